This design comes from an exercise in tuning for small area, a short achievable clock period and few clock cycles per item on the open sky130 flow, not from production work.
Where RTL was checked, it was by simulation tests only, not by an equivalence proof against the original.
Order is by start time. A run may have started before the one above it ended, and the first run may already hold edits.
Not every run is shown, and edits may drop behaviour that the tests do not exercise.
For runs 5 to 10, 21 and 27, only the layout was checked, not whether the RTL still works.

--- design/flow/config.mk ---
export PLATFORM = sky130hd
export DESIGN_NAME = MLP_RTL_IP_v1_0
export DESIGN_NICKNAME = MLP_RTL_IP_v1_0
export VERILOG_FILES = /design/flow/design.v
export SDC_FILE = /design/flow/constraint.sdc
export NUM_CORES = 4
export LEC_CHECK = 0
export CAP_MARGIN = 20
export CORE_MARGIN = 2
export CORE_UTILIZATION = 40
export SLEW_MARGIN = 20
--- design/flow/constraint.sdc ---
create_clock -name core_clock -period 6.0 [get_ports {ACLK}]
set_input_delay 1.2000 -clock core_clock [delete_from_list [all_inputs] [get_ports {ACLK}]]
set_output_delay 1.2000 -clock core_clock [all_outputs]
set_load 0.01 [all_outputs]
--- design/flow/design.v ---
`timescale 1ns / 1ps
module perceptron
    #(
        parameter WORDSIZE = 8,  
        parameter DIMENSION = 8  
    )
    (
    input clk,
    input rst,
    input start,
    input [(DIMENSION * WORDSIZE) - 1:0] data_in,
    input [(DIMENSION * WORDSIZE) - 1:0] weight,
    input [WORDSIZE - 1:0] bias,
    input activation_mode,
    output reg [WORDSIZE - 1:0] data_out,
    output reg done
    );
    reg start_status;
    reg go;
    reg [7:0] sigmoid_lookup_table[255:0];
    initial $readmemh("perceptron_sigmoid.mem", sigmoid_lookup_table);
    integer step;
    reg [(DIMENSION * WORDSIZE * 2) - 1:0] multiply_buffer;
    reg [WORDSIZE * 2 - 1:0] sum_buffer;
    genvar i;
    generate
        for (i=DIMENSION * WORDSIZE; i>0; i=i - WORDSIZE) begin: multiply
            always @(posedge clk) begin
                if (step == 0) begin
                    multiply_buffer[i * 2 - 1 -: WORDSIZE * 2] <= data_in[i - 1 -: WORDSIZE] * weight[i - 1 -: WORDSIZE];
                end
            end
        end
    endgenerate
    integer j;
    always @(posedge clk) begin
        if (!rst) begin
            start_status <= 0;
            go <= 0;
            step <= 0;
            done <= 0;
            sum_buffer <= bias;
            data_out <= 0;
        end else begin
            if (start && !start_status) begin
                go <= 1;
                step <= 0;
                done <= 0;
                sum_buffer <= bias;
            end else if (go) begin
                case (step)
                    1: for (j=DIMENSION * WORDSIZE * 2; j>0; j=j - WORDSIZE * 2) sum_buffer = sum_buffer + multiply_buffer[j - 1 -: WORDSIZE * 2];
                    2:
                    begin
                        if (activation_mode == 0) data_out <= sum_buffer[WORDSIZE * 2 - 1:WORDSIZE] + sum_buffer[WORDSIZE - 1];
                        else data_out <= sigmoid_lookup_table[sum_buffer[WORDSIZE * 2 - 1:WORDSIZE] + sum_buffer[WORDSIZE - 1]];
                        go <= 0;
                        done <= 1;
                    end
                endcase
                if (step < 2) step <= step + 1;
            end
            start_status <= start;
        end
    end
endmodule
module mlp
(
    input clk,
    input rst,
    input [55:0] data_in,
    input [63:0] data_weight_1_1,
    input [63:0] data_weight_1_2,
    input [23:0] data_weight_2_1,
    input start,
    output [7:0] data_out,
    output done
);
wire [15:0] data_out_1;
wire done_1;
wire done_1_1;
wire done_1_2;
assign done_1 = done_1_1 && done_1_2;
defparam perceptron_1_1.WORDSIZE = 8;
defparam perceptron_1_1.DIMENSION = 7;
perceptron perceptron_1_1 (
    .clk(clk),
    .rst(rst),
    .start(start),
    .data_in(data_in),
    .weight(data_weight_1_1[63:8]),
    .bias(data_weight_1_1[7:0]),
    .activation_mode(1),
    .data_out(data_out_1[7:0]),
    .done(done_1_1)
);
defparam perceptron_1_2.WORDSIZE = 8;
defparam perceptron_1_2.DIMENSION = 7;
perceptron perceptron_1_2 (
    .clk(clk),
    .rst(rst),
    .start(start),
    .data_in(data_in),
    .weight(data_weight_1_2[63:8]),
    .bias(data_weight_1_2[7:0]),
    .activation_mode(1),
    .data_out(data_out_1[15:8]),
    .done(done_1_2)
);
defparam perceptron_2_1.WORDSIZE = 8;
defparam perceptron_2_1.DIMENSION = 2;
perceptron perceptron_2_1 (
    .clk(clk),
    .rst(rst),
    .start(done_1),
    .data_in(data_out_1),
    .weight(data_weight_2_1[23:8]),
    .bias(data_weight_2_1[7:0]),
    .activation_mode(0),
    .data_out(data_out),
    .done(done)
);
endmodule
module MLP_RTL_IP_v1_0 
	(
		ACLK,
		ARESETN,
		S_AXIS_TREADY,
		S_AXIS_TDATA,
		S_AXIS_TLAST,
		S_AXIS_TVALID,
		M_AXIS_TVALID,
		M_AXIS_TDATA,
		M_AXIS_TLAST,
		M_AXIS_TREADY
	);
input ACLK;  
input ARESETN;  
output S_AXIS_TREADY;  
input [31:0] S_AXIS_TDATA;  
input S_AXIS_TLAST;  
input S_AXIS_TVALID;  
output M_AXIS_TVALID;  
output [31:0] M_AXIS_TDATA;  
output M_AXIS_TLAST;  
input M_AXIS_TREADY;  
    localparam Set_Weights = 3'b100;
    localparam Read_Inputs = 3'b010;
    localparam Write_Outputs  = 3'b001;
    reg [2:0] state;
    reg [55:0] data_in;
    wire [7:0] data_out;
    reg [63:0] data_weight_1_1;
    reg [63:0] data_weight_1_2;
    reg [23:0] data_weight_2_1;
    wire done;
    reg start;
    reg [4:0] weight_cnt;
    reg data_in_cnt;
    reg [3:0] pipeline_cnt;
    assign S_AXIS_TREADY = (state == Set_Weights || state == Read_Inputs);
    assign M_AXIS_TVALID = (state == Write_Outputs) && (pipeline_cnt == 8);
    assign M_AXIS_TLAST = M_AXIS_TVALID;
    assign M_AXIS_TDATA = {24'b0, data_out};
    always @(posedge ACLK) 
    begin
        if (!ARESETN)
        begin
            state <= Set_Weights;
            weight_cnt <= 0;
            data_in_cnt <= 0;
            pipeline_cnt <= 0;
            start <= 0;
        end
        else
            case (state)
                Set_Weights:
                    if (S_AXIS_TVALID == 1)
                    begin
                        if (weight_cnt < 8) begin
                            data_weight_1_1[(weight_cnt + 4) * 8 - 1-:32] <= S_AXIS_TDATA;
                            weight_cnt = weight_cnt + 4;
                        end else if (weight_cnt < 16) begin
                            data_weight_1_2[(weight_cnt + 4 - 8) * 8 - 1-:32] <= S_AXIS_TDATA;
                            weight_cnt = weight_cnt + 4;
                        end else begin
                            data_weight_2_1 <= S_AXIS_TDATA[23:0];
                            state <= Read_Inputs;
                            weight_cnt = 0;
                        end
                    end
                Read_Inputs:
                    if (S_AXIS_TVALID == 1) 
                    begin
                        if (data_in_cnt == 0) begin
                            data_in[31:0] <= S_AXIS_TDATA;
                            data_in_cnt = data_in_cnt + 1;
                        end else if (data_in_cnt == 1) begin
                            data_in[55:32] <= S_AXIS_TDATA[23:0];
                            state <= Write_Outputs;
                            start <= 1;
                            data_in_cnt = 0;
                        end
                    end
                Write_Outputs:
                    if (pipeline_cnt == 8)
                    begin
                        if (M_AXIS_TREADY == 1) begin
                            start <= 0;
                            state <= Read_Inputs;
                            pipeline_cnt = 0;
                        end
                    end else pipeline_cnt = pipeline_cnt + 1;
            endcase
    end
    mlp U (
        .clk(ACLK),
        .data_in(data_in),
        .data_out(data_out),
        .data_weight_1_1(data_weight_1_1),
        .data_weight_1_2(data_weight_1_2),
        .data_weight_2_1(data_weight_2_1),
        .done(done),
        .rst(ARESETN),
        .start(start)
    );
endmodule
--- design/flow/perceptron_sigmoid.mem ---
0c
0c
0c
0c
0d
0d
0d
0e
0e
0e
0f
0f
0f
10
10
10
11
11
12
12
12
13
13
14
14
15
15
15
16
16
17
17
18
18
19
1a
1a
1b
1b
1c
1c
1d
1e
1e
1f
20
20
21
22
22
23
24
24
25
26
27
27
28
29
2a
2b
2c
2c
2d
2e
2f
30
31
32
33
34
35
36
37
38
39
3a
3b
3c
3d
3e
3f
40
42
43
44
45
46
48
49
4a
4b
4c
4e
4f
50
52
53
54
56
57
58
5a
5b
5c
5e
5f
61
62
63
65
66
68
69
6b
6c
6e
6f
71
72
74
75
77
78
7a
7b
7d
7e
80
81
82
84
85
87
88
8a
8b
8d
8e
90
91
93
94
96
97
99
9a
9c
9d
9e
a0
a1
a3
a4
a5
a7
a8
a9
ab
ac
ad
af
b0
b1
b3
b4
b5
b6
b7
b9
ba
bb
bc
bd
bf
c0
c1
c2
c3
c4
c5
c6
c7
c8
c9
ca
cb
cc
cd
ce
cf
d0
d1
d2
d3
d3
d4
d5
d6
d7
d8
d8
d9
da
db
db
dc
dd
dd
de
df
df
e0
e1
e1
e2
e3
e3
e4
e4
e5
e5
e6
e7
e7
e8
e8
e9
e9
ea
ea
ea
eb
eb
ec
ec
ed
ed
ed
ee
ee
ef
ef
ef
f0
f0
f0
f1
f1
f1
f2
f2
f2
f3
f3
f3
--- design/flow/run.sh ---
#!/bin/bash
# synth_recipe.tcl (not shown) runs the flow's synth.tcl, then flattens the netlist and writes it again
# the make line also repeats each setting of config.mk as NAME=value (left out here)
make -C /OpenROAD-flow-scripts/flow DESIGN_CONFIG=/design/flow/config.mk WORK_HOME=/design/flow/orfs CLKGATE_MAP_FILE= SYNTH_SCRIPT=/design/flow/synth_recipe.tcl finish
==> run summary, run 1 <==
Timing
The final setup TNS is 0 ps. The max-slew violation total from the final report is 0. Across all setup checks in the final design, the least slack found is 958 ps. Setup repair after global routing left no endpoint under its margin. Setup violations remaining at the end of the flow were counted as 0.

The actual slew at the worst max-slew pin is 1100 ps. The clock period minus final worst setup slack is 5040 ps. Of the available clock period, the critical path in the final layout requires between 80 and 90%.

The count of final hold-check violations came to 0. The tightest slew margin relative to the limit is roughly a quarter. On the final layout, the worst clock skew is about 29 ps. For this run, the top clock speed supported by timing is 198 MHz.

Final layout
The post-synthesis to final-layout area growth is 8.46%. The leading cell type in the layout, fill and taps excluded is inv_1. The post-route cell area is between 0.07 and 0.08 mm^2. The filler cells instantiated in the layout total 15700.

The final layout contains 8148 nets. Leaving out fill and tap cells, the most frequent cells in the layout are inv_1, fa_1, nand2_1, ha_1, and2_1. Once layout is complete, the utilization of the core stands at 43.7%. In the final layout, the share of cells above drive strength 1 is 5.51%.

Worst setup path
The startpoint of the lowest-slack register-to-register path is U.perceptron_1_2.multiply_buffer[3]. Tracing the worst setup path back leads to its startpoint at U.perceptron_1_2.multiply_buffer[3]. Walking the worst path, the cells encountered are fa_1 -> fa_1 -> fa_1 -> fa_1 -> ha_1 -> a211oi_1 -> o21ai_0 -> a31oi_1 -> o21ai_0 -> o41ai_1 -> o21ai_0 -> xnor2_1 -> a211oi_1. For the worst flop-to-flop path, the logic depth is 13. In this run the critical register-to-register path is captured at U.perceptron_1_2.sum_buffer[15].

The internal reg-to-reg setup slack is 960 ps. The critical-path cell with the highest stage delay is fa_1. Data on the critical path is required at its endpoint by 6600 ps. STA classifies the critical path startpoint as a register. For the worst setup path, the data arrival time is 5640 ps.

The critical path is of the reg2reg type. For this run, the slowest stage of the critical path takes 560 ps. The top fanout value on the critical path is 2.

The dominant cell type by count on the critical path is fa_1. The critical path ends at U.perceptron_1_2.sum_buffer[15]. The endpoint type of the worst setup path is a register.

Placement
Input and output buffers added on the ports amount to 46. Once placement finished, the instance area stood at between 0.06 and 0.07 mm^2. OpenSTA, run right after detailed placement, puts the worst setup slack at ~1000 ps. The congestion estimate from routability-driven global placement came to ~0.9.

Once detailed placement completed, the half-perimeter wirelength came to 129000 um.

Synthesis
The number of synthesized flops with an enable pin is 488. Synthesis handed over a netlist of 6703 instances. For this run, the number of Yosys warnings is 6. The average size of a mapped cell is 9.92 um^2. For this run, the leading register cell type out of synthesis is edfxtp_1. Counting flops and latches in the post-synthesis netlist gives 651. The async set or reset register ratio after synthesis is 0%. The sequential fraction of the synthesis area is 27.0%. The netlist uses 85 different library cells. The total standard cell area after synthesis is 0.0665 mm^2.

Drt
Across all layers, the routed design uses 46400 vias. The post-detailed-routing wire length is 172000 um. The routed length per instance is roughly 19 um.

The first routing iteration left around 3900 violations. In this run the remaining antenna-violating nets after routing total 0. In the routed design, unresolved DRC markers number 0. The first TritonRoute pass finished after 5 iterations.

Using the TritonRoute via totals, the vias-per-cell ratio works out to 5.19.

Die
For this design the top-level I/O count stands at 72. The die area is 0.169 mm^2. The initial core utilization is 40.3%.

The core area is 0.165 mm^2. The height of the die is 412 um. In this run the core area contains 149 standard-cell rows. The horizontal die dimension is 412 um.

Clock tree
TritonCTS built the clock tree. Post-CTS timing repair inserted 0 buffers for setup. Clock-pin slew was measured on the worst setup and hold paths at about 60 ps. The clock tree synthesis step divided the H-tree into 3 levels. The clock passes through at most 3 buffers. The clock latency at the later pin of the worst-skew pair is 700 ps. The number of instances resized during post-cts repair is 0. The root buffer cell is clkbuf_16. The number of buffers added by the clock tree synthesis step is just over 80. The clock sink count is approximately 650. Buffers inserted to repair hold after CTS numbered 0.

Global route
The initial antenna violation count is 18. After global routing the overflow that remains totals 0. For this run, the total global-route usage over all layers was measured as 20.5%.

Entering global routing, the biggest net connects 113 pins. The via count of the first global-routing pass is approximately 47000. The first global-routing pass estimated around 270000 um of wire.

Status
The flow ran to the end and the layout has no timing, DRC or antenna violations.

Flow run
The tool flagged a number of max-cap violations equal to 0.

Min path
The origin of the worst min-delay path is U.perceptron_1_1.step[31]. The worst min-delay path class is reg2reg.
==> state kept, by name (all words and copies together), names as in the netlist, 3 cells and up <==
name / cells
data_weight_1_1: 64
U.perceptron_2_1.multiply_buffer: 32
state: 3
U.perceptron_2_1.step: 32
U.perceptron_1_1.step: 32
U.perceptron_1_2.sum_buffer: 16
U.perceptron_1_2.data_out: 8
U.perceptron_1_1.data_out: 8
U.perceptron_2_1.data_out: 8
U.perceptron_1_2.step: 32
U.perceptron_1_1.sum_buffer: 16
U.perceptron_2_1.sum_buffer: 16
pipeline_cnt: 4
U.perceptron_1_2.multiply_buffer: 112
data_weight_2_1: 24
data_in: 56
data_weight_1_2: 64
U.perceptron_1_1.multiply_buffer: 112
weight_cnt: 3
==> cell families after synthesis <==
kind of cell	after synthesis	synth area share [%]
AOI/OAI and AO/OA	725	7.07
and+or+nand+nor	2142	15.8
adders and majority gates	1446	35.9
DFF	651	27.0
buffers and inverters	1254	7.26
muxes	153	2.60
xor gates and xnor gates	331	4.39
other	1	0.00564
==> stage by stage <==
| step | instances | hold WS, ps |
|---|---|---|
| floorplan | 6726 | 436 |
| global placement | 8769 | 456 |
| detailed placement | 8770 | 461 |
| CTS | 8920 | 473 |
| global route | 8921 | 492 |
| finish | 8937 | 474 |
==> synth_stat cells (all sizes together) (13+ instances only) <==
cell type	number	share of area [%]
a21o	23	0.26
o22ai	17	0.16
o211ai	40	0.45
nand4	26	0.24
a211oi	24	0.27
mux2	129	2.2
a31oi	36	0.34
and3	34	0.32
nor4	28	0.32
nand2	756	4.3
clkbuf	193	1.1
or3	46	0.43
buf	58	0.50
a41oi	13	0.17
nand3	119	0.90
dfxtp	163	4.9
nor3	81	0.61
nand2b	27	0.25
a21boi	37	0.42
or2	21	0.20
fa	767	23
edfxtp	488	22
mux2i	21	0.32
xor2	83	1.1
a21oi	194	1.5
o221ai	14	0.18
o21ai	172	1.3
and2	595	5.6
nor2b	49	0.46
ha	679	13
nor2	328	1.9
xnor2	248	3.3
o31ai	24	0.29
inv	1001	5.7
==> metal layers <==
| metal | share of wire, % | routed length (um) | global-route usage [%] |
|---|---|---|---|
| met1 | 45 | 76800 | 28.5 |
| met2 | 45 | 77000 | 31.8 |
| met3 | 7.1 | 12200 | 4.22 |
| met4 | 3.5 | 5960 | 7.12 |
| met5 | 0.018 | 31 | 0 |
==> worst min-delay path by stage <==
stage                                     end  slack [ps]  cells after the start
floorplan           U.perceptron_1_1.step[31]         440                      2
global placement    U.perceptron_1_1.step[31]         460                      2
detailed placement  U.perceptron_1_1.step[31]         460                      2
CTS                 U.perceptron_1_1.step[31]         470                      2
global route        U.perceptron_1_1.step[31]         490                      2
finish              U.perceptron_1_1.step[31]         470                      2
==> critical path, delay by kind of cell, from the launching register on <==
kind	cells	cell delay [ps]
DFF	1	390
xor gates and xnor gates	1	160
adders and majority gates	5	2510
AOI/OAI and AO/OA	7	1900
==> layout make-up <==
| cell class | instances | area (um^2) | share of cell area [%] |
|---|---|---|---|
| Multi-Input combinational cell | 4821 | 44000 | 61.0 |
| Clock inverter | 48 | 571 | 0.791 |
| Tap cell | 2189 | 2740 | 3.80 |
| Timing Repair Buffer | 107 | 951 | 1.32 |
| Sequential cell | 651 | 17900 | 24.8 |
| Antenna cell | 16 | 40.0 | 0.0555 |
| Clock buffer | 102 | 2170 | 3.01 |
| Inverter | 1003 | 3760 | 5.22 |
Testbench counts, summed over its fixed seeds: cycles 11,304, items 1,024.
Power of run 1 is not shown: the default activity estimate is doubtful for this run.
==> run 2: changes to the inputs <==
==> design/flow/design.v (replaced) <==
module perceptron_sigmoid (
    input  [7:0] idx,
    output [7:0] val
);
    reg [7:0] sigmoid_lookup_table [255:0];
    initial $readmemh("perceptron_sigmoid.mem", sigmoid_lookup_table);
    assign val = sigmoid_lookup_table[idx];
endmodule
module mlp_s1 (
    input  [31:0] x,
    input  [31:0] w,
    output [51:0] r
);
    wire p0_0_0 = x[0] & w[0];
    wire p0_0_1 = x[0] & w[1];
    wire p0_0_2 = x[0] & w[2];
    wire p0_0_3 = x[0] & w[3];
    wire p0_0_4 = x[0] & w[4];
    wire p0_0_5 = x[0] & w[5];
    wire p0_0_6 = x[0] & w[6];
    wire p0_0_7 = x[0] & w[7];
    wire p0_1_0 = x[1] & w[0];
    wire p0_1_1 = x[1] & w[1];
    wire p0_1_2 = x[1] & w[2];
    wire p0_1_3 = x[1] & w[3];
    wire p0_1_4 = x[1] & w[4];
    wire p0_1_5 = x[1] & w[5];
    wire p0_1_6 = x[1] & w[6];
    wire p0_1_7 = x[1] & w[7];
    wire p0_2_0 = x[2] & w[0];
    wire p0_2_1 = x[2] & w[1];
    wire p0_2_2 = x[2] & w[2];
    wire p0_2_3 = x[2] & w[3];
    wire p0_2_4 = x[2] & w[4];
    wire p0_2_5 = x[2] & w[5];
    wire p0_2_6 = x[2] & w[6];
    wire p0_2_7 = x[2] & w[7];
    wire p0_3_0 = x[3] & w[0];
    wire p0_3_1 = x[3] & w[1];
    wire p0_3_2 = x[3] & w[2];
    wire p0_3_3 = x[3] & w[3];
    wire p0_3_4 = x[3] & w[4];
    wire p0_3_5 = x[3] & w[5];
    wire p0_3_6 = x[3] & w[6];
    wire p0_3_7 = x[3] & w[7];
    wire p0_4_0 = x[4] & w[0];
    wire p0_4_1 = x[4] & w[1];
    wire p0_4_2 = x[4] & w[2];
    wire p0_4_3 = x[4] & w[3];
    wire p0_4_4 = x[4] & w[4];
    wire p0_4_5 = x[4] & w[5];
    wire p0_4_6 = x[4] & w[6];
    wire p0_4_7 = x[4] & w[7];
    wire p0_5_0 = x[5] & w[0];
    wire p0_5_1 = x[5] & w[1];
    wire p0_5_2 = x[5] & w[2];
    wire p0_5_3 = x[5] & w[3];
    wire p0_5_4 = x[5] & w[4];
    wire p0_5_5 = x[5] & w[5];
    wire p0_5_6 = x[5] & w[6];
    wire p0_5_7 = x[5] & w[7];
    wire p0_6_0 = x[6] & w[0];
    wire p0_6_1 = x[6] & w[1];
    wire p0_6_2 = x[6] & w[2];
    wire p0_6_3 = x[6] & w[3];
    wire p0_6_4 = x[6] & w[4];
    wire p0_6_5 = x[6] & w[5];
    wire p0_6_6 = x[6] & w[6];
    wire p0_6_7 = x[6] & w[7];
    wire p0_7_0 = x[7] & w[0];
    wire p0_7_1 = x[7] & w[1];
    wire p0_7_2 = x[7] & w[2];
    wire p0_7_3 = x[7] & w[3];
    wire p0_7_4 = x[7] & w[4];
    wire p0_7_5 = x[7] & w[5];
    wire p0_7_6 = x[7] & w[6];
    wire p0_7_7 = x[7] & w[7];
    wire p1_0_0 = x[8] & w[8];
    wire p1_0_1 = x[8] & w[9];
    wire p1_0_2 = x[8] & w[10];
    wire p1_0_3 = x[8] & w[11];
    wire p1_0_4 = x[8] & w[12];
    wire p1_0_5 = x[8] & w[13];
    wire p1_0_6 = x[8] & w[14];
    wire p1_0_7 = x[8] & w[15];
    wire p1_1_0 = x[9] & w[8];
    wire p1_1_1 = x[9] & w[9];
    wire p1_1_2 = x[9] & w[10];
    wire p1_1_3 = x[9] & w[11];
    wire p1_1_4 = x[9] & w[12];
    wire p1_1_5 = x[9] & w[13];
    wire p1_1_6 = x[9] & w[14];
    wire p1_1_7 = x[9] & w[15];
    wire p1_2_0 = x[10] & w[8];
    wire p1_2_1 = x[10] & w[9];
    wire p1_2_2 = x[10] & w[10];
    wire p1_2_3 = x[10] & w[11];
    wire p1_2_4 = x[10] & w[12];
    wire p1_2_5 = x[10] & w[13];
    wire p1_2_6 = x[10] & w[14];
    wire p1_2_7 = x[10] & w[15];
    wire p1_3_0 = x[11] & w[8];
    wire p1_3_1 = x[11] & w[9];
    wire p1_3_2 = x[11] & w[10];
    wire p1_3_3 = x[11] & w[11];
    wire p1_3_4 = x[11] & w[12];
    wire p1_3_5 = x[11] & w[13];
    wire p1_3_6 = x[11] & w[14];
    wire p1_3_7 = x[11] & w[15];
    wire p1_4_0 = x[12] & w[8];
    wire p1_4_1 = x[12] & w[9];
    wire p1_4_2 = x[12] & w[10];
    wire p1_4_3 = x[12] & w[11];
    wire p1_4_4 = x[12] & w[12];
    wire p1_4_5 = x[12] & w[13];
    wire p1_4_6 = x[12] & w[14];
    wire p1_4_7 = x[12] & w[15];
    wire p1_5_0 = x[13] & w[8];
    wire p1_5_1 = x[13] & w[9];
    wire p1_5_2 = x[13] & w[10];
    wire p1_5_3 = x[13] & w[11];
    wire p1_5_4 = x[13] & w[12];
    wire p1_5_5 = x[13] & w[13];
    wire p1_5_6 = x[13] & w[14];
    wire p1_5_7 = x[13] & w[15];
    wire p1_6_0 = x[14] & w[8];
    wire p1_6_1 = x[14] & w[9];
    wire p1_6_2 = x[14] & w[10];
    wire p1_6_3 = x[14] & w[11];
    wire p1_6_4 = x[14] & w[12];
    wire p1_6_5 = x[14] & w[13];
    wire p1_6_6 = x[14] & w[14];
    wire p1_6_7 = x[14] & w[15];
    wire p1_7_0 = x[15] & w[8];
    wire p1_7_1 = x[15] & w[9];
    wire p1_7_2 = x[15] & w[10];
    wire p1_7_3 = x[15] & w[11];
    wire p1_7_4 = x[15] & w[12];
    wire p1_7_5 = x[15] & w[13];
    wire p1_7_6 = x[15] & w[14];
    wire p1_7_7 = x[15] & w[15];
    wire p2_0_0 = x[16] & w[16];
    wire p2_0_1 = x[16] & w[17];
    wire p2_0_2 = x[16] & w[18];
    wire p2_0_3 = x[16] & w[19];
    wire p2_0_4 = x[16] & w[20];
    wire p2_0_5 = x[16] & w[21];
    wire p2_0_6 = x[16] & w[22];
    wire p2_0_7 = x[16] & w[23];
    wire p2_1_0 = x[17] & w[16];
    wire p2_1_1 = x[17] & w[17];
    wire p2_1_2 = x[17] & w[18];
    wire p2_1_3 = x[17] & w[19];
    wire p2_1_4 = x[17] & w[20];
    wire p2_1_5 = x[17] & w[21];
    wire p2_1_6 = x[17] & w[22];
    wire p2_1_7 = x[17] & w[23];
    wire p2_2_0 = x[18] & w[16];
    wire p2_2_1 = x[18] & w[17];
    wire p2_2_2 = x[18] & w[18];
    wire p2_2_3 = x[18] & w[19];
    wire p2_2_4 = x[18] & w[20];
    wire p2_2_5 = x[18] & w[21];
    wire p2_2_6 = x[18] & w[22];
    wire p2_2_7 = x[18] & w[23];
    wire p2_3_0 = x[19] & w[16];
    wire p2_3_1 = x[19] & w[17];
    wire p2_3_2 = x[19] & w[18];
    wire p2_3_3 = x[19] & w[19];
    wire p2_3_4 = x[19] & w[20];
    wire p2_3_5 = x[19] & w[21];
    wire p2_3_6 = x[19] & w[22];
    wire p2_3_7 = x[19] & w[23];
    wire p2_4_0 = x[20] & w[16];
    wire p2_4_1 = x[20] & w[17];
    wire p2_4_2 = x[20] & w[18];
    wire p2_4_3 = x[20] & w[19];
    wire p2_4_4 = x[20] & w[20];
    wire p2_4_5 = x[20] & w[21];
    wire p2_4_6 = x[20] & w[22];
    wire p2_4_7 = x[20] & w[23];
    wire p2_5_0 = x[21] & w[16];
    wire p2_5_1 = x[21] & w[17];
    wire p2_5_2 = x[21] & w[18];
    wire p2_5_3 = x[21] & w[19];
    wire p2_5_4 = x[21] & w[20];
    wire p2_5_5 = x[21] & w[21];
    wire p2_5_6 = x[21] & w[22];
    wire p2_5_7 = x[21] & w[23];
    wire p2_6_0 = x[22] & w[16];
    wire p2_6_1 = x[22] & w[17];
    wire p2_6_2 = x[22] & w[18];
    wire p2_6_3 = x[22] & w[19];
    wire p2_6_4 = x[22] & w[20];
    wire p2_6_5 = x[22] & w[21];
    wire p2_6_6 = x[22] & w[22];
    wire p2_6_7 = x[22] & w[23];
    wire p2_7_0 = x[23] & w[16];
    wire p2_7_1 = x[23] & w[17];
    wire p2_7_2 = x[23] & w[18];
    wire p2_7_3 = x[23] & w[19];
    wire p2_7_4 = x[23] & w[20];
    wire p2_7_5 = x[23] & w[21];
    wire p2_7_6 = x[23] & w[22];
    wire p2_7_7 = x[23] & w[23];
    wire p3_0_0 = x[24] & w[24];
    wire p3_0_1 = x[24] & w[25];
    wire p3_0_2 = x[24] & w[26];
    wire p3_0_3 = x[24] & w[27];
    wire p3_0_4 = x[24] & w[28];
    wire p3_0_5 = x[24] & w[29];
    wire p3_0_6 = x[24] & w[30];
    wire p3_0_7 = x[24] & w[31];
    wire p3_1_0 = x[25] & w[24];
    wire p3_1_1 = x[25] & w[25];
    wire p3_1_2 = x[25] & w[26];
    wire p3_1_3 = x[25] & w[27];
    wire p3_1_4 = x[25] & w[28];
    wire p3_1_5 = x[25] & w[29];
    wire p3_1_6 = x[25] & w[30];
    wire p3_1_7 = x[25] & w[31];
    wire p3_2_0 = x[26] & w[24];
    wire p3_2_1 = x[26] & w[25];
    wire p3_2_2 = x[26] & w[26];
    wire p3_2_3 = x[26] & w[27];
    wire p3_2_4 = x[26] & w[28];
    wire p3_2_5 = x[26] & w[29];
    wire p3_2_6 = x[26] & w[30];
    wire p3_2_7 = x[26] & w[31];
    wire p3_3_0 = x[27] & w[24];
    wire p3_3_1 = x[27] & w[25];
    wire p3_3_2 = x[27] & w[26];
    wire p3_3_3 = x[27] & w[27];
    wire p3_3_4 = x[27] & w[28];
    wire p3_3_5 = x[27] & w[29];
    wire p3_3_6 = x[27] & w[30];
    wire p3_3_7 = x[27] & w[31];
    wire p3_4_0 = x[28] & w[24];
    wire p3_4_1 = x[28] & w[25];
    wire p3_4_2 = x[28] & w[26];
    wire p3_4_3 = x[28] & w[27];
    wire p3_4_4 = x[28] & w[28];
    wire p3_4_5 = x[28] & w[29];
    wire p3_4_6 = x[28] & w[30];
    wire p3_4_7 = x[28] & w[31];
    wire p3_5_0 = x[29] & w[24];
    wire p3_5_1 = x[29] & w[25];
    wire p3_5_2 = x[29] & w[26];
    wire p3_5_3 = x[29] & w[27];
    wire p3_5_4 = x[29] & w[28];
    wire p3_5_5 = x[29] & w[29];
    wire p3_5_6 = x[29] & w[30];
    wire p3_5_7 = x[29] & w[31];
    wire p3_6_0 = x[30] & w[24];
    wire p3_6_1 = x[30] & w[25];
    wire p3_6_2 = x[30] & w[26];
    wire p3_6_3 = x[30] & w[27];
    wire p3_6_4 = x[30] & w[28];
    wire p3_6_5 = x[30] & w[29];
    wire p3_6_6 = x[30] & w[30];
    wire p3_6_7 = x[30] & w[31];
    wire p3_7_0 = x[31] & w[24];
    wire p3_7_1 = x[31] & w[25];
    wire p3_7_2 = x[31] & w[26];
    wire p3_7_3 = x[31] & w[27];
    wire p3_7_4 = x[31] & w[28];
    wire p3_7_5 = x[31] & w[29];
    wire p3_7_6 = x[31] & w[30];
    wire p3_7_7 = x[31] & w[31];
    wire s1_1, s1_2;
    mlp_fa s1_1_u (.a(p0_0_0), .b(p1_0_0), .c(p2_0_0), .s(s1_1), .co(s1_2));
    wire s1_3, s1_4;
    mlp_fa s1_3_u (.a(p0_0_1), .b(p0_1_0), .c(p1_0_1), .s(s1_3), .co(s1_4));
    wire s1_5, s1_6;
    mlp_fa s1_5_u (.a(p1_1_0), .b(p2_0_1), .c(p2_1_0), .s(s1_5), .co(s1_6));
    wire s1_7, s1_8;
    mlp_fa s1_7_u (.a(p3_0_1), .b(p3_1_0), .c(s1_2), .s(s1_7), .co(s1_8));
    wire s1_9, s1_10;
    mlp_fa s1_9_u (.a(s1_3), .b(s1_5), .c(s1_7), .s(s1_9), .co(s1_10));
    wire s1_11, s1_12;
    mlp_fa s1_11_u (.a(p0_0_2), .b(p0_1_1), .c(p0_2_0), .s(s1_11), .co(s1_12));
    wire s1_13, s1_14;
    mlp_fa s1_13_u (.a(p1_0_2), .b(p1_1_1), .c(p1_2_0), .s(s1_13), .co(s1_14));
    wire s1_15, s1_16;
    mlp_fa s1_15_u (.a(p2_0_2), .b(p2_1_1), .c(p2_2_0), .s(s1_15), .co(s1_16));
    wire s1_17, s1_18;
    mlp_fa s1_17_u (.a(p3_0_2), .b(p3_1_1), .c(p3_2_0), .s(s1_17), .co(s1_18));
    wire s1_19, s1_20;
    mlp_fa s1_19_u (.a(s1_4), .b(s1_6), .c(s1_11), .s(s1_19), .co(s1_20));
    wire s1_21, s1_22;
    mlp_fa s1_21_u (.a(s1_13), .b(s1_15), .c(s1_17), .s(s1_21), .co(s1_22));
    wire s1_23, s1_24;
    mlp_fa s1_23_u (.a(s1_8), .b(s1_19), .c(s1_21), .s(s1_23), .co(s1_24));
    wire s1_25, s1_26;
    mlp_fa s1_25_u (.a(p0_0_3), .b(p0_1_2), .c(p0_2_1), .s(s1_25), .co(s1_26));
    wire s1_27, s1_28;
    mlp_fa s1_27_u (.a(p0_3_0), .b(p1_0_3), .c(p1_1_2), .s(s1_27), .co(s1_28));
    wire s1_29, s1_30;
    mlp_fa s1_29_u (.a(p1_2_1), .b(p1_3_0), .c(p2_0_3), .s(s1_29), .co(s1_30));
    wire s1_31, s1_32;
    mlp_fa s1_31_u (.a(p2_1_2), .b(p2_2_1), .c(p2_3_0), .s(s1_31), .co(s1_32));
    wire s1_33, s1_34;
    mlp_fa s1_33_u (.a(p3_0_3), .b(p3_1_2), .c(p3_2_1), .s(s1_33), .co(s1_34));
    wire s1_35, s1_36;
    mlp_fa s1_35_u (.a(p3_3_0), .b(s1_12), .c(s1_14), .s(s1_35), .co(s1_36));
    wire s1_37, s1_38;
    mlp_fa s1_37_u (.a(s1_16), .b(s1_18), .c(s1_25), .s(s1_37), .co(s1_38));
    wire s1_39, s1_40;
    mlp_fa s1_39_u (.a(s1_27), .b(s1_29), .c(s1_31), .s(s1_39), .co(s1_40));
    wire s1_41, s1_42;
    mlp_fa s1_41_u (.a(s1_33), .b(s1_35), .c(s1_20), .s(s1_41), .co(s1_42));
    wire s1_43, s1_44;
    mlp_fa s1_43_u (.a(s1_22), .b(s1_37), .c(s1_39), .s(s1_43), .co(s1_44));
    wire s1_45, s1_46;
    mlp_fa s1_45_u (.a(s1_24), .b(s1_41), .c(s1_43), .s(s1_45), .co(s1_46));
    wire s1_47, s1_48;
    mlp_fa s1_47_u (.a(p0_0_4), .b(p0_1_3), .c(p0_2_2), .s(s1_47), .co(s1_48));
    wire s1_49, s1_50;
    mlp_fa s1_49_u (.a(p0_3_1), .b(p0_4_0), .c(p1_0_4), .s(s1_49), .co(s1_50));
    wire s1_51, s1_52;
    mlp_fa s1_51_u (.a(p1_1_3), .b(p1_2_2), .c(p1_3_1), .s(s1_51), .co(s1_52));
    wire s1_53, s1_54;
    mlp_fa s1_53_u (.a(p1_4_0), .b(p2_0_4), .c(p2_1_3), .s(s1_53), .co(s1_54));
    wire s1_55, s1_56;
    mlp_fa s1_55_u (.a(p2_2_2), .b(p2_3_1), .c(p2_4_0), .s(s1_55), .co(s1_56));
    wire s1_57, s1_58;
    mlp_fa s1_57_u (.a(p3_0_4), .b(p3_1_3), .c(p3_2_2), .s(s1_57), .co(s1_58));
    wire s1_59, s1_60;
    mlp_fa s1_59_u (.a(p3_3_1), .b(p3_4_0), .c(s1_26), .s(s1_59), .co(s1_60));
    wire s1_61, s1_62;
    mlp_fa s1_61_u (.a(s1_28), .b(s1_30), .c(s1_32), .s(s1_61), .co(s1_62));
    wire s1_63, s1_64;
    mlp_fa s1_63_u (.a(s1_34), .b(s1_47), .c(s1_49), .s(s1_63), .co(s1_64));
    wire s1_65, s1_66;
    mlp_fa s1_65_u (.a(s1_51), .b(s1_53), .c(s1_55), .s(s1_65), .co(s1_66));
    wire s1_67, s1_68;
    mlp_fa s1_67_u (.a(s1_57), .b(s1_36), .c(s1_59), .s(s1_67), .co(s1_68));
    wire s1_69, s1_70;
    mlp_fa s1_69_u (.a(s1_61), .b(s1_38), .c(s1_40), .s(s1_69), .co(s1_70));
    wire s1_71, s1_72;
    mlp_fa s1_71_u (.a(s1_63), .b(s1_65), .c(s1_42), .s(s1_71), .co(s1_72));
    wire s1_73, s1_74;
    mlp_fa s1_73_u (.a(s1_44), .b(s1_67), .c(s1_69), .s(s1_73), .co(s1_74));
    wire s1_75, s1_76;
    mlp_fa s1_75_u (.a(p0_0_5), .b(p0_1_4), .c(p0_2_3), .s(s1_75), .co(s1_76));
    wire s1_77, s1_78;
    mlp_fa s1_77_u (.a(p0_3_2), .b(p0_4_1), .c(p0_5_0), .s(s1_77), .co(s1_78));
    wire s1_79, s1_80;
    mlp_fa s1_79_u (.a(p1_0_5), .b(p1_1_4), .c(p1_2_3), .s(s1_79), .co(s1_80));
    wire s1_81, s1_82;
    mlp_fa s1_81_u (.a(p1_3_2), .b(p1_4_1), .c(p1_5_0), .s(s1_81), .co(s1_82));
    wire s1_83, s1_84;
    mlp_fa s1_83_u (.a(p2_0_5), .b(p2_1_4), .c(p2_2_3), .s(s1_83), .co(s1_84));
    wire s1_85, s1_86;
    mlp_fa s1_85_u (.a(p2_3_2), .b(p2_4_1), .c(p2_5_0), .s(s1_85), .co(s1_86));
    wire s1_87, s1_88;
    mlp_fa s1_87_u (.a(p3_0_5), .b(p3_1_4), .c(p3_2_3), .s(s1_87), .co(s1_88));
    wire s1_89, s1_90;
    mlp_fa s1_89_u (.a(p3_3_2), .b(p3_4_1), .c(p3_5_0), .s(s1_89), .co(s1_90));
    wire s1_91, s1_92;
    mlp_fa s1_91_u (.a(s1_48), .b(s1_50), .c(s1_52), .s(s1_91), .co(s1_92));
    wire s1_93, s1_94;
    mlp_fa s1_93_u (.a(s1_54), .b(s1_56), .c(s1_58), .s(s1_93), .co(s1_94));
    wire s1_95, s1_96;
    mlp_fa s1_95_u (.a(s1_75), .b(s1_77), .c(s1_79), .s(s1_95), .co(s1_96));
    wire s1_97, s1_98;
    mlp_fa s1_97_u (.a(s1_81), .b(s1_83), .c(s1_85), .s(s1_97), .co(s1_98));
    wire s1_99, s1_100;
    mlp_fa s1_99_u (.a(s1_87), .b(s1_89), .c(s1_60), .s(s1_99), .co(s1_100));
    wire s1_101, s1_102;
    mlp_fa s1_101_u (.a(s1_62), .b(s1_91), .c(s1_93), .s(s1_101), .co(s1_102));
    wire s1_103, s1_104;
    mlp_fa s1_103_u (.a(s1_64), .b(s1_66), .c(s1_95), .s(s1_103), .co(s1_104));
    wire s1_105, s1_106;
    mlp_fa s1_105_u (.a(s1_97), .b(s1_99), .c(s1_68), .s(s1_105), .co(s1_106));
    wire s1_107, s1_108;
    mlp_fa s1_107_u (.a(s1_70), .b(s1_101), .c(s1_103), .s(s1_107), .co(s1_108));
    wire s1_109, s1_110;
    mlp_fa s1_109_u (.a(s1_72), .b(s1_74), .c(s1_105), .s(s1_109), .co(s1_110));
    wire s1_111, s1_112;
    mlp_fa s1_111_u (.a(p0_0_6), .b(p0_1_5), .c(p0_2_4), .s(s1_111), .co(s1_112));
    wire s1_113, s1_114;
    mlp_fa s1_113_u (.a(p0_3_3), .b(p0_4_2), .c(p0_5_1), .s(s1_113), .co(s1_114));
    wire s1_115, s1_116;
    mlp_fa s1_115_u (.a(p0_6_0), .b(p1_0_6), .c(p1_1_5), .s(s1_115), .co(s1_116));
    wire s1_117, s1_118;
    mlp_fa s1_117_u (.a(p1_2_4), .b(p1_3_3), .c(p1_4_2), .s(s1_117), .co(s1_118));
    wire s1_119, s1_120;
    mlp_fa s1_119_u (.a(p1_5_1), .b(p1_6_0), .c(p2_0_6), .s(s1_119), .co(s1_120));
    wire s1_121, s1_122;
    mlp_fa s1_121_u (.a(p2_1_5), .b(p2_2_4), .c(p2_3_3), .s(s1_121), .co(s1_122));
    wire s1_123, s1_124;
    mlp_fa s1_123_u (.a(p2_4_2), .b(p2_5_1), .c(p2_6_0), .s(s1_123), .co(s1_124));
    wire s1_125, s1_126;
    mlp_fa s1_125_u (.a(p3_0_6), .b(p3_1_5), .c(p3_2_4), .s(s1_125), .co(s1_126));
    wire s1_127, s1_128;
    mlp_fa s1_127_u (.a(p3_3_3), .b(p3_4_2), .c(p3_5_1), .s(s1_127), .co(s1_128));
    wire s1_129, s1_130;
    mlp_fa s1_129_u (.a(p3_6_0), .b(s1_76), .c(s1_78), .s(s1_129), .co(s1_130));
    wire s1_131, s1_132;
    mlp_fa s1_131_u (.a(s1_80), .b(s1_82), .c(s1_84), .s(s1_131), .co(s1_132));
    wire s1_133, s1_134;
    mlp_fa s1_133_u (.a(s1_86), .b(s1_88), .c(s1_90), .s(s1_133), .co(s1_134));
    wire s1_135, s1_136;
    mlp_fa s1_135_u (.a(s1_111), .b(s1_113), .c(s1_115), .s(s1_135), .co(s1_136));
    wire s1_137, s1_138;
    mlp_fa s1_137_u (.a(s1_117), .b(s1_119), .c(s1_121), .s(s1_137), .co(s1_138));
    wire s1_139, s1_140;
    mlp_fa s1_139_u (.a(s1_123), .b(s1_125), .c(s1_127), .s(s1_139), .co(s1_140));
    wire s1_141, s1_142;
    mlp_fa s1_141_u (.a(s1_92), .b(s1_94), .c(s1_129), .s(s1_141), .co(s1_142));
    wire s1_143, s1_144;
    mlp_fa s1_143_u (.a(s1_131), .b(s1_133), .c(s1_96), .s(s1_143), .co(s1_144));
    wire s1_145, s1_146;
    mlp_fa s1_145_u (.a(s1_98), .b(s1_135), .c(s1_137), .s(s1_145), .co(s1_146));
    wire s1_147, s1_148;
    mlp_fa s1_147_u (.a(s1_139), .b(s1_100), .c(s1_102), .s(s1_147), .co(s1_148));
    wire s1_149, s1_150;
    mlp_fa s1_149_u (.a(s1_104), .b(s1_141), .c(s1_143), .s(s1_149), .co(s1_150));
    wire s1_151, s1_152;
    mlp_fa s1_151_u (.a(s1_145), .b(s1_106), .c(s1_147), .s(s1_151), .co(s1_152));
    wire s1_153, s1_154;
    mlp_fa s1_153_u (.a(p0_0_7), .b(p0_1_6), .c(p0_2_5), .s(s1_153), .co(s1_154));
    wire s1_155, s1_156;
    mlp_fa s1_155_u (.a(p0_3_4), .b(p0_4_3), .c(p0_5_2), .s(s1_155), .co(s1_156));
    wire s1_157, s1_158;
    mlp_fa s1_157_u (.a(p0_6_1), .b(p0_7_0), .c(p1_0_7), .s(s1_157), .co(s1_158));
    wire s1_159, s1_160;
    mlp_fa s1_159_u (.a(p1_1_6), .b(p1_2_5), .c(p1_3_4), .s(s1_159), .co(s1_160));
    wire s1_161, s1_162;
    mlp_fa s1_161_u (.a(p1_4_3), .b(p1_5_2), .c(p1_6_1), .s(s1_161), .co(s1_162));
    wire s1_163, s1_164;
    mlp_fa s1_163_u (.a(p1_7_0), .b(p2_0_7), .c(p2_1_6), .s(s1_163), .co(s1_164));
    wire s1_165, s1_166;
    mlp_fa s1_165_u (.a(p2_2_5), .b(p2_3_4), .c(p2_4_3), .s(s1_165), .co(s1_166));
    wire s1_167, s1_168;
    mlp_fa s1_167_u (.a(p2_5_2), .b(p2_6_1), .c(p2_7_0), .s(s1_167), .co(s1_168));
    wire s1_169, s1_170;
    mlp_fa s1_169_u (.a(p3_0_7), .b(p3_1_6), .c(p3_2_5), .s(s1_169), .co(s1_170));
    wire s1_171, s1_172;
    mlp_fa s1_171_u (.a(p3_3_4), .b(p3_4_3), .c(p3_5_2), .s(s1_171), .co(s1_172));
    wire s1_173, s1_174;
    mlp_fa s1_173_u (.a(p3_6_1), .b(p3_7_0), .c(s1_112), .s(s1_173), .co(s1_174));
    wire s1_175, s1_176;
    mlp_fa s1_175_u (.a(s1_114), .b(s1_116), .c(s1_118), .s(s1_175), .co(s1_176));
    wire s1_177, s1_178;
    mlp_fa s1_177_u (.a(s1_120), .b(s1_122), .c(s1_124), .s(s1_177), .co(s1_178));
    wire s1_179, s1_180;
    mlp_fa s1_179_u (.a(s1_126), .b(s1_128), .c(s1_153), .s(s1_179), .co(s1_180));
    wire s1_181, s1_182;
    mlp_fa s1_181_u (.a(s1_155), .b(s1_157), .c(s1_159), .s(s1_181), .co(s1_182));
    wire s1_183, s1_184;
    mlp_fa s1_183_u (.a(s1_161), .b(s1_163), .c(s1_165), .s(s1_183), .co(s1_184));
    wire s1_185, s1_186;
    mlp_fa s1_185_u (.a(s1_167), .b(s1_169), .c(s1_171), .s(s1_185), .co(s1_186));
    wire s1_187, s1_188;
    mlp_fa s1_187_u (.a(s1_130), .b(s1_132), .c(s1_134), .s(s1_187), .co(s1_188));
    wire s1_189, s1_190;
    mlp_fa s1_189_u (.a(s1_173), .b(s1_175), .c(s1_177), .s(s1_189), .co(s1_190));
    wire s1_191, s1_192;
    mlp_fa s1_191_u (.a(s1_136), .b(s1_138), .c(s1_140), .s(s1_191), .co(s1_192));
    wire s1_193, s1_194;
    mlp_fa s1_193_u (.a(s1_179), .b(s1_181), .c(s1_183), .s(s1_193), .co(s1_194));
    wire s1_195, s1_196;
    mlp_fa s1_195_u (.a(s1_185), .b(s1_187), .c(s1_142), .s(s1_195), .co(s1_196));
    wire s1_197, s1_198;
    mlp_fa s1_197_u (.a(s1_144), .b(s1_146), .c(s1_189), .s(s1_197), .co(s1_198));
    wire s1_199, s1_200;
    mlp_fa s1_199_u (.a(s1_191), .b(s1_193), .c(s1_148), .s(s1_199), .co(s1_200));
    wire s1_201, s1_202;
    mlp_fa s1_201_u (.a(p0_1_7), .b(p0_2_6), .c(p0_3_5), .s(s1_201), .co(s1_202));
    wire s1_203, s1_204;
    mlp_fa s1_203_u (.a(p0_4_4), .b(p0_5_3), .c(p0_6_2), .s(s1_203), .co(s1_204));
    wire s1_205, s1_206;
    mlp_fa s1_205_u (.a(p0_7_1), .b(p1_1_7), .c(p1_2_6), .s(s1_205), .co(s1_206));
    wire s1_207, s1_208;
    mlp_fa s1_207_u (.a(p1_3_5), .b(p1_4_4), .c(p1_5_3), .s(s1_207), .co(s1_208));
    wire s1_209, s1_210;
    mlp_fa s1_209_u (.a(p1_6_2), .b(p1_7_1), .c(p2_1_7), .s(s1_209), .co(s1_210));
    wire s1_211, s1_212;
    mlp_fa s1_211_u (.a(p2_2_6), .b(p2_3_5), .c(p2_4_4), .s(s1_211), .co(s1_212));
    wire s1_213, s1_214;
    mlp_fa s1_213_u (.a(p2_5_3), .b(p2_6_2), .c(p2_7_1), .s(s1_213), .co(s1_214));
    wire s1_215, s1_216;
    mlp_fa s1_215_u (.a(p3_1_7), .b(p3_2_6), .c(p3_3_5), .s(s1_215), .co(s1_216));
    wire s1_217, s1_218;
    mlp_fa s1_217_u (.a(p3_4_4), .b(p3_5_3), .c(p3_6_2), .s(s1_217), .co(s1_218));
    wire s1_219, s1_220;
    mlp_fa s1_219_u (.a(p3_7_1), .b(s1_154), .c(s1_156), .s(s1_219), .co(s1_220));
    wire s1_221, s1_222;
    mlp_fa s1_221_u (.a(s1_158), .b(s1_160), .c(s1_162), .s(s1_221), .co(s1_222));
    wire s1_223, s1_224;
    mlp_fa s1_223_u (.a(s1_164), .b(s1_166), .c(s1_168), .s(s1_223), .co(s1_224));
    wire s1_225, s1_226;
    mlp_fa s1_225_u (.a(s1_170), .b(s1_172), .c(s1_201), .s(s1_225), .co(s1_226));
    wire s1_227, s1_228;
    mlp_fa s1_227_u (.a(s1_203), .b(s1_205), .c(s1_207), .s(s1_227), .co(s1_228));
    wire s1_229, s1_230;
    mlp_fa s1_229_u (.a(s1_209), .b(s1_211), .c(s1_213), .s(s1_229), .co(s1_230));
    wire s1_231, s1_232;
    mlp_fa s1_231_u (.a(s1_215), .b(s1_217), .c(s1_174), .s(s1_231), .co(s1_232));
    wire s1_233, s1_234;
    mlp_fa s1_233_u (.a(s1_176), .b(s1_178), .c(s1_219), .s(s1_233), .co(s1_234));
    wire s1_235, s1_236;
    mlp_fa s1_235_u (.a(s1_221), .b(s1_223), .c(s1_180), .s(s1_235), .co(s1_236));
    wire s1_237, s1_238;
    mlp_fa s1_237_u (.a(s1_182), .b(s1_184), .c(s1_186), .s(s1_237), .co(s1_238));
    wire s1_239, s1_240;
    mlp_fa s1_239_u (.a(s1_225), .b(s1_227), .c(s1_229), .s(s1_239), .co(s1_240));
    wire s1_241, s1_242;
    mlp_fa s1_241_u (.a(s1_188), .b(s1_231), .c(s1_190), .s(s1_241), .co(s1_242));
    wire s1_243, s1_244;
    mlp_fa s1_243_u (.a(s1_192), .b(s1_194), .c(s1_233), .s(s1_243), .co(s1_244));
    wire s1_245, s1_246;
    mlp_fa s1_245_u (.a(s1_235), .b(s1_237), .c(s1_239), .s(s1_245), .co(s1_246));
    wire s1_247, s1_248;
    mlp_fa s1_247_u (.a(s1_196), .b(s1_198), .c(s1_241), .s(s1_247), .co(s1_248));
    wire s1_249, s1_250;
    mlp_fa s1_249_u (.a(p0_2_7), .b(p0_3_6), .c(p0_4_5), .s(s1_249), .co(s1_250));
    wire s1_251, s1_252;
    mlp_fa s1_251_u (.a(p0_5_4), .b(p0_6_3), .c(p0_7_2), .s(s1_251), .co(s1_252));
    wire s1_253, s1_254;
    mlp_fa s1_253_u (.a(p1_2_7), .b(p1_3_6), .c(p1_4_5), .s(s1_253), .co(s1_254));
    wire s1_255, s1_256;
    mlp_fa s1_255_u (.a(p1_5_4), .b(p1_6_3), .c(p1_7_2), .s(s1_255), .co(s1_256));
    wire s1_257, s1_258;
    mlp_fa s1_257_u (.a(p2_2_7), .b(p2_3_6), .c(p2_4_5), .s(s1_257), .co(s1_258));
    wire s1_259, s1_260;
    mlp_fa s1_259_u (.a(p2_5_4), .b(p2_6_3), .c(p2_7_2), .s(s1_259), .co(s1_260));
    wire s1_261, s1_262;
    mlp_fa s1_261_u (.a(p3_2_7), .b(p3_3_6), .c(p3_4_5), .s(s1_261), .co(s1_262));
    wire s1_263, s1_264;
    mlp_fa s1_263_u (.a(p3_5_4), .b(p3_6_3), .c(p3_7_2), .s(s1_263), .co(s1_264));
    wire s1_265, s1_266;
    mlp_fa s1_265_u (.a(s1_202), .b(s1_204), .c(s1_206), .s(s1_265), .co(s1_266));
    wire s1_267, s1_268;
    mlp_fa s1_267_u (.a(s1_208), .b(s1_210), .c(s1_212), .s(s1_267), .co(s1_268));
    wire s1_269, s1_270;
    mlp_fa s1_269_u (.a(s1_214), .b(s1_216), .c(s1_218), .s(s1_269), .co(s1_270));
    wire s1_271, s1_272;
    mlp_fa s1_271_u (.a(s1_249), .b(s1_251), .c(s1_253), .s(s1_271), .co(s1_272));
    wire s1_273, s1_274;
    mlp_fa s1_273_u (.a(s1_255), .b(s1_257), .c(s1_259), .s(s1_273), .co(s1_274));
    wire s1_275, s1_276;
    mlp_fa s1_275_u (.a(s1_261), .b(s1_263), .c(s1_220), .s(s1_275), .co(s1_276));
    wire s1_277, s1_278;
    mlp_fa s1_277_u (.a(s1_222), .b(s1_224), .c(s1_265), .s(s1_277), .co(s1_278));
    wire s1_279, s1_280;
    mlp_fa s1_279_u (.a(s1_267), .b(s1_269), .c(s1_226), .s(s1_279), .co(s1_280));
    wire s1_281, s1_282;
    mlp_fa s1_281_u (.a(s1_228), .b(s1_230), .c(s1_271), .s(s1_281), .co(s1_282));
    wire s1_283, s1_284;
    mlp_fa s1_283_u (.a(s1_273), .b(s1_232), .c(s1_275), .s(s1_283), .co(s1_284));
    wire s1_285, s1_286;
    mlp_fa s1_285_u (.a(s1_234), .b(s1_236), .c(s1_238), .s(s1_285), .co(s1_286));
    wire s1_287, s1_288;
    mlp_fa s1_287_u (.a(s1_240), .b(s1_277), .c(s1_279), .s(s1_287), .co(s1_288));
    wire s1_289, s1_290;
    mlp_fa s1_289_u (.a(s1_281), .b(s1_242), .c(s1_244), .s(s1_289), .co(s1_290));
    wire s1_291, s1_292;
    mlp_fa s1_291_u (.a(p0_3_7), .b(p0_4_6), .c(p0_5_5), .s(s1_291), .co(s1_292));
    wire s1_293, s1_294;
    mlp_fa s1_293_u (.a(p0_6_4), .b(p0_7_3), .c(p1_3_7), .s(s1_293), .co(s1_294));
    wire s1_295, s1_296;
    mlp_fa s1_295_u (.a(p1_4_6), .b(p1_5_5), .c(p1_6_4), .s(s1_295), .co(s1_296));
    wire s1_297, s1_298;
    mlp_fa s1_297_u (.a(p1_7_3), .b(p2_3_7), .c(p2_4_6), .s(s1_297), .co(s1_298));
    wire s1_299, s1_300;
    mlp_fa s1_299_u (.a(p2_5_5), .b(p2_6_4), .c(p2_7_3), .s(s1_299), .co(s1_300));
    wire s1_301, s1_302;
    mlp_fa s1_301_u (.a(p3_3_7), .b(p3_4_6), .c(p3_5_5), .s(s1_301), .co(s1_302));
    wire s1_303, s1_304;
    mlp_fa s1_303_u (.a(p3_6_4), .b(p3_7_3), .c(s1_250), .s(s1_303), .co(s1_304));
    wire s1_305, s1_306;
    mlp_fa s1_305_u (.a(s1_252), .b(s1_254), .c(s1_256), .s(s1_305), .co(s1_306));
    wire s1_307, s1_308;
    mlp_fa s1_307_u (.a(s1_258), .b(s1_260), .c(s1_262), .s(s1_307), .co(s1_308));
    wire s1_309, s1_310;
    mlp_fa s1_309_u (.a(s1_264), .b(s1_291), .c(s1_293), .s(s1_309), .co(s1_310));
    wire s1_311, s1_312;
    mlp_fa s1_311_u (.a(s1_295), .b(s1_297), .c(s1_299), .s(s1_311), .co(s1_312));
    wire s1_313, s1_314;
    mlp_fa s1_313_u (.a(s1_301), .b(s1_266), .c(s1_268), .s(s1_313), .co(s1_314));
    wire s1_315, s1_316;
    mlp_fa s1_315_u (.a(s1_270), .b(s1_303), .c(s1_305), .s(s1_315), .co(s1_316));
    wire s1_317, s1_318;
    mlp_fa s1_317_u (.a(s1_307), .b(s1_272), .c(s1_274), .s(s1_317), .co(s1_318));
    wire s1_319, s1_320;
    mlp_fa s1_319_u (.a(s1_309), .b(s1_311), .c(s1_276), .s(s1_319), .co(s1_320));
    wire s1_321, s1_322;
    mlp_fa s1_321_u (.a(s1_313), .b(s1_278), .c(s1_280), .s(s1_321), .co(s1_322));
    wire s1_323, s1_324;
    mlp_fa s1_323_u (.a(s1_282), .b(s1_315), .c(s1_317), .s(s1_323), .co(s1_324));
    wire s1_325, s1_326;
    mlp_fa s1_325_u (.a(s1_284), .b(s1_286), .c(s1_319), .s(s1_325), .co(s1_326));
    wire s1_327, s1_328;
    mlp_fa s1_327_u (.a(p0_4_7), .b(p0_5_6), .c(p0_6_5), .s(s1_327), .co(s1_328));
    wire s1_329, s1_330;
    mlp_fa s1_329_u (.a(p0_7_4), .b(p1_4_7), .c(p1_5_6), .s(s1_329), .co(s1_330));
    wire s1_331, s1_332;
    mlp_fa s1_331_u (.a(p1_6_5), .b(p1_7_4), .c(p2_4_7), .s(s1_331), .co(s1_332));
    wire s1_333, s1_334;
    mlp_fa s1_333_u (.a(p2_5_6), .b(p2_6_5), .c(p2_7_4), .s(s1_333), .co(s1_334));
    wire s1_335, s1_336;
    mlp_fa s1_335_u (.a(p3_4_7), .b(p3_5_6), .c(p3_6_5), .s(s1_335), .co(s1_336));
    wire s1_337, s1_338;
    mlp_fa s1_337_u (.a(p3_7_4), .b(s1_292), .c(s1_294), .s(s1_337), .co(s1_338));
    wire s1_339, s1_340;
    mlp_fa s1_339_u (.a(s1_296), .b(s1_298), .c(s1_300), .s(s1_339), .co(s1_340));
    wire s1_341, s1_342;
    mlp_fa s1_341_u (.a(s1_302), .b(s1_327), .c(s1_329), .s(s1_341), .co(s1_342));
    wire s1_343, s1_344;
    mlp_fa s1_343_u (.a(s1_331), .b(s1_333), .c(s1_335), .s(s1_343), .co(s1_344));
    wire s1_345, s1_346;
    mlp_fa s1_345_u (.a(s1_304), .b(s1_306), .c(s1_308), .s(s1_345), .co(s1_346));
    wire s1_347, s1_348;
    mlp_fa s1_347_u (.a(s1_337), .b(s1_339), .c(s1_310), .s(s1_347), .co(s1_348));
    wire s1_349, s1_350;
    mlp_fa s1_349_u (.a(s1_312), .b(s1_341), .c(s1_343), .s(s1_349), .co(s1_350));
    wire s1_351, s1_352;
    mlp_fa s1_351_u (.a(s1_314), .b(s1_345), .c(s1_316), .s(s1_351), .co(s1_352));
    wire s1_353, s1_354;
    mlp_fa s1_353_u (.a(s1_318), .b(s1_347), .c(s1_349), .s(s1_353), .co(s1_354));
    wire s1_355, s1_356;
    mlp_fa s1_355_u (.a(s1_320), .b(s1_322), .c(s1_324), .s(s1_355), .co(s1_356));
    wire s1_357, s1_358;
    mlp_fa s1_357_u (.a(p0_5_7), .b(p0_6_6), .c(p0_7_5), .s(s1_357), .co(s1_358));
    wire s1_359, s1_360;
    mlp_fa s1_359_u (.a(p1_5_7), .b(p1_6_6), .c(p1_7_5), .s(s1_359), .co(s1_360));
    wire s1_361, s1_362;
    mlp_fa s1_361_u (.a(p2_5_7), .b(p2_6_6), .c(p2_7_5), .s(s1_361), .co(s1_362));
    wire s1_363, s1_364;
    mlp_fa s1_363_u (.a(p3_5_7), .b(p3_6_6), .c(p3_7_5), .s(s1_363), .co(s1_364));
    wire s1_365, s1_366;
    mlp_fa s1_365_u (.a(s1_328), .b(s1_330), .c(s1_332), .s(s1_365), .co(s1_366));
    wire s1_367, s1_368;
    mlp_fa s1_367_u (.a(s1_334), .b(s1_336), .c(s1_357), .s(s1_367), .co(s1_368));
    wire s1_369, s1_370;
    mlp_fa s1_369_u (.a(s1_359), .b(s1_361), .c(s1_363), .s(s1_369), .co(s1_370));
    wire s1_371, s1_372;
    mlp_fa s1_371_u (.a(s1_338), .b(s1_340), .c(s1_365), .s(s1_371), .co(s1_372));
    wire s1_373, s1_374;
    mlp_fa s1_373_u (.a(s1_342), .b(s1_344), .c(s1_367), .s(s1_373), .co(s1_374));
    wire s1_375, s1_376;
    mlp_fa s1_375_u (.a(s1_369), .b(s1_346), .c(s1_348), .s(s1_375), .co(s1_376));
    wire s1_377, s1_378;
    mlp_fa s1_377_u (.a(s1_350), .b(s1_371), .c(s1_373), .s(s1_377), .co(s1_378));
    wire s1_379, s1_380;
    mlp_fa s1_379_u (.a(p0_6_7), .b(p0_7_6), .c(p1_6_7), .s(s1_379), .co(s1_380));
    wire s1_381, s1_382;
    mlp_fa s1_381_u (.a(p1_7_6), .b(p2_6_7), .c(p2_7_6), .s(s1_381), .co(s1_382));
    wire s1_383, s1_384;
    mlp_fa s1_383_u (.a(p3_6_7), .b(p3_7_6), .c(s1_358), .s(s1_383), .co(s1_384));
    wire s1_385, s1_386;
    mlp_fa s1_385_u (.a(s1_360), .b(s1_362), .c(s1_364), .s(s1_385), .co(s1_386));
    wire s1_387, s1_388;
    mlp_fa s1_387_u (.a(s1_379), .b(s1_381), .c(s1_366), .s(s1_387), .co(s1_388));
    wire s1_389, s1_390;
    mlp_fa s1_389_u (.a(s1_383), .b(s1_385), .c(s1_368), .s(s1_389), .co(s1_390));
    wire s1_391, s1_392;
    mlp_fa s1_391_u (.a(s1_370), .b(s1_387), .c(s1_372), .s(s1_391), .co(s1_392));
    wire s1_393, s1_394;
    mlp_fa s1_393_u (.a(s1_374), .b(s1_389), .c(s1_376), .s(s1_393), .co(s1_394));
    wire s1_395, s1_396;
    mlp_fa s1_395_u (.a(p0_7_7), .b(p1_7_7), .c(p2_7_7), .s(s1_395), .co(s1_396));
    wire s1_397, s1_398;
    mlp_fa s1_397_u (.a(p3_7_7), .b(s1_380), .c(s1_382), .s(s1_397), .co(s1_398));
    wire s1_399, s1_400;
    mlp_fa s1_399_u (.a(s1_395), .b(s1_384), .c(s1_386), .s(s1_399), .co(s1_400));
    wire s1_401, s1_402;
    mlp_fa s1_401_u (.a(s1_397), .b(s1_388), .c(s1_399), .s(s1_401), .co(s1_402));
    wire s1_403, s1_404;
    mlp_fa s1_403_u (.a(s1_390), .b(s1_392), .c(s1_401), .s(s1_403), .co(s1_404));
    wire s1_405 = s1_396 ^ s1_398 ^ s1_400;
    assign r = {s1_404, s1_405, s1_402, s1_403, s1_394, s1_393, s1_378, s1_391, s1_356, s1_377, s1_354, s1_375, s1_352, s1_355, s1_326, s1_353, s1_351, s1_325, s1_290, s1_323, s1_321, s1_288, s1_289, s1_248, s1_287, s1_246, s1_285, s1_283, s1_247, s1_200, s1_245, s1_243, s1_199, s1_152, s1_197, s1_195, s1_150, s1_151, s1_110, s1_149, s1_108, s1_109, s1_107, s1_73, s1_46, s1_71, s1_45, s1_23, s1_10, s1_9, s1_1, p3_0_0};
endmodule
module mlp_s2 (
    input  [51:0] r,
    input  [15:0] base,
    output [15:0] y
);
    wire s2_1 = r[24] ^ r[25];
    wire s2_2 = r[24] & r[25];
    wire s2_3 = r[30] ^ r[31];
    wire s2_4 = r[30] & r[31];
    wire s2_5 = r[11] ^ r[12];
    wire s2_6 = r[11] & r[12];
    wire s2_7, s2_8;
    mlp_fa s2_7_u (.a(r[15]), .b(r[16]), .c(r[17]), .s(s2_7), .co(s2_8));
    wire s2_9 = r[18] ^ r[19];
    wire s2_10 = r[18] & r[19];
    wire s2_11, s2_12;
    mlp_fa s2_11_u (.a(r[20]), .b(r[21]), .c(r[22]), .s(s2_11), .co(s2_12));
    wire s2_13 = r[23] ^ base[8];
    wire s2_14 = r[23] & base[8];
    wire s2_15, s2_16;
    mlp_fa s2_15_u (.a(r[26]), .b(r[27]), .c(r[28]), .s(s2_15), .co(s2_16));
    wire s2_17, s2_18;
    mlp_fa s2_17_u (.a(r[29]), .b(s2_1), .c(base[9]), .s(s2_17), .co(s2_18));
    wire s2_19, s2_20;
    mlp_fa s2_19_u (.a(r[32]), .b(r[33]), .c(r[34]), .s(s2_19), .co(s2_20));
    wire s2_21, s2_22;
    mlp_fa s2_21_u (.a(s2_2), .b(s2_3), .c(base[10]), .s(s2_21), .co(s2_22));
    wire s2_23, s2_24;
    mlp_fa s2_23_u (.a(r[35]), .b(r[36]), .c(r[37]), .s(s2_23), .co(s2_24));
    wire s2_25, s2_26;
    mlp_fa s2_25_u (.a(r[38]), .b(s2_4), .c(base[11]), .s(s2_25), .co(s2_26));
    wire s2_27, s2_28;
    mlp_fa s2_27_u (.a(r[39]), .b(r[40]), .c(r[41]), .s(s2_27), .co(s2_28));
    wire s2_29, s2_30;
    mlp_fa s2_29_u (.a(r[42]), .b(r[43]), .c(base[12]), .s(s2_29), .co(s2_30));
    wire s2_31, s2_32;
    mlp_fa s2_31_u (.a(r[44]), .b(r[45]), .c(r[46]), .s(s2_31), .co(s2_32));
    wire s2_33 = r[6] ^ r[7];
    wire s2_34 = r[6] & r[7];
    wire s2_35 = r[9] ^ r[10];
    wire s2_36 = r[9] & r[10];
    wire s2_37, s2_38;
    mlp_fa s2_37_u (.a(r[13]), .b(r[14]), .c(s2_5), .s(s2_37), .co(s2_38));
    wire s2_39, s2_40;
    mlp_fa s2_39_u (.a(s2_6), .b(s2_9), .c(base[7]), .s(s2_39), .co(s2_40));
    wire s2_41, s2_42;
    mlp_fa s2_41_u (.a(s2_10), .b(s2_8), .c(s2_11), .s(s2_41), .co(s2_42));
    wire s2_43, s2_44;
    mlp_fa s2_43_u (.a(s2_12), .b(s2_15), .c(s2_14), .s(s2_43), .co(s2_44));
    wire s2_45, s2_46;
    mlp_fa s2_45_u (.a(s2_16), .b(s2_19), .c(s2_18), .s(s2_45), .co(s2_46));
    wire s2_47, s2_48;
    mlp_fa s2_47_u (.a(s2_20), .b(s2_23), .c(s2_22), .s(s2_47), .co(s2_48));
    wire s2_49, s2_50;
    mlp_fa s2_49_u (.a(s2_24), .b(s2_27), .c(s2_26), .s(s2_49), .co(s2_50));
    wire s2_51, s2_52;
    mlp_fa s2_51_u (.a(base[13]), .b(s2_28), .c(s2_31), .s(s2_51), .co(s2_52));
    wire s2_53, s2_54;
    mlp_fa s2_53_u (.a(r[47]), .b(r[48]), .c(base[14]), .s(s2_53), .co(s2_54));
    wire s2_55 = r[49] ^ r[50] ^ r[51];
    wire s2_56 = r[0] ^ r[1];
    wire s2_57 = r[0] & r[1];
    wire s2_58 = r[2] ^ base[1];
    wire s2_59 = r[2] & base[1];
    wire s2_60, s2_61;
    mlp_fa s2_60_u (.a(r[3]), .b(r[4]), .c(base[2]), .s(s2_60), .co(s2_61));
    wire s2_62 = r[5] ^ base[3];
    wire s2_63 = r[5] & base[3];
    wire s2_64, s2_65;
    mlp_fa s2_64_u (.a(r[8]), .b(s2_33), .c(base[4]), .s(s2_64), .co(s2_65));
    wire s2_66, s2_67;
    mlp_fa s2_66_u (.a(s2_34), .b(s2_35), .c(base[5]), .s(s2_66), .co(s2_67));
    wire s2_68, s2_69;
    mlp_fa s2_68_u (.a(s2_36), .b(base[6]), .c(s2_37), .s(s2_68), .co(s2_69));
    wire s2_70, s2_71;
    mlp_fa s2_70_u (.a(s2_7), .b(s2_38), .c(s2_39), .s(s2_70), .co(s2_71));
    wire s2_72, s2_73;
    mlp_fa s2_72_u (.a(s2_13), .b(s2_40), .c(s2_41), .s(s2_72), .co(s2_73));
    wire s2_74, s2_75;
    mlp_fa s2_74_u (.a(s2_17), .b(s2_42), .c(s2_43), .s(s2_74), .co(s2_75));
    wire s2_76, s2_77;
    mlp_fa s2_76_u (.a(s2_21), .b(s2_44), .c(s2_45), .s(s2_76), .co(s2_77));
    wire s2_78, s2_79;
    mlp_fa s2_78_u (.a(s2_25), .b(s2_46), .c(s2_47), .s(s2_78), .co(s2_79));
    wire s2_80, s2_81;
    mlp_fa s2_80_u (.a(s2_29), .b(s2_48), .c(s2_49), .s(s2_80), .co(s2_81));
    wire s2_82, s2_83;
    mlp_fa s2_82_u (.a(s2_30), .b(s2_51), .c(s2_50), .s(s2_82), .co(s2_83));
    wire s2_84, s2_85;
    mlp_fa s2_84_u (.a(s2_32), .b(s2_53), .c(s2_52), .s(s2_84), .co(s2_85));
    wire s2_86 = base[15] ^ s2_55 ^ s2_54;
    wire [15:0] ra = {s2_85, s2_83, s2_81, s2_79, s2_77, s2_75, s2_73, s2_71, s2_69, s2_67, s2_65, s2_63, s2_61, s2_59, s2_57, s2_56};
    wire [15:0] rb = {s2_86, s2_84, s2_82, s2_80, s2_78, s2_76, s2_74, s2_72, s2_70, s2_68, s2_66, s2_64, s2_62, s2_60, s2_58, base[0]};
    assign y = ra + rb;
endmodule
module mlp_l2 (
    input  [7:0]  h,
    input  [7:0]  c,
    input  [15:0] base,
    output [15:0] y
);
    wire q_0_0 = h[0] & c[0];
    wire q_0_1 = h[0] & c[1];
    wire q_0_2 = h[0] & c[2];
    wire q_0_3 = h[0] & c[3];
    wire q_0_4 = h[0] & c[4];
    wire q_0_5 = h[0] & c[5];
    wire q_0_6 = h[0] & c[6];
    wire q_0_7 = h[0] & c[7];
    wire q_1_0 = h[1] & c[0];
    wire q_1_1 = h[1] & c[1];
    wire q_1_2 = h[1] & c[2];
    wire q_1_3 = h[1] & c[3];
    wire q_1_4 = h[1] & c[4];
    wire q_1_5 = h[1] & c[5];
    wire q_1_6 = h[1] & c[6];
    wire q_1_7 = h[1] & c[7];
    wire q_2_0 = h[2] & c[0];
    wire q_2_1 = h[2] & c[1];
    wire q_2_2 = h[2] & c[2];
    wire q_2_3 = h[2] & c[3];
    wire q_2_4 = h[2] & c[4];
    wire q_2_5 = h[2] & c[5];
    wire q_2_6 = h[2] & c[6];
    wire q_2_7 = h[2] & c[7];
    wire q_3_0 = h[3] & c[0];
    wire q_3_1 = h[3] & c[1];
    wire q_3_2 = h[3] & c[2];
    wire q_3_3 = h[3] & c[3];
    wire q_3_4 = h[3] & c[4];
    wire q_3_5 = h[3] & c[5];
    wire q_3_6 = h[3] & c[6];
    wire q_3_7 = h[3] & c[7];
    wire q_4_0 = h[4] & c[0];
    wire q_4_1 = h[4] & c[1];
    wire q_4_2 = h[4] & c[2];
    wire q_4_3 = h[4] & c[3];
    wire q_4_4 = h[4] & c[4];
    wire q_4_5 = h[4] & c[5];
    wire q_4_6 = h[4] & c[6];
    wire q_4_7 = h[4] & c[7];
    wire q_5_0 = h[5] & c[0];
    wire q_5_1 = h[5] & c[1];
    wire q_5_2 = h[5] & c[2];
    wire q_5_3 = h[5] & c[3];
    wire q_5_4 = h[5] & c[4];
    wire q_5_5 = h[5] & c[5];
    wire q_5_6 = h[5] & c[6];
    wire q_5_7 = h[5] & c[7];
    wire q_6_0 = h[6] & c[0];
    wire q_6_1 = h[6] & c[1];
    wire q_6_2 = h[6] & c[2];
    wire q_6_3 = h[6] & c[3];
    wire q_6_4 = h[6] & c[4];
    wire q_6_5 = h[6] & c[5];
    wire q_6_6 = h[6] & c[6];
    wire q_6_7 = h[6] & c[7];
    wire q_7_0 = h[7] & c[0];
    wire q_7_1 = h[7] & c[1];
    wire q_7_2 = h[7] & c[2];
    wire q_7_3 = h[7] & c[3];
    wire q_7_4 = h[7] & c[4];
    wire q_7_5 = h[7] & c[5];
    wire q_7_6 = h[7] & c[6];
    wire q_7_7 = h[7] & c[7];
    wire l2_1 = q_0_5 ^ q_1_4;
    wire l2_2 = q_0_5 & q_1_4;
    wire l2_3, l2_4;
    mlp_fa l2_3_u (.a(q_0_6), .b(q_1_5), .c(q_2_4), .s(l2_3), .co(l2_4));
    wire l2_5 = q_3_3 ^ q_4_2;
    wire l2_6 = q_3_3 & q_4_2;
    wire l2_7, l2_8;
    mlp_fa l2_7_u (.a(q_0_7), .b(q_1_6), .c(q_2_5), .s(l2_7), .co(l2_8));
    wire l2_9, l2_10;
    mlp_fa l2_9_u (.a(q_3_4), .b(q_4_3), .c(q_5_2), .s(l2_9), .co(l2_10));
    wire l2_11 = q_6_1 ^ q_7_0;
    wire l2_12 = q_6_1 & q_7_0;
    wire l2_13, l2_14;
    mlp_fa l2_13_u (.a(q_1_7), .b(q_2_6), .c(q_3_5), .s(l2_13), .co(l2_14));
    wire l2_15, l2_16;
    mlp_fa l2_15_u (.a(q_4_4), .b(q_5_3), .c(q_6_2), .s(l2_15), .co(l2_16));
    wire l2_17 = q_7_1 ^ base[8];
    wire l2_18 = q_7_1 & base[8];
    wire l2_19, l2_20;
    mlp_fa l2_19_u (.a(q_2_7), .b(q_3_6), .c(q_4_5), .s(l2_19), .co(l2_20));
    wire l2_21, l2_22;
    mlp_fa l2_21_u (.a(q_5_4), .b(q_6_3), .c(q_7_2), .s(l2_21), .co(l2_22));
    wire l2_23, l2_24;
    mlp_fa l2_23_u (.a(q_3_7), .b(q_4_6), .c(q_5_5), .s(l2_23), .co(l2_24));
    wire l2_25 = q_0_3 ^ q_1_2;
    wire l2_26 = q_0_3 & q_1_2;
    wire l2_27, l2_28;
    mlp_fa l2_27_u (.a(q_0_4), .b(q_1_3), .c(q_2_2), .s(l2_27), .co(l2_28));
    wire l2_29 = q_3_1 ^ q_4_0;
    wire l2_30 = q_3_1 & q_4_0;
    wire l2_31, l2_32;
    mlp_fa l2_31_u (.a(q_2_3), .b(q_3_2), .c(q_4_1), .s(l2_31), .co(l2_32));
    wire l2_33, l2_34;
    mlp_fa l2_33_u (.a(q_5_0), .b(base[5]), .c(l2_1), .s(l2_33), .co(l2_34));
    wire l2_35, l2_36;
    mlp_fa l2_35_u (.a(q_5_1), .b(q_6_0), .c(base[6]), .s(l2_35), .co(l2_36));
    wire l2_37, l2_38;
    mlp_fa l2_37_u (.a(l2_2), .b(l2_5), .c(l2_3), .s(l2_37), .co(l2_38));
    wire l2_39, l2_40;
    mlp_fa l2_39_u (.a(base[7]), .b(l2_6), .c(l2_11), .s(l2_39), .co(l2_40));
    wire l2_41, l2_42;
    mlp_fa l2_41_u (.a(l2_4), .b(l2_7), .c(l2_9), .s(l2_41), .co(l2_42));
    wire l2_43, l2_44;
    mlp_fa l2_43_u (.a(l2_12), .b(l2_8), .c(l2_10), .s(l2_43), .co(l2_44));
    wire l2_45, l2_46;
    mlp_fa l2_45_u (.a(l2_13), .b(l2_15), .c(l2_17), .s(l2_45), .co(l2_46));
    wire l2_47, l2_48;
    mlp_fa l2_47_u (.a(base[9]), .b(l2_18), .c(l2_14), .s(l2_47), .co(l2_48));
    wire l2_49, l2_50;
    mlp_fa l2_49_u (.a(l2_16), .b(l2_19), .c(l2_21), .s(l2_49), .co(l2_50));
    wire l2_51, l2_52;
    mlp_fa l2_51_u (.a(q_6_4), .b(q_7_3), .c(base[10]), .s(l2_51), .co(l2_52));
    wire l2_53, l2_54;
    mlp_fa l2_53_u (.a(l2_20), .b(l2_22), .c(l2_23), .s(l2_53), .co(l2_54));
    wire l2_55, l2_56;
    mlp_fa l2_55_u (.a(q_4_7), .b(q_5_6), .c(q_6_5), .s(l2_55), .co(l2_56));
    wire l2_57, l2_58;
    mlp_fa l2_57_u (.a(q_7_4), .b(base[11]), .c(l2_24), .s(l2_57), .co(l2_58));
    wire l2_59, l2_60;
    mlp_fa l2_59_u (.a(q_5_7), .b(q_6_6), .c(q_7_5), .s(l2_59), .co(l2_60));
    wire l2_61 = q_0_2 ^ q_1_1;
    wire l2_62 = q_0_2 & q_1_1;
    wire l2_63, l2_64;
    mlp_fa l2_63_u (.a(q_2_1), .b(q_3_0), .c(base[3]), .s(l2_63), .co(l2_64));
    wire l2_65, l2_66;
    mlp_fa l2_65_u (.a(base[4]), .b(l2_26), .c(l2_29), .s(l2_65), .co(l2_66));
    wire l2_67, l2_68;
    mlp_fa l2_67_u (.a(l2_30), .b(l2_28), .c(l2_31), .s(l2_67), .co(l2_68));
    wire l2_69, l2_70;
    mlp_fa l2_69_u (.a(l2_32), .b(l2_35), .c(l2_34), .s(l2_69), .co(l2_70));
    wire l2_71, l2_72;
    mlp_fa l2_71_u (.a(l2_36), .b(l2_39), .c(l2_38), .s(l2_71), .co(l2_72));
    wire l2_73, l2_74;
    mlp_fa l2_73_u (.a(l2_40), .b(l2_42), .c(l2_43), .s(l2_73), .co(l2_74));
    wire l2_75, l2_76;
    mlp_fa l2_75_u (.a(l2_44), .b(l2_46), .c(l2_47), .s(l2_75), .co(l2_76));
    wire l2_77, l2_78;
    mlp_fa l2_77_u (.a(l2_51), .b(l2_48), .c(l2_50), .s(l2_77), .co(l2_78));
    wire l2_79, l2_80;
    mlp_fa l2_79_u (.a(l2_55), .b(l2_52), .c(l2_54), .s(l2_79), .co(l2_80));
    wire l2_81, l2_82;
    mlp_fa l2_81_u (.a(base[12]), .b(l2_56), .c(l2_59), .s(l2_81), .co(l2_82));
    wire l2_83, l2_84;
    mlp_fa l2_83_u (.a(q_6_7), .b(q_7_6), .c(base[13]), .s(l2_83), .co(l2_84));
    wire l2_85 = q_0_1 ^ q_1_0;
    wire l2_86 = q_0_1 & q_1_0;
    wire l2_87, l2_88;
    mlp_fa l2_87_u (.a(q_2_0), .b(base[2]), .c(l2_61), .s(l2_87), .co(l2_88));
    wire l2_89, l2_90;
    mlp_fa l2_89_u (.a(l2_62), .b(l2_25), .c(l2_63), .s(l2_89), .co(l2_90));
    wire l2_91, l2_92;
    mlp_fa l2_91_u (.a(l2_27), .b(l2_64), .c(l2_65), .s(l2_91), .co(l2_92));
    wire l2_93, l2_94;
    mlp_fa l2_93_u (.a(l2_66), .b(l2_33), .c(l2_67), .s(l2_93), .co(l2_94));
    wire l2_95, l2_96;
    mlp_fa l2_95_u (.a(l2_68), .b(l2_37), .c(l2_69), .s(l2_95), .co(l2_96));
    wire l2_97, l2_98;
    mlp_fa l2_97_u (.a(l2_41), .b(l2_70), .c(l2_71), .s(l2_97), .co(l2_98));
    wire l2_99, l2_100;
    mlp_fa l2_99_u (.a(l2_45), .b(l2_72), .c(l2_73), .s(l2_99), .co(l2_100));
    wire l2_101, l2_102;
    mlp_fa l2_101_u (.a(l2_49), .b(l2_74), .c(l2_75), .s(l2_101), .co(l2_102));
    wire l2_103, l2_104;
    mlp_fa l2_103_u (.a(l2_53), .b(l2_76), .c(l2_77), .s(l2_103), .co(l2_104));
    wire l2_105, l2_106;
    mlp_fa l2_105_u (.a(l2_57), .b(l2_78), .c(l2_79), .s(l2_105), .co(l2_106));
    wire l2_107, l2_108;
    mlp_fa l2_107_u (.a(l2_58), .b(l2_81), .c(l2_80), .s(l2_107), .co(l2_108));
    wire l2_109, l2_110;
    mlp_fa l2_109_u (.a(l2_60), .b(l2_83), .c(l2_82), .s(l2_109), .co(l2_110));
    wire l2_111, l2_112;
    mlp_fa l2_111_u (.a(q_7_7), .b(base[14]), .c(l2_84), .s(l2_111), .co(l2_112));
    wire [15:0] ra = {l2_112, l2_110, l2_108, l2_106, l2_104, l2_102, l2_100, l2_98, l2_96, l2_94, l2_92, l2_90, l2_88, l2_86, l2_85, q_0_0};
    wire [15:0] rb = {base[15], l2_111, l2_109, l2_107, l2_105, l2_103, l2_101, l2_99, l2_97, l2_95, l2_93, l2_91, l2_89, l2_87, base[1], base[0]};
    assign y = ra + rb;
endmodule
module mlp_neuron (
    input         clk,
    input  [31:0] x,       
    input  [31:0] w,       
    input         v1,      
    input         p1,      
    input  [7:0]  bias,
    output reg [15:0] acc
);
    reg  [51:0] r1;
    wire [51:0] r1_d;
    wire [15:0] sum;
    mlp_s1 s1 (.x(x), .w(w), .r(r1_d));
    wire [15:0] base = p1 ? acc : {7'd0, bias[7], ~bias[7], bias[6:0]};
    mlp_s2 s2 (.r(r1), .base(base), .y(sum));
    always @(posedge clk) begin
        r1 <= r1_d;
        if (v1) acc <= sum;
    end
endmodule
module mlp_fa (
    input  a,
    input  b,
    input  c,
    output s,
    output co
);
    assign s  = a ^ b ^ c;
    assign co = (a & b) | (a & c) | (b & c);
endmodule
module MLP_RTL_IP_v1_0 (
    ACLK,
    ARESETN,
    S_AXIS_TREADY,
    S_AXIS_TDATA,
    S_AXIS_TLAST,
    S_AXIS_TVALID,
    M_AXIS_TVALID,
    M_AXIS_TDATA,
    M_AXIS_TLAST,
    M_AXIS_TREADY
);
    input         ACLK;
    input         ARESETN;
    output        S_AXIS_TREADY;
    input  [31:0] S_AXIS_TDATA;
    input         S_AXIS_TLAST;
    input         S_AXIS_TVALID;
    output        M_AXIS_TVALID;
    output [31:0] M_AXIS_TDATA;
    output        M_AXIS_TLAST;
    input         M_AXIS_TREADY;
    reg       par;       
    reg       run;       
    reg [2:0] wcnt;      
    reg       word1;     
    reg [2:0] cnt;       
    reg       ov;        
    wire take = ov & M_AXIS_TREADY;
    reg  rdy;
    always @(*) begin
        if (!run) begin
            case (wcnt)
                3'd1, 3'd3: rdy = par;
                default:    rdy = ~par;
            endcase
        end else if (word1) begin
            rdy = ~par & ~cnt[2];
        end else begin
            rdy = par;
        end
    end
    assign S_AXIS_TREADY = rdy;
    wire acc_in = S_AXIS_TVALID & rdy;
    wire ld     = acc_in & ~run;
    reg [23:0] ra1, rb1, ra2, rb2;    
    reg [7:0]  a13, a23;              
    reg [7:0]  b1, b2, b3;
    reg [7:0]  rac, rbc;              
    always @(posedge ACLK) begin
        ra1 <= rb1;
        rb1 <= (ld & (wcnt == 3'd0 | wcnt == 3'd1)) ? S_AXIS_TDATA[31:8] : ra1;
        ra2 <= rb2;
        rb2 <= (ld & (wcnt == 3'd2 | wcnt == 3'd3)) ? S_AXIS_TDATA[31:8] : ra2;
        if (ld & wcnt == 3'd4) begin
            rac <= S_AXIS_TDATA[23:16];
            rbc <= S_AXIS_TDATA[15:8];
        end else begin
            rac <= rbc;
            rbc <= rac;
        end
        if (ld & wcnt == 3'd0) b1  <= S_AXIS_TDATA[7:0];
        if (ld & wcnt == 3'd1) a13 <= S_AXIS_TDATA[7:0];
        if (ld & wcnt == 3'd2) b2  <= S_AXIS_TDATA[7:0];
        if (ld & wcnt == 3'd3) a23 <= S_AXIS_TDATA[7:0];
        if (ld & wcnt == 3'd4) b3  <= S_AXIS_TDATA[7:0];
    end
    reg [31:0] xr;
    reg        xv, xp;
    always @(posedge ACLK) begin
        xr[23:0]  <= S_AXIS_TDATA[23:0];
        xr[31:24] <= S_AXIS_TDATA[31:24] & {8{par}};    
    end
    reg v1, p1, vs;
    wire [15:0] acc1, acc2;
    mlp_neuron n1 (.clk(ACLK), .x(xr), .w({a13, ra1}), .v1(v1), .p1(p1), .bias(b1), .acc(acc1));
    mlp_neuron n2 (.clk(ACLK), .x(xr), .w({a23, ra2}), .v1(v1), .p1(p1), .bias(b2), .acc(acc2));
    reg  [7:0] idx2;
    reg  [7:0] h;
    reg        vh1, vh2;
    wire [7:0] g;
    perceptron_sigmoid sig (.idx(vh1 ? idx2 : acc1[15:8]), .val(g));
    always @(posedge ACLK) begin
        idx2 <= acc2[15:8];
        h    <= g;
    end
    reg  [15:0] p;
    wire [15:0] l2;
    mlp_l2 l2u (.h(h), .c(rac), .base(vh2 ? p : {7'd0, b3[7], ~b3[7], b3[6:0]}), .y(l2));
    always @(posedge ACLK) p <= l2;
    reg [7:0] q0, q1, q2, q3;
    reg [3:0] wp, rp;    
    wire push = vh2;
    always @(posedge ACLK) begin
        if (push & wp[0]) q0 <= l2[15:8];
        if (push & wp[1]) q1 <= l2[15:8];
        if (push & wp[2]) q2 <= l2[15:8];
        if (push & wp[3]) q3 <= l2[15:8];
    end
    wire [7:0] yo = ({8{rp[0]}} & q0) | ({8{rp[1]}} & q1) |
                    ({8{rp[2]}} & q2) | ({8{rp[3]}} & q3);
    reg [2:0] qn;        
    assign M_AXIS_TVALID = ov;
    assign M_AXIS_TLAST  = ov;
    assign M_AXIS_TDATA  = {24'd0, yo};
    wire [2:0] qn_next = qn + {2'd0, push} - {2'd0, take};
    always @(posedge ACLK) begin
        if (!ARESETN) begin
            par   <= 1'b0;
            run   <= 1'b0;
            wcnt  <= 3'd0;
            word1 <= 1'b0;
            cnt   <= 3'd0;
            ov    <= 1'b0;
            xv    <= 1'b0;
            xp    <= 1'b0;
            v1    <= 1'b0;
            p1    <= 1'b0;
            vs    <= 1'b0;
            vh1   <= 1'b0;
            vh2   <= 1'b0;
            wp    <= 4'b0001;
            rp    <= 4'b0001;
            qn    <= 3'd0;
        end else begin
            par <= ~par;
            if (ld) begin
                wcnt <= wcnt + 3'd1;
                if (wcnt == 3'd4) run <= 1'b1;
            end
            if (acc_in & run) word1 <= ~word1;
            xv  <= acc_in & run;
            xp  <= word1;
            v1  <= xv;
            p1  <= xp;
            vs  <= v1 & p1;
            vh1 <= vs;
            vh2 <= vh1;
            cnt <= cnt + {2'd0, acc_in & run & word1} - {2'd0, take};
            if (push) wp <= {wp[2:0], wp[3]};
            if (take) rp <= {rp[2:0], rp[3]};
            qn  <= qn_next;
            ov  <= qn_next != 3'd0;
        end
    end
endmodule
--- a/design/flow/config.mk
+++ b/design/flow/config.mk
@@ -11 +11,3 @@
 export SLEW_MARGIN = 20
+export SYNTH_HIERARCHICAL = 1
+export SYNTH_MINIMUM_KEEP_SIZE = 0
==> run 2 against run 1 <==
First-iteration DRC count down 65%. Highest routed layer is now met4. Non-clock buffer count down 53. Sequential share of layout area up 3.0 points. Design area down 54%. Largest cell class unchanged. Still clean on timing, DRC and antenna.
==> run summary, run 2 <==
Status
The run finished with no timing, DRC or antenna violations.

Synthesis
By instance count, the leading cell after synthesis is and2_1. The fraction of the mapped netlist area in compound gates came to 5.91% (-1.2 points). The register bit total from synthesis is 412 (-37%).

The synthesized netlist cell count is 2520 (-62%). By area the synthesized netlist is led by fa_1, dfxtp_1, and2_1. The total standard cell area after synthesis is 0.0312 mm^2 (-53%). The area share of the largest cell type after synthesis is 33.4% (+10 points). The async set or reset register ratio after synthesis came to 0% (unchanged). The adder and majority cell fraction of the synthesized area is 37.2% (+1.4 points). The sequential fraction of the synthesis area is 29.8% (+2.8 points). The primary flip-flop cell chosen by synthesis mapping is dfxtp_1. The cell type contributing the most total cell area after synthesis is fa_1.

By area, the combinational part of the netlist is dominated by adder cells. The post-synthesis xor/xnor area fraction came to 1.69% (-2.7 points). The average size of a mapped cell is 12.4 um^2 (+25%). The number of unique standard cell types used by synthesis is 86 (+1.2%). The simple-gate portion of the synthesized area was 16.1% (+0.22 points).

The number of warning messages in the yosys log is 9 (+3). In the synthesized netlist, the cells that appear most often are and2_1, fa_1, dfxtp_1, buf_4, edfxtp_1. The number of synthesized flops with an enable pin is 104 (-79%).

The mux share of post-synthesis cell area was 4.75% (+2.1 points).

Drt
The number of DRC violations after detailed routing is 0 (unchanged). The routed length per instance was 22.0 um (+14%). The uppermost metal layer occupied by signal nets is met4. The per-cell via count in the routed design was 5.23 (+0.74%). The amount of wire on met2 after detailed routing came to 33800 um (-56%). The iteration count of the initial detailed-routing pass came to 6 (+1).

The detailed-route via count is 18500 (-60%). The routed wire length on met3 was 5700 um (-53%). The post-detailed-routing wire length is 77600 um (-55%). The first-iteration detailed-routing DRC count was 1370 (-65%).

The number of nets with antenna violations after routing was 0 (unchanged). The routed length on met1 is 35000 um (-54%).

Timing
The number of setup violations in the final report is 0 (unchanged). The final setup TNS is 0 ps (unchanged). The final cycle utilization of the critical path came to 80.3% (-3.8 points). The count of final hold-check violations was 0 (unchanged).

The setup skew after layout is 23.4 ps (-5.61 ps). Setup repair after global routing left no endpoint under its margin. The actual slew at the worst max-slew pin is 1070 ps (-32.3 ps). The achievable frequency is 208 MHz (+4.7%). The tightest slew margin relative to the limit is 28.3% (+2.2 points). The clock period minus final worst setup slack is 4820 ps (-226 ps). The max-slew violation total from the final report is 0 (unchanged).

Final layout
The fraction of final layout cells with drive strength greater than 1 is 8.55% (+3.0 points). The number of nets at the end of the flow is 3109 (-62%). The largest registers in the layout are n1.r1 (52), n2.r1 (52), xr (32). The post-synthesis to final-layout area growth is 6.74%. The top cell types in the final layout, fill and taps aside, are and2_1, fa_1, dfxtp_1, edfxtp_1, ha_1. The leading cell type in the layout, fill and taps excluded is and2_1. The number of fill cells is 7162 (-54%).

Worst setup path
The endpoint type of the worst setup path is a register. The start-to-end type of the worst setup path is reg2reg. The internal reg-to-reg setup slack is 1180 ps (+230 ps). The required time at the worst-slack endpoint is 6290 ps (-310 ps). The top fanout value on the critical path came to 9 (+7).

The endpoint arrival time on the critical path is 5110 ps (-530 ps). STA classifies the critical path startpoint as a register.

Die
The core area came to 0.0773 mm^2 (-53%). The die area is 0.0802 mm^2 (-53%). The initial core utilization is 40.3% (+0.045 points). The horizontal die dimension is 283 um (-31%). The count of pins on the block boundary is 72 (unchanged). The number of rows created at floorplan is 102 (-32%). The height of the die is 283 um (-31%).

Global route
The via count of the first global-routing pass is 20700 (-56%). The all-layer global routing usage came to 20.1% (-0.39 points). The global-route wire length before repair is 124000 um (-54%).

The aggregate global routing overflow is 0 (unchanged). The maximum number of pins on one net before global-route repair came to 69 (-39%). The initial antenna violation count is 3 (-15).

Placement
The number of buffers added on ports is 46 (unchanged). The post-DP HPWL is 60100 um (-54%). The routability-driven placement congestion ratio is 0.883 (-2.9%).

Clock tree
The number of instances resized during post-cts repair is 0 (unchanged). The H-tree level count is 2 (-1). The deepest clock path buffer count is 3 (unchanged). The clock-pin slew of the registers on the worst-case setup and hold paths is 60 ps (about the same).

The post-CTS repair timing setup buffer count is 0 (unchanged). The clock latency at the later pin of the worst-skew pair was 580 ps (-120 ps). The clock sink count is 412 (-37%). The count of hold buffers inserted by post-cts repair is 0 (unchanged). TritonCTS built the clock tree. The number of buffers added by the clock tree synthesis step is 45 (-44%). The root buffer cell is clkbuf_16.

Min path
The worst min-delay path class is reg2reg.

Flow run
The count of maximum capacitance violations is 0 (unchanged).
## run 2: per-module statistics from Yosys (local to each module, per instance)
module	area, um^2	flops+latches	copies in the design	cells inside
MLP_RTL_IP_v1_0	8600	276	1	542
mlp_fa	20.0	0	516	1
mlp_l2	1310	0	1	180
mlp_neuron	1690	68	2	87
mlp_s1	2020	0	2	309
mlp_s2	873	0	2	106
perceptron_sigmoid	1790	0	1	278
## run 2: critical path, stage by stage (launching register included)
cell,delay [ps]
dfxtp_1,520
and2_1,200
fa_1,440
fa_1,450
fa_1,530
fa_1,410
ha_1,380
a21oi_1,310
nand2b_1,110
o31ai_2,410
o41ai_2,150
a311oi_1,620
## run 2: logic make-up (layout without fill, tap and decap cells)
| kind of cell | Yosys count | in the layout |
|---|---|---|
| AOI/OAI and AO/OA | 252 | 252 |
| xor gates and xnor gates | 56 | 56 |
| adders and majority gates | 616 | 616 |
| buffers and inverters | 221 | 170 |
| DFF | 412 | 412 |
| muxes | 111 | 111 |
| other | 1 | 26 |
| and+or+nand+nor | 851 | 851 |
## run 2: metal layers
layer | GRT usage (%) | up-vias
li1 | - | 8087
met1 | 29.0 | 9603
met2 | 29.9 | 679
met3 | 4.13 | 116
met4 | 7.65 | 0
met5 | 0 | -
## run 2: path summary, 6_finish.rpt
| kind | start | cells after the start | end |
|---|---|---|---|
| max | rac[6] | 11 | q1[7] |
| min | rb2[11] | 0 | ra2[11] |
| max reg2reg | rac[6] | 11 | q1[7] |
| min reg2reg | rb2[11] | 0 | ra2[11] |
## run 2: final cells by class
class / instances / area [um^2] / share of cell area (%)
sequential: 412 / 9290 / 27.9
antenna: 2 / 5.00 / 0.0150
multi-input combinational: 1910 / 20600 / 61.8
clock buffer: 60 / 1270 / 3.82
timing repair buffer: 54 / 520 / 1.56
tap: 1040 / 1300 / 3.91
clock inverter: 23 / 213 / 0.639
inverter: 33 / 124 / 0.372
## run 2: per-stage QoR
stage	worst slack (ps)	util (%)	instance area [um^2]	hold slack, ps	std cells
floorplan	1660	-	31300	310	2543
global placement	1340	41.1	31800	310	3449
detailed placement	1330	41.1	31800	312	3449
CTS	1230	43.1	33300	320	3532
global route	957	43.1	33300	322	3533
finish	1180	43.1	33300	320	3534
Testbench counts for the RTL of run 2, summed over its fixed seeds: cycles 2,136, items 1,024.
Power of run 2 is not shown: the default activity estimate is doubtful for this run.
==> run 3: too many edits to list; what changed since run 2 <==
design/flow/design.v: 1133 -> 1197 lines; modules unchanged: 2
  mlp_s1: edited, 668 -> 687 lines, shown in part
  mlp_s2: edited, 95 -> 91 lines
  mlp_l2: edited, 186 -> 218 lines, not shown
  mlp_neuron: edited, 20 -> 25 lines
  MLP_RTL_IP_v1_0: edited, 146 -> 158 lines, not shown
==> module mlp_s1 as of run 3, first 52 of 687 lines <==
module mlp_s1 (
    input  [31:0] xn,      
    input  [31:0] wn,      
    input  [8:0]  bias,    
    output [51:0] r
);
    wire p0_0_0 = ~(xn[0] | wn[0]);
    wire p0_0_1 = ~(xn[0] | wn[1]);
    wire p0_0_2 = ~(xn[0] | wn[2]);
    wire p0_0_3 = ~(xn[0] | wn[3]);
    wire p0_0_4 = ~(xn[0] | wn[4]);
    wire p0_0_5 = ~(xn[0] | wn[5]);
    wire p0_0_6 = ~(xn[0] | wn[6]);
    wire p0_0_7 = ~(xn[0] | wn[7]);
    wire p0_1_0 = ~(xn[1] | wn[0]);
    wire p0_1_1 = ~(xn[1] | wn[1]);
    wire p0_1_2 = ~(xn[1] | wn[2]);
    wire p0_1_3 = ~(xn[1] | wn[3]);
    wire p0_1_4 = ~(xn[1] | wn[4]);
    wire p0_1_5 = ~(xn[1] | wn[5]);
    wire p0_1_6 = ~(xn[1] | wn[6]);
    wire p0_1_7 = ~(xn[1] | wn[7]);
    wire p0_2_0 = ~(xn[2] | wn[0]);
    wire p0_2_1 = ~(xn[2] | wn[1]);
    wire p0_2_2 = ~(xn[2] | wn[2]);
    wire p0_2_3 = ~(xn[2] | wn[3]);
    wire p0_2_4 = ~(xn[2] | wn[4]);
    wire p0_2_5 = ~(xn[2] | wn[5]);
    wire p0_2_6 = ~(xn[2] | wn[6]);
    wire p0_2_7 = ~(xn[2] | wn[7]);
    wire p0_3_0 = ~(xn[3] | wn[0]);
    wire p0_3_1 = ~(xn[3] | wn[1]);
    wire p0_3_2 = ~(xn[3] | wn[2]);
    wire p0_3_3 = ~(xn[3] | wn[3]);
    wire p0_3_4 = ~(xn[3] | wn[4]);
    wire p0_3_5 = ~(xn[3] | wn[5]);
    wire p0_3_6 = ~(xn[3] | wn[6]);
    wire p0_3_7 = ~(xn[3] | wn[7]);
    wire p0_4_0 = ~(xn[4] | wn[0]);
    wire p0_4_1 = ~(xn[4] | wn[1]);
    wire p0_4_2 = ~(xn[4] | wn[2]);
    wire p0_4_3 = ~(xn[4] | wn[3]);
    wire p0_4_4 = ~(xn[4] | wn[4]);
    wire p0_4_5 = ~(xn[4] | wn[5]);
    wire p0_4_6 = ~(xn[4] | wn[6]);
    wire p0_4_7 = ~(xn[4] | wn[7]);
    wire p0_5_0 = ~(xn[5] | wn[0]);
    wire p0_5_1 = ~(xn[5] | wn[1]);
    wire p0_5_2 = ~(xn[5] | wn[2]);
    wire p0_5_3 = ~(xn[5] | wn[3]);
    wire p0_5_4 = ~(xn[5] | wn[4]);
    wire p0_5_5 = ~(xn[5] | wn[5]);
==> module mlp_s2 as of run 3 <==
module mlp_s2 (
    input  [51:0] r,
    input  [15:0] acc,
    output [15:0] y
);
    wire s2_1 = r[29] ^ r[30];
    wire s2_2 = r[29] & r[30];
    wire s2_3 = r[8] ^ r[9];
    wire s2_4 = r[8] & r[9];
    wire s2_5 = r[12] ^ r[13];
    wire s2_6 = r[12] & r[13];
    wire s2_7, s2_8;
    mlp_fa s2_7_u (.a(r[15]), .b(r[16]), .c(r[17]), .s(s2_7), .co(s2_8));
    wire s2_9 = r[18] ^ r[19];
    wire s2_10 = r[18] & r[19];
    wire s2_11, s2_12;
    mlp_fa s2_11_u (.a(r[20]), .b(r[21]), .c(r[22]), .s(s2_11), .co(s2_12));
    wire s2_13 = r[23] ^ acc[8];
    wire s2_14 = r[23] & acc[8];
    wire s2_15, s2_16;
    mlp_fa s2_15_u (.a(r[24]), .b(r[25]), .c(r[26]), .s(s2_15), .co(s2_16));
    wire s2_17, s2_18;
    mlp_fa s2_17_u (.a(r[27]), .b(r[28]), .c(acc[9]), .s(s2_17), .co(s2_18));
    wire s2_19, s2_20;
    mlp_fa s2_19_u (.a(r[31]), .b(r[32]), .c(r[33]), .s(s2_19), .co(s2_20));
    wire s2_21, s2_22;
    mlp_fa s2_21_u (.a(r[34]), .b(acc[10]), .c(s2_1), .s(s2_21), .co(s2_22));
    wire s2_23, s2_24;
    mlp_fa s2_23_u (.a(r[35]), .b(r[36]), .c(r[37]), .s(s2_23), .co(s2_24));
    wire s2_25, s2_26;
    mlp_fa s2_25_u (.a(r[38]), .b(acc[11]), .c(s2_2), .s(s2_25), .co(s2_26));
    wire s2_27, s2_28;
    mlp_fa s2_27_u (.a(r[39]), .b(r[40]), .c(r[41]), .s(s2_27), .co(s2_28));
    wire s2_29, s2_30;
    mlp_fa s2_29_u (.a(r[42]), .b(r[43]), .c(acc[12]), .s(s2_29), .co(s2_30));
    wire s2_31, s2_32;
    mlp_fa s2_31_u (.a(r[44]), .b(r[45]), .c(r[46]), .s(s2_31), .co(s2_32));
    wire s2_33 = r[5] ^ r[6];
    wire s2_34 = r[5] & r[6];
    wire s2_35, s2_36;
    mlp_fa s2_35_u (.a(r[10]), .b(r[11]), .c(acc[5]), .s(s2_35), .co(s2_36));
    wire s2_37, s2_38;
    mlp_fa s2_37_u (.a(r[14]), .b(acc[6]), .c(s2_4), .s(s2_37), .co(s2_38));
    wire s2_39, s2_40;
    mlp_fa s2_39_u (.a(acc[7]), .b(s2_6), .c(s2_9), .s(s2_39), .co(s2_40));
    wire s2_41, s2_42;
    mlp_fa s2_41_u (.a(s2_10), .b(s2_13), .c(s2_8), .s(s2_41), .co(s2_42));
    wire s2_43, s2_44;
    mlp_fa s2_43_u (.a(s2_14), .b(s2_12), .c(s2_15), .s(s2_43), .co(s2_44));
    wire s2_45, s2_46;
    mlp_fa s2_45_u (.a(s2_16), .b(s2_18), .c(s2_19), .s(s2_45), .co(s2_46));
    wire s2_47, s2_48;
    mlp_fa s2_47_u (.a(s2_20), .b(s2_23), .c(s2_22), .s(s2_47), .co(s2_48));
    wire s2_49, s2_50;
    mlp_fa s2_49_u (.a(s2_24), .b(s2_27), .c(s2_29), .s(s2_49), .co(s2_50));
    wire s2_51, s2_52;
    mlp_fa s2_51_u (.a(acc[13]), .b(s2_28), .c(s2_30), .s(s2_51), .co(s2_52));
    wire s2_53, s2_54;
    mlp_fa s2_53_u (.a(r[47]), .b(r[48]), .c(acc[14]), .s(s2_53), .co(s2_54));
    wire s2_55 = r[49] ^ r[50] ^ r[51];
    wire s2_56 = r[2] ^ r[3];
    wire s2_57 = r[2] & r[3];
    wire s2_58 = r[4] ^ acc[3];
    wire s2_59 = r[4] & acc[3];
    wire s2_60, s2_61;
    mlp_fa s2_60_u (.a(r[7]), .b(acc[4]), .c(s2_33), .s(s2_60), .co(s2_61));
    wire s2_62, s2_63;
    mlp_fa s2_62_u (.a(s2_34), .b(s2_3), .c(s2_35), .s(s2_62), .co(s2_63));
    wire s2_64, s2_65;
    mlp_fa s2_64_u (.a(s2_5), .b(s2_36), .c(s2_37), .s(s2_64), .co(s2_65));
    wire s2_66, s2_67;
    mlp_fa s2_66_u (.a(s2_7), .b(s2_38), .c(s2_39), .s(s2_66), .co(s2_67));
    wire s2_68, s2_69;
    mlp_fa s2_68_u (.a(s2_11), .b(s2_40), .c(s2_41), .s(s2_68), .co(s2_69));
    wire s2_70, s2_71;
    mlp_fa s2_70_u (.a(s2_17), .b(s2_42), .c(s2_43), .s(s2_70), .co(s2_71));
    wire s2_72, s2_73;
    mlp_fa s2_72_u (.a(s2_21), .b(s2_44), .c(s2_45), .s(s2_72), .co(s2_73));
    wire s2_74, s2_75;
    mlp_fa s2_74_u (.a(s2_25), .b(s2_46), .c(s2_47), .s(s2_74), .co(s2_75));
    wire s2_76, s2_77;
    mlp_fa s2_76_u (.a(s2_26), .b(s2_49), .c(s2_48), .s(s2_76), .co(s2_77));
    wire s2_78, s2_79;
    mlp_fa s2_78_u (.a(s2_31), .b(s2_51), .c(s2_50), .s(s2_78), .co(s2_79));
    wire s2_80, s2_81;
    mlp_fa s2_80_u (.a(s2_32), .b(s2_53), .c(s2_52), .s(s2_80), .co(s2_81));
    wire s2_82 = acc[15] ^ s2_54 ^ s2_55;
    wire [15:0] ra = {s2_81, s2_79, s2_77, s2_75, s2_73, s2_71, s2_69, s2_67, s2_65, s2_63, s2_61, s2_59, s2_57, s2_56, r[1], r[0]};
    wire [15:0] rb = {s2_82, s2_80, s2_78, s2_76, s2_74, s2_72, s2_70, s2_68, s2_66, s2_64, s2_62, s2_60, s2_58, acc[2], acc[1], acc[0]};
    assign y = ra + rb;
endmodule
==> module mlp_neuron as of run 3 <==
module mlp_neuron (
    input         clk,
    input  [31:0] xn,      
    input  [31:0] wn,      
    input  [7:0]  bias,
    input         ph0,     
    input         v1,      
    input         p1,      
    input         clr,     
    output [7:0]  s
);
    reg  [51:0] r1;
    wire [51:0] r1_d;
    reg  [15:0] acc;
    wire [15:0] sum;
    wire [8:0]  brow = {bias[7], ~bias[7], bias[6:0]} & {9{ph0}};
    mlp_s1 s1 (.xn(xn), .wn(wn), .bias(brow), .r(r1_d));
    mlp_s2 s2 (.r(r1), .acc(acc), .y(sum));
    always @(posedge clk) begin
        r1 <= r1_d;
        if (clr) acc <= 16'd0;
        else if (v1) acc <= sum & {16{~p1}};
    end
    assign s = sum[15:8];
endmodule
==> run 3 against run 2 <==
Worst setup slack improved by 770 ps. Largest cell class unchanged. Critical endpoint is now S_AXIS_TREADY. Via count is 7.4% higher. Count of clock-buffer cells in the layout stayed put. Utilization decreased by 1.0 points. Synthesized cell count up 13%. Critical path type is now reg2out. Still clean. Clock skew increased by 61 ps. Critical path depth down 6. Design area fell by 0.72%.
==> run summary, run 3 <==
Clock tree
The cell sitting at the root of the clock tree is a clkbuf_16. The post-CTS repair timing setup buffer count is 0 (unchanged). The number of buffers added by the clock tree synthesis step is 47 (+4.4%).

The clock-pin slew of the registers on the worst-case setup and hold paths is 60 ps (about the same). The number of instances resized during post-cts repair is 0 (unchanged). The clock latency at the later pin of the worst-skew pair came to 640 ps (+60 ps). The count of hold buffers inserted by post-cts repair is 0 (unchanged). The clock sink count is 437 (+6.1%). The deepest clock path buffer count is 3 (unchanged). TritonCTS built the clock tree. The H-tree level count was 2 (unchanged).

Drt
The post-detailed-routing wire length came to 80500 um (+3.7%). The detailed-route via count is 19900 (+7.4%). The number of nets with antenna violations after routing is 0 (unchanged).

The number of DRC violations after detailed routing was 0 (unchanged). The first-iteration detailed-routing DRC count is 1673 (+22%). The iteration count of the initial detailed-routing pass came to 5 (-1). The per-cell via count in the routed design is 5.34 (+2.1%). The routed length per instance is 21.7 um (-1.4%).

Timing
The final cycle utilization of the critical path is 67.4% (-13 points). The count of final hold-check violations came to 0 (unchanged). The actual slew at the worst max-slew pin is 1150 ps (+77.3 ps). The max-slew violation total from the final report was 0 (unchanged). The final setup TNS is 0 ps (unchanged). The achievable frequency is 247 MHz (+19%). The clock period minus final worst setup slack is 4040 ps (-772 ps). Setup repair after global routing left no endpoint under its margin. The tightest slew margin relative to the limit is 23.3% (-5.0 points). The setup skew after layout is 84.8 ps (+61.3 ps). The number of setup violations in the final report was 0 (unchanged).

Global route
The global-route wire length before repair is 128000 um (+3.4%). The all-layer global routing usage is 20.5% (+0.32 points). The maximum number of pins on one net before global-route repair is 67 (-2.9%).

The aggregate global routing overflow came to 0 (unchanged). The initial antenna violation count is 1 (-2). The via count of the first global-routing pass is 21800 (+5.5%).

Final layout
The number of fill cells is 7394 (+3.2%). The largest registers in the layout are n1.r1 (52), n2.r1 (52), xr (32). The number of nets at the end of the flow is 3309 (+6.4%). The post-synthesis to final-layout area growth is 4.70%. In the layout the commonest cells are fa_1, nor2_1, dfxtp_1, and2_1, nand2_1. The leading cell type in the layout, fill and taps excluded is fa_1. The fraction of final layout cells with drive strength greater than 1 is 5.89% (-2.7 points).

Die
The core area is 0.0786 mm^2 (+1.6%). The horizontal die dimension came to 285 um (+0.60%). The initial core utilization is 40.2% (-0.17 points). The height of the die is 285 um (+0.60%). The number of rows created at floorplan is 103 (+0.98%). The count of pins on the block boundary is 72 (unchanged).

The die area is 0.0812 mm^2 (+1.2%).

Synthesis
The register bit total from synthesis was 437 (+6.1%). The total standard cell area after synthesis was 0.0316 mm^2 (+1.2%). The primary flip-flop cell chosen by synthesis mapping is dfxtp_1.

The synthesized netlist cell count is 2852 (+13%). The main combinational cell family by area after synthesis is adder cells. The cell type contributing the most total cell area after synthesis is fa_1. The simple-gate portion of the synthesized area is 14.0% (-2.0 points). The adder and majority cell fraction of the synthesized area was 38.7% (+1.4 points). The fraction of the mapped netlist area in compound gates was 6.37% (+0.46 points).

The leading cell type by number of instances after synthesis is fa_1. The mux share of post-synthesis cell area was 1.75% (-3.0 points). The area share of the largest cell type after synthesis came to 35.0% (+1.6 points).

The async set or reset register ratio after synthesis is 0% (unchanged). The number of synthesized flops with an enable pin is 72 (-31%). The number of unique standard cell types used by synthesis came to 82 (-4.7%). The sequential fraction of the synthesis area is 30.0% (+0.21 points). The post-synthesis xor/xnor area fraction is 1.58% (-0.11 points). In the post-synthesis netlist, the biggest area contributors are fa_1, dfxtp_1, edfxtp_1. The average size of a mapped cell came to 11.1 um^2 (-11%).

The number of warning messages in the yosys log is 9 (unchanged). The commonest cells after synthesis are fa_1, nor2_1, dfxtp_1, buf_4, and2_1.

Worst setup path
The required time at the worst-slack endpoint is 4800 ps (-1490 ps). The worst setup path is captured at a primary output. The top fanout value on the critical path was 18 (+9). The kind of launch point of the worst setup path is a register. The endpoint arrival time on the critical path was 2840 ps (-2270 ps). The start-to-end type of the worst setup path is reg2out.

Placement
The number of buffers added on ports is 46 (unchanged). The post-DP HPWL is 61800 um (+2.8%). The routability-driven placement congestion ratio is 0.901 (+2.1%).

Min path
The worst min-delay path class is reg2reg.

Flow run
The count of maximum capacitance violations came to 0 (unchanged).

Status
The flow ran to the end and the layout has no timing, DRC or antenna violations.
-- run 3: cell count changes in the layout (fill, tap and decap cells not counted), moves of 21 or more --
| cell | change |
|---|---|
| nand3b_1 | +34 |
| dfxtp_1 | +56 |
| a21oi_1 | +26 |
| nor2_1 | +510 |
| nand2b_1 | +28 |
| nand2_1 | +21 |
| mux2_4 | -50 |
| and2_1 | -499 |
| edfxtp_1 | -32 |
| fa_1 | +31 |
| o21ai_0 | +31 |
-- run 3: final timing paths --
| kind | start | to | slack (ps) | depth (start not counted) |
|---|---|---|---|---|
| worst min register to register | rb1[5] | ra1[5] | 310 | 0 |
| worst max register to register | xr[20] | n1.r1[28] | 2120 | 7 |
| worst min-delay path | rb1[5] | ra1[5] | 310 | 0 |
| worst max-delay path | run | S_AXIS_TREADY | 1960 | 5 |
-- run 3: per-module statistics from Yosys (local to each module, per instance) --
module | copies in the design | cells | area [um^2]
perceptron_sigmoid | 1 | 269 | 1770
mlp_s2 | 2 | 103 | 873
MLP_RTL_IP_v1_0 | 1 | 715 | 9400
mlp_l2 | 1 | 106 | 777
mlp_s1 | 2 | 373 | 1700
mlp_neuron | 2 | 131 | 1770
mlp_fa | 548 | 1 | 20.0
-- run 3: logic make-up after synthesis --
logic type,Yosys count
flops,437
simple gates,959
buf+inv,407
xor+xnor,52
compound gates,304
fa+ha+maj,645
other cells,1
mux,47
-- run 3: cell type report --
cell class                      instances  area [um^2]  area share, %
Clock inverter                         28          382           1.15
Inverter                               50          188          0.568
Sequential cell                       437         9470           28.6
Tap cell                             1050         1310           3.97
Multi-Input combinational cell       2031        19800           59.9
Antenna cell                            1         2.50        0.00757
Clock buffer                           60         1290           3.89
Timing Repair Buffer                   60          606           1.83
-- run 3: worst max-delay path: stages, from the launching register on --
cell	delay, ps
dfxtp_1	350
inv_1	620
buf_4	450
nand3_1	120
a21boi_0	140
clkdlybuf4s50_1	530
-- run 3: metrics by stage --
stage          std cells  area [um^2]  hold slack [ps]  setup WS, ps  utilization, %
2_1_floorplan       2875        31700              310          2670               -
3_3_place_gp        3626        31300              310          2240            39.9
3_5_place_dp        3627        31400              312          2240            39.9
4_1_cts             3715        33000              299          1920            42.0
5_1_grt             3716        33100              305          1780            42.1
6_report            3717        33100              311          1960            42.1
-- run 3: metal layers --
| layer | share of wire [%] | global-route usage, % |
|---|---|---|
| met5 | 0 | 0 |
| met2 | 46 | 32.5 |
| met3 | 9.4 | 4.49 |
| met4 | 3.9 | 7.85 |
| met1 | 41 | 27.5 |
Testbench counts for the RTL of run 3, summed over its fixed seeds: cycles 2,144, items 1,024.
Power of run 3 is not shown: default switching activity piles up to over one toggle a cycle in this logic, so the estimate is an artifact.
==> run 4: changes to the inputs <==
--- a/design/flow/config.mk
+++ b/design/flow/config.mk
@@ -10,2 +10,3 @@
 export CORE_UTILIZATION = 40
+export SETUP_SLACK_MARGIN = 2.5
 export SLEW_MARGIN = 20
==> run 4 against run 3 <==
Still clean. Flip-flop and latch count stayed put. First-iteration DRC count down 4.1%. Clock skew is 3.0 ps lower. Via count is 0.44% higher. Design area grew 1.4%. Register-to-register slack improved by 390 ps. Global-route usage grew 0.068 points. Critical path depth is 4 higher. Die area unchanged. Synthesized cell count unchanged. Synthesized area is the same. Routed wire length rose by 0.78%. Critical endpoint is now n2.acc[8].
==> run summary, run 4 <==
Die
The initial core utilization came to 40.2% (unchanged). The height of the die is 285 um (unchanged). The number of rows created at floorplan is 103 (unchanged). The core area is 0.0786 mm^2 (unchanged).

The count of pins on the block boundary came to 72 (unchanged). The die area is 0.0812 mm^2 (unchanged). The horizontal die dimension is 285 um (unchanged).

Timing
The achievable frequency came to 287 MHz (+16%). Setup repair after global routing could not meet its margin everywhere. The clock period minus final worst setup slack came to 3490 ps (-554 ps). The max-slew violation total from the final report was 0 (unchanged).

The final cycle utilization of the critical path was 58.2% (-9.2 points). The setup skew after layout is 81.8 ps (-2.95 ps). The final setup TNS is 0 ps (unchanged). The tightest slew margin relative to the limit is 33.0% (+9.7 points).

The number of setup violations in the final report came to 0 (unchanged). The smallest hold slack is 311 ps (-0.376 ps). The actual slew at the worst max-slew pin is 1010 ps (-144 ps). The count of final hold-check violations was 0 (unchanged).

Drt
The detailed-route via count is 19900 (+0.44%). The per-cell via count in the routed design is 5.34 (about the same). The number of DRC violations after detailed routing is 0 (unchanged). The post-detailed-routing wire length is 81200 um (+0.78%). The routed length per instance was 21.7 um (+0.26%). The first-iteration detailed-routing DRC count is 1605 (-4.1%). The number of nets with antenna violations after routing was 0 (unchanged). The iteration count of the initial detailed-routing pass came to 5 (unchanged).

Synthesis
After synthesis, the cell types taking the most area are fa_1, dfxtp_1, edfxtp_1. The sequential fraction of the synthesis area was 30.0% (unchanged). The synthesized netlist cell count came to 2852 (unchanged).

The number of synthesized flops with an enable pin came to 72 (unchanged). By count the netlist is led by fa_1, nor2_1, dfxtp_1, buf_4, and2_1. The number of warning messages in the yosys log is 9 (unchanged). The average size of a mapped cell is 11.1 um^2 (unchanged). fa_1 is the most common cell in the netlist. Among all flip-flop cells after synthesis, the most frequent one is dfxtp_1. The total standard cell area after synthesis came to 0.0316 mm^2 (unchanged). The register bit total from synthesis is 437 (unchanged). The area share of the largest cell type after synthesis was 35.0% (unchanged). The async set or reset register ratio after synthesis is 0% (unchanged). The number of unique standard cell types used by synthesis is 82 (unchanged).

The synthesized design spends more area on one cell type than any other, namely fa_1.

Min path
The worst min-delay path class is reg2reg. The hold-critical path depth is 0 (unchanged).

Placement
The routability-driven placement congestion ratio is 0.901 (unchanged). The post-DP HPWL was 61800 um (unchanged). The instance count after placement with tap cells included is 3627 (unchanged). The placed standard-cell area is 0.0314 mm^2 (unchanged). The number of buffers added on ports is 46 (unchanged).

Final layout
The post-route cell area is 0.0335 mm^2 (+1.4%). The top cell types in the final layout, fill and taps aside, are fa_1, nor2_1, dfxtp_1, and2_1, nand2_1. Relative to the synthesized area, the layout overhead comes to 6.15%. The number of nets at the end of the flow came to 3328 (+0.57%). The fraction of final layout cells with drive strength greater than 1 is 9.27% (+3.4 points). The number of cells in the finished layout apart from fillers is 3736 (+0.51%). The leading cell type in the layout, fill and taps excluded is fa_1. The largest registers in the layout are n1.r1 (52), n2.r1 (52), xr (32).

Global route
The global-route wire length before repair is 129000 um (+0.34%). The via count of the first global-routing pass is 21900 (+0.32%). The maximum number of pins on one net before global-route repair was 67 (unchanged). The all-layer global routing usage was 20.5% (+0.068 points). The aggregate global routing overflow is 0 (unchanged). The initial antenna violation count is 1 (unchanged).

Status
The flow ran to the end and the layout has no timing, DRC or antenna violations.

Flow run
The count of maximum capacitance violations is 0 (unchanged).

Worst setup path
The kind of launch point of the worst setup path is a register. The required time at the worst-slack endpoint is 6550 ps (+1750 ps). The top fanout value on the critical path came to 5 (-13). The path depth of the worst reg2reg path was 9 (+2). The worst setup path is captured at a register. The start-to-end type of the worst setup path is reg2reg.

The endpoint arrival time on the critical path is 4040 ps (+1200 ps).

Clock tree
The clock tree from TritonCTS is built. The root buffer cell is clkbuf_16. The H-tree level count is 2 (unchanged). The clock latency at the later pin of the worst-skew pair is 630 ps (about the same). The deepest clock path buffer count is 3 (unchanged). The number of buffers added by the clock tree synthesis step was 47 (unchanged). The clock sink count came to 437 (unchanged). The clock-pin slew of the registers on the worst-case setup and hold paths is 60 ps (about the same).
==> run 4: timing repair <==
item                                    4_1_cts  5_1_grt
pin swaps                                     1       15
cloned                                        0        1
hold buffers                                  0        0
endpoints found under the setup margin       50       25
gates resized for setup                      53       50
setup buffers                                 3       15
==> run 4: critical path: stages, from the launching register on <==
cell and delay [ps]:
dfxtp_1 300, ha_1 290, fa_1 510, fa_1 410, ha_1 420, o211a_1 320, a21boi_1 150, xnor2_1 700
nand3b_1 140, a21oi_1 170
==> run 4: metal layers <==
metal	vias up	part of all wire, %	GRT usage (%)
met3	159	8.6	4.48
met1	10300	41	27.5
met4	0	4.0	7.88
met5	-	0	0
li1	8580	-	-
met2	880	46	32.6
==> run 4: path summary, 6_finish.rpt <==
check	slack, ps	startpoint	to
worst min-delay path	310	rb1[5]	ra1[5]
worst min register to register	310	rb1[5]	ra1[5]
worst max-delay path	2510	n2.r1[18]	n2.acc[8]
worst max register to register	2510	n2.r1[18]	n2.acc[8]
==> run 4: cell families after synthesis <==
group / synth area share, %
fa+ha+maj: 38.7
buf+inv: 7.60
xor+xnor: 1.58
other cells: 0.0119
compound gates: 6.37
simple gates: 14.0
flops: 30.0
mux: 1.75
==> run 4: area by class of cell <==
type	count	area (um^2)
Fill cell	7335	45100
Inverter	50	195
Tap cell	1050	1310
Antenna cell	1	2.50
Timing Repair inverter	1	5.00
Sequential cell	437	9550
Multi-Input combinational cell	2031	20000
Clock inverter	28	382
Timing Repair Buffer	78	739
Clock buffer	60	1290
==> run 4: modules after synthesis (local to each module, per instance) <==
module	flops+latches	copies in the design	cells inside	area, um^2
MLP_RTL_IP_v1_0	301	1	715	9400
mlp_fa	0	548	1	20.0
mlp_l2	0	1	106	777
mlp_neuron	68	2	131	1770
mlp_s1	0	2	373	1700
mlp_s2	0	2	103	873
perceptron_sigmoid	0	1	269	1770
==> run 4: stage by stage <==
| step | utilization (%) | worst slack [ps] |
|---|---|---|
| floorplan | - | 2670 |
| global placement | 39.9 | 2240 |
| detailed placement | 39.9 | 2240 |
| CTS | 42.2 | 2480 |
| global route | 42.6 | 2370 |
| finish | 42.6 | 2510 |
Power of run 4 is left out for the same reason.
==> run 5: changes to the inputs <==
--- a/design/flow/design.v
+++ b/design/flow/design.v
@@ -1068,19 +1068,25 @@
     wire take = ov & M_AXIS_TREADY;
-    reg  rdy;
+    reg  rdy;            
+    assign S_AXIS_TREADY = rdy;
+    wire acc_in = S_AXIS_TVALID & rdy;
+    wire [31:0] dn = ~S_AXIS_TDATA;
+    wire       par_n   = ~par;
+    wire       run_n   = run | (acc_in & ~run & wcnt == 3'd4);
+    wire [2:0] wcnt_n  = wcnt + {2'd0, acc_in & ~run};
+    wire       word1_n = word1 ^ (acc_in & run);
+    wire [2:0] cnt_n   = cnt + {2'd0, acc_in & run & word1} - {2'd0, take};
+    reg        rdy_n;
     always @(*) begin
-        if (!run) begin
-            case (wcnt)
-                3'd1, 3'd3: rdy = par;
-                default:    rdy = ~par;
+        if (!run_n) begin
+            case (wcnt_n)
+                3'd1, 3'd3: rdy_n = par_n;
+                default:    rdy_n = ~par_n;
             endcase
-        end else if (word1) begin
-            rdy = ~par & ~cnt[2];
+        end else if (word1_n) begin
+            rdy_n = ~par_n & ~cnt_n[2];
         end else begin
-            rdy = par;
+            rdy_n = par_n;
         end
     end
-    assign S_AXIS_TREADY = rdy;
-    wire acc_in = S_AXIS_TVALID & rdy;
-    wire ld     = acc_in & ~run;
-    wire [31:0] dn = ~S_AXIS_TDATA;
+    wire ldw = ~run & rdy;
     reg [23:0] ra1, rb1, ra2, rb2;    
@@ -1091,6 +1097,6 @@
         ra1 <= rb1;
-        rb1 <= (ld & (wcnt == 3'd0 | wcnt == 3'd1)) ? dn[31:8] : ra1;
+        rb1 <= (ldw & (wcnt == 3'd0 | wcnt == 3'd1)) ? dn[31:8] : ra1;
         ra2 <= rb2;
-        rb2 <= (ld & (wcnt == 3'd2 | wcnt == 3'd3)) ? dn[31:8] : ra2;
-        if (ld & wcnt == 3'd4) begin
+        rb2 <= (ldw & (wcnt == 3'd2 | wcnt == 3'd3)) ? dn[31:8] : ra2;
+        if (ldw & wcnt == 3'd4) begin
             rac <= S_AXIS_TDATA[23:16];
@@ -1101,7 +1107,7 @@
         end
-        if (ld & wcnt == 3'd0) b1  <= S_AXIS_TDATA[7:0];
-        if (ld & wcnt == 3'd1) a13 <= dn[7:0];
-        if (ld & wcnt == 3'd2) b2  <= S_AXIS_TDATA[7:0];
-        if (ld & wcnt == 3'd3) a23 <= dn[7:0];
-        if (ld & wcnt == 3'd4) b3  <= S_AXIS_TDATA[7:0];
+        if (ldw & wcnt == 3'd0) b1  <= S_AXIS_TDATA[7:0];
+        if (ldw & wcnt == 3'd1) a13 <= dn[7:0];
+        if (ldw & wcnt == 3'd2) b2  <= S_AXIS_TDATA[7:0];
+        if (ldw & wcnt == 3'd3) a23 <= dn[7:0];
+        if (ldw & wcnt == 3'd4) b3  <= S_AXIS_TDATA[7:0];
     end
@@ -1139,14 +1145,18 @@
     wire [15:0] l2sum = ls + lc;
-    reg [7:0] q0, q1, q2, q3;
-    reg [3:0] wp, rp;    
-    wire push = vq;
-    always @(posedge ACLK) begin
-        if (push & wp[0]) q0 <= l2sum[15:8];
-        if (push & wp[1]) q1 <= l2sum[15:8];
-        if (push & wp[2]) q2 <= l2sum[15:8];
-        if (push & wp[3]) q3 <= l2sum[15:8];
-    end
-    wire [7:0] yo = ({8{rp[0]}} & q0) | ({8{rp[1]}} & q1) |
-                    ({8{rp[2]}} & q2) | ({8{rp[3]}} & q3);
-    reg [2:0] qn;        
+    reg  [7:0] yo;
+    reg  [7:0] q0, q1, q2;
+    reg  [2:0] wp, rp;   
+    reg  [1:0] fc;       
+    wire [7:0] y    = l2sum[15:8];
+    wire       push = vq;
+    wire       adv  = take | ~ov;               
+    wire       pop  = adv & (fc != 2'd0);
+    wire       qwr  = push & ~(adv & fc == 2'd0);
+    wire [7:0] qh   = ({8{rp[0]}} & q0) | ({8{rp[1]}} & q1) | ({8{rp[2]}} & q2);
+    always @(posedge ACLK) begin
+        if (qwr & wp[0]) q0 <= y;
+        if (qwr & wp[1]) q1 <= y;
+        if (qwr & wp[2]) q2 <= y;
+        if (adv) yo <= (fc != 2'd0) ? qh : y;
+    end
     assign M_AXIS_TVALID = ov;
@@ -1154,3 +1164,2 @@
     assign M_AXIS_TDATA  = {24'd0, yo};
-    wire [2:0] qn_next = qn + {2'd0, push} - {2'd0, take};
     always @(posedge ACLK) begin
@@ -1162,2 +1171,3 @@
             cnt   <= 3'd0;
+            rdy   <= 1'b1;
             ov    <= 1'b0;
@@ -1171,12 +1181,12 @@
             vq    <= 1'b0;
-            wp    <= 4'b0001;
-            rp    <= 4'b0001;
-            qn    <= 3'd0;
+            wp    <= 3'b001;
+            rp    <= 3'b001;
+            fc    <= 2'd0;
         end else begin
-            par <= ~par;
-            if (ld) begin
-                wcnt <= wcnt + 3'd1;
-                if (wcnt == 3'd4) run <= 1'b1;
-            end
-            if (acc_in & run) word1 <= ~word1;
+            par   <= par_n;
+            run   <= run_n;
+            wcnt  <= wcnt_n;
+            word1 <= word1_n;
+            cnt   <= cnt_n;
+            rdy   <= rdy_n;
             xv  <= acc_in & run;
@@ -1189,7 +1199,6 @@
             vq  <= vh2;
-            cnt <= cnt + {2'd0, acc_in & run & word1} - {2'd0, take};
-            if (push) wp <= {wp[2:0], wp[3]};
-            if (take) rp <= {rp[2:0], rp[3]};
-            qn  <= qn_next;
-            ov  <= qn_next != 3'd0;
+            if (qwr) wp <= {wp[1:0], wp[2]};
+            if (pop) rp <= {rp[1:0], rp[2]};
+            fc <= fc + {1'b0, qwr} - {1'b0, pop};
+            if (adv) ov <= push | (fc != 2'd0);
         end
==> run 5 against run 4 <==
Synthesized cell count grew 2.3%. Flip-flop and latch count shrank 2. Count of clock-buffer cells in the layout grew 2. Die area grew 0.59%. Via count grew 2.3%. Critical path type unchanged. Highest routed layer unchanged.
==> run summary, run 5 <==
Placement
The post-placement worst setup slack was 2140 ps (-99.7 ps). The routability-driven placement congestion ratio came to 0.897 (-0.52%). The post-DP HPWL came to 61400 um (-0.57%). The number of buffers added on ports is 46 (unchanged).

Die
The number of rows created at floorplan is 103 (unchanged). The die area is 0.0817 mm^2 (+0.59%). The initial core utilization is 40.3% (+0.11 points). The count of pins on the block boundary is 72 (unchanged). The horizontal die dimension came to 286 um (+0.29%). The core area was 0.0789 mm^2 (+0.33%). The height of the die is 286 um (+0.29%).

Worst setup path
The buffer and inverter count on the worst path was 0 (unchanged). By instance count, the cell type seen most on the critical path is fa_1. The critical path goes through fa_1 -> fa_1 -> fa_1 -> ha_4 -> and3_4 -> o2111ai_4 -> and4_4 -> nor4_4 -> nand3b_1 -> a21oi_1. The delay of the slowest cell on the worst path is 570 ps (-130 ps).

On the critical path the largest part of the delay comes from adder cells. The top fanout value on the critical path is 5 (unchanged). The endpoint arrival time on the critical path is 4010 ps (-30 ps). The kind of launch point of the worst setup path is a register. The critical-path cell with the highest stage delay is fa_1. The endpoint type of the worst setup path is a register. The required time at the worst-slack endpoint is 6530 ps (-20 ps). The setup path with the least slack is of type reg2reg.

Drt
The detailed-route via count is 20400 (+2.3%). The number of DRC violations after detailed routing is 0 (unchanged). The first-iteration detailed-routing DRC count is 1925 (+20%). The iteration count of the initial detailed-routing pass came to 6 (+1).

The per-cell via count in the routed design is 5.38 (+0.82%). The routed length per instance came to 21.2 um (-2.2%). The number of nets with antenna violations after routing is 0 (unchanged).

The post-detailed-routing wire length was 80500 um (-0.80%).

Clock tree
The clock-pin slew of the registers on the worst-case setup and hold paths was 70 ps (about the same). The deepest clock path buffer count is 3 (unchanged). The clock sink count was 435 (-0.46%). The number of buffers added by the clock tree synthesis step is 46 (-2.1%). The H-tree level count is 2 (unchanged).

The clock tree from TritonCTS is built. The clock latency at the later pin of the worst-skew pair is 590 ps (-40 ps). The count of hold buffers inserted by post-cts repair is 0 (unchanged). The tree is rooted in a clkbuf_16.

Synthesis
The average size of a mapped cell is 10.9 um^2 (-1.7%). The number of unique standard cell types used by synthesis is 88 (+7.3%). The number of synthesized flops with an enable pin is 72 (unchanged).

The sequential fraction of the synthesis area is 29.7% (-0.30 points). In the synthesized netlist, the cells that appear most often are nor2_1, fa_1, dfxtp_1, buf_4, nand2_1. The area share of the largest cell type after synthesis is 34.7% (-0.27 points). Of all cell types, the one taking the most synthesized area is fa_1. The number of warning messages in the yosys log is 9 (unchanged).

The async set or reset register ratio after synthesis is 0% (unchanged). The register bit total from synthesis is 435 (-0.46%). The synthesized netlist cell count was 2919 (+2.3%).

nor2_1 is the most common cell in the netlist. The primary flip-flop cell chosen by synthesis mapping is dfxtp_1. By area the synthesized netlist is led by fa_1, dfxtp_1, edfxtp_1. The total standard cell area after synthesis is 0.0318 mm^2 (+0.60%).

Global route
The initial antenna violation count is 4 (+3). The aggregate global routing overflow is 0 (unchanged). The maximum number of pins on one net before global-route repair is 66 (-1.5%). The all-layer global routing usage is 20.1% (-0.39 points). The global-route wire length before repair is 127000 um (-1.5%).

The via count of the first global-routing pass came to 21900 (-0.0046%).

Timing
The actual slew at the worst max-slew pin was 797 ps (-208 ps). The number of setup violations in the final report was 0 (unchanged). The final setup slack of the worst path is 2510 ps (+0.340 ps). The achievable frequency is 287 MHz (about the same). The count of final hold-check violations is 0 (unchanged).

The setup skew after layout came to 26.1 ps (-55.7 ps). The clock period minus final worst setup slack is 3490 ps (-0.340 ps). Setup repair after global routing could not meet its margin everywhere.

The tightest slew margin relative to the limit came to 46.8% (+14 points). The max-slew violation total from the final report is 0 (unchanged). The smallest hold slack is 325 ps (+14.6 ps). The final setup TNS was 0 ps (unchanged). The final cycle utilization of the critical path is 58.2% (about the same).

Final layout
The leading cell type in the layout, fill and taps excluded is nor2_1. In the layout the commonest cells are nor2_1, fa_1, dfxtp_1, nand2_1, and2_1. The number of nets at the end of the flow came to 3381 (+1.6%). The largest registers in the layout are n1.r1 (52), n2.r1 (52), xr (32). The number of inserted diodes was 0 (-1). The fraction of final layout cells with drive strength greater than 1 is 8.50% (-0.77 points). The area growth from synthesis to layout is 5.58%.

Min path
The tightest min-delay check is of the reg2reg type.

Flow run
The count of maximum capacitance violations is 0 (unchanged).

Status
The flow ran to the end and the layout has no timing, DRC or antenna violations.
[run 5: changes by cell type after synthesis, moves of 7 or more]
cell and delta:
nand2_1 +22, nor2b_1 -9, o21ai_0 +28, clkbuf_1 +9, mux2_2 -16, a222oi_1 +8, nor2_1 +24, o21ai_1 -7
a22oi_1 -16
[run 5: logic make-up (layout without fill, tap and decap cells)]
| group | count (synthesis) | in the layout | share of synthesized area (%) |
|---|---|---|---|
| AND/OR/NAND/NOR | 1009 | 1009 | 14.6 |
| adder cells (fa/ha/maj) | 642 | 642 | 38.3 |
| flip-flops | 435 | 435 | 29.7 |
| buffers and inverters | 416 | 214 | 7.59 |
| AO/OA/AOI/OAI | 330 | 330 | 6.98 |
| XOR/XNOR | 52 | 52 | 1.58 |
| multiplexers | 34 | 34 | 1.26 |
| other | 1 | 24 | 0.0118 |
[run 5: what timing repair did]
action                     CTS  global route
pin swaps                    6            20
gates resized for setup     57            29
setup buffers                4            12
setup endpoints to repair   43            18
[run 5: layout make-up]
cell class	count	area (um^2)
clock buffers	62	1350
clock inverters	24	246
multi-input cells	2091	20300
well taps	1050	1310
flip-flops and latches	435	9480
fillers	7462	45300
repair buffers	75	678
inverters	53	199
[run 5: worst paths after layout]
kind	startpoint	endpoint	slack, ps	depth (start not counted)
setup / recovery	n2.r1[31]	n2.acc[15]	2510	10
setup reg to reg	n2.r1[31]	n2.acc[15]	2510	10
hold / removal	rb2[16]	ra2[16]	330	0
hold reg to reg	rb2[16]	ra2[16]	330	0
[run 5: worst reg2reg max path, delay by kind of cell (launching register included)]
family | cells | cell delay (ps)
compound gates | 2 | 360
simple gates | 4 | 900
fa+ha+maj | 4 | 1840
flops | 1 | 310
[run 5: layer usage]
metal | wire length [um] | global-route usage, %
met4 | 3470 | 8.29
met3 | 7050 | 4.37
met1 | 33000 | 27.2
met2 | 37000 | 31.5
met5 | 0 | 0
[run 5: Yosys stat by module, one instance, submodules excluded]
module,copies in the design,cells inside
MLP_RTL_IP_v1_0,1,782
mlp_neuron,2,131
perceptron_sigmoid,1,269
mlp_s1,2,373
mlp_s2,2,103
mlp_l2,1,106
mlp_fa,548,1
[run 5: per-stage QoR]
stage               util (%)  instances  instance area (um^2)
global route            42.5       3790                 33500
detailed placement      40.0       3688                 31500
floorplan                  -       2942                 31900
CTS                     42.2       3778                 33300
finish                  42.5       3790                 33500
global placement        40.0       3688                 31500
Power of run 5 is left out for the same reason.
==> run 6: changes to the inputs <==
--- a/design/flow/config.mk
+++ b/design/flow/config.mk
@@ -10,3 +10,3 @@
 export CORE_UTILIZATION = 40
-export SETUP_SLACK_MARGIN = 2.5
+export SETUP_SLACK_MARGIN = 3.0
 export SLEW_MARGIN = 20
==> run 6 against run 5 <==
Largest cell class unchanged. Critical path depth is the same. Register-to-register slack barely moved. Die area unchanged. Design area rose by 10%. Critical endpoint is now sa[5]. First-iteration DRC count is 14% higher. Count of clock-buffer cells in the layout unchanged. Clock skew increased by 10 ps. Worst setup slack gained 14 ps. Synthesized cell count unchanged. Still clean on timing, DRC and antenna. Synthesized area is the same. Via count is 4.5% higher. Hold slack got worse by 1.4 ps.
==> run summary, run 6 <==
Status
The flow ran to the end and the layout has no timing, DRC or antenna violations.

Synthesis
The leading cell type by number of instances after synthesis is nor2_1. The number of unique standard cell types used by synthesis came to 88 (unchanged). The commonest cells after synthesis are nor2_1, fa_1, dfxtp_1, buf_4, nand2_1.

Ranked by total cell area, the synthesized netlist is headed by fa_1, dfxtp_1, edfxtp_1. The register bit total from synthesis is 435 (unchanged). Of all cell types, the one taking the most synthesized area is fa_1.

The total standard cell area after synthesis was 0.0318 mm^2 (unchanged). The synthesized netlist cell count was 2919 (unchanged). The primary flip-flop cell chosen by synthesis mapping is dfxtp_1. The average size of a mapped cell is 10.9 um^2 (unchanged). The area share of the largest cell type after synthesis is 34.7% (unchanged). The number of synthesized flops with an enable pin is 72 (unchanged). The async set or reset register ratio after synthesis is 0% (unchanged). The sequential fraction of the synthesis area was 29.7% (unchanged). The number of warning messages in the yosys log is 9 (unchanged).

Timing
The achievable frequency was 288 MHz (+0.40%). The smallest hold slack came to 324 ps (-1.36 ps). The clock period minus final worst setup slack came to 3480 ps (-13.7 ps). Setup repair after global routing could not meet its margin everywhere.

The tightest slew margin relative to the limit is 28.0% (-19 points). The number of setup violations in the final report was 0 (unchanged). The final setup TNS is 0 ps (unchanged). The setup skew after layout came to 36.4 ps (+10.2 ps). The final setup slack of the worst path is 2520 ps (+13.7 ps).

The actual slew at the worst max-slew pin came to 1080 ps (+280 ps). The final cycle utilization of the critical path was 57.9% (-0.23 points). The max-slew violation total from the final report was 0 (unchanged). The count of final hold-check violations is 0 (unchanged).

Die
The number of rows created at floorplan came to 103 (unchanged). The height of the die is 286 um (unchanged). The horizontal die dimension was 286 um (unchanged). The initial core utilization came to 40.3% (unchanged). The die area came to 0.0817 mm^2 (unchanged). The core area is 0.0789 mm^2 (unchanged). The count of pins on the block boundary is 72 (unchanged).

Global route
The global-route wire length before repair is 136000 um (+7.3%). The initial antenna violation count is 5 (+1). The via count of the first global-routing pass is 23100 (+5.4%). The maximum number of pins on one net before global-route repair is 66 (unchanged). The all-layer global routing usage is 21.9% (+1.8 points). The aggregate global routing overflow is 0 (unchanged).

Worst setup path
The endpoint arrival time on the critical path is 3920 ps (-90 ps). The required time at the worst-slack endpoint is 6450 ps (-80 ps). The top fanout value on the critical path was 4 (-1). The startpoint of the lowest-slack register-to-register path is n1.r1[24]. The critical path is of the reg2reg type. The endpoint type of the worst setup path is a register. The path depth of the worst reg2reg path is 10 (unchanged). The start point of the critical path is n1.r1[24]. The worst setup path is launched from a register.

Clock tree
The number of buffers added by the clock tree synthesis step is 46 (unchanged). The count of hold buffers inserted by post-cts repair is 0 (unchanged). The clock sink count was 435 (unchanged). The H-tree level count is 2 (unchanged). The root buffer cell is clkbuf_16. The clock latency at the later pin of the worst-skew pair came to 610 ps (+20 ps). The clock-pin slew of the registers on the worst-case setup and hold paths is 60 ps (about the same). The clock tree from TritonCTS is built.

The deepest clock path buffer count is 3 (unchanged).

Final layout
The number of fill cells was 6988 (-6.4%). The number of nets at the end of the flow is 3533 (+4.5%). In the final layout, the registers with the most flip-flops are n1.r1 (52), n2.r1 (52), xr (32).

The top cell types in the final layout, fill and taps aside, are nor2_1, fa_1, dfxtp_1, fa_2, nand2_1. The fraction of final layout cells with drive strength greater than 1 came to 26.3% (+18 points). The leading cell type in the layout, fill and taps excluded is nor2_1.

The final standard cell utilization of the core is 46.8% (+4.3 points). The post-synthesis to final-layout area growth is 16.2%. The number of inserted diodes is 0 (unchanged).

Min path
The worst min-delay path class is reg2reg. The origin of the worst min-delay path is rb2[4]. The hold-critical path depth came to 0 (unchanged).

Flow run
The count of maximum capacitance violations was 0 (unchanged).

Drt
The routed length per instance is 22.5 um (+5.9%). The number of nets with antenna violations after routing was 0 (unchanged). The iteration count of the initial detailed-routing pass is 5 (-1).

The first-iteration detailed-routing DRC count is 2199 (+14%). The per-cell via count in the routed design is 5.41 (+0.51%). The detailed-route via count came to 21300 (+4.5%). The number of DRC violations after detailed routing is 0 (unchanged). The post-detailed-routing wire length is 88600 um (+10%).

Placement
The routability-driven placement congestion ratio is 0.904 (+0.86%). The post-placement worst setup slack was 2270 ps (+130 ps). The post-DP HPWL came to 61100 um (-0.52%). The number of buffers added on ports is 46 (unchanged).
[run 6: cell counts after synthesis]
Identical to the previous run, type by type.
[run 6: per-layer routing]
metal,global-route usage [%],up-vias,routed length [um]
met4,10.5,4,4610
met1,28.2,10900,34500
met2,34.1,1127,40600
li1,-,9103,-
met3,6.24,220,8860
met5,0,-,20
[run 6: kinds of logic after synthesis]
| family | share of synthesized area (%) |
|---|---|
| flops | 29.7 |
| compound gates | 6.98 |
| mux | 1.26 |
| other cells | 0.0118 |
| xor+xnor | 1.58 |
| fa+ha+maj | 38.3 |
| simple gates | 14.6 |
| buf+inv | 7.59 |
[run 6: cell type report]
type                       instances  area (um^2)  share of cell area, %
clock inverter                    22          208                  0.563
multi-input combinational       2091        21300                   57.7
inverter                          53          203                  0.549
clock buffer                      62         1350                   3.64
tap                             1050         1310                   3.56
sequential                       435         9740                   26.4
timing repair buffer             227         2820                   7.64
[run 6: path summary, 6_finish.rpt]
path / to / slack, ps
hold reg to reg: ra2[4] / 320
setup reg to reg: sa[5] / 2520
setup / recovery: sa[5] / 2520
hold / removal: ra2[4] / 320
[run 6: worst max-delay path: stages (launching register included)]
cell	delay, ps
dfxtp_2	320
fa_1	550
fa_1	430
fa_1	500
ha_4	340
and3_4	210
o2111ai_4	170
buf_4	210
a21boi_1	110
o211ai_1	150
mux2_4	330
[run 6: per-module statistics from Yosys (local to each module, per instance)]
module	area [um^2]	cells	times used
mlp_fa	20.0	1	548
mlp_neuron	1770	131	2
mlp_l2	777	106	1
MLP_RTL_IP_v1_0	9590	782	1
mlp_s2	873	103	2
perceptron_sigmoid	1770	269	1
mlp_s1	1700	373	2
[run 6: what timing repair did]
action	4_1_cts	5_1_grt
endpoints found under the setup margin	137	68
setup buffers	147	24
resized for setup	324	217
pin swaps	81	117
[run 6: per-stage QoR]
step / std cells / area (um^2)
after floorplan: 2942 / 32700
after global placement: 3685 / 31800
after detailed placement: 3685 / 31800
after CTS: 3916 / 36000
after global routing: 3940 / 36900
final: 3940 / 36900
Power of run 6 is left out for the same reason.
==> run 7: too many edits to list; what changed since run 6 <==
design/flow/design.v: 1206 -> 1212 lines; modules unchanged: 2
  mlp_s1: edited, 687 -> 663 lines, shown in part
  mlp_s2: edited, 91 -> 147 lines, not shown
  mlp_l2: edited, 218 -> 186 lines, not shown
  mlp_neuron: edited, 25 -> 25 lines
  MLP_RTL_IP_v1_0: edited, 167 -> 173 lines
==> module mlp_s1, changes in run 7, first 34 of 568 lines <==
@@ -4,3 +4,3 @@
     input  [8:0]  bias,    
-    output [51:0] r
+    output [63:0] r
 );
@@ -289,5 +289,5 @@
     wire s1_27, s1_28;
-    mlp_fa s1_27_u (.a(s1_19), .b(s1_21), .c(s1_23), .s(s1_27), .co(s1_28));
+    mlp_fa s1_27_u (.a(s1_19), .b(s1_21), .c(s1_12), .s(s1_27), .co(s1_28));
     wire s1_29, s1_30;
-    mlp_fa s1_29_u (.a(s1_12), .b(s1_25), .c(s1_14), .s(s1_29), .co(s1_30));
+    mlp_fa s1_29_u (.a(s1_23), .b(s1_25), .c(s1_14), .s(s1_29), .co(s1_30));
     wire s1_31, s1_32;
@@ -311,377 +311,353 @@
     wire s1_49, s1_50;
-    mlp_fa s1_49_u (.a(s1_41), .b(s1_43), .c(s1_26), .s(s1_49), .co(s1_50));
+    mlp_fa s1_49_u (.a(s1_26), .b(s1_41), .c(s1_43), .s(s1_49), .co(s1_50));
     wire s1_51, s1_52;
-    mlp_fa s1_51_u (.a(s1_45), .b(s1_47), .c(s1_28), .s(s1_51), .co(s1_52));
+    mlp_fa s1_51_u (.a(s1_45), .b(s1_28), .c(s1_47), .s(s1_51), .co(s1_52));
     wire s1_53, s1_54;
-    mlp_fa s1_53_u (.a(s1_49), .b(s1_30), .c(s1_51), .s(s1_53), .co(s1_54));
+    mlp_fa s1_53_u (.a(p0_0_4), .b(p0_1_3), .c(p0_2_2), .s(s1_53), .co(s1_54));
     wire s1_55, s1_56;
-    mlp_fa s1_55_u (.a(p0_0_4), .b(p0_1_3), .c(p0_2_2), .s(s1_55), .co(s1_56));
+    mlp_fa s1_55_u (.a(p0_3_1), .b(p0_4_0), .c(p1_0_4), .s(s1_55), .co(s1_56));
     wire s1_57, s1_58;
-    mlp_fa s1_57_u (.a(p0_3_1), .b(p0_4_0), .c(p1_0_4), .s(s1_57), .co(s1_58));
+    mlp_fa s1_57_u (.a(p1_1_3), .b(p1_2_2), .c(p1_3_1), .s(s1_57), .co(s1_58));
     wire s1_59, s1_60;
-    mlp_fa s1_59_u (.a(p1_1_3), .b(p1_2_2), .c(p1_3_1), .s(s1_59), .co(s1_60));
+    mlp_fa s1_59_u (.a(p1_4_0), .b(p2_0_4), .c(p2_1_3), .s(s1_59), .co(s1_60));
     wire s1_61, s1_62;
-    mlp_fa s1_61_u (.a(p1_4_0), .b(p2_0_4), .c(p2_1_3), .s(s1_61), .co(s1_62));
==> module mlp_neuron as of run 7 <==
module mlp_neuron (
    input         clk,
    input  [31:0] xn,      
    input  [31:0] wn,      
    input  [7:0]  bias,
    input         ph0,     
    input         v1,      
    input         p1,      
    output reg [15:0] as,
    output reg [15:0] ac
);
    reg  [63:0] r1;
    wire [63:0] r1_d;
    wire [15:0] ys, yc;
    wire [8:0]  brow = {bias[7], ~bias[7], bias[6:0]} & {9{ph0}};
    mlp_s1 s1 (.xn(xn), .wn(wn), .bias(brow), .r(r1_d));
    mlp_s2 s2 (.r(r1), .as(as & {16{p1}}), .ac(ac & {16{p1}}), .ys(ys), .yc(yc));
    always @(posedge clk) begin
        r1 <= r1_d;
        if (v1) begin
            as <= ys;
            ac <= yc;
        end
    end
endmodule
==> module MLP_RTL_IP_v1_0, changes in run 7 <==
@@ -46,3 +46,3 @@
         end else if (word1_n) begin
-            rdy_n = ~par_n & ~cnt_n[2];
+            rdy_n = ~par_n & (cnt_n < 3'd5);
         end else begin
@@ -62,4 +62,4 @@
         if (ldw & wcnt == 3'd4) begin
-            rac <= S_AXIS_TDATA[23:16];
-            rbc <= S_AXIS_TDATA[15:8];
+            rac <= S_AXIS_TDATA[15:8];
+            rbc <= S_AXIS_TDATA[23:16];
         end else begin
@@ -80,8 +80,10 @@
     end
-    reg v1, p1, vs;
-    wire [7:0] s1, s2;
+    reg v1, p1, vs, vc;
+    wire [15:0] as1, ac1, as2, ac2;
     mlp_neuron n1 (.clk(ACLK), .xn(xr), .wn({a13, ra1}), .bias(b1), .ph0(~xp),
-                   .v1(v1), .p1(p1), .clr(~run), .s(s1));
+                   .v1(v1), .p1(p1), .as(as1), .ac(ac1));
     mlp_neuron n2 (.clk(ACLK), .xn(xr), .wn({a23, ra2}), .bias(b2), .ph0(~xp),
-                   .v1(v1), .p1(p1), .clr(~run), .s(s2));
+                   .v1(v1), .p1(p1), .as(as2), .ac(ac2));
+    wire [15:0] s1 = as1 + ac1;
+    wire [15:0] s2 = as2 + ac2;
     reg  [7:0] sa, sb;   
@@ -91,4 +93,4 @@
     always @(posedge ACLK) begin
-        sa <= (v1 & p1) ? s1 : sb;
-        sb <= s2;
+        sa <= vs ? s1[15:8] : sb;
+        sb <= s2[15:8];
     end
@@ -96,7 +98,6 @@
     always @(posedge ACLK) h <= g;
-    reg  [15:0] ls, lc;
+    reg  [15:0] ls, lc, pc;
     wire [15:0] ls_d, lc_d;
     wire [15:0] b3row = {7'd0, b3[7], ~b3[7], b3[6:0]};
-    mlp_l2 l2u (.h(h), .c(rac), .bs(vh2 ? ls : b3row), .bc(lc & {16{vh2}}),
-                .ys(ls_d), .yc(lc_d));
+    mlp_l2 l2u (.h(h), .c(rac), .base(vh2 ? ls : b3row), .ys(ls_d), .yc(lc_d));
     always @(posedge ACLK) begin
@@ -104,8 +105,9 @@
         lc <= lc_d;
+        pc <= lc;
     end
-    wire [15:0] l2sum = ls + lc;
+    wire [15:0] l2sum = ls + lc + pc;
     reg  [7:0] yo;
-    reg  [7:0] q0, q1, q2;
-    reg  [2:0] wp, rp;   
-    reg  [1:0] fc;       
+    reg  [7:0] q0, q1, q2, q3;
+    reg  [3:0] wp, rp;   
+    reg  [2:0] fc;       
     wire [7:0] y    = l2sum[15:8];
@@ -113,5 +115,6 @@
     wire       adv  = take | ~ov;               
-    wire       pop  = adv & (fc != 2'd0);
-    wire       qwr  = push & ~(adv & fc == 2'd0);
-    wire [7:0] qh   = ({8{rp[0]}} & q0) | ({8{rp[1]}} & q1) | ({8{rp[2]}} & q2);
+    wire       pop  = adv & (fc != 3'd0);
+    wire       qwr  = push & ~(adv & fc == 3'd0);
+    wire [7:0] qh   = ({8{rp[0]}} & q0) | ({8{rp[1]}} & q1) |
+                      ({8{rp[2]}} & q2) | ({8{rp[3]}} & q3);
     always @(posedge ACLK) begin
@@ -120,3 +123,4 @@
         if (qwr & wp[2]) q2 <= y;
-        if (adv) yo <= (fc != 2'd0) ? qh : y;
+        if (qwr & wp[3]) q3 <= y;
+        if (adv) yo <= (fc != 3'd0) ? qh : y;
     end
@@ -139,2 +143,3 @@
             vs    <= 1'b0;
+            vc    <= 1'b0;
             vh1   <= 1'b0;
@@ -142,5 +147,5 @@
             vq    <= 1'b0;
-            wp    <= 3'b001;
-            rp    <= 3'b001;
-            fc    <= 2'd0;
+            wp    <= 4'b0001;
+            rp    <= 4'b0001;
+            fc    <= 3'd0;
         end else begin
@@ -157,9 +162,10 @@
             vs  <= v1 & p1;
-            vh1 <= vs;
+            vc  <= vs;
+            vh1 <= vc;
             vh2 <= vh1;
             vq  <= vh2;
-            if (qwr) wp <= {wp[1:0], wp[2]};
-            if (pop) rp <= {rp[1:0], rp[2]};
-            fc <= fc + {1'b0, qwr} - {1'b0, pop};
-            if (adv) ov <= push | (fc != 2'd0);
+            if (qwr) wp <= {wp[2:0], wp[3]};
+            if (pop) rp <= {rp[2:0], rp[3]};
+            fc <= fc + {2'd0, qwr} - {2'd0, pop};
+            if (adv) ov <= push | (fc != 3'd0);
         end
--- a/design/flow/config.mk
+++ b/design/flow/config.mk
@@ -10,3 +10,3 @@
 export CORE_UTILIZATION = 40
-export SETUP_SLACK_MARGIN = 3.0
+export SETUP_SLACK_MARGIN = 2.8
 export SLEW_MARGIN = 20
==> run 7 against run 6 <==
Largest cell class unchanged. Register-to-register slack better by 400 ps. Hold slack worse by 14 ps. Sequential share of layout area rose by 6.7 points. Design area down 2.9%. Highest routed layer unchanged. Synthesized cell count increased by 2.3%.
==> run summary, run 7 <==
Timing
The number of setup violations in the final report came to 0 (unchanged). The count of final hold-check violations was 0 (unchanged). The max-slew violation total from the final report came to 0 (unchanged). Setup repair after global routing left no endpoint under its margin.

The setup skew after layout is 38.1 ps (+1.79 ps). The tightest slew margin relative to the limit was 34.8% (+6.7 points). The final setup TNS is 0 ps (unchanged).

The clock period minus final worst setup slack is 3080 ps (-397 ps). The actual slew at the worst max-slew pin is 977 ps (-101 ps). The achievable frequency is 325 MHz (+13%). The final setup slack of the worst path is 2920 ps (+397 ps). The final cycle utilization of the critical path is 51.3% (-6.6 points).

Synthesis
The number of unique standard cell types used by synthesis is 78 (-11%). The adder and majority cell fraction of the synthesized area is 36.5% (-1.8 points). The post-synthesis xor/xnor area fraction is 1.20% (-0.37 points).

The register bit total from synthesis is 519 (+19%). The average size of a mapped cell is 11.6 um^2 (+6.8%). The sequential fraction of the synthesis area is 34.1% (+4.4 points). The mux share of post-synthesis cell area is 1.90% (+0.64 points). The primary flip-flop cell chosen by synthesis mapping is dfxtp_1. By area the synthesized netlist is led by fa_1, dfxtp_1, edfxtp_1. The fraction of the mapped netlist area in compound gates is 4.99% (-2.0 points). The async set or reset register ratio after synthesis is 0% (unchanged). The area share of the largest cell type after synthesis was 33.4% (-1.4 points). The total standard cell area after synthesis is 0.0347 mm^2 (+9.2%). The synthesized netlist cell count is 2985 (+2.3%).

The number of synthesized flops with an enable pin came to 144 (+100%). After synthesis, the largest family of logic cells by area is adder cells. Sorting the synthesized cells by how often they occur yields fa_1, nor2_1, dfxtp_1, buf_4, edfxtp_1. Yosys instantiated no cell more often than fa_1. The biggest area contributor in the post-synthesis netlist is fa_1. The simple-gate portion of the synthesized area is 12.4% (-2.2 points).

The number of warning messages in the yosys log is 9 (unchanged).

Worst setup path
The required time at the worst-slack endpoint is 6470 ps (+20 ps). The path depth of the worst reg2reg path was 6 (-4). The kind of launch point of the worst setup path is a register. Walking the worst path, the cells encountered are inv_1 -> and2_1 -> fa_1 -> fa_1 -> fa_1 -> fa_1. The worst register-to-register path begins at xp.

The worst setup path is of the reg2reg kind. The endpoint identified for the worst register-to-register timing path is n1.r1[13]. The endpoint arrival time on the critical path was 3550 ps (-370 ps). The buffer and inverter count on the worst path is 1 (unchanged). The critical-path cell with the highest stage delay is fa_1.

The dominant cell type by count on the critical path is fa_1. The critical path's top delay family is adder cells. The top fanout value on the critical path came to 18 (+14).

The internal reg-to-reg setup slack is 2920 ps (+400 ps). The worst setup path is captured at a register. The delay of the slowest cell on the worst path is 540 ps (about the same).

Die
The height of the die is 298 um (+4.4%). The initial core utilization is 40.5% (+0.26 points). The count of pins on the block boundary is 72 (unchanged). The core area is 0.0855 mm^2 (+8.5%). The horizontal die dimension was 298 um (+4.4%). The number of rows created at floorplan is 107 (+3.9%). The die area is 0.0891 mm^2 (+9.0%).

Global route
The met1 global-route usage is 26.8% (-1.4 points). The all-layer global routing usage came to 19.6% (-2.3 points). The aggregate global routing overflow is 0 (unchanged).

The maximum number of pins on one net before global-route repair is 61 (-7.6%). The met2 demand-to-capacity share in global routing is 30.4% (-3.7 points). The global-route wire length before repair is 135000 um (-0.77%). The initial antenna violation count came to 5 (unchanged). The met3 usage is 4.57% (-1.7 points). The via count of the first global-routing pass is 22500 (-2.6%).

In this run the most used layer during global routing was met2.

Min path
The hold-critical path depth is 0 (unchanged). For hold timing, the worst endpoint is ra1[15]. The worst min-delay path class is reg2reg. In this run the most critical hold path is launched from rb1[15].

Final layout
Leaving out fill and tap cells, the most frequent cell in the layout is fa_1. The number of cells in the finished layout apart from fillers was 3862 (-2.0%). The top cell types in the final layout, fill and taps aside, are fa_1, nor2_1, dfxtp_1, edfxtp_1, and2_1. The post-route cell area is 0.0359 mm^2 (-2.9%). The fraction of final layout cells with drive strength greater than 1 came to 9.46% (-17 points). The post-synthesis to final-layout area growth is 3.41%.

The number of inserted diodes is 0 (unchanged). The number of nets at the end of the flow is 3376 (-4.4%). The largest registers in the layout are n1.r1 (64), n2.r1 (64), xr (32).

Drt
The number of nets with antenna violations after routing was 0 (unchanged). The iteration count of the initial detailed-routing pass was 6 (+1). The number of DRC violations after detailed routing was 0 (unchanged). The routed length per instance was 22.4 um (-0.53%). The detailed-route via count is 20400 (-4.3%). The post-detailed-routing wire length came to 86400 um (-2.5%).

The per-cell via count in the routed design is 5.28 (-2.4%). The first-iteration detailed-routing DRC count was 1735 (-21%).

Clock tree
The clock-pin slew of the registers on the worst-case setup and hold paths is 60 ps (about the same). In this run the clock root is driven by a clkbuf_16. The clock latency at the later pin of the worst-skew pair is 640 ps (+30 ps).

The H-tree level count is 2 (unchanged). The number of buffers added by the clock tree synthesis step is 54 (+17%). The clock tree from TritonCTS is built. The deepest clock path buffer count is 3 (unchanged).

The clock sink count came to 519 (+19%). The count of hold buffers inserted by post-cts repair is 0 (unchanged).

Status
The flow ran to the end and the layout has no timing, DRC or antenna violations.

Placement
The post-placement worst setup slack is 2120 ps (-151 ps). The placed standard-cell area is 0.0339 mm^2 (+6.8%). The instance count after placement with tap cells included was 3760 (+2.0%). The number of buffers added on ports is 46 (unchanged). The post-DP HPWL came to 66300 um (+8.6%). The routability-driven placement congestion ratio was 0.927 (+2.5%).

Flow run
The count of maximum capacitance violations came to 0 (unchanged).
## run 7: cell count changes in the layout (fill, tap and decap cells not counted), sizes merged, moves of 14 or more
cell | before | now
a21o | 24 | 4
a21oi | 88 | 44
a22oi | 0 | 15
and2 | 126 | 176
buf | 181 | 12
edfxtp | 72 | 144
fa | 551 | 578
inv | 56 | 74
mux2 | 19 | 33
nand2 | 129 | 89
nand2b | 52 | 18
nand3b | 36 | 1
o21ai | 106 | 82
xor2 | 24 | 10
## run 7: routing by layer
metal	part of all wire, %	up-vias	wire length, um
met3	9.0	227	7760
met5	0.031	-	27
met1	42	10400	36100
met4	4.2	4	3660
met2	45	1007	38900
li1	-	8706	-
## run 7: how the worst max path moves through the flow
stage | start | to | slack (ps) | cells after the start
2_1_floorplan | S_AXIS_TVALID | rdy | 2840 | 13
5_1_grt | xp | n1.r1[13] | 2840 | 6
6_report | xp | n1.r1[13] | 2920 | 6
3_3_place_gp | S_AXIS_TVALID | rdy | 2120 | 14
4_1_cts | xr[23] | n1.r1[53] | 2800 | 5
3_5_place_dp | S_AXIS_TVALID | rdy | 2120 | 14
## run 7: worst register-to-register path: cells and delay by family, from the launching register on
family / cells / cell delay (ps)
simple gates: 1 / 250
flops: 1 / 330
fa+ha+maj: 4 / 1870
buf+inv: 1 / 470
## run 7: per-stage QoR
step                util [%]  hold WS (ps)
finish                  41.9           310
detailed placement      39.7           312
global route            41.9           325
global placement        39.7           310
floorplan                  -           310
CTS                     41.9           314
## run 7: per-module statistics from Yosys (local to each module, per instance)
module	copies in the design	area, um^2	cells	flip-flops and latches
mlp_fa	562	20.0	1	0
mlp_l2	1	741	104	0
perceptron_sigmoid	1	1830	268	0
mlp_s2	2	415	45	0
MLP_RTL_IP_v1_0	1	11400	911	327
mlp_neuron	2	2550	140	96
mlp_s1	2	1790	385	0
## run 7: area by class of cell
cell class | count | area (um^2)
inverters | 65 | 248
flip-flops and latches | 519 | 11900
multi-input cells | 1975 | 19900
clock buffers | 76 | 1630
repair buffers | 58 | 553
well taps | 1144 | 1430
clock inverters | 25 | 226
fillers | 7902 | 49700
## run 7: cells by family after synthesis
family                   after synthesis
AO/OA/AOI/OAI                        261
XOR/XNOR                              38
adder cells (fa/ha/maj)              666
buffers and inverters                514
flip-flops                           519
multiplexers                          51
other                                  1
AND/OR/NAND/NOR                      935
## run 7: timing repair
action / CTS / global route
resized for setup: 30 / 15
setup buffers: 1 / 0
pin swaps: 1 / 1
endpoints found under the setup margin: 70 / 25
Power of run 7 is not shown: the default activity estimate is doubtful for this run.
==> run 8: changes to the inputs <==
--- a/design/flow/config.mk
+++ b/design/flow/config.mk
@@ -10,3 +10,3 @@
 export CORE_UTILIZATION = 40
-export SETUP_SLACK_MARGIN = 2.8
+export SETUP_SLACK_MARGIN = 3.2
 export SLEW_MARGIN = 20
==> run 8 against run 7 <==
Non-clock buffer count up 109. Cell count rose by 2.8%. Critical path type unchanged. Critical path depth stayed put. Utilization increased by 2.1 points. Still clean. Largest cell class unchanged. Via count is 3.0% higher. Critical endpoint unchanged. Count of clock-buffer cells in the layout is 9 lower. Routed wire length grew 3.3%. First-iteration DRC count rose by 18%. Design area grew 5.1%. Die area unchanged. Clock skew decreased by 9.3 ps.
==> run summary, run 8 <==
Status
The run finished with no timing, DRC or antenna violations.

Final layout
The fraction of final layout cells with drive strength greater than 1 is 17.9% (+8.5 points). The largest registers in the layout are n1.r1 (64), n2.r1 (64), xr (32). The number of fill cells was 7757 (-1.8%).

The library cells used most frequently in the layout, excluding fill and tap cells, are nor2_1, fa_1, dfxtp_1, edfxtp_1, and2_1. The number of nets at the end of the flow is 3483 (+3.2%). From synthesis to final layout, the design area changed by 8.64%.

Synthesis
The synthesized netlist cell count is 2985 (unchanged). The number of warning messages in the yosys log is 9 (unchanged). The area share of the largest cell type after synthesis is 33.4% (unchanged). The total standard cell area after synthesis was 0.0347 mm^2 (unchanged). The register bit total from synthesis is 519 (unchanged). By area the synthesized netlist is led by fa_1, dfxtp_1, edfxtp_1. Summed over all instances, the cell type with the most area after synthesis is fa_1. The average size of a mapped cell came to 11.6 um^2 (unchanged). The sequential fraction of the synthesis area came to 34.1% (unchanged).

The number of synthesized flops with an enable pin is 144 (unchanged). The async set or reset register ratio after synthesis is 0% (unchanged). Sorting the synthesized cells by how often they occur yields fa_1, nor2_1, dfxtp_1, buf_4, edfxtp_1.

For this run, the leading register cell type out of synthesis is dfxtp_1. The leading cell type by number of instances after synthesis is fa_1. The number of unique standard cell types used by synthesis is 78 (unchanged).

Worst setup path
The kind of launch point of the worst setup path is a register. Traced cell by cell, the critical path runs through clkbuf_8 -> nor2_1 -> fa_1 -> fa_2 -> fa_1 -> fa_1. By instance count, the cell type seen most on the critical path is fa_1. The delay of the slowest cell on the worst path is 580 ps (+40 ps). STA classifies the critical path endpoint as a register.

The required time at the worst-slack endpoint was 6460 ps (about the same). The top fanout value on the critical path is 7 (-11). The endpoint arrival time on the critical path came to 3290 ps (-260 ps). Among all stages on the critical path, the largest delay is contributed by fa_1. The start-to-end type of the worst setup path is reg2reg.

Timing
The achievable frequency is 353 MHz (+8.7%). The final cycle utilization of the critical path is 47.2% (-4.1 points). The clock period minus final worst setup slack came to 2830 ps (-247 ps). The tightest slew margin relative to the limit is 33.8% (-0.97 points). The final setup TNS is 0 ps (unchanged). The max-slew violation total from the final report is 0 (unchanged). Setup repair after global routing could not meet its margin everywhere. The count of final hold-check violations came to 0 (unchanged). The setup skew after layout is 28.9 ps (-9.27 ps). The actual slew at the worst max-slew pin was 991 ps (+14.6 ps).

The number of setup violations in the final report came to 0 (unchanged).

Placement
The number of buffers added on ports came to 46 (unchanged). The post-DP HPWL is 65100 um (-1.9%). The routability-driven placement congestion ratio is 0.906 (-2.2%).

Drt
The number of nets with antenna violations after routing is 0 (unchanged). The iteration count of the initial detailed-routing pass came to 7 (+1). The per-cell via count in the routed design is 5.29 (+0.24%).

The number of DRC violations after detailed routing is 0 (unchanged). The first-iteration detailed-routing DRC count was 2044 (+18%). The routed length per instance is 22.5 um (+0.45%). The detailed-route via count is 21000 (+3.0%). The post-detailed-routing wire length is 89200 um (+3.3%).

Die
The number of rows created at floorplan is 107 (unchanged). The horizontal die dimension is 298 um (unchanged). The height of the die is 298 um (unchanged).

The initial core utilization is 40.5% (unchanged). The core area is 0.0855 mm^2 (unchanged). The die area came to 0.0891 mm^2 (unchanged). The count of pins on the block boundary is 72 (unchanged).

Clock tree
The H-tree level count is 2 (unchanged). The clock latency at the later pin of the worst-skew pair came to 610 ps (-30 ps). The clock sink count is 519 (unchanged). The count of hold buffers inserted by post-cts repair is 0 (unchanged).

The number of buffers added by the clock tree synthesis step is 51 (-5.6%). The root buffer cell is clkbuf_16. The clock tree from TritonCTS is built.

The clock-pin slew of the registers on the worst-case setup and hold paths was 70 ps (about the same). The deepest clock path buffer count is 3 (unchanged).

Global route
The global-route wire length before repair is 134000 um (-0.35%). The all-layer global routing usage is 19.8% (+0.13 points). The maximum number of pins on one net before global-route repair was 63 (+3.3%). The aggregate global routing overflow is 0 (unchanged).

The initial antenna violation count is 4 (-1). The via count of the first global-routing pass is 22400 (-0.39%).

Flow run
The count of maximum capacitance violations came to 0 (unchanged).

Min path
The worst hold path belongs to the class reg2reg.
==> run 8: cell count changes in the layout (fill, tap and decap cells not counted), moves of 8 or more <==
cell and delta:
nor2_2 +19, nor2_1 -19, fa_2 +37, ha_1 -8, ha_4 +8, dfxtp_2 +8
fa_1 -37, buf_12 +34, dfxtp_4 +48, buf_6 +9, buf_4 +62, dfxtp_1 -56
==> run 8: layer usage <==
| metal | share of wire, % | wire length, um | vias up | GRT usage [%] |
|---|---|---|---|---|
| met5 | 0.026 | 23 | - | 0 |
| met4 | 4.2 | 3790 | 4 | 6.76 |
| met3 | 9.8 | 8780 | 246 | 4.58 |
| met2 | 45 | 40400 | 1125 | 31.2 |
| met1 | 41 | 36300 | 10700 | 26.9 |
| li1 | - | - | 8920 | - |
==> run 8: worst paths after layout <==
kind | to | from | slack, ps | cells past startpoint
worst max-delay path | n1.r1[13] | xr[10] | 3170 | 6
worst min-delay path | ra2[5] | rb2[5] | 320 | 0
worst max register to register | n1.r1[13] | xr[10] | 3170 | 6
worst min register to register | ra2[5] | rb2[5] | 320 | 0
==> run 8: what timing repair did <==
action / 4_1_cts / 5_1_grt
setup endpoints to repair: 191 / 89
pin swaps: 15 / 28
gates cloned: 1 / 0
endpoints found under the hold margin: 0 / 0
gates resized for setup: 154 / 100
setup buffers: 63 / 48
==> run 8: Yosys stat by module, one instance, submodules excluded <==
module	copies in the design	cells inside	cell area [um^2]	flip-flops and latches
MLP_RTL_IP_v1_0	1	911	11400	327
mlp_fa	562	1	20.0	0
mlp_l2	1	104	741	0
mlp_neuron	2	140	2550	96
mlp_s1	2	385	1790	0
mlp_s2	2	45	415	0
perceptron_sigmoid	1	268	1830	0
==> run 8: cell families after synthesis <==
logic type	after synthesis	synth area share [%]
compound gates	261	4.99
fa+ha+maj	666	36.5
buf+inv	514	8.85
flops	519	34.1
xor+xnor	38	1.20
simple gates	935	12.4
mux	51	1.90
other cells	1	0.0108
==> run 8: area by class of cell <==
type | instances | area [um^2] | share of cell area [%]
antenna | 3 | 7.51 | 0.0199
clock buffer | 67 | 1470 | 3.90
clock inverter | 29 | 302 | 0.800
inverter | 65 | 250 | 0.664
multi-input combinational | 1975 | 20300 | 53.8
sequential | 519 | 12100 | 32.0
tap | 1144 | 1430 | 3.80
timing repair buffer | 167 | 1870 | 4.95
timing repair inverter | 1 | 7.51 | 0.0199
==> run 8: worst max-delay path: cells and delay by family, from the launching register on <==
family	cells	cell delay, ps
flops	1	390
buf+inv	1	200
simple gates	1	80
fa+ha+maj	4	2010
==> run 8: per-stage QoR <==
stage | std cells | area [um^2] | hold WS, ps | setup WS (ps) | util [%]
2_1_floorplan | 3008 | 34800 | 310 | 2960 | -
5_1_grt | 3967 | 37700 | 324 | 3130 | 44.0
3_3_place_gp | 3759 | 34000 | 310 | 2320 | 39.7
3_5_place_dp | 3759 | 34000 | 312 | 2320 | 39.7
6_report | 3970 | 37700 | 321 | 3170 | 44.0
4_1_cts | 3919 | 36800 | 324 | 3100 | 43.1
Power of run 8 is not shown: the default activity estimate is doubtful for this run.
==> run 9: changes to the inputs <==
--- a/design/flow/config.mk
+++ b/design/flow/config.mk
@@ -10,3 +10,3 @@
 export CORE_UTILIZATION = 40
-export SETUP_SLACK_MARGIN = 3.2
+export SETUP_SLACK_MARGIN = 3.6
 export SLEW_MARGIN = 20
==> run 9 against run 8 <==
Cell count rose by 3.5%. Register-to-register slack better by 40 ps. Clock skew up 26 ps. Hold slack improved by 1.8 ps. Critical path depth unchanged. Utilization increased by 5.6 points. Flip-flop and latch count unchanged. Global-route usage increased by 1.2 points.
==> run summary, run 9 <==
Synthesis
The register bit total from synthesis is 519 (unchanged). The number of synthesized flops with an enable pin was 144 (unchanged). The cell type contributing the most total cell area after synthesis is fa_1. The async set or reset register ratio after synthesis is 0% (unchanged).

The sequential fraction of the synthesis area is 34.1% (unchanged). The total standard cell area after synthesis is 0.0347 mm^2 (unchanged). The primary flip-flop cell chosen by synthesis mapping is dfxtp_1. The average size of a mapped cell was 11.6 um^2 (unchanged). Ranked by total cell area, the synthesized netlist is headed by fa_1, dfxtp_1, edfxtp_1. The area share of the largest cell type after synthesis was 33.4% (unchanged). The synthesized netlist cell count was 2985 (unchanged).

The number of unique standard cell types used by synthesis is 78 (unchanged). The number of warning messages in the yosys log is 9 (unchanged). After synthesis, the most frequently instantiated cells are fa_1, nor2_1, dfxtp_1, buf_4, edfxtp_1. fa_1 is the most common cell in the netlist.

Timing
The tightest slew margin relative to the limit came to 30.9% (-2.9 points). The final setup TNS is 0 ps (unchanged). The achievable frequency is 359 MHz (+1.5%). The smallest hold slack came to 323 ps (+1.80 ps). Setup repair after global routing could not meet its margin everywhere. The count of final hold-check violations came to 0 (unchanged). The clock period minus final worst setup slack is 2790 ps (-42.3 ps). The setup skew after layout came to 54.6 ps (+25.7 ps). The final cycle utilization of the critical path is 46.5% (-0.70 points). The max-slew violation total from the final report is 0 (unchanged). The actual slew at the worst max-slew pin came to 1040 ps (+45.3 ps). The number of setup violations in the final report was 0 (unchanged).

Final layout
The number of fill cells is 7156 (-7.7%). The final standard cell utilization of the core came to 49.6% (+5.6 points). The number of nets at the end of the flow came to 3618 (+3.9%). The top cell types in the final layout, fill and taps aside, are fa_2, dfxtp_1, nor2_1, fa_1, nor2_4.

The largest registers in the layout are n1.r1 (64), n2.r1 (64), xr (32). From synthesis to final layout, the design area changed by 22.4%. The fraction of final layout cells with drive strength greater than 1 is 46.0% (+28 points).

The leading cell type in the layout, fill and taps excluded is fa_2.

Worst setup path
The endpoint arrival time on the critical path is 3350 ps (+60 ps). The buffer and inverter count on the worst path came to 1 (unchanged). The startpoint of the lowest-slack register-to-register path is a23[5].

Among all stages on the critical path, the largest delay is contributed by fa_2. The dominant cell type by count on the critical path is fa_2. The delay of the slowest cell on the worst path was 550 ps (-30 ps). The path depth of the worst reg2reg path came to 6 (unchanged). The required time at the worst-slack endpoint is 6560 ps (+100 ps). Traced cell by cell, the critical path runs through buf_6 -> nor2_4 -> fa_2 -> fa_2 -> fa_2 -> fa_2.

The critical path in this run is classified as reg2reg. STA classifies the critical path endpoint as a register. STA classifies the critical path startpoint as a register. The top fanout value on the critical path came to 3 (-4). The critical path's top delay family is adder cells. The endpoint of the most critical register-to-register path is n2.r1[49]. The internal reg-to-reg setup slack is 3210 ps (+40 ps).

Die
The count of pins on the block boundary was 72 (unchanged). The horizontal die dimension is 298 um (unchanged). The number of rows created at floorplan is 107 (unchanged). The height of the die was 298 um (unchanged). The core area is 0.0855 mm^2 (unchanged). The initial core utilization is 40.5% (unchanged). The die area is 0.0891 mm^2 (unchanged).

Min path
The sink of the worst hold path is ra1[5]. In this run the most critical hold path is launched from rb1[5]. The hold-critical path depth came to 0 (unchanged). The min-delay analysis places its worst path in the category reg2reg.

Drt
The first-iteration detailed-routing DRC count is 1705 (-17%). The number of nets with antenna violations after routing is 0 (unchanged). The number of DRC violations after detailed routing came to 0 (unchanged). The per-cell via count in the routed design is 5.28 (-0.22%). The routed length per instance was 22.8 um (+1.6%). The post-detailed-routing wire length is 93900 um (+5.2%). The iteration count of the initial detailed-routing pass is 7 (unchanged). The detailed-route via count is 21700 (+3.3%).

Global route
The initial antenna violation count was 14 (+10). The aggregate global routing overflow was 0 (unchanged). The maximum number of pins on one net before global-route repair is 66 (+4.8%).

The global-route wire length before repair is 143000 um (+6.1%). The via count of the first global-routing pass came to 23800 (+6.3%). The all-layer global routing usage came to 21.0% (+1.2 points).

Status
The flow ran to the end and the layout has no timing, DRC or antenna violations.

Clock tree
CTS placed an instance of clkbuf_16 at the clock tree root. The H-tree level count was 2 (unchanged). The number of buffers added by the clock tree synthesis step is 55 (+7.8%). The clock sink count came to 519 (unchanged). The deepest clock path buffer count is 3 (unchanged).

The clock-pin slew of the registers on the worst-case setup and hold paths came to 60 ps (about the same). The clock latency at the later pin of the worst-skew pair was 630 ps (+20 ps). TritonCTS built the clock tree.

Flow run
The count of maximum capacitance violations is 0 (unchanged).

Placement
The routability-driven placement congestion ratio is 0.893 (-1.5%). The post-DP HPWL is 63800 um (-1.9%). The number of buffers added on ports is 46 (unchanged).
==> run 9: worst max path at each step <==
| stage | slack [ps] | cells past startpoint | startpoint | endpoint |
|---|---|---|---|---|
| 3_5_place_dp | 2250 | 14 | S_AXIS_TVALID | rdy |
| 3_3_place_gp | 2250 | 14 | S_AXIS_TVALID | rdy |
| 6_report | 3210 | 6 | a23[5] | n2.r1[49] |
| 4_1_cts | 3250 | 6 | a23[6] | n2.r1[49] |
| 2_1_floorplan | 2970 | 13 | S_AXIS_TVALID | rdy |
| 5_1_grt | 3160 | 6 | a13[5] | n1.r1[49] |
==> run 9: cell families (layout without fill, tap and decap cells) <==
family / after synthesis / after routing / synth area share, %
other: 1 / 27 / 0.0108
adder cells (fa/ha/maj): 666 / 666 / 36.5
buffers and inverters: 514 / 468 / 8.85
XOR/XNOR: 38 / 38 / 1.20
AO/OA/AOI/OAI: 261 / 261 / 4.99
AND/OR/NAND/NOR: 935 / 935 / 12.4
multiplexers: 51 / 51 / 1.90
flip-flops: 519 / 519 / 34.1
==> run 9: what timing repair did <==
item,CTS,global route
endpoints found under the hold margin,0,0
pin swaps,174,136
setup endpoints to repair,249,211
gates cloned,4,2
buffers inserted,192,42
hold buffers,0,0
gates resized for setup,452,173
==> run 9: layout make-up <==
class                      instances  area, um^2  share of cell area [%]
antenna                            3        7.51                  0.0177
inverter                          65         272                   0.639
clock inverter                    31         239                   0.563
sequential                       519       12200                    28.8
tap                             1144        1430                    3.37
multi-input combinational       1975       23100                    54.4
clock buffer                      73        1530                    3.60
timing repair buffer             299        3650                    8.60
==> run 9: through the flow <==
stage / instance area (um^2) / cells / setup WS, ps
floorplan: 38100 / 3008 / 2970
CTS: 41400 / 4062 / 3250
global placement: 36100 / 3762 / 2250
global route: 42500 / 4106 / 3160
detailed placement: 36100 / 3762 / 2250
finish: 42500 / 4109 / 3210
==> run 9: per-module statistics from Yosys (local to each module, per instance) <==
module              cell area (um^2)  flops+latches  copies in the design
perceptron_sigmoid              1830              0                     1
mlp_s2                           415              0                     2
mlp_fa                          20.0              0                   562
mlp_l2                           741              0                     1
mlp_s1                          1790              0                     2
MLP_RTL_IP_v1_0                11400            327                     1
mlp_neuron                      2550             96                     2
==> run 9: worst register-to-register path, cell delays in order (launching register included) <==
cell and delay [ps]:
edfxtp_1 490, buf_6 180, nor2_4 100, fa_2 450
fa_2 550, fa_2 440, fa_2 530
==> run 9: per-layer routing <==
layer	track usage, %	up-vias	part of all wire [%]	wire (um)
li1	-	9231	-	-
met1	29.2	11300	42	39100
met5	0	-	0.060	56
met3	4.26	205	8.3	7780
met2	32.4	984	46	43000
met4	8.10	8	4.2	3970
Power of run 9 is not shown: the default activity estimate is doubtful for this run.
==> run 10: changes to the inputs <==
--- a/design/flow/config.mk
+++ b/design/flow/config.mk
@@ -10,3 +10,3 @@
 export CORE_UTILIZATION = 40
-export SETUP_SLACK_MARGIN = 3.6
+export SETUP_SLACK_MARGIN = 3.4
 export SLEW_MARGIN = 20
==> run 10 against run 9 <==
Sequential share of layout area rose by 0.55 points. Hold slack worse by 8.3 ps. First-iteration DRC count increased by 24%. Count of clock-buffer cells in the layout is 4 lower. Global-route usage increased by 0.14 points. Cell count down 0.22%. Critical path depth rose by 1. Fmax fell by 1.3%. Worst setup slack worse by 37 ps. Design area shrank 2.3%. Still clean. Flip-flop and latch count unchanged. Synthesized area unchanged. Largest cell class unchanged.
==> run summary, run 10 <==
Status
The run finished with no timing, DRC or antenna violations.

Timing
The final cycle utilization of the critical path is 47.1% (+0.61 points). The setup skew after layout is 71.1 ps (+16.5 ps). The final setup TNS was 0 ps (unchanged).

Setup repair after global routing could not meet its margin everywhere. The tightest slew margin relative to the limit is 29.4% (-1.5 points). The max-slew violation total from the final report is 0 (unchanged). The actual slew at the worst max-slew pin is 1050 ps (+18.0 ps). The count of final hold-check violations is 0 (unchanged).

The achievable frequency is 354 MHz (-1.3%). The clock period minus final worst setup slack is 2830 ps (+36.6 ps). The number of setup violations in the final report is 0 (unchanged).

Global route
The via count of the first global-routing pass is 23700 (-0.42%). The global-route wire length before repair is 143000 um (about the same). The aggregate global routing overflow is 0 (unchanged).

The all-layer global routing usage is 21.1% (+0.14 points). The initial antenna violation count is 1 (-13). The maximum number of pins on one net before global-route repair is 66 (unchanged).

Placement
The number of buffers added on ports came to 46 (unchanged). The post-DP HPWL is 62900 um (-1.5%). The routability-driven placement congestion ratio is 0.874 (-2.1%).

Drt
The first-iteration detailed-routing DRC count is 2121 (+24%). The number of nets with antenna violations after routing is 0 (unchanged). The per-cell via count in the routed design is 5.30 (+0.34%). The iteration count of the initial detailed-routing pass is 6 (-1). The detailed-route via count is 21700 (+0.12%). The number of DRC violations after detailed routing is 0 (unchanged). The routed length per instance is 23.2 um (+1.6%). The post-detailed-routing wire length is 95200 um (+1.4%).

Min path
The worst min-delay path class is reg2reg. The hold-critical path depth is 0 (unchanged). The origin of the worst min-delay path is rb1[7]. The worst hold path terminates at ra1[7].

Synthesis
The number of synthesized flops with an enable pin is 144 (unchanged). The register bit total from synthesis is 519 (unchanged). Of all cell types, the one taking the most synthesized area is fa_1. The most common cell in the synthesized netlist is fa_1. The most used flip-flop cell after synthesis is dfxtp_1. The total standard cell area after synthesis was 0.0347 mm^2 (unchanged). The area share of the largest cell type after synthesis is 33.4% (unchanged). Yosys attributes the largest share of cell area to fa_1, dfxtp_1, edfxtp_1. Ranked by instance count, the synthesized netlist is headed by fa_1, nor2_1, dfxtp_1, buf_4, edfxtp_1.

The number of warning messages in the yosys log was 9 (unchanged). The synthesized netlist cell count was 2985 (unchanged). The number of unique standard cell types used by synthesis is 78 (unchanged). The sequential fraction of the synthesis area is 34.1% (unchanged).

The async set or reset register ratio after synthesis came to 0% (unchanged). The average size of a mapped cell is 11.6 um^2 (unchanged).

Worst setup path
Traced cell by cell, the critical path runs through clkinvlp_4 -> buf_12 -> and2_4 -> fa_2 -> fa_2 -> fa_2 -> fa_2. The critical-path cell with the highest stage delay is fa_2. The worst setup path is captured at a register. The kind of launch point of the worst setup path is a register. The startpoint of the lowest-slack register-to-register path is xp. The required time at the worst-slack endpoint is 6530 ps (-30 ps). The internal reg-to-reg setup slack is 3170 ps (-40 ps). The delay of the slowest cell on the worst path is 550 ps (about the same). The top fanout value on the critical path was 7 (+4). The setup path with the least slack is of type reg2reg. The endpoint of the most critical register-to-register path is n1.r1[13]. The endpoint arrival time on the critical path is 3360 ps (about the same). The path depth of the worst reg2reg path was 7 (+1). Among the stages of the critical path, the cell type that occurs most often is fa_2.

Die
The core area was 0.0855 mm^2 (unchanged). The count of pins on the block boundary is 72 (unchanged). The die area is 0.0891 mm^2 (unchanged). The height of the die is 298 um (unchanged).

The horizontal die dimension was 298 um (unchanged). The initial core utilization was 40.5% (unchanged). The number of rows created at floorplan is 107 (unchanged).

Final layout
The register area was 0.0122 mm^2 (-0.41%). The largest registers in the layout are n1.r1 (64), n2.r1 (64), xr (32). In the layout the commonest cells are nor2_1, fa_1, fa_2, dfxtp_1. The post-synthesis to final-layout area growth is 19.6%. The number of fill cells is 7244 (+1.2%). The fraction of final layout cells with drive strength greater than 1 was 38.4% (-7.6 points).

The number of nets at the end of the flow is 3611 (-0.19%). The library cell used most frequently in the layout, excluding fill and tap cells, is nor2_1. The area used by multi-input combinational logic is 0.0220 mm^2 (-4.8%).

Clock tree
The clock latency at the later pin of the worst-skew pair is 650 ps (+20 ps). The H-tree level count is 2 (unchanged). The number of buffers added by the clock tree synthesis step came to 55 (unchanged).

TritonCTS built the clock tree. In this run the clock root is driven by a clkbuf_16. The deepest clock path buffer count is 3 (unchanged).

The count of hold buffers inserted by post-cts repair is 0 (unchanged). The clock sink count came to 519 (unchanged). The clock-pin slew of the registers on the worst-case setup and hold paths was 60 ps (about the same).

Flow run
The count of maximum capacitance violations is 0 (unchanged).
## run 10: changes by cell type in the layout (fill, tap and decap cells not counted), moves of 10 or more
cell | before | now
and2_2 | 31 | 46
and2_4 | 46 | 26
buf_2 | 12 | 0
buf_6 | 60 | 46
bufinv_16 | 1 | 11
dfxtp_2 | 16 | 33
dfxtp_4 | 96 | 77
dlygate4sd2_1 | 0 | 11
fa_1 | 190 | 297
fa_2 | 388 | 281
nor2_1 | 258 | 344
nor2_4 | 158 | 72
## run 10: through the flow
step / cell area, um^2 / hold slack (ps) / setup WS [ps] / util (%) / std cells
3_3_place_gp: 34700 / 310 / 2330 / 40.5 / 3758
5_1_grt: 41500 / 317 / 3130 / 48.5 / 4099
4_1_cts: 40200 / 310 / 3190 / 46.9 / 4057
3_5_place_dp: 34700 / 312 / 2320 / 40.5 / 3758
2_1_floorplan: 36200 / 310 / 2970 / - / 3008
6_report: 41500 / 315 / 3170 / 48.5 / 4100
## run 10: layout make-up
class	count	area share (%)
Clock inverter	35	1.29
Inverter	65	0.627
Timing Repair Buffer	292	8.71
Multi-Input combinational cell	1975	53.0
Sequential cell	519	29.3
Clock buffer	69	3.57
Tap cell	1144	3.45
Antenna cell	1	0.00603
## run 10: worst max-delay path: cells and delay by family (launching register included)
kind | cells | cell delay (ps)
simple gates | 1 | 140
flops | 1 | 380
buf+inv | 2 | 280
fa+ha+maj | 4 | 1890
## run 10: layer usage
| layer | part of all wire, % | global-route usage (%) | up-vias | wire length, um |
|---|---|---|---|---|
| met1 | 40 | 28.7 | 11200 | 38300 |
| met4 | 4.6 | 8.57 | 0 | 4340 |
| met2 | 45 | 32.0 | 1097 | 42600 |
| met5 | 0 | 0 | - | 0 |
| li1 | - | - | 9205 | - |
| met3 | 10 | 5.98 | 212 | 9940 |
## run 10: how the worst max path moves through the flow
stage             startpoint   endpoint  depth (start not counted)
6_report                  xp  n1.r1[13]                          7
5_1_grt                   xp  n1.r1[13]                          7
4_1_cts                   xp  n1.r1[13]                          7
3_5_place_dp   S_AXIS_TVALID        rdy                         14
3_3_place_gp   S_AXIS_TVALID        rdy                         14
2_1_floorplan  S_AXIS_TVALID        rdy                         13
## run 10: cells by family (layout without fill, tap and decap cells)
kind of cell / after synthesis / after routing / share of synthesized area, %
AO/OA/AOI/OAI: 261 / 261 / 4.99
other: 1 / 25 / 0.0108
flip-flops: 519 / 519 / 34.1
AND/OR/NAND/NOR: 935 / 935 / 12.4
adder cells (fa/ha/maj): 666 / 666 / 36.5
buffers and inverters: 514 / 461 / 8.85
multiplexers: 51 / 51 / 1.90
XOR/XNOR: 38 / 38 / 1.20
## run 10: what timing repair did
action | in CTS | in global routing
gates cloned | 3 | 4
resized for setup | 449 | 271
pin swaps | 141 | 168
setup buffers | 192 | 38
setup endpoints to repair | 234 | 161
## run 10: Yosys stat by module (local to each module, per instance)
module	cells	copies in the design
mlp_s1	385	2
mlp_l2	104	1
mlp_neuron	140	2
perceptron_sigmoid	268	1
mlp_s2	45	2
MLP_RTL_IP_v1_0	911	1
mlp_fa	1	562
Power of run 10 is not shown: the default activity estimate is doubtful for this run.
==> run 11: changes to the inputs <==
--- a/design/flow/design.v
+++ b/design/flow/design.v
@@ -1010,4 +1010,3 @@
     input         ph0,     
-    input         v1,      
-    input         p1,      
+    input         keep,    
     output reg [15:0] as,
@@ -1020,9 +1019,7 @@
     mlp_s1 s1 (.xn(xn), .wn(wn), .bias(brow), .r(r1_d));
-    mlp_s2 s2 (.r(r1), .as(as & {16{p1}}), .ac(ac & {16{p1}}), .ys(ys), .yc(yc));
+    mlp_s2 s2 (.r(r1), .as(as & {16{keep}}), .ac(ac & {16{keep}}), .ys(ys), .yc(yc));
     always @(posedge clk) begin
         r1 <= r1_d;
-        if (v1) begin
-            as <= ys;
-            ac <= yc;
-        end
+        as <= ys;
+        ac <= yc;
     end
@@ -1077,15 +1074,25 @@
     wire [2:0] cnt_n   = cnt + {2'd0, acc_in & run & word1} - {2'd0, take};
-    reg        rdy_n;
-    always @(*) begin
-        if (!run_n) begin
-            case (wcnt_n)
-                3'd1, 3'd3: rdy_n = par_n;
-                default:    rdy_n = ~par_n;
-            endcase
-        end else if (word1_n) begin
-            rdy_n = ~par_n & (cnt_n < 3'd5);
-        end else begin
-            rdy_n = par_n;
+    function rdy_of;
+        input       run_x;
+        input [2:0] wcnt_x;
+        input       word1_x;
+        input [2:0] cnt_x;
+        begin
+            if (!run_x)
+                rdy_of = (wcnt_x == 3'd1 || wcnt_x == 3'd3) ? par_n : ~par_n;
+            else if (word1_x)
+                rdy_of = ~par_n & (cnt_x < 3'd5);
+            else
+                rdy_of = par_n;
         end
-    end
+    endfunction
+    wire       run_a   = run | (wcnt == 3'd4);
+    wire [2:0] wcnt_a  = wcnt + {2'd0, ~run};
+    wire       word1_a = word1 ^ run;
+    wire [2:0] cnt_a   = cnt + {2'd0, run & word1};
+    wire r00 = rdy_of(run,   wcnt,   word1,   cnt);
+    wire r01 = rdy_of(run,   wcnt,   word1,   cnt - 3'd1);
+    wire r10 = rdy_of(run_a, wcnt_a, word1_a, cnt_a);
+    wire r11 = rdy_of(run_a, wcnt_a, word1_a, cnt_a - 3'd1);
+    wire rdy_n = acc_in ? (take ? r11 : r10) : (take ? r01 : r00);
     wire ldw = ~run & rdy;
@@ -1116,11 +1123,11 @@
     always @(posedge ACLK) begin
-        xr[23:0]  <= dn[23:0];
-        xr[31:24] <= dn[31:24] | {8{~par}};    
+        xr[23:0]  <= dn[23:0]  | {24{~(acc_in & run)}};
+        xr[31:24] <= dn[31:24] | {8{~(acc_in & run & par)}};
     end
-    reg v1, p1, vs, vc;
+    reg v1, p1, k1, vs, vc;
     wire [15:0] as1, ac1, as2, ac2;
-    mlp_neuron n1 (.clk(ACLK), .xn(xr), .wn({a13, ra1}), .bias(b1), .ph0(~xp),
-                   .v1(v1), .p1(p1), .as(as1), .ac(ac1));
-    mlp_neuron n2 (.clk(ACLK), .xn(xr), .wn({a23, ra2}), .bias(b2), .ph0(~xp),
-                   .v1(v1), .p1(p1), .as(as2), .ac(ac2));
+    mlp_neuron n1 (.clk(ACLK), .xn(xr), .wn({a13, ra1}), .bias(b1), .ph0(xv & ~xp),
+                   .keep(k1), .as(as1), .ac(ac1));
+    mlp_neuron n2 (.clk(ACLK), .xn(xr), .wn({a23, ra2}), .bias(b2), .ph0(xv & ~xp),
+                   .keep(k1), .as(as2), .ac(ac2));
     wire [15:0] s1 = as1 + ac1;
@@ -1181,2 +1188,3 @@
             p1    <= 1'b0;
+            k1    <= 1'b0;
             vs    <= 1'b0;
@@ -1200,2 +1208,3 @@
             p1  <= xp;
+            k1  <= xp | ~xv;
             vs  <= v1 & p1;
--- a/design/flow/config.mk
+++ b/design/flow/config.mk
@@ -10,3 +10,3 @@
 export CORE_UTILIZATION = 40
-export SETUP_SLACK_MARGIN = 3.4
+export SETUP_SLACK_MARGIN = 3.2
 export SLEW_MARGIN = 20
==> run 11 against run 10 <==
Die area down 1.7%. Register-to-register slack worse by 40 ps. Worst setup slack worse by 42 ps. Sequential share of layout area up 1.6 points. Non-clock buffer count down 159. Cell count down 2.6%. Count of clock-buffer cells in the layout up 4. Flip-flop and latch count up 1. Utilization down 4.9 points. First-iteration DRC count down 15%. Routed wire length down 13%. Largest cell class unchanged.
==> run summary, run 11 <==
Status
The flow ran to the end and the layout has no timing, DRC or antenna violations.

Synthesis
The largest total area in the synthesized netlist belongs to fa_1. The number of synthesized flops with an enable pin was 80 (-44%). The commonest cells after synthesis are fa_1, nor2_1, dfxtp_1, buf_4, nand2_1.

The average size of a mapped cell is 11.2 um^2 (-3.3%). The synthesized netlist cell count is 3032 (+1.6%). The primary flip-flop cell chosen by synthesis mapping is dfxtp_1.

The sequential fraction of the synthesis area came to 32.9% (-1.2 points). In the post-synthesis netlist, the biggest area contributors are fa_1, dfxtp_1, edfxtp_1. fa_1 is the most common cell in the netlist.

The area share of the largest cell type after synthesis is 34.0% (+0.59 points). The register bit total from synthesis came to 520 (+0.19%). The async set or reset register ratio after synthesis is 0% (unchanged). The number of warning messages in the yosys log is 9 (unchanged). The number of unique standard cell types used by synthesis is 78 (unchanged).

The total standard cell area after synthesis is 0.0341 mm^2 (-1.7%).

Timing
The setup skew after layout is 43.3 ps (-27.8 ps). The achievable frequency is 349 MHz (-1.4%). The tightest slew margin relative to the limit was 25.3% (-4.1 points). The final cycle utilization of the critical path is 47.8% (+0.69 points). The clock period minus final worst setup slack is 2870 ps (+41.5 ps). The max-slew violation total from the final report was 0 (unchanged). The final setup slack of the worst path is 3130 ps (-41.5 ps). The final setup TNS is 0 ps (unchanged). The count of final hold-check violations is 0 (unchanged).

Setup repair after global routing could not meet its margin everywhere. The number of setup violations in the final report is 0 (unchanged). The actual slew at the worst max-slew pin came to 1120 ps (+61.3 ps).

Final layout
The fraction of final layout cells with drive strength greater than 1 is 15.2% (-23 points). The largest registers in the layout are n1.r1 (64), n2.r1 (64), xr (32). The number of nets at the end of the flow is 3513 (-2.7%). The post-synthesis to final-layout area growth is 8.29%. The number of inserted diodes came to 0 (-1). The library cell used most frequently in the layout, excluding fill and tap cells, is fa_1. The library cells used most frequently in the layout, excluding fill and tap cells, are fa_1, nor2_1, dfxtp_1, nand2_1, and2_1. The final standard cell utilization of the core is 43.6% (-4.9 points).

Die
The initial core utilization was 40.2% (-0.32 points). The number of rows created at floorplan came to 107 (unchanged). The horizontal die dimension is 296 um (-0.86%). The count of pins on the block boundary is 72 (unchanged). The core area was 0.0847 mm^2 (-0.94%). The die area is 0.0876 mm^2 (-1.7%). The height of the die came to 296 um (-0.86%).

Drt
The iteration count of the initial detailed-routing pass came to 5 (-1). The number of nets with antenna violations after routing came to 0 (unchanged). The post-detailed-routing wire length is 82500 um (-13%). The first-iteration detailed-routing DRC count is 1795 (-15%). The detailed-route via count is 20100 (-7.3%). The amount of wire on met2 after detailed routing is 36800 um (-14%). The routed length on met1 came to 34400 um (-10%). The routed wire length on met3 is 7300 um (-27%). After detailed routing, no signal wire sits above met5. The per-cell via count in the routed design is 5.05 (-4.7%). The number of DRC violations after detailed routing is 0 (unchanged). The routed length per instance was 20.7 um (-11%).

Global route
The aggregate global routing overflow was 0 (unchanged). The maximum number of pins on one net before global-route repair is 70 (+6.1%). The via count of the first global-routing pass is 21300 (-10%). The global-route wire length before repair is 127000 um (-11%). The initial antenna violation count was 4 (+3). The all-layer global routing usage was 19.3% (-1.9 points).

Placement
The routability-driven placement congestion ratio is 0.899 (+2.8%). The post-DP HPWL came to 59700 um (-5.1%). The number of buffers added on ports came to 46 (unchanged). The post-placement worst setup slack is 2200 ps (-121 ps).

Clock tree
The clock latency at the later pin of the worst-skew pair is 640 ps (about the same). The H-tree level count is 2 (unchanged). The deepest clock path buffer count is 3 (unchanged). The clock sink count is 520 (+0.19%). The number of buffers added by the clock tree synthesis step is 56 (+1.8%). The root buffer cell is clkbuf_16.

The clock-pin slew of the registers on the worst-case setup and hold paths was 60 ps (about the same). The clock tree from TritonCTS is built.

Worst setup path
The endpoint arrival time on the critical path is 3240 ps (-120 ps). The delay of the slowest cell on the worst path came to 540 ps (about the same). The top fanout value on the critical path came to 5 (-2). The required time at the worst-slack endpoint is 6370 ps (-160 ps). The kind of launch point of the worst setup path is a register. On the critical path, the stage with the largest delay is an instance of fa_1. Traced cell by cell, the critical path runs through fa_1 -> ha_2 -> nand2b_1 -> a211oi_2 -> o31ai_4 -> a21oi_2 -> or3_4 -> xor2_4 -> o21a_1.

The buffer and inverter count on the worst path is 0 (-2). The endpoint type of the worst setup path is a register. The critical path's top delay family is adder cells. The start-to-end type of the worst setup path is reg2reg.

Flow run
The count of maximum capacitance violations came to 0 (unchanged).

Min path
The min-delay analysis places its worst path in the category reg2reg.
[run 11: changes by cell type after synthesis, sizes merged, moves of 14 or more]
cell and delta:
nand2 +77, inv -26, dfxtp +65, mux2 -19
a21oi +14, edfxtp -64
[run 11: area by class of cell]
type | count | area [um^2]
Clock buffer | 73 | 1660
Timing Repair Buffer | 133 | 1470
Clock inverter | 32 | 472
Multi-Input combinational cell | 2048 | 20300
Timing Repair inverter | 1 | 5.00
Fill cell | 7783 | 47800
Inverter | 41 | 159
Sequential cell | 520 | 11400
Tap cell | 1144 | 1430
[run 11: stage by stage]
stage                     hold slack, ps  cell area, um^2  cells
after detailed placement             312            33400   3808
final                                296            36900   3992
after CTS                            297            36100   3938
after global routing                 314            36900   3992
after global placement               310            33400   3808
after floorplan                      310            34200   3055
[run 11: path summary, 6_finish.rpt]
path | start | to | slack, ps | depth (start not counted)
max | ls[2] | yo[6] | 3130 | 9
min | rb1[9] | ra1[9] | 300 | 0
max reg2reg | ls[2] | yo[6] | 3130 | 9
min reg2reg | rb1[9] | ra1[9] | 300 | 0
[run 11: timing repair]
item | 4_1_cts | 5_1_grt
hold buffers | 0 | 0
pin swaps | 15 | 25
cloned | 1 | 1
setup buffers | 24 | 53
endpoints found under the setup margin | 163 | 95
gates resized for setup | 139 | 59
[run 11: per-layer routing]
metal / vias up / global-route usage, %
li1: 8914 / -
met1: 10200 / 26.5
met2: 827 / 29.4
met3: 155 / 4.08
met4: 6 / 8.21
met5: - / 0
[run 11: kinds of logic (layout without fill, tap and decap cells)]
logic type / Yosys count / in the layout / synth area share [%]
flops: 520 / 520 / 32.9
simple gates: 1009 / 1009 / 13.4
mux: 25 / 25 / 0.859
buf+inv: 487 / 280 / 8.76
other cells: 1 / 24 / 0.0110
xor+xnor: 47 / 47 / 1.46
fa+ha+maj: 675 / 675 / 37.5
compound gates: 268 / 268 / 5.08
[run 11: modules after synthesis (local to each module, per instance)]
| module | area, um^2 | cells inside |
|---|---|---|
| MLP_RTL_IP_v1_0 | 11500 | 945 |
| mlp_neuron | 2230 | 140 |
| mlp_s1 | 1790 | 385 |
| perceptron_sigmoid | 1760 | 281 |
| mlp_l2 | 741 | 104 |
| mlp_s2 | 415 | 45 |
| mlp_fa | 20.0 | 1 |
Testbench counts for the RTL of run 11, summed over its fixed seeds: cycles 2,152, items 1,024.
Power of run 11 is not shown: the default activity estimate is doubtful for this run.
==> run 12: changes to the inputs <==
--- a/design/flow/config.mk
+++ b/design/flow/config.mk
@@ -9,3 +9,3 @@
 export CORE_MARGIN = 2
-export CORE_UTILIZATION = 40
+export CORE_UTILIZATION = 60
 export SETUP_SLACK_MARGIN = 3.2
==> run 12 against run 11 <==
Still clean. Utilization rose by 22 points. Cell count fell by 8.7%. Count of clock-buffer cells in the layout rose by 2. Highest routed layer unchanged.
==> run summary, run 12 <==
Status
The run finished with no timing, DRC or antenna violations.

Die
The number of rows created at floorplan was 87 (-19%). The count of pins on the block boundary came to 72 (unchanged). The core area is 0.0563 mm^2 (-34%). The height of the die is 242 um (-18%). The die area was 0.0587 mm^2 (-33%).

The horizontal die dimension came to 242 um (-18%). The initial core utilization came to 60.6% (+20 points).

Timing
The count of final hold-check violations came to 0 (unchanged). The tightest slew margin relative to the limit came to 42.9% (+18 points). The final setup TNS was 0 ps (unchanged).

The smallest hold slack is 316 ps (+20.1 ps). The setup skew after layout is 46.2 ps (+2.91 ps). The max-slew violation total from the final report is 0 (unchanged). The achievable frequency was 344 MHz (-1.2%). The clock period minus final worst setup slack is 2900 ps (+36.3 ps). The number of setup violations in the final report is 0 (unchanged).

Setup repair after global routing could not meet its margin everywhere. The actual slew at the worst max-slew pin is 855 ps (-261 ps). The final cycle utilization of the critical path came to 48.4% (+0.60 points).

Clock tree
The deepest clock path buffer count is 3 (unchanged). The clock sink count is 520 (unchanged). The root buffer cell is clkbuf_16. The count of hold buffers inserted by post-cts repair is 0 (unchanged).

TritonCTS built the clock tree. The clock-pin slew of the registers on the worst-case setup and hold paths is 60 ps (about the same). The number of buffers added by the clock tree synthesis step is 54 (-3.6%). The H-tree level count is 2 (unchanged). The clock latency at the later pin of the worst-skew pair is 640 ps (about the same).

Synthesis
The synthesized netlist cell count came to 3032 (unchanged). The number of warning messages in the yosys log was 9 (unchanged). The primary flip-flop cell chosen by synthesis mapping is dfxtp_1. The async set or reset register ratio after synthesis came to 0% (unchanged). The register bit total from synthesis is 520 (unchanged).

The number of unique standard cell types used by synthesis is 78 (unchanged). Summed over all instances, the cell type with the most area after synthesis is fa_1. Sorting the synthesized cells by area gives the leading types as fa_1, dfxtp_1, edfxtp_1. Sorting the synthesized cells by how often they occur yields fa_1, nor2_1, dfxtp_1, buf_4, nand2_1. The leading cell type by number of instances after synthesis is fa_1. The number of synthesized flops with an enable pin came to 80 (unchanged). The average size of a mapped cell was 11.2 um^2 (unchanged). The total standard cell area after synthesis is 0.0341 mm^2 (unchanged). The area share of the largest cell type after synthesis is 34.0% (unchanged). The sequential fraction of the synthesis area came to 32.9% (unchanged).

Drt
The number of nets with antenna violations after routing is 0 (unchanged). The first-iteration detailed-routing DRC count is 1748 (-2.6%). The per-cell via count in the routed design is 5.77 (+14%). The number of DRC violations after detailed routing is 0 (unchanged). The iteration count of the initial detailed-routing pass is 7 (+2).

The post-detailed-routing wire length was 88600 um (+7.4%). The routed length per instance is 24.3 um (+18%). The detailed-route via count is 21000 (+4.4%).

Worst setup path
STA classifies the critical path startpoint as a register. The worst setup path is captured at a register. The top fanout value on the critical path came to 4 (-1). The endpoint arrival time on the critical path is 3390 ps (+150 ps).

The slowest stage of the critical path belongs to the cell fa_1. The buffer and inverter count on the worst path is 2 (+2). The required time at the worst-slack endpoint is 6480 ps (+110 ps). Broken down by cell family, the worst path's largest delay share belongs to adder cells. The delay of the slowest cell on the worst path came to 540 ps (about the same). The worst setup path is of the reg2reg kind. The critical path goes through nor2b_4 -> buf_6 -> buf_6 -> and2_4 -> fa_2 -> fa_2 -> fa_1 -> fa_1.

Final layout
The fraction of final layout cells with drive strength greater than 1 came to 18.7% (+3.5 points). The final standard cell utilization of the core is 65.9% (+22 points). The number of inserted diodes is 0 (unchanged).

Leaving out fill and tap cells, the most frequent cell in the layout is fa_1. In the layout the commonest cells are fa_1, nor2_1, dfxtp_1, nand2_1, and2_1. From synthesis to final layout, the design area changed by 8.86%.

The number of cells in the finished layout apart from fillers is 3643 (-8.7%). The number of nets at the end of the flow was 3553 (+1.1%). The largest registers in the layout are n1.r1 (64), n2.r1 (64), xr (32).

Global route
The via count of the first global-routing pass came to 22500 (+5.8%). The aggregate global routing overflow was 0 (unchanged). The all-layer global routing usage was 30.0% (+11 points). The initial antenna violation count came to 6 (+2).

The global-route wire length before repair is 132000 um (+4.1%). The maximum number of pins on one net before global-route repair was 70 (unchanged).

Placement
The instance count after placement with tap cells included came to 3421 (-10%). The post-DP HPWL is 63000 um (+5.5%). The number of buffers added on ports is 46 (unchanged).

The routability-driven placement congestion ratio is 0.942 (+4.7%).

Min path
The worst min-delay path class is reg2reg.

Flow run
The count of maximum capacitance violations came to 0 (unchanged).
-- run 12: cell counts after synthesis --
Identical to the previous run, type by type.
-- run 12: worst register-to-register path, cell delays in order, from the launching register on --
cell and delay, ps:
dfxtp_2 320, nor2b_4 270, buf_6 150, buf_6 100
and2_4 140, fa_2 430, fa_2 370, fa_1 540
fa_1 440
-- run 12: repair_timing --
action | 4_1_cts | 5_1_grt
cloned | 1 | 1
hold endpoints to repair | 0 | 0
buffers inserted | 44 | 74
resized for setup | 147 | 151
endpoints found under the setup margin | 176 | 103
pin swaps | 11 | 64
-- run 12: per-stage QoR --
step                instance area (um^2)  worst slack, ps
floorplan                          34200             3070
global placement                   32900             2070
detailed placement                 32900             2040
CTS                                35600             3120
global route                       37100             3000
finish                             37100             3100
-- run 12: final cells by class --
type	count	area, um^2
tap	756	946
fill	4296	19200
inverter	41	159
clock buffer	75	1600
timing repair inverter	1	5.00
multi-input combinational	2049	20500
sequential	520	11500
timing repair buffer	174	2020
clock inverter	27	362
-- run 12: final timing paths --
kind	startpoint	end	slack, ps	cells past startpoint
setup reg to reg	xv	n1.r1[13]	3100	8
setup / recovery	xv	n1.r1[13]	3100	8
hold reg to reg	rb1[18]	ra1[18]	320	0
hold / removal	rb1[18]	ra1[18]	320	0
-- run 12: routing by layer --
layer,wire [um],track usage (%)
met1,34000,39.2
met2,41200,48.5
met3,7950,5.94
met4,5350,13.8
met5,27,0
-- run 12: per-module statistics from Yosys, one instance, submodules excluded --
module              flops+latches  cells  times used  area, um^2
mlp_s1                          0    385           2        1790
mlp_fa                          0      1         562        20.0
MLP_RTL_IP_v1_0               328    945           1       11500
perceptron_sigmoid              0    281           1        1760
mlp_neuron                     96    140           2        2230
mlp_l2                          0    104           1         741
mlp_s2                          0     45           2         415
-- run 12: cells by family after synthesis --
family | Yosys count | synth area share, %
other | 1 | 0.0110
and+or+nand+nor | 1009 | 13.4
xor gates and xnor gates | 47 | 1.46
AOI/OAI and AO/OA | 268 | 5.08
muxes | 25 | 0.859
DFF | 520 | 32.9
adders and majority gates | 675 | 37.5
buffers and inverters | 487 | 8.76
Power of run 12 is not shown: the default activity estimate is doubtful for this run.
==> run 13: changes to the inputs <==
--- a/design/flow/config.mk
+++ b/design/flow/config.mk
@@ -9,3 +9,4 @@
 export CORE_MARGIN = 2
-export CORE_UTILIZATION = 60
+export CORE_UTILIZATION = 40
+export CTS_BUF_LIST = sky130_fd_sc_hd__clkbuf_4 sky130_fd_sc_hd__clkbuf_8
 export SETUP_SLACK_MARGIN = 3.2
==> run 13 against run 12 <==
Synthesized area stayed put. Register-to-register slack worse by 20 ps. Non-clock buffer count is 37 lower. Critical path type unchanged. Hold slack better by 3.1 ps. Critical path depth is 2 higher. Utilization is 22 points lower.
==> run summary, run 13 <==
Timing
The final cycle utilization of the critical path was 48.7% (+0.28 points). The actual slew at the worst max-slew pin came to 1150 ps (+294 ps). Setup repair after global routing could not meet its margin everywhere. The count of final hold-check violations is 0 (unchanged). The achievable frequency was 342 MHz (-0.57%). The tightest slew margin relative to the limit is 23.1% (-20 points). The number of setup violations in the final report is 0 (unchanged). The max-slew violation total from the final report was 0 (unchanged). The final setup TNS is 0 ps (unchanged).

The clock period minus final worst setup slack is 2920 ps (+16.6 ps). The setup skew after layout is 58.3 ps (+12.1 ps).

Clock tree
The root buffer cell is clkbuf_8. The deepest clock path buffer count was 3 (unchanged). The clock tree from TritonCTS is built.

The clock sink count is 520 (unchanged). The clock-pin slew of the registers on the worst-case setup and hold paths is 70 ps (about the same). The clock latency at the later pin of the worst-skew pair is 710 ps (+70 ps). The H-tree level count was 3 (+1).

The number of buffers added by the clock tree synthesis step is 88 (+63%). The count of hold buffers inserted by post-cts repair is 0 (unchanged).

Synthesis
The register bit total from synthesis is 520 (unchanged). The average size of a mapped cell is 11.2 um^2 (unchanged). The most common cell in the synthesized netlist is fa_1. The number of warning messages in the yosys log came to 9 (unchanged).

The number of unique standard cell types used by synthesis was 78 (unchanged). The sequential fraction of the synthesis area came to 32.9% (unchanged). The number of synthesized flops with an enable pin is 80 (unchanged).

Sorting the synthesized cells by area gives the leading types as fa_1, dfxtp_1, edfxtp_1. The synthesized netlist cell count came to 3032 (unchanged). The area share of the largest cell type after synthesis is 34.0% (unchanged). By count the netlist is led by fa_1, nor2_1, dfxtp_1, buf_4, nand2_1.

The total standard cell area after synthesis is 0.0341 mm^2 (unchanged). The synthesized design spends more area on one cell type than any other, namely fa_1. Among all flip-flop cells after synthesis, the most frequent one is dfxtp_1. The async set or reset register ratio after synthesis is 0% (unchanged).

Final layout
The number of fill cells is 7806 (+82%). In the layout the commonest cells are fa_1, nor2_1, dfxtp_1, nand2_1, clkbuf_8. In the final layout, the registers with the most flip-flops are n1.r1 (64), n2.r1 (64), xr (32). The post-synthesis to final-layout area growth is 8.17%. The fraction of final layout cells with drive strength greater than 1 is 17.8% (-0.91 points).

The number of nets at the end of the flow was 3549 (-0.11%). The library cell used most frequently in the layout, excluding fill and tap cells, is fa_1.

Min path
The tightest min-delay check is of the reg2reg type. The hold-critical path depth was 0 (unchanged). The sink of the worst hold path is ra2[19]. The origin of the worst min-delay path is rb2[19].

Drt
The routed length per instance came to 20.5 um (-16%). The first-iteration detailed-routing DRC count came to 1614 (-7.7%). The iteration count of the initial detailed-routing pass is 5 (-2).

The post-detailed-routing wire length is 83100 um (-6.2%). The detailed-route via count is 20300 (-3.6%). The number of DRC violations after detailed routing is 0 (unchanged). The per-cell via count in the routed design came to 5.00 (-13%).

The number of nets with antenna violations after routing is 0 (unchanged).

Global route
The global-route wire length before repair was 128000 um (-3.5%). The initial antenna violation count is 4 (-2). The aggregate global routing overflow is 0 (unchanged). The maximum number of pins on one net before global-route repair is 70 (unchanged).

The via count of the first global-routing pass is 21500 (-4.2%). The all-layer global routing usage is 19.4% (-11 points).

Worst setup path
The top fanout value on the critical path came to 5 (+1). The worst register-to-register path begins at ls[2]. The critical path is of the reg2reg type. In this run the critical register-to-register path is captured at yo[6]. The endpoint type of the worst setup path is a register.

For this design, the slowest cell found on the critical path is fa_1. The endpoint arrival time on the critical path came to 3380 ps (about the same). The path depth of the worst reg2reg path is 10 (+2).

The kind of launch point of the worst setup path is a register. The internal reg-to-reg setup slack was 3080 ps (-20 ps). In this run the worst setup path begins at ls[2]. The buffer and inverter count on the worst path was 1 (-1). The critical path's top delay family is adder cells. The delay of the slowest cell on the worst path was 540 ps (about the same).

The required time at the worst-slack endpoint came to 6460 ps (-20 ps). Walking the worst path, the cells encountered are fa_1 -> ha_2 -> nand2b_1 -> a211oi_2 -> o31ai_4 -> buf_4 -> a21oi_2 -> or3_4 -> xor2_4 -> o21a_1.

Die
The initial core utilization is 40.2% (-20 points). The count of pins on the block boundary is 72 (unchanged). The number of rows created at floorplan is 107 (+23%). The die area is 0.0876 mm^2 (+49%). The core area is 0.0847 mm^2 (+51%).

The horizontal die dimension is 296 um (+22%). The height of the die is 296 um (+22%).

Flow run
The count of maximum capacitance violations is 0 (unchanged).

Placement
The number of buffers added on ports is 46 (unchanged). The routability-driven placement congestion ratio is 0.899 (-4.5%). The post-DP HPWL was 59700 um (-5.3%).

Status
The flow ran to the end and the layout has no timing, DRC or antenna violations.
## run 13: cell counts after synthesis
Identical to the previous run, type by type.
## run 13: worst max path at each step
stage	end	slack, ps	cells after the start
6_report	yo[6]	3080	10
3_5_place_dp	cnt[2]	2200	13
3_3_place_gp	cnt[2]	2230	13
5_1_grt	yo[6]	3020	10
4_1_cts	yo[6]	3020	10
2_1_floorplan	cnt[2]	3070	12
## run 13: cell families after synthesis
group,count (synthesis),synth area share (%)
and+or+nand+nor,1009,13.4
AOI/OAI and AO/OA,268,5.08
buffers and inverters,487,8.76
muxes,25,0.859
adders and majority gates,675,37.5
other,1,0.0110
xor gates and xnor gates,47,1.46
DFF,520,32.9
## run 13: area by class of cell
| class | instances | area (um^2) | share of cell area (%) |
|---|---|---|---|
| repair buffers | 137 | 1470 | 3.99 |
| diodes | 2 | 5.00 | 0.0136 |
| inverters | 41 | 159 | 0.431 |
| clock buffers | 125 | 1610 | 4.38 |
| flip-flops and latches | 520 | 11400 | 31.0 |
| multi-input cells | 2048 | 20300 | 55.1 |
| repair inverters | 1 | 5.00 | 0.0136 |
| well taps | 1144 | 1430 | 3.88 |
| clock inverters | 39 | 442 | 1.20 |
## run 13: Yosys stat by module, one instance, submodules excluded
module              copies in the design  flops+latches  cell area, um^2
mlp_s2                                 2              0              415
mlp_neuron                             2             96             2230
mlp_fa                               562              0             20.0
MLP_RTL_IP_v1_0                        1            328            11500
mlp_l2                                 1              0              741
perceptron_sigmoid                     1              0             1760
mlp_s1                                 2              0             1790
## run 13: what timing repair did
| action | CTS | global route |
|---|---|---|
| setup buffers | 22 | 59 |
| gates cloned | 1 | 1 |
| gates resized for setup | 147 | 78 |
| pin swaps | 11 | 18 |
| endpoints found under the setup margin | 173 | 93 |
## run 13: stage by stage
| stage | std cells | setup WS, ps | cell area [um^2] | util [%] | hold WS, ps |
|---|---|---|---|---|---|
| floorplan | 3055 | 3070 | 34200 | - | 310 |
| global placement | 3808 | 2230 | 33400 | 39.4 | 310 |
| detailed placement | 3808 | 2200 | 33400 | 39.4 | 312 |
| CTS | 3995 | 3020 | 36000 | 42.5 | 312 |
| global route | 4056 | 3020 | 36900 | 43.5 | 328 |
| finish | 4057 | 3080 | 36900 | 43.5 | 319 |
## run 13: per-layer routing
metal	track usage [%]	share of wire (%)	routed length, um
met1	26.3	42	34500
met4	7.53	4.3	3550
met5	0	0.052	43
met2	30.1	45	37300
met3	4.83	9.2	7670
## run 13: worst reg2reg max path, delay by kind of cell (launching register included)
| family | cells | cell delay, ps |
|---|---|---|
| AO/OA/AOI/OAI | 4 | 700 |
| XOR/XNOR | 1 | 200 |
| adder cells (fa/ha/maj) | 2 | 810 |
| buffers and inverters | 1 | 170 |
| flip-flops | 1 | 330 |
| AND/OR/NAND/NOR | 2 | 530 |
Power of run 13 is not shown: the default activity estimate is doubtful for this run.
==> run 14: changes to the inputs <==
--- a/design/flow/config.mk
+++ b/design/flow/config.mk
@@ -10,3 +10,5 @@
 export CORE_UTILIZATION = 40
-export CTS_BUF_LIST = sky130_fd_sc_hd__clkbuf_4 sky130_fd_sc_hd__clkbuf_8
+export CTS_BUF_LIST = sky130_fd_sc_hd__clkbuf_8 sky130_fd_sc_hd__clkbuf_16
+export CTS_CLUSTER_DIAMETER = 60
+export CTS_CLUSTER_SIZE = 20
 export SETUP_SLACK_MARGIN = 3.2
==> run 14 against run 13 <==
Die area is the same. Clock skew shrank 27 ps. Still clean. Synthesized area is the same. Hold slack gained 1.6 ps. Utilization shrank 0.49 points. Flip-flop and latch count is the same.
==> run summary, run 14 <==
Clock tree
The H-tree level count was 2 (-1). The root buffer cell is clkbuf_16. The count of hold buffers inserted by post-cts repair is 0 (unchanged). The clock latency at the later pin of the worst-skew pair is 610 ps (-100 ps). The number of buffers added by the clock tree synthesis step is 45 (-49%). TritonCTS built the clock tree.

The deepest clock path buffer count is 3 (unchanged). The clock sink count is 520 (unchanged). The clock-pin slew of the registers on the worst-case setup and hold paths is 80 ps (about the same).

Placement
The post-DP HPWL is 59700 um (unchanged). The number of buffers added on ports is 46 (unchanged). The placed standard-cell area is 0.0334 mm^2 (unchanged). The routability-driven placement congestion ratio is 0.899 (unchanged).

Drt
The routed length per instance came to 20.6 um (+0.43%). The first-iteration detailed-routing DRC count was 1533 (-5.0%). The number of nets with antenna violations after routing is 0 (unchanged). The detailed-route via count was 20000 (-1.1%).

The number of DRC violations after detailed routing is 0 (unchanged). The post-detailed-routing wire length came to 81800 um (-1.6%). The iteration count of the initial detailed-routing pass came to 5 (unchanged). The per-cell via count in the routed design is 5.04 (+0.96%).

Die
The initial core utilization is 40.2% (unchanged). The horizontal die dimension is 296 um (unchanged). The height of the die is 296 um (unchanged).

The die area came to 0.0876 mm^2 (unchanged). The count of pins on the block boundary came to 72 (unchanged). The number of rows created at floorplan is 107 (unchanged). The core area is 0.0847 mm^2 (unchanged).

Global route
The aggregate global routing overflow is 0 (unchanged). The all-layer global routing usage is 19.1% (-0.31 points). The maximum number of pins on one net before global-route repair was 70 (unchanged). The via count of the first global-routing pass is 21200 (-1.7%). The initial antenna violation count is 6 (+2). The global-route wire length before repair was 126000 um (-1.1%).

Synthesis
The number of warning messages in the yosys log is 9 (unchanged). Ranked by instance count, the synthesized netlist is headed by fa_1, nor2_1, dfxtp_1, buf_4, nand2_1. The synthesized netlist cell count is 3032 (unchanged). The number of synthesized flops with an enable pin is 80 (unchanged). The async set or reset register ratio after synthesis is 0% (unchanged).

The adder and majority cell fraction of the synthesized area is 37.5% (unchanged). The register bit total from synthesis came to 520 (unchanged). The area share of the largest cell type after synthesis came to 34.0% (unchanged).

The largest total area in the synthesized netlist belongs to fa_1. The main combinational cell family by area after synthesis is adder cells. Among all flip-flop cells after synthesis, the most frequent one is dfxtp_1. The post-synthesis xor/xnor area fraction is 1.46% (unchanged).

The number of unique standard cell types used by synthesis was 78 (unchanged). The sequential fraction of the synthesis area is 32.9% (unchanged). Yosys attributes the largest share of cell area to fa_1, dfxtp_1, edfxtp_1. The average size of a mapped cell is 11.2 um^2 (unchanged). The simple-gate portion of the synthesized area is 13.4% (unchanged). The mux share of post-synthesis cell area is 0.859% (unchanged). The fraction of the mapped netlist area in compound gates is 5.08% (unchanged). The leading cell type by number of instances after synthesis is fa_1.

The total standard cell area after synthesis is 0.0341 mm^2 (unchanged).

Final layout
The fraction of final layout cells with drive strength greater than 1 is 15.4% (-2.4 points). The post-synthesis to final-layout area growth is 6.96%. The number of fill cells came to 7835 (+0.37%).

The post-route cell area is 0.0365 mm^2 (-1.1%). The number of inserted diodes is 0 (-2). The leading cell type in the layout, fill and taps excluded is fa_1. In the final layout, the registers with the most flip-flops are n1.r1 (64), n2.r1 (64), xr (32). The final standard cell utilization of the core is 43.0% (-0.49 points). The top cell types in the final layout, fill and taps aside, are fa_1, nor2_1, dfxtp_1, nand2_1, and2_1. The number of nets at the end of the flow is 3506 (-1.2%).

Worst setup path
The worst setup path is captured at a register. The required time at the worst-slack endpoint is 6480 ps (+20 ps). The top fanout value on the critical path is 8 (+3). The start-to-end type of the worst setup path is reg2reg. The worst setup path is launched from a register. The endpoint arrival time on the critical path is 3340 ps (-40 ps).

The path depth of the worst reg2reg path is 6 (-4).

Timing
The smallest hold slack is 321 ps (+1.57 ps). The clock period minus final worst setup slack is 2870 ps (-52.6 ps). The max-slew violation total from the final report was 0 (unchanged). Setup repair after global routing could not meet its margin everywhere. The setup skew after layout was 31.5 ps (-26.9 ps). The actual slew at the worst max-slew pin is 1150 ps (-2.62 ps). The tightest slew margin relative to the limit is 23.3% (+0.18 points). The number of setup violations in the final report is 0 (unchanged). The final setup TNS is 0 ps (unchanged). The count of final hold-check violations is 0 (unchanged). The achievable frequency came to 349 MHz (+1.8%). The final cycle utilization of the critical path is 47.8% (-0.88 points).

Min path
The path class of the tightest hold or removal check is reg2reg. The hold-critical path depth is 0 (unchanged).

Flow run
The count of maximum capacitance violations is 0 (unchanged).

Status
The run finished with no timing, DRC or antenna violations.
[run 14: cell counts after synthesis]
No cell type changed its count.
[run 14: kinds of logic after synthesis]
| group | count (synthesis) |
|---|---|
| AOI/OAI and AO/OA | 268 |
| other | 1 |
| muxes | 25 |
| and+or+nand+nor | 1009 |
| DFF | 520 |
| buffers and inverters | 487 |
| adders and majority gates | 675 |
| xor gates and xnor gates | 47 |
[run 14: metal layers]
| metal | routed length (um) | vias up | track usage (%) |
|---|---|---|---|
| met1 | 34300 | 10200 | 26.5 |
| met3 | 7070 | 159 | 3.75 |
| met5 | 67 | - | 0 |
| li1 | - | 8883 | - |
| met2 | 36400 | 832 | 29.5 |
| met4 | 3980 | 10 | 7.70 |
[run 14: final timing paths]
path / startpoint / to / slack (ps)
setup / recovery: a13[1] / n1.r1[24] / 3130
hold / removal: rb2[15] / ra2[15] / 320
setup reg to reg: a13[1] / n1.r1[24] / 3130
hold reg to reg: rb2[15] / ra2[15] / 320
[run 14: per-module statistics from Yosys (local to each module, per instance)]
module,copies in the design,cells
mlp_s2,2,45
perceptron_sigmoid,1,281
mlp_fa,562,1
mlp_neuron,2,140
mlp_l2,1,104
MLP_RTL_IP_v1_0,1,945
mlp_s1,2,385
[run 14: critical path: stages, from the launching register on]
cell	delay, ps
edfxtp_1	640
buf_4	200
nor2_2	40
fa_1	430
fa_1	520
fa_2	420
fa_1	480
[run 14: area by class of cell]
type	instances	area [um^2]	area share [%]
Multi-Input combinational cell	2048	20400	55.9
Sequential cell	520	11400	31.3
Timing Repair Buffer	138	1500	4.10
Tap cell	1144	1430	3.93
Clock buffer	48	1170	3.20
Clock inverter	35	415	1.14
Inverter	41	159	0.436
[run 14: timing repair]
item                                    in CTS  in global routing
pin swaps                                   14                 25
resized for setup                          142                 81
gates cloned                                 1                  0
setup buffers                               22                 60
endpoints found under the setup margin     164                106
[run 14: stage by stage]
| step | cells | worst slack [ps] |
|---|---|---|
| 3_5_place_dp | 3808 | 2200 |
| 3_3_place_gp | 3808 | 2230 |
| 2_1_floorplan | 3055 | 3070 |
| 6_report | 3974 | 3130 |
| 4_1_cts | 3914 | 3070 |
| 5_1_grt | 3974 | 3070 |
Power of run 14 is not shown: the default activity estimate is doubtful for this run.
==> run 15: changes to the inputs <==
--- a/design/flow/config.mk
+++ b/design/flow/config.mk
@@ -7,2 +7,3 @@
 export LEC_CHECK = 0
+export ABC_CLOCK_PERIOD_IN_PS = 2900
 export CAP_MARGIN = 20
@@ -10,5 +11,5 @@
 export CORE_UTILIZATION = 40
-export CTS_BUF_LIST = sky130_fd_sc_hd__clkbuf_8 sky130_fd_sc_hd__clkbuf_16
-export CTS_CLUSTER_DIAMETER = 60
-export CTS_CLUSTER_SIZE = 20
+export CTS_BUF_LIST = sky130_fd_sc_hd__clkbuf_16
+export CTS_CLUSTER_DIAMETER = 80
+export CTS_CLUSTER_SIZE = 30
 export SETUP_SLACK_MARGIN = 3.2
==> run 15 against run 14 <==
Still clean. Synthesized area did not move. Routed wire length increased by 0.73%. Fmax fell by 0.58%. Clock skew fell by 0.83 ps.
==> run summary, run 15 <==
Drt
The post-detailed-routing wire length is 82400 um (+0.73%). The first-iteration detailed-routing DRC count was 1784 (+16%). The routed length per instance came to 20.8 um (+0.98%). The number of DRC violations after detailed routing is 0 (unchanged).

The iteration count of the initial detailed-routing pass was 7 (+2). The number of nets with antenna violations after routing is 0 (unchanged). The per-cell via count in the routed design is 5.04 (about the same).

The detailed-route via count came to 20000 (-0.34%).

Synthesis
The total standard cell area after synthesis is 0.0341 mm^2 (unchanged). The average size of a mapped cell was 11.2 um^2 (unchanged). The area share of the largest cell type after synthesis is 34.0% (unchanged).

The async set or reset register ratio after synthesis was 0% (unchanged). The number of synthesized flops with an enable pin is 80 (unchanged). The sequential fraction of the synthesis area is 32.9% (unchanged).

The number of warning messages in the yosys log was 9 (unchanged). In the post-synthesis netlist, the biggest area contributors are fa_1, dfxtp_1, edfxtp_1. The synthesized netlist cell count is 3032 (unchanged). Yosys instantiated no cell more often than fa_1. The cell type contributing the most total cell area after synthesis is fa_1. The number of unique standard cell types used by synthesis is 78 (unchanged). The primary flip-flop cell chosen by synthesis mapping is dfxtp_1. The commonest cells after synthesis are fa_1, nor2_1, dfxtp_1, buf_4, nand2_1.

The register bit total from synthesis is 520 (unchanged).

Clock tree
The H-tree level count is 1 (-1). The deepest clock path buffer count came to 3 (unchanged). The clock latency at the later pin of the worst-skew pair is 610 ps (about the same). The clock sink count is 520 (unchanged). TritonCTS built the clock tree. The root buffer cell is clkbuf_16. The count of hold buffers inserted by post-cts repair is 0 (unchanged). The number of buffers added by the clock tree synthesis step is 27 (-40%). The clock-pin slew of the registers on the worst-case setup and hold paths is 110 ps (+30 ps).

Timing
The final cycle utilization of the critical path is 48.1% (+0.28 points). The achievable frequency is 347 MHz (-0.58%). The actual slew at the worst max-slew pin was 1160 ps (+16.6 ps).

Setup repair after global routing could not meet its margin everywhere. The setup skew after layout was 30.6 ps (-0.825 ps). The final setup TNS came to 0 ps (unchanged). The tightest slew margin relative to the limit is 22.2% (-1.1 points). The clock period minus final worst setup slack was 2880 ps (+16.9 ps). The number of setup violations in the final report was 0 (unchanged). The smallest hold slack is 328 ps (+7.70 ps). The count of final hold-check violations is 0 (unchanged). The max-slew violation total from the final report was 0 (unchanged).

Die
The die area is 0.0876 mm^2 (unchanged). The count of pins on the block boundary is 72 (unchanged). The core area was 0.0847 mm^2 (unchanged). The horizontal die dimension is 296 um (unchanged). The initial core utilization was 40.2% (unchanged). The height of the die is 296 um (unchanged). The number of rows created at floorplan is 107 (unchanged).

Worst setup path
The buffer and inverter count on the worst path is 0 (-1). The capture point of the worst path is yo[6]. The startpoint identified for the worst register-to-register timing path is ls[2].

The endpoint identified for the worst register-to-register timing path is yo[6]. The required time at the worst-slack endpoint is 6370 ps (-110 ps). Traced cell by cell, the critical path runs through fa_1 -> ha_2 -> a211oi_2 -> a211oi_4 -> o31ai_4 -> a21oi_2 -> or3_4 -> xor2_4 -> o21a_1. The endpoint arrival time on the critical path is 3250 ps (-90 ps). STA classifies the critical path endpoint as a register. Tracing the worst setup path back leads to its startpoint at ls[2]. The worst setup path is launched from a register. The critical-path cell with the highest stage delay is fa_1.

The start-to-end type of the worst setup path is reg2reg. The critical path's top delay family is compound AO/OA/AOI/OAI gates. The delay of the slowest cell on the worst path came to 470 ps (-170 ps). The count of cell instances traversed by the critical path was 9 (+3). The internal reg-to-reg setup slack is 3120 ps (-20 ps). The path depth of the worst reg2reg path was 9 (+3). The top fanout value on the critical path came to 4 (-4).

Global route
The all-layer global routing usage is 18.9% (-0.20 points). The initial antenna violation count was 5 (-1). The global-route wire length before repair is 125000 um (-0.69%).

The via count of the first global-routing pass is 21000 (-0.94%). The aggregate global routing overflow is 0 (unchanged). The maximum number of pins on one net before global-route repair came to 70 (unchanged).

Final layout
The largest registers in the layout are n1.r1 (64), n2.r1 (64), xr (32). The number of nets at the end of the flow is 3511 (+0.14%). The leading cell type in the layout, fill and taps excluded is fa_1. The fraction of final layout cells with drive strength greater than 1 is 15.4% (+0.025 points).

The post-synthesis to final-layout area growth is 6.21%. The top cell types in the final layout, fill and taps aside, are fa_1, nor2_1, dfxtp_1, nand2_1, and2_1.

Min path
The worst min-delay path class is reg2reg.

Placement
The routability-driven placement congestion ratio was 0.899 (unchanged). The number of buffers added on ports came to 46 (unchanged). The post-DP HPWL is 59700 um (unchanged).

Flow run
The count of maximum capacitance violations is 0 (unchanged).

Status
The flow ran to the end and the layout has no timing, DRC or antenna violations.
-- run 15: cell families (layout without fill, tap and decap cells) --
family,after synthesis,in the layout,share of synthesized area [%]
AND/OR/NAND/NOR,1009,1009,13.4
adder cells (fa/ha/maj),675,675,37.5
flip-flops,520,520,32.9
buffers and inverters,487,251,8.76
AO/OA/AOI/OAI,268,268,5.08
XOR/XNOR,47,47,1.46
multiplexers,25,25,0.859
other,1,25,0.0110
-- run 15: timing repair --
| item | CTS | global route |
|---|---|---|
| setup endpoints to repair | 167 | 108 |
| pin swaps | 14 | 33 |
| cloned | 1 | 0 |
| hold endpoints to repair | 0 | 0 |
| buffers inserted | 23 | 82 |
| resized for setup | 146 | 92 |
-- run 15: layout make-up --
cell class              count  area [um^2]
diodes                      1         2.50
clock buffers              28          701
clock inverters            21          244
fillers                  7836        48500
inverters                  41          159
multi-input cells        2048        20400
flip-flops and latches    520        11400
well taps                1144         1430
repair buffers            161         1800
-- run 15: stage by stage --
stage	util, %	cell area [um^2]	cells	setup slack [ps]
after detailed placement	39.4	33400	3808	2200
after global placement	39.4	33400	3808	2230
after floorplan	-	34200	3055	3070
after CTS	41.2	34900	3881	3060
after global routing	42.7	36200	3963	3040
final	42.7	36200	3964	3120
-- run 15: Yosys stat by module (local to each module, per instance) --
module / times used / flip-flops and latches / cells
MLP_RTL_IP_v1_0: 1 / 328 / 945
mlp_fa: 562 / 0 / 1
mlp_l2: 1 / 0 / 104
mlp_neuron: 2 / 96 / 140
mlp_s1: 2 / 0 / 385
mlp_s2: 2 / 0 / 45
perceptron_sigmoid: 1 / 0 / 281
-- run 15: per-layer routing --
layer	GRT usage, %	wire length, um	part of all wire [%]	up-vias
li1	-	-	-	8871
met1	26.5	34900	42	10100
met2	29.4	36800	45	815
met3	3.34	6850	8.3	136
met4	7.30	3750	4.6	6
met5	0	40	0.049	-
-- run 15: worst min path at each step --
stage             from       to  slack, ps  depth (start not counted)
3_3_place_gp   rb1[12]  ra1[12]        310                          0
3_5_place_dp   rb2[15]  ra2[15]        310                          0
6_report       rb1[18]  ra1[18]        330                          0
2_1_floorplan   rb1[0]   ra1[0]        310                          0
4_1_cts        rb2[19]  ra2[19]        330                          0
5_1_grt         rb1[4]   ra1[4]        340                          0
Power of run 15 is not shown: the default activity estimate is doubtful for this run.
==> run 16: changes to the inputs <==
--- a/design/flow/config.mk
+++ b/design/flow/config.mk
@@ -7,6 +7,5 @@
 export LEC_CHECK = 0
-export ABC_CLOCK_PERIOD_IN_PS = 2900
 export CAP_MARGIN = 20
 export CORE_MARGIN = 2
-export CORE_UTILIZATION = 40
+export CORE_UTILIZATION = 50
 export CTS_BUF_LIST = sky130_fd_sc_hd__clkbuf_16
==> run 16 against run 15 <==
Clock skew is 15 ps higher. Register-to-register slack worse by 80 ps. Highest routed layer unchanged. Synthesized area did not move. Worst setup slack worse by 78 ps. Largest cell class unchanged. Fmax decreased by 2.6%. Via count up 3.9%. Critical path type unchanged.
==> run summary, run 16 <==
Status
The flow ran to the end and the layout has no timing, DRC or antenna violations.

Clock tree
The clock sink count is 520 (unchanged). The clock-pin slew of the registers on the worst-case setup and hold paths is 110 ps (about the same). The root buffer cell chosen for the clock tree is clkbuf_16.

The H-tree level count is 1 (unchanged). The clock latency at the later pin of the worst-skew pair came to 660 ps (+50 ps). The deepest clock path buffer count came to 3 (unchanged). The clock tree from TritonCTS is built. The number of buffers added by the clock tree synthesis step is 28 (+3.7%).

Final layout
The largest registers in the layout are n1.r1 (64), n2.r1 (64), xr (32). The fraction of final layout cells with drive strength greater than 1 came to 16.4% (+0.94 points). The number of cells in the finished layout apart from fillers was 3709 (-6.4%). The library cells used most frequently in the layout, excluding fill and tap cells, are fa_1, nor2_1, dfxtp_1, nand2_1, and2_1. The number of nets at the end of the flow is 3525 (+0.40%). The library cell used most frequently in the layout, excluding fill and tap cells, is fa_1. Relative to the synthesized area, the layout overhead comes to 5.72%. The post-route cell area is 0.0360 mm^2 (-0.47%).

Synthesis
The total standard cell area after synthesis was 0.0341 mm^2 (unchanged). The leading cell type by number of instances after synthesis is fa_1. The number of warning messages in the yosys log is 9 (unchanged).

The synthesized netlist cell count is 3032 (unchanged). The primary flip-flop cell chosen by synthesis mapping is dfxtp_1. The number of unique standard cell types used by synthesis was 78 (unchanged).

The register bit total from synthesis is 520 (unchanged). Summed over all instances, the cell type with the most area after synthesis is fa_1. The average size of a mapped cell was 11.2 um^2 (unchanged). The sequential fraction of the synthesis area was 32.9% (unchanged). By area the synthesized netlist is led by fa_1, dfxtp_1, edfxtp_1. The area share of the largest cell type after synthesis is 34.0% (unchanged).

The commonest cells after synthesis are fa_1, nor2_1, dfxtp_1, buf_4, nand2_1. The number of synthesized flops with an enable pin was 80 (unchanged). The async set or reset register ratio after synthesis is 0% (unchanged).

Placement
The routability-driven placement congestion ratio came to 0.893 (-0.71%). The number of buffers added on ports is 46 (unchanged). The placed standard-cell area came to 0.0330 mm^2 (-1.1%). The post-DP HPWL is 61100 um (+2.4%).

The instance count after placement with tap cells included was 3535 (-7.2%).

Timing
The final setup TNS is 0 ps (unchanged). Setup repair after global routing could not meet its margin everywhere. The tightest slew margin relative to the limit came to 40.4% (+18 points). The number of setup violations in the final report is 0 (unchanged). The smallest hold slack is 316 ps (-11.9 ps). The achievable frequency is 338 MHz (-2.6%).

The final cycle utilization of the critical path is 49.4% (+1.3 points). The count of final hold-check violations is 0 (unchanged). The clock period minus final worst setup slack is 2960 ps (+78.0 ps). The setup skew after layout is 45.9 ps (+15.3 ps).

The max-slew violation total from the final report was 0 (unchanged). The actual slew at the worst max-slew pin is 892 ps (-271 ps).

Worst setup path
The endpoint arrival time on the critical path is 3370 ps (+120 ps). The required time at the worst-slack endpoint was 6410 ps (+40 ps). The kind of launch point of the worst setup path is a register. The top fanout value on the critical path is 5 (+1).

The delay of the slowest cell on the worst path came to 470 ps (about the same). The start point of the critical path is ls[8]. The internal reg-to-reg setup slack is 3040 ps (-80 ps). In this run the critical register-to-register path is captured at yo[6]. The capture point of the worst path is yo[6].

In this run the critical register-to-register path is launched from ls[8]. The path depth of the worst reg2reg path is 9 (unchanged). Traced cell by cell, the critical path runs through fa_1 -> ha_1 -> a21o_1 -> a21o_1 -> a21oi_4 -> a21oi_4 -> or3_4 -> xor2_4 -> o21a_1.

The slowest stage of the critical path belongs to the cell fa_1. The worst setup path is of the reg2reg kind. STA classifies the critical path endpoint as a register.

Drt
The per-cell via count in the routed design was 5.60 (+11%). The routed length per instance came to 23.1 um (+11%). The first-iteration detailed-routing DRC count is 1941 (+8.8%). The number of nets with antenna violations after routing is 0 (unchanged). The iteration count of the initial detailed-routing pass is 5 (-2). The number of DRC violations after detailed routing is 0 (unchanged).

The post-detailed-routing wire length was 85800 um (+4.2%). The detailed-route via count is 20800 (+3.9%).

Min path
The min-delay analysis places its worst path in the category reg2reg.

Global route
The aggregate global routing overflow is 0 (unchanged). The maximum number of pins on one net before global-route repair is 70 (unchanged). The global-route wire length before repair was 129000 um (+3.2%). The via count of the first global-routing pass is 22100 (+5.4%).

The all-layer global routing usage came to 24.2% (+5.3 points). The initial antenna violation count is 3 (-2).

Die
The horizontal die dimension is 265 um (-10%). The number of rows created at floorplan is 95 (-11%). The core area is 0.0673 mm^2 (-21%). The die area came to 0.0703 mm^2 (-20%).

The height of the die was 265 um (-10%). The initial core utilization is 50.7% (+10 points). The count of pins on the block boundary is 72 (unchanged).

Flow run
The count of maximum capacitance violations came to 0 (unchanged).
==> run 16: cell counts after synthesis <==
Identical to the previous run, type by type.
==> run 16: metrics by stage <==
stage	util [%]	setup slack (ps)
finish	53.6	3040
global route	53.5	2960
CTS	51.7	3070
detailed placement	49.1	2070
global placement	49.1	2070
floorplan	-	3070
==> run 16: metal layers <==
layer | GRT usage [%] | part of all wire, %
met1 | 31.7 | 38
met3 | 4.55 | 9.0
met5 | 0 | 0.015
met2 | 39.3 | 47
met4 | 10.9 | 5.9
==> run 16: per-module statistics from Yosys, one instance, submodules excluded, excerpt <==
| module | cells inside | copies in the design | flip-flops and latches |
|---|---|---|---|
| MLP_RTL_IP_v1_0 | 945 | 1 | 328 |
| mlp_fa | 1 | 562 | 0 |
| mlp_l2 | 104 | 1 | 0 |
| mlp_neuron | 140 | 2 | 96 |
| mlp_s2 | 45 | 2 | 0 |
| perceptron_sigmoid | 281 | 1 | 0 |
==> run 16: timing repair <==
item,in CTS,in global routing
endpoints found under the setup margin,187,94
buffers inserted,35,85
resized for setup,153,96
pin swaps,11,30
gates cloned,1,0
hold buffers,0,0
==> run 16: worst min path at each step <==
| stage | start | end | slack, ps | depth (start not counted) |
|---|---|---|---|---|
| after detailed placement | rb1[6] | ra1[6] | 310 | 0 |
| after global placement | rb1[8] | ra1[8] | 310 | 0 |
| final | rb2[10] | ra2[10] | 320 | 0 |
| after global routing | rb2[10] | ra2[10] | 300 | 0 |
| after CTS | rb2[10] | ra2[10] | 320 | 0 |
| after floorplan | rb1[0] | ra1[0] | 310 | 0 |
==> run 16: critical path, delay by kind of cell (launching register included) <==
kind	cells	cell delay, ps
fa+ha+maj	2	880
simple gates	1	430
xor+xnor	1	190
flops	1	350
compound gates	5	870
==> run 16: logic make-up (layout without fill, tap and decap cells) <==
family          count (synthesis)  in the layout  synth area share [%]
buf+inv                       487            265                  8.76
compound gates                268            268                  5.08
other cells                     1             26                0.0110
mux                            25             25                 0.859
simple gates                 1009           1010                  13.4
fa+ha+maj                     675            675                  37.5
xor+xnor                       47             47                  1.46
flops                         520            520                  32.9
==> run 16: area by class of cell <==
| type | count | area [um^2] |
|---|---|---|
| Fill cell | 5736 | 31200 |
| Multi-Input combinational cell | 2049 | 20400 |
| Sequential cell | 520 | 11400 |
| Timing Repair Buffer | 173 | 1920 |
| Tap cell | 873 | 1090 |
| Clock buffer | 28 | 701 |
| Clock inverter | 23 | 333 |
| Inverter | 41 | 159 |
| Antenna cell | 2 | 5.00 |
Power of run 16 is not shown: the default activity estimate is doubtful for this run.
==> run 17: changes to the inputs <==
--- a/design/flow/config.mk
+++ b/design/flow/config.mk
@@ -9,3 +9,3 @@
 export CORE_MARGIN = 2
-export CORE_UTILIZATION = 50
+export CORE_UTILIZATION = 40
 export CTS_BUF_LIST = sky130_fd_sc_hd__clkbuf_16
==> run 17 against run 16 <==
Fmax increased by 2.7%. Non-clock buffer count decreased by 12. Still clean on timing, DRC and antenna. Worst setup slack improved by 78 ps. Global-route usage decreased by 5.3 points. Critical path depth unchanged. Register-to-register slack improved by 80 ps. Clock skew decreased by 15 ps. Hold slack improved by 12 ps. Utilization decreased by 11 points.
==> run summary, run 17 <==
Status
The flow ran to the end and the layout has no timing, DRC or antenna violations.

Placement
The routability-driven placement congestion ratio was 0.899 (+0.72%). The post-DP HPWL is 59700 um (-2.3%). The number of buffers added on ports is 46 (unchanged).

Drt
The number of nets with antenna violations after routing is 0 (unchanged). The per-cell via count in the routed design came to 5.04 (-10%). The number of DRC violations after detailed routing is 0 (unchanged). The iteration count of the initial detailed-routing pass is 7 (+2). The routed wire length on met3 came to 6850 um (-12%). The amount of wire on met2 after detailed routing is 36800 um (-9.3%).

The routed length per instance is 20.8 um (-10%). The uppermost metal layer occupied by signal nets is met5. The first-iteration detailed-routing DRC count is 1784 (-8.1%).

The routed length on met1 is 34900 um (+7.9%). The post-detailed-routing wire length is 82400 um (-4.0%). The detailed-route via count came to 20000 (-3.8%).

Final layout
The fraction of final layout cells with drive strength greater than 1 is 15.4% (-0.94 points). The post-synthesis to final-layout area growth is 6.21%. The number of nets at the end of the flow is 3511 (-0.40%). The leading cell type in the layout, fill and taps excluded is fa_1. In the layout the commonest cells are fa_1, nor2_1, dfxtp_1, nand2_1, and2_1. The largest registers in the layout are n1.r1 (64), n2.r1 (64), xr (32). The number of fill cells is 7836 (+37%).

Timing
The number of setup violations in the final report is 0 (unchanged). The final cycle utilization of the critical path is 48.1% (-1.3 points). The smallest hold slack is 328 ps (+11.9 ps). The clock period minus final worst setup slack is 2880 ps (-78.0 ps). The count of final hold-check violations is 0 (unchanged).

The max-slew violation total from the final report is 0 (unchanged). The setup skew after layout is 30.6 ps (-15.3 ps). Setup repair after global routing could not meet its margin everywhere.

The achievable frequency is 347 MHz (+2.7%). The final setup TNS is 0 ps (unchanged). The tightest slew margin relative to the limit is 22.2% (-18 points). The actual slew at the worst max-slew pin is 1160 ps (+271 ps).

Synthesis
The leading cell type by number of instances after synthesis is fa_1. The number of unique standard cell types used by synthesis is 78 (unchanged). The async set or reset register ratio after synthesis is 0% (unchanged). The sequential fraction of the synthesis area came to 32.9% (unchanged).

The total standard cell area after synthesis came to 0.0341 mm^2 (unchanged). The number of synthesized flops with an enable pin came to 80 (unchanged). After synthesis, the cell types taking the most area are fa_1, dfxtp_1, edfxtp_1. The cell type contributing the most total cell area after synthesis is fa_1. The area share of the largest cell type after synthesis is 34.0% (unchanged).

The number of warning messages in the yosys log came to 9 (unchanged). The register bit total from synthesis is 520 (unchanged). The most used flip-flop cell after synthesis is dfxtp_1. Ranked by instance count, the synthesized netlist is headed by fa_1, nor2_1, dfxtp_1, buf_4, nand2_1. The synthesized netlist cell count is 3032 (unchanged). The average size of a mapped cell came to 11.2 um^2 (unchanged).

Global route
The aggregate global routing overflow came to 0 (unchanged). The global-route wire length before repair came to 125000 um (-3.1%). The via count of the first global-routing pass is 21000 (-5.1%).

The initial antenna violation count is 5 (+2). The all-layer global routing usage is 18.9% (-5.3 points). The maximum number of pins on one net before global-route repair is 70 (unchanged).

Die
The core area is 0.0847 mm^2 (+26%). The count of pins on the block boundary is 72 (unchanged). The horizontal die dimension is 296 um (+12%). The die area is 0.0876 mm^2 (+25%).

The height of the die came to 296 um (+12%). The initial core utilization was 40.2% (-10 points). The number of rows created at floorplan came to 107 (+13%).

Worst setup path
STA classifies the critical path endpoint as a register. The endpoint arrival time on the critical path is 3250 ps (-120 ps). The required time at the worst-slack endpoint is 6370 ps (-40 ps).

The critical path goes through fa_1 -> ha_2 -> a211oi_2 -> a211oi_4 -> o31ai_4 -> a21oi_2 -> or3_4 -> xor2_4 -> o21a_1. The top fanout value on the critical path came to 4 (-1). The worst setup path is launched from a register. The worst register-to-register path begins at ls[2]. The critical path is of the reg2reg type. The critical-path cell with the highest stage delay is fa_1. The delay of the slowest cell on the worst path is 470 ps (about the same).

Tracing the worst setup path back leads to its startpoint at ls[2].

Min path
The origin of the worst min-delay path is rb1[18]. The worst min-delay path class is reg2reg.

Clock tree
The number of buffers added by the clock tree synthesis step came to 27 (-3.6%). The deepest clock path buffer count is 3 (unchanged). The clock latency at the later pin of the worst-skew pair is 610 ps (-50 ps). The clock tree from TritonCTS is built.

The root buffer cell is clkbuf_16. The H-tree level count was 1 (unchanged). The clock-pin slew of the registers on the worst-case setup and hold paths came to 110 ps (about the same).

The clock sink count is 520 (unchanged).

Flow run
The count of maximum capacitance violations came to 0 (unchanged).
==> run 17: cell counts after synthesis <==
No cell type changed its count.
==> run 17: what timing repair did <==
item | CTS | global route
gates cloned | 1 | 0
endpoints found under the setup margin | 167 | 108
hold buffers | 0 | 0
buffers inserted | 23 | 82
pin swaps | 14 | 33
resized for setup | 146 | 92
==> run 17: Yosys stat by module (local to each module, per instance) <==
| module | cells inside | area, um^2 | times used | flops+latches |
|---|---|---|---|---|
| mlp_s1 | 385 | 1790 | 2 | 0 |
| mlp_s2 | 45 | 415 | 2 | 0 |
| mlp_neuron | 140 | 2230 | 2 | 96 |
| MLP_RTL_IP_v1_0 | 945 | 11500 | 1 | 328 |
| perceptron_sigmoid | 281 | 1760 | 1 | 0 |
| mlp_l2 | 104 | 741 | 1 | 0 |
| mlp_fa | 1 | 20.0 | 562 | 0 |
==> run 17: routing by layer <==
metal  up-vias  global-route usage, %
met3       136                   3.34
met5         -                      0
li1       8871                      -
met2       815                   29.4
met1     10100                   26.5
met4         6                   7.30
==> run 17: critical path, delay by kind of cell, from the launching register on <==
| kind | cells | cell delay, ps |
|---|---|---|
| AO/OA/AOI/OAI | 5 | 960 |
| XOR/XNOR | 1 | 190 |
| adder cells (fa/ha/maj) | 2 | 680 |
| flip-flops | 1 | 350 |
| AND/OR/NAND/NOR | 1 | 440 |
==> run 17: cell families after synthesis <==
kind of cell / after synthesis / synth area share, %
XOR/XNOR: 47 / 1.46
AO/OA/AOI/OAI: 268 / 5.08
buffers and inverters: 487 / 8.76
AND/OR/NAND/NOR: 1009 / 13.4
multiplexers: 25 / 0.859
flip-flops: 520 / 32.9
adder cells (fa/ha/maj): 675 / 37.5
other: 1 / 0.0110
==> run 17: layout make-up <==
cell class	instances	area (um^2)	share of cell area, %
Antenna cell	1	2.50	0.00691
Multi-Input combinational cell	2048	20400	56.5
Sequential cell	520	11400	31.5
Clock inverter	21	244	0.674
Inverter	41	159	0.439
Tap cell	1144	1430	3.95
Clock buffer	28	701	1.94
Timing Repair Buffer	161	1800	4.96
==> run 17: final timing paths <==
path | to | slack (ps) | cells past startpoint
min | ra1[18] | 330 | 0
max | yo[6] | 3120 | 9
max reg2reg | yo[6] | 3120 | 9
min reg2reg | ra1[18] | 330 | 0
==> run 17: through the flow <==
stage	setup WS, ps	instance area [um^2]	utilization (%)	std cells
after floorplan	3070	34200	-	3055
after global placement	2230	33400	39.4	3808
after detailed placement	2200	33400	39.4	3808
after CTS	3060	34900	41.2	3881
after global routing	3040	36200	42.7	3963
final	3120	36200	42.7	3964
Power of run 17 is not shown: the default activity estimate is doubtful for this run.
==> run 18: changes to the inputs <==
--- a/design/flow/config.mk
+++ b/design/flow/config.mk
@@ -13,3 +13,3 @@
 export CTS_CLUSTER_SIZE = 30
-export SETUP_SLACK_MARGIN = 3.2
+export SETUP_SLACK_MARGIN = 3.0
 export SLEW_MARGIN = 20
==> run 18 against run 17 <==
First-iteration DRC count decreased by 8.9%. Global-route usage decreased by 0.28 points. Routed wire length decreased by 4.9%. Fmax decreased by 3.7%. Still clean on timing, DRC and antenna. Design area decreased by 3.8%.
==> run summary, run 18 <==
Drt
The iteration count of the initial detailed-routing pass is 5 (-2). The post-detailed-routing wire length is 78300 um (-4.9%). The per-cell via count in the routed design is 5.05 (+0.23%). The detailed-route via count is 19600 (-2.1%). The first-iteration detailed-routing DRC count came to 1626 (-8.9%). The number of DRC violations after detailed routing came to 0 (unchanged). The routed length per instance came to 20.2 um (-2.6%).

The number of nets with antenna violations after routing is 0 (unchanged).

Worst setup path
The setup path with the least slack is of type reg2reg. The worst register-to-register path begins at pc[4]. The endpoint type of the worst setup path is a register. The critical path starts at pc[4].

Traced cell by cell, the critical path runs through fa_1 -> ha_4 -> a211oi_2 -> nor2_2 -> o31ai_4 -> a21oi_2 -> or3_4 -> xor2_4 -> o21a_1. The buffer and inverter count on the worst path is 0 (unchanged). The kind of launch point of the worst setup path is a register. The top fanout value on the critical path is 5 (+1).

The endpoint arrival time on the critical path came to 3370 ps (+120 ps). The delay of the slowest cell on the worst path is 570 ps (+100 ps). The slowest stage of the critical path is the fa_1 cell.

The critical path's top delay family is compound AO/OA/AOI/OAI gates. The required time at the worst-slack endpoint is 6380 ps (about the same).

Timing
The max-slew violation total from the final report is 0 (unchanged). The count of final hold-check violations was 0 (unchanged). The clock period minus final worst setup slack is 2990 ps (+110 ps). The smallest hold slack came to 328 ps (-0.706 ps). The final setup TNS is 0 ps (unchanged).

The tightest slew margin relative to the limit came to 27.5% (+5.3 points). The actual slew at the worst max-slew pin is 1080 ps (-79.5 ps). The final cycle utilization of the critical path is 49.9% (+1.8 points). Setup repair after global routing could not meet its margin everywhere.

The setup skew after layout is 30.4 ps (-0.203 ps). The number of setup violations in the final report is 0 (unchanged). The achievable frequency is 334 MHz (-3.7%).

Die
The core area was 0.0847 mm^2 (unchanged). The height of the die is 296 um (unchanged). The die area is 0.0876 mm^2 (unchanged). The initial core utilization came to 40.2% (unchanged). The count of pins on the block boundary was 72 (unchanged). The horizontal die dimension is 296 um (unchanged). The number of rows created at floorplan is 107 (unchanged).

Global route
The via count of the first global-routing pass is 20700 (-1.4%). The global-route wire length before repair was 124000 um (-0.92%). The met2 demand-to-capacity share in global routing came to 29.0% (-0.33 points).

The initial antenna violation count came to 2 (-3). The maximum number of pins on one net before global-route repair is 70 (unchanged). The met3 usage came to 3.34% (-0.0075 points). The met1 global-route usage is 26.6% (+0.12 points). The aggregate global routing overflow came to 0 (unchanged). The all-layer global routing usage is 18.6% (-0.28 points). The global routing stage identified its most utilized layer as met2.

Final layout
The fraction of final layout cells with drive strength greater than 1 is 8.37% (-7.1 points). The number of nets at the end of the flow is 3414 (-2.8%). From synthesis to final layout, the design area changed by 2.15%. The register area is 0.0113 mm^2 (-1.2%). The area used by multi-input combinational logic is 0.0202 mm^2 (-1.4%). The leading cell type in the layout, fill and taps excluded is fa_1. The top cell types in the final layout, fill and taps aside, are fa_1, nor2_1, dfxtp_1, nand2_1, and2_1. The largest registers in the layout are n1.r1 (64), n2.r1 (64), xr (32).

The number of fill cells is 7968 (+1.7%).

Status
The flow ran to the end and the layout has no timing, DRC or antenna violations.

Synthesis
The area share of the largest cell type after synthesis is 34.0% (unchanged). fa_1 takes more of the synthesized area than any other cell. The total standard cell area after synthesis was 0.0341 mm^2 (unchanged). The number of synthesized flops with an enable pin is 80 (unchanged). Among all flip-flop cells after synthesis, the most frequent one is dfxtp_1. Sorting the synthesized cells by how often they occur yields fa_1, nor2_1, dfxtp_1, buf_4, nand2_1. The average size of a mapped cell was 11.2 um^2 (unchanged). The number of unique standard cell types used by synthesis was 78 (unchanged). The number of warning messages in the yosys log is 9 (unchanged).

The register bit total from synthesis is 520 (unchanged). The synthesized netlist cell count is 3032 (unchanged). Yosys attributes the largest share of cell area to fa_1, dfxtp_1, edfxtp_1. The most common cell in the synthesized netlist is fa_1. The sequential fraction of the synthesis area is 32.9% (unchanged). The async set or reset register ratio after synthesis is 0% (unchanged).

Clock tree
The clock tree from TritonCTS is built. The root buffer cell is clkbuf_16. The number of buffers added by the clock tree synthesis step is 28 (+3.7%). The clock latency at the later pin of the worst-skew pair is 620 ps (about the same).

The deepest clock path buffer count is 3 (unchanged). The H-tree level count is 1 (unchanged). The clock-pin slew of the registers on the worst-case setup and hold paths came to 110 ps (about the same). The clock sink count came to 520 (unchanged).

Min path
The origin of the worst min-delay path is rb2[14]. The tightest min-delay check is of the reg2reg type.

Placement
The number of buffers added on ports is 46 (unchanged). The post-DP HPWL was 59300 um (-0.60%). The routability-driven placement congestion ratio is 0.880 (-2.2%).

Flow run
The count of maximum capacitance violations is 0 (unchanged).
run 18: cell families (layout without fill, tap and decap cells):
family / after synthesis / in the layout / share of synthesized area (%)
AND/OR/NAND/NOR: 1009 / 1009 / 13.4
adder cells (fa/ha/maj): 675 / 675 / 37.5
flip-flops: 520 / 520 / 32.9
buffers and inverters: 487 / 156 / 8.76
AO/OA/AOI/OAI: 268 / 268 / 5.08
XOR/XNOR: 47 / 47 / 1.46
multiplexers: 25 / 25 / 0.859
other: 1 / 27 / 0.0110
run 18: area by class of cell:
class | instances | share of cell area [%]
Multi-Input combinational cell | 2048 | 57.9
Sequential cell | 520 | 32.4
Tap cell | 1144 | 4.11
Clock buffer | 32 | 2.30
Timing Repair Buffer | 63 | 1.92
Clock inverter | 20 | 0.855
Inverter | 41 | 0.453
Antenna cell | 3 | 0.0216
run 18: worst register-to-register path, delay by kind of cell, from the launching register on:
kind / cells / cell delay [ps]
xor+xnor: 1 / 190
compound gates: 4 / 880
fa+ha+maj: 2 / 780
simple gates: 2 / 550
flops: 1 / 340
run 18: per-stage QoR:
step,setup WS (ps),cells,instance area [um^2],util [%]
after floorplan,2980,3055,34200,-
after global placement,2160,3809,33300,39.3
after detailed placement,2140,3809,33300,39.3
after CTS,2890,3865,34600,40.8
after global routing,2920,3868,34800,41.1
final,3010,3871,34800,41.1
run 18: per-layer routing:
| metal | share of wire [%] | wire length (um) |
|---|---|---|
| met2 | 46 | 35800 |
| met3 | 7.0 | 5480 |
| met1 | 44 | 34300 |
| met4 | 3.5 | 2730 |
| met5 | 0.029 | 23 |
run 18: what timing repair did:
| action | CTS | global route |
|---|---|---|
| endpoints found under the setup margin | 115 | 47 |
| cloned | 1 | 0 |
| resized for setup | 39 | 44 |
| hold buffers | 0 | 0 |
| buffers inserted | 3 | 3 |
| pin swaps | 1 | 15 |
run 18: final timing paths:
check / endpoint / slack, ps / depth (start not counted)
worst min-delay path: ra2[14] / 330 / 0
worst max-delay path: yo[6] / 3010 / 9
worst max register to register: yo[6] / 3010 / 9
worst min register to register: ra2[14] / 330 / 0
run 18: modules after synthesis, one instance, submodules excluded:
module | flops+latches | cells inside
MLP_RTL_IP_v1_0 | 328 | 945
mlp_neuron | 96 | 140
mlp_s1 | 0 | 385
perceptron_sigmoid | 0 | 281
mlp_l2 | 0 | 104
mlp_s2 | 0 | 45
mlp_fa | 0 | 1
Power of run 18 is not shown: the default activity estimate is doubtful for this run.
==> run 19: changes to the inputs <==
--- a/design/flow/config.mk
+++ b/design/flow/config.mk
@@ -13,3 +13,3 @@
 export CTS_CLUSTER_SIZE = 30
-export SETUP_SLACK_MARGIN = 3.0
+export SETUP_SLACK_MARGIN = 2.8
 export SLEW_MARGIN = 20
==> run 19 against run 18 <==
Still clean. Clock skew grew 4.8 ps. Count of clock-buffer cells in the layout shrank 5. Synthesized area stayed put. Non-clock buffer count fell by 4. Synthesized cell count did not move. Utilization down 0.49 points. Critical path type unchanged. Critical endpoint is now n1.r1[31].
==> run summary, run 19 <==
Global route
The all-layer global routing usage came to 18.3% (-0.31 points). The aggregate global routing overflow is 0 (unchanged). The global-route wire length before repair is 122000 um (-1.7%). The maximum number of pins on one net before global-route repair is 70 (unchanged). The via count of the first global-routing pass is 20200 (-2.5%).

The initial antenna violation count was 1 (-1).

Final layout
The number of fill cells is 7997 (+0.36%). The number of inserted diodes came to 0 (-3). The number of nets at the end of the flow is 3409 (-0.15%). The register area is 0.0113 mm^2 (-0.24%). Compared with the post-synthesis result, the final layout area differs by 0.936%.

In the final layout, the registers with the most flip-flops are n1.r1 (64), n2.r1 (64), xr (32). In the layout the commonest cells are fa_1, nor2_1, dfxtp_1, nand2_1, and2_1. Leaving out fill and tap cells, the most frequent cell in the layout is fa_1. The area used by multi-input combinational logic came to 0.0200 mm^2 (-0.65%). The number of cells in the finished layout apart from fillers came to 3861 (-0.26%). The fraction of final layout cells with drive strength greater than 1 was 7.43% (-0.94 points).

Synthesis
The number of warning messages in the yosys log came to 9 (unchanged). By area the synthesized netlist is led by fa_1, dfxtp_1, edfxtp_1. The cell type contributing the most total cell area after synthesis is fa_1.

The post-synthesis xor/xnor area fraction is 1.46% (unchanged). The async set or reset register ratio after synthesis is 0% (unchanged). The main combinational cell family by area after synthesis is adder cells. Counting instances in the post-synthesis netlist gives the leading cell types as fa_1, nor2_1, dfxtp_1, buf_4, nand2_1. The number of synthesized flops with an enable pin came to 80 (unchanged). The total standard cell area after synthesis is 0.0341 mm^2 (unchanged). The number of unique standard cell types used by synthesis is 78 (unchanged).

The leading cell type by number of instances after synthesis is fa_1. The sequential fraction of the synthesis area is 32.9% (unchanged). The area share of the largest cell type after synthesis is 34.0% (unchanged). The adder and majority cell fraction of the synthesized area is 37.5% (unchanged). The primary flip-flop cell chosen by synthesis mapping is dfxtp_1.

The register bit total from synthesis was 520 (unchanged). The fraction of the mapped netlist area in compound gates is 5.08% (unchanged). The mux share of post-synthesis cell area is 0.859% (unchanged). The simple-gate portion of the synthesized area is 13.4% (unchanged).

The average size of a mapped cell is 11.2 um^2 (unchanged). The synthesized netlist cell count is 3032 (unchanged).

Drt
The detailed-route via count came to 19400 (-0.90%). The number of DRC violations after detailed routing came to 0 (unchanged). The post-detailed-routing wire length is 77400 um (-1.1%).

The iteration count of the initial detailed-routing pass is 6 (+1). The per-cell via count in the routed design is 5.02 (-0.64%). The number of nets with antenna violations after routing is 0 (unchanged).

The routed length per instance came to 20.1 um (-0.88%). The first-iteration detailed-routing DRC count came to 1583 (-2.6%).

Min path
The hold-critical path depth is 0 (unchanged). The min-delay analysis places its worst path in the category reg2reg.

Placement
The post-DP HPWL is 59800 um (+0.78%). The instance count after placement with tap cells included is 3810 (+0.026%). The routability-driven placement congestion ratio is 0.881 (+0.16%). The number of buffers added on ports is 46 (unchanged).

Clock tree
Clock tree synthesis selected as its root buffer the cell clkbuf_16. The number of buffers added by the clock tree synthesis step is 27 (-3.6%). The H-tree level count is 1 (unchanged). The clock-pin slew of the registers on the worst-case setup and hold paths is 110 ps (about the same). The count of hold buffers inserted by post-cts repair was 0 (unchanged).

TritonCTS built the clock tree. The clock sink count is 520 (unchanged). The clock latency at the later pin of the worst-skew pair is 600 ps (-20 ps). The deepest clock path buffer count is 3 (unchanged).

Worst setup path
The endpoint arrival time on the critical path was 3600 ps (+230 ps). The top fanout value on the critical path is 16 (+11). The start-to-end type of the worst setup path is reg2reg. The required time at the worst-slack endpoint was 6490 ps (+110 ps). The path depth of the worst reg2reg path came to 5 (-4). The worst setup path is captured at a register. The kind of launch point of the worst setup path is a register.

Die
The initial core utilization is 40.2% (unchanged). The height of the die is 296 um (unchanged). The count of pins on the block boundary came to 72 (unchanged). The number of rows created at floorplan is 107 (unchanged).

The horizontal die dimension is 296 um (unchanged). The core area is 0.0847 mm^2 (unchanged). The die area is 0.0876 mm^2 (unchanged).

Timing
The tightest slew margin relative to the limit came to 27.0% (-0.48 points). The final setup TNS was 0 ps (unchanged). The final cycle utilization of the critical path is 51.9% (+1.9 points). The count of final hold-check violations was 0 (unchanged).

The number of setup violations in the final report is 0 (unchanged). The smallest hold slack is 323 ps (-4.89 ps). Setup repair after global routing left no endpoint under its margin. The actual slew at the worst max-slew pin is 1090 ps (+9.67 ps).

The max-slew violation total from the final report is 0 (unchanged). The setup skew after layout is 35.2 ps (+4.82 ps). The achievable frequency came to 321 MHz (-3.8%).

The clock period minus final worst setup slack was 3110 ps (+117 ps).

Status
The run finished with no timing, DRC or antenna violations.

Flow run
The count of maximum capacitance violations is 0 (unchanged).
[run 19: cell types whose count changed in the layout (fill, tap and decap cells not counted), moves of 3 or more]
| cell | previous run | this run |
|---|---|---|
| dfxtp_4 | 9 | 0 |
| inv_6 | 0 | 7 |
| dfxtp_2 | 31 | 36 |
| clkbuf_16 | 32 | 28 |
| dfxtp_1 | 400 | 404 |
| ha_1 | 93 | 97 |
| buf_6 | 3 | 0 |
| diode_2 | 3 | 0 |
[run 19: stage by stage]
stage,setup WS (ps),area (um^2),utilization [%]
global placement,2180,33300,39.3
CTS,2790,34300,40.4
finish,2890,34400,40.6
floorplan,2800,34200,-
global route,2800,34400,40.6
detailed placement,2140,33300,39.3
[run 19: repair_timing]
item,4_1_cts,5_1_grt
buffers inserted,0,1
cloned,0,1
endpoints found under the hold margin,0,0
pin swaps,0,2
endpoints found under the setup margin,11,47
gates resized for setup,12,34
[run 19: area by class of cell]
type	count	share of cell area, %
Multi-Input combinational cell	2048	58.2
Sequential cell	520	32.7
Tap cell	1144	4.16
Clock buffer	27	1.96
Timing Repair Buffer	59	1.71
Clock inverter	22	0.753
Inverter	41	0.447
[run 19: cells by family after synthesis]
family | after synthesis
simple gates | 1009
fa+ha+maj | 675
xor+xnor | 47
compound gates | 268
other cells | 1
mux | 25
buf+inv | 487
flops | 520
[run 19: modules after synthesis (local to each module, per instance)]
module | copies in the design | area (um^2)
mlp_fa | 562 | 20.0
MLP_RTL_IP_v1_0 | 1 | 11500
mlp_l2 | 1 | 741
mlp_s2 | 2 | 415
mlp_neuron | 2 | 2230
mlp_s1 | 2 | 1790
perceptron_sigmoid | 1 | 1760
[run 19: final timing paths]
kind | start | to | slack (ps)
min | rb1[12] | ra1[12] | 320
max reg2reg | xr[23] | n1.r1[31] | 2890
max | xr[23] | n1.r1[31] | 2890
min reg2reg | rb1[12] | ra1[12] | 320
[run 19: metal layers]
| metal | wire (um) | track usage, % |
|---|---|---|
| met5 | 0 | 0 |
| met4 | 2390 | 5.14 |
| met3 | 6030 | 3.08 |
| met2 | 35500 | 28.6 |
| met1 | 33500 | 26.3 |
[run 19: worst max-delay path, stage by stage (launching register included)]
cell,delay (ps)
dfxtp_1,890
nor2_1,130
fa_1,500
fa_1,470
fa_1,580
fa_1,430
Power of run 19 is not shown: the default activity estimate is doubtful for this run.
==> run 20: changes to the inputs <==
--- a/design/flow/config.mk
+++ b/design/flow/config.mk
@@ -13,3 +13,3 @@
 export CTS_CLUSTER_SIZE = 30
-export SETUP_SLACK_MARGIN = 2.8
+export SETUP_SLACK_MARGIN = 3.3
 export SLEW_MARGIN = 20
==> run 20 against run 19 <==
Worst setup slack gained 200 ps. Hold slack lost 24 ps. Critical path depth grew 4. Count of clock-buffer cells in the layout grew 1. Design area grew 9.0%. Flip-flop and latch count is the same. Global-route usage grew 1.2 points. Die area is the same.
==> run summary, run 20 <==
Synthesis
The number of synthesized flops with an enable pin is 80 (unchanged). The average size of a mapped cell came to 11.2 um^2 (unchanged). The register bit total from synthesis came to 520 (unchanged). The cell type contributing the most total cell area after synthesis is fa_1. The post-synthesis xor/xnor area fraction came to 1.46% (unchanged). The mux share of post-synthesis cell area is 0.859% (unchanged). The sequential fraction of the synthesis area is 32.9% (unchanged). The total standard cell area after synthesis is 0.0341 mm^2 (unchanged). The async set or reset register ratio after synthesis is 0% (unchanged).

The synthesized netlist cell count came to 3032 (unchanged). The adder and majority cell fraction of the synthesized area came to 37.5% (unchanged). The area share of the largest cell type after synthesis is 34.0% (unchanged).

The fraction of the mapped netlist area in compound gates came to 5.08% (unchanged). The number of unique standard cell types used by synthesis is 78 (unchanged). The simple-gate portion of the synthesized area was 13.4% (unchanged). After synthesis, the largest family of logic cells by area is adder cells. In the synthesized netlist, the cells that appear most often are fa_1, nor2_1, dfxtp_1, buf_4, nand2_1. By area the synthesized netlist is led by fa_1, dfxtp_1, edfxtp_1. The number of warning messages in the yosys log is 9 (unchanged). Yosys instantiated no cell more often than fa_1. The primary flip-flop cell chosen by synthesis mapping is dfxtp_1.

Worst setup path
The internal reg-to-reg setup slack came to 3090 ps (+200 ps). The critical path goes through fa_1 -> ha_1 -> nand4_1 -> a211oi_4 -> o31ai_4 -> a21oi_2 -> or3_4 -> xor2_4 -> o21a_1. The critical path is of the reg2reg type. The worst setup path is launched from a register.

The worst setup path is captured at a register. The critical-path cell with the highest stage delay is fa_1. The buffer and inverter count on the worst path is 0 (unchanged). The required time at the worst-slack endpoint is 6370 ps (-120 ps). The delay of the slowest cell on the worst path was 470 ps (-420 ps). The top fanout value on the critical path came to 4 (-12). The endpoint arrival time on the critical path came to 3280 ps (-320 ps). The critical path's top delay family is adder cells.

Clock tree
The count of hold buffers inserted by post-cts repair is 0 (unchanged). The clock-pin slew of the registers on the worst-case setup and hold paths is 110 ps (about the same). TritonCTS built the clock tree. The clock sink count came to 520 (unchanged). The clock latency at the later pin of the worst-skew pair is 620 ps (+20 ps).

The H-tree level count is 1 (unchanged). The deepest clock path buffer count was 3 (unchanged). The number of buffers added by the clock tree synthesis step came to 28 (+3.7%). The root buffer cell chosen for the clock tree is clkbuf_16.

Die
The initial core utilization was 40.2% (unchanged). The number of rows created at floorplan was 107 (unchanged). The core area came to 0.0847 mm^2 (unchanged).

The height of the die is 296 um (unchanged). The count of pins on the block boundary is 72 (unchanged). The horizontal die dimension is 296 um (unchanged). The die area was 0.0876 mm^2 (unchanged).

Final layout
The number of cells in the finished layout apart from fillers is 4019 (+4.1%). The area used by multi-input combinational logic came to 0.0210 mm^2 (+4.6%). The register area is 0.0115 mm^2 (+2.1%). The number of inserted diodes is 0 (unchanged).

In the final layout, the registers with the most flip-flops are n1.r1 (64), n2.r1 (64), xr (32). The fraction of final layout cells with drive strength greater than 1 is 23.7% (+16 points). The number of fill cells is 7676 (-4.0%). The library cells used most frequently in the layout, excluding fill and tap cells, are nor2_1, fa_1, dfxtp_1, nand2_1, fa_2.

Compared with the post-synthesis result, the final layout area differs by 9.98%. The number of nets at the end of the flow came to 3565 (+4.6%). The leading cell type in the layout, fill and taps excluded is nor2_1.

Timing
Setup repair after global routing could not meet its margin everywhere. The count of final hold-check violations came to 0 (unchanged). The final cycle utilization of the critical path came to 48.5% (-3.4 points).

The tightest slew margin relative to the limit is 26.4% (-0.62 points). The max-slew violation total from the final report was 0 (unchanged). The clock period minus final worst setup slack is 2910 ps (-203 ps). The achievable frequency is 344 MHz (+7.0%).

The number of setup violations in the final report is 0 (unchanged). The final setup TNS was 0 ps (unchanged). The setup skew after layout came to 36.0 ps (+0.739 ps). The actual slew at the worst max-slew pin is 1100 ps (+7.33 ps).

Placement
The routability-driven placement congestion ratio is 0.881 (about the same). The number of buffers added on ports is 46 (unchanged). The instance count after placement with tap cells included came to 3806 (-0.10%). The post-DP HPWL was 59800 um (about the same).

Drt
The routed length per instance is 21.1 um (+5.3%). The post-detailed-routing wire length is 84800 um (+9.6%). The number of nets with antenna violations after routing is 0 (unchanged). The detailed-route via count came to 20500 (+6.0%). The number of DRC violations after detailed routing is 0 (unchanged). The first-iteration detailed-routing DRC count was 1775 (+12%).

The iteration count of the initial detailed-routing pass is 8 (+2). The per-cell via count in the routed design was 5.11 (+1.8%).

Global route
The all-layer global routing usage was 19.5% (+1.2 points). The global-route wire length before repair is 129000 um (+5.5%). The maximum number of pins on one net before global-route repair is 70 (unchanged). The initial antenna violation count is 7 (+6). The aggregate global routing overflow is 0 (unchanged). The via count of the first global-routing pass came to 21400 (+5.9%).

Min path
The path class of the tightest hold or removal check is reg2reg.

Flow run
The count of maximum capacitance violations was 0 (unchanged).

Status
The run finished with no timing, DRC or antenna violations.
==> run 20: cell counts after synthesis <==
No cell type changed its count.
==> run 20: kinds of logic after synthesis <==
logic type,after synthesis
compound gates,268
flops,520
xor+xnor,47
simple gates,1009
other cells,1
fa+ha+maj,675
buf+inv,487
mux,25
==> run 20: metal layers <==
metal	up-vias	global-route usage, %	wire, um
met4	12	6.75	3570
met3	141	4.11	7380
met5	-	0	128
met1	10500	27.0	35200
li1	8991	-	-
met2	875	30.5	38500
==> run 20: cell type report <==
cell class                      count  area share (%)
Multi-Input combinational cell   2050            55.9
Clock inverter                     24           0.858
Tap cell                         1144            3.82
Inverter                           41           0.424
Timing Repair Buffer              212            6.46
Sequential cell                   520            30.7
Clock buffer                       28            1.87
==> run 20: final timing paths <==
kind | start | end | cells after the start
worst max-delay path | ls[6] | yo[6] | 9
worst min-delay path | rb2[8] | ra2[8] | 0
worst max register to register | ls[6] | yo[6] | 9
worst min register to register | rb2[8] | ra2[8] | 0
==> run 20: modules after synthesis (local to each module, per instance) <==
| module | flip-flops and latches | area [um^2] | cells |
|---|---|---|---|
| mlp_fa | 0 | 20.0 | 1 |
| MLP_RTL_IP_v1_0 | 328 | 11500 | 945 |
| perceptron_sigmoid | 0 | 1760 | 281 |
| mlp_neuron | 96 | 2230 | 140 |
| mlp_s2 | 0 | 415 | 45 |
| mlp_l2 | 0 | 741 | 104 |
| mlp_s1 | 0 | 1790 | 385 |
==> run 20: stage by stage <==
stage / util, % / cell area [um^2] / hold slack, ps / setup WS (ps)
6_report: 44.2 / 37500 / 299 / 3090
2_1_floorplan: - / 34300 / 310 / 3070
3_3_place_gp: 39.4 / 33400 / 310 / 1990
4_1_cts: 42.8 / 36300 / 304 / 3070
3_5_place_dp: 39.4 / 33400 / 312 / 2010
5_1_grt: 44.2 / 37500 / 307 / 3010
==> run 20: what timing repair did <==
| item | in CTS | in global routing |
|---|---|---|
| pin swaps | 33 | 95 |
| endpoints found under the setup margin | 196 | 160 |
| gates resized for setup | 241 | 258 |
| setup buffers | 115 | 43 |
| gates cloned | 2 | 1 |
Power of run 20 is not shown: the default activity estimate is doubtful for this run.
==> run 21: changes to the inputs <==
--- a/design/flow/design.v
+++ b/design/flow/design.v
@@ -12,3 +12,3 @@
     input  [8:0]  bias,    
-    output [63:0] r
+    output [47:0] r
 );
@@ -323,352 +323,384 @@
     wire s1_53, s1_54;
-    mlp_fa s1_53_u (.a(p0_0_4), .b(p0_1_3), .c(p0_2_2), .s(s1_53), .co(s1_54));
+    mlp_fa s1_53_u (.a(s1_49), .b(s1_30), .c(s1_51), .s(s1_53), .co(s1_54));
     wire s1_55, s1_56;
-    mlp_fa s1_55_u (.a(p0_3_1), .b(p0_4_0), .c(p1_0_4), .s(s1_55), .co(s1_56));
+    mlp_fa s1_55_u (.a(p0_0_4), .b(p0_1_3), .c(p0_2_2), .s(s1_55), .co(s1_56));
     wire s1_57, s1_58;
-    mlp_fa s1_57_u (.a(p1_1_3), .b(p1_2_2), .c(p1_3_1), .s(s1_57), .co(s1_58));
+    mlp_fa s1_57_u (.a(p0_3_1), .b(p0_4_0), .c(p1_0_4), .s(s1_57), .co(s1_58));
     wire s1_59, s1_60;
-    mlp_fa s1_59_u (.a(p1_4_0), .b(p2_0_4), .c(p2_1_3), .s(s1_59), .co(s1_60));
+    mlp_fa s1_59_u (.a(p1_1_3), .b(p1_2_2), .c(p1_3_1), .s(s1_59), .co(s1_60));
     wire s1_61, s1_62;
-    mlp_fa s1_61_u (.a(p2_2_2), .b(p2_3_1), .c(p2_4_0), .s(s1_61), .co(s1_62));
+    mlp_fa s1_61_u (.a(p1_4_0), .b(p2_0_4), .c(p2_1_3), .s(s1_61), .co(s1_62));
     wire s1_63, s1_64;
-    mlp_fa s1_63_u (.a(p3_0_4), .b(p3_1_3), .c(p3_2_2), .s(s1_63), .co(s1_64));
+    mlp_fa s1_63_u (.a(p2_2_2), .b(p2_3_1), .c(p2_4_0), .s(s1_63), .co(s1_64));
     wire s1_65, s1_66;
-    mlp_fa s1_65_u (.a(p3_3_1), .b(p3_4_0), .c(bias[4]), .s(s1_65), .co(s1_66));
+    mlp_fa s1_65_u (.a(p3_0_4), .b(p3_1_3), .c(p3_2_2), .s(s1_65), .co(s1_66));
     wire s1_67, s1_68;
-    mlp_fa s1_67_u (.a(s1_32), .b(s1_34), .c(s1_36), .s(s1_67), .co(s1_68));
+    mlp_fa s1_67_u (.a(p3_3_1), .b(p3_4_0), .c(bias[4]), .s(s1_67), .co(s1_68));
     wire s1_69, s1_70;
-    mlp_fa s1_69_u (.a(s1_38), .b(s1_40), .c(s1_53), .s(s1_69), .co(s1_70));
+    mlp_fa s1_69_u (.a(s1_32), .b(s1_34), .c(s1_36), .s(s1_69), .co(s1_70));
     wire s1_71, s1_72;
-    mlp_fa s1_71_u (.a(s1_55), .b(s1_57), .c(s1_59), .s(s1_71), .co(s1_72));
+    mlp_fa s1_71_u (.a(s1_38), .b(s1_40), .c(s1_55), .s(s1_71), .co(s1_72));
     wire s1_73, s1_74;
-    mlp_fa s1_73_u (.a(s1_61), .b(s1_63), .c(s1_65), .s(s1_73), .co(s1_74));
+    mlp_fa s1_73_u (.a(s1_57), .b(s1_59), .c(s1_61), .s(s1_73), .co(s1_74));
     wire s1_75, s1_76;
-    mlp_fa s1_75_u (.a(s1_42), .b(s1_44), .c(s1_46), .s(s1_75), .co(s1_76));
+    mlp_fa s1_75_u (.a(s1_63), .b(s1_65), .c(s1_67), .s(s1_75), .co(s1_76));
     wire s1_77, s1_78;
-    mlp_fa s1_77_u (.a(s1_67), .b(s1_69), .c(s1_71), .s(s1_77), .co(s1_78));
+    mlp_fa s1_77_u (.a(s1_42), .b(s1_44), .c(s1_46), .s(s1_77), .co(s1_78));
     wire s1_79, s1_80;
-    mlp_fa s1_79_u (.a(s1_73), .b(s1_48), .c(s1_50), .s(s1_79), .co(s1_80));
+    mlp_fa s1_79_u (.a(s1_69), .b(s1_71), .c(s1_73), .s(s1_79), .co(s1_80));
     wire s1_81, s1_82;
-    mlp_fa s1_81_u (.a(p0_0_5), .b(p0_1_4), .c(p0_2_3), .s(s1_81), .co(s1_82));
+    mlp_fa s1_81_u (.a(s1_75), .b(s1_48), .c(s1_50), .s(s1_81), .co(s1_82));
     wire s1_83, s1_84;
-    mlp_fa s1_83_u (.a(p0_3_2), .b(p0_4_1), .c(p0_5_0), .s(s1_83), .co(s1_84));
+    mlp_fa s1_83_u (.a(s1_77), .b(s1_79), .c(s1_52), .s(s1_83), .co(s1_84));
     wire s1_85, s1_86;
-    mlp_fa s1_85_u (.a(p1_0_5), .b(p1_1_4), .c(p1_2_3), .s(s1_85), .co(s1_86));
+    mlp_fa s1_85_u (.a(p0_0_5), .b(p0_1_4), .c(p0_2_3), .s(s1_85), .co(s1_86));
     wire s1_87, s1_88;
-    mlp_fa s1_87_u (.a(p1_3_2), .b(p1_4_1), .c(p1_5_0), .s(s1_87), .co(s1_88));
+    mlp_fa s1_87_u (.a(p0_3_2), .b(p0_4_1), .c(p0_5_0), .s(s1_87), .co(s1_88));
     wire s1_89, s1_90;
-    mlp_fa s1_89_u (.a(p2_0_5), .b(p2_1_4), .c(p2_2_3), .s(s1_89), .co(s1_90));
+    mlp_fa s1_89_u (.a(p1_0_5), .b(p1_1_4), .c(p1_2_3), .s(s1_89), .co(s1_90));
     wire s1_91, s1_92;
-    mlp_fa s1_91_u (.a(p2_3_2), .b(p2_4_1), .c(p2_5_0), .s(s1_91), .co(s1_92));
+    mlp_fa s1_91_u (.a(p1_3_2), .b(p1_4_1), .c(p1_5_0), .s(s1_91), .co(s1_92));
     wire s1_93, s1_94;
-    mlp_fa s1_93_u (.a(p3_0_5), .b(p3_1_4), .c(p3_2_3), .s(s1_93), .co(s1_94));
+    mlp_fa s1_93_u (.a(p2_0_5), .b(p2_1_4), .c(p2_2_3), .s(s1_93), .co(s1_94));
     wire s1_95, s1_96;
-    mlp_fa s1_95_u (.a(p3_3_2), .b(p3_4_1), .c(p3_5_0), .s(s1_95), .co(s1_96));
+    mlp_fa s1_95_u (.a(p2_3_2), .b(p2_4_1), .c(p2_5_0), .s(s1_95), .co(s1_96));
     wire s1_97, s1_98;
-    mlp_fa s1_97_u (.a(bias[5]), .b(s1_54), .c(s1_56), .s(s1_97), .co(s1_98));
+    mlp_fa s1_97_u (.a(p3_0_5), .b(p3_1_4), .c(p3_2_3), .s(s1_97), .co(s1_98));
     wire s1_99, s1_100;
-    mlp_fa s1_99_u (.a(s1_58), .b(s1_60), .c(s1_62), .s(s1_99), .co(s1_100));
+    mlp_fa s1_99_u (.a(p3_3_2), .b(p3_4_1), .c(p3_5_0), .s(s1_99), .co(s1_100));
     wire s1_101, s1_102;
-    mlp_fa s1_101_u (.a(s1_64), .b(s1_66), .c(s1_81), .s(s1_101), .co(s1_102));
+    mlp_fa s1_101_u (.a(bias[5]), .b(s1_56), .c(s1_58), .s(s1_101), .co(s1_102));
     wire s1_103, s1_104;
-    mlp_fa s1_103_u (.a(s1_83), .b(s1_85), .c(s1_87), .s(s1_103), .co(s1_104));
+    mlp_fa s1_103_u (.a(s1_60), .b(s1_62), .c(s1_64), .s(s1_103), .co(s1_104));
     wire s1_105, s1_106;
-    mlp_fa s1_105_u (.a(s1_89), .b(s1_91), .c(s1_93), .s(s1_105), .co(s1_106));
+    mlp_fa s1_105_u (.a(s1_66), .b(s1_68), .c(s1_85), .s(s1_105), .co(s1_106));
     wire s1_107, s1_108;
-    mlp_fa s1_107_u (.a(s1_95), .b(s1_68), .c(s1_70), .s(s1_107), .co(s1_108));
+    mlp_fa s1_107_u (.a(s1_87), .b(s1_89), .c(s1_91), .s(s1_107), .co(s1_108));
     wire s1_109, s1_110;
-    mlp_fa s1_109_u (.a(s1_72), .b(s1_74), .c(s1_97), .s(s1_109), .co(s1_110));
+    mlp_fa s1_109_u (.a(s1_93), .b(s1_95), .c(s1_97), .s(s1_109), .co(s1_110));
     wire s1_111, s1_112;
-    mlp_fa s1_111_u (.a(s1_99), .b(s1_101), .c(s1_103), .s(s1_111), .co(s1_112));
+    mlp_fa s1_111_u (.a(s1_99), .b(s1_70), .c(s1_72), .s(s1_111), .co(s1_112));
     wire s1_113, s1_114;
-    mlp_fa s1_113_u (.a(s1_105), .b(s1_76), .c(s1_78), .s(s1_113), .co(s1_114));
+    mlp_fa s1_113_u (.a(s1_74), .b(s1_76), .c(s1_101), .s(s1_113), .co(s1_114));
     wire s1_115, s1_116;
-    mlp_fa s1_115_u (.a(s1_107), .b(s1_109), .c(s1_111), .s(s1_115), .co(s1_116));
+    mlp_fa s1_115_u (.a(s1_103), .b(s1_105), .c(s1_107), .s(s1_115), .co(s1_116));
     wire s1_117, s1_118;
-    mlp_fa s1_117_u (.a(p0_0_6), .b(p0_1_5), .c(p0_2_4), .s(s1_117), .co(s1_118));
+    mlp_fa s1_117_u (.a(s1_109), .b(s1_78), .c(s1_80), .s(s1_117), .co(s1_118));
     wire s1_119, s1_120;
-    mlp_fa s1_119_u (.a(p0_3_3), .b(p0_4_2), .c(p0_5_1), .s(s1_119), .co(s1_120));
+    mlp_fa s1_119_u (.a(s1_111), .b(s1_113), .c(s1_115), .s(s1_119), .co(s1_120));
     wire s1_121, s1_122;
-    mlp_fa s1_121_u (.a(p0_6_0), .b(p1_0_6), .c(p1_1_5), .s(s1_121), .co(s1_122));
+    mlp_fa s1_121_u (.a(s1_82), .b(s1_117), .c(s1_119), .s(s1_121), .co(s1_122));
     wire s1_123, s1_124;
-    mlp_fa s1_123_u (.a(p1_2_4), .b(p1_3_3), .c(p1_4_2), .s(s1_123), .co(s1_124));
+    mlp_fa s1_123_u (.a(p0_0_6), .b(p0_1_5), .c(p0_2_4), .s(s1_123), .co(s1_124));
     wire s1_125, s1_126;
-    mlp_fa s1_125_u (.a(p1_5_1), .b(p1_6_0), .c(p2_0_6), .s(s1_125), .co(s1_126));
+    mlp_fa s1_125_u (.a(p0_3_3), .b(p0_4_2), .c(p0_5_1), .s(s1_125), .co(s1_126));
     wire s1_127, s1_128;
-    mlp_fa s1_127_u (.a(p2_1_5), .b(p2_2_4), .c(p2_3_3), .s(s1_127), .co(s1_128));
+    mlp_fa s1_127_u (.a(p0_6_0), .b(p1_0_6), .c(p1_1_5), .s(s1_127), .co(s1_128));
     wire s1_129, s1_130;
-    mlp_fa s1_129_u (.a(p2_4_2), .b(p2_5_1), .c(p2_6_0), .s(s1_129), .co(s1_130));
+    mlp_fa s1_129_u (.a(p1_2_4), .b(p1_3_3), .c(p1_4_2), .s(s1_129), .co(s1_130));
     wire s1_131, s1_132;
-    mlp_fa s1_131_u (.a(p3_0_6), .b(p3_1_5), .c(p3_2_4), .s(s1_131), .co(s1_132));
+    mlp_fa s1_131_u (.a(p1_5_1), .b(p1_6_0), .c(p2_0_6), .s(s1_131), .co(s1_132));
     wire s1_133, s1_134;
-    mlp_fa s1_133_u (.a(p3_3_3), .b(p3_4_2), .c(p3_5_1), .s(s1_133), .co(s1_134));
+    mlp_fa s1_133_u (.a(p2_1_5), .b(p2_2_4), .c(p2_3_3), .s(s1_133), .co(s1_134));
     wire s1_135, s1_136;
-    mlp_fa s1_135_u (.a(p3_6_0), .b(bias[6]), .c(s1_82), .s(s1_135), .co(s1_136));
+    mlp_fa s1_135_u (.a(p2_4_2), .b(p2_5_1), .c(p2_6_0), .s(s1_135), .co(s1_136));
     wire s1_137, s1_138;
-    mlp_fa s1_137_u (.a(s1_84), .b(s1_86), .c(s1_88), .s(s1_137), .co(s1_138));
+    mlp_fa s1_137_u (.a(p3_0_6), .b(p3_1_5), .c(p3_2_4), .s(s1_137), .co(s1_138));
     wire s1_139, s1_140;
-    mlp_fa s1_139_u (.a(s1_90), .b(s1_92), .c(s1_94), .s(s1_139), .co(s1_140));
+    mlp_fa s1_139_u (.a(p3_3_3), .b(p3_4_2), .c(p3_5_1), .s(s1_139), .co(s1_140));
     wire s1_141, s1_142;
-    mlp_fa s1_141_u (.a(s1_96), .b(s1_117), .c(s1_119), .s(s1_141), .co(s1_142));
+    mlp_fa s1_141_u (.a(p3_6_0), .b(bias[6]), .c(s1_86), .s(s1_141), .co(s1_142));
     wire s1_143, s1_144;
-    mlp_fa s1_143_u (.a(s1_121), .b(s1_123), .c(s1_125), .s(s1_143), .co(s1_144));
+    mlp_fa s1_143_u (.a(s1_88), .b(s1_90), .c(s1_92), .s(s1_143), .co(s1_144));
     wire s1_145, s1_146;
-    mlp_fa s1_145_u (.a(s1_127), .b(s1_129), .c(s1_131), .s(s1_145), .co(s1_146));
+    mlp_fa s1_145_u (.a(s1_94), .b(s1_96), .c(s1_98), .s(s1_145), .co(s1_146));
     wire s1_147, s1_148;
-    mlp_fa s1_147_u (.a(s1_133), .b(s1_98), .c(s1_100), .s(s1_147), .co(s1_148));
+    mlp_fa s1_147_u (.a(s1_100), .b(s1_123), .c(s1_125), .s(s1_147), .co(s1_148));
     wire s1_149, s1_150;
-    mlp_fa s1_149_u (.a(s1_102), .b(s1_104), .c(s1_106), .s(s1_149), .co(s1_150));
+    mlp_fa s1_149_u (.a(s1_127), .b(s1_129), .c(s1_131), .s(s1_149), .co(s1_150));
     wire s1_151, s1_152;
-    mlp_fa s1_151_u (.a(s1_135), .b(s1_137), .c(s1_139), .s(s1_151), .co(s1_152));
+    mlp_fa s1_151_u (.a(s1_133), .b(s1_135), .c(s1_137), .s(s1_151), .co(s1_152));
     wire s1_153, s1_154;
-    mlp_fa s1_153_u (.a(s1_141), .b(s1_143), .c(s1_145), .s(s1_153), .co(s1_154));
+    mlp_fa s1_153_u (.a(s1_139), .b(s1_102), .c(s1_104), .s(s1_153), .co(s1_154));
     wire s1_155, s1_156;
-    mlp_fa s1_155_u (.a(s1_108), .b(s1_110), .c(s1_147), .s(s1_155), .co(s1_156));
+    mlp_fa s1_155_u (.a(s1_106), .b(s1_108), .c(s1_110), .s(s1_155), .co(s1_156));
     wire s1_157, s1_158;
-    mlp_fa s1_157_u (.a(s1_112), .b(s1_149), .c(s1_151), .s(s1_157), .co(s1_158));
+    mlp_fa s1_157_u (.a(s1_141), .b(s1_143), .c(s1_145), .s(s1_157), .co(s1_158));
     wire s1_159, s1_160;
-    mlp_fa s1_159_u (.a(p0_0_7), .b(p0_1_6), .c(p0_2_5), .s(s1_159), .co(s1_160));
+    mlp_fa s1_159_u (.a(s1_147), .b(s1_149), .c(s1_151), .s(s1_159), .co(s1_160));
     wire s1_161, s1_162;
-    mlp_fa s1_161_u (.a(p0_3_4), .b(p0_4_3), .c(p0_5_2), .s(s1_161), .co(s1_162));
+    mlp_fa s1_161_u (.a(s1_112), .b(s1_114), .c(s1_153), .s(s1_161), .co(s1_162));
     wire s1_163, s1_164;
-    mlp_fa s1_163_u (.a(p0_6_1), .b(p0_7_0), .c(p1_0_7), .s(s1_163), .co(s1_164));
+    mlp_fa s1_163_u (.a(s1_116), .b(s1_155), .c(s1_157), .s(s1_163), .co(s1_164));
     wire s1_165, s1_166;
-    mlp_fa s1_165_u (.a(p1_1_6), .b(p1_2_5), .c(p1_3_4), .s(s1_165), .co(s1_166));
+    mlp_fa s1_165_u (.a(s1_159), .b(s1_118), .c(s1_161), .s(s1_165), .co(s1_166));
     wire s1_167, s1_168;
-    mlp_fa s1_167_u (.a(p1_4_3), .b(p1_5_2), .c(p1_6_1), .s(s1_167), .co(s1_168));
+    mlp_fa s1_167_u (.a(p0_0_7), .b(p0_1_6), .c(p0_2_5), .s(s1_167), .co(s1_168));
     wire s1_169, s1_170;
-    mlp_fa s1_169_u (.a(p1_7_0), .b(p2_0_7), .c(p2_1_6), .s(s1_169), .co(s1_170));
+    mlp_fa s1_169_u (.a(p0_3_4), .b(p0_4_3), .c(p0_5_2), .s(s1_169), .co(s1_170));
     wire s1_171, s1_172;
-    mlp_fa s1_171_u (.a(p2_2_5), .b(p2_3_4), .c(p2_4_3), .s(s1_171), .co(s1_172));
+    mlp_fa s1_171_u (.a(p0_6_1), .b(p0_7_0), .c(p1_0_7), .s(s1_171), .co(s1_172));
     wire s1_173, s1_174;
-    mlp_fa s1_173_u (.a(p2_5_2), .b(p2_6_1), .c(p2_7_0), .s(s1_173), .co(s1_174));
+    mlp_fa s1_173_u (.a(p1_1_6), .b(p1_2_5), .c(p1_3_4), .s(s1_173), .co(s1_174));
     wire s1_175, s1_176;
-    mlp_fa s1_175_u (.a(p3_0_7), .b(p3_1_6), .c(p3_2_5), .s(s1_175), .co(s1_176));
+    mlp_fa s1_175_u (.a(p1_4_3), .b(p1_5_2), .c(p1_6_1), .s(s1_175), .co(s1_176));
     wire s1_177, s1_178;
-    mlp_fa s1_177_u (.a(p3_3_4), .b(p3_4_3), .c(p3_5_2), .s(s1_177), .co(s1_178));
+    mlp_fa s1_177_u (.a(p1_7_0), .b(p2_0_7), .c(p2_1_6), .s(s1_177), .co(s1_178));
     wire s1_179, s1_180;
-    mlp_fa s1_179_u (.a(p3_6_1), .b(p3_7_0), .c(bias[7]), .s(s1_179), .co(s1_180));
+    mlp_fa s1_179_u (.a(p2_2_5), .b(p2_3_4), .c(p2_4_3), .s(s1_179), .co(s1_180));
     wire s1_181, s1_182;
-    mlp_fa s1_181_u (.a(s1_118), .b(s1_120), .c(s1_122), .s(s1_181), .co(s1_182));
+    mlp_fa s1_181_u (.a(p2_5_2), .b(p2_6_1), .c(p2_7_0), .s(s1_181), .co(s1_182));
     wire s1_183, s1_184;
-    mlp_fa s1_183_u (.a(s1_124), .b(s1_126), .c(s1_128), .s(s1_183), .co(s1_184));
+    mlp_fa s1_183_u (.a(p3_0_7), .b(p3_1_6), .c(p3_2_5), .s(s1_183), .co(s1_184));
     wire s1_185, s1_186;
-    mlp_fa s1_185_u (.a(s1_130), .b(s1_132), .c(s1_134), .s(s1_185), .co(s1_186));
+    mlp_fa s1_185_u (.a(p3_3_4), .b(p3_4_3), .c(p3_5_2), .s(s1_185), .co(s1_186));
     wire s1_187, s1_188;
-    mlp_fa s1_187_u (.a(s1_159), .b(s1_161), .c(s1_163), .s(s1_187), .co(s1_188));
+    mlp_fa s1_187_u (.a(p3_6_1), .b(p3_7_0), .c(bias[7]), .s(s1_187), .co(s1_188));
     wire s1_189, s1_190;
-    mlp_fa s1_189_u (.a(s1_165), .b(s1_167), .c(s1_169), .s(s1_189), .co(s1_190));
+    mlp_fa s1_189_u (.a(s1_124), .b(s1_126), .c(s1_128), .s(s1_189), .co(s1_190));
     wire s1_191, s1_192;
-    mlp_fa s1_191_u (.a(s1_171), .b(s1_173), .c(s1_175), .s(s1_191), .co(s1_192));
+    mlp_fa s1_191_u (.a(s1_130), .b(s1_132), .c(s1_134), .s(s1_191), .co(s1_192));
     wire s1_193, s1_194;
-    mlp_fa s1_193_u (.a(s1_177), .b(s1_179), .c(s1_136), .s(s1_193), .co(s1_194));
+    mlp_fa s1_193_u (.a(s1_136), .b(s1_138), .c(s1_140), .s(s1_193), .co(s1_194));
     wire s1_195, s1_196;
-    mlp_fa s1_195_u (.a(s1_138), .b(s1_140), .c(s1_142), .s(s1_195), .co(s1_196));
+    mlp_fa s1_195_u (.a(s1_167), .b(s1_169), .c(s1_171), .s(s1_195), .co(s1_196));
     wire s1_197, s1_198;
-    mlp_fa s1_197_u (.a(s1_144), .b(s1_146), .c(s1_181), .s(s1_197), .co(s1_198));
+    mlp_fa s1_197_u (.a(s1_173), .b(s1_175), .c(s1_177), .s(s1_197), .co(s1_198));
     wire s1_199, s1_200;
-    mlp_fa s1_199_u (.a(s1_183), .b(s1_185), .c(s1_187), .s(s1_199), .co(s1_200));
+    mlp_fa s1_199_u (.a(s1_179), .b(s1_181), .c(s1_183), .s(s1_199), .co(s1_200));
     wire s1_201, s1_202;
-    mlp_fa s1_201_u (.a(s1_189), .b(s1_191), .c(s1_148), .s(s1_201), .co(s1_202));
+    mlp_fa s1_201_u (.a(s1_185), .b(s1_187), .c(s1_142), .s(s1_201), .co(s1_202));
     wire s1_203, s1_204;
-    mlp_fa s1_203_u (.a(s1_150), .b(s1_152), .c(s1_193), .s(s1_203), .co(s1_204));
+    mlp_fa s1_203_u (.a(s1_144), .b(s1_146), .c(s1_148), .s(s1_203), .co(s1_204));
     wire s1_205, s1_206;
-    mlp_fa s1_205_u (.a(s1_154), .b(s1_195), .c(s1_197), .s(s1_205), .co(s1_206));
+    mlp_fa s1_205_u (.a(s1_150), .b(s1_152), .c(s1_189), .s(s1_205), .co(s1_206));
     wire s1_207, s1_208;
-    mlp_fa s1_207_u (.a(p0_1_7), .b(p0_2_6), .c(p0_3_5), .s(s1_207), .co(s1_208));
+    mlp_fa s1_207_u (.a(s1_191), .b(s1_193), .c(s1_195), .s(s1_207), .co(s1_208));
     wire s1_209, s1_210;
-    mlp_fa s1_209_u (.a(p0_4_4), .b(p0_5_3), .c(p0_6_2), .s(s1_209), .co(s1_210));
+    mlp_fa s1_209_u (.a(s1_197), .b(s1_199), .c(s1_154), .s(s1_209), .co(s1_210));
     wire s1_211, s1_212;
-    mlp_fa s1_211_u (.a(p0_7_1), .b(p1_1_7), .c(p1_2_6), .s(s1_211), .co(s1_212));
+    mlp_fa s1_211_u (.a(s1_156), .b(s1_158), .c(s1_201), .s(s1_211), .co(s1_212));
     wire s1_213, s1_214;
-    mlp_fa s1_213_u (.a(p1_3_5), .b(p1_4_4), .c(p1_5_3), .s(s1_213), .co(s1_214));
+    mlp_fa s1_213_u (.a(s1_160), .b(s1_203), .c(s1_205), .s(s1_213), .co(s1_214));
     wire s1_215, s1_216;
-    mlp_fa s1_215_u (.a(p1_6_2), .b(p1_7_1), .c(p2_1_7), .s(s1_215), .co(s1_216));
+    mlp_fa s1_215_u (.a(s1_207), .b(s1_162), .c(s1_209), .s(s1_215), .co(s1_216));
     wire s1_217, s1_218;
-    mlp_fa s1_217_u (.a(p2_2_6), .b(p2_3_5), .c(p2_4_4), .s(s1_217), .co(s1_218));
+    mlp_fa s1_217_u (.a(s1_164), .b(s1_211), .c(s1_213), .s(s1_217), .co(s1_218));
     wire s1_219, s1_220;
-    mlp_fa s1_219_u (.a(p2_5_3), .b(p2_6_2), .c(p2_7_1), .s(s1_219), .co(s1_220));
+    mlp_fa s1_219_u (.a(p0_1_7), .b(p0_2_6), .c(p0_3_5), .s(s1_219), .co(s1_220));
     wire s1_221, s1_222;
-    mlp_fa s1_221_u (.a(p3_1_7), .b(p3_2_6), .c(p3_3_5), .s(s1_221), .co(s1_222));
+    mlp_fa s1_221_u (.a(p0_4_4), .b(p0_5_3), .c(p0_6_2), .s(s1_221), .co(s1_222));
     wire s1_223, s1_224;
-    mlp_fa s1_223_u (.a(p3_4_4), .b(p3_5_3), .c(p3_6_2), .s(s1_223), .co(s1_224));
+    mlp_fa s1_223_u (.a(p0_7_1), .b(p1_1_7), .c(p1_2_6), .s(s1_223), .co(s1_224));
     wire s1_225, s1_226;
-    mlp_fa s1_225_u (.a(p3_7_1), .b(bias[8]), .c(s1_160), .s(s1_225), .co(s1_226));
+    mlp_fa s1_225_u (.a(p1_3_5), .b(p1_4_4), .c(p1_5_3), .s(s1_225), .co(s1_226));
     wire s1_227, s1_228;
-    mlp_fa s1_227_u (.a(s1_162), .b(s1_164), .c(s1_166), .s(s1_227), .co(s1_228));
+    mlp_fa s1_227_u (.a(p1_6_2), .b(p1_7_1), .c(p2_1_7), .s(s1_227), .co(s1_228));
     wire s1_229, s1_230;
-    mlp_fa s1_229_u (.a(s1_168), .b(s1_170), .c(s1_172), .s(s1_229), .co(s1_230));
+    mlp_fa s1_229_u (.a(p2_2_6), .b(p2_3_5), .c(p2_4_4), .s(s1_229), .co(s1_230));
     wire s1_231, s1_232;
-    mlp_fa s1_231_u (.a(s1_174), .b(s1_176), .c(s1_178), .s(s1_231), .co(s1_232));
+    mlp_fa s1_231_u (.a(p2_5_3), .b(p2_6_2), .c(p2_7_1), .s(s1_231), .co(s1_232));
     wire s1_233, s1_234;
-    mlp_fa s1_233_u (.a(s1_180), .b(s1_207), .c(s1_209), .s(s1_233), .co(s1_234));
+    mlp_fa s1_233_u (.a(p3_1_7), .b(p3_2_6), .c(p3_3_5), .s(s1_233), .co(s1_234));
     wire s1_235, s1_236;
-    mlp_fa s1_235_u (.a(s1_211), .b(s1_213), .c(s1_215), .s(s1_235), .co(s1_236));
+    mlp_fa s1_235_u (.a(p3_4_4), .b(p3_5_3), .c(p3_6_2), .s(s1_235), .co(s1_236));
     wire s1_237, s1_238;
-    mlp_fa s1_237_u (.a(s1_217), .b(s1_219), .c(s1_221), .s(s1_237), .co(s1_238));
+    mlp_fa s1_237_u (.a(p3_7_1), .b(bias[8]), .c(s1_168), .s(s1_237), .co(s1_238));
     wire s1_239, s1_240;
-    mlp_fa s1_239_u (.a(s1_223), .b(s1_182), .c(s1_184), .s(s1_239), .co(s1_240));
+    mlp_fa s1_239_u (.a(s1_170), .b(s1_172), .c(s1_174), .s(s1_239), .co(s1_240));
     wire s1_241, s1_242;
-    mlp_fa s1_241_u (.a(s1_186), .b(s1_188), .c(s1_190), .s(s1_241), .co(s1_242));
+    mlp_fa s1_241_u (.a(s1_176), .b(s1_178), .c(s1_180), .s(s1_241), .co(s1_242));
     wire s1_243, s1_244;
-    mlp_fa s1_243_u (.a(s1_192), .b(s1_225), .c(s1_227), .s(s1_243), .co(s1_244));
+    mlp_fa s1_243_u (.a(s1_182), .b(s1_184), .c(s1_186), .s(s1_243), .co(s1_244));
     wire s1_245, s1_246;
-    mlp_fa s1_245_u (.a(s1_229), .b(s1_231), .c(s1_233), .s(s1_245), .co(s1_246));
+    mlp_fa s1_245_u (.a(s1_188), .b(s1_219), .c(s1_221), .s(s1_245), .co(s1_246));
     wire s1_247, s1_248;
-    mlp_fa s1_247_u (.a(s1_235), .b(s1_237), .c(s1_194), .s(s1_247), .co(s1_248));
+    mlp_fa s1_247_u (.a(s1_223), .b(s1_225), .c(s1_227), .s(s1_247), .co(s1_248));
     wire s1_249, s1_250;
-    mlp_fa s1_249_u (.a(s1_196), .b(s1_198), .c(s1_239), .s(s1_249), .co(s1_250));
+    mlp_fa s1_249_u (.a(s1_229), .b(s1_231), .c(s1_233), .s(s1_249), .co(s1_250));
     wire s1_251, s1_252;
-    mlp_fa s1_251_u (.a(s1_200), .b(s1_241), .c(s1_243), .s(s1_251), .co(s1_252));
+    mlp_fa s1_251_u (.a(s1_235), .b(s1_190), .c(s1_192), .s(s1_251), .co(s1_252));
     wire s1_253, s1_254;
-    mlp_fa s1_253_u (.a(p0_2_7), .b(p0_3_6), .c(p0_4_5), .s(s1_253), .co(s1_254));
+    mlp_fa s1_253_u (.a(s1_194), .b(s1_196), .c(s1_198), .s(s1_253), .co(s1_254));
     wire s1_255, s1_256;
-    mlp_fa s1_255_u (.a(p0_5_4), .b(p0_6_3), .c(p0_7_2), .s(s1_255), .co(s1_256));
+    mlp_fa s1_255_u (.a(s1_200), .b(s1_237), .c(s1_239), .s(s1_255), .co(s1_256));
     wire s1_257, s1_258;
-    mlp_fa s1_257_u (.a(p1_2_7), .b(p1_3_6), .c(p1_4_5), .s(s1_257), .co(s1_258));
+    mlp_fa s1_257_u (.a(s1_241), .b(s1_243), .c(s1_245), .s(s1_257), .co(s1_258));
     wire s1_259, s1_260;
-    mlp_fa s1_259_u (.a(p1_5_4), .b(p1_6_3), .c(p1_7_2), .s(s1_259), .co(s1_260));
+    mlp_fa s1_259_u (.a(s1_247), .b(s1_249), .c(s1_202), .s(s1_259), .co(s1_260));
     wire s1_261, s1_262;
-    mlp_fa s1_261_u (.a(p2_2_7), .b(p2_3_6), .c(p2_4_5), .s(s1_261), .co(s1_262));
+    mlp_fa s1_261_u (.a(s1_204), .b(s1_206), .c(s1_251), .s(s1_261), .co(s1_262));
     wire s1_263, s1_264;
-    mlp_fa s1_263_u (.a(p2_5_4), .b(p2_6_3), .c(p2_7_2), .s(s1_263), .co(s1_264));
+    mlp_fa s1_263_u (.a(s1_208), .b(s1_253), .c(s1_255), .s(s1_263), .co(s1_264));
     wire s1_265, s1_266;
-    mlp_fa s1_265_u (.a(p3_2_7), .b(p3_3_6), .c(p3_4_5), .s(s1_265), .co(s1_266));
+    mlp_fa s1_265_u (.a(s1_257), .b(s1_210), .c(s1_212), .s(s1_265), .co(s1_266));
     wire s1_267, s1_268;
-    mlp_fa s1_267_u (.a(p3_5_4), .b(p3_6_3), .c(p3_7_2), .s(s1_267), .co(s1_268));
+    mlp_fa s1_267_u (.a(s1_259), .b(s1_214), .c(s1_261), .s(s1_267), .co(s1_268));
     wire s1_269, s1_270;
-    mlp_fa s1_269_u (.a(s1_208), .b(s1_210), .c(s1_212), .s(s1_269), .co(s1_270));
+    mlp_fa s1_269_u (.a(p0_2_7), .b(p0_3_6), .c(p0_4_5), .s(s1_269), .co(s1_270));
     wire s1_271, s1_272;
-    mlp_fa s1_271_u (.a(s1_214), .b(s1_216), .c(s1_218), .s(s1_271), .co(s1_272));
+    mlp_fa s1_271_u (.a(p0_5_4), .b(p0_6_3), .c(p0_7_2), .s(s1_271), .co(s1_272));
     wire s1_273, s1_274;
-    mlp_fa s1_273_u (.a(s1_220), .b(s1_222), .c(s1_224), .s(s1_273), .co(s1_274));
+    mlp_fa s1_273_u (.a(p1_2_7), .b(p1_3_6), .c(p1_4_5), .s(s1_273), .co(s1_274));
     wire s1_275, s1_276;
-    mlp_fa s1_275_u (.a(s1_253), .b(s1_255), .c(s1_257), .s(s1_275), .co(s1_276));
+    mlp_fa s1_275_u (.a(p1_5_4), .b(p1_6_3), .c(p1_7_2), .s(s1_275), .co(s1_276));
     wire s1_277, s1_278;
-    mlp_fa s1_277_u (.a(s1_259), .b(s1_261), .c(s1_263), .s(s1_277), .co(s1_278));
+    mlp_fa s1_277_u (.a(p2_2_7), .b(p2_3_6), .c(p2_4_5), .s(s1_277), .co(s1_278));
     wire s1_279, s1_280;
-    mlp_fa s1_279_u (.a(s1_265), .b(s1_267), .c(s1_226), .s(s1_279), .co(s1_280));
+    mlp_fa s1_279_u (.a(p2_5_4), .b(p2_6_3), .c(p2_7_2), .s(s1_279), .co(s1_280));
     wire s1_281, s1_282;
-    mlp_fa s1_281_u (.a(s1_228), .b(s1_230), .c(s1_232), .s(s1_281), .co(s1_282));
+    mlp_fa s1_281_u (.a(p3_2_7), .b(p3_3_6), .c(p3_4_5), .s(s1_281), .co(s1_282));
     wire s1_283, s1_284;
-    mlp_fa s1_283_u (.a(s1_234), .b(s1_236), .c(s1_238), .s(s1_283), .co(s1_284));
+    mlp_fa s1_283_u (.a(p3_5_4), .b(p3_6_3), .c(p3_7_2), .s(s1_283), .co(s1_284));
     wire s1_285, s1_286;
-    mlp_fa s1_285_u (.a(s1_269), .b(s1_271), .c(s1_273), .s(s1_285), .co(s1_286));
+    mlp_fa s1_285_u (.a(s1_220), .b(s1_222), .c(s1_224), .s(s1_285), .co(s1_286));
     wire s1_287, s1_288;
-    mlp_fa s1_287_u (.a(s1_275), .b(s1_277), .c(s1_240), .s(s1_287), .co(s1_288));
+    mlp_fa s1_287_u (.a(s1_226), .b(s1_228), .c(s1_230), .s(s1_287), .co(s1_288));
     wire s1_289, s1_290;
-    mlp_fa s1_289_u (.a(s1_242), .b(s1_244), .c(s1_279), .s(s1_289), .co(s1_290));
+    mlp_fa s1_289_u (.a(s1_232), .b(s1_234), .c(s1_236), .s(s1_289), .co(s1_290));
     wire s1_291, s1_292;
-    mlp_fa s1_291_u (.a(s1_281), .b(s1_246), .c(s1_283), .s(s1_291), .co(s1_292));
+    mlp_fa s1_291_u (.a(s1_269), .b(s1_271), .c(s1_273), .s(s1_291), .co(s1_292));
     wire s1_293, s1_294;
-    mlp_fa s1_293_u (.a(p0_3_7), .b(p0_4_6), .c(p0_5_5), .s(s1_293), .co(s1_294));
+    mlp_fa s1_293_u (.a(s1_275), .b(s1_277), .c(s1_279), .s(s1_293), .co(s1_294));
     wire s1_295, s1_296;
-    mlp_fa s1_295_u (.a(p0_6_4), .b(p0_7_3), .c(p1_3_7), .s(s1_295), .co(s1_296));
+    mlp_fa s1_295_u (.a(s1_281), .b(s1_283), .c(s1_238), .s(s1_295), .co(s1_296));
     wire s1_297, s1_298;
-    mlp_fa s1_297_u (.a(p1_4_6), .b(p1_5_5), .c(p1_6_4), .s(s1_297), .co(s1_298));
+    mlp_fa s1_297_u (.a(s1_240), .b(s1_242), .c(s1_244), .s(s1_297), .co(s1_298));
     wire s1_299, s1_300;
-    mlp_fa s1_299_u (.a(p1_7_3), .b(p2_3_7), .c(p2_4_6), .s(s1_299), .co(s1_300));
+    mlp_fa s1_299_u (.a(s1_246), .b(s1_248), .c(s1_250), .s(s1_299), .co(s1_300));
     wire s1_301, s1_302;
-    mlp_fa s1_301_u (.a(p2_5_5), .b(p2_6_4), .c(p2_7_3), .s(s1_301), .co(s1_302));
+    mlp_fa s1_301_u (.a(s1_285), .b(s1_287), .c(s1_289), .s(s1_301), .co(s1_302));
     wire s1_303, s1_304;
-    mlp_fa s1_303_u (.a(p3_3_7), .b(p3_4_6), .c(p3_5_5), .s(s1_303), .co(s1_304));
+    mlp_fa s1_303_u (.a(s1_291), .b(s1_293), .c(s1_252), .s(s1_303), .co(s1_304));
     wire s1_305, s1_306;
-    mlp_fa s1_305_u (.a(p3_6_4), .b(p3_7_3), .c(s1_254), .s(s1_305), .co(s1_306));
+    mlp_fa s1_305_u (.a(s1_254), .b(s1_256), .c(s1_295), .s(s1_305), .co(s1_306));
     wire s1_307, s1_308;
-    mlp_fa s1_307_u (.a(s1_256), .b(s1_258), .c(s1_260), .s(s1_307), .co(s1_308));
+    mlp_fa s1_307_u (.a(s1_297), .b(s1_258), .c(s1_299), .s(s1_307), .co(s1_308));
     wire s1_309, s1_310;
-    mlp_fa s1_309_u (.a(s1_262), .b(s1_264), .c(s1_266), .s(s1_309), .co(s1_310));
+    mlp_fa s1_309_u (.a(s1_301), .b(s1_260), .c(s1_262), .s(s1_309), .co(s1_310));
     wire s1_311, s1_312;
-    mlp_fa s1_311_u (.a(s1_268), .b(s1_293), .c(s1_295), .s(s1_311), .co(s1_312));
+    mlp_fa s1_311_u (.a(s1_303), .b(s1_264), .c(s1_305), .s(s1_311), .co(s1_312));
     wire s1_313, s1_314;
-    mlp_fa s1_313_u (.a(s1_297), .b(s1_299), .c(s1_301), .s(s1_313), .co(s1_314));
+    mlp_fa s1_313_u (.a(p0_3_7), .b(p0_4_6), .c(p0_5_5), .s(s1_313), .co(s1_314));
     wire s1_315, s1_316;
-    mlp_fa s1_315_u (.a(s1_303), .b(s1_270), .c(s1_272), .s(s1_315), .co(s1_316));
+    mlp_fa s1_315_u (.a(p0_6_4), .b(p0_7_3), .c(p1_3_7), .s(s1_315), .co(s1_316));
     wire s1_317, s1_318;
-    mlp_fa s1_317_u (.a(s1_274), .b(s1_276), .c(s1_278), .s(s1_317), .co(s1_318));
+    mlp_fa s1_317_u (.a(p1_4_6), .b(p1_5_5), .c(p1_6_4), .s(s1_317), .co(s1_318));
     wire s1_319, s1_320;
-    mlp_fa s1_319_u (.a(s1_305), .b(s1_307), .c(s1_309), .s(s1_319), .co(s1_320));
+    mlp_fa s1_319_u (.a(p1_7_3), .b(p2_3_7), .c(p2_4_6), .s(s1_319), .co(s1_320));
     wire s1_321, s1_322;
-    mlp_fa s1_321_u (.a(s1_311), .b(s1_313), .c(s1_280), .s(s1_321), .co(s1_322));
+    mlp_fa s1_321_u (.a(p2_5_5), .b(p2_6_4), .c(p2_7_3), .s(s1_321), .co(s1_322));
     wire s1_323, s1_324;
-    mlp_fa s1_323_u (.a(s1_282), .b(s1_284), .c(s1_286), .s(s1_323), .co(s1_324));
+    mlp_fa s1_323_u (.a(p3_3_7), .b(p3_4_6), .c(p3_5_5), .s(s1_323), .co(s1_324));
     wire s1_325, s1_326;
-    mlp_fa s1_325_u (.a(s1_315), .b(s1_317), .c(s1_319), .s(s1_325), .co(s1_326));
+    mlp_fa s1_325_u (.a(p3_6_4), .b(p3_7_3), .c(s1_270), .s(s1_325), .co(s1_326));
     wire s1_327, s1_328;
-    mlp_fa s1_327_u (.a(p0_4_7), .b(p0_5_6), .c(p0_6_5), .s(s1_327), .co(s1_328));
+    mlp_fa s1_327_u (.a(s1_272), .b(s1_274), .c(s1_276), .s(s1_327), .co(s1_328));
     wire s1_329, s1_330;
-    mlp_fa s1_329_u (.a(p0_7_4), .b(p1_4_7), .c(p1_5_6), .s(s1_329), .co(s1_330));
+    mlp_fa s1_329_u (.a(s1_278), .b(s1_280), .c(s1_282), .s(s1_329), .co(s1_330));
     wire s1_331, s1_332;
-    mlp_fa s1_331_u (.a(p1_6_5), .b(p1_7_4), .c(p2_4_7), .s(s1_331), .co(s1_332));
+    mlp_fa s1_331_u (.a(s1_284), .b(s1_313), .c(s1_315), .s(s1_331), .co(s1_332));
     wire s1_333, s1_334;
-    mlp_fa s1_333_u (.a(p2_5_6), .b(p2_6_5), .c(p2_7_4), .s(s1_333), .co(s1_334));
+    mlp_fa s1_333_u (.a(s1_317), .b(s1_319), .c(s1_321), .s(s1_333), .co(s1_334));
     wire s1_335, s1_336;
-    mlp_fa s1_335_u (.a(p3_4_7), .b(p3_5_6), .c(p3_6_5), .s(s1_335), .co(s1_336));
+    mlp_fa s1_335_u (.a(s1_323), .b(s1_286), .c(s1_288), .s(s1_335), .co(s1_336));
     wire s1_337, s1_338;
-    mlp_fa s1_337_u (.a(p3_7_4), .b(s1_294), .c(s1_296), .s(s1_337), .co(s1_338));
+    mlp_fa s1_337_u (.a(s1_290), .b(s1_292), .c(s1_294), .s(s1_337), .co(s1_338));
     wire s1_339, s1_340;
-    mlp_fa s1_339_u (.a(s1_298), .b(s1_300), .c(s1_302), .s(s1_339), .co(s1_340));
+    mlp_fa s1_339_u (.a(s1_325), .b(s1_327), .c(s1_329), .s(s1_339), .co(s1_340));
     wire s1_341, s1_342;
-    mlp_fa s1_341_u (.a(s1_304), .b(s1_327), .c(s1_329), .s(s1_341), .co(s1_342));
+    mlp_fa s1_341_u (.a(s1_331), .b(s1_333), .c(s1_296), .s(s1_341), .co(s1_342));
     wire s1_343, s1_344;
-    mlp_fa s1_343_u (.a(s1_331), .b(s1_333), .c(s1_335), .s(s1_343), .co(s1_344));
+    mlp_fa s1_343_u (.a(s1_298), .b(s1_300), .c(s1_302), .s(s1_343), .co(s1_344));
     wire s1_345, s1_346;
-    mlp_fa s1_345_u (.a(s1_306), .b(s1_308), .c(s1_310), .s(s1_345), .co(s1_346));
+    mlp_fa s1_345_u (.a(s1_335), .b(s1_337), .c(s1_339), .s(s1_345), .co(s1_346));
     wire s1_347, s1_348;
-    mlp_fa s1_347_u (.a(s1_312), .b(s1_314), .c(s1_337), .s(s1_347), .co(s1_348));
+    mlp_fa s1_347_u (.a(s1_304), .b(s1_306), .c(s1_341), .s(s1_347), .co(s1_348));
     wire s1_349, s1_350;
-    mlp_fa s1_349_u (.a(s1_339), .b(s1_341), .c(s1_343), .s(s1_349), .co(s1_350));
+    mlp_fa s1_349_u (.a(s1_308), .b(s1_343), .c(s1_345), .s(s1_349), .co(s1_350));
     wire s1_351, s1_352;
-    mlp_fa s1_351_u (.a(s1_316), .b(s1_318), .c(s1_320), .s(s1_351), .co(s1_352));
+    mlp_fa s1_351_u (.a(p0_4_7), .b(p0_5_6), .c(p0_6_5), .s(s1_351), .co(s1_352));
     wire s1_353, s1_354;
-    mlp_fa s1_353_u (.a(s1_345), .b(s1_347), .c(s1_349), .s(s1_353), .co(s1_354));
+    mlp_fa s1_353_u (.a(p0_7_4), .b(p1_4_7), .c(p1_5_6), .s(s1_353), .co(s1_354));
     wire s1_355, s1_356;
-    mlp_fa s1_355_u (.a(p0_5_7), .b(p0_6_6), .c(p0_7_5), .s(s1_355), .co(s1_356));
+    mlp_fa s1_355_u (.a(p1_6_5), .b(p1_7_4), .c(p2_4_7), .s(s1_355), .co(s1_356));
     wire s1_357, s1_358;
-    mlp_fa s1_357_u (.a(p1_5_7), .b(p1_6_6), .c(p1_7_5), .s(s1_357), .co(s1_358));
+    mlp_fa s1_357_u (.a(p2_5_6), .b(p2_6_5), .c(p2_7_4), .s(s1_357), .co(s1_358));
     wire s1_359, s1_360;
-    mlp_fa s1_359_u (.a(p2_5_7), .b(p2_6_6), .c(p2_7_5), .s(s1_359), .co(s1_360));
+    mlp_fa s1_359_u (.a(p3_4_7), .b(p3_5_6), .c(p3_6_5), .s(s1_359), .co(s1_360));
     wire s1_361, s1_362;
-    mlp_fa s1_361_u (.a(p3_5_7), .b(p3_6_6), .c(p3_7_5), .s(s1_361), .co(s1_362));
+    mlp_fa s1_361_u (.a(p3_7_4), .b(s1_314), .c(s1_316), .s(s1_361), .co(s1_362));
     wire s1_363, s1_364;
-    mlp_fa s1_363_u (.a(s1_328), .b(s1_330), .c(s1_332), .s(s1_363), .co(s1_364));
+    mlp_fa s1_363_u (.a(s1_318), .b(s1_320), .c(s1_322), .s(s1_363), .co(s1_364));
     wire s1_365, s1_366;
-    mlp_fa s1_365_u (.a(s1_334), .b(s1_336), .c(s1_355), .s(s1_365), .co(s1_366));
+    mlp_fa s1_365_u (.a(s1_324), .b(s1_351), .c(s1_353), .s(s1_365), .co(s1_366));
     wire s1_367, s1_368;
-    mlp_fa s1_367_u (.a(s1_357), .b(s1_359), .c(s1_361), .s(s1_367), .co(s1_368));
+    mlp_fa s1_367_u (.a(s1_355), .b(s1_357), .c(s1_359), .s(s1_367), .co(s1_368));
     wire s1_369, s1_370;
-    mlp_fa s1_369_u (.a(s1_338), .b(s1_340), .c(s1_342), .s(s1_369), .co(s1_370));
+    mlp_fa s1_369_u (.a(s1_326), .b(s1_328), .c(s1_330), .s(s1_369), .co(s1_370));
     wire s1_371, s1_372;
-    mlp_fa s1_371_u (.a(s1_344), .b(s1_363), .c(s1_365), .s(s1_371), .co(s1_372));
+    mlp_fa s1_371_u (.a(s1_332), .b(s1_334), .c(s1_361), .s(s1_371), .co(s1_372));
     wire s1_373, s1_374;
-    mlp_fa s1_373_u (.a(s1_367), .b(s1_346), .c(s1_348), .s(s1_373), .co(s1_374));
+    mlp_fa s1_373_u (.a(s1_363), .b(s1_365), .c(s1_367), .s(s1_373), .co(s1_374));
     wire s1_375, s1_376;
-    mlp_fa s1_375_u (.a(s1_350), .b(s1_369), .c(s1_371), .s(s1_375), .co(s1_376));
+    mlp_fa s1_375_u (.a(s1_336), .b(s1_338), .c(s1_340), .s(s1_375), .co(s1_376));
     wire s1_377, s1_378;
-    mlp_fa s1_377_u (.a(p0_6_7), .b(p0_7_6), .c(p1_6_7), .s(s1_377), .co(s1_378));
+    mlp_fa s1_377_u (.a(s1_369), .b(s1_371), .c(s1_373), .s(s1_377), .co(s1_378));
     wire s1_379, s1_380;
-    mlp_fa s1_379_u (.a(p1_7_6), .b(p2_6_7), .c(p2_7_6), .s(s1_379), .co(s1_380));
+    mlp_fa s1_379_u (.a(s1_342), .b(s1_344), .c(s1_346), .s(s1_379), .co(s1_380));
     wire s1_381, s1_382;
-    mlp_fa s1_381_u (.a(p3_6_7), .b(p3_7_6), .c(s1_356), .s(s1_381), .co(s1_382));
+    mlp_fa s1_381_u (.a(p0_5_7), .b(p0_6_6), .c(p0_7_5), .s(s1_381), .co(s1_382));
     wire s1_383, s1_384;
-    mlp_fa s1_383_u (.a(s1_358), .b(s1_360), .c(s1_362), .s(s1_383), .co(s1_384));
+    mlp_fa s1_383_u (.a(p1_5_7), .b(p1_6_6), .c(p1_7_5), .s(s1_383), .co(s1_384));
     wire s1_385, s1_386;
-    mlp_fa s1_385_u (.a(s1_377), .b(s1_379), .c(s1_364), .s(s1_385), .co(s1_386));
+    mlp_fa s1_385_u (.a(p2_5_7), .b(p2_6_6), .c(p2_7_5), .s(s1_385), .co(s1_386));
     wire s1_387, s1_388;
-    mlp_fa s1_387_u (.a(s1_366), .b(s1_368), .c(s1_381), .s(s1_387), .co(s1_388));
+    mlp_fa s1_387_u (.a(p3_5_7), .b(p3_6_6), .c(p3_7_5), .s(s1_387), .co(s1_388));
     wire s1_389, s1_390;
-    mlp_fa s1_389_u (.a(s1_383), .b(s1_370), .c(s1_385), .s(s1_389), .co(s1_390));
+    mlp_fa s1_389_u (.a(s1_352), .b(s1_354), .c(s1_356), .s(s1_389), .co(s1_390));
     wire s1_391, s1_392;
-    mlp_fa s1_391_u (.a(p0_7_7), .b(p1_7_7), .c(p2_7_7), .s(s1_391), .co(s1_392));
+    mlp_fa s1_391_u (.a(s1_358), .b(s1_360), .c(s1_381), .s(s1_391), .co(s1_392));
     wire s1_393, s1_394;
-    mlp_fa s1_393_u (.a(p3_7_7), .b(s1_378), .c(s1_380), .s(s1_393), .co(s1_394));
+    mlp_fa s1_393_u (.a(s1_383), .b(s1_385), .c(s1_387), .s(s1_393), .co(s1_394));
     wire s1_395, s1_396;
-    mlp_fa s1_395_u (.a(s1_391), .b(s1_382), .c(s1_384), .s(s1_395), .co(s1_396));
+    mlp_fa s1_395_u (.a(s1_362), .b(s1_364), .c(s1_366), .s(s1_395), .co(s1_396));
     wire s1_397, s1_398;
-    mlp_fa s1_397_u (.a(s1_393), .b(s1_386), .c(s1_388), .s(s1_397), .co(s1_398));
-    wire s1_399 = s1_392 ^ s1_394 ^ s1_396;
-    assign r = {s1_399, s1_398, s1_397, s1_390, s1_395, s1_376, s1_389, s1_374, s1_387, s1_372, s1_375, s1_354, s1_373, s1_352, s1_353, s1_351, s1_326, s1_324, s1_322, s1_325, s1_323, s1_292, s1_321, s1_290, s1_288, s1_291, s1_289, s1_252, s1_287, s1_250, s1_248, s1_285, s1_251, s1_249, s1_206, s1_247, s1_204, s1_202, s1_245, s1_205, s1_203, s1_158, s1_201, s1_156, s1_199, s1_157, s1_116, s1_155, s1_114, s1_153, s1_115, s1_113, s1_80, s1_79, s1_52, s1_77, s1_75, s1_51, s1_30, s1_49, s1_29, s1_27, s1_13, s1_3};
+    mlp_fa s1_397_u (.a(s1_368), .b(s1_389), .c(s1_391), .s(s1_397), .co(s1_398));
+    wire s1_399, s1_400;
+    mlp_fa s1_399_u (.a(s1_393), .b(s1_370), .c(s1_372), .s(s1_399), .co(s1_400));
+    wire s1_401, s1_402;
+    mlp_fa s1_401_u (.a(s1_374), .b(s1_395), .c(s1_397), .s(s1_401), .co(s1_402));
+    wire s1_403, s1_404;
+    mlp_fa s1_403_u (.a(s1_376), .b(s1_399), .c(s1_378), .s(s1_403), .co(s1_404));
+    wire s1_405, s1_406;
+    mlp_fa s1_405_u (.a(p0_6_7), .b(p0_7_6), .c(p1_6_7), .s(s1_405), .co(s1_406));
+    wire s1_407, s1_408;
+    mlp_fa s1_407_u (.a(p1_7_6), .b(p2_6_7), .c(p2_7_6), .s(s1_407), .co(s1_408));
+    wire s1_409, s1_410;
+    mlp_fa s1_409_u (.a(p3_6_7), .b(p3_7_6), .c(s1_382), .s(s1_409), .co(s1_410));
+    wire s1_411, s1_412;
+    mlp_fa s1_411_u (.a(s1_384), .b(s1_386), .c(s1_388), .s(s1_411), .co(s1_412));
+    wire s1_413, s1_414;
+    mlp_fa s1_413_u (.a(s1_405), .b(s1_407), .c(s1_390), .s(s1_413), .co(s1_414));
+    wire s1_415, s1_416;
+    mlp_fa s1_415_u (.a(s1_392), .b(s1_394), .c(s1_409), .s(s1_415), .co(s1_416));
+    wire s1_417, s1_418;
+    mlp_fa s1_417_u (.a(s1_411), .b(s1_396), .c(s1_413), .s(s1_417), .co(s1_418));
+    wire s1_419, s1_420;
+    mlp_fa s1_419_u (.a(s1_398), .b(s1_415), .c(s1_400), .s(s1_419), .co(s1_420));
+    wire s1_421, s1_422;
+    mlp_fa s1_421_u (.a(p0_7_7), .b(p1_7_7), .c(p2_7_7), .s(s1_421), .co(s1_422));
+    wire s1_423, s1_424;
+    mlp_fa s1_423_u (.a(p3_7_7), .b(s1_406), .c(s1_408), .s(s1_423), .co(s1_424));
+    wire s1_425, s1_426;
+    mlp_fa s1_425_u (.a(s1_421), .b(s1_410), .c(s1_412), .s(s1_425), .co(s1_426));
+    wire s1_427, s1_428;
+    mlp_fa s1_427_u (.a(s1_423), .b(s1_414), .c(s1_416), .s(s1_427), .co(s1_428));
+    wire s1_429, s1_430;
+    mlp_fa s1_429_u (.a(s1_425), .b(s1_418), .c(s1_427), .s(s1_429), .co(s1_430));
+    wire s1_431 = s1_422 ^ s1_424 ^ s1_426;
+    assign r = {s1_430, s1_431, s1_428, s1_429, s1_420, s1_404, s1_419, s1_402, s1_417, s1_403, s1_380, s1_401, s1_379, s1_350, s1_348, s1_377, s1_375, s1_349, s1_347, s1_312, s1_310, s1_311, s1_309, s1_268, s1_266, s1_307, s1_267, s1_218, s1_265, s1_216, s1_263, s1_217, s1_215, s1_166, s1_122, s1_165, s1_163, s1_120, s1_121, s1_84, s1_83, s1_54, s1_81, s1_53, s1_29, s1_27, s1_13, s1_3};
 endmodule
 module mlp_s2 (
-    input  [63:0] r,
+    input  [47:0] r,
     input  [15:0] as,
@@ -678,141 +710,109 @@
 );
-    wire s2_1 = r[14] ^ r[15];
-    wire s2_2 = r[14] & r[15];
+    wire s2_1 = r[17] ^ r[18];
+    wire s2_2 = r[17] & r[18];
     wire s2_3, s2_4;
-    mlp_fa s2_3_u (.a(r[19]), .b(r[20]), .c(r[21]), .s(s2_3), .co(s2_4));
-    wire s2_5 = r[22] ^ r[23];
-    wire s2_6 = r[22] & r[23];
+    mlp_fa s2_3_u (.a(r[22]), .b(r[23]), .c(r[24]), .s(s2_3), .co(s2_4));
+    wire s2_5 = r[27] ^ r[28];
+    wire s2_6 = r[27] & r[28];
     wire s2_7, s2_8;
-    mlp_fa s2_7_u (.a(r[25]), .b(r[26]), .c(r[27]), .s(s2_7), .co(s2_8));
-    wire s2_9, s2_10;
-    mlp_fa s2_9_u (.a(r[28]), .b(r[29]), .c(r[30]), .s(s2_9), .co(s2_10));
-    wire s2_11 = r[31] ^ as[8];
-    wire s2_12 = r[31] & as[8];
+    mlp_fa s2_7_u (.a(r[31]), .b(r[32]), .c(r[33]), .s(s2_7), .co(s2_8));
+    wire s2_9 = r[5] ^ r[6];
+    wire s2_10 = r[5] & r[6];
+    wire s2_11 = r[8] ^ r[9];
+    wire s2_12 = r[8] & r[9];
     wire s2_13, s2_14;
-    mlp_fa s2_13_u (.a(r[32]), .b(r[33]), .c(r[34]), .s(s2_13), .co(s2_14));
-    wire s2_15, s2_16;
-    mlp_fa s2_15_u (.a(r[35]), .b(r[36]), .c(r[37]), .s(s2_15), .co(s2_16));
+    mlp_fa s2_13_u (.a(r[10]), .b(r[11]), .c(r[12]), .s(s2_13), .co(s2_14));
+    wire s2_15 = r[13] ^ as[6];
+    wire s2_16 = r[13] & as[6];
     wire s2_17, s2_18;
-    mlp_fa s2_17_u (.a(r[38]), .b(as[9]), .c(ac[9]), .s(s2_17), .co(s2_18));
-    wire s2_19, s2_20;
-    mlp_fa s2_19_u (.a(r[39]), .b(r[40]), .c(r[41]), .s(s2_19), .co(s2_20));
+    mlp_fa s2_17_u (.a(r[14]), .b(r[15]), .c(r[16]), .s(s2_17), .co(s2_18));
+    wire s2_19 = as[7] ^ ac[7];
+    wire s2_20 = as[7] & ac[7];
     wire s2_21, s2_22;
-    mlp_fa s2_21_u (.a(r[42]), .b(r[43]), .c(r[44]), .s(s2_21), .co(s2_22));
-    wire s2_23 = as[10] ^ ac[10];
-    wire s2_24 = as[10] & ac[10];
+    mlp_fa s2_21_u (.a(r[19]), .b(r[20]), .c(r[21]), .s(s2_21), .co(s2_22));
+    wire s2_23, s2_24;
+    mlp_fa s2_23_u (.a(s2_1), .b(as[8]), .c(ac[8]), .s(s2_23), .co(s2_24));
     wire s2_25, s2_26;
-    mlp_fa s2_25_u (.a(r[45]), .b(r[46]), .c(r[47]), .s(s2_25), .co(s2_26));
+    mlp_fa s2_25_u (.a(r[25]), .b(r[26]), .c(s2_2), .s(s2_25), .co(s2_26));
     wire s2_27, s2_28;
-    mlp_fa s2_27_u (.a(r[48]), .b(r[49]), .c(as[11]), .s(s2_27), .co(s2_28));
+    mlp_fa s2_27_u (.a(as[9]), .b(ac[9]), .c(s2_3), .s(s2_27), .co(s2_28));
     wire s2_29, s2_30;
-    mlp_fa s2_29_u (.a(r[50]), .b(r[51]), .c(r[52]), .s(s2_29), .co(s2_30));
+    mlp_fa s2_29_u (.a(r[29]), .b(r[30]), .c(s2_5), .s(s2_29), .co(s2_30));
     wire s2_31, s2_32;
-    mlp_fa s2_31_u (.a(r[54]), .b(r[55]), .c(r[56]), .s(s2_31), .co(s2_32));
-    wire s2_33 = r[4] ^ r[5];
-    wire s2_34 = r[4] & r[5];
+    mlp_fa s2_31_u (.a(as[10]), .b(ac[10]), .c(s2_4), .s(s2_31), .co(s2_32));
+    wire s2_33, s2_34;
+    mlp_fa s2_33_u (.a(r[34]), .b(r[35]), .c(s2_6), .s(s2_33), .co(s2_34));
     wire s2_35, s2_36;
-    mlp_fa s2_35_u (.a(r[7]), .b(r[8]), .c(r[9]), .s(s2_35), .co(s2_36));
-    wire s2_37 = r[10] ^ as[4];
-    wire s2_38 = r[10] & as[4];
+    mlp_fa s2_35_u (.a(as[11]), .b(ac[11]), .c(s2_7), .s(s2_35), .co(s2_36));
+    wire s2_37, s2_38;
+    mlp_fa s2_37_u (.a(r[36]), .b(r[37]), .c(r[38]), .s(s2_37), .co(s2_38));
     wire s2_39, s2_40;
-    mlp_fa s2_39_u (.a(r[11]), .b(r[12]), .c(r[13]), .s(s2_39), .co(s2_40));
-    wire s2_41 = as[5] ^ ac[5];
-    wire s2_42 = as[5] & ac[5];
+    mlp_fa s2_39_u (.a(as[12]), .b(ac[12]), .c(s2_8), .s(s2_39), .co(s2_40));
+    wire s2_41, s2_42;
+    mlp_fa s2_41_u (.a(r[39]), .b(r[40]), .c(r[41]), .s(s2_41), .co(s2_42));
     wire s2_43, s2_44;
-    mlp_fa s2_43_u (.a(r[16]), .b(r[17]), .c(r[18]), .s(s2_43), .co(s2_44));
+    mlp_fa s2_43_u (.a(r[42]), .b(as[13]), .c(ac[13]), .s(s2_43), .co(s2_44));
     wire s2_45, s2_46;
-    mlp_fa s2_45_u (.a(s2_1), .b(as[6]), .c(ac[6]), .s(s2_45), .co(s2_46));
-    wire s2_47, s2_48;
-    mlp_fa s2_47_u (.a(r[24]), .b(s2_2), .c(s2_5), .s(s2_47), .co(s2_48));
-    wire s2_49, s2_50;
-    mlp_fa s2_49_u (.a(as[7]), .b(ac[7]), .c(s2_3), .s(s2_49), .co(s2_50));
-    wire s2_51, s2_52;
-    mlp_fa s2_51_u (.a(s2_6), .b(ac[8]), .c(s2_4), .s(s2_51), .co(s2_52));
-    wire s2_53, s2_54;
-    mlp_fa s2_53_u (.a(s2_7), .b(s2_9), .c(s2_11), .s(s2_53), .co(s2_54));
-    wire s2_55, s2_56;
-    mlp_fa s2_55_u (.a(s2_8), .b(s2_10), .c(s2_13), .s(s2_55), .co(s2_56));
-    wire s2_57, s2_58;
-    mlp_fa s2_57_u (.a(s2_15), .b(s2_12), .c(s2_17), .s(s2_57), .co(s2_58));
-    wire s2_59, s2_60;
-    mlp_fa s2_59_u (.a(s2_14), .b(s2_16), .c(s2_19), .s(s2_59), .co(s2_60));
-    wire s2_61, s2_62;
-    mlp_fa s2_61_u (.a(s2_21), .b(s2_23), .c(s2_18), .s(s2_61), .co(s2_62));
-    wire s2_63, s2_64;
-    mlp_fa s2_63_u (.a(ac[11]), .b(s2_20), .c(s2_22), .s(s2_63), .co(s2_64));
-    wire s2_65, s2_66;
-    mlp_fa s2_65_u (.a(s2_25), .b(s2_24), .c(s2_27), .s(s2_65), .co(s2_66));
-    wire s2_67, s2_68;
-    mlp_fa s2_67_u (.a(r[53]), .b(as[12]), .c(ac[12]), .s(s2_67), .co(s2_68));
-    wire s2_69, s2_70;
-    mlp_fa s2_69_u (.a(s2_26), .b(s2_29), .c(s2_28), .s(s2_69), .co(s2_70));
-    wire s2_71, s2_72;
-    mlp_fa s2_71_u (.a(r[57]), .b(r[58]), .c(as[13]), .s(s2_71), .co(s2_72));
-    wire s2_73, s2_74;
-    mlp_fa s2_73_u (.a(ac[13]), .b(s2_30), .c(s2_31), .s(s2_73), .co(s2_74));
-    wire s2_75, s2_76;
-    mlp_fa s2_75_u (.a(r[59]), .b(r[60]), .c(r[61]), .s(s2_75), .co(s2_76));
+    mlp_fa s2_45_u (.a(r[43]), .b(r[44]), .c(as[14]), .s(s2_45), .co(s2_46));
+    wire s2_47 = r[45] ^ r[46] ^ r[47];
+    wire s2_48 = r[2] ^ r[3];
+    wire s2_49 = r[2] & r[3];
+    wire s2_50 = r[4] ^ as[3];
+    wire s2_51 = r[4] & as[3];
+    wire s2_52, s2_53;
+    mlp_fa s2_52_u (.a(r[7]), .b(s2_9), .c(as[4]), .s(s2_52), .co(s2_53));
+    wire s2_54, s2_55;
+    mlp_fa s2_54_u (.a(s2_10), .b(s2_11), .c(as[5]), .s(s2_54), .co(s2_55));
+    wire s2_56, s2_57;
+    mlp_fa s2_56_u (.a(s2_12), .b(ac[6]), .c(s2_13), .s(s2_56), .co(s2_57));
+    wire s2_58, s2_59;
+    mlp_fa s2_58_u (.a(s2_14), .b(s2_17), .c(s2_16), .s(s2_58), .co(s2_59));
+    wire s2_60, s2_61;
+    mlp_fa s2_60_u (.a(s2_18), .b(s2_21), .c(s2_20), .s(s2_60), .co(s2_61));
+    wire s2_62, s2_63;
+    mlp_fa s2_62_u (.a(s2_22), .b(s2_25), .c(s2_24), .s(s2_62), .co(s2_63));
+    wire s2_64, s2_65;
+    mlp_fa s2_64_u (.a(s2_26), .b(s2_29), .c(s2_28), .s(s2_64), .co(s2_65));
+    wire s2_66, s2_67;
+    mlp_fa s2_66_u (.a(s2_33), .b(s2_30), .c(s2_32), .s(s2_66), .co(s2_67));
+    wire s2_68, s2_69;
+    mlp_fa s2_68_u (.a(s2_37), .b(s2_34), .c(s2_36), .s(s2_68), .co(s2_69));
+    wire s2_70, s2_71;
+    mlp_fa s2_70_u (.a(s2_38), .b(s2_41), .c(s2_43), .s(s2_70), .co(s2_71));
+    wire s2_72, s2_73;
+    mlp_fa s2_72_u (.a(ac[14]), .b(s2_42), .c(s2_44), .s(s2_72), .co(s2_73));
+    wire s2_74 = as[15] ^ ac[15] ^ s2_47;
+    wire s2_75 = r[0] ^ as[0];
+    wire s2_76 = r[0] & as[0];
     wire s2_77, s2_78;
-    mlp_fa s2_77_u (.a(as[14]), .b(ac[14]), .c(s2_32), .s(s2_77), .co(s2_78));
-    wire s2_79 = r[62] ^ r[63] ^ as[15];
-    wire s2_80 = r[2] ^ r[3];
-    wire s2_81 = r[2] & r[3];
-    wire s2_82, s2_83;
-    mlp_fa s2_82_u (.a(r[6]), .b(s2_33), .c(as[3]), .s(s2_82), .co(s2_83));
-    wire s2_84, s2_85;
-    mlp_fa s2_84_u (.a(s2_34), .b(ac[4]), .c(s2_35), .s(s2_84), .co(s2_85));
-    wire s2_86, s2_87;
-    mlp_fa s2_86_u (.a(s2_36), .b(s2_39), .c(s2_38), .s(s2_86), .co(s2_87));
-    wire s2_88, s2_89;
-    mlp_fa s2_88_u (.a(s2_40), .b(s2_43), .c(s2_42), .s(s2_88), .co(s2_89));
-    wire s2_90, s2_91;
-    mlp_fa s2_90_u (.a(s2_44), .b(s2_47), .c(s2_46), .s(s2_90), .co(s2_91));
-    wire s2_92, s2_93;
-    mlp_fa s2_92_u (.a(s2_48), .b(s2_50), .c(s2_51), .s(s2_92), .co(s2_93));
-    wire s2_94, s2_95;
-    mlp_fa s2_94_u (.a(s2_52), .b(s2_55), .c(s2_54), .s(s2_94), .co(s2_95));
-    wire s2_96, s2_97;
-    mlp_fa s2_96_u (.a(s2_56), .b(s2_59), .c(s2_58), .s(s2_96), .co(s2_97));
-    wire s2_98, s2_99;
-    mlp_fa s2_98_u (.a(s2_60), .b(s2_63), .c(s2_62), .s(s2_98), .co(s2_99));
-    wire s2_100, s2_101;
-    mlp_fa s2_100_u (.a(s2_67), .b(s2_64), .c(s2_66), .s(s2_100), .co(s2_101));
-    wire s2_102, s2_103;
-    mlp_fa s2_102_u (.a(s2_68), .b(s2_71), .c(s2_73), .s(s2_102), .co(s2_103));
-    wire s2_104, s2_105;
-    mlp_fa s2_104_u (.a(s2_75), .b(s2_72), .c(s2_74), .s(s2_104), .co(s2_105));
-    wire s2_106 = ac[15] ^ s2_76 ^ s2_79;
-    wire s2_107 = r[0] ^ as[0];
-    wire s2_108 = r[0] & as[0];
-    wire s2_109, s2_110;
-    mlp_fa s2_109_u (.a(r[1]), .b(as[1]), .c(ac[1]), .s(s2_109), .co(s2_110));
-    wire s2_111, s2_112;
-    mlp_fa s2_111_u (.a(s2_80), .b(as[2]), .c(ac[2]), .s(s2_111), .co(s2_112));
-    wire s2_113, s2_114;
-    mlp_fa s2_113_u (.a(s2_81), .b(ac[3]), .c(s2_82), .s(s2_113), .co(s2_114));
-    wire s2_115, s2_116;
-    mlp_fa s2_115_u (.a(s2_37), .b(s2_83), .c(s2_84), .s(s2_115), .co(s2_116));
-    wire s2_117, s2_118;
-    mlp_fa s2_117_u (.a(s2_41), .b(s2_85), .c(s2_86), .s(s2_117), .co(s2_118));
-    wire s2_119, s2_120;
-    mlp_fa s2_119_u (.a(s2_45), .b(s2_87), .c(s2_88), .s(s2_119), .co(s2_120));
-    wire s2_121, s2_122;
-    mlp_fa s2_121_u (.a(s2_49), .b(s2_89), .c(s2_90), .s(s2_121), .co(s2_122));
-    wire s2_123, s2_124;
-    mlp_fa s2_123_u (.a(s2_53), .b(s2_91), .c(s2_92), .s(s2_123), .co(s2_124));
-    wire s2_125, s2_126;
-    mlp_fa s2_125_u (.a(s2_57), .b(s2_93), .c(s2_94), .s(s2_125), .co(s2_126));
-    wire s2_127, s2_128;
-    mlp_fa s2_127_u (.a(s2_61), .b(s2_95), .c(s2_96), .s(s2_127), .co(s2_128));
-    wire s2_129, s2_130;
-    mlp_fa s2_129_u (.a(s2_65), .b(s2_97), .c(s2_98), .s(s2_129), .co(s2_130));
-    wire s2_131, s2_132;
-    mlp_fa s2_131_u (.a(s2_69), .b(s2_99), .c(s2_100), .s(s2_131), .co(s2_132));
-    wire s2_133, s2_134;
-    mlp_fa s2_133_u (.a(s2_70), .b(s2_102), .c(s2_101), .s(s2_133), .co(s2_134));
-    wire s2_135, s2_136;
-    mlp_fa s2_135_u (.a(s2_77), .b(s2_103), .c(s2_104), .s(s2_135), .co(s2_136));
-    wire s2_137 = s2_78 ^ s2_106 ^ s2_105;
-    assign ys = {s2_136, s2_134, s2_132, s2_130, s2_128, s2_126, s2_124, s2_122, s2_120, s2_118, s2_116, s2_114, s2_112, s2_110, s2_108, s2_107};
-    assign yc = {s2_137, s2_135, s2_133, s2_131, s2_129, s2_127, s2_125, s2_123, s2_121, s2_119, s2_117, s2_115, s2_113, s2_111, s2_109, ac[0]};
+    mlp_fa s2_77_u (.a(r[1]), .b(as[1]), .c(ac[1]), .s(s2_77), .co(s2_78));
+    wire s2_79, s2_80;
+    mlp_fa s2_79_u (.a(s2_48), .b(as[2]), .c(ac[2]), .s(s2_79), .co(s2_80));
+    wire s2_81, s2_82;
+    mlp_fa s2_81_u (.a(s2_49), .b(ac[3]), .c(s2_50), .s(s2_81), .co(s2_82));
+    wire s2_83, s2_84;
+    mlp_fa s2_83_u (.a(ac[4]), .b(s2_51), .c(s2_52), .s(s2_83), .co(s2_84));
+    wire s2_85, s2_86;
+    mlp_fa s2_85_u (.a(ac[5]), .b(s2_53), .c(s2_54), .s(s2_85), .co(s2_86));
+    wire s2_87, s2_88;
+    mlp_fa s2_87_u (.a(s2_15), .b(s2_55), .c(s2_56), .s(s2_87), .co(s2_88));
+    wire s2_89, s2_90;
+    mlp_fa s2_89_u (.a(s2_19), .b(s2_57), .c(s2_58), .s(s2_89), .co(s2_90));
+    wire s2_91, s2_92;
+    mlp_fa s2_91_u (.a(s2_23), .b(s2_59), .c(s2_60), .s(s2_91), .co(s2_92));
+    wire s2_93, s2_94;
+    mlp_fa s2_93_u (.a(s2_27), .b(s2_61), .c(s2_62), .s(s2_93), .co(s2_94));
+    wire s2_95, s2_96;
+    mlp_fa s2_95_u (.a(s2_31), .b(s2_63), .c(s2_64), .s(s2_95), .co(s2_96));
+    wire s2_97, s2_98;
+    mlp_fa s2_97_u (.a(s2_35), .b(s2_65), .c(s2_66), .s(s2_97), .co(s2_98));
+    wire s2_99, s2_100;
+    mlp_fa s2_99_u (.a(s2_39), .b(s2_67), .c(s2_68), .s(s2_99), .co(s2_100));
+    wire s2_101, s2_102;
+    mlp_fa s2_101_u (.a(s2_40), .b(s2_70), .c(s2_69), .s(s2_101), .co(s2_102));
+    wire s2_103, s2_104;
+    mlp_fa s2_103_u (.a(s2_45), .b(s2_71), .c(s2_72), .s(s2_103), .co(s2_104));
+    wire s2_105 = s2_46 ^ s2_74 ^ s2_73;
+    assign ys = {s2_104, s2_102, s2_100, s2_98, s2_96, s2_94, s2_92, s2_90, s2_88, s2_86, s2_84, s2_82, s2_80, s2_78, s2_76, s2_75};
+    assign yc = {s2_105, s2_103, s2_101, s2_99, s2_97, s2_95, s2_93, s2_91, s2_89, s2_87, s2_85, s2_83, s2_81, s2_79, s2_77, ac[0]};
 endmodule
@@ -1014,4 +1014,4 @@
 );
-    reg  [63:0] r1;
-    wire [63:0] r1_d;
+    reg  [47:0] r1;
+    wire [47:0] r1_d;
     wire [15:0] ys, yc;
--- a/design/flow/config.mk
+++ b/design/flow/config.mk
@@ -13,3 +13,3 @@
 export CTS_CLUSTER_SIZE = 30
-export SETUP_SLACK_MARGIN = 3.3
+export SETUP_SLACK_MARGIN = 3.2
 export SLEW_MARGIN = 20
==> run 21 against run 20 <==
Non-clock buffer count increased by 38. Cell count shrank 1.8%. Via count grew 1.8%. Flip-flop and latch count is 32 lower. First-iteration DRC count decreased by 9.4%. Highest routed layer is now met4. Fmax down 9.9%. Critical path depth fell by 2. Critical path type unchanged.
==> run summary, run 21 <==
Drt
The per-cell via count in the routed design came to 5.30 (+3.6%). The number of DRC violations after detailed routing came to 0 (unchanged). The routed length per instance is 22.0 um (+4.2%). The first-iteration detailed-routing DRC count is 1608 (-9.4%).

The detailed-route via count was 20900 (+1.8%). The iteration count of the initial detailed-routing pass is 6 (-2). The post-detailed-routing wire length came to 86800 um (+2.3%). The number of nets with antenna violations after routing is 0 (unchanged).

Synthesis
The synthesized netlist cell count is 2968 (-2.1%). The sequential fraction of the synthesis area is 31.8% (-1.1 points). For this run, the leading register cell type out of synthesis is dfxtp_1. The average size of a mapped cell was 11.2 um^2 (-0.47%).

The number of synthesized flops with an enable pin was 80 (unchanged). The async set or reset register ratio after synthesis is 0% (unchanged). The total standard cell area after synthesis is 0.0332 mm^2 (-2.6%).

Yosys instantiated no cell more often than fa_1. The number of unique standard cell types used by synthesis was 79 (+1.3%). Sorting the synthesized cells by area gives the leading types as fa_1, dfxtp_1, edfxtp_1. The number of warning messages in the yosys log is 9 (unchanged). The biggest area contributor in the post-synthesis netlist is fa_1. The commonest cells after synthesis are fa_1, nor2_1, dfxtp_1, buf_4, nand2_1. The register bit total from synthesis was 488 (-6.2%). The area share of the largest cell type after synthesis is 34.8% (+0.90 points).

Worst setup path
The kind of launch point of the worst setup path is a register. The endpoint arrival time on the critical path is 3730 ps (+450 ps). The internal reg-to-reg setup slack is 2770 ps (-320 ps). The required time at the worst-slack endpoint came to 6500 ps (+130 ps). The start-to-end type of the worst setup path is reg2reg. The top fanout value on the critical path is 6 (+2). The endpoint type of the worst setup path is a register.

Timing
The achievable frequency is 310 MHz (-9.9%). The actual slew at the worst max-slew pin is 1140 ps (+41.7 ps). The tightest slew margin relative to the limit was 23.7% (-2.7 points). The final cycle utilization of the critical path is 53.8% (+5.4 points).

Setup repair after global routing could not meet its margin everywhere. The setup skew after layout came to 32.4 ps (-3.61 ps). The final setup TNS is 0 ps (unchanged).

The number of setup violations in the final report is 0 (unchanged). The smallest hold slack is 314 ps (+15.1 ps). The count of final hold-check violations is 0 (unchanged). The max-slew violation total from the final report was 0 (unchanged). The clock period minus final worst setup slack is 3230 ps (+321 ps).

Clock tree
The clock sink count is 488 (-6.2%). The deepest clock path buffer count is 3 (unchanged). The H-tree level count is 1 (unchanged). TritonCTS built the clock tree. The root buffer cell is clkbuf_16.

The count of hold buffers inserted by post-cts repair is 0 (unchanged). The clock-pin slew of the registers on the worst-case setup and hold paths is 110 ps (about the same). The clock latency at the later pin of the worst-skew pair is 620 ps (about the same). The number of buffers added by the clock tree synthesis step was 26 (-7.1%).

Final layout
The post-route cell area is 0.0381 mm^2 (+1.5%). Relative to the synthesized area, the layout overhead comes to 14.6%. The largest registers in the layout are n1.r1 (48), n2.r1 (48), xr (32).

The final standard cell utilization of the core is 46.3% (+2.1 points). The number of nets at the end of the flow is 3568 (+0.084%). The library cells used most frequently in the layout, excluding fill and tap cells, are nor2_1, fa_1, dfxtp_1, fa_2, nand2_1. The fraction of final layout cells with drive strength greater than 1 is 32.7% (+9.0 points). The number of inserted diodes is 0 (unchanged). The library cell used most frequently in the layout, excluding fill and tap cells, is nor2_1.

Die
The count of pins on the block boundary is 72 (unchanged). The number of rows created at floorplan is 105 (-1.9%). The die area is 0.0853 mm^2 (-2.5%). The horizontal die dimension is 292 um (-1.3%).

The core area came to 0.0821 mm^2 (-3.1%). The initial core utilization is 40.4% (+0.22 points). The height of the die is 292 um (-1.3%).

Global route
The global-route wire length before repair is 135000 um (+4.4%). The initial antenna violation count is 0 (-7). The met1 global-route usage came to 27.3% (+0.31 points). The met3 usage is 4.51% (+0.41 points). The met2 demand-to-capacity share in global routing is 32.2% (+1.8 points). The layer with the highest usage after global routing is met2. The all-layer global routing usage is 20.6% (+1.1 points). The maximum number of pins on one net before global-route repair is 70 (unchanged). The via count of the first global-routing pass is 22900 (+7.2%). The aggregate global routing overflow was 0 (unchanged).

Placement
The routability-driven placement congestion ratio is 0.891 (+1.1%). The placed standard-cell area is 0.0330 mm^2 (-1.0%). The number of buffers added on ports is 46 (unchanged). The post-DP HPWL came to 60800 um (+1.8%).

Min path
The worst min-delay path class is reg2reg.

Status
The run finished with no timing, DRC or antenna violations.

Flow run
The count of maximum capacitance violations came to 0 (unchanged).
==> run 21: changes by cell type in the layout (fill, tap and decap cells not counted), sizes merged <==
cell           before  now
buf               164  202
clkbuf             30   29
clkdlybuf4s15       1    0
clkdlybuf4s50      34   43
clkinv             10   11
dfxtp             440  408
dlygate4sd2        11    2
dlymetal6s2s        0    1
inv                53   49
nor2b              19   18
==> run 21: cell type report <==
cell class	count	area, um^2
fill	7086	44100
inverter	41	159
tap	1070	1340
timing repair buffer	250	2870
clock inverter	21	288
sequential	488	10900
clock buffer	27	676
multi-input combinational	2049	21900
==> run 21: cell families (layout without fill, tap and decap cells) <==
kind of cell | Yosys count | count (layout) | synth area share [%]
multiplexers | 25 | 25 | 0.882
XOR/XNOR | 47 | 47 | 1.50
buffers and inverters | 455 | 339 | 8.27
flip-flops | 488 | 488 | 31.8
other | 1 | 24 | 0.0113
AND/OR/NAND/NOR | 1009 | 1010 | 13.8
AO/OA/AOI/OAI | 268 | 268 | 5.23
adder cells (fa/ha/maj) | 675 | 675 | 38.5
==> run 21: modules after synthesis (local to each module, per instance) <==
| module | copies in the design | flip-flops and latches |
|---|---|---|
| mlp_s1 | 2 | 0 |
| MLP_RTL_IP_v1_0 | 1 | 328 |
| mlp_fa | 562 | 0 |
| mlp_l2 | 1 | 0 |
| perceptron_sigmoid | 1 | 0 |
| mlp_neuron | 2 | 80 |
| mlp_s2 | 2 | 0 |
==> run 21: worst max-delay path, stage by stage, from the launching register on <==
cell and delay, ps:
dfxtp_4 360, buf_4 180, nor2_1 190, fa_2 500
fa_2 410, fa_2 600, fa_1 440, fa_1 440
==> run 21: timing repair <==
action,CTS,global route
gates cloned,2,1
setup endpoints to repair,137,135
buffers inserted,163,29
gates resized for setup,493,184
endpoints found under the hold margin,0,0
pin swaps,149,118
==> run 21: per-layer routing <==
metal,vias to the layer above,part of all wire [%],routed length [um]
li1,8985,-,-
met1,10800,40,34900
met2,920,46,40000
met3,193,8.7,7520
met4,0,5.1,4410
met5,-,0,0
==> run 21: final timing paths <==
path	from	to	cells after the start
min reg2reg	rb2[2]	ra2[2]	0
max reg2reg	xr[17]	n1.r1[9]	7
min	rb2[2]	ra2[2]	0
max	xr[17]	n1.r1[9]	7
==> run 21: through the flow <==
stage | setup slack, ps | instances
finish | 2770 | 3946
global route | 2690 | 3946
CTS | 2760 | 3916
detailed placement | 2060 | 3703
global placement | 2070 | 3703
floorplan | 2880 | 2991
Power of run 21 is not shown: the default activity estimate is doubtful for this run.
==> run 22: changes to the inputs <==
==> design/flow/design.v: back to that of run 11 <==
--- a/design/flow/config.mk
+++ b/design/flow/config.mk
@@ -13,3 +13,3 @@
 export CTS_CLUSTER_SIZE = 30
-export SETUP_SLACK_MARGIN = 3.2
+export SETUP_SLACK_MARGIN = 3.1
 export SLEW_MARGIN = 20
==> run 22 against run 21 <==
Highest routed layer is now met5. First-iteration DRC count down 11%. Flip-flop and latch count up 32. Register-to-register slack better by 260 ps.
==> run summary, run 22 <==
Status
The flow ran to the end and the layout has no timing, DRC or antenna violations.

Worst setup path
The top fanout value on the critical path was 5 (-1). The worst setup path is of the reg2reg kind. Walking the worst path, the cells encountered are fa_1 -> ha_1 -> nand4_1 -> a211oi_4 -> o31ai_4 -> buf_4 -> a21oi_4 -> or3_4 -> xor2_4 -> o21a_1. The required time at the worst-slack endpoint is 6360 ps (-140 ps). The critical-path cell with the highest stage delay is fa_1.

The endpoint type of the worst setup path is a register. The kind of launch point of the worst setup path is a register. The delay of the slowest cell on the worst path is 480 ps (-120 ps). The endpoint arrival time on the critical path was 3330 ps (-400 ps).

Global route
The via count of the first global-routing pass was 20500 (-11%). The maximum number of pins on one net before global-route repair was 70 (unchanged). The all-layer global routing usage is 18.5% (-2.1 points). The aggregate global routing overflow is 0 (unchanged). The global-route wire length before repair was 123000 um (-8.7%). The initial antenna violation count came to 5 (+5).

Synthesis
The number of synthesized flops with an enable pin is 80 (unchanged). Among all cell types in the netlist, the one instantiated most often is fa_1. The async set or reset register ratio after synthesis is 0% (unchanged).

The largest total area in the synthesized netlist belongs to fa_1. The average size of a mapped cell is 11.2 um^2 (+0.47%). The synthesized netlist cell count is 3032 (+2.2%).

The register bit total from synthesis is 520 (+6.6%). The area share of the largest cell type after synthesis was 34.0% (-0.90 points). The number of warning messages in the yosys log came to 9 (unchanged).

The sequential fraction of the synthesis area is 32.9% (+1.1 points). Ranked by total cell area, the synthesized netlist is headed by fa_1, dfxtp_1, edfxtp_1. The number of unique standard cell types used by synthesis came to 78 (-1.3%). By count the netlist is led by fa_1, nor2_1, dfxtp_1, buf_4, nand2_1.

The total standard cell area after synthesis is 0.0341 mm^2 (+2.6%). The primary flip-flop cell chosen by synthesis mapping is dfxtp_1.

Clock tree
The number of buffers added by the clock tree synthesis step is 28 (+7.7%). The deepest clock path buffer count came to 3 (unchanged). The H-tree level count was 1 (unchanged).

The clock tree from TritonCTS is built. The clock latency at the later pin of the worst-skew pair is 610 ps (about the same). The root buffer cell is clkbuf_16. The clock-pin slew of the registers on the worst-case setup and hold paths is 110 ps (about the same). The count of hold buffers inserted by post-cts repair is 0 (unchanged).

The clock sink count is 520 (+6.6%).

Placement
The post-DP HPWL is 59900 um (-1.6%). The routability-driven placement congestion ratio was 0.882 (-0.97%). The number of buffers added on ports came to 46 (unchanged).

Drt
The number of nets with antenna violations after routing came to 0 (unchanged). The detailed-route via count is 19600 (-6.4%). The iteration count of the initial detailed-routing pass is 5 (-1). The first-iteration detailed-routing DRC count was 1438 (-11%). The routed length per instance is 20.3 um (-7.9%). The per-cell via count in the routed design was 5.03 (-5.0%). The number of DRC violations after detailed routing is 0 (unchanged). The post-detailed-routing wire length is 78800 um (-9.3%).

Die
The number of rows created at floorplan is 107 (+1.9%). The initial core utilization is 40.2% (-0.22 points). The core area is 0.0847 mm^2 (+3.2%). The die area is 0.0876 mm^2 (+2.6%). The height of the die is 296 um (+1.3%). The count of pins on the block boundary is 72 (unchanged).

The horizontal die dimension is 296 um (+1.3%).

Timing
The setup skew after layout is 32.7 ps (+0.341 ps). The final setup TNS is 0 ps (unchanged). Setup repair after global routing could not meet its margin everywhere. The achievable frequency is 337 MHz (+8.7%). The max-slew violation total from the final report came to 0 (unchanged). The final cycle utilization of the critical path was 49.5% (-4.3 points). The actual slew at the worst max-slew pin is 842 ps (-300 ps). The count of final hold-check violations is 0 (unchanged). The tightest slew margin relative to the limit was 43.6% (+20 points). The number of setup violations in the final report was 0 (unchanged). The clock period minus final worst setup slack is 2970 ps (-258 ps).

Final layout
The post-synthesis to final-layout area growth is 2.88%. The fraction of final layout cells with drive strength greater than 1 was 11.0% (-22 points). The number of nets at the end of the flow is 3435 (-3.7%). In the layout the commonest cells are fa_1, nor2_1, dfxtp_1, nand2_1, and2_1.

The number of inserted diodes is 0 (unchanged). The leading cell type in the layout, fill and taps excluded is fa_1. The largest registers in the layout are n1.r1 (64), n2.r1 (64), xr (32).

Min path
The path class of the tightest hold or removal check is reg2reg.

Flow run
The count of maximum capacitance violations is 0 (unchanged).
-- run 22: changes by cell type after synthesis --
cell	before	now
a21oi_2	1	0
a21oi_1	57	58
dfxtp_1	408	440
buf_4	223	255
-- run 22: Yosys stat by module, one instance, submodules excluded --
module	copies in the design	cells
mlp_neuron	2	140
mlp_l2	1	104
MLP_RTL_IP_v1_0	1	945
mlp_s2	2	45
perceptron_sigmoid	1	281
mlp_fa	562	1
mlp_s1	2	385
-- run 22: stage by stage --
stage	hold WS, ps	area [um^2]	util [%]	setup slack [ps]	std cells
finish	292	35100	41.4	3030	3888
global route	303	35100	41.4	2940	3888
CTS	303	34600	40.8	2960	3866
detailed placement	312	33300	39.3	2210	3809
global placement	310	33300	39.3	2220	3809
floorplan	310	34200	-	3030	3055
-- run 22: final timing paths --
check	start	end	slack (ps)	cells past startpoint
max	ls[6]	yo[6]	3030	10
min	rb1[11]	ra1[11]	290	0
max reg2reg	ls[6]	yo[6]	3030	10
min reg2reg	rb1[11]	ra1[11]	290	0
-- run 22: critical path, delay by kind of cell (launching register included) --
family / cells / cell delay [ps]
adders and majority gates: 2 / 780
AOI/OAI and AO/OA: 4 / 630
and+or+nand+nor: 2 / 610
DFF: 1 / 340
xor gates and xnor gates: 1 / 190
buffers and inverters: 1 / 180
-- run 22: what timing repair did --
| item | in CTS | in global routing |
|---|---|---|
| pin swaps | 9 | 10 |
| setup buffers | 5 | 21 |
| endpoints found under the hold margin | 0 | 0 |
| endpoints found under the setup margin | 143 | 63 |
| resized for setup | 66 | 91 |
| cloned | 1 | 0 |
-- run 22: area by class of cell --
cell class | instances | area (um^2)
Clock buffer | 29 | 726
Clock inverter | 22 | 297
Fill cell | 7957 | 49700
Inverter | 41 | 155
Multi-Input combinational cell | 2048 | 20200
Sequential cell | 520 | 11400
Tap cell | 1144 | 1430
Timing Repair Buffer | 84 | 853
-- run 22: cell families (layout without fill, tap and decap cells) --
kind of cell	after synthesis	count (layout)	share of synthesized area [%]
flip-flops	520	520	32.9
multiplexers	25	25	0.859
other	1	24	0.0110
AND/OR/NAND/NOR	1009	1009	13.4
buffers and inverters	487	176	8.76
adder cells (fa/ha/maj)	675	675	37.5
AO/OA/AOI/OAI	268	268	5.08
XOR/XNOR	47	47	1.46
-- run 22: layer usage --
| metal | up-vias | wire (um) | track usage [%] |
|---|---|---|---|
| met1 | 9961 | 33300 | 25.6 |
| met2 | 763 | 35600 | 28.7 |
| met3 | 110 | 6730 | 3.99 |
| met5 | - | 27 | 0 |
| met4 | 4 | 3040 | 6.65 |
| li1 | 8728 | - | - |
Testbench counts for the RTL of run 22, summed over its fixed seeds: cycles 2,152, items 1,024.
Power of run 22 is not shown: the default activity estimate is doubtful for this run.
==> run 23: too many edits to list; what changed since run 22 <==
design/flow/design.v: 1221 -> 1210 lines; modules unchanged: 3
  mlp_s1: edited, 663 -> 651 lines, shown in part
  mlp_s2: edited, 147 -> 145 lines, not shown
  mlp_neuron: edited, 22 -> 20 lines
  MLP_RTL_IP_v1_0: edited, 185 -> 190 lines
==> module mlp_s1, changes in run 23, first 35 of 600 lines <==
@@ -3,4 +3,4 @@
     input  [31:0] wn,      
-    input  [8:0]  bias,    
-    output [63:0] r
+    input         b8,      
+    output [61:0] r
 );
@@ -265,349 +265,349 @@
     wire s1_3, s1_4;
-    mlp_fa s1_3_u (.a(p3_0_0), .b(bias[0]), .c(s1_1), .s(s1_3), .co(s1_4));
+    mlp_fa s1_3_u (.a(p0_0_1), .b(p0_1_0), .c(p1_0_1), .s(s1_3), .co(s1_4));
     wire s1_5, s1_6;
-    mlp_fa s1_5_u (.a(p0_0_1), .b(p0_1_0), .c(p1_0_1), .s(s1_5), .co(s1_6));
+    mlp_fa s1_5_u (.a(p1_1_0), .b(p2_0_1), .c(p2_1_0), .s(s1_5), .co(s1_6));
     wire s1_7, s1_8;
-    mlp_fa s1_7_u (.a(p1_1_0), .b(p2_0_1), .c(p2_1_0), .s(s1_7), .co(s1_8));
+    mlp_fa s1_7_u (.a(p3_0_1), .b(p3_1_0), .c(s1_2), .s(s1_7), .co(s1_8));
     wire s1_9, s1_10;
-    mlp_fa s1_9_u (.a(p3_0_1), .b(p3_1_0), .c(bias[1]), .s(s1_9), .co(s1_10));
+    mlp_fa s1_9_u (.a(s1_3), .b(s1_5), .c(s1_7), .s(s1_9), .co(s1_10));
     wire s1_11, s1_12;
-    mlp_fa s1_11_u (.a(s1_2), .b(s1_5), .c(s1_7), .s(s1_11), .co(s1_12));
+    mlp_fa s1_11_u (.a(p0_0_2), .b(p0_1_1), .c(p0_2_0), .s(s1_11), .co(s1_12));
     wire s1_13, s1_14;
-    mlp_fa s1_13_u (.a(s1_9), .b(s1_4), .c(s1_11), .s(s1_13), .co(s1_14));
+    mlp_fa s1_13_u (.a(p1_0_2), .b(p1_1_1), .c(p1_2_0), .s(s1_13), .co(s1_14));
     wire s1_15, s1_16;
-    mlp_fa s1_15_u (.a(p0_0_2), .b(p0_1_1), .c(p0_2_0), .s(s1_15), .co(s1_16));
+    mlp_fa s1_15_u (.a(p2_0_2), .b(p2_1_1), .c(p2_2_0), .s(s1_15), .co(s1_16));
     wire s1_17, s1_18;
-    mlp_fa s1_17_u (.a(p1_0_2), .b(p1_1_1), .c(p1_2_0), .s(s1_17), .co(s1_18));
+    mlp_fa s1_17_u (.a(p3_0_2), .b(p3_1_1), .c(p3_2_0), .s(s1_17), .co(s1_18));
     wire s1_19, s1_20;
-    mlp_fa s1_19_u (.a(p2_0_2), .b(p2_1_1), .c(p2_2_0), .s(s1_19), .co(s1_20));
+    mlp_fa s1_19_u (.a(s1_4), .b(s1_6), .c(s1_11), .s(s1_19), .co(s1_20));
==> module mlp_neuron as of run 23 <==
module mlp_neuron (
    input         clk,
    input  [31:0] xn,      
    input  [31:0] wn,      
    input         b8,      
    input         keep,    
    output reg [15:0] as,
    output reg [15:0] ac
);
    reg  [61:0] r1;
    wire [61:0] r1_d;
    wire [15:0] ys, yc;
    mlp_s1 s1 (.xn(xn), .wn(wn), .b8(b8), .r(r1_d));
    mlp_s2 s2 (.r(r1), .as(as & {16{keep}}), .ac(ac & {16{keep}}), .ys(ys), .yc(yc));
    always @(posedge clk) begin
        r1 <= r1_d;
        as <= ys;
        ac <= yc;
    end
endmodule
==> module MLP_RTL_IP_v1_0, changes in run 23 <==
@@ -61,6 +61,8 @@
     wire rdy_n = acc_in ? (take ? r11 : r10) : (take ? r01 : r00);
+    wire [7:0] blane = wcnt[0] ? dn[7:0] : {S_AXIS_TDATA[7], dn[6:0]};
     wire ldw = ~run & rdy;
     reg [23:0] ra1, rb1, ra2, rb2;    
-    reg [7:0]  a13, a23;              
-    reg [7:0]  b1, b2, b3;
+    reg [7:0]  ra13, rb13, ra23, rb23;    
+    reg        b17, b27;
+    reg [7:0]  b3;
     reg [7:0]  rac, rbc;              
@@ -78,6 +80,8 @@
         end
-        if (ldw & wcnt == 3'd0) b1  <= S_AXIS_TDATA[7:0];
-        if (ldw & wcnt == 3'd1) a13 <= dn[7:0];
-        if (ldw & wcnt == 3'd2) b2  <= S_AXIS_TDATA[7:0];
-        if (ldw & wcnt == 3'd3) a23 <= dn[7:0];
+        ra13 <= (ldw & (wcnt == 3'd0 | wcnt == 3'd1)) ? blane : rb13;
+        rb13 <= ra13;
+        ra23 <= (ldw & (wcnt == 3'd2 | wcnt == 3'd3)) ? blane : rb23;
+        rb23 <= ra23;
+        if (ldw & wcnt == 3'd0) b17 <= S_AXIS_TDATA[7];
+        if (ldw & wcnt == 3'd2) b27 <= S_AXIS_TDATA[7];
         if (ldw & wcnt == 3'd4) b3  <= S_AXIS_TDATA[7:0];
@@ -88,3 +92,4 @@
         xr[23:0]  <= dn[23:0]  | {24{~(acc_in & run)}};
-        xr[31:24] <= dn[31:24] | {8{~(acc_in & run & par)}};
+        xr[31:25] <= dn[31:25] | {7{~(acc_in & run & par)}};
+        xr[24]    <= (acc_in & run) ? (par & dn[24]) : 1'b1;
     end
@@ -92,5 +97,5 @@
     wire [15:0] as1, ac1, as2, ac2;
-    mlp_neuron n1 (.clk(ACLK), .xn(xr), .wn({a13, ra1}), .bias(b1), .ph0(xv & ~xp),
+    mlp_neuron n1 (.clk(ACLK), .xn(xr), .wn({ra13, ra1}), .b8(b17 & xv & xp),
                    .keep(k1), .as(as1), .ac(ac1));
-    mlp_neuron n2 (.clk(ACLK), .xn(xr), .wn({a23, ra2}), .bias(b2), .ph0(xv & ~xp),
+    mlp_neuron n2 (.clk(ACLK), .xn(xr), .wn({ra23, ra2}), .b8(b27 & xv & xp),
                    .keep(k1), .as(as2), .ac(ac2));
--- a/design/flow/config.mk
+++ b/design/flow/config.mk
@@ -13,3 +13,3 @@
 export CTS_CLUSTER_SIZE = 30
-export SETUP_SLACK_MARGIN = 3.1
+export SETUP_SLACK_MARGIN = 3.2
 export SLEW_MARGIN = 20
==> run 23 against run 22 <==
Still clean on timing, DRC and antenna. First-iteration DRC count rose by 33%. Fmax decreased by 2.2%. Via count up 0.62%. Routed wire length increased by 0.23%. Hold slack better by 13 ps. Count of clock-buffer cells in the layout unchanged. Global-route usage down 0.25 points. Flip-flop and latch count decreased by 2. Cell count down 0.46%. Register-to-register slack lost 70 ps. Non-clock buffer count rose by 51. Synthesized area fell by 1.9%. Critical endpoint unchanged. Highest routed layer unchanged.
==> run summary, run 23 <==
Die
The die area came to 0.0859 mm^2 (-1.9%). The count of pins on the block boundary is 72 (unchanged). The core area is 0.0832 mm^2 (-1.9%). The horizontal die dimension came to 293 um (-0.94%). The initial core utilization came to 40.2% (about the same). The number of rows created at floorplan came to 106 (-0.93%). The height of the die is 293 um (-0.94%).

Clock tree
The deepest clock path buffer count came to 3 (unchanged). The clock-pin slew of the registers on the worst-case setup and hold paths is 110 ps (about the same). The number of buffers added by the clock tree synthesis step is 29 (+3.6%). The clock sink count is 518 (-0.38%).

The clock tree from TritonCTS is built. The H-tree level count came to 1 (unchanged). The root buffer cell chosen for the clock tree is clkbuf_16.

The clock latency at the later pin of the worst-skew pair is 630 ps (+20 ps).

Status
The run finished with no timing, DRC or antenna violations.

Worst setup path
The critical-path cell with the highest stage delay is fa_1. The endpoint arrival time on the critical path was 3390 ps (+60 ps). The buffer and inverter count on the worst path was 1 (unchanged). The path depth of the worst reg2reg path is 10 (unchanged). The endpoint of the most critical register-to-register path is yo[6]. The internal reg-to-reg setup slack came to 2960 ps (-70 ps). The critical path's top delay family is compound AO/OA/AOI/OAI gates. The delay of the slowest cell on the worst path was 570 ps (+90 ps). The critical path ends at yo[6]. The count of cell instances traversed by the critical path came to 10 (unchanged). The required time at the worst-slack endpoint is 6350 ps (about the same). STA classifies the critical path startpoint as a register. The startpoint of the lowest-slack register-to-register path is ls[4].

The start point of the critical path is ls[4]. The endpoint type of the worst setup path is a register. Traced cell by cell, the critical path runs through fa_1 -> ha_4 -> a211oi_2 -> nor2_2 -> o31ai_4 -> buf_4 -> a21oi_2 -> or3_4 -> xor2_2 -> o21a_1.

The start-to-end type of the worst setup path is reg2reg. The top fanout value on the critical path was 5 (unchanged).

Drt
The per-cell via count in the routed design came to 5.09 (+1.1%). The iteration count of the initial detailed-routing pass is 6 (+1). The routed length per instance came to 20.4 um (+0.69%).

The detailed-route via count is 19700 (+0.62%). The number of nets with antenna violations after routing is 0 (unchanged). The first-iteration detailed-routing DRC count is 1910 (+33%). The number of DRC violations after detailed routing was 0 (unchanged).

The post-detailed-routing wire length came to 78900 um (+0.23%).

Timing
The setup skew after layout was 35.5 ps (+2.80 ps). The number of setup violations in the final report is 0 (unchanged). The clock period minus final worst setup slack is 3040 ps (+67.8 ps). The max-slew violation total from the final report is 0 (unchanged). The final setup TNS was 0 ps (unchanged). The achievable frequency was 329 MHz (-2.2%).

The count of final hold-check violations is 0 (unchanged). The tightest slew margin relative to the limit is 33.9% (-9.8 points). Setup repair after global routing could not meet its margin everywhere. The final cycle utilization of the critical path was 50.7% (+1.1 points). The actual slew at the worst max-slew pin is 989 ps (+147 ps).

Synthesis
The number of warning messages in the yosys log is 9 (unchanged). The sequential fraction of the synthesis area is 32.5% (-0.38 points). The area share of the largest cell type after synthesis was 33.6% (-0.30 points). The synthesized netlist cell count is 3021 (-0.36%).

The average size of a mapped cell is 11.1 um^2 (-1.5%). fa_1 takes more of the synthesized area than any other cell. Ranked by total cell area, the synthesized netlist is headed by fa_1, dfxtp_1, nor2_1.

The most used flip-flop cell after synthesis is dfxtp_1. The async set or reset register ratio after synthesis is 0% (unchanged). Counting instances in the post-synthesis netlist gives the leading cell types as fa_1, nor2_1, dfxtp_1, buf_4, nand2_1.

The total standard cell area after synthesis is 0.0334 mm^2 (-1.9%). The leading cell type by number of instances after synthesis is fa_1. The number of synthesized flops with an enable pin came to 50 (-38%). The register bit total from synthesis is 518 (-0.38%). The number of unique standard cell types used by synthesis was 78 (unchanged).

Global route
The all-layer global routing usage came to 18.3% (-0.25 points). The global-route wire length before repair is 121000 um (-1.7%). The maximum number of pins on one net before global-route repair was 70 (unchanged). The aggregate global routing overflow was 0 (unchanged). The via count of the first global-routing pass is 20400 (-0.65%). The initial antenna violation count is 7 (+2).

Final layout
The area used by multi-input combinational logic is 0.0200 mm^2 (-1.2%). Compared with the post-synthesis result, the final layout area differs by 5.17%. In the final layout, the registers with the most flip-flops are n1.r1 (62), n2.r1 (62), xr (32).

The number of nets at the end of the flow is 3465 (+0.87%). The register area is 0.0111 mm^2 (-2.6%). In the layout the commonest cells are fa_1, nor2_1, dfxtp_1, nand2_1, o21ai_0. The number of fill cells is 7682 (-3.5%). The library cell used most frequently in the layout, excluding fill and tap cells, is fa_1. The fraction of final layout cells with drive strength greater than 1 came to 13.8% (+2.8 points).

Placement
The post-DP HPWL is 56800 um (-5.2%). The number of buffers added on ports is 46 (unchanged). The routability-driven placement congestion ratio is 0.890 (+0.94%).

Flow run
The count of maximum capacitance violations is 0 (unchanged).

Min path
The worst hold path belongs to the class reg2reg.
run 23: changes by cell type after synthesis, sizes merged, moves of 3 or more:
cell,before,now
nand2,166,181
dfxtp,440,468
o21ai,88,105
and2,176,159
clkbuf,147,151
inv,38,31
nor2,565,562
edfxtp,80,50
fa,578,562
buf,299,293
nor2b,18,15
run 23: how the worst min path moves through the flow:
stage               cells after the start    start  slack [ps]  endpoint
finish                                  0   rb1[0]         310    ra1[0]
detailed placement                      0   rb1[9]         310    ra1[9]
global route                            0   rb1[0]         310    ra1[0]
CTS                                     0   rb1[0]         310    ra1[0]
floorplan                               0   rb1[0]         310    ra1[0]
global placement                        0  rb1[22]         310   ra1[22]
run 23: final cells by class:
class / count / area share (%)
flip-flops and latches: 518 / 31.6
repair buffers: 135 / 4.38
diodes: 2 / 0.0142
well taps: 1080 / 3.84
inverters: 34 / 0.370
clock inverters: 23 / 0.979
clock buffers: 29 / 2.06
multi-input cells: 2049 / 56.8
run 23: through the flow:
stage | setup slack [ps] | area (um^2) | util (%) | hold slack, ps | std cells
finish | 2960 | 35200 | 42.3 | 305 | 3870
global route | 2860 | 35200 | 42.3 | 308 | 3868
CTS | 2930 | 34100 | 41.0 | 308 | 3792
detailed placement | 2080 | 32700 | 39.3 | 312 | 3734
global placement | 2060 | 32700 | 39.3 | 310 | 3734
floorplan | 3040 | 33600 | - | 310 | 3044
run 23: cells by family after synthesis:
kind of cell             share of synthesized area (%)
XOR/XNOR                                          1.51
multiplexers                                     0.876
buffers and inverters                             8.79
flip-flops                                        32.5
AND/OR/NAND/NOR                                   13.5
adder cells (fa/ha/maj)                           37.4
AO/OA/AOI/OAI                                     5.46
other                                           0.0112
run 23: repair_timing:
| item | CTS | global route |
|---|---|---|
| setup endpoints to repair | 180 | 103 |
| pin swaps | 7 | 14 |
| cloned | 1 | 0 |
| setup buffers | 5 | 75 |
| gates resized for setup | 133 | 55 |
| hold buffers | 0 | 0 |
run 23: per-layer routing:
metal	GRT usage, %	vias up	wire, um
li1	-	8816	-
met1	25.5	9984	32800
met2	28.3	751	35900
met3	3.47	127	6720
met4	7.14	10	3390
met5	0	-	64
run 23: per-module statistics from Yosys, one instance, submodules excluded:
module | copies in the design | cells inside | flip-flops and latches
mlp_s2 | 2 | 46 | 0
mlp_fa | 546 | 1 | 0
mlp_neuron | 2 | 129 | 94
perceptron_sigmoid | 1 | 281 | 0
mlp_s1 | 2 | 383 | 0
mlp_l2 | 1 | 104 | 0
MLP_RTL_IP_v1_0 | 1 | 974 | 330
Testbench counts for the RTL of run 23, summed over its fixed seeds: cycles 2,152, items 1,024.
Power of run 23 is not shown: the default activity estimate is doubtful for this run.
==> run 24: changes to the inputs <==
--- a/design/flow/config.mk
+++ b/design/flow/config.mk
@@ -13,3 +13,3 @@
 export CTS_CLUSTER_SIZE = 30
-export SETUP_SLACK_MARGIN = 3.2
+export SETUP_SLACK_MARGIN = 3.0
 export SLEW_MARGIN = 20
==> run 24 against run 23 <==
Register-to-register slack better by 70 ps. Critical path depth decreased by 1. Worst setup slack improved by 72 ps. Clock skew increased by 1.8 ps. Synthesized cell count is the same. Count of clock-buffer cells in the layout did not move. Utilization fell by 1.5 points. Design area is 3.4% lower. First-iteration DRC count fell by 23%. Synthesized area did not move. Critical path type unchanged. Highest routed layer unchanged.
==> run summary, run 24 <==
Status
The run finished with no timing, DRC or antenna violations.

Clock tree
The clock sink count came to 518 (unchanged). The count of hold buffers inserted by post-cts repair is 0 (unchanged). The number of buffers added by the clock tree synthesis step was 28 (-3.4%). The root buffer cell is clkbuf_16. The H-tree level count came to 1 (unchanged).

The deepest clock path buffer count came to 3 (unchanged). The clock latency at the later pin of the worst-skew pair is 620 ps (about the same). The clock-pin slew of the registers on the worst-case setup and hold paths came to 110 ps (about the same). TritonCTS built the clock tree.

Worst setup path
The worst register-to-register path ends at yo[6]. The start point of the critical path is pc[4]. The path depth of the worst reg2reg path is 9 (-1).

The endpoint arrival time on the critical path is 3350 ps (-40 ps). The required time at the worst-slack endpoint was 6380 ps (+30 ps). The top fanout value on the critical path is 5 (unchanged). The start-to-end type of the worst setup path is reg2reg. The worst register-to-register path begins at pc[4].

The kind of launch point of the worst setup path is a register. The internal reg-to-reg setup slack was 3030 ps (+70 ps). The critical path ends at yo[6].

The endpoint type of the worst setup path is a register.

Die
The number of rows created at floorplan is 106 (unchanged). The height of the die is 293 um (unchanged). The count of pins on the block boundary came to 72 (unchanged).

The die area is 0.0859 mm^2 (unchanged). The initial core utilization is 40.2% (unchanged). The horizontal die dimension is 293 um (unchanged). The core area is 0.0832 mm^2 (unchanged).

Final layout
Compared with the post-synthesis result, the final layout area differs by 1.55%. The largest registers in the layout are n1.r1 (62), n2.r1 (62), xr (32). The number of nets at the end of the flow came to 3387 (-2.3%). The fraction of final layout cells with drive strength greater than 1 was 8.34% (-5.5 points). The leading cell type in the layout, fill and taps excluded is fa_1. Leaving out fill and tap cells, the most frequent cells in the layout are fa_1, nor2_1, dfxtp_1, nand2_1, o21ai_0.

Global route
The maximum number of pins on one net before global-route repair is 70 (unchanged). The all-layer global routing usage is 18.3% (-0.028 points). The aggregate global routing overflow came to 0 (unchanged). The via count of the first global-routing pass is 20400 (+0.16%). The initial antenna violation count is 5 (-2).

The global-route wire length before repair is 121000 um (about the same).

Drt
The number of nets with antenna violations after routing is 0 (unchanged). The post-detailed-routing wire length came to 75700 um (-4.1%). The number of DRC violations after detailed routing came to 0 (unchanged). The routed length per instance is 20.0 um (-2.1%).

The detailed-route via count is 19200 (-2.2%). The iteration count of the initial detailed-routing pass came to 5 (-1). The per-cell via count in the routed design came to 5.08 (-0.17%). The first-iteration detailed-routing DRC count came to 1480 (-23%).

Placement
The post-DP HPWL is 56700 um (about the same). The routability-driven placement congestion ratio is 0.880 (-1.1%). The number of buffers added on ports is 46 (unchanged).

Timing
The final cycle utilization of the critical path is 49.4% (-1.2 points). The max-slew violation total from the final report is 0 (unchanged). The count of final hold-check violations is 0 (unchanged). The final setup TNS is 0 ps (unchanged). Setup repair after global routing could not meet its margin everywhere. The clock period minus final worst setup slack is 2970 ps (-72.2 ps).

The actual slew at the worst max-slew pin is 886 ps (-103 ps). The tightest slew margin relative to the limit is 40.8% (+7.0 points). The achievable frequency came to 337 MHz (+2.4%).

The number of setup violations in the final report is 0 (unchanged). The setup skew after layout is 37.3 ps (+1.80 ps).

Synthesis
The register bit total from synthesis is 518 (unchanged). Ranked by total cell area, the synthesized netlist is headed by fa_1, dfxtp_1, nor2_1. Yosys instantiated no cell more often than fa_1.

The adder and majority cell fraction of the synthesized area is 37.4% (unchanged). The average size of a mapped cell is 11.1 um^2 (unchanged). After synthesis, the largest family of logic cells by area is adder cells.

Counting instances in the post-synthesis netlist gives the leading cell types as fa_1, nor2_1, dfxtp_1, buf_4, nand2_1. The fraction of the mapped netlist area in compound gates was 5.46% (unchanged). The synthesized netlist cell count is 3021 (unchanged). The primary flip-flop cell chosen by synthesis mapping is dfxtp_1.

The async set or reset register ratio after synthesis is 0% (unchanged). The total standard cell area after synthesis is 0.0334 mm^2 (unchanged). The simple-gate portion of the synthesized area was 13.5% (unchanged). The post-synthesis xor/xnor area fraction is 1.51% (unchanged). The area share of the largest cell type after synthesis is 33.6% (unchanged). The sequential fraction of the synthesis area is 32.5% (unchanged). The mux share of post-synthesis cell area came to 0.876% (unchanged). The number of unique standard cell types used by synthesis came to 78 (unchanged). The biggest area contributor in the post-synthesis netlist is fa_1. The number of warning messages in the yosys log came to 9 (unchanged). The number of synthesized flops with an enable pin is 50 (unchanged).

Min path
The worst hold path belongs to the class reg2reg. The hold-critical path depth is 0 (unchanged).

Flow run
The count of maximum capacitance violations is 0 (unchanged).
run 24: how the worst min path moves through the flow:
stage                     startpoint       to  slack [ps]
final                        rb1[20]  ra1[20]         300
after global routing         rb1[20]  ra1[20]         310
after CTS                    rb1[20]  ra1[20]         310
after detailed placement     rb1[21]  ra1[21]         310
after global placement        rb2[5]   ra2[5]         310
after floorplan               rb1[0]   ra1[0]         310
run 24: area by class of cell:
cell class	count	area, um^2
fill	7766	49200
multi-input combinational	2049	19900
sequential	518	10900
tap	1080	1350
clock buffer	29	726
timing repair buffer	57	568
clock inverter	21	349
inverter	34	131
timing repair inverter	1	5.00
antenna	1	2.50
run 24: what timing repair did:
item	CTS	global route
pin swaps	1	8
cloned	1	1
setup endpoints to repair	113	54
resized for setup	37	38
buffers inserted	2	1
run 24: worst max-delay path: stages, from the launching register on:
cell and delay, ps:
dfxtp_1 330, fa_1 570, ha_4 210, a211oi_2 220, nor2_2 90, o31ai_4 370, a21oi_2 110, or3_4 460
xor2_4 190, o21a_1 180
run 24: kinds of logic after synthesis:
kind of cell               after synthesis
buffers and inverters                  478
other                                    1
and+or+nand+nor                       1004
DFF                                    518
AOI/OAI and AO/OA                      286
xor gates and xnor gates                48
adders and majority gates              661
muxes                                   25
run 24: metrics by stage:
| stage | hold WS (ps) | instances | worst slack, ps | utilization, % | instance area [um^2] |
|---|---|---|---|---|---|
| 3_3_place_gp | 310 | 3734 | 1960 | 39.2 | 32600 |
| 5_1_grt | 307 | 3789 | 2960 | 40.8 | 34000 |
| 4_1_cts | 305 | 3787 | 2880 | 40.6 | 33800 |
| 2_1_floorplan | 310 | 3044 | 3000 | - | 33600 |
| 3_5_place_dp | 312 | 3734 | 1940 | 39.2 | 32600 |
| 6_report | 301 | 3790 | 3030 | 40.8 | 34000 |
run 24: per-module statistics from Yosys, one instance, submodules excluded:
module / flops+latches / cell area, um^2 / times used
MLP_RTL_IP_v1_0: 330 / 11300 / 1
perceptron_sigmoid: 0 / 1760 / 1
mlp_s1: 0 / 1770 / 2
mlp_neuron: 94 / 2140 / 2
mlp_s2: 0 / 428 / 2
mlp_l2: 0 / 741 / 1
mlp_fa: 0 / 20.0 / 546
run 24: metal layers:
metal | share of wire [%] | global-route usage (%) | up-vias
met5 | 0.059 | 0 | -
met2 | 46 | 29.2 | 700
li1 | - | - | 8654
met3 | 7.5 | 3.46 | 105
met4 | 3.3 | 5.39 | 8
met1 | 43 | 25.2 | 9781
Power of run 24 is not shown: the default activity estimate is doubtful for this run.
## Run 25: large edit since run 24, in outline
design/flow/design.v: 1210 -> 1707 lines; modules unchanged: 3
  mlp_s1: edited, 651 -> 1162 lines, shown in part
  mlp_s2: edited, 145 -> 126 lines, not shown
  mlp_s3: new, 34 lines
  mlp_neuron: edited, 20 -> 19 lines
  MLP_RTL_IP_v1_0: edited, 190 -> 162 lines
==> module mlp_s1, changes in run 25, first 51 of 1108 lines <==
@@ -1,6 +1,6 @@
 module mlp_s1 (
-    input  [31:0] xn,      
-    input  [31:0] wn,      
-    input         b8,      
-    output [61:0] r
+    input  [55:0] xn,      
+    input  [55:0] wn,      
+    input  [8:0]  bias,    
+    output [100:0] r
 );
@@ -262,390 +262,901 @@
     wire p3_7_7 = ~(xn[31] | wn[31]);
+    wire p4_0_0 = ~(xn[32] | wn[32]);
+    wire p4_0_1 = ~(xn[32] | wn[33]);
+    wire p4_0_2 = ~(xn[32] | wn[34]);
+    wire p4_0_3 = ~(xn[32] | wn[35]);
+    wire p4_0_4 = ~(xn[32] | wn[36]);
+    wire p4_0_5 = ~(xn[32] | wn[37]);
+    wire p4_0_6 = ~(xn[32] | wn[38]);
+    wire p4_0_7 = ~(xn[32] | wn[39]);
+    wire p4_1_0 = ~(xn[33] | wn[32]);
+    wire p4_1_1 = ~(xn[33] | wn[33]);
+    wire p4_1_2 = ~(xn[33] | wn[34]);
+    wire p4_1_3 = ~(xn[33] | wn[35]);
+    wire p4_1_4 = ~(xn[33] | wn[36]);
+    wire p4_1_5 = ~(xn[33] | wn[37]);
+    wire p4_1_6 = ~(xn[33] | wn[38]);
+    wire p4_1_7 = ~(xn[33] | wn[39]);
+    wire p4_2_0 = ~(xn[34] | wn[32]);
+    wire p4_2_1 = ~(xn[34] | wn[33]);
+    wire p4_2_2 = ~(xn[34] | wn[34]);
+    wire p4_2_3 = ~(xn[34] | wn[35]);
+    wire p4_2_4 = ~(xn[34] | wn[36]);
+    wire p4_2_5 = ~(xn[34] | wn[37]);
+    wire p4_2_6 = ~(xn[34] | wn[38]);
+    wire p4_2_7 = ~(xn[34] | wn[39]);
+    wire p4_3_0 = ~(xn[35] | wn[32]);
+    wire p4_3_1 = ~(xn[35] | wn[33]);
+    wire p4_3_2 = ~(xn[35] | wn[34]);
+    wire p4_3_3 = ~(xn[35] | wn[35]);
+    wire p4_3_4 = ~(xn[35] | wn[36]);
+    wire p4_3_5 = ~(xn[35] | wn[37]);
+    wire p4_3_6 = ~(xn[35] | wn[38]);
+    wire p4_3_7 = ~(xn[35] | wn[39]);
+    wire p4_4_0 = ~(xn[36] | wn[32]);
+    wire p4_4_1 = ~(xn[36] | wn[33]);
+    wire p4_4_2 = ~(xn[36] | wn[34]);
+    wire p4_4_3 = ~(xn[36] | wn[35]);
+    wire p4_4_4 = ~(xn[36] | wn[36]);
+    wire p4_4_5 = ~(xn[36] | wn[37]);
==> module mlp_s3 as of run 25 <==
module mlp_s3 (
    input  [44:0] r,
    output [7:0]  y
);
    wire s3_1 = r[6] ^ r[7];
    wire s3_2 = r[6] & r[7];
    wire s3_3, s3_4;
    mlp_fa s3_3_u (.a(r[9]), .b(r[10]), .c(r[11]), .s(s3_3), .co(s3_4));
    wire s3_5, s3_6;
    mlp_fa s3_5_u (.a(r[12]), .b(r[13]), .c(r[14]), .s(s3_5), .co(s3_6));
    wire s3_7, s3_8;
    mlp_fa s3_7_u (.a(r[15]), .b(r[16]), .c(r[17]), .s(s3_7), .co(s3_8));
    wire s3_9, s3_10;
    mlp_fa s3_9_u (.a(r[18]), .b(r[19]), .c(r[20]), .s(s3_9), .co(s3_10));
    wire s3_11, s3_12;
    mlp_fa s3_11_u (.a(r[21]), .b(r[22]), .c(r[23]), .s(s3_11), .co(s3_12));
    wire s3_13, s3_14;
    mlp_fa s3_13_u (.a(r[24]), .b(r[25]), .c(r[26]), .s(s3_13), .co(s3_14));
    wire s3_15, s3_16;
    mlp_fa s3_15_u (.a(r[27]), .b(r[28]), .c(r[29]), .s(s3_15), .co(s3_16));
    wire s3_17, s3_18;
    mlp_fa s3_17_u (.a(r[30]), .b(r[31]), .c(r[32]), .s(s3_17), .co(s3_18));
    wire s3_19, s3_20;
    mlp_fa s3_19_u (.a(r[33]), .b(r[34]), .c(r[35]), .s(s3_19), .co(s3_20));
    wire s3_21, s3_22;
    mlp_fa s3_21_u (.a(r[36]), .b(r[37]), .c(r[38]), .s(s3_21), .co(s3_22));
    wire s3_23, s3_24;
    mlp_fa s3_23_u (.a(r[39]), .b(r[40]), .c(r[41]), .s(s3_23), .co(s3_24));
    wire s3_25 = r[42] ^ r[43] ^ r[44];
    wire [15:0] ra = {s3_24, s3_22, s3_20, s3_18, s3_16, s3_14, s3_12, s3_10, s3_8, s3_6, s3_4, s3_2, s3_1, r[4], r[2], r[0]};
    wire [15:0] rb = {s3_25, s3_23, s3_21, s3_19, s3_17, s3_15, s3_13, s3_11, s3_9, s3_7, s3_5, s3_3, r[8], r[5], r[3], r[1]};
    wire [15:0] sum = ra + rb;
    assign y = sum[15:8];
endmodule
==> module mlp_neuron as of run 25 <==
module mlp_neuron (
    input         clk,
    input  [55:0] xn,      
    input  [55:0] wn,      
    input  [8:0]  bias,    
    output [7:0]  s        
);
    reg  [100:0] r1;
    reg  [44:0] r2;
    wire [100:0] r1_d;
    wire [44:0] r2_d;
    mlp_s1 s1 (.xn(xn), .wn(wn), .bias(bias), .r(r1_d));
    mlp_s2 s2 (.r(r1), .y(r2_d));
    mlp_s3 s3 (.r(r2), .y(s));
    always @(posedge clk) begin
        r1 <= r1_d;
        r2 <= r2_d;
    end
endmodule
==> module MLP_RTL_IP_v1_0 as of run 25 <==
module MLP_RTL_IP_v1_0 (
    ACLK,
    ARESETN,
    S_AXIS_TREADY,
    S_AXIS_TDATA,
    S_AXIS_TLAST,
    S_AXIS_TVALID,
    M_AXIS_TVALID,
    M_AXIS_TDATA,
    M_AXIS_TLAST,
    M_AXIS_TREADY
);
    input         ACLK;
    input         ARESETN;
    output        S_AXIS_TREADY;
    input  [31:0] S_AXIS_TDATA;
    input         S_AXIS_TLAST;
    input         S_AXIS_TVALID;
    output        M_AXIS_TVALID;
    output [31:0] M_AXIS_TDATA;
    output        M_AXIS_TLAST;
    input         M_AXIS_TREADY;
    reg       par;       
    reg       run;       
    reg [2:0] wcnt;      
    reg       word1;     
    reg [2:0] cnt;       
    reg       ov;        
    wire take = ov & M_AXIS_TREADY;
    reg  rdy;            
    assign S_AXIS_TREADY = rdy;
    wire acc_in = S_AXIS_TVALID & rdy;
    wire [31:0] dn = ~S_AXIS_TDATA;
    wire       par_n   = ~par;
    wire       run_n   = run | (acc_in & ~run & wcnt == 3'd4);
    wire [2:0] wcnt_n  = wcnt + {2'd0, acc_in & ~run};
    wire       word1_n = word1 ^ (acc_in & run);
    wire [2:0] cnt_n   = cnt + {2'd0, acc_in & run & word1} - {2'd0, take};
    function rdy_of;
        input       run_x;
        input [2:0] wcnt_x;
        input       word1_x;
        input [2:0] cnt_x;
        begin
            if (!run_x)
                rdy_of = (wcnt_x == 3'd0 || wcnt_x == 3'd3) ? ~par_n : par_n;
            else if (word1_x)
                rdy_of = par_n & (cnt_x < 3'd5);
            else
                rdy_of = ~par_n;
        end
    endfunction
    wire       run_a   = run | (wcnt == 3'd4);
    wire [2:0] wcnt_a  = wcnt + {2'd0, ~run};
    wire       word1_a = word1 ^ run;
    wire [2:0] cnt_a   = cnt + {2'd0, run & word1};
    wire r00 = rdy_of(run,   wcnt,   word1,   cnt);
    wire r01 = rdy_of(run,   wcnt,   word1,   cnt - 3'd1);
    wire r10 = rdy_of(run_a, wcnt_a, word1_a, cnt_a);
    wire r11 = rdy_of(run_a, wcnt_a, word1_a, cnt_a - 3'd1);
    wire rdy_n = acc_in ? (take ? r11 : r10) : (take ? r01 : r00);
    wire ldw = ~run & rdy;
    reg [32:0] ra0, rb0;              
    reg [31:0] ra3, rb3;              
    reg [7:0]  b3;
    reg [7:0]  rac, rbc;              
    wire [32:0] f0 = {S_AXIS_TDATA[7], ~S_AXIS_TDATA[7], S_AXIS_TDATA[6:0], dn[31:8]};
    always @(posedge ACLK) begin
        ra0 <= rb0;
        rb0 <= (ldw & (wcnt == 3'd0 | wcnt == 3'd2)) ? f0 : ra0;
        ra3 <= (ldw & (wcnt == 3'd1 | wcnt == 3'd3)) ? dn : rb3;
        rb3 <= ra3;
        if (ldw & wcnt == 3'd4) begin
            rac <= S_AXIS_TDATA[15:8];
            rbc <= S_AXIS_TDATA[23:16];
        end else begin
            rac <= rbc;
            rbc <= rac;
        end
        if (ldw & wcnt == 3'd4) b3 <= S_AXIS_TDATA[7:0];
    end
    reg [31:0] xr0, xq;
    reg [23:0] xr1;
    always @(posedge ACLK) begin
        if (run & ~word1 & ~par) xr0 <= dn;
        if (run & word1 & par) begin
            xq  <= xr0;
            xr1 <= dn[23:0];
        end
    end
    wire [7:0] s;
    mlp_neuron nu (.clk(ACLK), .xn({xr1, xq}), .wn({ra3, ra0[23:0]}), .bias(ra0[32:24]),
                   .s(s));
    reg  [7:0] sa;       
    reg  [7:0] h;
    reg  [6:0] f;        
    wire       vh1 = f[4];
    wire       vh2 = f[5];
    wire       vq  = f[6];
    wire [7:0] g;
    always @(posedge ACLK) sa <= s;
    perceptron_sigmoid sig (.idx(sa), .val(g));
    always @(posedge ACLK) h <= g;
    reg  [15:0] ls, lc, pc;
    wire [15:0] ls_d, lc_d;
    wire [15:0] b3row = {7'd0, b3[7], ~b3[7], b3[6:0]};
    mlp_l2 l2u (.h(h), .c(rac), .base(vh2 ? ls : b3row), .ys(ls_d), .yc(lc_d));
    always @(posedge ACLK) begin
        ls <= ls_d;
        lc <= lc_d;
        pc <= lc;
    end
    wire [15:0] l2sum = ls + lc + pc;
    reg  [7:0] yo;
    reg  [7:0] q0, q1, q2, q3;
    reg  [3:0] wp, rp;   
    reg  [2:0] fc;       
    wire [7:0] y    = l2sum[15:8];
    wire       push = vq;
    wire       adv  = take | ~ov;               
    wire       pop  = adv & (fc != 3'd0);
    wire       qwr  = push & ~(adv & fc == 3'd0);
    wire [7:0] qh   = ({8{rp[0]}} & q0) | ({8{rp[1]}} & q1) |
                      ({8{rp[2]}} & q2) | ({8{rp[3]}} & q3);
    always @(posedge ACLK) begin
        if (qwr & wp[0]) q0 <= y;
        if (qwr & wp[1]) q1 <= y;
        if (qwr & wp[2]) q2 <= y;
        if (qwr & wp[3]) q3 <= y;
        if (adv) yo <= (fc != 3'd0) ? qh : y;
    end
    assign M_AXIS_TVALID = ov;
    assign M_AXIS_TLAST  = ov;
    assign M_AXIS_TDATA  = {24'd0, yo};
    always @(posedge ACLK) begin
        if (!ARESETN) begin
            par   <= 1'b0;
            run   <= 1'b0;
            wcnt  <= 3'd0;
            word1 <= 1'b0;
            cnt   <= 3'd0;
            rdy   <= 1'b1;
            f     <= 7'd0;
            ov    <= 1'b0;
            wp    <= 4'b0001;
            rp    <= 4'b0001;
            fc    <= 3'd0;
        end else begin
            par   <= par_n;
            run   <= run_n;
            wcnt  <= wcnt_n;
            word1 <= word1_n;
            cnt   <= cnt_n;
            rdy   <= rdy_n;
            f     <= {f[5:0], acc_in & run & word1};
            if (qwr) wp <= {wp[2:0], wp[3]};
            if (pop) rp <= {rp[2:0], rp[3]};
            fc <= fc + {2'd0, qwr} - {2'd0, pop};
            if (adv) ov <= push | (fc != 3'd0);
        end
    end
endmodule
--- a/design/flow/config.mk
+++ b/design/flow/config.mk
@@ -13,3 +13,3 @@
 export CTS_CLUSTER_SIZE = 30
-export SETUP_SLACK_MARGIN = 3.0
+export SETUP_SLACK_MARGIN = 3.3
 export SLEW_MARGIN = 20
==> run 25 against run 24 <==
Hold slack gained 30 ps. Register-to-register slack gained 90 ps. Worst setup slack gained 88 ps.
==> run summary, run 25 <==
Die
The initial core utilization is 40.3% (+0.048 points). The count of pins on the block boundary is 72 (unchanged). The number of rows created at floorplan came to 102 (-3.8%).

The die area is 0.0798 mm^2 (-7.1%). The horizontal die dimension is 283 um (-3.6%). The height of the die is 283 um (-3.6%).

The core area was 0.0771 mm^2 (-7.3%).

Worst setup path
The delay of the slowest cell on the worst path is 590 ps (+20 ps). Traced cell by cell, the critical path runs through buf_6 -> nor2_4 -> fa_1 -> fa_2 -> fa_2 -> fa_2. The critical path starts at xq[15]. The endpoint type of the worst setup path is a register.

The kind of launch point of the worst setup path is a register. The critical-path cell with the highest stage delay is fa_2. The required time at the worst-slack endpoint is 6560 ps (+180 ps). The endpoint of the most critical register-to-register path is nu.r1[77]. The endpoint arrival time on the critical path is 3430 ps (+80 ps).

The top fanout value on the critical path was 4 (-1). The critical path in this run is classified as reg2reg. The startpoint identified for the worst register-to-register timing path is xq[15]. The dominant cell type by count on the critical path is fa_2. The path depth of the worst reg2reg path is 6 (-3). The internal reg-to-reg setup slack is 3120 ps (+90 ps).

Final layout
The library cell used most frequently in the layout, excluding fill and tap cells, is fa_1. The area used by multi-input combinational logic was 0.0181 mm^2 (-8.8%). The fraction of final layout cells with drive strength greater than 1 came to 27.3% (+19 points). Compared with the post-synthesis result, the final layout area differs by 11.8%.

The number of nets at the end of the flow is 3164 (-6.6%). The final standard cell utilization of the core was 45.0% (+4.2 points). Leaving out fill and tap cells, the most frequent cells in the layout are fa_1, dfxtp_1, nor2_1, nor2_2, edfxtp_1. The number of fill cells is 7004 (-9.8%). The register area was 0.0120 mm^2 (+9.8%).

The most flop-heavy register is nu.r1. The number of flip-flops under the largest register name is 101. In the final layout, the registers with the most flip-flops are nu.r1 (101), nu.r2 (45).

Clock tree
The clock-pin slew of the registers on the worst-case setup and hold paths is 110 ps (about the same). The deepest clock path buffer count was 3 (unchanged). TritonCTS built the clock tree. The H-tree level count came to 1 (unchanged).

The clock sink count is 521 (+0.58%). The count of hold buffers inserted by post-cts repair is 0 (unchanged). The number of buffers added by the clock tree synthesis step is 26 (-7.1%). The clock latency at the later pin of the worst-skew pair is 630 ps (about the same).

The root buffer cell is clkbuf_16.

Synthesis
The number of synthesized flops with an enable pin is 136 (+170%). The synthesized netlist cell count came to 2724 (-9.8%). Yosys attributes the largest share of cell area to fa_1, dfxtp_1, edfxtp_1. The number of unique standard cell types used by synthesis was 72 (-7.7%). The async set or reset register ratio after synthesis is 0% (unchanged). The sequential fraction of the synthesis area is 38.0% (+5.5 points). The area share of the largest cell type after synthesis is 30.9% (-2.7 points). The total standard cell area after synthesis was 0.0310 mm^2 (-7.2%). In the post-synthesis netlist, the cell with the most instances is nor2_1. The register bit total from synthesis is 521 (+0.58%).

The number of warning messages in the yosys log is 9 (unchanged). In the synthesized netlist the dominant register cell turns out to be dfxtp_1. The average size of a mapped cell was 11.4 um^2 (+2.9%).

Of all cell types, the one taking the most synthesized area is fa_1. After synthesis, the most frequently instantiated cells are nor2_1, fa_1, dfxtp_1, buf_4, edfxtp_1.

Timing
The final setup TNS was 0 ps (unchanged). The actual slew at the worst max-slew pin is 840 ps (-46.3 ps). The number of setup violations in the final report is 0 (unchanged). Setup repair after global routing could not meet its margin everywhere. The count of final hold-check violations was 0 (unchanged).

The setup skew after layout was 28.4 ps (-8.91 ps). The tightest slew margin relative to the limit is 43.9% (+3.1 points). The achievable frequency is 347 MHz (+3.1%). The final cycle utilization of the critical path is 48.0% (-1.5 points). The smallest hold slack is 331 ps (+29.5 ps). The max-slew violation total from the final report is 0 (unchanged). The clock period minus final worst setup slack is 2880 ps (-88.4 ps).

Drt
The detailed-route via count was 19000 (-1.5%). The post-detailed-routing wire length is 84400 um (+11%). The first-iteration detailed-routing DRC count was 1491 (+0.74%).

The iteration count of the initial detailed-routing pass was 5 (unchanged). The number of nets with antenna violations after routing came to 0 (unchanged). The routed length per instance is 23.2 um (+16%). The number of DRC violations after detailed routing is 0 (unchanged).

The per-cell via count in the routed design is 5.21 (+2.7%).

Min path
The worst hold path begins at rb0[18]. The path class of the tightest hold or removal check is reg2reg. The worst hold path terminates at ra0[18]. The hold-critical path depth is 0 (unchanged).

Global route
The maximum number of pins on one net before global-route repair is 70 (unchanged). The all-layer global routing usage was 21.3% (+3.1 points). The via count of the first global-routing pass is 20200 (-0.81%). The global-route wire length before repair was 126000 um (+4.5%). The initial antenna violation count is 5 (unchanged). The aggregate global routing overflow is 0 (unchanged).

Placement
The number of buffers added on ports was 46 (unchanged). The post-DP HPWL is 63300 um (+12%). The routability-driven placement congestion ratio is 0.972 (+10%).

Status
The run finished with no timing, DRC or antenna violations.

Flow run
The count of maximum capacitance violations was 0 (unchanged).
run 25: changes by cell type after synthesis, sizes merged, moves of 7 or more:
cell	delta
a21oi	+13
and2	-71
buf	-42
clkbuf	-21
dfxtp	-83
edfxtp	+86
fa	-83
ha	-25
inv	+56
nand2	-50
nand3	-8
nor2	-48
o21ai	+20
xnor2	-7
run 25: timing repair:
item | CTS | global route
setup buffers | 94 | 29
pin swaps | 116 | 141
gates resized for setup | 311 | 231
endpoints found under the setup margin | 147 | 107
run 25: per-stage QoR:
step / area (um^2) / std cells / setup WS (ps)
2_1_floorplan: 31600 / 2747 / 3080
3_3_place_gp: 30900 / 3463 / 2390
3_5_place_dp: 30900 / 3463 / 2360
4_1_cts: 33700 / 3605 / 3100
5_1_grt: 34700 / 3634 / 3080
6_report: 34700 / 3635 / 3120
run 25: layout make-up:
class                           count  area share [%]
Clock buffer                       26            1.88
Clock inverter                     22           0.689
Sequential cell                   521            34.6
Timing Repair Buffer              180            5.85
Antenna cell                        1         0.00721
Inverter                           88           0.956
Multi-Input combinational cell   1757            52.2
Tap cell                         1040            3.75
run 25: worst max path at each step:
| stage | cells after the start | endpoint | slack [ps] |
|---|---|---|---|
| finish | 6 | nu.r1[77] | 3120 |
| global route | 6 | nu.r1[77] | 3080 |
| CTS | 6 | nu.r1[77] | 3100 |
| detailed placement | 12 | fc[2] | 2360 |
| global placement | 12 | fc[2] | 2390 |
| floorplan | 10 | fc[2] | 3080 |
run 25: per-layer routing:
layer  wire [um]  track usage [%]  vias to the layer above
li1            -                -                     8185
met1       35100             29.0                     9777
met2       39400             34.5                      794
met3        6910             3.89                      193
met4        2940             7.24                        4
met5          51                0                        -
run 25: cell families after synthesis:
| group | count (synthesis) | share of synthesized area (%) |
|---|---|---|
| and+or+nand+nor | 800 | 10.9 |
| adders and majority gates | 553 | 33.9 |
| DFF | 521 | 38.0 |
| buffers and inverters | 469 | 8.77 |
| AOI/OAI and AO/OA | 324 | 6.50 |
| xor gates and xnor gates | 37 | 1.19 |
| muxes | 19 | 0.734 |
| other | 1 | 0.0121 |
run 25: per-module statistics from Yosys (local to each module, per instance):
| module | cells inside | flip-flops and latches | times used |
|---|---|---|---|
| mlp_s3 | 93 | 0 | 1 |
| perceptron_sigmoid | 281 | 0 | 1 |
| MLP_RTL_IP_v1_0 | 919 | 375 | 1 |
| mlp_l2 | 104 | 0 | 1 |
| mlp_fa | 1 | 0 | 463 |
| mlp_s2 | 55 | 0 | 1 |
| mlp_neuron | 146 | 146 | 1 |
| mlp_s1 | 663 | 0 | 1 |
run 25: critical path: cells and delay by family (launching register included):
kind	cells	cell delay, ps
buffers and inverters	1	190
flip-flops	1	530
AND/OR/NAND/NOR	1	70
adder cells (fa/ha/maj)	4	2030
Testbench counts for the RTL of run 25, summed over its fixed seeds: cycles 2,160, items 1,024.
Power of run 25 is not shown: default switching activity piles up to over one toggle a cycle in this logic, so the estimate is an artifact.
==> run 26: changes to the inputs <==
--- a/design/flow/config.mk
+++ b/design/flow/config.mk
@@ -13,3 +13,3 @@
 export CTS_CLUSTER_SIZE = 30
-export SETUP_SLACK_MARGIN = 3.3
+export SETUP_SLACK_MARGIN = 3.0
 export SLEW_MARGIN = 20
==> run 26 against run 25 <==
Global-route usage is 0.61 points lower. Still clean on timing, DRC and antenna. Synthesized cell count stayed put. Utilization is 3.0 points lower. Sequential share of layout area is 2.0 points higher. Hold slack worse by 2.4 ps. Flip-flop and latch count stayed put. Count of clock-buffer cells in the layout is 2 lower. Worst setup slack worse by 85 ps. Critical path depth is 1 lower. Clock skew is 0.76 ps higher. Die area stayed put.
==> run summary, run 26 <==
Final layout
The post-route cell area was 0.0324 mm^2 (-6.7%). The number of fill cells is 7247 (+3.5%). The most flop-heavy register is nu.r1.

The fraction of final layout cells with drive strength greater than 1 is 8.19% (-19 points). The number of flip-flops under the largest register name is 101 (unchanged). The post-synthesis to final-layout area growth is 4.32%. Leaving out fill and tap cells, the most frequent cell in the layout is nor2_1.

In the final layout, the registers with the most flip-flops are nu.r1 (101), nu.r2 (45). In the layout the commonest cells are nor2_1, fa_1, dfxtp_1, edfxtp_1, nand2_1. The number of nets at the end of the flow is 3099 (-2.1%).

Synthesis
The fraction of the mapped netlist area in compound gates is 6.50% (unchanged). The average size of a mapped cell is 11.4 um^2 (unchanged). The adder and majority cell fraction of the synthesized area is 33.9% (unchanged). The async set or reset register ratio after synthesis was 0% (unchanged).

The cell type contributing the most total cell area after synthesis is fa_1. The mux share of post-synthesis cell area was 0.734% (unchanged). The area share of the largest cell type after synthesis is 30.9% (unchanged). In the synthesized netlist the dominant register cell turns out to be dfxtp_1. By instance count, the leading cell after synthesis is nor2_1. The simple-gate portion of the synthesized area is 10.9% (unchanged). The sequential fraction of the synthesis area is 38.0% (unchanged). The number of warning messages in the yosys log is 9 (unchanged). By area, the combinational part of the netlist is dominated by adder cells. The post-synthesis xor/xnor area fraction is 1.19% (unchanged). The total standard cell area after synthesis was 0.0310 mm^2 (unchanged).

The number of synthesized flops with an enable pin is 136 (unchanged). The number of unique standard cell types used by synthesis is 72 (unchanged). The commonest cells after synthesis are nor2_1, fa_1, dfxtp_1, buf_4, edfxtp_1. The synthesized netlist cell count was 2724 (unchanged). The register bit total from synthesis is 521 (unchanged). After synthesis, the cell types taking the most area are fa_1, dfxtp_1, edfxtp_1.

Worst setup path
The delay of the slowest cell on the worst path was 700 ps (+110 ps). The critical path starts at xr1[2]. The worst setup path is captured at a register. In this run the worst setup path terminates at nu.r1[8]. The endpoint arrival time on the critical path is 3440 ps (about the same). The required time at the worst-slack endpoint is 6480 ps (-80 ps). The critical-path cell with the highest stage delay is edfxtp_1. The top fanout value on the critical path is 8 (+4). The worst setup path is launched from a register. The startpoint of the lowest-slack register-to-register path is xr1[2]. The endpoint of the most critical register-to-register path is nu.r1[8].

By startpoint and endpoint, the worst setup path is classified as reg2reg. The signal on the critical path passes through nor2_1 -> fa_1 -> fa_1 -> fa_1 -> fa_1. Among the stages of the critical path, the cell type that occurs most often is fa_1.

The path depth of the worst reg2reg path is 5 (-1). The internal reg-to-reg setup slack is 3040 ps (-80 ps).

Drt
The routed length per instance came to 22.8 um (-1.9%). The number of nets with antenna violations after routing is 0 (unchanged). The first-iteration detailed-routing DRC count is 1547 (+3.8%). The detailed-route via count is 18700 (-1.2%). The number of DRC violations after detailed routing is 0 (unchanged). The per-cell via count in the routed design is 5.25 (+0.63%). The iteration count of the initial detailed-routing pass was 6 (+1). The post-detailed-routing wire length was 81300 um (-3.7%).

Die
The core area is 0.0771 mm^2 (unchanged). The number of rows created at floorplan is 102 (unchanged). The height of the die came to 283 um (unchanged). The count of pins on the block boundary is 72 (unchanged). The initial core utilization is 40.3% (unchanged).

The die area is 0.0798 mm^2 (unchanged). The horizontal die dimension came to 283 um (unchanged).

Clock tree
The number of buffers added by the clock tree synthesis step came to 24 (-7.7%). The count of hold buffers inserted by post-cts repair is 0 (unchanged). The clock sink count came to 521 (unchanged). The deepest clock path buffer count is 3 (unchanged). The root buffer cell is clkbuf_16. The H-tree level count came to 1 (unchanged). The clock latency at the later pin of the worst-skew pair is 610 ps (-20 ps).

The clock tree from TritonCTS is built. The clock-pin slew of the registers on the worst-case setup and hold paths is 110 ps (about the same).

Global route
The global-route wire length before repair is 123000 um (-2.8%). The initial antenna violation count is 1 (-4). The aggregate global routing overflow is 0 (unchanged). The maximum number of pins on one net before global-route repair is 70 (unchanged). The all-layer global routing usage is 20.7% (-0.61 points). The via count of the first global-routing pass is 19800 (-2.2%).

Timing
The final setup TNS is 0 ps (unchanged). The number of setup violations in the final report is 0 (unchanged). The actual slew at the worst max-slew pin is 1020 ps (+180 ps). The max-slew violation total from the final report is 0 (unchanged). The achievable frequency came to 337 MHz (-2.9%). The final cycle utilization of the critical path is 49.4% (+1.4 points). The count of final hold-check violations is 0 (unchanged).

The setup skew after layout is 29.2 ps (+0.758 ps). The tightest slew margin relative to the limit is 31.9% (-12 points). Setup repair after global routing left no endpoint under its margin. The clock period minus final worst setup slack is 2960 ps (+84.7 ps).

Placement
The routability-driven placement congestion ratio came to 0.967 (-0.57%). The number of buffers added on ports was 46 (unchanged). The post-DP HPWL came to 63100 um (-0.31%). The placed standard-cell area came to 0.0306 mm^2 (-1.1%).

Min path
The worst min-delay path class is reg2reg.

Flow run
The count of maximum capacitance violations is 0 (unchanged).

Status
The flow ran to the end and the layout has no timing, DRC or antenna violations.
-- run 26: changes by cell type in the layout (fill, tap and decap cells not counted), sizes merged --
cell           before  now
buf               133   71
dlygate4sd2        10    1
clkdlybuf4s50      33   45
bufinv              0    1
inv               106  103
dlymetal6s2s        2    0
clkbuf             28   24
-- run 26: per-stage QoR --
| stage | utilization [%] | worst slack, ps | instances | hold slack [ps] |
|---|---|---|---|---|
| 6_report | 42.0 | 3040 | 3568 | 328 |
| 5_1_grt | 42.0 | 2970 | 3567 | 338 |
| 4_1_cts | 41.2 | 3000 | 3524 | 333 |
| 3_5_place_dp | 39.6 | 2240 | 3458 | 312 |
| 3_3_place_gp | 39.6 | 2290 | 3458 | 310 |
| 2_1_floorplan | - | 3030 | 2747 | 310 |
-- run 26: final cells by class --
type	count	area, um^2	share of cell area (%)
inverter	88	332	1.02
tap	1040	1300	4.02
multi-input combinational	1757	16700	51.7
sequential	521	11900	36.7
timing repair buffer	117	1320	4.08
antenna	1	2.50	0.00773
clock inverter	20	215	0.665
clock buffer	24	601	1.86
-- run 26: per-module statistics from Yosys (local to each module, per instance), a selection --
| module | flops+latches | area, um^2 | cells inside |
|---|---|---|---|
| mlp_s1 | 0 | 3050 | 663 |
| mlp_s3 | 0 | 651 | 93 |
| perceptron_sigmoid | 0 | 1760 | 281 |
| mlp_neuron | 146 | 2920 | 146 |
| mlp_s2 | 0 | 465 | 55 |
| MLP_RTL_IP_v1_0 | 375 | 12200 | 919 |
| mlp_l2 | 0 | 741 | 104 |
-- run 26: per-layer routing --
metal | GRT usage, % | part of all wire, %
met5 | 0 | 0.016
met4 | 5.79 | 3.3
met3 | 3.72 | 8.4
met2 | 33.5 | 46
met1 | 28.7 | 42
-- run 26: timing repair --
action | CTS | global route
resized for setup | 37 | 39
pin swaps | 0 | 6
setup buffers | 22 | 43
endpoints found under the setup margin | 48 | 40
-- run 26: logic make-up after synthesis --
| logic type | after synthesis |
|---|---|
| AOI/OAI and AO/OA | 324 |
| xor gates and xnor gates | 37 |
| adders and majority gates | 553 |
| buffers and inverters | 469 |
| DFF | 521 |
| muxes | 19 |
| other | 1 |
| and+or+nand+nor | 800 |
-- run 26: worst min-delay path by stage --
stage,from,endpoint,cells past startpoint,slack (ps)
2_1_floorplan,rb0[0],ra0[0],0,310
3_3_place_gp,rb0[16],ra0[16],0,310
3_5_place_dp,rb0[14],ra0[14],0,310
4_1_cts,rb0[14],ra0[14],0,330
5_1_grt,rb0[5],ra0[5],0,340
6_report,rb0[12],ra0[12],0,330
-- run 26: worst max-delay path: cells and delay by family (launching register included) --
kind	cells	cell delay, ps
AND/OR/NAND/NOR	1	130
flip-flops	1	700
adder cells (fa/ha/maj)	4	2010
Power of run 26 is left out for the same reason.
==> run 27: changes to the inputs <==
--- a/design/flow/design.v
+++ b/design/flow/design.v
@@ -1172,3 +1172,3 @@
     input  [100:0] r,
-    output [44:0] y
+    output [31:0] y
 );
@@ -1294,35 +1294,35 @@
     wire s2_120 = r[100] ^ s2_94 ^ s2_97;
-    assign y = {s2_96, s2_120, s2_119, s2_92, s2_118, s2_117, s2_88, s2_116, s2_115, s2_87, s2_114, s2_113, s2_83, s2_112, s2_111, s2_79, s2_110, s2_109, s2_75, s2_108, s2_107, s2_71, s2_106, s2_105, s2_67, s2_104, s2_103, s2_63, s2_102, s2_101, s2_57, s2_100, s2_99, s2_55, r[14], s2_98, r[8], r[7], r[6], r[5], r[4], r[3], r[2], r[1], r[0]};
+    wire s2_121 = r[6] ^ r[7];
+    wire s2_122 = r[6] & r[7];
+    wire s2_123, s2_124;
+    mlp_fa s2_123_u (.a(r[14]), .b(s2_98), .c(s2_55), .s(s2_123), .co(s2_124));
+    wire s2_125, s2_126;
+    mlp_fa s2_125_u (.a(s2_99), .b(s2_57), .c(s2_100), .s(s2_125), .co(s2_126));
+    wire s2_127, s2_128;
+    mlp_fa s2_127_u (.a(s2_63), .b(s2_101), .c(s2_102), .s(s2_127), .co(s2_128));
+    wire s2_129, s2_130;
+    mlp_fa s2_129_u (.a(s2_103), .b(s2_67), .c(s2_104), .s(s2_129), .co(s2_130));
+    wire s2_131, s2_132;
+    mlp_fa s2_131_u (.a(s2_71), .b(s2_105), .c(s2_106), .s(s2_131), .co(s2_132));
+    wire s2_133, s2_134;
+    mlp_fa s2_133_u (.a(s2_107), .b(s2_75), .c(s2_108), .s(s2_133), .co(s2_134));
+    wire s2_135, s2_136;
+    mlp_fa s2_135_u (.a(s2_79), .b(s2_109), .c(s2_110), .s(s2_135), .co(s2_136));
+    wire s2_137, s2_138;
+    mlp_fa s2_137_u (.a(s2_83), .b(s2_111), .c(s2_112), .s(s2_137), .co(s2_138));
+    wire s2_139, s2_140;
+    mlp_fa s2_139_u (.a(s2_87), .b(s2_113), .c(s2_114), .s(s2_139), .co(s2_140));
+    wire s2_141, s2_142;
+    mlp_fa s2_141_u (.a(s2_88), .b(s2_116), .c(s2_115), .s(s2_141), .co(s2_142));
+    wire s2_143, s2_144;
+    mlp_fa s2_143_u (.a(s2_92), .b(s2_118), .c(s2_117), .s(s2_143), .co(s2_144));
+    wire s2_145 = s2_96 ^ s2_120 ^ s2_119;
+    assign y = {s2_145, s2_144, s2_143, s2_142, s2_141, s2_140, s2_139, s2_138, s2_137, s2_136, s2_135, s2_134, s2_133, s2_132, s2_131, s2_130, s2_129, s2_128, s2_127, s2_126, s2_125, s2_124, s2_123, s2_122, r[8], s2_121, r[5], r[4], r[3], r[2], r[1], r[0]};
 endmodule
 module mlp_s3 (
-    input  [44:0] r,
+    input  [31:0] r,
     output [7:0]  y
 );
-    wire s3_1 = r[6] ^ r[7];
-    wire s3_2 = r[6] & r[7];
-    wire s3_3, s3_4;
-    mlp_fa s3_3_u (.a(r[9]), .b(r[10]), .c(r[11]), .s(s3_3), .co(s3_4));
-    wire s3_5, s3_6;
-    mlp_fa s3_5_u (.a(r[12]), .b(r[13]), .c(r[14]), .s(s3_5), .co(s3_6));
-    wire s3_7, s3_8;
-    mlp_fa s3_7_u (.a(r[15]), .b(r[16]), .c(r[17]), .s(s3_7), .co(s3_8));
-    wire s3_9, s3_10;
-    mlp_fa s3_9_u (.a(r[18]), .b(r[19]), .c(r[20]), .s(s3_9), .co(s3_10));
-    wire s3_11, s3_12;
-    mlp_fa s3_11_u (.a(r[21]), .b(r[22]), .c(r[23]), .s(s3_11), .co(s3_12));
-    wire s3_13, s3_14;
-    mlp_fa s3_13_u (.a(r[24]), .b(r[25]), .c(r[26]), .s(s3_13), .co(s3_14));
-    wire s3_15, s3_16;
-    mlp_fa s3_15_u (.a(r[27]), .b(r[28]), .c(r[29]), .s(s3_15), .co(s3_16));
-    wire s3_17, s3_18;
-    mlp_fa s3_17_u (.a(r[30]), .b(r[31]), .c(r[32]), .s(s3_17), .co(s3_18));
-    wire s3_19, s3_20;
-    mlp_fa s3_19_u (.a(r[33]), .b(r[34]), .c(r[35]), .s(s3_19), .co(s3_20));
-    wire s3_21, s3_22;
-    mlp_fa s3_21_u (.a(r[36]), .b(r[37]), .c(r[38]), .s(s3_21), .co(s3_22));
-    wire s3_23, s3_24;
-    mlp_fa s3_23_u (.a(r[39]), .b(r[40]), .c(r[41]), .s(s3_23), .co(s3_24));
-    wire s3_25 = r[42] ^ r[43] ^ r[44];
-    wire [15:0] ra = {s3_24, s3_22, s3_20, s3_18, s3_16, s3_14, s3_12, s3_10, s3_8, s3_6, s3_4, s3_2, s3_1, r[4], r[2], r[0]};
-    wire [15:0] rb = {s3_25, s3_23, s3_21, s3_19, s3_17, s3_15, s3_13, s3_11, s3_9, s3_7, s3_5, s3_3, r[8], r[5], r[3], r[1]};
+    wire [15:0] ra = {r[30], r[28], r[26], r[24], r[22], r[20], r[18], r[16], r[14], r[12], r[10], r[8], r[6], r[4], r[2], r[0]};
+    wire [15:0] rb = {r[31], r[29], r[27], r[25], r[23], r[21], r[19], r[17], r[15], r[13], r[11], r[9], r[7], r[5], r[3], r[1]};
     wire [15:0] sum = ra + rb;
@@ -1524,5 +1524,5 @@
     reg  [100:0] r1;
-    reg  [44:0] r2;
+    reg  [31:0] r2;
     wire [100:0] r1_d;
-    wire [44:0] r2_d;
+    wire [31:0] r2_d;
     mlp_s1 s1 (.xn(xn), .wn(wn), .bias(bias), .r(r1_d));
@@ -1630,6 +1630,4 @@
         if (run & ~word1 & ~par) xr0 <= dn;
-        if (run & word1 & par) begin
-            xq  <= xr0;
-            xr1 <= dn[23:0];
-        end
+        if (par) xr1 <= dn[23:0];
+        xq <= xr0;
     end
==> run 27 against run 26 <==
Flip-flop and latch count decreased by 13. Via count decreased by 2.2%. Count of clock-buffer cells in the layout unchanged. First-iteration DRC count decreased by 4.8%. Global-route usage decreased by 0.23 points. Critical path depth unchanged. Hold slack improved by 3.3 ps. Routed wire length decreased by 1.8%. Design area decreased by 2.7%. Register-to-register slack about the same. Cell count decreased by 3.1%.
==> run summary, run 27 <==
Status
The flow ran to the end and the layout has no timing, DRC or antenna violations.

Timing
The smallest hold slack is 331 ps (+3.28 ps). The max-slew violation total from the final report is 0 (unchanged). The count of final hold-check violations was 0 (unchanged). The actual slew at the worst max-slew pin is 1080 ps (+63.3 ps). The tightest slew margin relative to the limit is 27.6% (-4.2 points). The achievable frequency was 338 MHz (+0.11%). The number of setup violations in the final report was 0 (unchanged). Setup repair after global routing could not meet its margin everywhere. The clock period minus final worst setup slack came to 2960 ps (-3.19 ps). The final setup TNS is 0 ps (unchanged).

The final cycle utilization of the critical path is 49.3% (-0.053 points). The setup skew after layout is 31.0 ps (+1.82 ps).

Clock tree
The clock-pin slew of the registers on the worst-case setup and hold paths is 110 ps (about the same). The deepest clock path buffer count is 3 (unchanged). The count of hold buffers inserted by post-cts repair is 0 (unchanged). The tree is rooted in a clkbuf_16.

The H-tree level count came to 1 (unchanged). TritonCTS built the clock tree. The clock latency at the later pin of the worst-skew pair came to 610 ps (about the same).

The clock sink count is 508 (-2.5%). The number of buffers added by the clock tree synthesis step came to 24 (unchanged).

Synthesis
In the post-synthesis netlist, the biggest area contributors are fa_1, dfxtp_1, edfxtp_1. The area share of the largest cell type after synthesis is 31.5% (+0.61 points). The post-synthesis xor/xnor area fraction is 1.23% (+0.040 points).

The async set or reset register ratio after synthesis is 0% (unchanged). The number of unique standard cell types used by synthesis is 79 (+9.7%). The adder and majority cell fraction of the synthesized area is 34.6% (+0.67 points). The mux share of post-synthesis cell area is 0.991% (+0.26 points). The commonest cells after synthesis are nor2_1, fa_1, dfxtp_1, buf_4, nand2_1. The synthesized netlist cell count is 2686 (-1.4%). The total standard cell area after synthesis is 0.0304 mm^2 (-1.9%).

The number of warning messages in the yosys log is 9 (unchanged). The synthesized design spends more area on one cell type than any other, namely fa_1. The register bit total from synthesis is 508 (-2.5%). The simple-gate portion of the synthesized area is 11.7% (+0.80 points).

The average size of a mapped cell is 11.3 um^2 (-0.56%). After synthesis, the largest family of logic cells by area is adder cells. The sequential fraction of the synthesis area is 36.8% (-1.2 points). In the synthesized netlist the dominant register cell turns out to be dfxtp_1.

The fraction of the mapped netlist area in compound gates is 6.21% (-0.29 points). The leading cell type by number of instances after synthesis is nor2_1. The number of synthesized flops with an enable pin is 104 (-24%).

Final layout
Ranked by flip-flop count, first place goes to nu.r1. The number of nets at the end of the flow is 3052 (-1.5%). The library cell used most frequently in the layout, excluding fill and tap cells, is nor2_1. The area used by multi-input combinational logic came to 0.0168 mm^2 (+0.30%). The post-synthesis to final-layout area growth is 3.47%. The number of fill cells is 7056 (-2.6%). The library cells used most frequently in the layout, excluding fill and tap cells, are nor2_1, fa_1, dfxtp_1, nand2_1, o21ai_0. The number of flip-flops under the largest register name is 101 (unchanged).

In the final layout, the registers with the most flip-flops are nu.r1 (101), ra0 (33), rb0 (33). The fraction of final layout cells with drive strength greater than 1 is 7.50% (-0.69 points). The final standard cell utilization of the core is 41.7% (-0.33 points). The register area is 0.0113 mm^2 (-4.8%).

Global route
The global-route wire length before repair is 120000 um (-2.4%). The all-layer global routing usage was 20.5% (-0.23 points). The initial antenna violation count is 1 (unchanged). The maximum number of pins on one net before global-route repair was 67 (-4.3%). The aggregate global routing overflow was 0 (unchanged). The via count of the first global-routing pass came to 19400 (-2.1%).

Worst setup path
The worst setup path is launched from a register. The required time at the worst-slack endpoint is 6490 ps (about the same). Walking the worst path, the cells encountered are nor2_1 -> fa_1 -> fa_1 -> fa_1 -> fa_1.

The worst setup path is captured at a register. The internal reg-to-reg setup slack is 3040 ps (about the same). The start-to-end type of the worst setup path is reg2reg.

The top fanout value on the critical path came to 8 (unchanged). The endpoint arrival time on the critical path is 3450 ps (about the same). The endpoint of the most critical register-to-register path is nu.r1[27]. The delay of the slowest cell on the worst path is 680 ps (-20 ps). The startpoint of the lowest-slack register-to-register path is xq[29].

The critical path's top delay family is adder cells. The path depth of the worst reg2reg path is 5 (unchanged). The buffer and inverter count on the worst path is 0 (unchanged).

The dominant cell type by count on the critical path is fa_1. The slowest stage of the critical path belongs to the cell dfxtp_1.

Die
The die area was 0.0783 mm^2 (-1.9%). The height of the die is 280 um (-0.96%). The number of rows created at floorplan is 101 (-0.98%).

The horizontal die dimension is 280 um (-0.96%). The count of pins on the block boundary is 72 (unchanged). The initial core utilization is 40.3% (about the same). The core area came to 0.0756 mm^2 (-2.0%).

Drt
The routed length per instance is 23.1 um (+1.3%). The first-iteration detailed-routing DRC count is 1473 (-4.8%). The number of DRC violations after detailed routing was 0 (unchanged). The detailed-route via count came to 18300 (-2.2%). The number of nets with antenna violations after routing is 0 (unchanged). The iteration count of the initial detailed-routing pass is 5 (-1).

The post-detailed-routing wire length came to 79800 um (-1.8%). The per-cell via count in the routed design is 5.29 (+0.90%).

Min path
The sink of the worst hold path is ra0[30]. The origin of the worst min-delay path is rb0[30]. The path class of the tightest hold or removal check is reg2reg.

The hold-critical path depth came to 0 (unchanged).

Placement
The routability-driven placement congestion ratio is 0.975 (+0.90%). The post-DP HPWL is 62000 um (-1.8%). The number of buffers added on ports is 46 (unchanged).

Flow run
The count of maximum capacitance violations is 0 (unchanged).
-- run 27: changes by cell type in the layout (fill, tap and decap cells not counted), moves of 6 or more --
cell	change
buf_4	-24
nor2_1	-11
o221ai_1	+6
and3_1	+8
dfxtp_2	+14
dfxtp_1	+7
nor3_1	+8
a21oi_1	-24
buf_12	-7
nand3_1	+12
nand2_1	-7
edfxtp_1	-32
o311ai_0	-6
-- run 27: worst max-delay path by stage --
stage | startpoint | endpoint | slack (ps) | depth (start not counted)
after global routing | ls[3] | q1[6] | 2990 | 10
final | xq[29] | nu.r1[27] | 3040 | 5
after detailed placement | M_AXIS_TREADY | fc[2] | 2400 | 12
after CTS | xq[16] | nu.r1[27] | 3000 | 5
after floorplan | M_AXIS_TREADY | fc[2] | 3000 | 10
after global placement | M_AXIS_TREADY | fc[2] | 2370 | 12
-- run 27: timing repair --
| action | CTS | global route |
|---|---|---|
| gates resized for setup | 44 | 30 |
| pin swaps | 1 | 2 |
| endpoints found under the setup margin | 55 | 43 |
| buffers inserted | 15 | 17 |
-- run 27: per-layer routing --
layer  part of all wire (%)  track usage [%]  vias to the layer above
li1                       -                -                     7927
met1                     42             27.6                     9506
met2                     48             34.1                      705
met3                    6.7             3.05                      175
met4                    3.5             6.57                        0
met5                      0                0                        -
-- run 27: area by class of cell --
cell class              instances  area share [%]
flip-flops and latches        508            35.9
clock buffers                  24            1.91
clock inverters                20           0.759
repair buffers                 86            3.18
inverters                      90            1.07
diodes                          1         0.00795
well taps                     978            3.89
multi-input cells            1752            53.3
-- run 27: cells by family (layout without fill, tap and decap cells) --
family / count (synthesis) / after routing
and+or+nand+nor: 819 / 819
adders and majority gates: 553 / 553
AOI/OAI and AO/OA: 295 / 295
muxes: 25 / 25
buffers and inverters: 449 / 220
xor gates and xnor gates: 36 / 36
other: 1 / 25
DFF: 508 / 508
-- run 27: modules after synthesis, one instance, submodules excluded, excerpt --
module	cells inside	cell area (um^2)	times used	flip-flops and latches
perceptron_sigmoid	269	1770	1	0
MLP_RTL_IP_v1_0	936	12000	1	375
mlp_s3	74	571	1	0
mlp_l2	104	741	1	0
mlp_neuron	133	2660	1	133
mlp_fa	1	20.0	463	0
-- run 27: stage by stage --
stage                     worst slack [ps]  cells  instance area, um^2
after detailed placement              2400   3382                30100
after global routing                  2990   3458                31500
after global placement                2370   3382                30100
final                                 3040   3459                31500
after floorplan                       3000   2709                30500
after CTS                             3000   3441                31200
Power of run 27 is left out for the same reason.
==> run 28: changes to the inputs <==
--- a/design/flow/design.v
+++ b/design/flow/design.v
@@ -1172,3 +1172,3 @@
     input  [100:0] r,
-    output [31:0] y
+    output [16:0] y        
 );
@@ -1319,12 +1319,29 @@
     wire s2_145 = s2_96 ^ s2_120 ^ s2_119;
-    assign y = {s2_145, s2_144, s2_143, s2_142, s2_141, s2_140, s2_139, s2_138, s2_137, s2_136, s2_135, s2_134, s2_133, s2_132, s2_131, s2_130, s2_129, s2_128, s2_127, s2_126, s2_125, s2_124, s2_123, s2_122, r[8], s2_121, r[5], r[4], r[3], r[2], r[1], r[0]};
-endmodule
-module mlp_s3 (
-    input  [31:0] r,
-    output [7:0]  y
-);
-    wire [15:0] ra = {r[30], r[28], r[26], r[24], r[22], r[20], r[18], r[16], r[14], r[12], r[10], r[8], r[6], r[4], r[2], r[0]};
-    wire [15:0] rb = {r[31], r[29], r[27], r[25], r[23], r[21], r[19], r[17], r[15], r[13], r[11], r[9], r[7], r[5], r[3], r[1]};
-    wire [15:0] sum = ra + rb;
-    assign y = sum[15:8];
+    wire [7:0] lg = {s2_128, s2_126, s2_124, s2_122, s2_121, r[4], r[2], r[0]} & {s2_129, s2_127, s2_125, s2_123, r[8], r[5], r[3], r[1]};
+    wire [7:0] lp = {s2_128, s2_126, s2_124, s2_122, s2_121, r[4], r[2], r[0]} ^ {s2_129, s2_127, s2_125, s2_123, r[8], r[5], r[3], r[1]};
+    wire cg1 = lg[1] | (lp[1] & lg[0]);
+    wire cp1 = lp[1] & lp[0];
+    wire cg2 = lg[3] | (lp[3] & lg[2]);
+    wire cp2 = lp[3] & lp[2];
+    wire cg3 = lg[5] | (lp[5] & lg[4]);
+    wire cp3 = lp[5] & lp[4];
+    wire cg4 = lg[7] | (lp[7] & lg[6]);
+    wire cp4 = lp[7] & lp[6];
+    wire cg5 = lg[2] | (lp[2] & cg1);
+    wire cp5 = lp[2] & cp1;
+    wire cg6 = cg2 | (cp2 & cg1);
+    wire cp6 = cp2 & cp1;
+    wire cg7 = lg[6] | (lp[6] & cg3);
+    wire cp7 = lp[6] & cp3;
+    wire cg8 = cg4 | (cp4 & cg3);
+    wire cp8 = cp4 & cp3;
+    wire cg9 = lg[4] | (lp[4] & cg6);
+    wire cp9 = lp[4] & cp6;
+    wire cg10 = cg3 | (cp3 & cg6);
+    wire cp10 = cp3 & cp6;
+    wire cg11 = cg7 | (cp7 & cg6);
+    wire cp11 = cp7 & cp6;
+    wire cg12 = cg8 | (cp8 & cg6);
+    wire cp12 = cp8 & cp6;
+    assign y = {s2_144, s2_142, s2_140, s2_138, s2_136, s2_134, s2_132, s2_130, s2_145, s2_143, s2_141, s2_139, s2_137, s2_135, s2_133, s2_131, cg12};
 endmodule
@@ -1524,8 +1541,8 @@
     reg  [100:0] r1;
-    reg  [31:0] r2;
+    reg  [16:0] r2;
     wire [100:0] r1_d;
-    wire [31:0] r2_d;
+    wire [16:0] r2_d;
     mlp_s1 s1 (.xn(xn), .wn(wn), .bias(bias), .r(r1_d));
     mlp_s2 s2 (.r(r1), .y(r2_d));
-    mlp_s3 s3 (.r(r2), .y(s));
+    assign s = r2[16:9] + r2[8:1] + {7'd0, r2[0]};
     always @(posedge clk) begin
==> run 28 against run 27 <==
Register-to-register slack about the same. Synthesized cell count down 2.1%. Via count down 2.5%. Cell count down 1.5%. Sequential share of layout area down 0.46 points. Routed wire length down 2.5%. Global-route usage about the same. Worst setup slack better by 5.0 ps. Utilization up 0.18 points. Flip-flop and latch count down 15.
==> run summary, run 28 <==
Drt
The post-detailed-routing wire length was 77800 um (-2.5%). The number of nets with antenna violations after routing is 0 (unchanged). The routed length per instance came to 22.8 um (-1.1%). The per-cell via count in the routed design is 5.24 (-1.0%). The detailed-route via count is 17900 (-2.5%). The first-iteration detailed-routing DRC count came to 1305 (-11%). The number of DRC violations after detailed routing is 0 (unchanged). The iteration count of the initial detailed-routing pass is 5 (unchanged).

Global route
The initial antenna violation count is 0 (-1). The via count of the first global-routing pass is 19500 (+0.63%). The maximum number of pins on one net before global-route repair is 67 (unchanged). The aggregate global routing overflow came to 0 (unchanged). The met1 global-route usage is 27.8% (+0.22 points). The global-route wire length before repair came to 119000 um (-0.87%). The all-layer global routing usage is 20.4% (-0.050 points).

The layer with the highest usage after global routing is met2. The met3 usage is 3.10% (+0.047 points). The met2 demand-to-capacity share in global routing was 32.8% (-1.4 points).

Die
The die area came to 0.0770 mm^2 (-1.6%). The height of the die is 277 um (-0.83%). The horizontal die dimension was 277 um (-0.83%).

The count of pins on the block boundary is 72 (unchanged). The number of rows created at floorplan is 100 (-0.99%). The initial core utilization came to 40.3% (+0.061 points). The core area came to 0.0742 mm^2 (-1.8%).

Clock tree
The clock latency at the later pin of the worst-skew pair is 640 ps (+30 ps). The deepest clock path buffer count was 3 (unchanged). The number of buffers added by the clock tree synthesis step came to 26 (+8.3%). The clock sink count is 493 (-3.0%). The clock-pin slew of the registers on the worst-case setup and hold paths was 110 ps (about the same). The H-tree level count came to 1 (unchanged). The count of hold buffers inserted by post-cts repair is 0 (unchanged). The tree is rooted in a clkbuf_16. TritonCTS built the clock tree.

Status
The flow ran to the end and the layout has no timing, DRC or antenna violations.

Final layout
In the layout the commonest cells are nor2_1, fa_1, dfxtp_1, nand2_1, edfxtp_1. The leading cell type in the layout, fill and taps excluded is nor2_1. The area used by multi-input combinational logic is 0.0166 mm^2 (-0.80%).

The fraction of final layout cells with drive strength greater than 1 was 8.17% (+0.67 points). The number of nets at the end of the flow was 3007 (-1.5%). In the final layout, the registers with the most flip-flops are nu.r1 (101), ra0 (33), rb0 (33). Compared with the post-synthesis result, the final layout area differs by 3.78%. The number of flip-flops under the largest register name is 101 (unchanged).

The most flop-heavy register is nu.r1. The register area is 0.0110 mm^2 (-2.6%). The number of fill cells was 6896 (-2.3%).

Worst setup path
The endpoint arrival time on the critical path came to 3480 ps (+30 ps). The kind of launch point of the worst setup path is a register. The startpoint of the lowest-slack register-to-register path is xq[3]. The worst register-to-register path ends at nu.r1[47].

The path depth of the worst reg2reg path is 5 (unchanged). The required time at the worst-slack endpoint is 6520 ps (+30 ps). The worst setup path is captured at a register.

The top fanout value on the critical path was 8 (unchanged). The internal reg-to-reg setup slack is 3040 ps (about the same). The start-to-end type of the worst setup path is reg2reg.

Timing
The clock period minus final worst setup slack came to 2960 ps (-5.04 ps). The final setup TNS is 0 ps (unchanged). The setup skew after layout is 26.5 ps (-4.46 ps). The achievable frequency was 338 MHz (+0.17%). The count of final hold-check violations is 0 (unchanged). The number of setup violations in the final report is 0 (unchanged).

The actual slew at the worst max-slew pin is 1080 ps (-2.72 ps). The tightest slew margin relative to the limit is 27.8% (+0.18 points). The final cycle utilization of the critical path came to 49.3% (-0.084 points). The max-slew violation total from the final report came to 0 (unchanged).

Setup repair after global routing left no endpoint under its margin.

Min path
The hold-critical path depth is 0 (unchanged). For hold timing, the worst endpoint is ra0[0]. The startpoint identified for the worst hold timing path is rb0[0]. In this run the worst hold path is classified as reg2reg.

Synthesis
The total standard cell area after synthesis came to 0.0299 mm^2 (-1.7%). In the synthesized netlist, the cells that appear most often are nor2_1, fa_1, dfxtp_1, buf_4, nand2_1. fa_1 takes more of the synthesized area than any other cell. The number of synthesized flops with an enable pin came to 104 (unchanged).

The sequential fraction of the synthesis area is 36.5% (-0.38 points). The number of unique standard cell types used by synthesis is 87 (+10%). The number of warning messages in the yosys log came to 9 (unchanged). The most common cell in the synthesized netlist is nor2_1. The synthesized netlist cell count is 2629 (-2.1%).

The average size of a mapped cell came to 11.4 um^2 (+0.46%). By area the synthesized netlist is led by fa_1, dfxtp_1, edfxtp_1. The register bit total from synthesis is 493 (-3.0%). The area share of the largest cell type after synthesis is 32.2% (+0.67 points). The async set or reset register ratio after synthesis is 0% (unchanged). The primary flip-flop cell chosen by synthesis mapping is dfxtp_1.

Flow run
The count of maximum capacitance violations came to 0 (unchanged).

Placement
The post-DP HPWL came to 60900 um (-1.7%). The routability-driven placement congestion ratio came to 0.981 (+0.57%). The number of buffers added on ports was 46 (unchanged).
## run 28: what timing repair did
action | CTS | global route
buffers inserted | 12 | 16
gates cloned | 0 | 0
pin swaps | 0 | 2
gates resized for setup | 34 | 45
setup endpoints to repair | 45 | 47
## run 28: how the worst max path moves through the flow
stage,from,end,slack (ps),cells after the start
2_1_floorplan,M_AXIS_TREADY,fc[2],3010,10
3_3_place_gp,M_AXIS_TREADY,fc[2],2330,12
3_5_place_dp,M_AXIS_TREADY,fc[2],2310,12
4_1_cts,ra0[8],nu.r1[27],3000,5
5_1_grt,sa[1],h[0],3000,7
6_report,xq[3],nu.r1[47],3040,5
## run 28: per-layer routing
metal / up-vias / routed length, um
li1: 7779 / -
met1: 9209 / 33500
met2: 672 / 36000
met3: 191 / 4970
met4: 0 / 3360
met5: - / 0
## run 28: kinds of logic (layout without fill, tap and decap cells)
kind of cell,after synthesis,in the layout,share of synthesized area (%)
AO/OA/AOI/OAI,288,288,6.31
XOR/XNOR,34,34,1.10
adder cells (fa/ha/maj),554,554,35.2
buffers and inverters,438,222,8.33
flip-flops,493,493,36.5
multiplexers,25,25,1.01
other,1,26,0.0125
AND/OR/NAND/NOR,796,796,11.5
## run 28: cell type report
| class | instances | area share [%] |
|---|---|---|
| Multi-Input combinational cell | 1721 | 53.6 |
| Sequential cell | 493 | 35.4 |
| Tap cell | 969 | 3.90 |
| Timing Repair Buffer | 82 | 2.89 |
| Clock buffer | 26 | 2.10 |
| Inverter | 92 | 1.11 |
| Clock inverter | 22 | 0.943 |
| Antenna cell | 2 | 0.0161 |
## run 28: critical path, cell delays in order (launching register included)
cell	delay (ps)
dfxtp_1	600
nor2_1	130
fa_1	580
fa_1	480
fa_1	610
fa_1	440
## run 28: stage by stage
| stage | instance area (um^2) | hold slack [ps] | setup slack, ps | cells | util (%) |
|---|---|---|---|---|---|
| 2_1_floorplan | 30000 | 310 | 3010 | 2652 | - |
| 4_1_cts | 30800 | 329 | 3000 | 3389 | 41.5 |
| 5_1_grt | 31000 | 336 | 3000 | 3405 | 41.8 |
| 6_report | 31000 | 325 | 3040 | 3407 | 41.8 |
| 3_3_place_gp | 29600 | 310 | 2330 | 3329 | 39.9 |
| 3_5_place_dp | 29600 | 312 | 2310 | 3329 | 39.9 |
## run 28: per-module statistics from Yosys (local to each module, per instance)
| module | cell area (um^2) | cells | flip-flops and latches |
|---|---|---|---|
| MLP_RTL_IP_v1_0 | 12000 | 922 | 375 |
| mlp_fa | 20.0 | 1 | 0 |
| mlp_l2 | 741 | 104 | 0 |
| mlp_neuron | 2700 | 160 | 118 |
| mlp_s1 | 3050 | 663 | 0 |
| mlp_s2 | 427 | 48 | 0 |
| perceptron_sigmoid | 1770 | 269 | 0 |
Testbench counts for the RTL of run 28, summed over its fixed seeds: cycles 2,160, items 1,024.
Power of run 28 is left out for the same reason.
==> run 29: changes to the inputs <==
--- a/design/flow/design.v
+++ b/design/flow/design.v
@@ -1546,3 +1546,4 @@
     mlp_s2 s2 (.r(r1), .y(r2_d));
-    assign s = r2[16:9] + r2[8:1] + {7'd0, r2[0]};
+    wire [8:0] sc = {r2[16:9], 1'b1} + {r2[8:1], r2[0]};    
+    assign s = sc[8:1];
     always @(posedge clk) begin
@@ -1609,3 +1610,3 @@
             else if (word1_x)
-                rdy_of = par_n & (cnt_x < 3'd5);
+                rdy_of = par_n & (cnt_x < 3'd4);
             else
@@ -1635,4 +1636,4 @@
         if (ldw & wcnt == 3'd4) begin
-            rac <= S_AXIS_TDATA[15:8];
-            rbc <= S_AXIS_TDATA[23:16];
+            rac <= S_AXIS_TDATA[23:16];
+            rbc <= S_AXIS_TDATA[15:8];
         end else begin
@@ -1653,11 +1654,8 @@
                    .s(s));
-    reg  [7:0] sa;       
     reg  [7:0] h;
-    reg  [6:0] f;        
-    wire       vh1 = f[4];
-    wire       vh2 = f[5];
-    wire       vq  = f[6];
+    reg  [5:0] f;        
+    wire       vh2 = f[4];
+    wire       vq  = f[5];
     wire [7:0] g;
-    always @(posedge ACLK) sa <= s;
-    perceptron_sigmoid sig (.idx(sa), .val(g));
+    perceptron_sigmoid sig (.idx(s), .val(g));
     always @(posedge ACLK) h <= g;
@@ -1674,5 +1672,5 @@
     reg  [7:0] yo;
-    reg  [7:0] q0, q1, q2, q3;
-    reg  [3:0] wp, rp;   
-    reg  [2:0] fc;       
+    reg  [7:0] q0, q1, q2;
+    reg  [2:0] wp, rp;   
+    reg  [1:0] fc;       
     wire [7:0] y    = l2sum[15:8];
@@ -1680,6 +1678,5 @@
     wire       adv  = take | ~ov;               
-    wire       pop  = adv & (fc != 3'd0);
-    wire       qwr  = push & ~(adv & fc == 3'd0);
-    wire [7:0] qh   = ({8{rp[0]}} & q0) | ({8{rp[1]}} & q1) |
-                      ({8{rp[2]}} & q2) | ({8{rp[3]}} & q3);
+    wire       pop  = adv & (fc != 2'd0);
+    wire       qwr  = push & ~(adv & fc == 2'd0);
+    wire [7:0] qh   = ({8{rp[0]}} & q0) | ({8{rp[1]}} & q1) | ({8{rp[2]}} & q2);
     always @(posedge ACLK) begin
@@ -1688,4 +1685,3 @@
         if (qwr & wp[2]) q2 <= y;
-        if (qwr & wp[3]) q3 <= y;
-        if (adv) yo <= (fc != 3'd0) ? qh : y;
+        if (adv) yo <= (fc != 2'd0) ? qh : y;
     end
@@ -1702,7 +1698,7 @@
             rdy   <= 1'b1;
-            f     <= 7'd0;
+            f     <= 6'd0;
             ov    <= 1'b0;
-            wp    <= 4'b0001;
-            rp    <= 4'b0001;
-            fc    <= 3'd0;
+            wp    <= 3'b001;
+            rp    <= 3'b001;
+            fc    <= 2'd0;
         end else begin
@@ -1714,7 +1710,7 @@
             rdy   <= rdy_n;
-            f     <= {f[5:0], acc_in & run & word1};
-            if (qwr) wp <= {wp[2:0], wp[3]};
-            if (pop) rp <= {rp[2:0], rp[3]};
-            fc <= fc + {2'd0, qwr} - {2'd0, pop};
-            if (adv) ov <= push | (fc != 3'd0);
+            f     <= {f[4:0], acc_in & run & word1};
+            if (qwr) wp <= {wp[1:0], wp[2]};
+            if (pop) rp <= {rp[1:0], rp[2]};
+            fc <= fc + {1'b0, qwr} - {1'b0, pop};
+            if (adv) ov <= push | (fc != 2'd0);
         end
--- a/design/flow/config.mk
+++ b/design/flow/config.mk
@@ -13,3 +13,3 @@
 export CTS_CLUSTER_SIZE = 30
-export SETUP_SLACK_MARGIN = 3.0
+export SETUP_SLACK_MARGIN = 3.15
 export SLEW_MARGIN = 20
==> run 29 against run 28 <==
Clock skew increased by 1.6 ps. Cell count unchanged. Critical path depth increased by 4. Critical path type unchanged. Count of clock-buffer cells in the layout decreased by 1. First-iteration DRC count increased by 18%.
==> run summary, run 29 <==
Drt
The detailed-route via count was 18100 (+1.3%). The first-iteration detailed-routing DRC count is 1546 (+18%). The number of DRC violations after detailed routing is 0 (unchanged). The iteration count of the initial detailed-routing pass is 6 (+1). The routed length per instance came to 23.2 um (+1.8%). The number of nets with antenna violations after routing came to 0 (unchanged). The post-detailed-routing wire length is 79200 um (+1.8%). The per-cell via count in the routed design was 5.31 (+1.3%).

Timing
The final cycle utilization of the critical path is 51.0% (+1.8 points). Setup repair after global routing could not meet its margin everywhere. The clock period minus final worst setup slack was 3060 ps (+108 ps). The count of final hold-check violations came to 0 (unchanged).

The achievable frequency is 327 MHz (-3.5%). The max-slew violation total from the final report is 0 (unchanged). The setup skew after layout is 28.1 ps (+1.56 ps).

The actual slew at the worst max-slew pin is 1040 ps (-44.9 ps). The tightest slew margin relative to the limit is 30.8% (+3.0 points). The final setup TNS is 0 ps (unchanged). The number of setup violations in the final report is 0 (unchanged).

Global route
The aggregate global routing overflow is 0 (unchanged). The met3 usage came to 4.01% (+0.91 points). The layer with the highest usage after global routing is met2.

The maximum number of pins on one net before global-route repair is 67 (unchanged). The met2 demand-to-capacity share in global routing came to 35.8% (+3.0 points). The global-route wire length before repair is 120000 um (+1.4%). The via count of the first global-routing pass is 19800 (+1.8%). The initial antenna violation count is 3 (+3).

The all-layer global routing usage is 21.4% (+0.95 points). The met1 global-route usage is 27.6% (-0.23 points).

Die
The height of the die is 275 um (-1.1%). The core area is 0.0727 mm^2 (-2.0%). The horizontal die dimension was 275 um (-1.1%). The number of rows created at floorplan is 99 (-1.0%).

The initial core utilization is 40.3% (-0.063 points). The count of pins on the block boundary came to 72 (unchanged). The die area is 0.0754 mm^2 (-2.1%).

Clock tree
The clock sink count is 473 (-4.1%). The H-tree level count is 1 (unchanged). The clock latency at the later pin of the worst-skew pair is 620 ps (-20 ps). The count of hold buffers inserted by post-cts repair is 0 (unchanged). The clock-pin slew of the registers on the worst-case setup and hold paths came to 110 ps (about the same). The clock tree from TritonCTS is built. The deepest clock path buffer count is 3 (unchanged).

In this run the clock root is driven by a clkbuf_16. The number of buffers added by the clock tree synthesis step was 25 (-3.8%).

Final layout
The largest registers in the layout are nu.r1 (101), ra0 (33), rb0 (33). The fraction of final layout cells with drive strength greater than 1 is 13.8% (+5.6 points). The most flop-heavy register is nu.r1. The number of fill cells is 6729 (-2.4%). The leading cell type in the layout, fill and taps excluded is nor2_1. In the layout the commonest cells are nor2_1, fa_1, dfxtp_1, nand2_1, o21ai_0. The number of flip-flops under the largest register name was 101 (unchanged). The number of nets at the end of the flow came to 3015 (+0.27%). The post-synthesis to final-layout area growth is 7.74%.

Worst setup path
For this design, the slowest cell found on the critical path is fa_2. The top fanout value on the critical path is 2 (-6). The kind of launch point of the worst setup path is a register.

The endpoint type of the worst setup path is a register. The delay of the slowest cell on the worst path came to 610 ps (about the same). The required time at the worst-slack endpoint is 6400 ps (-120 ps).

The endpoint arrival time on the critical path is 3460 ps (-20 ps). The signal on the critical path passes through ha_4 -> fa_1 -> fa_1 -> fa_2 -> ha_4 -> buf_4 -> a21oi_1 -> o21a_1 -> o211ai_1. The start-to-end type of the worst setup path is reg2reg.

Placement
The routability-driven placement congestion ratio is 0.953 (-2.9%). The number of buffers added on ports is 46 (unchanged). The post-DP HPWL is 60700 um (-0.33%).

Synthesis
The average size of a mapped cell is 11.3 um^2 (-1.0%). The synthesized netlist cell count is 2599 (-1.1%). The sequential fraction of the synthesis area is 35.6% (-0.84 points). The number of synthesized flops with an enable pin is 96 (-7.7%). The number of unique standard cell types used by synthesis is 76 (-13%). The register bit total from synthesis is 473 (-4.1%).

The async set or reset register ratio after synthesis is 0% (unchanged). The total standard cell area after synthesis was 0.0293 mm^2 (-2.2%). Yosys attributes the largest share of cell area to fa_1, dfxtp_1, edfxtp_1.

By instance count, the leading cell after synthesis is nor2_1. Among all flip-flop cells after synthesis, the most frequent one is dfxtp_1. The area share of the largest cell type after synthesis is 32.8% (+0.57 points). The commonest cells after synthesis are nor2_1, fa_1, dfxtp_1, buf_4, nand2_1.

The cell type contributing the most total cell area after synthesis is fa_1. The number of warning messages in the yosys log is 9 (unchanged).

Status
The run finished with no timing, DRC or antenna violations.

Flow run
The count of maximum capacitance violations is 0 (unchanged).

Min path
The worst min-delay path class is reg2reg.
## run 29: cell types whose count changed after synthesis, moves of 8 or more
cell      change
dfxtp_1      -12
nor2_1       +10
edfxtp_1      -8
a22oi_1      -12
o21ai_1      -63
a21oi_1      +14
o21ai_0      +67
nand2_1      +12
inv_1        -26
## run 29: timing repair
| action | 4_1_cts | 5_1_grt |
|---|---|---|
| resized for setup | 159 | 109 |
| setup endpoints to repair | 94 | 59 |
| pin swaps | 25 | 44 |
| gates cloned | 7 | 1 |
| setup buffers | 53 | 17 |
## run 29: final timing paths
| check | start | endpoint | slack, ps | depth (start not counted) |
|---|---|---|---|---|
| hold reg to reg | rb0[1] | ra0[1] | 320 | 0 |
| setup / recovery | nu.r1[22] | nu.r2[0] | 2940 | 9 |
| setup reg to reg | nu.r1[22] | nu.r2[0] | 2940 | 9 |
| hold / removal | rb0[1] | ra0[1] | 320 | 0 |
## run 29: through the flow
| step | cell area (um^2) | setup WS (ps) | hold WS, ps | std cells | util (%) |
|---|---|---|---|---|---|
| finish | 31500 | 2940 | 325 | 3407 | 43.4 |
| global route | 31500 | 2860 | 336 | 3406 | 43.4 |
| CTS | 31000 | 2810 | 331 | 3388 | 42.7 |
| detailed placement | 29000 | 2120 | 312 | 3283 | 39.8 |
| global placement | 29000 | 2210 | 310 | 3283 | 39.8 |
| floorplan | 29400 | 3150 | 310 | 2622 | - |
## run 29: layout make-up
type	instances	area, um^2	area share [%]
Antenna cell	1	2.50	0.00793
Clock buffer	25	626	1.98
Clock inverter	20	300	0.952
Inverter	63	246	0.781
Multi-Input combinational cell	1734	17000	53.7
Sequential cell	473	10700	33.8
Tap cell	959	1200	3.80
Timing Repair Buffer	132	1560	4.96
## run 29: metal layers
metal	share of wire [%]	wire length [um]	up-vias
met5	0	0	-
met4	4.0	3150	0
met3	7.3	5770	202
met2	48	38300	790
met1	40	32000	9327
li1	-	-	7772
## run 29: cells by family (layout without fill, tap and decap cells)
kind of cell	Yosys count	in the layout	synth area share (%)
and+or+nand+nor	801	801	11.7
adders and majority gates	549	549	35.7
DFF	473	473	35.6
buffers and inverters	415	240	8.30
AOI/OAI and AO/OA	301	301	6.58
xor gates and xnor gates	40	40	1.30
muxes	19	19	0.774
other	1	25	0.0128
## run 29: worst max-delay path: cells and delay by family, from the launching register on
family	cells	cell delay [ps]
fa+ha+maj	5	1910
compound gates	3	480
flops	1	350
buf+inv	1	130
## run 29: Yosys stat by module, one instance, submodules excluded
module              flip-flops and latches  area (um^2)  copies in the design  cells inside
MLP_RTL_IP_v1_0                        355        11300                     1           882
mlp_s1                                   0         3050                     1           663
mlp_neuron                             118         2690                     1           158
perceptron_sigmoid                       0         1760                     1           281
mlp_l2                                   0          741                     1           104
mlp_s2                                   0          427                     1            48
mlp_fa                                   0         20.0                   463             1
Testbench counts for the RTL of run 29, summed over its fixed seeds: cycles 2,152, items 1,024.
Power of run 29 is left out for the same reason.
==> run 30: changes to the inputs <==
--- a/design/flow/config.mk
+++ b/design/flow/config.mk
@@ -13,3 +13,3 @@
 export CTS_CLUSTER_SIZE = 30
-export SETUP_SLACK_MARGIN = 3.15
+export SETUP_SLACK_MARGIN = 3.0
 export SLEW_MARGIN = 20
==> run 30 against run 29 <==
Sequential share of layout area rose by 0.59 points. Via count fell by 0.73%. Critical endpoint unchanged. Register-to-register slack improved by 40 ps. Flip-flop and latch count did not move. Synthesized area did not move. Still clean on timing, DRC and antenna.
==> run summary, run 30 <==
Worst setup path
The required time at the worst-slack endpoint is 6460 ps (+60 ps). The startpoint of the lowest-slack register-to-register path is nu.r1[21]. The path depth of the worst reg2reg path is 8 (-1).

The internal reg-to-reg setup slack is 2970 ps (+40 ps). The kind of launch point of the worst setup path is a register. In this run the critical register-to-register path is captured at nu.r2[0]. The endpoint type of the worst setup path is a register. The top fanout value on the critical path was 2 (unchanged).

The endpoint arrival time on the critical path is 3480 ps (+20 ps). The start-to-end type of the worst setup path is reg2reg.

Drt
The routed length per instance was 22.7 um (-2.4%). The number of DRC violations after detailed routing is 0 (unchanged). The per-cell via count in the routed design was 5.33 (+0.45%). The detailed-route via count is 18000 (-0.73%). The post-detailed-routing wire length is 76400 um (-3.5%).

The iteration count of the initial detailed-routing pass is 6 (unchanged). The number of nets with antenna violations after routing is 0 (unchanged). The first-iteration detailed-routing DRC count was 1654 (+7.0%).

Die
The number of rows created at floorplan is 99 (unchanged). The horizontal die dimension is 275 um (unchanged). The initial core utilization was 40.3% (unchanged). The count of pins on the block boundary is 72 (unchanged).

The height of the die is 275 um (unchanged). The core area is 0.0727 mm^2 (unchanged). The die area is 0.0754 mm^2 (unchanged).

Timing
The achievable frequency was 330 MHz (+1.2%). The count of final hold-check violations is 0 (unchanged). The clock period minus final worst setup slack is 3030 ps (-36.5 ps). The tightest slew margin relative to the limit is 31.5% (+0.68 points). The final setup slack of the worst path is 2970 ps (+36.5 ps). The final setup TNS is 0 ps (unchanged). The final cycle utilization of the critical path is 50.4% (-0.61 points). The number of setup violations in the final report is 0 (unchanged).

The actual slew at the worst max-slew pin is 1030 ps (-10.2 ps). The setup skew after layout was 54.3 ps (+26.2 ps). Setup repair after global routing could not meet its margin everywhere. The max-slew violation total from the final report is 0 (unchanged).

Min path
The hold-critical path depth is 0 (unchanged). In this run the most critical hold path is launched from rb0[18]. For hold timing, the worst endpoint is ra0[18]. The tightest min-delay check is of the reg2reg type.

Synthesis
By count the netlist is led by nor2_1, fa_1, dfxtp_1, buf_4, nand2_1. nor2_1 is the most common cell in the netlist. The biggest area contributor in the post-synthesis netlist is fa_1. Yosys attributes the largest share of cell area to fa_1, dfxtp_1, edfxtp_1. The number of warning messages in the yosys log was 9 (unchanged). The sequential fraction of the synthesis area was 35.6% (unchanged). The area share of the largest cell type after synthesis is 32.8% (unchanged). For this run, the leading register cell type out of synthesis is dfxtp_1.

The synthesized netlist cell count is 2599 (unchanged). The average size of a mapped cell is 11.3 um^2 (unchanged). The register bit total from synthesis was 473 (unchanged).

The total standard cell area after synthesis is 0.0293 mm^2 (unchanged). The number of unique standard cell types used by synthesis is 76 (unchanged). The number of synthesized flops with an enable pin is 96 (unchanged).

The async set or reset register ratio after synthesis is 0% (unchanged).

Clock tree
The clock sink count was 473 (unchanged). The number of buffers added by the clock tree synthesis step came to 25 (unchanged). The count of hold buffers inserted by post-cts repair was 0 (unchanged).

TritonCTS built the clock tree. The deepest clock path buffer count is 3 (unchanged). The root buffer cell is clkbuf_16. The clock latency at the later pin of the worst-skew pair is 630 ps (about the same). The H-tree level count is 1 (unchanged). The clock-pin slew of the registers on the worst-case setup and hold paths is 110 ps (about the same).

Final layout
The number of nets at the end of the flow is 2975 (-1.3%). Leaving out fill and tap cells, the most frequent cells in the layout are nor2_1, fa_1, dfxtp_1, nand2_1, o21ai_0. The largest registers in the layout are nu.r1 (101), ra0 (33), rb0 (33).

The post-route cell area came to 0.0306 mm^2 (-3.0%). The register with the most flip-flops in the final layout is nu.r1. The leading cell type in the layout, fill and taps excluded is nor2_1. The fraction of final layout cells with drive strength greater than 1 is 8.64% (-5.2 points). The number of flip-flops under the largest register name is 101 (unchanged). The post-synthesis to final-layout area growth is 4.56%.

Global route
The maximum number of pins on one net before global-route repair was 68 (+1.5%). The all-layer global routing usage is 20.3% (-1.1 points). The aggregate global routing overflow is 0 (unchanged).

The via count of the first global-routing pass is 19500 (-1.9%). The global-route wire length before repair is 116000 um (-4.0%). The initial antenna violation count came to 2 (-1).

Flow run
The count of maximum capacitance violations is 0 (unchanged).

Placement
The placed standard-cell area is 0.0289 mm^2 (about the same). The post-placement worst setup slack is 2170 ps (+43.9 ps). The routability-driven placement congestion ratio came to 0.952 (-0.12%). The number of buffers added on ports came to 46 (unchanged). The post-DP HPWL came to 59400 um (-2.2%).

Status
The flow ran to the end and the layout has no timing, DRC or antenna violations.
run 30: cell counts after synthesis:
Identical to the previous run, type by type.
run 30: logic make-up (layout without fill, tap and decap cells):
logic type | after synthesis | in the layout | synth area share, %
compound gates | 301 | 301 | 6.58
xor+xnor | 40 | 40 | 1.30
fa+ha+maj | 549 | 549 | 35.7
buf+inv | 415 | 200 | 8.30
flops | 473 | 473 | 35.6
mux | 19 | 19 | 0.774
other cells | 1 | 25 | 0.0128
simple gates | 801 | 801 | 11.7
run 30: per-module statistics from Yosys (local to each module, per instance):
| module | cell area [um^2] | times used | flops+latches | cells inside |
|---|---|---|---|---|
| MLP_RTL_IP_v1_0 | 11300 | 1 | 355 | 882 |
| mlp_fa | 20.0 | 463 | 0 | 1 |
| mlp_l2 | 741 | 1 | 0 | 104 |
| mlp_neuron | 2690 | 1 | 118 | 158 |
| mlp_s1 | 3050 | 1 | 0 | 663 |
| mlp_s2 | 427 | 1 | 0 | 48 |
| perceptron_sigmoid | 1760 | 1 | 0 | 281 |
run 30: critical path, cell delays in order, from the launching register on:
cell	delay (ps)
dfxtp_2	340
ha_4	230
fa_2	360
fa_1	530
fa_2	470
ha_4	290
and4_4	210
nand2_1	50
o211ai_1	370
run 30: per-layer routing:
metal / vias up / GRT usage [%] / wire, um
li1: 7700 / - / -
met1: 9208 / 26.4 / 31400
met2: 821 / 34.6 / 36600
met3: 230 / 2.97 / 5170
met4: 0 / 7.55 / 3200
met5: - / 0 / 0
run 30: metrics by stage:
stage / cells / util [%] / hold WS, ps
finish: 3367 / 42.1 / 317
global route: 3366 / 42.1 / 317
CTS: 3347 / 41.6 / 319
detailed placement: 3284 / 39.8 / 312
global placement: 3284 / 39.8 / 310
floorplan: 2622 / - / 310
run 30: repair_timing:
item,in CTS,in global routing
endpoints found under the setup margin,33,31
gates cloned,3,3
gates resized for setup,58,56
setup buffers,15,16
pin swaps,7,6
run 30: worst max path at each step:
stage,from,endpoint,slack (ps),cells after the start
CTS,nu.r2[1],h[3],2860,12
finish,nu.r1[21],nu.r2[0],2970,8
floorplan,nu.r2[0],h[1],3010,11
global route,nu.r2[1],h[3],2860,12
global placement,nu.r2[1],h[3],2170,12
detailed placement,nu.r2[1],h[3],2170,12
run 30: layout make-up:
cell class | count | area (um^2)
multi-input cells | 1734 | 16700
flip-flops and latches | 473 | 10500
fillers | 6801 | 42100
clock buffers | 26 | 651
diodes | 1 | 2.50
inverters | 63 | 249
well taps | 959 | 1200
clock inverters | 19 | 269
repair buffers | 92 | 1050
Power of run 30 is left out for the same reason.
==> run 31: changes to the inputs <==
==> design/flow/design.v: back to that of run 28 <==
--- a/design/flow/config.mk
+++ b/design/flow/config.mk
@@ -11,4 +11,4 @@
 export CTS_BUF_LIST = sky130_fd_sc_hd__clkbuf_16
-export CTS_CLUSTER_DIAMETER = 80
-export CTS_CLUSTER_SIZE = 30
+export CTS_CLUSTER_DIAMETER = 90
+export CTS_CLUSTER_SIZE = 35
 export SETUP_SLACK_MARGIN = 3.0
==> run 31 against run 30 <==
Still clean. Global-route usage about the same. Die area up 2.2%. Sequential share of layout area up 1.2 points. First-iteration DRC count down 16%. Count of clock-buffer cells in the layout down 3. Critical path type unchanged.
==> run summary, run 31 <==
Timing
The actual slew at the worst max-slew pin was 1010 ps (-18.1 ps). The number of setup violations in the final report is 0 (unchanged). The tightest slew margin relative to the limit is 32.9% (+1.4 points). The clock period minus final worst setup slack is 2970 ps (-55.3 ps). The max-slew violation total from the final report is 0 (unchanged). The final cycle utilization of the critical path was 49.5% (-0.92 points). Setup repair after global routing could not meet its margin everywhere. The final setup TNS is 0 ps (unchanged).

The count of final hold-check violations is 0 (unchanged). The achievable frequency is 337 MHz (+1.9%). The setup skew after layout was 50.4 ps (-3.91 ps).

Drt
The detailed-route via count is 17800 (-0.96%). The routed length per instance was 22.8 um (+0.57%). The routed length on met1 is 33100 um (+5.4%). The amount of wire on met2 after detailed routing is 36000 um (-1.7%).

The number of nets with antenna violations after routing is 0 (unchanged). The routed wire length on met3 was 5340 um (+3.2%). The uppermost metal layer occupied by signal nets is met4. The first-iteration detailed-routing DRC count is 1384 (-16%).

The per-cell via count in the routed design came to 5.23 (-1.9%). The number of DRC violations after detailed routing came to 0 (unchanged). The iteration count of the initial detailed-routing pass is 7 (+1).

The post-detailed-routing wire length is 77500 um (+1.5%).

Placement
The routability-driven placement congestion ratio was 0.981 (+3.1%). The post-DP HPWL came to 60900 um (+2.6%). The placed standard-cell area is 0.0296 mm^2 (+2.3%). The number of buffers added on ports is 46 (unchanged).

Clock tree
The clock latency at the later pin of the worst-skew pair came to 620 ps (about the same). The deepest clock path buffer count is 3 (unchanged). The number of buffers added by the clock tree synthesis step is 22 (-12%). The count of hold buffers inserted by post-cts repair is 0 (unchanged). The cell sitting at the root of the clock tree is a clkbuf_16. The clock sink count came to 493 (+4.2%). TritonCTS built the clock tree. The clock-pin slew of the registers on the worst-case setup and hold paths is 120 ps (about the same). The H-tree level count was 1 (unchanged).

Final layout
Compared with the post-synthesis result, the final layout area differs by 3.27%. The number of nets at the end of the flow is 3004 (+0.97%). The number of inserted diodes is 0 (-1). The fraction of final layout cells with drive strength greater than 1 is 7.58% (-1.1 points). The largest registers in the layout are nu.r1 (101), ra0 (33), rb0 (33). The library cell used most frequently in the layout, excluding fill and tap cells, is nor2_1. The post-route cell area is 0.0309 mm^2 (+0.95%). The most flop-heavy register is nu.r1. The number of flip-flops under the largest register name is 101 (unchanged). Leaving out fill and tap cells, the most frequent cells in the layout are nor2_1, fa_1, dfxtp_1, nand2_1, edfxtp_1.

Global route
The maximum number of pins on one net before global-route repair is 67 (-1.5%). The initial antenna violation count is 0 (-2). The via count of the first global-routing pass is 19400 (-0.18%). The global-route wire length before repair is 118000 um (+2.3%). The all-layer global routing usage is 20.3% (about the same). The aggregate global routing overflow is 0 (unchanged).

Die
The count of pins on the block boundary came to 72 (unchanged). The number of rows created at floorplan is 100 (+1.0%). The core area is 0.0742 mm^2 (+2.0%). The initial core utilization was 40.3% (+0.063 points). The horizontal die dimension is 277 um (+1.1%). The height of the die is 277 um (+1.1%).

The die area is 0.0770 mm^2 (+2.2%).

Worst setup path
The cell family contributing the most delay on the critical path is adder cells. The dominant cell type by count on the critical path is fa_1. The required time at the worst-slack endpoint was 6500 ps (+40 ps). The kind of launch point of the worst setup path is a register. The internal reg-to-reg setup slack is 3030 ps (+60 ps). The endpoint arrival time on the critical path is 3470 ps (about the same).

STA classifies the critical path endpoint as a register. The count of cell instances traversed by the critical path is 5 (-3). Walking the worst path, the cells encountered are nor2_1 -> fa_1 -> fa_1 -> fa_1 -> fa_1. The top fanout value on the critical path came to 8 (+6). The delay of the slowest cell on the worst path was 610 ps (+80 ps). The critical-path cell with the highest stage delay is dfxtp_1. The path depth of the worst reg2reg path is 5 (-3). The start-to-end type of the worst setup path is reg2reg. The buffer and inverter count on the worst path is 0 (unchanged).

Synthesis
The average size of a mapped cell came to 11.4 um^2 (+1.0%). Ranked by total cell area, the synthesized netlist is headed by fa_1, dfxtp_1, edfxtp_1. The primary flip-flop cell chosen by synthesis mapping is dfxtp_1.

The synthesized netlist cell count is 2629 (+1.2%). The number of unique standard cell types used by synthesis came to 87 (+14%). The area share of the largest cell type after synthesis was 32.2% (-0.57 points).

The total standard cell area after synthesis is 0.0299 mm^2 (+2.2%). The sequential fraction of the synthesis area is 36.5% (+0.84 points). The number of warning messages in the yosys log came to 9 (unchanged). The number of synthesized flops with an enable pin is 104 (+8.3%). By count the netlist is led by nor2_1, fa_1, dfxtp_1, buf_4, nand2_1. The async set or reset register ratio after synthesis is 0% (unchanged). The register bit total from synthesis came to 493 (+4.2%).

Yosys instantiated no cell more often than nor2_1. fa_1 takes more of the synthesized area than any other cell.

Min path
The hold-critical path depth is 0 (unchanged). The worst min-delay path class is reg2reg.

Flow run
The count of maximum capacitance violations is 0 (unchanged).

Status
The run finished with no timing, DRC or antenna violations.
## run 31: changes by cell type in the layout (fill, tap and decap cells not counted), sizes merged, moves of 7 or more
cell | previous run | this run
a21oi | 62 | 50
inv | 71 | 105
edfxtp | 96 | 104
dfxtp | 377 | 389
a222oi | 8 | 1
nand2 | 136 | 124
nor2 | 504 | 494
a22oi | 2 | 14
## run 31: final cells by class
class	instances	area (um^2)
Multi-Input combinational cell	1721	16600
Inverter	92	345
Clock buffer	23	576
Sequential cell	493	11000
Fill cell	6909	43300
Clock inverter	17	229
Timing Repair Buffer	83	903
Tap cell	969	1210
## run 31: kinds of logic (layout without fill, tap and decap cells)
| group | after synthesis | after routing | synth area share, % |
|---|---|---|---|
| AOI/OAI and AO/OA | 288 | 288 | 6.31 |
| muxes | 25 | 25 | 1.01 |
| xor gates and xnor gates | 34 | 34 | 1.10 |
| and+or+nand+nor | 796 | 796 | 11.5 |
| buffers and inverters | 438 | 215 | 8.33 |
| adders and majority gates | 554 | 554 | 35.2 |
| DFF | 493 | 493 | 36.5 |
| other | 1 | 24 | 0.0125 |
## run 31: per-stage QoR
step / hold WS, ps / setup WS [ps] / instances / util, %
global route: 338 / 2970 / 3398 / 41.6
detailed placement: 312 / 2310 / 3329 / 39.9
global placement: 310 / 2330 / 3329 / 39.9
CTS: 332 / 3000 / 3382 / 41.3
finish: 328 / 3030 / 3398 / 41.6
floorplan: 310 / 3010 / 2652 / -
## run 31: per-module statistics from Yosys (local to each module, per instance)
module              flip-flops and latches  cells inside
mlp_s2                                   0            48
mlp_fa                                   0             1
perceptron_sigmoid                       0           269
mlp_s1                                   0           663
mlp_neuron                             118           160
mlp_l2                                   0           104
MLP_RTL_IP_v1_0                        375           922
## run 31: routing by layer
layer	vias to the layer above	global-route usage [%]
met5	-	0
met4	0	7.89
met3	169	3.07
met2	697	32.8
met1	9160	27.7
li1	7760	-
## run 31: repair_timing
| action | 4_1_cts | 5_1_grt |
|---|---|---|
| hold endpoints to repair | 0 | 0 |
| gates resized for setup | 37 | 35 |
| setup endpoints to repair | 50 | 49 |
| buffers inserted | 13 | 15 |
| pin swaps | 0 | 3 |
## run 31: path summary, 6_finish.rpt
path | end | startpoint
setup / recovery | nu.r1[47] | xq[3]
hold / removal | ra0[19] | rb0[19]
setup reg to reg | nu.r1[47] | xq[3]
hold reg to reg | ra0[19] | rb0[19]
Testbench counts for the RTL of run 31, summed over its fixed seeds: cycles 2,160, items 1,024.
Power of run 31 is left out for the same reason.
==> run 32: changes to the inputs <==
==> design/flow/design.v: back to that of run 29 <==
--- a/design/flow/config.mk
+++ b/design/flow/config.mk
@@ -9,6 +9,6 @@
 export CORE_MARGIN = 2
-export CORE_UTILIZATION = 40
+export CORE_UTILIZATION = 47
 export CTS_BUF_LIST = sky130_fd_sc_hd__clkbuf_16
-export CTS_CLUSTER_DIAMETER = 90
-export CTS_CLUSTER_SIZE = 35
+export CTS_CLUSTER_DIAMETER = 80
+export CTS_CLUSTER_SIZE = 30
 export SETUP_SLACK_MARGIN = 3.0
==> run 32 against run 31 <==
Synthesized area decreased by 2.2%. Utilization is 7.8 points higher. Synthesized cell count down 1.1%. Clock skew down 18 ps. Routed wire length shrank 4.0%. Hold slack better by 3.9 ps.
==> run summary, run 32 <==
Synthesis
The register bit total from synthesis came to 473 (-4.1%). The number of warning messages in the yosys log is 9 (unchanged). The async set or reset register ratio after synthesis is 0% (unchanged).

Yosys attributes the largest share of cell area to fa_1, dfxtp_1, edfxtp_1. fa_1 takes more of the synthesized area than any other cell. Ranked by instance count, the synthesized netlist is headed by nor2_1, fa_1, dfxtp_1, buf_4, nand2_1. The number of unique standard cell types used by synthesis is 76 (-13%). The total standard cell area after synthesis is 0.0293 mm^2 (-2.2%). The primary flip-flop cell chosen by synthesis mapping is dfxtp_1. The average size of a mapped cell came to 11.3 um^2 (-1.0%). The synthesized netlist cell count is 2599 (-1.1%). The area share of the largest cell type after synthesis is 32.8% (+0.57 points).

The sequential fraction of the synthesis area is 35.6% (-0.84 points). The number of synthesized flops with an enable pin is 96 (-7.7%). The leading cell type by number of instances after synthesis is nor2_1.

Worst setup path
For this design, the slowest cell found on the critical path is dfxtp_1. The top fanout value on the critical path was 8 (unchanged). The required time at the worst-slack endpoint was 6490 ps (about the same). The endpoint arrival time on the critical path is 3480 ps (about the same). The path depth of the worst reg2reg path is 5 (unchanged).

The most critical setup path has its startpoint at xq[3]. The count of cell instances traversed by the critical path is 5 (unchanged). The signal on the critical path passes through nor2_1 -> fa_1 -> fa_1 -> fa_1 -> fa_1. The dominant cell type by count on the critical path is fa_1. The worst setup path is captured at a register.

In this run the critical register-to-register path is launched from xq[3]. The buffer and inverter count on the worst path was 0 (unchanged). The kind of launch point of the worst setup path is a register. In this design, the largest share of critical-path delay is due to adder cells. The start-to-end type of the worst setup path is reg2reg. The delay of the slowest cell on the worst path is 630 ps (+20 ps).

Global route
The global-route wire length before repair was 115000 um (-3.0%). The initial antenna violation count was 1 (+1). The via count of the first global-routing pass is 19100 (-1.7%). The maximum number of pins on one net before global-route repair is 69 (+3.0%). The all-layer global routing usage is 23.9% (+3.6 points). The aggregate global routing overflow came to 0 (unchanged).

Drt
The per-cell via count in the routed design is 5.42 (+3.6%). The post-detailed-routing wire length is 74400 um (-4.0%). The iteration count of the initial detailed-routing pass is 8 (+1).

The number of nets with antenna violations after routing is 0 (unchanged). The number of DRC violations after detailed routing was 0 (unchanged). The routed length per instance came to 22.9 um (+0.49%). The detailed-route via count is 17600 (-1.0%).

The first-iteration detailed-routing DRC count is 1361 (-1.7%).

Timing
The actual slew at the worst max-slew pin came to 1060 ps (+48.5 ps). The achievable frequency is 334 MHz (-0.88%). The final cycle utilization of the critical path was 50.0% (+0.44 points). The max-slew violation total from the final report was 0 (unchanged). Setup repair after global routing could not meet its margin everywhere.

The tightest slew margin relative to the limit is 29.5% (-3.4 points). The final setup TNS is 0 ps (unchanged). The setup skew after layout is 32.8 ps (-17.5 ps).

The clock period minus final worst setup slack is 3000 ps (+26.3 ps). The smallest hold slack was 332 ps (+3.93 ps). The count of final hold-check violations came to 0 (unchanged).

The number of setup violations in the final report is 0 (unchanged).

Die
The height of the die was 254 um (-8.6%). The count of pins on the block boundary is 72 (unchanged). The number of rows created at floorplan is 91 (-9.0%). The initial core utilization came to 47.5% (+7.2 points). The die area is 0.0643 mm^2 (-16%). The core area is 0.0616 mm^2 (-17%). The horizontal die dimension came to 254 um (-8.6%).

Placement
The number of buffers added on ports was 46 (unchanged). The post-DP HPWL came to 58600 um (-3.9%). The routability-driven placement congestion ratio came to 0.971 (-1.0%).

Clock tree
The clock latency at the later pin of the worst-skew pair was 620 ps (about the same). The H-tree level count is 1 (unchanged). The root buffer cell is clkbuf_16.

The clock-pin slew of the registers on the worst-case setup and hold paths is 110 ps (about the same). TritonCTS built the clock tree. The deepest clock path buffer count is 3 (unchanged).

The clock sink count is 473 (-4.1%). The number of buffers added by the clock tree synthesis step is 24 (+9.1%).

Status
The flow ran to the end and the layout has no timing, DRC or antenna violations.

Final layout
Leaving out fill and tap cells, the most frequent cell in the layout is nor2_1. More flip-flops sit in one register than any other, and that register is nu.r1. The number of nets at the end of the flow is 2979 (-0.83%). Relative to the synthesized area, the layout overhead comes to 3.95%. The number of flip-flops under the largest register name is 101 (unchanged). The number of inserted diodes was 0 (unchanged). The largest registers in the layout are nu.r1 (101), ra0 (33), rb0 (33). The fraction of final layout cells with drive strength greater than 1 is 8.30% (+0.72 points). In the layout the commonest cells are nor2_1, fa_1, dfxtp_1, nand2_1, o21ai_0.

Min path
The tightest min-delay check is of the reg2reg type. The origin of the worst min-delay path is rb0[1]. The hold-critical path depth is 0 (unchanged).

Flow run
The count of maximum capacitance violations was 0 (unchanged).
==> run 32: cell count changes in the layout (fill, tap and decap cells not counted), moves of 7 or more <==
cell	change
o21ai_0	+65
edfxtp_1	-8
inv_1	-28
a22oi_1	-12
o21ai_1	-61
a222oi_1	+7
a21oi_1	+14
dfxtp_2	-11
ha_1	-7
buf_4	+9
nand2_1	+10
==> run 32: routing by layer <==
layer	GRT usage, %	part of all wire (%)	up-vias	routed length [um]
li1	-	-	7696	-
met1	31.6	42	9052	31200
met2	40.0	47	663	35300
met3	3.96	6.6	194	4920
met4	8.52	4.0	0	2990
met5	0	0	-	0
==> run 32: path summary, 6_finish.rpt <==
check        slack, ps         to
max               3000  nu.r1[47]
max reg2reg       3000  nu.r1[47]
min reg2reg        330     ra0[1]
min                330     ra0[1]
==> run 32: cell families after synthesis <==
family                   Yosys count  share of synthesized area [%]
multiplexers                      19                          0.774
AND/OR/NAND/NOR                  801                           11.7
buffers and inverters            415                           8.30
flip-flops                       473                           35.6
other                              1                         0.0128
AO/OA/AOI/OAI                    301                           6.58
XOR/XNOR                          40                           1.30
adder cells (fa/ha/maj)          549                           35.7
==> run 32: per-module statistics from Yosys (local to each module, per instance) <==
module              cells  times used  flip-flops and latches  cell area (um^2)
MLP_RTL_IP_v1_0       882           1                     355             11300
mlp_s1                663           1                       0              3050
mlp_neuron            158           1                     118              2690
perceptron_sigmoid    281           1                       0              1760
mlp_l2                104           1                       0               741
mlp_s2                 48           1                       0               427
mlp_fa                  1         463                       0              20.0
==> run 32: final cells by class <==
cell class / count / area, um^2
fillers: 5493 / 31200
multi-input cells: 1734 / 16700
flip-flops and latches: 473 / 10500
repair buffers: 97 / 1090
well taps: 837 / 1050
clock buffers: 24 / 601
clock inverters: 19 / 258
inverters: 63 / 246
==> run 32: worst register-to-register path: cells and delay by family (launching register included) <==
family | cells | cell delay, ps
adder cells (fa/ha/maj) | 4 | 2110
flip-flops | 1 | 630
AND/OR/NAND/NOR | 1 | 140
==> run 32: what timing repair did <==
action	in CTS	in global routing
endpoints found under the setup margin	37	52
setup buffers	24	17
cloned	2	0
pin swaps	8	3
hold buffers	0	0
gates resized for setup	47	57
==> run 32: per-stage QoR <==
| step | util, % | area [um^2] | setup WS, ps | cells |
|---|---|---|---|---|
| final | 49.4 | 30400 | 3000 | 3247 |
| after global routing | 49.4 | 30400 | 2870 | 3247 |
| after CTS | 48.9 | 30100 | 2910 | 3230 |
| after detailed placement | 46.7 | 28800 | 2300 | 3161 |
| after global placement | 46.7 | 28800 | 2260 | 3161 |
| after floorplan | - | 29400 | 3010 | 2622 |
Testbench counts for the RTL of run 32, summed over its fixed seeds: cycles 2,152, items 1,024.
Power of run 32 is left out for the same reason.
==> run 33: changes to the inputs <==
--- a/design/flow/config.mk
+++ b/design/flow/config.mk
@@ -9,3 +9,3 @@
 export CORE_MARGIN = 2
-export CORE_UTILIZATION = 47
+export CORE_UTILIZATION = 35
 export CTS_BUF_LIST = sky130_fd_sc_hd__clkbuf_16
==> run 33 against run 32 <==
Sequential share of layout area is 0.41 points lower. Global-route usage is 6.7 points lower. Critical path type unchanged. Critical endpoint unchanged. Still clean. Synthesized cell count unchanged.
==> run summary, run 33 <==
Timing
The final cycle utilization of the critical path is 49.4% (-0.55 points). The achievable frequency came to 337 MHz (+1.1%). The count of final hold-check violations is 0 (unchanged). The setup skew after layout was 40.3 ps (+7.50 ps). The final setup TNS came to 0 ps (unchanged). The max-slew violation total from the final report came to 0 (unchanged). The tightest slew margin relative to the limit came to 31.5% (+2.0 points). The number of setup violations in the final report is 0 (unchanged). The clock period minus final worst setup slack is 2960 ps (-33.0 ps).

The actual slew at the worst max-slew pin is 1030 ps (-30.4 ps). Setup repair after global routing could not meet its margin everywhere. The final setup slack of the worst path was 3040 ps (+33.0 ps).

Worst setup path
The dominant cell type by count on the critical path is fa_1. On the critical path, the stage with the largest delay is an instance of edfxtp_1. The critical path's top delay family is adder cells. The start point of the critical path is xr1[20].

The signal on the critical path passes through nor2_1 -> fa_1 -> fa_1 -> fa_1 -> fa_1. The delay of the slowest cell on the worst path came to 700 ps (+70 ps). The worst setup path is launched from a register.

The count of cell instances traversed by the critical path is 5 (unchanged). The required time at the worst-slack endpoint is 6470 ps (-20 ps). The endpoint arrival time on the critical path was 3430 ps (-50 ps). The top fanout value on the critical path is 8 (unchanged). The buffer and inverter count on the worst path is 0 (unchanged). The worst setup path is of the reg2reg kind. The path depth of the worst reg2reg path came to 5 (unchanged).

STA classifies the critical path endpoint as a register. The startpoint of the lowest-slack register-to-register path is xr1[20].

Final layout
Leaving out fill and tap cells, the most frequent cell in the layout is nor2_1. The number of flip-flops under the largest register name is 101 (unchanged). The number of nets at the end of the flow is 2994 (+0.50%).

The number of fill cells came to 8101 (+47%). In the layout the commonest cells are nor2_1, fa_1, dfxtp_1, nand2_1, o21ai_0. The most flop-heavy register is nu.r1. Relative to the synthesized area, the layout overhead comes to 5.05%. The post-route cell area is 0.0308 mm^2 (+1.1%).

The fraction of final layout cells with drive strength greater than 1 is 8.30% (about the same). The largest registers in the layout are nu.r1 (101), ra0 (33), rb0 (33).

Drt
The per-cell via count in the routed design was 5.08 (-6.4%). The post-detailed-routing wire length is 73900 um (-0.68%). The detailed-route via count is 17800 (+1.1%). The first-iteration detailed-routing DRC count came to 1707 (+25%). The number of nets with antenna violations after routing is 0 (unchanged). The number of DRC violations after detailed routing is 0 (unchanged). The routed length per instance came to 21.1 um (-8.0%). The iteration count of the initial detailed-routing pass is 6 (-2).

Synthesis
Ranked by instance count, the synthesized netlist is headed by nor2_1, fa_1, dfxtp_1, buf_4, nand2_1. In the post-synthesis netlist, the biggest area contributors are fa_1, dfxtp_1, edfxtp_1. The register bit total from synthesis came to 473 (unchanged). The number of synthesized flops with an enable pin is 96 (unchanged). The most used flip-flop cell after synthesis is dfxtp_1.

The sequential fraction of the synthesis area is 35.6% (unchanged). The cell type contributing the most total cell area after synthesis is fa_1. The total standard cell area after synthesis is 0.0293 mm^2 (unchanged). The average size of a mapped cell was 11.3 um^2 (unchanged). The number of warning messages in the yosys log is 9 (unchanged). The synthesized netlist cell count is 2599 (unchanged). The leading cell type by number of instances after synthesis is nor2_1. The async set or reset register ratio after synthesis is 0% (unchanged). The area share of the largest cell type after synthesis came to 32.8% (unchanged). The number of unique standard cell types used by synthesis is 76 (unchanged).

Placement
The routability-driven placement congestion ratio was 0.965 (-0.64%). The number of buffers added on ports was 46 (unchanged). The placed standard-cell area is 0.0291 mm^2 (+1.1%). The post-DP HPWL is 56400 um (-3.6%). The post-placement worst setup slack is 2360 ps (+62.3 ps).

Die
The die area is 0.0860 mm^2 (+34%). The horizontal die dimension is 293 um (+16%). The initial core utilization was 35.1% (-12 points).

The core area came to 0.0833 mm^2 (+35%). The count of pins on the block boundary was 72 (unchanged). The number of rows created at floorplan is 106 (+16%).

The height of the die is 293 um (+16%).

Global route
The global-route wire length before repair was 112000 um (-2.2%). The initial antenna violation count came to 1 (unchanged). The maximum number of pins on one net before global-route repair is 69 (unchanged).

The all-layer global routing usage was 17.2% (-6.7 points). The via count of the first global-routing pass is 18400 (-3.7%). The aggregate global routing overflow is 0 (unchanged).

Min path
The origin of the worst min-delay path is rb0[23]. In this run the worst hold path is classified as reg2reg. The hold-critical path depth came to 0 (unchanged).

Clock tree
The number of buffers added by the clock tree synthesis step is 22 (-8.3%). The clock tree from TritonCTS is built. The H-tree level count is 1 (unchanged). The clock sink count is 473 (unchanged). The clock latency at the later pin of the worst-skew pair was 590 ps (-30 ps).

The clock-pin slew of the registers on the worst-case setup and hold paths is 110 ps (about the same). The root buffer cell chosen for the clock tree is clkbuf_16. The count of hold buffers inserted by post-cts repair came to 0 (unchanged).

The deepest clock path buffer count is 3 (unchanged).

Status
The flow ran to the end and the layout has no timing, DRC or antenna violations.

Flow run
The count of maximum capacitance violations is 0 (unchanged).
[run 33: cell counts after synthesis]
No cell type changed its count.
[run 33: metal layers]
metal	share of wire [%]	track usage [%]	vias up
li1	-	-	7724
met1	43	23.6	9088
met2	45	27.6	811
met3	8.5	3.96	165
met4	3.1	4.36	2
met5	0.016	0	-
[run 33: what timing repair did]
item / CTS / global route
setup buffers: 22 / 30
setup endpoints to repair: 27 / 39
pin swaps: 3 / 15
cloned: 2 / 4
resized for setup: 43 / 55
[run 33: kinds of logic (layout without fill, tap and decap cells)]
kind of cell    count (synthesis)  count (layout)  share of synthesized area (%)
compound gates                301             301                           6.58
xor+xnor                       40              40                           1.30
fa+ha+maj                     549             549                           35.7
buf+inv                       415             216                           8.30
flops                         473             473                           35.6
mux                            19              19                          0.774
other cells                     1              25                         0.0128
simple gates                  801             801                           11.7
[run 33: stage by stage]
stage | std cells | utilization (%) | hold slack [ps]
after CTS | 3469 | 36.3 | 329
after detailed placement | 3406 | 34.9 | 312
after global routing | 3503 | 36.9 | 334
after global placement | 3406 | 34.9 | 310
after floorplan | 2622 | - | 310
final | 3504 | 36.9 | 324
[run 33: path summary, 6_finish.rpt]
kind                             endpoint  slack [ps]
worst max-delay path            nu.r1[47]        3040
worst min-delay path              ra0[23]         320
worst max register to register  nu.r1[47]        3040
worst min register to register    ra0[23]         320
[run 33: layout make-up]
cell class	instances	area (um^2)	share of cell area, %
sequential	473	10500	34.1
clock buffer	24	601	1.95
timing repair buffer	114	1260	4.09
inverter	63	250	0.814
tap	1080	1350	4.39
clock inverter	15	136	0.443
multi-input combinational	1734	16700	54.2
antenna	1	2.50	0.00814
[run 33: Yosys stat by module, one instance, submodules excluded]
module              times used  cell area (um^2)
mlp_fa                     463              20.0
mlp_s1                       1              3050
MLP_RTL_IP_v1_0              1             11300
perceptron_sigmoid           1              1760
mlp_neuron                   1              2690
mlp_l2                       1               741
mlp_s2                       1               427
[run 33: worst reg2reg max path, cell delays in order, from the launching register on]
cell and delay [ps]:
edfxtp_1 700, nor2_1 120, fa_1 430, fa_1 510, fa_1 640, fa_1 450
Power of run 33 is left out for the same reason.

static timing again, ports no longer ideal:
The results above use ideal ports. As a check the final layouts listed here were re-extracted and re-timed, cells and wires unchanged.
Step 1 sets driving cells, clkbuf_16 on the clock port and buf_2 on the other inputs (assumed; they add their load-dependent delay and slew).
Step 2 adds t to the input delays and takes it off the output delays; t is the mean of the earliest and latest rising clock arrival at the registers after step 1. Input paths then give back, and output paths get back, about the clock's delay inside the block.
Slacks: ideal ports / drivers / drivers and shift; pairs: ideal ports / drivers.
run | t (ns) | slack for setup (ns) | hold slack, ns | worst setup path at the end | pins driven straight from the clock port
run 1 | 0.766 | 0.958 / 0.958 / 0.958 | 0.474 / 0.474 / 0.474 | register to register | 1
run 2 | 0.625 | 1.184 / 1.184 / 1.184 | 0.320 / 0.320 / 0.320 | register to register | 1
run 3 | 0.656 | 1.956 / 1.894 / 2.124 | 0.311 / 0.311 / 0.311 | register to register | 1
run 4 | 0.656 | 2.510 / 2.510 / 2.221 | 0.311 / 0.311 / 0.311 | input to register | 1
run 5 | 0.643 | 2.510 / 2.510 / 2.112 | 0.325 / 0.325 / 0.325 | input to register | 1
run 6 | 0.645 | 2.524 / 2.524 / 2.485 | 0.324 / 0.324 / 0.324 | input to register | 1
run 7 | 0.677 | 2.921 / 2.921 / 2.347 | 0.310 / 0.310 / 0.310 | input to register | 1
run 8 | 0.661 | 3.168 / 3.168 / 2.691 | 0.321 / 0.321 / 0.321 | input to register | 1
run 9 | 0.672 | 3.211 / 3.211 / 2.765 | 0.323 / 0.323 / 0.323 | input to register | 1
run 10 | 0.682 | 3.174 / 3.174 / 2.743 | 0.315 / 0.315 / 0.315 | input to register | 1
run 11 | 0.689 | 3.133 / 3.133 / 2.647 | 0.296 / 0.296 / 0.296 | input to register | 1
run 12 | 0.681 | 3.096 / 3.096 / 2.723 | 0.316 / 0.316 / 0.316 | input to register | 1
run 13 | 0.748 | 3.080 / 3.080 / 2.587 | 0.319 / 0.319 / 0.319 | input to register | 1
run 14 | 0.663 | 3.132 / 3.132 / 2.665 | 0.321 / 0.321 / 0.321 | input to register | 1
run 15 | 0.661 | 3.115 / 3.115 / 2.671 | 0.328 / 0.328 / 0.328 | input to register | 1
run 16 | 0.695 | 3.037 / 3.037 / 2.644 | 0.316 / 0.316 / 0.316 | input to register | 1
run 17 | 0.661 | 3.115 / 3.115 / 2.671 | 0.328 / 0.328 / 0.328 | input to register | 1
run 18 | 0.672 | 3.006 / 3.006 / 2.512 | 0.328 / 0.328 / 0.328 | input to register | 1
run 19 | 0.656 | 2.889 / 2.889 / 2.317 | 0.323 / 0.323 / 0.323 | input to register | 1
run 20 | 0.667 | 3.092 / 3.092 / 2.725 | 0.299 / 0.299 / 0.299 | input to register | 1
run 21 | 0.671 | 2.771 / 2.771 / 2.631 | 0.314 / 0.314 / 0.314 | input to register | 1
run 22 | 0.663 | 3.029 / 3.029 / 2.606 | 0.292 / 0.292 / 0.292 | input to register | 1
run 23 | 0.665 | 2.961 / 2.961 / 2.632 | 0.305 / 0.305 / 0.305 | input to register | 1
run 24 | 0.657 | 3.033 / 3.033 / 2.523 | 0.301 / 0.301 / 0.301 | input to register | 1
run 25 | 0.668 | 3.121 / 3.121 / 2.868 | 0.331 / 0.331 / 0.331 | input to register | 1
run 26 | 0.651 | 3.037 / 2.995 / 2.583 | 0.328 / 0.328 / 0.328 | input to register | 1
run 27 | 0.659 | 3.040 / 3.019 / 2.515 | 0.331 / 0.331 / 0.331 | input to register | 1
run 28 | 0.681 | 3.045 / 3.045 / 2.652 | 0.325 / 0.325 / 0.325 | input to register | 1
run 29 | 0.665 | 2.937 / 2.937 / 2.658 | 0.325 / 0.325 / 0.325 | input to register | 1
run 30 | 0.657 | 2.974 / 2.974 / 2.588 | 0.317 / 0.317 / 0.317 | input to register | 1
run 31 | 0.656 | 3.029 / 3.029 / 2.676 | 0.328 / 0.328 / 0.328 | input to register | 1
run 32 | 0.661 | 3.003 / 3.003 / 2.569 | 0.332 / 0.332 / 0.332 | input to register | 1
run 33 | 0.629 | 3.036 / 3.036 / 2.564 | 0.324 / 0.324 / 0.324 | input to register | 1
After both steps every run listed still meets setup and hold. For run 7, which loses most, drivers alone change the setup slack by 0.000 ns; drivers and shift together by -0.574 ns.
